This design comes from an exercise in tuning for small area on the open sky130 flow, not from production work. Function was checked by simulation only, so behaviour that the tests miss may differ from the original. Runs are listed by start time; runs that overlapped did not see each other's results, and the first one shown may already differ from the original design. Not every run is shown, and edits may drop behaviour that the tests do not exercise. Power is estimated from default activity; no workload was simulated.

$ cat flow/config.mk
export PLATFORM = sky130hd
export DESIGN_NAME = FFT
export DESIGN_NICKNAME = FFT
export VERILOG_FILES = /design/flow/design.v
export SDC_FILE = /design/flow/constraint.sdc
export NUM_CORES = 4
export LEC_CHECK = 0
export CAP_MARGIN = 20
export CORE_MARGIN = 2
export CORE_UTILIZATION = 40
export SLEW_MARGIN = 20
$ cat flow/run.sh
#!/bin/bash
# synth_recipe.tcl (not shown) runs the flow's synth.tcl, then flattens the netlist and writes it again
# the make line also repeats each setting of config.mk as NAME=value (left out here)
make -C /OpenROAD-flow-scripts/flow DESIGN_CONFIG=/design/flow/config.mk WORK_HOME=/design/flow/orfs CLKGATE_MAP_FILE= SYNTH_SCRIPT=/design/flow/synth_recipe.tcl finish
$ cat flow/constraint.sdc
create_clock -name core_clock -period 10.0 [get_ports {clk}]
set_input_delay 2.0000 -clock core_clock [delete_from_list [all_inputs] [get_ports {clk}]]
set_output_delay 2.0000 -clock core_clock [all_outputs]
set_load 0.01 [all_outputs]
$ cat flow/design.v
module SR16(
    input                   clk,
    input                   rst_n,
    input [11:0]             in_r,  
    input [11:0]             in_i,  
    output [11:0]            out_r, 
    output [11:0]            out_i  
);
                    parameter LENGTH = 16;
    integer i;
    reg [11:0] r_bus [LENGTH-1:0];
    reg [11:0] i_bus [LENGTH-1:0];
    assign out_r = r_bus[0];
    assign out_i = i_bus[0];
    always@ (posedge clk or negedge rst_n) begin
        if(!rst_n) begin
            for(i = 0; i < LENGTH; i = i+1) begin
                r_bus[i] <= 0;
                i_bus[i] <= 0;
            end
        end
        else begin
            r_bus[LENGTH-1] <= in_r;
            i_bus[LENGTH-1] <= in_i;
            for(i = 0; i < (LENGTH-1); i = i+1) begin
                r_bus[i] <= r_bus[i+1];
                i_bus[i] <= i_bus[i+1];
            end
        end
    end
endmodule
module SR8(
    input                   clk,
    input                   rst_n,
    input [14:0]            in_r,
    input [14:0]            in_i,
    output [14:0]           out_r,
    output [14:0]           out_i
);
                    parameter LENGTH = 8;
    integer i;
    reg [14:0] r_bus [LENGTH-1:0];
    reg [14:0] i_bus [LENGTH-1:0];
    assign out_r = r_bus[0];
    assign out_i = i_bus[0];
    always@ (posedge clk or negedge rst_n) begin
        if(!rst_n) begin
            for(i = 0; i < LENGTH; i = i+1) begin
                r_bus[i] <= 0;
                i_bus[i] <= 0;
            end
        end
        else begin
            r_bus[LENGTH-1] <= in_r;
            i_bus[LENGTH-1] <= in_i;
            for(i = 0; i < (LENGTH-1); i = i+1) begin
                r_bus[i] <= r_bus[i+1];
                i_bus[i] <= i_bus[i+1];
            end
        end
    end
endmodule
module SR4(
    input                   clk,
    input                   rst_n,
    input [15:0]            in_r,
    input [15:0]            in_i,
    output [15:0]           out_r,
    output [15:0]           out_i
);
                    parameter LENGTH = 4;
    integer i;
    reg [15:0] r_bus [LENGTH-1:0];
    reg [15:0] i_bus [LENGTH-1:0];
    assign out_r = r_bus[0];
    assign out_i = i_bus[0];
    always@ (posedge clk or negedge rst_n) begin
        if(!rst_n) begin
            for(i = 0; i < LENGTH; i = i+1) begin
                r_bus[i] <= 0;
                i_bus[i] <= 0;
            end
        end
        else begin
            r_bus[LENGTH-1] <= in_r;
            i_bus[LENGTH-1] <= in_i;
            for(i = 0; i < (LENGTH-1); i = i+1) begin
                r_bus[i] <= r_bus[i+1];
                i_bus[i] <= i_bus[i+1];
            end
        end
    end
endmodule
module SR2(
    input                   clk,
    input                   rst_n,
    input [16:0]            in_r,
    input [16:0]            in_i,
    output [16:0]           out_r,
    output [16:0]           out_i
);
                    parameter LENGTH = 2;
    integer i;
    reg [16:0] r_bus [LENGTH-1:0];
    reg [16:0] i_bus [LENGTH-1:0];
    assign out_r = r_bus[0];
    assign out_i = i_bus[0];
    always@ (posedge clk or negedge rst_n) begin
        if(!rst_n) begin
            for(i = 0; i < LENGTH; i = i+1) begin
                r_bus[i] <= 0;
                i_bus[i] <= 0;
            end
        end
        else begin
            r_bus[LENGTH-1] <= in_r;
            i_bus[LENGTH-1] <= in_i;
            for(i = 0; i < (LENGTH-1); i = i+1) begin
                r_bus[i] <= r_bus[i+1];
                i_bus[i] <= i_bus[i+1];
            end
        end
    end
endmodule
module SR1(
    input                   clk,
    input                   rst_n,
    input [17:0]            in_r,
    input [17:0]            in_i,
    output [17:0]           out_r,
    output [17:0]           out_i
);
                    parameter LENGTH = 1;
    integer i;
    reg [17:0] r_bus [LENGTH-1:0];
    reg [17:0] i_bus [LENGTH-1:0];
    assign out_r = r_bus[0];
    assign out_i = i_bus[0];
    always@ (posedge clk or negedge rst_n) begin
        if(!rst_n) begin
            for(i = 0; i < LENGTH; i = i+1) begin
                r_bus[i] <= 0;
                i_bus[i] <= 0;
            end
        end
        else begin
            r_bus[LENGTH-1] <= in_r;
            i_bus[LENGTH-1] <= in_i;
            for(i = 0; i < (LENGTH-1); i = i+1) begin
                r_bus[i] <= r_bus[i+1];
                i_bus[i] <= i_bus[i+1];
            end
        end
    end
endmodule
module CTRL16(
    input                       clk,
    input                       rst_n,
    input                       valid_i,
    input signed [10:0]          data_in_r,  
    input signed [10:0]          data_in_i,  
    output reg                  valid_o,         
    output reg [1:0]            state,
    output reg signed [10:0]     data_out_r,  
    output reg signed [10:0]     data_out_i,  
    output reg signed [7:0]     WN_r,
    output reg signed [7:0]     WN_i
);
    parameter IDLE      = 2'b00;
    parameter FIRST     = 2'b01;
    parameter SECOND    = 2'b10;
    parameter WAITING   = 2'b11;
    reg [8:0] count, next_count;
    reg [1:0] next_state;
    reg next_valid_o;
    always@(*) begin
        next_count = count;
        next_state = state;
        next_valid_o = valid_o;
        case(state)
            IDLE: begin
                next_count = 0;
                if(valid_i) begin
                    next_state = WAITING;
                    next_count = 1;
                end
            end
            WAITING: begin
                next_count = count + 1;
                if(count == 16) begin
                    next_state = FIRST;
                    next_valid_o = 1;
                end
            end
            FIRST: begin
                next_count = count + 1;
                if(count == 32) begin
                    next_state = SECOND;
                end
            end
            SECOND: begin
                next_count = count + 1;
                if(count == 48) begin
                    if(valid_i) begin
                        next_state = FIRST;
                        next_count = 17;
                    end
                    else begin
                        next_state = IDLE;
                        next_count = 0;
                        next_valid_o = 0;
                    end
                end
            end
        endcase
    end
    always@(*) begin
        case(count)
            33: begin
                WN_r = 8'b01000000;
                WN_i = 8'b00000000;
            end
            34: begin
                WN_r = 8'b00111110;
                WN_i = 8'b11110011;
            end
            35: begin
                WN_r = 8'b00111011;
                WN_i = 8'b11100111;
            end
            36: begin
                WN_r = 8'b00110101;
                WN_i = 8'b11011100;
            end
            37: begin
                WN_r = 8'b00101101;
                WN_i = 8'b11010010;
            end
            38: begin
                WN_r = 8'b00100011;
                WN_i = 8'b11001010;
            end
            39: begin
                WN_r = 8'b00011000;
                WN_i = 8'b11000100;
            end
            40: begin
                WN_r = 8'b00001100;
                WN_i = 8'b11000001;
            end
            41: begin
                WN_r = 8'b00000000;
                WN_i = 8'b11000000;
            end
            42: begin
                WN_r = 8'b11110011;
                WN_i = 8'b11000001;
            end
            43: begin
                WN_r = 8'b11100111;
                WN_i = 8'b11000100;
            end
            44: begin
                WN_r = 8'b11011100;
                WN_i = 8'b11001010;
            end
            45: begin
                WN_r = 8'b11010010;
                WN_i = 8'b11010010;
            end
            46: begin
                WN_r = 8'b11001010;
                WN_i = 8'b11011100;
            end
            47: begin
                WN_r = 8'b11000100;
                WN_i = 8'b11100111;
            end
            48: begin
                WN_r = 8'b11000001;
                WN_i = 8'b11110011;
            end
            default: begin
                WN_r = 8'b00000000;
                WN_i = 8'b00000000;
            end
        endcase
    end
    always@(posedge clk or negedge rst_n) begin
        if(!rst_n) begin
            state <= IDLE;
            count <= 0;
            data_out_r <= 0;
            data_out_i <= 0;
            valid_o <= 0;
        end
        else begin
            state <= next_state;
            count <= next_count;
            data_out_r <= data_in_r;
            data_out_i <= data_in_i;
            valid_o <= next_valid_o;
        end
    end
endmodule
module CTRL8(
    input                       clk,
    input                       rst_n,
    input                       valid_i,
    input signed [13:0]         data_in_r,
    input signed [13:0]         data_in_i,
    output reg                  valid_o,         
    output reg [1:0]            state,
    output reg signed [13:0]    data_out_r,
    output reg signed [13:0]    data_out_i,
    output reg signed [7:0]     WN_r,
    output reg signed [7:0]     WN_i
);
    parameter IDLE      = 2'b00;
    parameter FIRST     = 2'b01;
    parameter SECOND    = 2'b10;
    parameter WAITING   = 2'b11;
    reg [8:0] count, next_count;
    reg [1:0] next_state;
    reg next_valid_o;
    always@(*) begin
        next_count = count;
        next_state = state;
        next_valid_o = valid_o;
        case(state)
            IDLE: begin
                next_count = 0;
                if(valid_i) begin
                    next_state = WAITING;
                    next_count = 1;
                end
            end
            WAITING: begin
                next_count = count + 1;
                if(count == 8) begin
                    next_state = FIRST;
                    next_valid_o = 1;
                end
            end
            FIRST: begin
                next_count = count + 1;
                if(count == 16) begin
                    next_state = SECOND;
                end
            end
            SECOND: begin
                next_count = count + 1;
                if(count == 24) begin
                    if(valid_i) begin
                        next_state = FIRST;
                        next_count = 9;
                    end
                    else begin
                        next_state = IDLE;
                        next_count = 0;
                        next_valid_o = 0;
                    end
                end
            end
        endcase
    end
    always@(*) begin
        case(count)
            17: begin
                WN_r = 8'b01000000;
                WN_i = 8'b00000000;
            end
            18: begin
                WN_r = 8'b00111011;
                WN_i = 8'b11100111;
            end
            19: begin
                WN_r = 8'b00101101;
                WN_i = 8'b11010010;
            end
            20: begin
                WN_r = 8'b00011000;
                WN_i = 8'b11000100;
            end
            21: begin
                WN_r = 8'b00000000;
                WN_i = 8'b11000000;
            end
            22: begin
                WN_r = 8'b11100111;
                WN_i = 8'b11000100;
            end
            23: begin
                WN_r = 8'b11010010;
                WN_i = 8'b11010010;
            end
            24: begin
                WN_r = 8'b11000100;
                WN_i = 8'b11100111;
            end
            default: begin
                WN_r = 8'b00000000;
                WN_i = 8'b00000000;
            end
        endcase
    end
    always@(posedge clk or negedge rst_n) begin
        if(!rst_n) begin
            state <= IDLE;
            count <= 0;
            data_out_r <= 0;
            data_out_i <= 0;
            valid_o <= 0;
        end
        else begin
            state <= next_state;
            count <= next_count;
            data_out_r <= data_in_r;
            data_out_i <= data_in_i;
            valid_o <= next_valid_o;
        end
    end
endmodule
module CTRL4(
    input                       clk,
    input                       rst_n,
    input                       valid_i,
    input signed [14:0]         data_in_r,
    input signed [14:0]         data_in_i,
    output reg                  valid_o,         
    output reg [1:0]            state,
    output reg signed [14:0]    data_out_r,
    output reg signed [14:0]    data_out_i,
    output reg [7:0]            WN_r,
    output reg [7:0]            WN_i
);
    parameter IDLE      = 2'b00;
    parameter FIRST     = 2'b01;
    parameter SECOND    = 2'b10;
    parameter WAITING   = 2'b11;
    parameter ZERO      = 2'b00;
    parameter ONE       = 2'b01;
    parameter TWO       = 2'b10;
    parameter THREE     = 2'b11;
    reg [8:0] count, next_count;
    reg [1:0] next_state;
    reg next_valid_o;
    always@(*) begin
        next_count = count;
        next_state = state;
        next_valid_o = valid_o;
        case(state)
            IDLE: begin
                next_count = 0;
                if(valid_i) begin
                    next_state = WAITING;
                    next_count = 1;
                end
            end
            WAITING: begin
                next_count = count + 1;
                if(count == 4) begin
                    next_state = FIRST;
                    next_valid_o = 1;
                end
            end
            FIRST: begin
                next_count = count + 1;
                if(count == 8) begin
                    next_state = SECOND;
                end
            end
            SECOND: begin
                next_count = count + 1;
                if(count == 12) begin
                    if(valid_i) begin
                        next_state = FIRST;
                        next_count = 5;
                    end
                    else begin
                        next_state = IDLE;
                        next_count = 0;
                        next_valid_o = 0;
                    end
                end
            end
        endcase
    end
    always@(*) begin
        case(count)
            9: begin
                WN_r = 8'b01000000;
                WN_i = 8'b00000000;
            end
            10: begin
                WN_r = 8'b00101101;
                WN_i = 8'b11010010;
            end
            11: begin
                WN_r = 8'b00000000;
                WN_i = 8'b11000000;
            end
            12: begin
                WN_r = 8'b11010010;
                WN_i = 8'b11010010;
            end
            default: begin
                WN_r = 8'b00000000;
                WN_i = 8'b00000000;
            end
        endcase
    end
    always@(posedge clk or negedge rst_n) begin
        if(!rst_n) begin
            state <= IDLE;
            count <= 0;
            data_out_r <= 0;
            data_out_i <= 0;
            valid_o <= 0;
        end
        else begin
            state <= next_state;
            count <= next_count;
            data_out_r <= data_in_r;
            data_out_i <= data_in_i;
            valid_o <= next_valid_o;
        end
    end
endmodule
module CTRL2(
    input                       clk,
    input                       rst_n,
    input                       valid_i,
    input signed [15:0]         data_in_r,
    input signed [15:0]         data_in_i,
    output reg                  valid_o,         
    output reg [1:0]            state,
    output reg signed [15:0]    data_out_r,
    output reg signed [15:0]    data_out_i,
    output reg [1:0]            WN
);
    parameter IDLE      = 2'b00;
    parameter FIRST     = 2'b01;
    parameter SECOND    = 2'b10;
    parameter WAITING   = 2'b11;
    parameter ZERO      = 2'b00;
    parameter ONE       = 2'b01;
    parameter TWO       = 2'b10;
    parameter THREE     = 2'b11;
    reg [8:0] count, next_count;
    reg [1:0] next_state;
    reg next_valid_o;
    always@(*) begin
        next_count = count;
        next_state = state;
        next_valid_o = valid_o;
        case(state)
            IDLE: begin
                next_count = 0;
                if(valid_i) begin
                    next_state = WAITING;
                    next_count = 1;
                end
            end
            WAITING: begin
                next_count = count + 1;
                if(count == 2) begin
                    next_state = FIRST;
                    next_valid_o = 1;
                end
            end
            FIRST: begin
                next_count = count + 1;
                if(count == 4) begin
                    next_state = SECOND;
                end
            end
            SECOND: begin
                next_count = count + 1;
                if(count == 6) begin
                    if(valid_i) begin
                        next_state = FIRST;
                        next_count = 3;
                    end
                    else begin
                        next_state = IDLE;
                        next_count = 0;
                        next_valid_o = 0;
                    end
                end
            end
        endcase
    end
    always@(*) begin
        case(count)
            5:      WN = ZERO;  
            6:      WN = ONE;   
            default: WN = ZERO;
        endcase
    end
    always@(posedge clk or negedge rst_n) begin
        if(!rst_n) begin
            state <= IDLE;
            count <= 0;
            data_out_r <= 0;
            data_out_i <= 0;
            valid_o <= 0;
        end
        else begin
            state <= next_state;
            count <= next_count;
            data_out_r <= data_in_r;
            data_out_i <= data_in_i;
            valid_o <= next_valid_o;
        end
    end
endmodule
module CTRL1(
    input                       clk,
    input                       rst_n,
    input                       valid_i,
    input signed [16:0]         data_in_r,
    input signed [16:0]         data_in_i,
    output reg                  valid_o,         
    output reg [1:0]            state,
    output reg signed [16:0]    data_out_r,
    output reg signed [16:0]    data_out_i
);
    parameter IDLE      = 2'b00;
    parameter FIRST     = 2'b01;
    parameter SECOND    = 2'b10;
    parameter WAITING   = 2'b11;
    reg [8:0] count, next_count;
    reg [1:0] next_state;
    reg next_valid_o;
    always@(*) begin
        next_count = count;
        next_state = state;
        next_valid_o = valid_o;
        case(state)
            IDLE: begin
                next_count = 0;
                if(valid_i) begin
                    next_state = WAITING;
                    next_count = 1;
                end
            end
            WAITING: begin
                next_count = count + 1;
                if(count == 1) begin
                    next_state = FIRST;
                    next_valid_o = 1;
                end
            end
            FIRST: begin
                next_count = count + 1;
                if(count == 2) begin
                    next_state = SECOND;
                end
            end
            SECOND: begin
                next_count = count + 1;
                if(count == 3) begin
                    if(valid_i) begin
                        next_state = FIRST;
                        next_count = 2;
                    end
                    else begin
                        next_state = IDLE;
                        next_count = 0;
                        next_valid_o = 0;
                    end
                end
            end
        endcase
    end
    always@(posedge clk or negedge rst_n) begin
        if(!rst_n) begin
            state <= IDLE;
            count <= 0;
            data_out_r <= 0;
            data_out_i <= 0;
            valid_o <= 0;
        end
        else begin
            state <= next_state;
            count <= next_count;
            data_out_r <= data_in_r;
            data_out_i <= data_in_i;
            valid_o <= next_valid_o;
        end
    end
endmodule
module BUTTERFLY_R2_1(
    input [1:0]                 state,
    input signed [10:0]          A_r,
    input signed [10:0]          A_i,
    input signed [11:0]          B_r,
    input signed [11:0]          B_i,
    input signed [7:0]          WN_r,
    input signed [7:0]          WN_i,
    output reg signed [13:0]    out_r,
    output reg signed [13:0]    out_i,
    output reg signed [11:0]     SR_r,
    output reg signed [11:0]     SR_i
);
    parameter IDLE      = 2'b00;
    parameter FIRST     = 2'b01;
    parameter SECOND    = 2'b10;
    parameter WAITING   = 2'b11;
    wire signed [19:0] mul13, mul24, mul14, mul23;
    wire signed [20:0] tempA, tempB;
    wire signed [11:0] A_ext_r, A_ext_i;
    wire signed [12:0] ApB_r, ApB_i;
    wire signed [12:0] AmB_r, AmB_i;
    assign A_ext_r = {A_r[10], A_r};
    assign A_ext_i = {A_i[10], A_i};
    assign ApB_r = A_ext_r + B_r;
    assign ApB_i = A_ext_i + B_i;
    assign AmB_r = B_r - A_ext_r;
    assign AmB_i = B_i - A_ext_i;
    assign mul13 = B_r * WN_r;
    assign mul24 = B_i * WN_i;
    assign mul14 = B_r * WN_i;
    assign mul23 = B_i * WN_r;
    assign tempA = mul13 - mul24;
    assign tempB = mul14 + mul23;
    always@(*) begin
        case(state)          
            IDLE: begin
                out_r = 0;
                out_i = 0;
                SR_r = 0;
                SR_i = 0;
            end
            WAITING: begin
                out_r = 0;
                out_i = 0;
                SR_r = A_ext_r;
                SR_i = A_ext_i;
            end
            FIRST: begin
                out_r = {ApB_r[12:0], 1'b0};
                out_i = {ApB_i[12:0], 1'b0};
                SR_r = AmB_r[11:0];  
                SR_i = AmB_i[11:0];
            end
            SECOND: begin
                out_r = {tempA[18:5]};
                out_i = {tempB[18:5]};
                SR_r = A_ext_r;
                SR_i = A_ext_i;
            end
            default: begin
                out_r = 0;
                out_i = 0;
                SR_r = 0;
                SR_i = 0;
            end
        endcase
    end
endmodule
module BUTTERFLY_R2_2(
    input [1:0]                 state,
    input signed [13:0]         A_r,
    input signed [13:0]         A_i,
    input signed [14:0]         B_r,
    input signed [14:0]         B_i,
    input signed [7:0]          WN_r,
    input signed [7:0]          WN_i,
    output reg signed [14:0]    out_r,
    output reg signed [14:0]    out_i,
    output reg signed [14:0]    SR_r,
    output reg signed [14:0]    SR_i
);
    parameter IDLE      = 2'b00;
    parameter FIRST     = 2'b01;
    parameter SECOND    = 2'b10;
    parameter WAITING   = 2'b11;
    wire signed [22:0] mul13, mul24, mul14, mul23;
    wire signed [23:0] tempA, tempB;
    assign mul13 = B_r * WN_r;
    assign mul24 = B_i * WN_i;
    assign mul14 = B_r * WN_i;
    assign mul23 = B_i * WN_r;
    assign tempA = mul13 - mul24;
    assign tempB = mul14 + mul23;
    always@(*) begin
        case(state)          
            IDLE: begin
                out_r = 0;
                out_i = 0;
                SR_r = 0;
                SR_i = 0;
            end
            WAITING: begin
                out_r = 0;
                out_i = 0;
                SR_r = {A_r[13], A_r};
                SR_i = {A_i[13], A_i};
            end
            FIRST: begin
                out_r = $signed({A_r[13], A_r}) + B_r;
                out_i = $signed({A_i[13], A_i}) + B_i;
                SR_r = B_r - $signed({A_r[13], A_r});  
                SR_i = B_i - $signed({A_i[13], A_i});
            end
            SECOND: begin
                out_r = tempA[20:6];
                out_i = tempB[20:6];
                SR_r = {A_r[13], A_r};
                SR_i = {A_i[13], A_i};
            end
            default: begin
                out_r = 0;
                out_i = 0;
                SR_r = 0;
                SR_i = 0;
            end
        endcase
    end
endmodule
module BUTTERFLY_R2_3(
    input [1:0]                 state,
    input signed [14:0]         A_r,
    input signed [14:0]         A_i,
    input signed [15:0]         B_r,
    input signed [15:0]         B_i,
    input signed [7:0]          WN_r,
    input signed [7:0]          WN_i,
    output reg signed [15:0]    out_r,
    output reg signed [15:0]    out_i,
    output reg signed [15:0]    SR_r,
    output reg signed [15:0]    SR_i
);
    parameter IDLE      = 2'b00;
    parameter FIRST     = 2'b01;
    parameter SECOND    = 2'b10;
    parameter WAITING   = 2'b11;
    parameter ZERO      = 2'b00;
    parameter ONE       = 2'b01;
    parameter TWO       = 2'b10;
    parameter THREE     = 2'b11;
    wire signed [23:0] mul13, mul24, mul14, mul23;
    wire signed [24:0] tempA, tempB;
    assign mul13 = B_r * WN_r;
    assign mul24 = B_i * WN_i;
    assign mul14 = B_r * WN_i;
    assign mul23 = B_i * WN_r;
    assign tempA = mul13 - mul24;
    assign tempB = mul14 + mul23;
    always@(*) begin
        case(state)          
            IDLE: begin
                out_r = 0;
                out_i = 0;
                SR_r = 0;
                SR_i = 0;
            end
            WAITING: begin
                out_r = 0;
                out_i = 0;
                SR_r = {A_r[14], A_r};
                SR_i = {A_i[14], A_i};
            end
            FIRST: begin
                out_r = $signed({A_r[14], A_r}) + B_r;
                out_i = $signed({A_i[14], A_i}) + B_i;
                SR_r = B_r - $signed({A_r[14], A_r});  
                SR_i = B_i - $signed({A_i[14], A_i});
            end
            SECOND: begin
                out_r = tempA[21:6];
                out_i = tempB[21:6];
                SR_r = {A_r[14], A_r};
                SR_i = {A_i[14], A_i};
            end
            default: begin
                out_r = 0;
                out_i = 0;
                SR_r = 0;
                SR_i = 0;
            end
        endcase
    end
endmodule
module BUTTERFLY_R2_4(
    input [1:0]                 state,
    input signed [15:0]         A_r,
    input signed [15:0]         A_i,
    input signed [16:0]         B_r,
    input signed [16:0]         B_i,
    input [1:0]                 WN,
    output reg signed [16:0]    out_r,
    output reg signed [16:0]    out_i,
    output reg signed [16:0]    SR_r,
    output reg signed [16:0]    SR_i
);
    parameter IDLE      = 2'b00;
    parameter FIRST     = 2'b01;
    parameter SECOND    = 2'b10;
    parameter WAITING   = 2'b11;
    parameter ZERO      = 2'b00;
    parameter ONE       = 2'b01;
    parameter TWO       = 2'b10;
    parameter THREE     = 2'b11;
    wire [16:0] B_r_neg;
    assign B_r_neg = ~B_r + 1;
    always@(*) begin
        case(state)          
            IDLE: begin
                out_r = 0;
                out_i = 0;
                SR_r = 0;
                SR_i = 0;
            end
            WAITING: begin
                out_r = 0;
                out_i = 0;
                SR_r = {A_r[15], A_r};
                SR_i = {A_i[15], A_i};
            end
            FIRST: begin
                out_r = $signed({A_r[15], A_r}) + B_r;
                out_i = $signed({A_i[15], A_i}) + B_i;
                SR_r = B_r - $signed({A_r[15], A_r});  
                SR_i = B_i - $signed({A_i[15], A_i});
            end
            SECOND: begin
                case(WN)
                    ZERO: begin
                        out_r = B_r;
                        out_i = B_i;
                    end
                    ONE: begin
                        out_r = B_i;
                        out_i = B_r_neg;
                    end
                    default: begin
                        out_r = B_r;
                        out_i = B_i;
                    end
                endcase
                SR_r = {A_r[15], A_r};
                SR_i = {A_i[15], A_i};
            end
            default: begin
                out_r = 0;
                out_i = 0;
                SR_r = 0;
                SR_i = 0;
            end
        endcase
    end
endmodule
module BUTTERFLY_R2_5(
    input [1:0]                 state,
    input signed [16:0]         A_r,
    input signed [16:0]         A_i,
    input signed [17:0]         B_r,
    input signed [17:0]         B_i,
    output reg signed [16:0]    out_r,
    output reg signed [16:0]    out_i,
    output reg signed [17:0]    SR_r,
    output reg signed [17:0]    SR_i
);
    parameter IDLE      = 2'b00;
    parameter FIRST     = 2'b01;
    parameter SECOND    = 2'b10;
    parameter WAITING   = 2'b11;
    always@(*) begin
        case(state)          
            IDLE: begin
                out_r = 0;
                out_i = 0;
                SR_r = 0;
                SR_i = 0;
            end
            WAITING: begin
                out_r = 0;
                out_i = 0;
                SR_r = {A_r[16], A_r};
                SR_i = {A_i[16], A_i};
            end
            FIRST: begin
                out_r = $signed({A_r[16], A_r}) + B_r[17:0];
                out_i = $signed({A_i[16], A_i}) + B_i[17:0];
                SR_r = B_r - $signed({A_r[16], A_r});  
                SR_i = B_i - $signed({A_i[16], A_i});
            end
            SECOND: begin
                out_r = B_r[16:0];
                out_i = B_i[16:0];
                SR_r = {A_r[16], A_r};
                SR_i = {A_i[16], A_i};
            end
            default: begin
                out_r = 0;
                out_i = 0;
                SR_r = 0;
                SR_i = 0;
            end
        endcase
    end
endmodule
module STAGE1(
    input                   clk,
    input                   rst_n,
    input                   valid_i,
    input signed [10:0]      data_in_r,
    input signed [10:0]      data_in_i,
    output                  valid_o,
    output signed [13:0]    data_out_r,
    output signed [13:0]    data_out_i
);
    reg  [10:0] data_in_r_r, data_in_i_r;
    reg  valid_i_r;
    wire [1:0] state_bus;
    wire [7:0] WN_r_bus, WN_i_bus;
    wire [11:0] SR_r_bus, SR_i_bus;
    wire [11:0] FB_r_bus, FB_i_bus;
    wire [10:0] data_r_bus, data_i_bus;
    CTRL16 Control_unit(
        .clk(clk),
        .rst_n(rst_n),
        .valid_i(valid_i_r),
        .data_in_r(data_in_r_r),
        .data_in_i(data_in_i_r),
        .valid_o(valid_o),
        .state(state_bus),
        .data_out_r(data_r_bus),
        .data_out_i(data_i_bus),
        .WN_r(WN_r_bus),
        .WN_i(WN_i_bus)
    );
    SR16 shiftregister(
        .clk(clk),
        .rst_n(rst_n),
        .in_r(SR_r_bus),
        .in_i(SR_i_bus),
        .out_r(FB_r_bus),
        .out_i(FB_i_bus)
    );
    BUTTERFLY_R2_1 butterfly(
        .state(state_bus),
        .A_r(data_r_bus),
        .A_i(data_i_bus),
        .B_r(FB_r_bus),
        .B_i(FB_i_bus),
        .WN_r(WN_r_bus),
        .WN_i(WN_i_bus),
        .out_r(data_out_r),
        .out_i(data_out_i),
        .SR_r(SR_r_bus),
        .SR_i(SR_i_bus)
    );
    always@(posedge clk or negedge rst_n) begin
        if(!rst_n) begin
            data_in_r_r <= 0;
            data_in_i_r <= 0;
            valid_i_r <= 0;
        end
        else begin
            data_in_r_r <= data_in_r;
            data_in_i_r <= data_in_i;
            valid_i_r <= valid_i;
        end
    end
endmodule
module STAGE2(
    input                   clk,
    input                   rst_n,
    input                   valid_i,
    input signed [13:0]     data_in_r,
    input signed [13:0]     data_in_i,
    output                  valid_o,
    output signed [14:0]    data_out_r,
    output signed [14:0]    data_out_i
);
    reg  [13:0] data_in_r_r, data_in_i_r;
    reg  valid_i_r;
    wire [1:0] state_bus;
    wire [7:0] WN_r_bus, WN_i_bus;
    wire [14:0] SR_r_bus, SR_i_bus;
    wire [14:0] FB_r_bus, FB_i_bus;
    wire [13:0] data_r_bus, data_i_bus;
    CTRL8 Control_unit(
        .clk(clk),
        .rst_n(rst_n),
        .valid_i(valid_i_r),
        .data_in_r(data_in_r_r),
        .data_in_i(data_in_i_r),
        .valid_o(valid_o),
        .state(state_bus),
        .data_out_r(data_r_bus),
        .data_out_i(data_i_bus),
        .WN_r(WN_r_bus),
        .WN_i(WN_i_bus)
    );
    SR8 shiftregister(
        .clk(clk),
        .rst_n(rst_n),
        .in_r(SR_r_bus),
        .in_i(SR_i_bus),
        .out_r(FB_r_bus),
        .out_i(FB_i_bus)
    );
    BUTTERFLY_R2_2 butterfly(
        .state(state_bus),
        .A_r(data_r_bus),
        .A_i(data_i_bus),
        .B_r(FB_r_bus),
        .B_i(FB_i_bus),
        .WN_r(WN_r_bus),
        .WN_i(WN_i_bus),
        .out_r(data_out_r),
        .out_i(data_out_i),
        .SR_r(SR_r_bus),
        .SR_i(SR_i_bus)
    );
    always@(posedge clk or negedge rst_n) begin
        if(!rst_n) begin
            data_in_r_r <= 0;
            data_in_i_r <= 0;
            valid_i_r <= 0;
        end
        else begin
            data_in_r_r <= data_in_r;
            data_in_i_r <= data_in_i;
            valid_i_r <= valid_i;
        end
    end
endmodule
module STAGE3(
    input                   clk,
    input                   rst_n,
    input                   valid_i,
    input signed [14:0]     data_in_r,
    input signed [14:0]     data_in_i,
    output                  valid_o,
    output signed [15:0]    data_out_r,
    output signed [15:0]    data_out_i
);
    reg  [14:0] data_in_r_r, data_in_i_r;
    reg  valid_i_r;
    wire [1:0] state_bus;
    wire [7:0] WN_r_bus, WN_i_bus;
    wire [15:0] SR_r_bus, SR_i_bus;
    wire [15:0] FB_r_bus, FB_i_bus;
    wire [14:0] data_r_bus, data_i_bus;
    CTRL4 Control_unit(
        .clk(clk),
        .rst_n(rst_n),
        .valid_i(valid_i_r),
        .data_in_r(data_in_r_r),
        .data_in_i(data_in_i_r),
        .valid_o(valid_o),
        .state(state_bus),
        .data_out_r(data_r_bus),
        .data_out_i(data_i_bus),
        .WN_r(WN_r_bus),
        .WN_i(WN_i_bus)
    );
    SR4 shiftregister(
        .clk(clk),
        .rst_n(rst_n),
        .in_r(SR_r_bus),
        .in_i(SR_i_bus),
        .out_r(FB_r_bus),
        .out_i(FB_i_bus)
    );
    BUTTERFLY_R2_3 butterfly(
        .state(state_bus),
        .A_r(data_r_bus),
        .A_i(data_i_bus),
        .B_r(FB_r_bus),
        .B_i(FB_i_bus),
        .WN_r(WN_r_bus),
        .WN_i(WN_i_bus),
        .out_r(data_out_r),
        .out_i(data_out_i),
        .SR_r(SR_r_bus),
        .SR_i(SR_i_bus)
    );
    always@(posedge clk or negedge rst_n) begin
        if(!rst_n) begin
            data_in_r_r <= 0;
            data_in_i_r <= 0;
            valid_i_r <= 0;
        end
        else begin
            data_in_r_r <= data_in_r;
            data_in_i_r <= data_in_i;
            valid_i_r <= valid_i;
        end
    end
endmodule
module STAGE4(
    input                   clk,
    input                   rst_n,
    input                   valid_i,
    input signed [15:0]     data_in_r,
    input signed [15:0]     data_in_i,
    output                  valid_o,
    output signed [16:0]    data_out_r,
    output signed [16:0]    data_out_i
);
    reg  [15:0] data_in_r_r, data_in_i_r;
    reg  valid_i_r;
    wire [1:0] state_bus;
    wire [1:0] WN;
    wire [16:0] SR_r_bus, SR_i_bus;
    wire [16:0] FB_r_bus, FB_i_bus;
    wire [15:0] data_r_bus, data_i_bus;
    CTRL2 Control_unit(
        .clk(clk),
        .rst_n(rst_n),
        .valid_i(valid_i_r),
        .data_in_r(data_in_r_r),
        .data_in_i(data_in_i_r),
        .valid_o(valid_o),
        .state(state_bus),
        .data_out_r(data_r_bus),
        .data_out_i(data_i_bus),
        .WN(WN)
    );
    SR2 shiftregister(
        .clk(clk),
        .rst_n(rst_n),
        .in_r(SR_r_bus),
        .in_i(SR_i_bus),
        .out_r(FB_r_bus),
        .out_i(FB_i_bus)
    );
    BUTTERFLY_R2_4 butterfly(
        .state(state_bus),
        .A_r(data_r_bus),
        .A_i(data_i_bus),
        .B_r(FB_r_bus),
        .B_i(FB_i_bus),
        .WN(WN),
        .out_r(data_out_r),
        .out_i(data_out_i),
        .SR_r(SR_r_bus),
        .SR_i(SR_i_bus)
    );
    always@(posedge clk or negedge rst_n) begin
        if(!rst_n) begin
            data_in_r_r <= 0;
            data_in_i_r <= 0;
            valid_i_r <= 0;
        end
        else begin
            data_in_r_r <= data_in_r;
            data_in_i_r <= data_in_i;
            valid_i_r <= valid_i;
        end
    end
endmodule
module STAGE5(
    input                   clk,
    input                   rst_n,
    input                   valid_i,
    input signed [16:0]     data_in_r,
    input signed [16:0]     data_in_i,
    output                  valid_o,
    output signed [16:0]    data_out_r,
    output signed [16:0]    data_out_i
);
    reg  [16:0] data_in_r_r, data_in_i_r;
    reg  valid_i_r;
    wire [1:0] state_bus;
    wire [17:0] SR_r_bus, SR_i_bus;
    wire [17:0] FB_r_bus, FB_i_bus;
    wire [16:0] data_r_bus, data_i_bus;
    CTRL1 Control_unit(
        .clk(clk),
        .rst_n(rst_n),
        .valid_i(valid_i_r),
        .data_in_r(data_in_r_r),
        .data_in_i(data_in_i_r),
        .valid_o(valid_o),
        .state(state_bus),
        .data_out_r(data_r_bus),
        .data_out_i(data_i_bus)
    );
    SR1 shiftregister(
        .clk(clk),
        .rst_n(rst_n),
        .in_r(SR_r_bus),
        .in_i(SR_i_bus),
        .out_r(FB_r_bus),
        .out_i(FB_i_bus)
    );
    BUTTERFLY_R2_5 butterfly(
        .state(state_bus),
        .A_r(data_r_bus),
        .A_i(data_i_bus),
        .B_r(FB_r_bus),
        .B_i(FB_i_bus),
        .out_r(data_out_r),
        .out_i(data_out_i),
        .SR_r(SR_r_bus),
        .SR_i(SR_i_bus)
    );
    always@(posedge clk or negedge rst_n) begin
        if(!rst_n) begin
            data_in_r_r <= 0;
            data_in_i_r <= 0;
            valid_i_r <= 0;
        end
        else begin
            data_in_r_r <= data_in_r;
            data_in_i_r <= data_in_i;
            valid_i_r <= valid_i;
        end
    end
endmodule
module SORTING(
    clk,
    rst_n,
    start_sorting,
    out_r,
    out_i,
    answer,
    seq
);
input                 clk, rst_n, start_sorting;
input  [16:0]         out_r;
input  [16:0]         out_i;
output [16:0]         answer;
output reg            seq;
integer i, j;
reg [8:0] count, next_count;
reg next_finish;
reg [16:0] answer_moved;
reg start, next_start;
reg [16:0] result[0:63];
reg [16:0] next_result_r[0:31];
reg [16:0] next_result_i[0:31];
assign answer = answer_moved;
always@(*) begin
    next_count = count;
    next_finish = seq;
    next_start = start;
    if(start_sorting || start) begin
        next_count = count + 1; 
        next_start = 1;
    end
    case(count)
        32: answer_moved = result[0];
        33: answer_moved = result[1];
        34: answer_moved = result[2];
        35: answer_moved = result[3];
        36: answer_moved = result[4];
        37: answer_moved = result[5];
        38: answer_moved = result[6];
        39: answer_moved = result[7];
        40: answer_moved = result[8];
        41: answer_moved = result[9];
        42: answer_moved = result[10];
        43: answer_moved = result[11];
        44: answer_moved = result[12];
        45: answer_moved = result[13];
        46: answer_moved = result[14];
        47: answer_moved = result[15];
        48: answer_moved = result[16];
        49: answer_moved = result[17];
        50: answer_moved = result[18];
        51: answer_moved = result[19];
        52: answer_moved = result[20];
        53: answer_moved = result[21];
        54: answer_moved = result[22];
        55: answer_moved = result[23];
        56: answer_moved = result[24];
        57: answer_moved = result[25];
        58: answer_moved = result[26];
        59: answer_moved = result[27];
        60: answer_moved = result[28];
        61: answer_moved = result[29];
        62: answer_moved = result[30];
        63: answer_moved = result[31];
        64: answer_moved = result[32];
        65: answer_moved = result[33];
        66: answer_moved = result[34];
        67: answer_moved = result[35];
        68: answer_moved = result[36];
        69: answer_moved = result[37];
        70: answer_moved = result[38];
        71: answer_moved = result[39];
        72: answer_moved = result[40];
        73: answer_moved = result[41];
        74: answer_moved = result[42];
        75: answer_moved = result[43];
        76: answer_moved = result[44];
        77: answer_moved = result[45];
        78: answer_moved = result[46];
        79: answer_moved = result[47];
        80: answer_moved = result[48];
        81: answer_moved = result[49];
        82: answer_moved = result[50];
        83: answer_moved = result[51];
        84: answer_moved = result[52];
        85: answer_moved = result[53];
        86: answer_moved = result[54];
        87: answer_moved = result[55];
        88: answer_moved = result[56];
        89: answer_moved = result[57];
        90: answer_moved = result[58];
        91: answer_moved = result[59];
        92: answer_moved = result[60];
        93: answer_moved = result[61];
        94: answer_moved = result[62];
        95: answer_moved = result[63];
        default: begin
            answer_moved = 0;
        end    
    endcase
    if(count == 31) next_finish = 1;
    if(count == 95) begin
        next_finish = 0;
        next_start = 0;
        next_count = 0;
    end
end
always@(*) begin
    for (i = 0; i < 32; i = i+1) begin
        next_result_r[i] = result[i];
        next_result_i[i] = result[i+32];
    end
    case(count)
        0 : begin
            if(start_sorting) begin
                next_result_r[0] = out_r;
                next_result_i[0] = out_i;
            end
        end
        1 : begin
            next_result_r[16] = out_r;
            next_result_i[16] = out_i;
        end
        2 : begin
            next_result_r[8] = out_r;
            next_result_i[8] = out_i;
        end
        3 : begin
            next_result_r[24] = out_r;
            next_result_i[24] = out_i;
        end
        4 : begin
            next_result_r[4] = out_r;
            next_result_i[4] = out_i;
        end
        5 : begin
            next_result_r[20] = out_r;
            next_result_i[20] = out_i;
        end
        6 : begin
            next_result_r[12] = out_r;
            next_result_i[12] = out_i;
        end
        7 : begin
            next_result_r[28] = out_r;
            next_result_i[28] = out_i;
        end
        8 : begin
            next_result_r[2] = out_r;
            next_result_i[2] = out_i;
        end
        9 : begin
            next_result_r[18] = out_r;
            next_result_i[18] = out_i;
        end
        10 : begin
            next_result_r[10] = out_r;
            next_result_i[10] = out_i;
        end
        11 : begin
            next_result_r[26] = out_r;
            next_result_i[26] = out_i;
        end
        12 : begin
            next_result_r[6] = out_r;
            next_result_i[6] = out_i;
        end
        13 : begin
            next_result_r[22] = out_r;
            next_result_i[22] = out_i;
        end
        14 : begin
            next_result_r[14] = out_r;
            next_result_i[14] = out_i;
        end
        15 : begin
            next_result_r[30] = out_r;
            next_result_i[30] = out_i;
        end
        16 : begin
            next_result_r[1] = out_r;
            next_result_i[1] = out_i;
        end
        17 : begin
            next_result_r[17] = out_r;
            next_result_i[17] = out_i;
        end
        18 : begin
            next_result_r[9] = out_r;
            next_result_i[9] = out_i;
        end
        19 : begin
            next_result_r[25] = out_r;
            next_result_i[25] = out_i;
        end
        20 : begin
            next_result_r[5] = out_r;
            next_result_i[5] = out_i;
        end
        21 : begin
            next_result_r[21] = out_r;
            next_result_i[21] = out_i;
        end
        22 : begin
            next_result_r[13] = out_r;
            next_result_i[13] = out_i;
        end
        23 : begin
            next_result_r[29] = out_r;
            next_result_i[29] = out_i;
        end
        24 : begin
            next_result_r[3] = out_r;
            next_result_i[3] = out_i;
        end
        25 : begin
            next_result_r[19] = out_r;
            next_result_i[19] = out_i;
        end
        26 : begin
            next_result_r[11] = out_r;
            next_result_i[11] = out_i;
        end
        27 : begin
            next_result_r[27] = out_r;
            next_result_i[27] = out_i;
        end
        28 : begin
            next_result_r[7] = out_r;
            next_result_i[7] = out_i;
        end
        29 : begin
            next_result_r[23] = out_r;
            next_result_i[23] = out_i;
        end
        30 : begin
            next_result_r[15] = out_r;
            next_result_i[15] = out_i;
        end
        31 : begin
            next_result_r[31] = out_r;
            next_result_i[31] = out_i;
        end
        default: begin
            for (i = 0; i < 32; i = i+1) begin
                next_result_r[i] = result[i];
                next_result_i[i] = result[i+32];
            end
        end
    endcase
end
always@(posedge clk or negedge rst_n) begin
    if(!rst_n)begin
        count <= 0;
        seq <= 0;
        start <= 0;
        for (i = 0; i < 32; i = i+1) begin
            result[i] <= 0;
            result[i+32] <= 0;
        end
    end
    else begin
        count <= next_count;
        seq <= next_finish;
        start <= next_start;
        for (i = 0; i < 32; i = i+1) begin
            result[i] <= next_result_r[i];
            result[i+32] <= next_result_i[i];
        end
    end
end
endmodule
module FFT(
    input                   clk,
    input                   rst_n,
    input                   valid_i,
    input signed [10:0]      x_r,
    output                  finish,
    output signed [16:0]    answer
);
    wire [0:3] valid_o_bus;
    wire [13:0] data_r_bus_1, data_i_bus_1;
    wire [14:0] data_r_bus_2, data_i_bus_2;
    wire [15:0] data_r_bus_3, data_i_bus_3;
    wire [16:0] data_r_bus_4, data_i_bus_4;
    wire [16:0] X_r, X_i;
    wire         done;
    STAGE1 stg1(
        .clk(clk),
        .rst_n(rst_n),
        .valid_i(valid_i),
        .data_in_r(x_r),
        .data_in_i(11'd0),
        .valid_o(valid_o_bus[0]),
        .data_out_r(data_r_bus_1),
        .data_out_i(data_i_bus_1)
    );
    STAGE2 stg2(
        .clk(clk),
        .rst_n(rst_n),
        .valid_i(valid_o_bus[0]),
        .data_in_r(data_r_bus_1),
        .data_in_i(data_i_bus_1),
        .valid_o(valid_o_bus[1]),
        .data_out_r(data_r_bus_2),
        .data_out_i(data_i_bus_2)
    );
    STAGE3 stg3(
        .clk(clk),
        .rst_n(rst_n),
        .valid_i(valid_o_bus[1]),
        .data_in_r(data_r_bus_2),
        .data_in_i(data_i_bus_2),
        .valid_o(valid_o_bus[2]),
        .data_out_r(data_r_bus_3),
        .data_out_i(data_i_bus_3)
    );
    STAGE4 stg4(
        .clk(clk),
        .rst_n(rst_n),
        .valid_i(valid_o_bus[2]),
        .data_in_r(data_r_bus_3),
        .data_in_i(data_i_bus_3),
        .valid_o(valid_o_bus[3]),
        .data_out_r(data_r_bus_4),
        .data_out_i(data_i_bus_4)
    );
    STAGE5 stg5(
        .clk(clk),
        .rst_n(rst_n),
        .valid_i(valid_o_bus[3]),
        .data_in_r(data_r_bus_4),
        .data_in_i(data_i_bus_4),
        .valid_o(done),
        .data_out_r(X_r),
        .data_out_i(X_i)
    );
    SORTING sort(
        .clk(clk),
        .rst_n(rst_n),
        .start_sorting(done),
        .out_r(X_r),
        .out_i(X_i),
        .answer(answer),
        .seq(finish)
);
endmodule
==> notes.md, run 1 <==
The flow ran to the end and the layout has no timing, DRC or antenna violations. Routability-driven placement finished with a final weighted congestion of 0.8773. The detail route stage leaves a number of antenna-violating nets equal to 0. After detailed routing, the number of remaining DRC violations is 0. The number of H-tree levels is 4. In this run the post-CTS setup repair buffer count came out at 0. The maximum clock skew at final layout is 0.1606 ns. The overall power after layout came out at 27.58 mW.

The number of max-capacitance violations reported is 0. The required time of the worst setup path came out at 10.78 ns. The number of nets produced by synthesis is 14980. The dominant register cell in the synthesized netlist is sky130_fd_sc_hd__dfrtp_1. The filler-free cell count of the finished design came out at 17500. The commonest non-fill, non-tap cell in the layout is sky130_fd_sc_hd__dfrtp_1. The count of buffering cells on the critical path with inverters included came out at 8.

In this run the clock root is driven by a sky130_fd_sc_hd__clkbuf_16. The final worst setup slack is 1.416 ns. The worst setup path startpoint is stg2.Control_unit.count[2].

The highest layer touched by signal routing is met5. The total wirelength of the detailed-routed design came out at 386.8 mm. The proportion of register bits with asynchronous set or reset after synthesis came out at 100.0%. Detailed routing placed a total of 174.2 mm of wire on met2.

After synthesis, flip-flops and latches occupy 42.73% of the total area. The count of unique library cells instantiated by Yosys is 105. The floorplan die area is 0.3397 mm2.

The largest incremental delay on the critical path came out at 0.76 ns. The area overhead of the layout relative to synthesis is 10.19%. Setup repair after global routing left no endpoint under its margin.

The tightest min-delay check is of the reg -> reg type. The cell with the biggest individual delay on the critical path is sky130_fd_sc_hd__o21ai_0. Leaving out fill and tap cells, the most frequent cells in the layout are sky130_fd_sc_hd__dfrtp_1, sky130_fd_sc_hd__nand2_1, sky130_fd_sc_hd__inv_1.

The cell that appears most often on the critical path is sky130_fd_sc_hd__fa_1. The first global-routing pass estimated 595.3 mm of wire. The kind of end point of the critical path is a register.

At the pin with the least slew margin, the transition time is 1.192 ns. The relative max-transition margin came out at 20.57%. The start point of the worst min-delay path is stg3.shiftregister.i_bus[1][11].

From bottom edge to top edge, the die measures 582.8 um. The share of cells above drive strength 1 came out at 6.234%. The largest net degree at the start of global routing came out at 168. Of the total synthesized cell area, the portion taken by full adders, half adders and majority gates is 22.86%. The setup-violating endpoint count in the final report came out at 0.

For this design, the sink count on the clock tree is 2288. The multiplexer share of the synthesized area came out at 0.2063%. The area taken by flip-flops and latches came out at 0.05725 mm2. The Yosys warning count came out at 34. The utilization of the core after routing came out at 44.29%. After routing, the total negative slack on setup checks comes to 0 ns. Averaged over all synthesized cells, the footprint is 10.18 um2. The simple logic cell fraction of the synthesized area came out at 12.04%. The CTS buffer count came out at 243. The clock-pin slew of the registers on the worst-case setup and hold paths is 0.06 ns. Once detailed placement completed, the half-perimeter wirelength came to 263.3 mm. The combinational family with the most area after synthesis is adder cells.

The overall die width is 582.8 um. The final routed wire length divided by cell count came out at 22.11 um. The classification of the worst setup path is reg -> reg.

The footprint of the multi-input gates came out at 0.06827 mm2. The source-to-sink clock delay at the later pin of the worst-skew pair is 0.98 ns. In this run the deepest clock path goes through 4 buffers.

The final number of max-transition violations came out at 0. The worst setup slack before clock tree synthesis came out at 1.511 ns. The via density per instance is 5.315. After the last flow step, the layout net total stands at 14730. The worst path uses 85.84% of the clock period. The post-synth design cell area came out at 0.1340 mm2.

The startpoint identified for the worst register-to-register timing path is stg2.Control_unit.count[2]. The met1 wire length is 172.4 mm. The total iterations of the first detailed-routing run came out at 6.

The minimum clock period came out at 8.584 ns. The power per cell area came out at 186.8 mW/mm2. The leakage dissipation came out at 70.41 nW.

Across all hold checks on the routed design, the worst slack comes to 0.2526 ns. The filler cell count in the final layout is 31600. The floorplan has 212 rows.

Summing all placed instances gives a cell area of 0.1392 mm2. The maximum vdd drop came out at 0.2864 mV. The total met3 wirelength after detailed routing is 27.75 mm. The area of all placed cells without fillers came out at 0.1477 mm2. The maximum achievable frequency is 0.1165 GHz. The cell family contributing the most delay on the critical path is adder cells. The count of boundary I/O pins is 32.

The initial core utilization is 40.19%. Global routing used 22.97% of the available tracks. The number of placed instances, taps included, is 17050.

The post-synthesis compound-gate area fraction is 12.36%. The number of buffer cells added on primary ports is 31. The arrival time of data at the critical path endpoint came out at 9.37 ns. TritonCTS built the clock tree.

In this run, synthesis inferred 0 flip-flops with an integrated enable. The via count of the first global-routing pass is 93850. The flip-flop and latch count after synthesis is 2288.

In this run, the number of DRC markers left after iteration 0 of detailed routing was 8231. The element type at the critical path start is a register. The share of the synthesized netlist area taken by xor and xnor gates is 3.111%.

The initial antenna violation count came out at 16. The vias after detailed routing is 93010. The hold-fix buffer count after cts is 0. The final-report hold violation count came out at 0. The total grt overflow came out at 0.

The number of gates given a new drive strength after cts is 0. The maximum fanout along the worst path came out at 29. The number of instances in the synthesized netlist is 13160. The core area is 0.3334 mm2.
layout make-up:
| cell class | count | area share (%) |
|---|---|---|
| clock buffer | 340 | 4.794 |
| inverter | 1644 | 4.179 |
| clock inverter | 102 | 0.8897 |
| sequential | 2288 | 38.77 |
| multi-input combinational | 8492 | 46.24 |
| tap | 4387 | 3.717 |
| antenna | 7 | 0.01186 |
| timing repair buffer | 239 | 1.397 |
path summary, 6_finish.rpt:
check	to	slack, ns	cells past startpoint
min in group asynchronous	stg5.data_in_i_r[0]	0.99	1
hold reg to reg	stg3.shiftregister.i_bus[0][11]	0.25	0
setup reg to reg	stg3.data_in_r_r[14]	1.42	29
setup / recovery	stg3.data_in_r_r[14]	1.42	29
hold / removal	stg3.shiftregister.i_bus[0][11]	0.25	0
max in group asynchronous	stg2.shiftregister.i_bus[7][6]	6.72	3
sequential cells by signal, indices dropped and copies added, names as in the netlist, 17 cells and up:
signal and count:
stg5.Control_unit.data_out_r 17, sort.result 1088, stg2.shiftregister.i_bus 120, stg1.shiftregister.r_bus 192
stg1.shiftregister.i_bus 192, stg5.Control_unit.data_out_i 17, stg4.shiftregister.i_bus 34, stg5.shiftregister.i_bus 17
stg5.data_in_i_r 17, stg5.data_in_r_r 17, stg3.shiftregister.r_bus 64, stg4.shiftregister.r_bus 34
stg2.shiftregister.r_bus 120, stg3.shiftregister.i_bus 64, stg5.shiftregister.r_bus 17
cells in the mapped netlist (20+ instances only):
| cell | number | share of area (%) |
|---|---|---|
| sky130_fd_sc_hd__a211oi_1 | 31 | 0.17 |
| sky130_fd_sc_hd__nor2b_1 | 146 | 0.68 |
| sky130_fd_sc_hd__or3_1 | 60 | 0.28 |
| sky130_fd_sc_hd__and3_1 | 50 | 0.23 |
| sky130_fd_sc_hd__ha_1 | 744 | 6.9 |
| sky130_fd_sc_hd__nand3_1 | 92 | 0.34 |
| sky130_fd_sc_hd__nand4_1 | 100 | 0.47 |
| sky130_fd_sc_hd__inv_1 | 1637 | 4.6 |
| sky130_fd_sc_hd__nor4_1 | 22 | 0.10 |
| sky130_fd_sc_hd__nand2b_1 | 90 | 0.42 |
| sky130_fd_sc_hd__a22o_1 | 142 | 0.93 |
| sky130_fd_sc_hd__a221oi_1 | 161 | 1.1 |
| sky130_fd_sc_hd__a21o_1 | 59 | 0.33 |
| sky130_fd_sc_hd__buf_1 | 20 | 0.056 |
| sky130_fd_sc_hd__o22ai_1 | 39 | 0.18 |
| sky130_fd_sc_hd__fa_1 | 1065 | 16 |
| sky130_fd_sc_hd__a21oi_1 | 278 | 1.0 |
| sky130_fd_sc_hd__clkbuf_1 | 696 | 1.9 |
| sky130_fd_sc_hd__xnor2_1 | 334 | 2.2 |
| sky130_fd_sc_hd__a31oi_1 | 23 | 0.11 |
| sky130_fd_sc_hd__o21a_1 | 32 | 0.18 |
| sky130_fd_sc_hd__a222oi_1 | 44 | 0.33 |
| sky130_fd_sc_hd__and2_1 | 413 | 1.9 |
| sky130_fd_sc_hd__nor3_1 | 92 | 0.34 |
| sky130_fd_sc_hd__o21bai_1 | 53 | 0.30 |
| sky130_fd_sc_hd__xor2_1 | 142 | 0.93 |
| sky130_fd_sc_hd__o21ai_0 | 1240 | 4.6 |
| sky130_fd_sc_hd__nand2_1 | 1825 | 5.1 |
| sky130_fd_sc_hd__a22oi_1 | 338 | 1.9 |
| sky130_fd_sc_hd__nor2_1 | 590 | 1.7 |
| sky130_fd_sc_hd__o31ai_1 | 20 | 0.11 |
| sky130_fd_sc_hd__dfrtp_1 | 2288 | 43 |
cell families (layout without fill, tap and decap cells):
logic type / count (synthesis) / count (layout)
other: 1 / 8
AO/OA/AOI/OAI: 2624 / 2624
buffers and inverters: 2381 / 2325
flip-flops: 2288 / 2288
XOR/XNOR: 476 / 476
multiplexers: 25 / 25
adder cells (fa/ha/maj): 1809 / 1809
AND/OR/NAND/NOR: 3557 / 3557
where the power goes:
part / switching (mW) / internal [mW] / leakage (nW)
Clock: 3.93 / 5.54 / 4.12
Sequential: 0.926 / 10.5 / 31.5
Combinational: 4.58 / 2.16 / 34.8
per-layer routing:
metal	track usage, %	vias to the layer above
li1	-	42240
met1	32.85	47250
met2	35.97	2855
met3	3.664	649
met4	6.793	14
met5	0	-
==> run 2: changes to the inputs <==
==> flow/design.v (replaced) <==
module FFT(
    input                   clk,
    input                   rst_n,
    input                   valid_i,
    input signed [10:0]     x_r,
    output                  finish,
    output signed [16:0]    answer
);
    function [15:0] w32;     
        input [3:0] i;
        case (i)
            4'd0:  w32 = {8'b01000000, 8'b00000000};
            4'd1:  w32 = {8'b00111110, 8'b11110011};
            4'd2:  w32 = {8'b00111011, 8'b11100111};
            4'd3:  w32 = {8'b00110101, 8'b11011100};
            4'd4:  w32 = {8'b00101101, 8'b11010010};
            4'd5:  w32 = {8'b00100011, 8'b11001010};
            4'd6:  w32 = {8'b00011000, 8'b11000100};
            4'd7:  w32 = {8'b00001100, 8'b11000001};
            4'd8:  w32 = {8'b00000000, 8'b11000000};
            4'd9:  w32 = {8'b11110011, 8'b11000001};
            4'd10: w32 = {8'b11100111, 8'b11000100};
            4'd11: w32 = {8'b11011100, 8'b11001010};
            4'd12: w32 = {8'b11010010, 8'b11010010};
            4'd13: w32 = {8'b11001010, 8'b11011100};
            4'd14: w32 = {8'b11000100, 8'b11100111};
            default: w32 = {8'b11000001, 8'b11110011};
        endcase
    endfunction
    function [15:0] w16;     
        input [2:0] i;
        case (i)
            3'd0: w16 = {8'b01000000, 8'b00000000};
            3'd1: w16 = {8'b00111011, 8'b11100111};
            3'd2: w16 = {8'b00101101, 8'b11010010};
            3'd3: w16 = {8'b00011000, 8'b11000100};
            3'd4: w16 = {8'b00000000, 8'b11000000};
            3'd5: w16 = {8'b11100111, 8'b11000100};
            3'd6: w16 = {8'b11010010, 8'b11010010};
            default: w16 = {8'b11000100, 8'b11100111};
        endcase
    endfunction
    function [15:0] w8;      
        input [1:0] i;
        case (i)
            2'd0: w8 = {8'b01000000, 8'b00000000};
            2'd1: w8 = {8'b00101101, 8'b11010010};
            2'd2: w8 = {8'b00000000, 8'b11000000};
            default: w8 = {8'b11010010, 8'b11010010};
        endcase
    endfunction
    reg [5:0] A;         
    reg [5:0] C1;        
    reg [6:0] C2;        
    always @(posedge clk or negedge rst_n) begin
        if (!rst_n) begin
            A <= 6'd63;
        end else if (A == 6'd63) begin
            if (valid_i) A <= 6'd0;
        end else begin
            A <= A + 6'd1;
        end
    end
    always @(posedge clk) begin
        if (A == 6'd33) C1 <= 6'd63;
        else            C1 <= C1 + 6'd1;
    end
    always @(posedge clk or negedge rst_n) begin
        if (!rst_n)              C2 <= 7'd127;
        else if (A == 6'd50)     C2 <= 7'd0;
        else if (C2 != 7'd127)   C2 <= C2 + 7'd1;
    end
    assign finish = (C2 >= 7'd21) && (C2 <= 7'd84);
    reg [351:0] ring;
    wire [10:0] ring_last = ring[351:341];
    always @(posedge clk) begin
        ring <= {ring[340:0], (valid_i ? x_r : ring_last)};
    end
    wire signed [10:0] Q0 = ring[18*11 +: 11];
    wire signed [10:0] Q1 = ring[2*11 +: 11];
    wire [5:0] C1n = C1 + 6'd1;
    wire g_next = ~C1n[4];
    wire signed [12:0] s1sum = {Q0[10], Q0[10], Q0} + {Q1[10], Q1[10], Q1};
    wire signed [12:0] s1dif = {Q0[10], Q0[10], Q0} - {Q1[10], Q1[10], Q1};
    reg  signed [12:0] dreg;
    always @(posedge clk) begin
        dreg <= g_next ? s1sum : s1dif;
    end
    wire [15:0] W1 = w32(C1[3:0]);
    wire signed [11:0] d1 = dreg[11:0];
    wire signed [19:0] m1r = d1 * $signed(W1[15:8]);
    wire signed [19:0] m1i = d1 * $signed(W1[7:0]);
    wire signed [13:0] s1_r = C1[4] ? m1r[18:5] : {dreg, 1'b0};
    wire signed [13:0] s1_i = C1[4] ? m1i[18:5] : 14'sd0;
    reg  [8*30-1:0] sr2;
    wire signed [14:0] b2r = sr2[8*30-1 -: 15];
    wire signed [14:0] b2i = sr2[8*30-16 -: 15];
    wire signed [14:0] a2r = {s1_r[13], s1_r};
    wire signed [14:0] a2i = {s1_i[13], s1_i};
    wire [15:0] W2 = w16(C1[2:0]);
    wire signed [22:0] m2a = b2r * $signed(W2[15:8]);
    wire signed [22:0] m2b = b2i * $signed(W2[7:0]);
    wire signed [22:0] m2c = b2r * $signed(W2[7:0]);
    wire signed [22:0] m2d = b2i * $signed(W2[15:8]);
    wire signed [23:0] t2r = m2a - m2b;
    wire signed [23:0] t2i = m2c + m2d;
    wire first2 = C1[3];
    wire signed [14:0] s2_r = first2 ? a2r + b2r : t2r[20:6];
    wire signed [14:0] s2_i = first2 ? a2i + b2i : t2i[20:6];
    wire [14:0] in2r = first2 ? b2r - a2r : a2r;
    wire [14:0] in2i = first2 ? b2i - a2i : a2i;
    always @(posedge clk) begin
        sr2 <= {sr2[7*30-1:0], in2r, in2i};
    end
    reg  [4*32-1:0] sr3;
    wire signed [15:0] b3r = sr3[4*32-1 -: 16];
    wire signed [15:0] b3i = sr3[4*32-17 -: 16];
    wire signed [15:0] a3r = {s2_r[14], s2_r};
    wire signed [15:0] a3i = {s2_i[14], s2_i};
    wire [15:0] W3 = w8(C1[1:0]);
    wire signed [23:0] m3a = b3r * $signed(W3[15:8]);
    wire signed [23:0] m3b = b3i * $signed(W3[7:0]);
    wire signed [23:0] m3c = b3r * $signed(W3[7:0]);
    wire signed [23:0] m3d = b3i * $signed(W3[15:8]);
    wire signed [24:0] t3r = m3a - m3b;
    wire signed [24:0] t3i = m3c + m3d;
    wire first3 = C1[2];
    wire signed [15:0] s3_r = first3 ? a3r + b3r : t3r[21:6];
    wire signed [15:0] s3_i = first3 ? a3i + b3i : t3i[21:6];
    wire [15:0] in3r = first3 ? b3r - a3r : a3r;
    wire [15:0] in3i = first3 ? b3i - a3i : a3i;
    always @(posedge clk) begin
        sr3 <= {sr3[3*32-1:0], in3r, in3i};
    end
    reg  [2*34-1:0] sr4;
    wire signed [16:0] b4r = sr4[2*34-1 -: 17];
    wire signed [16:0] b4i = sr4[2*34-18 -: 17];
    wire signed [16:0] a4r = {s3_r[15], s3_r};
    wire signed [16:0] a4i = {s3_i[15], s3_i};
    wire first4 = C1[1];
    wire [5:0] e4o = C1 - 6'd14;
    wire pass2 = e4o[5];
    wire [16:0] s4_r = first4 ? a4r + b4r : (C1[0] ? b4i : b4r);
    wire [16:0] s4_i = first4 ? a4i + b4i : (C1[0] ? -b4r : b4i);
    wire [16:0] y = pass2 ? s4_i : s4_r;
    wire [16:0] in4r = first4 ? b4r - a4r : a4r;
    wire [16:0] in4i = first4 ? b4i - a4i : a4i;
    always @(posedge clk) begin
        sr4 <= {sr4[34-1:0], in4r, in4i};
    end
    reg [16:0] sr5, zreg;
    wire first5 = C1[0];
    always @(posedge clk) begin
        sr5  <= first5 ? sr5 - y : y;
        zreg <= first5 ? sr5 + y : sr5;
    end
    wire [4:0] tp1 = C2[4:0];
    wire [4:0] tp2 = C2[4:0] + 5'd17;
    wire sel1 = tp1[4] & ~tp1[0];
    wire sel2 = tp2[3] & ~tp2[1];
    reg [15*17-1:0] bf1;
    reg [6*17-1:0]  bf2;
    wire [16:0] bf1_out = bf1[15*17-1 -: 17];
    wire [16:0] bf2_out = bf2[6*17-1 -: 17];
    wire [16:0] u2 = sel1 ? zreg : bf1_out;
    always @(posedge clk) begin
        bf1 <= {bf1[14*17-1:0], (sel1 ? bf1_out : zreg)};
        bf2 <= {bf2[5*17-1:0], (sel2 ? bf2_out : u2)};
    end
    assign answer = sel2 ? u2 : bf2_out;
endmodule
==> notes.md, run 2 <==
The run finished, with violations left. The layout checks failed on setup timing. The filler-free cell count of the finished design came out at 10740 (-39%). The worst setup path is captured at a register.

The required time of the worst setup path is 10.66 ns (-0.12 ns). After detailed routing, no signal wire sits above met4. The minimum clock period came out at 11.63 ns (+3.046 ns). The hold-fix buffer count after cts is 0 (unchanged). The initial core utilization was 40.13% (-0.060 points).

The CTS buffer count was 118 (-51%). The met1 wire length is 79.65 mm (-54%). The filler cell count in the final layout is 16540 (-48%). The area of all placed cells without fillers came out at 0.09008 mm2 (-39%). The proportion of register bits with asynchronous set or reset after synthesis is 1.061% (-99 points). The number of enable flip-flop cells after synthesis is 0 (unchanged).

The number of buffer cells added on primary ports came out at 31 (unchanged). The net total in the final layout is 9758 (-34%). The total routing usage reported by global routing is 19.92% (-3.1 points). The maximum achievable frequency came out at 0.08599 GHz (-26%). The final number of max-transition violations was 0 (unchanged). Among all flip-flop cells after synthesis, the most frequent one is sky130_fd_sc_hd__dfxtp_1. The DRC violation total after the first TritonRoute iteration came out at 2234 (-73%). The count of buffering cells on the critical path with inverters included came out at 10 (+2). The measured slew at the worst slew-check pin came out at 1.082 ns (-0.1094 ns).

From synthesis to final layout, the design area changed by 23.00%. The total DRC errors in the routed layout came out at 0 (unchanged). The instance count along the most critical hold path is 0 (unchanged). The height of the die is 431.9 um (-26%).

The via density per instance is 4.691 (-12%). The count of boundary I/O pins came out at 32 (unchanged). The floorplan row count is 157 (-26%). The total grt overflow was 0 (unchanged). The number of buffers between clock root and the deepest sink was 3 (-1). The total iterations of the first detailed-routing run came to 5 (-1). The floorplan die area is 0.1865 mm2 (-45%).

The number of instances in the synthesized netlist is 7224 (-45%). The largest net degree at the start of global routing is 69 (-59%). The total wirelength of the detailed-routed design is 181.6 mm (-53%).

The area after detailed placement is 0.08443 mm2 (-39%). The number of H-tree levels came out at 3 (-1). The source-to-sink clock delay at the later pin of the worst-skew pair came out at 0.77 ns (-0.21 ns).

The detailed-routed wire length on met2 came out at 89.55 mm (-49%). Counting instances in the post-synthesis netlist gives the leading cell types as sky130_fd_sc_hd__inv_1, sky130_fd_sc_hd__dfxtp_1, sky130_fd_sc_hd__fa_1. The number of nets produced by synthesis was 8726 (-42%). Sorting the synthesized cells by area gives the leading types as sky130_fd_sc_hd__dfxtp_1, sky130_fd_sc_hd__fa_1, sky130_fd_sc_hd__ha_1.

The endpoint identified for the worst register-to-register timing path is zreg[16]. TritonCTS built the clock tree. The cell total after placement came to 10480 (-39%).

The register area share after synthesis came out at 33.60% (-9.1 points). The biggest area contributor in the post-synthesis netlist is sky130_fd_sc_hd__dfxtp_1. The total met3 wirelength after detailed routing came to 6.372 mm (-77%). The overall die width is 431.9 um (-26%). The startpoint of the most critical register-to-register path is C1[0]. The relative max-transition margin is 27.63% (+7.1 points). The number of routed nets with antenna violations is 0 (unchanged). The clock-pin slew of the registers on the worst-case setup and hold paths was 0.06 ns (about the same). The utilization of the core after routing came out at 49.36% (+5.1 points).

The number of max-capacitance violations reported is 0 (unchanged). The maximum clock skew at final layout is 0.06368 ns (-0.09691 ns). The CTS sink count is 1225 (-46%). The classification of the worst setup path is reg -> reg. The setup-violating endpoint count in the final report came out at 26 (+26). In the final layout, the registers with the most flip-flops are ring: 352 flops, bf1: 255 flops, sr2: 240 flops. On the critical path, the stage with the largest delay is an instance of sky130_fd_sc_hd__fa_1. The worst hold path terminates at sr2[115]. The cell occurring most often along the worst timing path is sky130_fd_sc_hd__fa_1. The count of cells along the worst register-to-register path is 52 (+79%). The vias after detailed routing was 50390 (-46%). The final worst setup slack came out at -1.630 ns (-3.046 ns). The Yosys warning count is 1 (-97%). The flip-flop and latch count after synthesis is 1225 (-46%). The commonest non-fill, non-tap cell in the layout is sky130_fd_sc_hd__inv_1. The wire length of the first global-routing pass came out at 291.8 mm (-51%). The cell family contributing the most delay on the critical path is adder cells. The final routed wire length divided by cell count came out at 16.90 um (-24%). sky130_fd_sc_hd__inv_1 is the most common cell in the netlist. In the layout the commonest cells are sky130_fd_sc_hd__inv_1, sky130_fd_sc_hd__dfxtp_1, sky130_fd_sc_hd__buf_4.

The count of unique library cells instantiated by Yosys is 94 (-10%). The initial antenna violation count was 4 (-12). The worst reg-to-reg setup slack is -1.63 ns (-3.05 ns). The worst hold path begins at sr2[85]. The core area was 0.1825 mm2 (-45%). The average cell area after synthesis is 10.14 um2 (-0.43%).

The arrival time of data at the critical path endpoint came out at 12.29 ns (+2.92 ns). The final-report hold violation count came out at 0 (unchanged). Counting flops per register, the top entry is ring.

The share of cells above drive strength 1 was 19.98% (+14 points). The number of flip-flops in the largest register is 352 (-68%). The post-route fraction of the period consumed by the critical path is 116.3% (+30 points). The detailed placer's ending HPWL is 147.6 mm (-44%). The portion of synthesized cell area occupied by the leading cell type came to 33.13% (-9.6 points). The worst min-delay path class is reg -> reg. The tree is rooted in a sky130_fd_sc_hd__clkbuf_16. The element type at the critical path start is a register.

The largest incremental delay on the critical path is 0.52 ns (-0.24 ns). The routability-driven placement congestion ratio is 0.9141 (+4.2%). Setup repair after global routing could not meet its margin everywhere. The via count of the first global-routing pass is 53980 (-42%). The post-synth design cell area was 0.07324 mm2 (-45%). The maximum fanout along the worst path came to 4 (-86%).
## run 2: cell count changes in the layout (fill, tap and decap cells not counted), moves of 127 or more
cell                        previous run  this run
sky130_fd_sc_hd__nor2_1              528       329
sky130_fd_sc_hd__fa_1               1065       853
sky130_fd_sc_hd__inv_1              1637      1302
sky130_fd_sc_hd__ha_1                739       590
sky130_fd_sc_hd__o21ai_0            1240       157
sky130_fd_sc_hd__a22oi_1             331         0
sky130_fd_sc_hd__a221oi_1            160         3
sky130_fd_sc_hd__a22o_1              142         2
sky130_fd_sc_hd__nand2_1            1787       472
sky130_fd_sc_hd__dfxtp_1               0      1207
sky130_fd_sc_hd__dfrtp_1            2288         0
sky130_fd_sc_hd__buf_4               194      1077
sky130_fd_sc_hd__clkbuf_16           246       119
## run 2: timing repair
| action | in CTS | in global routing |
|---|---|---|
| setup endpoints to repair | 36 | 40 |
| cloned | 0 | 1 |
| gates resized for setup | 156 | 123 |
| setup buffers | 21 | 21 |
| pin swaps | 47 | 65 |
## run 2: metrics by stage
stage                     TNS [ns]  hold WS (ns)  setup slack, ns
after floorplan             -13.20        0.3096           -1.747
after global placement      -26.58        0.3095           -1.831
after detailed placement    -32.92        0.3121           -2.088
after CTS                   -17.69        0.2653           -1.522
after global routing        -31.56        0.2800           -2.038
final                       -17.60        0.2784           -1.630
## run 2: layer usage
layer	vias to the layer above	global-route usage (%)
met5	-	0
met4	0	6.460
met3	242	2.370
met2	825	35.04
met1	24790	25.34
li1	24530	-
## run 2: cells by family after synthesis
kind of cell	share of synthesized area [%]
adder cells (fa/ha/maj)	34.21
buffers and inverters	7.979
multiplexers	1.601
AND/OR/NAND/NOR	11.07
AO/OA/AOI/OAI	7.551
flip-flops	33.60
XOR/XNOR	3.998
## run 2: worst max path at each step
stage                     startpoint        to  cells after the start
after floorplan                C1[1]  zreg[16]                     56
after global placement         C1[0]  zreg[16]                     55
after detailed placement       C1[0]  zreg[16]                     54
after CTS                      C1[0]  zreg[16]                     52
after global routing           C1[0]  zreg[16]                     55
final                          C1[0]  zreg[16]                     52
## run 2: layout make-up
| type | instances | area [um2] | area share, % |
|---|---|---|---|
| Tap cell | 2385 | 2984 | 3.313 |
| Clock buffer | 160 | 3342 | 3.710 |
| Multi-Input combinational cell | 4446 | 44430 | 49.33 |
| Sequential cell | 1225 | 24620 | 27.33 |
| Inverter | 1325 | 4984 | 5.533 |
| Clock inverter | 59 | 783.3 | 0.8695 |
| Timing Repair Buffer | 1140 | 8925 | 9.908 |
| Antenna cell | 2 | 5.005 | 0.005556 |
Power of run 2 is not shown: default switching activity piles up to over one toggle a cycle in this logic, so the estimate is an artifact.
==> run 3: changes to the inputs <==
--- a/flow/design.v
+++ b/flow/design.v
@@ -49,9 +49,13 @@
             default: w8 = {8'b11010010, 8'b11010010};
         endcase
     endfunction
-    reg [5:0] A;         
-    reg [5:0] C1;        
-    reg [6:0] C2;        
+    reg [5:0] A;
+    reg [5:0] P;
+    reg [3:0] c2;
+    reg [2:0] c3;
+    reg [1:0] c4;
+    reg       pass2;
+    reg [6:0] C2;
     always @(posedge clk or negedge rst_n) begin
         if (!rst_n) begin
             A <= 6'd63;
@@ -62,8 +66,12 @@
         end
     end
     always @(posedge clk) begin
-        if (A == 6'd33) C1 <= 6'd63;
-        else            C1 <= C1 + 6'd1;
+        if (A == 6'd31) P <= 6'd0;
+        else            P <= P + 6'd1;
+        c2 <= P[3:0];
+        c3 <= c2[2:0];
+        c4 <= c3[1:0];
+        pass2 <= P[5] ^ ~P[4];
     end
     always @(posedge clk or negedge rst_n) begin
         if (!rst_n)              C2 <= 7'd127;
@@ -76,80 +84,89 @@
     always @(posedge clk) begin
         ring <= {ring[340:0], (valid_i ? x_r : ring_last)};
     end
-    wire signed [10:0] Q0 = ring[18*11 +: 11];
-    wire signed [10:0] Q1 = ring[2*11 +: 11];
-    wire [5:0] C1n = C1 + 6'd1;
-    wire g_next = ~C1n[4];
+    wire signed [10:0] Q0 = ring[16*11 +: 11];
+    wire signed [10:0] Q1 = ring[0 +: 11];
+    wire g1 = ~P[4];
     wire signed [12:0] s1sum = {Q0[10], Q0[10], Q0} + {Q1[10], Q1[10], Q1};
-    wire signed [12:0] s1dif = {Q0[10], Q0[10], Q0} - {Q1[10], Q1[10], Q1};
-    reg  signed [12:0] dreg;
-    always @(posedge clk) begin
-        dreg <= g_next ? s1sum : s1dif;
-    end
-    wire [15:0] W1 = w32(C1[3:0]);
-    wire signed [11:0] d1 = dreg[11:0];
+    wire signed [11:0] d1 = {Q0[10], Q0} - {Q1[10], Q1};
+    wire [15:0] W1 = w32(P[3:0]);
     wire signed [19:0] m1r = d1 * $signed(W1[15:8]);
     wire signed [19:0] m1i = d1 * $signed(W1[7:0]);
-    wire signed [13:0] s1_r = C1[4] ? m1r[18:5] : {dreg, 1'b0};
-    wire signed [13:0] s1_i = C1[4] ? m1i[18:5] : 14'sd0;
+    reg  signed [13:0] s1_r, s1_i;
+    always @(posedge clk) begin
+        s1_r <= g1 ? {s1sum, 1'b0} : m1r[18:5];
+        s1_i <= g1 ? 14'sd0 : m1i[18:5];
+    end
     reg  [8*30-1:0] sr2;
     wire signed [14:0] b2r = sr2[8*30-1 -: 15];
     wire signed [14:0] b2i = sr2[8*30-16 -: 15];
     wire signed [14:0] a2r = {s1_r[13], s1_r};
     wire signed [14:0] a2i = {s1_i[13], s1_i};
-    wire [15:0] W2 = w16(C1[2:0]);
+    wire [15:0] W2 = w16(c2[2:0]);
     wire signed [22:0] m2a = b2r * $signed(W2[15:8]);
     wire signed [22:0] m2b = b2i * $signed(W2[7:0]);
     wire signed [22:0] m2c = b2r * $signed(W2[7:0]);
     wire signed [22:0] m2d = b2i * $signed(W2[15:8]);
     wire signed [23:0] t2r = m2a - m2b;
     wire signed [23:0] t2i = m2c + m2d;
-    wire first2 = C1[3];
-    wire signed [14:0] s2_r = first2 ? a2r + b2r : t2r[20:6];
-    wire signed [14:0] s2_i = first2 ? a2i + b2i : t2i[20:6];
+    wire first2 = c2[3];
     wire [14:0] in2r = first2 ? b2r - a2r : a2r;
     wire [14:0] in2i = first2 ? b2i - a2i : a2i;
+    reg  signed [14:0] s2_r, s2_i;
     always @(posedge clk) begin
         sr2 <= {sr2[7*30-1:0], in2r, in2i};
+        s2_r <= first2 ? a2r + b2r : t2r[20:6];
+        s2_i <= first2 ? a2i + b2i : t2i[20:6];
     end
     reg  [4*32-1:0] sr3;
     wire signed [15:0] b3r = sr3[4*32-1 -: 16];
     wire signed [15:0] b3i = sr3[4*32-17 -: 16];
     wire signed [15:0] a3r = {s2_r[14], s2_r};
     wire signed [15:0] a3i = {s2_i[14], s2_i};
-    wire [15:0] W3 = w8(C1[1:0]);
-    wire signed [23:0] m3a = b3r * $signed(W3[15:8]);
-    wire signed [23:0] m3b = b3i * $signed(W3[7:0]);
-    wire signed [23:0] m3c = b3r * $signed(W3[7:0]);
-    wire signed [23:0] m3d = b3i * $signed(W3[15:8]);
-    wire signed [24:0] t3r = m3a - m3b;
-    wire signed [24:0] t3i = m3c + m3d;
-    wire first3 = C1[2];
-    wire signed [15:0] s3_r = first3 ? a3r + b3r : t3r[21:6];
-    wire signed [15:0] s3_i = first3 ? a3i + b3i : t3i[21:6];
+    wire q3odd = c3[0];
+    wire m3 = c3[1];
+    wire signed [16:0] S3 = b3r + b3i;
+    wire signed [16:0] D3 = b3i - b3r;
+    wire signed [16:0] N3 = -S3;
+    wire signed [16:0] k1in = m3 ? D3 : S3;
+    wire signed [16:0] k2in = m3 ? N3 : D3;
+    wire signed [19:0] k1x5 = {{3{k1in[16]}}, k1in} + {{1{k1in[16]}}, k1in, 2'b00};
+    wire signed [22:0] k1 = {{3{k1x5[19]}}, k1x5} + {k1x5, 3'b000};
+    wire signed [19:0] k2x5 = {{3{k2in[16]}}, k2in} + {{1{k2in[16]}}, k2in, 2'b00};
+    wire signed [22:0] k2 = {{3{k2x5[19]}}, k2x5} + {k2x5, 3'b000};
+    wire signed [16:0] o1 = m3 ? D3 : {b3i[15], b3i};
+    wire signed [16:0] o2 = m3 ? N3 : ~{b3r[15], b3r};
+    wire signed [22:0] p3r = k1 + {{6{o1[16]}}, o1};
+    wire signed [22:0] p3i = k2 + {{6{o2[16]}}, o2} + {22'd0, ~m3};
+    wire signed [15:0] nb3r = -b3r;
+    wire signed [15:0] t3r = q3odd ? p3r[21:6] : (m3 ? b3i : b3r);
+    wire signed [15:0] t3i = q3odd ? p3i[21:6] : (m3 ? nb3r : b3i);
+    wire first3 = c3[2];
     wire [15:0] in3r = first3 ? b3r - a3r : a3r;
     wire [15:0] in3i = first3 ? b3i - a3i : a3i;
+    reg  signed [15:0] s3_r, s3_i;
     always @(posedge clk) begin
         sr3 <= {sr3[3*32-1:0], in3r, in3i};
+        s3_r <= first3 ? a3r + b3r : t3r;
+        s3_i <= first3 ? a3i + b3i : t3i;
     end
     reg  [2*34-1:0] sr4;
     wire signed [16:0] b4r = sr4[2*34-1 -: 17];
     wire signed [16:0] b4i = sr4[2*34-18 -: 17];
     wire signed [16:0] a4r = {s3_r[15], s3_r};
     wire signed [16:0] a4i = {s3_i[15], s3_i};
-    wire first4 = C1[1];
-    wire [5:0] e4o = C1 - 6'd14;
-    wire pass2 = e4o[5];
-    wire [16:0] s4_r = first4 ? a4r + b4r : (C1[0] ? b4i : b4r);
-    wire [16:0] s4_i = first4 ? a4i + b4i : (C1[0] ? -b4r : b4i);
-    wire [16:0] y = pass2 ? s4_i : s4_r;
+    wire first4 = c4[1];
+    wire [16:0] y4a = pass2 ? a4i : a4r;
+    wire [16:0] y4b = pass2 ? b4i : b4r;
+    wire [16:0] y4s = pass2 ? (c4[0] ? -b4r : b4i) : (c4[0] ? b4i : b4r);
+    wire [16:0] y = first4 ? y4a + y4b : y4s;
     wire [16:0] in4r = first4 ? b4r - a4r : a4r;
     wire [16:0] in4i = first4 ? b4i - a4i : a4i;
     always @(posedge clk) begin
         sr4 <= {sr4[34-1:0], in4r, in4i};
     end
     reg [16:0] sr5, zreg;
-    wire first5 = C1[0];
+    wire first5 = c4[0];
     always @(posedge clk) begin
         sr5  <= first5 ? sr5 - y : y;
         zreg <= first5 ? sr5 + y : sr5;
==> notes.md, run 3 <==
The share of cells above drive strength 1 is 5.760% (-14 points). The number of buffers between clock root and the deepest sink is 3 (unchanged). The post-synth design cell area is 0.06961 mm2 (-5.0%). The arrival time of data at the critical path endpoint came out at 9.24 ns (-3.05 ns). The average cell area after synthesis is 9.988 um2 (-1.5%). The detailed placer's ending HPWL came out at 124.2 mm (-16%). The proportion of register bits with asynchronous set or reset after synthesis is 0.9901% (-0.071 points). The register area share after synthesis is 37.88% (+4.3 points). The number of routed nets with antenna violations is 0 (unchanged). The floorplan die area is 0.1774 mm2 (-4.9%).

The kind of end point of the critical path is a register. The clock-pin slew of the registers on the worst-case setup and hold paths is 0.08 ns (+0.02 ns). In this run the clock root is driven by a sky130_fd_sc_hd__clkbuf_16. The CTS sink count is 1313 (+7.2%). The setup path with the least slack is of type reg -> reg. The number of nets produced by synthesis was 8140 (-6.7%). The top cell types in the final layout, fill and taps aside, are sky130_fd_sc_hd__dfxtp_1, sky130_fd_sc_hd__inv_1, sky130_fd_sc_hd__fa_1. The net total in the final layout is 8102 (-17%). The count of unique library cells instantiated by Yosys came to 88 (-6.4%).

The maximum achievable frequency was 0.1163 GHz (+35%). The total DRC errors in the routed layout came out at 0 (unchanged). The commonest cells after synthesis are sky130_fd_sc_hd__dfxtp_1, sky130_fd_sc_hd__inv_1, sky130_fd_sc_hd__fa_1. The total grt overflow is 0 (unchanged). The post-route fraction of the period consumed by the critical path was 85.98% (-30 points).

The cell accounting for the most synthesized area is sky130_fd_sc_hd__dfxtp_1. The post-CTS setup buffer count came out at 0 (-100%). The total iterations of the first detailed-routing run is 7 (+2).

The filler cell count in the final layout is 16610 (+0.39%). Setup repair after global routing left no endpoint under its margin. The CTS buffer count came out at 119 (+0.85%).

The area taken by flip-flops and latches came out at 0.02638 mm2 (+7.2%). The setup-violating endpoint count in the final report came to 0 (-100%). The flip-flop and latch count after synthesis came out at 1313 (+7.2%). The via density per instance came out at 4.906 (+4.6%). The total routing usage reported by global routing came to 18.26% (-1.7 points).

The minimum clock period came out at 8.598 ns (-3.032 ns). sky130_fd_sc_hd__dfxtp_1 is the most common cell in the netlist. The initial core utilization came out at 40.13% (about the same). The number of gates given a new drive strength after cts is 0 (-100%). The via count of the first global-routing pass came to 46610 (-14%).

The overall die width came out at 421.2 um (-2.5%). The number of instances in the synthesized netlist came out at 6969 (-3.5%). The final number of max-transition violations came to 0 (unchanged).

The total met3 wirelength after detailed routing is 6.999 mm (+9.8%). The portion of synthesized cell area occupied by the leading cell type came to 37.39% (+4.3 points). The area overhead of the layout relative to synthesis is 9.893%. The routability-driven placement congestion ratio was 0.9065 (-0.83%). The number of buffer cells added on primary ports came to 31 (unchanged).

The number of flip-flops in the largest register is 352 (unchanged). The most flop-heavy register is ring. The final total negative setup slack is 0 ns (+17.60 ns).

The maximum fanout along the worst path is 24 (+20). The element type at the critical path start is a register. The footprint of the multi-input gates is 0.03874 mm2 (-13%). The DRC violation total after the first TritonRoute iteration is 2698 (+21%). The count of boundary I/O pins came out at 32 (unchanged). In the post-synthesis netlist, the biggest area contributors are sky130_fd_sc_hd__dfxtp_1, sky130_fd_sc_hd__fa_1, sky130_fd_sc_hd__ha_1. The vias after detailed routing is 45910 (-8.9%). The initial antenna violation count is 2 (-2). The wire length of the first global-routing pass is 258.3 mm (-11%). The run finished with no timing, DRC or antenna violations.

The number of max-capacitance violations reported is 0 (unchanged). The floorplan row count is 153 (-2.5%). The commonest non-fill, non-tap cell in the layout is sky130_fd_sc_hd__dfxtp_1. The number of enable flip-flop cells after synthesis came to 0 (unchanged).

The measured slew at the worst slew-check pin came out at 1.052 ns (-0.02980 ns). The highest metal layer with signal wires is met4. The path class of the tightest hold or removal check is reg -> reg. TritonCTS built the clock tree. The maximum clock skew at final layout was 0.04570 ns (-0.01798 ns). The final-report hold violation count came to 0 (unchanged). The relative max-transition margin came out at 29.85% (+2.2 points). The hold-fix buffer count after cts came to 0 (unchanged).

The final routed wire length divided by cell count is 17.29 um (+2.3%). The required time of the worst setup path is 10.64 ns (-0.02 ns). The source-to-sink clock delay at the later pin of the worst-skew pair came out at 0.75 ns (-0.02 ns). The largest net degree at the start of global routing is 88 (+28%).

The core area is 0.1734 mm2 (-5.0%). For this run, the leading register cell type out of synthesis is sky130_fd_sc_hd__dfxtp_1. The total wirelength of the detailed-routed design is 161.8 mm (-11%). The height of the die is 421.2 um (-2.5%).

The number of H-tree levels came to 3 (unchanged). The Yosys warning count is 1 (unchanged). The detailed-routed wire length on met2 came out at 71.80 mm (-20%). The largest registers in the layout are ring: 352 flops, bf1: 255 flops, sr2: 240 flops.

The met1 wire length came out at 78.01 mm (-2.1%).
run 3: cells by family after synthesis:
family / after synthesis / share of synthesized area, %
buf+inv: 1213 / 6.554
mux: 139 / 2.099
simple gates: 1710 / 11.94
compound gates: 1044 / 9.367
fa+ha+maj: 1157 / 27.16
xor+xnor: 393 / 5.006
flops: 1313 / 37.88
run 3: critical path, cell delays in order (launching register included):
cell and delay (ns):
sky130_fd_sc_hd__dfxtp_1 0.95, sky130_fd_sc_hd__clkinv_1 0.52, sky130_fd_sc_hd__nand2_1 0.36, sky130_fd_sc_hd__nor2_1 0.12, sky130_fd_sc_hd__a21o_1 0.59, sky130_fd_sc_hd__and2_1 0.38, sky130_fd_sc_hd__fa_1 0.43, sky130_fd_sc_hd__inv_1 0.08
sky130_fd_sc_hd__fa_1 0.43, sky130_fd_sc_hd__fa_1 0.47, sky130_fd_sc_hd__fa_1 0.52, sky130_fd_sc_hd__inv_1 0.05, sky130_fd_sc_hd__fa_1 0.48, sky130_fd_sc_hd__inv_1 0.05, sky130_fd_sc_hd__fa_1 0.48, sky130_fd_sc_hd__inv_1 0.04
sky130_fd_sc_hd__ha_1 0.32, sky130_fd_sc_hd__and3_1 0.18, sky130_fd_sc_hd__a211oi_1 0.54, sky130_fd_sc_hd__a31oi_1 0.33, sky130_fd_sc_hd__a211o_1 0.39, sky130_fd_sc_hd__a31o_2 0.28, sky130_fd_sc_hd__xor2_1 0.14, sky130_fd_sc_hd__a221o_1 0.34
run 3: area by class of cell:
cell class	instances	area share [%]
clock buffer	164	4.377
sequential	1313	34.49
clock inverter	57	1.008
tap	2325	3.803
timing repair buffer	82	0.9061
inverter	972	4.770
multi-input combinational	4443	50.64
antenna	2	0.006543
run 3: per-stage QoR:
stage	worst slack, ns	hold WS [ns]	std cells	cell area (um2)	util (%)
after global routing	0.9721	0.3129	9356	76490	44.10
after CTS	1.439	0.2983	9356	76480	44.10
final	1.402	0.2956	9358	76500	44.11
after floorplan	3.101	0.3096	6969	69610	-
after global placement	1.641	0.3096	9135	72360	41.72
after detailed placement	1.439	0.3121	9135	72360	41.72
run 3: path summary, 6_finish.rpt:
check                           end  slack (ns)    start  cells after the start
max reg2reg                s2_i[13]        1.40    c2[0]                     23
min in group asynchronous      A[4]        2.04    rst_n                      1
max in group asynchronous      A[0]        7.93    rst_n                      1
min                         sr3[80]        0.30  sr3[48]                      0
min reg2reg                 sr3[80]        0.30  sr3[48]                      0
max                        s2_i[13]        1.40    c2[0]                     23
run 3: routing by layer:
metal | vias to the layer above | track usage, %
met5 | - | 0
met2 | 979 | 28.73
met4 | 0 | 5.741
met3 | 262 | 2.478
met1 | 22320 | 25.96
li1 | 22350 | -
Power of run 3 is left out for the same reason.
==> run 4: changes to the inputs <==
--- a/flow/design.v
+++ b/flow/design.v
@@ -54,6 +54,7 @@
     reg [3:0] c2;
     reg [2:0] c3;
     reg [1:0] c4;
+    reg       c5;
     reg       pass2;
     reg [6:0] C2;
     always @(posedge clk or negedge rst_n) begin
@@ -66,11 +67,12 @@
         end
     end
     always @(posedge clk) begin
-        if (A == 6'd31) P <= 6'd0;
+        if (A == 6'd29) P <= 6'd63;
         else            P <= P + 6'd1;
         c2 <= P[3:0];
         c3 <= c2[2:0];
         c4 <= c3[1:0];
+        c5 <= c4[0];
         pass2 <= P[5] ^ ~P[4];
     end
     always @(posedge clk or negedge rst_n) begin
@@ -84,17 +86,24 @@
     always @(posedge clk) begin
         ring <= {ring[340:0], (valid_i ? x_r : ring_last)};
     end
-    wire signed [10:0] Q0 = ring[16*11 +: 11];
-    wire signed [10:0] Q1 = ring[0 +: 11];
+    wire signed [10:0] Q0 = ring[14*11 +: 11];
+    wire signed [10:0] Q1 = ring[30*11 +: 11];
+    wire [5:0] Pn = P + 6'd1;
+    wire gn = ~Pn[4];
+    wire [12:0] q0e = {Q0[10], Q0[10], Q0};
+    wire [12:0] q1e = {Q1[10], Q1[10], Q1} ^ {13{~gn}};
+    wire [12:0] dsum;
+    rca #(13) add_d (.a(q0e), .b(q1e), .ci(~gn), .s(dsum));
+    reg  [12:0] dreg;
+    always @(posedge clk) dreg <= dsum;
     wire g1 = ~P[4];
-    wire signed [12:0] s1sum = {Q0[10], Q0[10], Q0} + {Q1[10], Q1[10], Q1};
-    wire signed [11:0] d1 = {Q0[10], Q0} - {Q1[10], Q1};
+    wire signed [11:0] d1 = dreg[11:0];
     wire [15:0] W1 = w32(P[3:0]);
     wire signed [19:0] m1r = d1 * $signed(W1[15:8]);
     wire signed [19:0] m1i = d1 * $signed(W1[7:0]);
     reg  signed [13:0] s1_r, s1_i;
     always @(posedge clk) begin
-        s1_r <= g1 ? {s1sum, 1'b0} : m1r[18:5];
+        s1_r <= g1 ? {dreg, 1'b0} : m1r[18:5];
         s1_i <= g1 ? 14'sd0 : m1i[18:5];
     end
     reg  [8*30-1:0] sr2;
@@ -110,13 +119,18 @@
     wire signed [23:0] t2r = m2a - m2b;
     wire signed [23:0] t2i = m2c + m2d;
     wire first2 = c2[3];
-    wire [14:0] in2r = first2 ? b2r - a2r : a2r;
-    wire [14:0] in2i = first2 ? b2i - a2i : a2i;
+    wire [14:0] g2r, g2i, h2r, h2i;
+    rca #(15) ag2r (.a(a2r), .b(b2r), .ci(1'b0), .s(g2r));
+    rca #(15) ag2i (.a(a2i), .b(b2i), .ci(1'b0), .s(g2i));
+    rca #(15) ah2r (.a(b2r), .b(~a2r), .ci(1'b1), .s(h2r));
+    rca #(15) ah2i (.a(b2i), .b(~a2i), .ci(1'b1), .s(h2i));
+    wire [14:0] in2r = first2 ? h2r : a2r;
+    wire [14:0] in2i = first2 ? h2i : a2i;
     reg  signed [14:0] s2_r, s2_i;
     always @(posedge clk) begin
         sr2 <= {sr2[7*30-1:0], in2r, in2i};
-        s2_r <= first2 ? a2r + b2r : t2r[20:6];
-        s2_i <= first2 ? a2i + b2i : t2i[20:6];
+        s2_r <= first2 ? g2r : t2r[20:6];
+        s2_i <= first2 ? g2i : t2i[20:6];
     end
     reg  [4*32-1:0] sr3;
     wire signed [15:0] b3r = sr3[4*32-1 -: 16];
@@ -138,17 +152,21 @@
     wire signed [16:0] o2 = m3 ? N3 : ~{b3r[15], b3r};
     wire signed [22:0] p3r = k1 + {{6{o1[16]}}, o1};
     wire signed [22:0] p3i = k2 + {{6{o2[16]}}, o2} + {22'd0, ~m3};
-    wire signed [15:0] nb3r = -b3r;
-    wire signed [15:0] t3r = q3odd ? p3r[21:6] : (m3 ? b3i : b3r);
-    wire signed [15:0] t3i = q3odd ? p3i[21:6] : (m3 ? nb3r : b3i);
     wire first3 = c3[2];
-    wire [15:0] in3r = first3 ? b3r - a3r : a3r;
-    wire [15:0] in3i = first3 ? b3i - a3i : a3i;
+    wire [15:0] g3r, g3i, h3r, h3i;
+    rca #(16) ag3r (.a(a3r), .b(b3r), .ci(1'b0), .s(g3r));
+    rca #(16) ag3i (.a(a3i), .b(b3i), .ci(1'b0), .s(g3i));
+    rca #(16) ah3r (.a(first3 ? b3r : 16'd0), .b(first3 ? ~a3r : ~b3r), .ci(1'b1), .s(h3r));
+    rca #(16) ah3i (.a(b3i), .b(~a3i), .ci(1'b1), .s(h3i));
+    wire [15:0] t3r = q3odd ? p3r[21:6] : (m3 ? b3i : b3r);
+    wire [15:0] t3i = q3odd ? p3i[21:6] : (m3 ? h3r : b3i);
+    wire [15:0] in3r = first3 ? h3r : a3r;
+    wire [15:0] in3i = first3 ? h3i : a3i;
     reg  signed [15:0] s3_r, s3_i;
     always @(posedge clk) begin
         sr3 <= {sr3[3*32-1:0], in3r, in3i};
-        s3_r <= first3 ? a3r + b3r : t3r;
-        s3_i <= first3 ? a3i + b3i : t3i;
+        s3_r <= first3 ? g3r : t3r;
+        s3_i <= first3 ? g3i : t3i;
     end
     reg  [2*34-1:0] sr4;
     wire signed [16:0] b4r = sr4[2*34-1 -: 17];
@@ -156,20 +174,29 @@
     wire signed [16:0] a4r = {s3_r[15], s3_r};
     wire signed [16:0] a4i = {s3_i[15], s3_i};
     wire first4 = c4[1];
-    wire [16:0] y4a = pass2 ? a4i : a4r;
-    wire [16:0] y4b = pass2 ? b4i : b4r;
-    wire [16:0] y4s = pass2 ? (c4[0] ? -b4r : b4i) : (c4[0] ? b4i : b4r);
-    wire [16:0] y = first4 ? y4a + y4b : y4s;
-    wire [16:0] in4r = first4 ? b4r - a4r : a4r;
-    wire [16:0] in4i = first4 ? b4i - a4i : a4i;
+    wire neg4 = ~first4 & pass2 & c4[0];
+    wire [16:0] y4a = first4 ? (pass2 ? a4i : a4r) : 17'd0;
+    wire [16:0] y4b = first4 ? (pass2 ? b4i : b4r)
+                    : (pass2 ? (c4[0] ? ~b4r : b4i) : (c4[0] ? b4i : b4r));
+    wire [16:0] y4, h4r, h4i;
+    rca #(17) ay4  (.a(y4a), .b(y4b), .ci(neg4), .s(y4));
+    reg  [16:0] y;
+    always @(posedge clk) y <= y4;
+    rca #(17) ah4r (.a(b4r), .b(~a4r), .ci(1'b1), .s(h4r));
+    rca #(17) ah4i (.a(b4i), .b(~a4i), .ci(1'b1), .s(h4i));
+    wire [16:0] in4r = first4 ? h4r : a4r;
+    wire [16:0] in4i = first4 ? h4i : a4i;
     always @(posedge clk) begin
         sr4 <= {sr4[34-1:0], in4r, in4i};
     end
     reg [16:0] sr5, zreg;
-    wire first5 = c4[0];
-    always @(posedge clk) begin
-        sr5  <= first5 ? sr5 - y : y;
-        zreg <= first5 ? sr5 + y : sr5;
+    wire first5 = c5;
+    wire [16:0] g5, h5;
+    rca #(17) ag5 (.a(sr5), .b(y), .ci(1'b0), .s(g5));
+    rca #(17) ah5 (.a(sr5), .b(~y), .ci(1'b1), .s(h5));
+    always @(posedge clk) begin
+        sr5  <= first5 ? h5 : y;
+        zreg <= first5 ? g5 : sr5;
     end
     wire [4:0] tp1 = C2[4:0];
     wire [4:0] tp2 = C2[4:0] + 5'd17;
@@ -186,3 +213,19 @@
     end
     assign answer = sel2 ? u2 : bf2_out;
 endmodule
+module rca #(parameter W = 8) (
+    input  [W-1:0] a,
+    input  [W-1:0] b,
+    input          ci,
+    output [W-1:0] s
+);
+    wire [W:0] c;
+    assign c[0] = ci;
+    genvar k;
+    generate
+        for (k = 0; k < W; k = k + 1) begin : bit_
+            assign s[k]   = a[k] ^ b[k] ^ c[k];
+            assign c[k+1] = (a[k] & b[k]) | (a[k] & c[k]) | (b[k] & c[k]);
+        end
+    endgenerate
+endmodule
==> notes.md, run 4 <==
The routability-driven placement congestion ratio came to 0.9024 (-0.45%). The initial core utilization came out at 40.18% (+0.043 points). In this run the worst hold path is classified as reg -> reg. The met1 wire length is 65.00 mm (-17%). The proportion of register bits with asynchronous set or reset after synthesis came out at 0.9680% (-0.022 points). The highest metal layer with signal wires is met4. The count of unique library cells instantiated by Yosys is 89 (+1.1%). The number of routed nets with antenna violations is 0 (unchanged). The post-route fraction of the period consumed by the critical path came out at 90.38% (+4.4 points).

The number of max-capacitance violations reported came out at 0 (unchanged). The final routed wire length divided by cell count is 17.05 um (-1.4%). In the post-synthesis netlist, the biggest area contributors are sky130_fd_sc_hd__dfxtp_1, sky130_fd_sc_hd__fa_1, sky130_fd_sc_hd__ha_1.

The cell accounting for the most synthesized area is sky130_fd_sc_hd__dfxtp_1. The maximum clock skew at final layout is 0.05966 ns (+0.01396 ns). The post-synth design cell area came to 0.06429 mm2 (-7.6%). The number of gates given a new drive strength after cts came out at 0 (unchanged). The classification of the worst setup path is reg -> reg.

The area after detailed placement is 0.06677 mm2 (-7.7%). The multiplexer share of the synthesized area is 1.711% (-0.39 points). The wire length of the first global-routing pass came out at 221.6 mm (-14%). The largest incremental delay on the critical path came out at 0.47 ns (-0.48 ns). The share of the synthesized netlist area taken by xor and xnor gates came out at 3.332% (-1.7 points). The kind of end point of the critical path is a register.

The relative max-transition margin came out at 19.65% (-10 points). Among all flip-flop cells after synthesis, the most frequent one is sky130_fd_sc_hd__dfxtp_1. Setup repair after global routing left no endpoint under its margin.

In the layout the commonest cells are sky130_fd_sc_hd__dfxtp_1, sky130_fd_sc_hd__inv_1, sky130_fd_sc_hd__fa_1. The detailed-routed wire length on met2 is 60.66 mm (-16%). Sorting the synthesized cells by how often they occur yields sky130_fd_sc_hd__dfxtp_1, sky130_fd_sc_hd__inv_1, sky130_fd_sc_hd__fa_1.

The vias after detailed routing is 38570 (-16%). The number of buffer cells added on primary ports is 31 (unchanged). The required time of the worst setup path is 10.71 ns (+0.07 ns). The number of nets produced by synthesis came out at 7054 (-13%).

The CTS buffer count is 133 (+12%). The portion of synthesized cell area occupied by the leading cell type came out at 41.41% (+4.0 points). The area of all placed cells without fillers is 0.07145 mm2 (-6.6%). The number of H-tree levels is 4 (+1).

The post-synthesis compound-gate area fraction was 6.806% (-2.6 points). The Yosys warning count is 1 (unchanged). The average cell area after synthesis came out at 10.88 um2 (+8.9%).

The cell with the biggest individual delay on the critical path is sky130_fd_sc_hd__fa_1. The floorplan row count is 147 (-3.9%). The element type at the critical path start is a register. The most frequent cell after synthesis is sky130_fd_sc_hd__dfxtp_1. The total met3 wirelength after detailed routing came out at 8.354 mm (+19%).

The CTS sink count is 1343 (+2.3%). The floorplan die area came out at 0.1639 mm2 (-7.6%). The maximum fanout along the worst path is 16 (-33%). The largest net degree at the start of global routing is 91 (+3.4%). The run finished with no timing, DRC or antenna violations. The simple logic cell fraction of the synthesized area is 8.773% (-3.2 points). The root buffer cell chosen for the clock tree is sky130_fd_sc_hd__clkbuf_16.

The number of enable flip-flop cells after synthesis came out at 0 (unchanged). The number of buffers between clock root and the deepest sink was 3 (unchanged). Counting stages on the worst path, the most repeated cell is sky130_fd_sc_hd__fa_1. The source-to-sink clock delay at the later pin of the worst-skew pair came out at 0.79 ns (+0.04 ns). The core area came out at 0.1600 mm2 (-7.7%). The number of instances in the synthesized netlist came to 5910 (-15%).

The initial antenna violation count is 8 (+6). The share of cells above drive strength 1 came out at 6.432% (+0.67 points). The commonest non-fill, non-tap cell in the layout is sky130_fd_sc_hd__dfxtp_1. The measured slew at the worst slew-check pin came to 1.201 ns (+0.1486 ns). The clock-pin slew of the registers on the worst-case setup and hold paths came to 0.07 ns (about the same).

The register area share after synthesis came to 41.95% (+4.1 points). The number of flip-flops in the largest register came out at 352 (unchanged). The total DRC errors in the routed layout is 0 (unchanged). The setup-violating endpoint count in the final report is 0 (unchanged). The post-synthesis adder-cell area fraction is 31.01% (+3.8 points). The final-report hold violation count came out at 0 (unchanged). After synthesis, the largest family of logic cells by area is adder cells. The via count of the first global-routing pass is 39650 (-15%).

The final number of max-transition violations was 0 (unchanged). The arrival time of data at the critical path endpoint came out at 9.75 ns (+0.51 ns). The most flop-heavy register is ring. The hold-fix buffer count after cts came to 0 (unchanged). The final total negative setup slack came out at 0 ns (unchanged).

Traced cell by cell, the critical path runs through nor2b_1 -> or2_2 -> o21ai_0 -> a21oi_1 -> a21oi_1 -> fa_1 -> fa_1 -> fa_1 -> fa_1 -> fa_1 -> fa_1 -> fa_1 -> fa_1 -> fa_1 -> fa_1 -> fa_1 -> fa_1 -> fa_1 -> fa_1 -> fa_1 -> fa_1 -> xnor2_1 -> xnor2_1. The total routing usage reported by global routing came out at 17.49% (-0.77 points). The via density per instance is 4.758 (-3.0%). The area overhead of the layout relative to synthesis is 11.14%. The minimum clock period is 9.038 ns (+0.4406 ns). The total grt overflow came out at 0 (unchanged). The DRC violation total after the first TritonRoute iteration is 2612 (-3.2%). The total iterations of the first detailed-routing run is 5 (-2). TritonCTS built the clock tree. The height of the die is 404.9 um (-3.9%). The count of boundary I/O pins came to 32 (unchanged). The total wirelength of the detailed-routed design is 138.2 mm (-15%). The post-CTS setup buffer count is 0 (unchanged).

The net total in the final layout came out at 7056 (-13%). The largest registers in the layout are ring: 352 flops, bf1: 255 flops, sr2: 240 flops. The detailed placer's ending HPWL came out at 105.6 mm (-15%).

The flip-flop and latch count after synthesis came out at 1343 (+2.3%). The maximum achievable frequency is 0.1106 GHz (-4.9%). The overall die width is 404.9 um (-3.9%).
==> run 4: worst paths after layout <==
| path | start | to | slack [ns] | cells after the start |
|---|---|---|---|---|
| setup / recovery | c4[0] | y[16] | 0.96 | 23 |
| hold / removal | sr3[20] | sr3[52] | 0.28 | 0 |
| setup reg to reg | c4[0] | y[16] | 0.96 | 23 |
| hold reg to reg | sr3[20] | sr3[52] | 0.28 | 0 |
| max in group asynchronous | rst_n | A[2] | 8.01 | 1 |
| min in group asynchronous | rst_n | A[5] | 1.95 | 1 |
==> run 4: area by class of cell <==
class | instances | area (um2)
Tap cell | 2086 | 2610
Antenna cell | 3 | 7.507
Clock buffer | 172 | 3725
Clock inverter | 68 | 945.9
Timing Repair Buffer | 69 | 595.6
Sequential cell | 1343 | 26980
Inverter | 897 | 3367
Fill cell | 14930 | 88560
Multi-Input combinational cell | 3468 | 33220
==> run 4: cell families after synthesis <==
logic type	after synthesis
xor+xnor	243
mux	103
compound gates	724
flops	1343
buf+inv	1099
simple gates	1268
fa+ha+maj	1130
==> run 4: routing by layer <==
metal  GRT usage [%]  vias to the layer above
met2           26.68                      973
met4           5.590                        0
met3           3.411                      214
met1           24.94                    18960
met5               0                        -
li1                -                    18420
==> run 4: worst max-delay path: cells and delay by family, from the launching register on <==
family,cells,cell delay (ns)
XOR/XNOR,2,0.34
adder cells (fa/ha/maj),16,7.34
AO/OA/AOI/OAI,3,0.36
flip-flops,1,0.31
AND/OR/NAND/NOR,2,0.61
==> run 4: through the flow <==
| stage | instances | worst slack, ns | util, % | hold slack, ns |
|---|---|---|---|---|
| 2_1_floorplan | 5910 | 1.056 | - | 0.3096 |
| 3_3_place_gp | 7863 | 0.7907 | 41.73 | 0.3095 |
| 3_5_place_dp | 7863 | 0.8887 | 41.73 | 0.3121 |
| 4_1_cts | 8103 | 0.8643 | 44.65 | 0.2765 |
| 5_1_grt | 8103 | 0.5209 | 44.65 | 0.2845 |
| 6_report | 8106 | 0.9615 | 44.65 | 0.2760 |
Power of run 4 is left out for the same reason.
==> run 5: changes to the inputs <==
==> flow/design.v: back to that of run 3 <==
--- a/flow/config.mk
+++ b/flow/config.mk
@@ -7,5 +7,6 @@
 export LEC_CHECK = 0
 export CAP_MARGIN = 20
 export CORE_MARGIN = 2
-export CORE_UTILIZATION = 40
+export CORE_UTILIZATION = 60
+export CTS_BUF_LIST = sky130_fd_sc_hd__clkbuf_4 sky130_fd_sc_hd__clkbuf_8
 export SLEW_MARGIN = 20
==> notes.md, run 5 <==
The via count of the first global-routing pass came out at 47120 (+19%). The final routed wire length divided by cell count is 18.26 um (+7.1%). The post-synthesis adder-cell area fraction came out at 27.16% (-3.8 points).

In the layout the commonest cells are sky130_fd_sc_hd__dfxtp_1, sky130_fd_sc_hd__inv_1, sky130_fd_sc_hd__fa_1. Clock tree synthesis selected as its root buffer the cell sky130_fd_sc_hd__clkbuf_8. The CTS buffer count came out at 194 (+46%). The tightest min-delay check is of the reg -> reg type. The final total negative setup slack came out at 0 ns (unchanged). The source-to-sink clock delay at the later pin of the worst-skew pair was 0.92 ns (+0.13 ns). The maximum achievable frequency is 0.1156 GHz (+4.5%). The flow ran to the end and the layout has no timing, DRC or antenna violations. In the final layout, the registers with the most flip-flops are ring: 352 flops, bf1: 255 flops, sr2: 240 flops. The area growth from synthesis to layout is 8.716%.

The number of H-tree levels is 4 (unchanged). The total routing usage reported by global routing is 27.37% (+9.9 points). The met3 layer usage reported by global route came out at 6.371% (+3.0 points).

The number of buffers between clock root and the deepest sink came out at 3 (unchanged). The number of buffer cells added on primary ports came out at 31 (unchanged). The flip-flop and latch count after synthesis is 1313 (-2.2%). The wire length of the first global-routing pass is 252.6 mm (+14%). The post-CTS setup buffer count is 0 (unchanged). The number of routed nets with antenna violations came out at 0 (unchanged).

The utilization of the core after routing came out at 66.00% (+21 points). The detailed placer's ending HPWL came out at 121.2 mm (+15%). Setup repair after global routing left no endpoint under its margin.

The number of nets produced by synthesis came out at 8140 (+15%). The core area is 0.1147 mm2 (-28%). The arrival time of data at the critical path endpoint came out at 9.41 ns (-0.34 ns). Leaving out fill and tap cells, the most frequent cell in the layout is sky130_fd_sc_hd__dfxtp_1. The share of the synthesized netlist area taken by xor and xnor gates is 5.006% (+1.7 points).

The setup-violating endpoint count in the final report came out at 0 (unchanged). The clock-pin slew of the registers on the worst-case setup and hold paths is 0.06 ns (about the same). The count of unique library cells instantiated by Yosys was 88 (-1.1%). The multiplexer share of the synthesized area came out at 2.099% (+0.39 points).

The area taken by flip-flops and latches is 0.02638 mm2 (-2.2%). The final number of max-transition violations came out at 0 (unchanged). The DRC violation total after the first TritonRoute iteration came out at 2750 (+5.3%). The number of flip-flops in the largest register is 352 (unchanged). The count of boundary I/O pins is 32 (unchanged). The met2 usage in global routing is 42.70% (+16 points).

The vias after detailed routing is 46180 (+20%). Among all cell types in the netlist, the one instantiated most often is sky130_fd_sc_hd__dfxtp_1. The maximum clock skew at final layout is 0.05478 ns (-0.004878 ns). The number of instances in the synthesized netlist is 6969 (+18%). The portion of synthesized cell area occupied by the leading cell type came to 37.39% (-4.0 points). The footprint of the multi-input gates came out at 0.03875 mm2 (+17%). The post-synthesis compound-gate area fraction came out at 9.367% (+2.6 points).

The post-route fraction of the period consumed by the critical path is 86.48% (-3.9 points). STA classifies the critical path endpoint as a register. The total iterations of the first detailed-routing run is 5 (unchanged).

The overall die width came out at 344.6 um (-15%). The cell accounting for the most synthesized area is sky130_fd_sc_hd__dfxtp_1. The relative max-transition margin came out at 31.19% (+12 points). The maximum fanout along the worst path is 26 (+10). The routability-driven placement congestion ratio came to 0.9326 (+3.3%). The Yosys warning count is 1 (unchanged). After global routing, the most crowded layer is met2. The hold-fix buffer count after cts came out at 0 (unchanged). STA classifies the critical path startpoint as a register. The via density per instance came out at 5.334 (+12%). The initial core utilization was 60.71% (+21 points). The worst setup path is of the reg -> reg kind. The initial antenna violation count came out at 8 (unchanged). The CTS sink count came out at 1313 (-2.2%).

The area of all placed cells without fillers came out at 0.07568 mm2 (+5.9%). The total grt overflow is 0 (unchanged). The total DRC errors in the routed layout came out at 0 (unchanged). The number of max-capacitance violations reported was 0 (unchanged).

The total wirelength of the detailed-routed design came out at 158.1 mm (+14%). The height of the die was 344.6 um (-15%). The post-synth design cell area is 0.06961 mm2 (+8.3%). The average cell area after synthesis is 9.988 um2 (-8.2%). The floorplan die area came to 0.1188 mm2 (-28%). In the synthesized netlist, the cells that appear most often are sky130_fd_sc_hd__dfxtp_1, sky130_fd_sc_hd__inv_1, sky130_fd_sc_hd__fa_1.

The met1 usage was 37.25% (+12 points). ring holds more flip-flops than any other register. The area after detailed placement is 0.07132 mm2 (+6.8%). The share of cells above drive strength 1 was 7.603% (+1.2 points). The combinational family with the most area after synthesis is adder cells. The register area share after synthesis came out at 37.88% (-4.1 points).

The filler cell count in the final layout came to 9189 (-38%). The simple logic cell fraction of the synthesized area came out at 11.94% (+3.2 points). The floorplan row count is 124 (-16%). The dominant register cell in the synthesized netlist is sky130_fd_sc_hd__dfxtp_1. By area the synthesized netlist is led by sky130_fd_sc_hd__dfxtp_1, sky130_fd_sc_hd__fa_1, sky130_fd_sc_hd__ha_1. The minimum clock period came out at 8.648 ns (-0.3902 ns). The CTS tree is done.

The final-report hold violation count is 0 (unchanged). The measured slew at the worst slew-check pin is 1.006 ns (-0.1948 ns). The number of enable flip-flop cells after synthesis is 0 (unchanged). The net total in the final layout is 8171 (+16%). The proportion of register bits with asynchronous set or reset after synthesis is 0.9901% (+0.022 points).

The number of gates given a new drive strength after cts came to 0 (unchanged). The largest net degree at the start of global routing came out at 85 (-6.6%). The required time of the worst setup path is 10.76 ns (+0.05 ns).
run 5: per-stage QoR:
step	instances	setup WS [ns]	hold slack, ns
2_1_floorplan	6969	3.101	0.3096
3_3_place_gp	8316	1.548	0.3095
3_5_place_dp	8316	1.341	0.3121
4_1_cts	8654	1.319	0.2929
5_1_grt	8655	0.7653	0.2950
6_report	8657	1.352	0.2977
run 5: area by class of cell:
type	instances	share of cell area, %
Inverter	972	4.821
Clock buffer	280	4.671
Timing Repair Buffer	76	0.8564
Sequential cell	1313	34.86
Multi-Input combinational cell	4443	51.21
Antenna cell	3	0.009920
Clock inverter	58	1.073
Tap cell	1512	2.500
run 5: worst max-delay path: stages, from the launching register on:
cell	delay, ns
sky130_fd_sc_hd__dfxtp_1	0.49
sky130_fd_sc_hd__nor2_1	0.61
sky130_fd_sc_hd__nand2_1	0.65
sky130_fd_sc_hd__nand2_1	1.00
sky130_fd_sc_hd__nand2_1	0.19
sky130_fd_sc_hd__fa_1	0.57
sky130_fd_sc_hd__fa_1	0.43
sky130_fd_sc_hd__fa_1	0.47
sky130_fd_sc_hd__fa_1	0.49
sky130_fd_sc_hd__inv_1	0.05
sky130_fd_sc_hd__fa_1	0.47
sky130_fd_sc_hd__inv_1	0.05
sky130_fd_sc_hd__fa_1	0.47
sky130_fd_sc_hd__inv_1	0.04
sky130_fd_sc_hd__ha_1	0.32
sky130_fd_sc_hd__and3_1	0.18
sky130_fd_sc_hd__a211oi_1	0.54
sky130_fd_sc_hd__a31oi_1	0.30
sky130_fd_sc_hd__a211o_1	0.39
sky130_fd_sc_hd__a31o_2	0.29
sky130_fd_sc_hd__xor2_1	0.14
sky130_fd_sc_hd__a221o_1	0.35
run 5: path summary, 6_finish.rpt:
kind                        start  endpoint  slack (ns)  cells after the start
max                         c2[1]  s2_i[13]        1.35                     21
min                        sr4[7]   sr4[41]        0.30                      0
max reg2reg                 c2[1]  s2_i[13]        1.35                     21
min reg2reg                sr4[7]   sr4[41]        0.30                      0
max in group asynchronous   rst_n      A[2]        8.09                      1
min in group asynchronous   rst_n     C2[4]        1.86                      1
run 5: kinds of logic after synthesis:
group                      Yosys count
DFF                               1313
xor gates and xnor gates           393
and+or+nand+nor                   1710
adders and majority gates         1157
muxes                              139
AOI/OAI and AO/OA                 1044
buffers and inverters             1213
run 5: layer usage:
| layer | wire length, um | vias up | share of wire [%] |
|---|---|---|---|
| li1 | - | 22530 | - |
| met1 | 72040 | 22270 | 46 |
| met2 | 70170 | 1115 | 44 |
| met3 | 10330 | 264 | 6.5 |
| met4 | 5512 | 4 | 3.5 |
| met5 | 23 | - | 0.015 |
Power of run 5 is left out for the same reason.
==> run 6: changes to the inputs <==
--- a/flow/design.v
+++ b/flow/design.v
@@ -54,6 +54,7 @@
     reg [3:0] c2;
     reg [2:0] c3;
     reg [1:0] c4;
+    reg       c5;
     reg       pass2;
     reg [6:0] C2;
     always @(posedge clk or negedge rst_n) begin
@@ -66,11 +67,12 @@
         end
     end
     always @(posedge clk) begin
-        if (A == 6'd31) P <= 6'd0;
+        if (A == 6'd29) P <= 6'd63;
         else            P <= P + 6'd1;
         c2 <= P[3:0];
         c3 <= c2[2:0];
         c4 <= c3[1:0];
+        c5 <= c4[0];
         pass2 <= P[5] ^ ~P[4];
     end
     always @(posedge clk or negedge rst_n) begin
@@ -84,39 +86,58 @@
     always @(posedge clk) begin
         ring <= {ring[340:0], (valid_i ? x_r : ring_last)};
     end
-    wire signed [10:0] Q0 = ring[16*11 +: 11];
-    wire signed [10:0] Q1 = ring[0 +: 11];
+    wire signed [10:0] Q0 = ring[14*11 +: 11];
+    wire signed [10:0] Q1 = ring[30*11 +: 11];
+    wire [5:0] Pn = P + 6'd1;
+    wire gn = ~Pn[4];
+    wire [12:0] q0e = {Q0[10], Q0[10], Q0};
+    wire [12:0] q1e = {Q1[10], Q1[10], Q1} ^ {13{~gn}};
+    wire [12:0] dsum;
+    rca #(13) add_d (.a(q0e), .b(q1e), .ci(~gn), .s(dsum));
+    reg  [12:0] dreg;
+    always @(posedge clk) dreg <= dsum;
     wire g1 = ~P[4];
-    wire signed [12:0] s1sum = {Q0[10], Q0[10], Q0} + {Q1[10], Q1[10], Q1};
-    wire signed [11:0] d1 = {Q0[10], Q0} - {Q1[10], Q1};
+    wire signed [11:0] d1 = dreg[11:0];
     wire [15:0] W1 = w32(P[3:0]);
     wire signed [19:0] m1r = d1 * $signed(W1[15:8]);
     wire signed [19:0] m1i = d1 * $signed(W1[7:0]);
     reg  signed [13:0] s1_r, s1_i;
     always @(posedge clk) begin
-        s1_r <= g1 ? {s1sum, 1'b0} : m1r[18:5];
+        s1_r <= g1 ? {dreg, 1'b0} : m1r[18:5];
         s1_i <= g1 ? 14'sd0 : m1i[18:5];
     end
     reg  [8*30-1:0] sr2;
     wire signed [14:0] b2r = sr2[8*30-1 -: 15];
     wire signed [14:0] b2i = sr2[8*30-16 -: 15];
+    wire signed [14:0] f2r = sr2[29:15];
+    wire signed [14:0] f2i = sr2[14:0];
     wire signed [14:0] a2r = {s1_r[13], s1_r};
     wire signed [14:0] a2i = {s1_i[13], s1_i};
-    wire [15:0] W2 = w16(c2[2:0]);
-    wire signed [22:0] m2a = b2r * $signed(W2[15:8]);
-    wire signed [22:0] m2b = b2i * $signed(W2[7:0]);
-    wire signed [22:0] m2c = b2r * $signed(W2[7:0]);
-    wire signed [22:0] m2d = b2i * $signed(W2[15:8]);
-    wire signed [23:0] t2r = m2a - m2b;
-    wire signed [23:0] t2i = m2c + m2d;
     wire first2 = c2[3];
-    wire [14:0] in2r = first2 ? b2r - a2r : a2r;
-    wire [14:0] in2i = first2 ? b2i - a2i : a2i;
+    wire imode = ~c2[3] & (c2[2:0] != 3'd0);
+    wire [2:0] widx = imode ? c2[2:0] : c2[2:0] - 3'd1;
+    wire [15:0] W2 = w16(widx);
+    wire signed [7:0] cu = imode ? W2[7:0] : W2[15:8];       
+    wire signed [7:0] cv = imode ? W2[15:8] : -W2[7:0];      
+    wire signed [14:0] ur = imode ? b2r : f2r;
+    wire signed [14:0] ui = imode ? b2i : f2i;
+    wire signed [22:0] m2a = ur * cu;
+    wire signed [22:0] m2b = ui * cv;
+    wire signed [23:0] t2 = m2a + m2b;
+    reg  [7*15-1:0] prl;
+    wire [14:0] g2r, g2i, h2r, h2i;
+    rca #(15) ag2r (.a(a2r), .b(b2r), .ci(1'b0), .s(g2r));
+    rca #(15) ag2i (.a(a2i), .b(b2i), .ci(1'b0), .s(g2i));
+    rca #(15) ah2r (.a(b2r), .b(~a2r), .ci(1'b1), .s(h2r));
+    rca #(15) ah2i (.a(b2i), .b(~a2i), .ci(1'b1), .s(h2i));
+    wire [14:0] in2r = first2 ? h2r : a2r;
+    wire [14:0] in2i = first2 ? h2i : a2i;
     reg  signed [14:0] s2_r, s2_i;
     always @(posedge clk) begin
         sr2 <= {sr2[7*30-1:0], in2r, in2i};
-        s2_r <= first2 ? a2r + b2r : t2r[20:6];
-        s2_i <= first2 ? a2i + b2i : t2i[20:6];
+        prl <= {prl[6*15-1:0], t2[20:6]};
+        s2_r <= first2 ? g2r : prl[7*15-1 -: 15];
+        s2_i <= first2 ? g2i : (imode ? t2[20:6] : b2i);
     end
     reg  [4*32-1:0] sr3;
     wire signed [15:0] b3r = sr3[4*32-1 -: 16];
@@ -138,17 +159,21 @@
     wire signed [16:0] o2 = m3 ? N3 : ~{b3r[15], b3r};
     wire signed [22:0] p3r = k1 + {{6{o1[16]}}, o1};
     wire signed [22:0] p3i = k2 + {{6{o2[16]}}, o2} + {22'd0, ~m3};
-    wire signed [15:0] nb3r = -b3r;
-    wire signed [15:0] t3r = q3odd ? p3r[21:6] : (m3 ? b3i : b3r);
-    wire signed [15:0] t3i = q3odd ? p3i[21:6] : (m3 ? nb3r : b3i);
     wire first3 = c3[2];
-    wire [15:0] in3r = first3 ? b3r - a3r : a3r;
-    wire [15:0] in3i = first3 ? b3i - a3i : a3i;
+    wire [15:0] g3r, g3i, h3r, h3i;
+    rca #(16) ag3r (.a(a3r), .b(b3r), .ci(1'b0), .s(g3r));
+    rca #(16) ag3i (.a(a3i), .b(b3i), .ci(1'b0), .s(g3i));
+    rca #(16) ah3r (.a(first3 ? b3r : 16'd0), .b(first3 ? ~a3r : ~b3r), .ci(1'b1), .s(h3r));
+    rca #(16) ah3i (.a(b3i), .b(~a3i), .ci(1'b1), .s(h3i));
+    wire [15:0] t3r = q3odd ? p3r[21:6] : (m3 ? b3i : b3r);
+    wire [15:0] t3i = q3odd ? p3i[21:6] : (m3 ? h3r : b3i);
+    wire [15:0] in3r = first3 ? h3r : a3r;
+    wire [15:0] in3i = first3 ? h3i : a3i;
     reg  signed [15:0] s3_r, s3_i;
     always @(posedge clk) begin
         sr3 <= {sr3[3*32-1:0], in3r, in3i};
-        s3_r <= first3 ? a3r + b3r : t3r;
-        s3_i <= first3 ? a3i + b3i : t3i;
+        s3_r <= first3 ? g3r : t3r;
+        s3_i <= first3 ? g3i : t3i;
     end
     reg  [2*34-1:0] sr4;
     wire signed [16:0] b4r = sr4[2*34-1 -: 17];
@@ -156,20 +181,29 @@
     wire signed [16:0] a4r = {s3_r[15], s3_r};
     wire signed [16:0] a4i = {s3_i[15], s3_i};
     wire first4 = c4[1];
-    wire [16:0] y4a = pass2 ? a4i : a4r;
-    wire [16:0] y4b = pass2 ? b4i : b4r;
-    wire [16:0] y4s = pass2 ? (c4[0] ? -b4r : b4i) : (c4[0] ? b4i : b4r);
-    wire [16:0] y = first4 ? y4a + y4b : y4s;
-    wire [16:0] in4r = first4 ? b4r - a4r : a4r;
-    wire [16:0] in4i = first4 ? b4i - a4i : a4i;
+    wire neg4 = ~first4 & pass2 & c4[0];
+    wire [16:0] y4a = first4 ? (pass2 ? a4i : a4r) : 17'd0;
+    wire [16:0] y4b = first4 ? (pass2 ? b4i : b4r)
+                    : (pass2 ? (c4[0] ? ~b4r : b4i) : (c4[0] ? b4i : b4r));
+    wire [16:0] y4, h4r, h4i;
+    rca #(17) ay4  (.a(y4a), .b(y4b), .ci(neg4), .s(y4));
+    reg  [16:0] y;
+    always @(posedge clk) y <= y4;
+    rca #(17) ah4r (.a(b4r), .b(~a4r), .ci(1'b1), .s(h4r));
+    rca #(17) ah4i (.a(b4i), .b(~a4i), .ci(1'b1), .s(h4i));
+    wire [16:0] in4r = first4 ? h4r : a4r;
+    wire [16:0] in4i = first4 ? h4i : a4i;
     always @(posedge clk) begin
         sr4 <= {sr4[34-1:0], in4r, in4i};
     end
     reg [16:0] sr5, zreg;
-    wire first5 = c4[0];
-    always @(posedge clk) begin
-        sr5  <= first5 ? sr5 - y : y;
-        zreg <= first5 ? sr5 + y : sr5;
+    wire first5 = c5;
+    wire [16:0] g5, h5;
+    rca #(17) ag5 (.a(sr5), .b(y), .ci(1'b0), .s(g5));
+    rca #(17) ah5 (.a(sr5), .b(~y), .ci(1'b1), .s(h5));
+    always @(posedge clk) begin
+        sr5  <= first5 ? h5 : y;
+        zreg <= first5 ? g5 : sr5;
     end
     wire [4:0] tp1 = C2[4:0];
     wire [4:0] tp2 = C2[4:0] + 5'd17;
@@ -186,3 +220,19 @@
     end
     assign answer = sel2 ? u2 : bf2_out;
 endmodule
+module rca #(parameter W = 8) (
+    input  [W-1:0] a,
+    input  [W-1:0] b,
+    input          ci,
+    output [W-1:0] s
+);
+    wire [W:0] c;
+    assign c[0] = ci;
+    genvar k;
+    generate
+        for (k = 0; k < W; k = k + 1) begin : bit_
+            assign s[k]   = a[k] ^ b[k] ^ c[k];
+            assign c[k+1] = (a[k] & b[k]) | (a[k] & c[k]) | (b[k] & c[k]);
+        end
+    endgenerate
+endmodule
--- a/flow/config.mk
+++ b/flow/config.mk
@@ -7,6 +7,5 @@
 export LEC_CHECK = 0
 export CAP_MARGIN = 20
 export CORE_MARGIN = 2
-export CORE_UTILIZATION = 60
-export CTS_BUF_LIST = sky130_fd_sc_hd__clkbuf_4 sky130_fd_sc_hd__clkbuf_8
+export CORE_UTILIZATION = 40
 export SLEW_MARGIN = 20
==> notes.md, run 6 <==
The number of routed nets with antenna violations is 0 (unchanged). The number of max-capacitance violations reported is 0 (unchanged). The number of flip-flops in the largest register came out at 352 (unchanged). The measured slew at the worst slew-check pin came out at 1.028 ns (+0.02206 ns). The maximum achievable frequency came to 0.1178 GHz (+1.9%).

The cell occurring most often along the worst timing path is sky130_fd_sc_hd__fa_1. The CTS sink count came to 1448 (+10%). The register area share after synthesis came to 48.15% (+10 points). The hold-fix buffer count after cts is 0 (unchanged). The maximum fanout along the worst path came out at 31 (+19%). The maximum clock skew at final layout came out at 0.03348 ns (-0.02130 ns). The largest net degree at the start of global routing is 106 (+25%). The portion of synthesized cell area occupied by the leading cell type came to 47.59% (+10 points). The final total negative setup slack came out at 0 ns (unchanged).

The tightest min-delay check is of the reg -> reg type. The number of instances in the synthesized netlist came out at 5345 (-23%). The critical path in this run is classified as reg -> reg. The routability-driven placement congestion ratio is 0.8934 (-4.2%). Setup repair after global routing left no endpoint under its margin. The minimum clock period came to 8.488 ns (-0.1604 ns). The floorplan die area is 0.1540 mm2 (+30%).

The post-CTS setup buffer count is 0 (unchanged). In this run the clock root is driven by a sky130_fd_sc_hd__clkbuf_16. The height of the die is 392.5 um (+14%). The utilization of the core after routing came out at 45.15% (-21 points). The largest incremental delay on the critical path is 0.55 ns (-0.45 ns). The required time of the worst setup path came out at 10.64 ns (-0.12 ns). The setup-violating endpoint count in the final report is 0 (unchanged).

STA classifies the critical path endpoint as a register. The overall die width is 392.5 um (+14%). The proportion of register bits with asynchronous set or reset after synthesis came out at 0.8978% (-0.092 points). The area overhead of the layout relative to synthesis is 12.01%. The synthesized design spends more area on one cell type than any other, namely sky130_fd_sc_hd__dfxtp_1.

The number of buffer cells added on primary ports was 31 (unchanged). The number of H-tree levels is 4 (unchanged). The total wirelength of the detailed-routed design is 123.8 mm (-22%).

The via density per instance is 4.673 (-12%). STA classifies the critical path startpoint as a register. The total DRC errors in the routed layout is 0 (unchanged). By count the netlist is led by sky130_fd_sc_hd__dfxtp_1, sky130_fd_sc_hd__inv_1, sky130_fd_sc_hd__fa_1. The final routed wire length divided by cell count is 16.49 um (-9.7%).

The vias after detailed routing is 35070 (-24%). The core area is 0.1498 mm2 (+31%). The CTS buffer count is 139 (-28%). The initial core utilization came out at 40.31% (-20 points).

In the final layout, the registers with the most flip-flops are ring: 352 flops, bf1: 255 flops, sr2: 240 flops. TritonCTS built the clock tree. The average cell area after synthesis is 11.29 um2 (+13%).

The post-synth design cell area is 0.06037 mm2 (-13%). The total routing usage reported by global routing was 16.70% (-11 points). The filler-free cell count of the finished design came out at 7506 (-13%). The detailed placer's ending HPWL came out at 94.47 mm (-22%). The most frequent cell after synthesis is sky130_fd_sc_hd__dfxtp_1. The Yosys warning count was 1 (unchanged).

The area after detailed placement is 0.06281 mm2 (-12%). The final number of max-transition violations is 0 (unchanged). The floorplan row count is 142 (+15%). The clock-pin slew of the registers on the worst-case setup and hold paths is 0.07 ns (about the same). The share of cells above drive strength 1 is 7.380% (-0.22 points). For this run, the leading register cell type out of synthesis is sky130_fd_sc_hd__dfxtp_1. The area of all placed cells without fillers is 0.06762 mm2 (-11%). The final-report hold violation count is 0 (unchanged).

The via count of the first global-routing pass came out at 36290 (-23%). The total grt overflow is 0 (unchanged). The number of nets produced by synthesis was 6217 (-24%). The post-route fraction of the period consumed by the critical path came out at 84.88% (-1.6 points). The filler cell count in the final layout is 13830 (+51%).

The cell total after placement was 7252 (-13%). Leaving out fill and tap cells, the most frequent cell in the layout is sky130_fd_sc_hd__dfxtp_1. The arrival time of data at the critical path endpoint came out at 9.13 ns (-0.28 ns). The source-to-sink clock delay at the later pin of the worst-skew pair is 0.76 ns (-0.16 ns). The count of unique library cells instantiated by Yosys is 91 (+3.4%). The net total in the final layout came to 6249 (-24%). The wire length of the first global-routing pass was 199.9 mm (-21%).

The number of enable flip-flop cells after synthesis came out at 0 (unchanged). The count of buffering cells on the critical path with inverters included came out at 7 (+4). Among cell families on the critical path, the largest total delay comes from adder cells. The relative max-transition margin came to 29.68% (-1.5 points). The flip-flop and latch count after synthesis is 1448 (+10%). The initial antenna violation count came to 5 (-3). The slowest stage of the critical path is the sky130_fd_sc_hd__fa_1 cell.

The DRC violation total after the first TritonRoute iteration is 1943 (-29%). The number of buffers between clock root and the deepest sink came out at 3 (unchanged). The count of boundary I/O pins came out at 32 (unchanged).

The run finished with no timing, DRC or antenna violations. By area the synthesized netlist is led by sky130_fd_sc_hd__dfxtp_1, sky130_fd_sc_hd__fa_1, sky130_fd_sc_hd__ha_1. The total iterations of the first detailed-routing run is 6 (+1). The most flop-heavy register is ring. The number of gates given a new drive strength after cts came out at 0 (unchanged). In the layout the commonest cells are sky130_fd_sc_hd__dfxtp_1, sky130_fd_sc_hd__inv_1, sky130_fd_sc_hd__fa_1.
run 6: cell types whose count changed after synthesis, sizes merged, moves of 41 or more:
cell and change:
nor3 -55, nand3 -45, o21ai -107, inv -337
nand2 -145, a21oi -54, xnor2 -159, dfxtp +135
ha -304, and2 -76, clkbuf -80, mux2i -48
nor2b -74, and3 -41
run 6: cells by family after synthesis:
family | synth area share, %
flip-flops | 48.15
adder cells (fa/ha/maj) | 25.22
XOR/XNOR | 3.300
buffers and inverters | 5.090
AO/OA/AOI/OAI | 7.343
AND/OR/NAND/NOR | 8.956
multiplexers | 1.942
run 6: metrics by stage:
step / hold slack (ns) / worst slack, ns
floorplan: 0.3096 / 1.706
global placement: 0.3095 / 1.511
detailed placement: 0.3121 / 1.473
CTS: 0.2928 / 1.466
global route: 0.3016 / 1.043
finish: 0.2954 / 1.512
run 6: worst paths after layout:
kind / from / to / slack, ns / cells after the start
max in group asynchronous: rst_n / A[3] / 7.89 / 1
min in group asynchronous: rst_n / A[4] / 2.06 / 1
worst min register to register: sr3[20] / sr3[52] / 0.30 / 0
worst max-delay path: c2[0] / s2_i[14] / 1.51 / 29
worst min-delay path: sr3[20] / sr3[52] / 0.30 / 0
worst max register to register: c2[0] / s2_i[14] / 1.51 / 29
run 6: final cells by class:
type / instances / area (um2) / area share, %
Clock inverter: 60 / 888.4 / 1.314
Clock buffer: 192 / 3920 / 5.797
Timing Repair Buffer: 66 / 573.1 / 0.8475
Tap cell: 2016 / 2522 / 3.730
Antenna cell: 2 / 5.005 / 0.007401
Inverter: 635 / 2384 / 3.525
Sequential cell: 1448 / 29080 / 43.01
Multi-Input combinational cell: 3087 / 28240 / 41.77
run 6: routing by layer:
metal | up-vias | wire length (um) | track usage (%)
li1 | 17050 | - | -
met1 | 17180 | 58900 | 23.03
met2 | 609 | 54460 | 25.84
met3 | 236 | 5376 | 2.904
met4 | 6 | 5051 | 7.063
met5 | - | 26 | 0
Power of run 6 is left out for the same reason.
==> run 7: changes to the inputs <==
--- a/flow/config.mk
+++ b/flow/config.mk
@@ -8,4 +8,6 @@
 export CAP_MARGIN = 20
 export CORE_MARGIN = 2
 export CORE_UTILIZATION = 40
+export CTS_CLUSTER_DIAMETER = 100
+export CTS_CLUSTER_SIZE = 32
 export SLEW_MARGIN = 20
==> notes.md, run 7 <==
The flow ran to the end and the layout has no timing, DRC or antenna violations. The post-route fraction of the period consumed by the critical path came to 86.03% (+1.1 points). The floorplan row count came out at 142 (unchanged). The number of H-tree levels was 2 (-2). The flip-flop and latch count after synthesis came to 1448 (unchanged). The CTS buffer count is 54 (-61%). The largest incremental delay on the critical path was 0.55 ns (about the same). The via count of the first global-routing pass is 35130 (-3.2%). The tightest min-delay check is of the reg -> reg type. In the synthesized netlist the dominant register cell turns out to be sky130_fd_sc_hd__dfxtp_1. The height of the die came to 392.5 um (unchanged). The number of gates given a new drive strength after cts came out at 0 (unchanged). The number of buffer cells added on primary ports is 31 (unchanged). The count of unique library cells instantiated by Yosys came to 91 (unchanged). Sorting the synthesized cells by how often they occur yields sky130_fd_sc_hd__dfxtp_1, sky130_fd_sc_hd__inv_1, sky130_fd_sc_hd__fa_1. The final number of max-transition violations came out at 0 (unchanged). The hold-fix buffer count after cts came out at 0 (unchanged). The final-report hold violation count came out at 0 (unchanged). The root buffer cell chosen for the clock tree is sky130_fd_sc_hd__clkbuf_16. The portion of synthesized cell area occupied by the leading cell type came to 47.59% (unchanged). The clock-pin slew of the registers on the worst-case setup and hold paths is 0.12 ns (+0.05 ns). The met1 usage came to 23.21% (+0.18 points).

The met3 layer usage reported by global route came out at 1.686% (-1.2 points). The minimum clock period came out at 8.603 ns (+0.1147 ns). The initial antenna violation count came out at 1 (-4).

The DRC violation total after the first TritonRoute iteration came out at 2048 (+5.4%). Ranked by total cell area, the synthesized netlist is headed by sky130_fd_sc_hd__dfxtp_1, sky130_fd_sc_hd__fa_1, sky130_fd_sc_hd__ha_1. By instance count, the cell type seen most on the critical path is sky130_fd_sc_hd__fa_1.

The critical path is of the reg -> reg type. The maximum achievable frequency came out at 0.1162 GHz (-1.3%). The number of routed nets with antenna violations is 0 (unchanged).

The source-to-sink clock delay at the later pin of the worst-skew pair came out at 0.71 ns (-0.05 ns). The number of nets produced by synthesis came to 6217 (unchanged). The total wirelength of the detailed-routed design is 121.2 mm (-2.1%). The arrival time of data at the critical path endpoint came to 9.20 ns (+0.07 ns). The detailed placer's ending HPWL came out at 94.47 mm (unchanged).

In the final layout, the registers with the most flip-flops are ring: 352 flops, bf1: 255 flops, sr2: 240 flops. The via density per instance came out at 4.687 (+0.30%). The largest net degree at the start of global routing is 106 (unchanged).

The maximum clock skew at final layout is 0.04173 ns (+0.008247 ns). The number of enable flip-flop cells after synthesis is 0 (unchanged). The relative max-transition margin came to 31.08% (+1.4 points).

The number of instances in the synthesized netlist was 5345 (unchanged). The filler cell count in the final layout is 14120 (+2.0%). The vias after detailed routing came to 34350 (-2.1%). The overall die width was 392.5 um (unchanged).

The measured slew at the worst slew-check pin came out at 1.034 ns (+0.005636 ns). The average cell area after synthesis was 11.29 um2 (unchanged). The required time of the worst setup path is 10.60 ns (-0.04 ns). The setup-violating endpoint count in the final report came out at 0 (unchanged). The element type at the critical path start is a register. The number of max-capacitance violations reported is 0 (unchanged). The met2 usage in global routing came to 26.14% (+0.30 points). The post-synth design cell area is 0.06037 mm2 (unchanged). The proportion of register bits with asynchronous set or reset after synthesis came out at 0.8978% (unchanged). The count of buffering cells on the critical path with inverters included is 7 (unchanged). The total grt overflow is 0 (unchanged). The post-CTS setup buffer count is 0 (unchanged). The final total negative setup slack came out at 0 ns (unchanged). More flip-flops sit in one register than any other, and that register is ring. The maximum fanout along the worst path is 31 (unchanged). The total iterations of the first detailed-routing run is 5 (-1). Broken down by cell family, the worst path's largest delay share belongs to adder cells. The register area share after synthesis was 48.15% (unchanged). The number of buffers between clock root and the deepest sink came out at 3 (unchanged). Setup repair after global routing left no endpoint under its margin.

The routability-driven placement congestion ratio is 0.8934 (unchanged). STA classifies the critical path endpoint as a register. The count of boundary I/O pins is 32 (unchanged). The net total in the final layout is 6164 (-1.4%). The wire length of the first global-routing pass is 196.2 mm (-1.9%). The largest total area in the synthesized netlist belongs to sky130_fd_sc_hd__dfxtp_1. The most frequent cell after synthesis is sky130_fd_sc_hd__dfxtp_1. The initial core utilization came out at 40.31% (unchanged). The share of cells above drive strength 1 came out at 4.726% (-2.7 points). met2 is the most crowded layer. From synthesis to final layout, the design area changed by 6.711%.

The Yosys warning count is 1 (unchanged). The total routing usage reported by global routing is 16.20% (-0.49 points). For this design, the slowest cell found on the critical path is sky130_fd_sc_hd__fa_1. In the layout the commonest cells are sky130_fd_sc_hd__dfxtp_1, sky130_fd_sc_hd__inv_1, sky130_fd_sc_hd__fa_1. The total DRC errors in the routed layout is 0 (unchanged).

The final routed wire length divided by cell count came to 16.54 um (+0.27%). The core area is 0.1498 mm2 (unchanged). The floorplan die area was 0.1540 mm2 (unchanged). The CTS tree is done. The CTS sink count was 1448 (unchanged). The number of flip-flops in the largest register is 352 (unchanged).

The library cell used most frequently in the layout, excluding fill and tap cells, is sky130_fd_sc_hd__dfxtp_1.
## run 7: cell types whose count changed in the layout (fill, tap and decap cells not counted), moves of 4 or more
| cell | change |
|---|---|
| sky130_fd_sc_hd__clkbuf_16 | -87 |
| sky130_fd_sc_hd__clkbuf_1 | -23 |
| sky130_fd_sc_hd__clkbuf_8 | -20 |
| sky130_fd_sc_hd__clkinv_2 | -18 |
| sky130_fd_sc_hd__bufinv_16 | -11 |
| sky130_fd_sc_hd__clkinv_4 | -7 |
| sky130_fd_sc_hd__clkinv_8 | -4 |
## run 7: final timing paths
path,start,endpoint,slack (ns),cells past startpoint
worst max-delay path,c2[0],s2_i[14],1.40,29
worst min-delay path,prl[77],prl[92],0.30,0
worst max register to register,c2[0],s2_i[14],1.40,29
worst min register to register,prl[77],prl[92],0.30,0
max in group asynchronous,rst_n,C2[6],7.86,1
min in group asynchronous,rst_n,A[0],2.10,1
## run 7: area by class of cell
| type | count | area (um2) | share of cell area (%) |
|---|---|---|---|
| sequential | 1448 | 29080 | 45.15 |
| multi-input combinational | 3087 | 28240 | 43.84 |
| tap | 2016 | 2522 | 3.916 |
| inverter | 635 | 2384 | 3.700 |
| clock buffer | 62 | 1381 | 2.144 |
| timing repair buffer | 66 | 573.1 | 0.8896 |
| clock inverter | 13 | 224.0 | 0.3477 |
| antenna | 3 | 7.507 | 0.01165 |
## run 7: cells by family (layout without fill, tap and decap cells)
group	count (synthesis)	in the layout	share of synthesized area, %
DFF	1448	1448	48.15
and+or+nand+nor	1178	1178	8.956
adders and majority gates	860	860	25.22
buffers and inverters	810	776	5.090
AOI/OAI and AO/OA	722	722	7.343
xor gates and xnor gates	221	221	3.300
muxes	106	106	1.942
other	0	3	0
## run 7: through the flow
step	cells	hold slack, ns	worst slack, ns	instance area (um2)	util, %
after floorplan	5345	0.3096	1.706	60370	-
after global placement	7252	0.3095	1.511	62810	41.93
after detailed placement	7252	0.3121	1.473	62810	41.93
after CTS	7327	0.2969	1.419	64410	43.01
after global routing	7327	0.3038	0.9872	64410	43.01
final	7330	0.3029	1.397	64420	43.01
## run 7: routing by layer
metal / routed length (um) / vias up / part of all wire (%)
met1: 59180 / 16990 / 49
met2: 54740 / 482 / 45
met4: 3199 / 0 / 2.6
li1: - / 16770 / -
met5: 0 / - / 0
met3: 4116 / 111 / 3.4
## run 7: worst reg2reg max path: cells and delay by family, from the launching register on
kind / cells / cell delay [ns]
xor gates and xnor gates: 1 / 0.12
and+or+nand+nor: 3 / 0.52
adders and majority gates: 8 / 3.53
buffers and inverters: 7 / 1.41
DFF: 1 / 0.33
AOI/OAI and AO/OA: 10 / 2.64
Power of run 7 is left out for the same reason.
==> run 8: changes to the inputs <==
--- a/flow/config.mk
+++ b/flow/config.mk
@@ -9,5 +9,5 @@
 export CORE_MARGIN = 2
 export CORE_UTILIZATION = 40
 export CTS_CLUSTER_DIAMETER = 100
-export CTS_CLUSTER_SIZE = 32
+export CTS_CLUSTER_SIZE = 25
 export SLEW_MARGIN = 20
==> notes.md, run 8 <==
The total iterations of the first detailed-routing run is 5 (unchanged). The Yosys warning count is 1 (unchanged). The number of enable flip-flop cells after synthesis was 0 (unchanged).

Tracing the worst setup path back leads to its startpoint at c2[0]. The initial core utilization is 40.31% (unchanged). The hold-fix buffer count after cts is 0 (unchanged). The arrival time of data at the critical path endpoint is 9.08 ns (-0.12 ns). The relative max-transition margin is 29.29% (-1.8 points). The total wirelength of the detailed-routed design is 121.8 mm (+0.44%). The total routing usage reported by global routing is 16.38% (+0.18 points).

The worst setup path is launched from a register. The number of max-capacitance violations reported is 0 (unchanged). The final-report hold violation count is 0 (unchanged). The setup-violating endpoint count in the final report came out at 0 (unchanged). Setup repair after global routing left no endpoint under its margin.

The number of instances in the synthesized netlist is 5345 (unchanged). The largest individual stage delay along the critical path comes from the cell sky130_fd_sc_hd__fa_1. The average cell area after synthesis is 11.29 um2 (unchanged). The net total in the final layout came out at 6180 (+0.26%). The proportion of register bits with asynchronous set or reset after synthesis was 0.8978% (unchanged). The via density per instance came to 4.691 (about the same). In the layout the commonest cells are sky130_fd_sc_hd__dfxtp_1, sky130_fd_sc_hd__inv_1, sky130_fd_sc_hd__fa_1. The footprint of the multi-input gates came out at 0.02824 mm2 (unchanged). The post-CTS setup buffer count is 0 (unchanged). The floorplan row count is 142 (unchanged). The CTS sink count came out at 1448 (unchanged).

The detailed placer's ending HPWL came out at 94.47 mm (unchanged). The endpoint of the worst-slack reg-to-reg timing path is s2_i[14]. By count the netlist is led by sky130_fd_sc_hd__dfxtp_1, sky130_fd_sc_hd__inv_1, sky130_fd_sc_hd__fa_1.

By instance count, the leading cell after synthesis is sky130_fd_sc_hd__dfxtp_1. The required time of the worst setup path came to 10.58 ns (-0.02 ns). The dominant register cell in the synthesized netlist is sky130_fd_sc_hd__dfxtp_1. The post-synth design cell area is 0.06037 mm2 (unchanged). The total DRC errors in the routed layout came out at 0 (unchanged). The worst hold-check slack is 0.2948 ns (-0.008028 ns). The area overhead of the layout relative to synthesis came out at 7.352%. The share of cells above drive strength 1 came out at 5.030% (+0.30 points). The number of flip-flops in the largest register came to 352 (unchanged). TritonCTS built the clock tree. The routability-driven placement congestion ratio came out at 0.8934 (unchanged). The overall die width is 392.5 um (unchanged). The count of cells along the worst register-to-register path came to 29 (unchanged).

The initial antenna violation count came out at 2 (+1). The maximum fanout along the worst path came out at 31 (unchanged). In this run the clock root is driven by a sky130_fd_sc_hd__clkbuf_16. The number of buffer cells added on primary ports was 31 (unchanged). The number of routed nets with antenna violations is 0 (unchanged). The number of H-tree levels came out at 3 (+1). The final routed wire length divided by cell count came out at 16.57 um (+0.21%). The flip-flop and latch count after synthesis came out at 1448 (unchanged). The largest incremental delay on the critical path is 0.55 ns (about the same). The post-route fraction of the period consumed by the critical path is 84.96% (-1.1 points).

The number of gates given a new drive strength after cts came out at 0 (unchanged). The largest net degree at the start of global routing is 106 (unchanged). The measured slew at the worst slew-check pin came to 1.034 ns (+0.00004375 ns). The final number of max-transition violations came to 0 (unchanged).

The area taken by flip-flops and latches came out at 0.02908 mm2 (unchanged). The path class of the tightest hold or removal check is reg -> reg. The critical path is of the reg -> reg type.

The vias after detailed routing came out at 34460 (+0.32%). The largest registers in the layout are ring: 352 flops, bf1: 255 flops, sr2: 240 flops. The total grt overflow came out at 0 (unchanged).

The register area share after synthesis is 48.15% (unchanged). The via count of the first global-routing pass is 35420 (+0.84%). The number of nets produced by synthesis came out at 6217 (unchanged). The count of boundary I/O pins was 32 (unchanged). The portion of synthesized cell area occupied by the leading cell type is 47.59% (unchanged). The CTS buffer count was 70 (+30%). The core area came out at 0.1498 mm2 (unchanged). The source-to-sink clock delay at the later pin of the worst-skew pair came out at 0.70 ns (about the same). The worst register-to-register path begins at c2[0]. The number of buffers between clock root and the deepest sink is 3 (unchanged). By area the synthesized netlist is led by sky130_fd_sc_hd__dfxtp_1, sky130_fd_sc_hd__fa_1, sky130_fd_sc_hd__ha_1. The flow ran to the end and the layout has no timing, DRC or antenna violations. The filler cell count in the final layout is 14090 (-0.17%). The kind of end point of the critical path is a register. ring holds more flip-flops than any other register. The height of the die came out at 392.5 um (unchanged). The count of unique library cells instantiated by Yosys was 91 (unchanged). The worst reg-to-reg setup slack came out at 1.50 ns (+0.11 ns). The floorplan die area is 0.1540 mm2 (unchanged). The maximum clock skew at final layout is 0.04196 ns (+0.0002337 ns). The maximum achievable frequency came out at 0.1177 GHz (+1.3%).

The clock-pin slew of the registers on the worst-case setup and hold paths came out at 0.09 ns (-0.03 ns). The DRC violation total after the first TritonRoute iteration came out at 1853 (-9.5%). The final total negative setup slack was 0 ns (unchanged). The minimum clock period is 8.496 ns (-0.1062 ns). The wire length of the first global-routing pass came out at 197.2 mm (+0.51%). By instance count, the cell type seen most on the critical path is sky130_fd_sc_hd__fa_1. Summed over all instances, the cell type with the most area after synthesis is sky130_fd_sc_hd__dfxtp_1. Leaving out fill and tap cells, the most frequent cell in the layout is sky130_fd_sc_hd__dfxtp_1. Following the worst setup path forward leads to its endpoint at s2_i[14].
==> run 8: cells by family after synthesis <==
kind of cell,after synthesis,share of synthesized area (%)
flops,1448,48.15
xor+xnor,221,3.300
compound gates,722,7.343
fa+ha+maj,860,25.22
buf+inv,810,5.090
mux,106,1.942
simple gates,1178,8.956
==> run 8: per-stage QoR <==
stage	area, um2	worst slack [ns]	std cells	utilization (%)
2_1_floorplan	60370	1.706	5345	-
3_3_place_gp	62810	1.511	7252	41.93
3_5_place_dp	62810	1.473	7252	41.93
4_1_cts	64800	1.478	7344	43.26
5_1_grt	64800	1.061	7344	43.26
6_report	64810	1.504	7347	43.27
==> run 8: critical path: cells and delay by family (launching register included) <==
family	cells	cell delay, ns
AOI/OAI and AO/OA	10	2.57
xor gates and xnor gates	1	0.12
adders and majority gates	8	3.51
buffers and inverters	7	1.35
DFF	1	0.32
and+or+nand+nor	3	0.51
==> run 8: per-layer routing <==
layer	part of all wire, %	vias up	track usage, %
li1	-	16810	-
met1	49	17060	23.27
met2	45	464	26.12
met3	3.3	129	2.103
met4	2.8	2	4.734
met5	0.011	-	0
==> run 8: area by class of cell <==
type | count | share of cell area [%]
clock buffers | 78 | 2.749
multi-input cells | 3087 | 43.58
diodes | 3 | 0.01158
repair buffers | 66 | 0.8843
flip-flops and latches | 1448 | 44.88
well taps | 2016 | 3.892
clock inverters | 14 | 0.3244
inverters | 635 | 3.678
==> run 8: worst min-delay path by stage <==
stage / slack (ns) / endpoint / cells after the start / from
3_5_place_dp: 0.31 / bf2[97] / 0 / bf2[80]
6_report: 0.29 / sr3[59] / 0 / sr3[27]
4_1_cts: 0.29 / sr3[59] / 0 / sr3[27]
3_3_place_gp: 0.31 / ring[219] / 0 / ring[208]
2_1_floorplan: 0.31 / bf1[100] / 0 / bf1[83]
5_1_grt: 0.30 / sr3[58] / 0 / sr3[26]
Power of run 8 is left out for the same reason.
==> run 9: too many edits to list; what changed since run 8 <==
flow/design.v: 238 -> 905 lines; modules unchanged: 1
  FFT: edited, 222 -> 215 lines
  s1mul: new, 275 lines, not shown
  s2mul: new, 399 lines, shown in part
==> module FFT, changes in run 9 <==
@@ -6,47 +6,38 @@
     output                  finish,
     output signed [16:0]    answer
 );
-    function [15:0] w32;     
+    function [15:0] w32m;    
         input [3:0] i;
         case (i)
-            4'd0:  w32 = {8'b01000000, 8'b00000000};
-            4'd1:  w32 = {8'b00111110, 8'b11110011};
-            4'd2:  w32 = {8'b00111011, 8'b11100111};
-            4'd3:  w32 = {8'b00110101, 8'b11011100};
-            4'd4:  w32 = {8'b00101101, 8'b11010010};
-            4'd5:  w32 = {8'b00100011, 8'b11001010};
-            4'd6:  w32 = {8'b00011000, 8'b11000100};
-            4'd7:  w32 = {8'b00001100, 8'b11000001};
-            4'd8:  w32 = {8'b00000000, 8'b11000000};
-            4'd9:  w32 = {8'b11110011, 8'b11000001};
-            4'd10: w32 = {8'b11100111, 8'b11000100};
-            4'd11: w32 = {8'b11011100, 8'b11001010};
-            4'd12: w32 = {8'b11010010, 8'b11010010};
-            4'd13: w32 = {8'b11001010, 8'b11011100};
-            4'd14: w32 = {8'b11000100, 8'b11100111};
-            default: w32 = {8'b11000001, 8'b11110011};
+            4'd0:  w32m = {1'b0, 7'd64, 1'b0, 7'd0};
+            4'd1:  w32m = {1'b0, 7'd62, 1'b1, 7'd13};
+            4'd2:  w32m = {1'b0, 7'd59, 1'b1, 7'd25};
+            4'd3:  w32m = {1'b0, 7'd53, 1'b1, 7'd36};
+            4'd4:  w32m = {1'b0, 7'd45, 1'b1, 7'd46};
+            4'd5:  w32m = {1'b0, 7'd35, 1'b1, 7'd54};
+            4'd6:  w32m = {1'b0, 7'd24, 1'b1, 7'd60};
+            4'd7:  w32m = {1'b0, 7'd12, 1'b1, 7'd63};
+            4'd8:  w32m = {1'b0, 7'd0,  1'b1, 7'd64};
+            4'd9:  w32m = {1'b1, 7'd13, 1'b1, 7'd63};
+            4'd10: w32m = {1'b1, 7'd25, 1'b1, 7'd60};
+            4'd11: w32m = {1'b1, 7'd36, 1'b1, 7'd54};
+            4'd12: w32m = {1'b1, 7'd46, 1'b1, 7'd46};
+            4'd13: w32m = {1'b1, 7'd54, 1'b1, 7'd36};
+            4'd14: w32m = {1'b1, 7'd60, 1'b1, 7'd25};
+            default: w32m = {1'b1, 7'd63, 1'b1, 7'd13};
         endcase
     endfunction
-    function [15:0] w16;     
+    function [15:0] w16m;    
         input [2:0] i;
         case (i)
-            3'd0: w16 = {8'b01000000, 8'b00000000};
-            3'd1: w16 = {8'b00111011, 8'b11100111};
-            3'd2: w16 = {8'b00101101, 8'b11010010};
-            3'd3: w16 = {8'b00011000, 8'b11000100};
-            3'd4: w16 = {8'b00000000, 8'b11000000};
-            3'd5: w16 = {8'b11100111, 8'b11000100};
-            3'd6: w16 = {8'b11010010, 8'b11010010};
-            default: w16 = {8'b11000100, 8'b11100111};
-        endcase
-    endfunction
-    function [15:0] w8;      
-        input [1:0] i;
-        case (i)
-            2'd0: w8 = {8'b01000000, 8'b00000000};
-            2'd1: w8 = {8'b00101101, 8'b11010010};
-            2'd2: w8 = {8'b00000000, 8'b11000000};
-            default: w8 = {8'b11010010, 8'b11010010};
+            3'd0: w16m = {1'b0, 7'd64, 1'b0, 7'd0};
+            3'd1: w16m = {1'b0, 7'd59, 1'b1, 7'd25};
+            3'd2: w16m = {1'b0, 7'd45, 1'b1, 7'd46};
+            3'd3: w16m = {1'b0, 7'd24, 1'b1, 7'd60};
+            3'd4: w16m = {1'b0, 7'd0,  1'b1, 7'd64};
+            3'd5: w16m = {1'b1, 7'd25, 1'b1, 7'd60};
+            3'd6: w16m = {1'b1, 7'd46, 1'b1, 7'd46};
+            default: w16m = {1'b1, 7'd60, 1'b1, 7'd25};
         endcase
     endfunction
     reg [5:0] A;
@@ -98,13 +89,14 @@
     always @(posedge clk) dreg <= dsum;
     wire g1 = ~P[4];
     wire signed [11:0] d1 = dreg[11:0];
-    wire [15:0] W1 = w32(P[3:0]);
-    wire signed [19:0] m1r = d1 * $signed(W1[15:8]);
-    wire signed [19:0] m1i = d1 * $signed(W1[7:0]);
+    wire [15:0] W1 = w32m(P[3:0]);
+    wire [13:0] m1r, m1i;
+    s1mul mul1 (.d(d1), .sr(W1[15]), .mr(W1[14:8]), .si(W1[7]), .mi(W1[6:0]),
+                .pr(m1r), .pi(m1i));
     reg  signed [13:0] s1_r, s1_i;
     always @(posedge clk) begin
-        s1_r <= g1 ? {dreg, 1'b0} : m1r[18:5];
-        s1_i <= g1 ? 14'sd0 : m1i[18:5];
+        s1_r <= g1 ? {dreg, 1'b0} : m1r;
+        s1_i <= g1 ? 14'sd0 : m1i;
     end
     reg  [8*30-1:0] sr2;
     wire signed [14:0] b2r = sr2[8*30-1 -: 15];
@@ -116,14 +108,15 @@
     wire first2 = c2[3];
     wire imode = ~c2[3] & (c2[2:0] != 3'd0);
     wire [2:0] widx = imode ? c2[2:0] : c2[2:0] - 3'd1;
-    wire [15:0] W2 = w16(widx);
-    wire signed [7:0] cu = imode ? W2[7:0] : W2[15:8];       
-    wire signed [7:0] cv = imode ? W2[15:8] : -W2[7:0];      
+    wire [15:0] W2 = w16m(widx);
+    wire       su = imode ? W2[7] : W2[15];
+    wire [6:0] mu = imode ? W2[6:0] : W2[14:8];
+    wire       sv = imode ? W2[15] : ~W2[7];
+    wire [6:0] mv = imode ? W2[14:8] : W2[6:0];
     wire signed [14:0] ur = imode ? b2r : f2r;
     wire signed [14:0] ui = imode ? b2i : f2i;
-    wire signed [22:0] m2a = ur * cu;
-    wire signed [22:0] m2b = ui * cv;
-    wire signed [23:0] t2 = m2a + m2b;
+    wire [14:0] t2;
+    s2mul mul2 (.u(ur), .su(su), .mu(mu), .v(ui), .sv(sv), .mv(mv), .p(t2));
     reg  [7*15-1:0] prl;
     wire [14:0] g2r, g2i, h2r, h2i;
     rca #(15) ag2r (.a(a2r), .b(b2r), .ci(1'b0), .s(g2r));
@@ -135,9 +128,9 @@
     reg  signed [14:0] s2_r, s2_i;
     always @(posedge clk) begin
         sr2 <= {sr2[7*30-1:0], in2r, in2i};
-        prl <= {prl[6*15-1:0], t2[20:6]};
+        prl <= {prl[6*15-1:0], t2};
         s2_r <= first2 ? g2r : prl[7*15-1 -: 15];
-        s2_i <= first2 ? g2i : (imode ? t2[20:6] : b2i);
+        s2_i <= first2 ? g2i : (imode ? t2 : b2i);
     end
     reg  [4*32-1:0] sr3;
     wire signed [15:0] b3r = sr3[4*32-1 -: 16];
==> module s2mul as of run 9, first 17 of 399 lines <==
module s2mul (input [14:0] u, input su, input [6:0] mu, input [14:0] v, input sv, input [6:0] mv,
              output [14:0] p);
    wire s2a_w0 = (mu[0] & (u[5] ^ su)) ^ (mu[1] & (u[4] ^ su));
    wire s2a_w1 = (mu[0] & (u[5] ^ su)) & (mu[1] & (u[4] ^ su));
    wire s2a_w2 = (mu[0] & (u[6] ^ su)) ^ (mu[1] & (u[5] ^ su)) ^ (mu[2] & (u[4] ^ su));
    wire s2a_w3 = ((mu[0] & (u[6] ^ su)) & (mu[1] & (u[5] ^ su))) | ((mu[0] & (u[6] ^ su)) & (mu[2] & (u[4] ^ su))) | ((mu[1] & (u[5] ^ su)) & (mu[2] & (u[4] ^ su)));
    wire s2a_w4 = (mu[3] & (u[3] ^ su)) ^ (mu[4] & (u[2] ^ su)) ^ (mu[5] & (u[1] ^ su));
    wire s2a_w5 = ((mu[3] & (u[3] ^ su)) & (mu[4] & (u[2] ^ su))) | ((mu[3] & (u[3] ^ su)) & (mu[5] & (u[1] ^ su))) | ((mu[4] & (u[2] ^ su)) & (mu[5] & (u[1] ^ su)));
    wire s2a_w6 = (mu[0] & (u[7] ^ su)) ^ (mu[1] & (u[6] ^ su)) ^ (mu[2] & (u[5] ^ su));
    wire s2a_w7 = ((mu[0] & (u[7] ^ su)) & (mu[1] & (u[6] ^ su))) | ((mu[0] & (u[7] ^ su)) & (mu[2] & (u[5] ^ su))) | ((mu[1] & (u[6] ^ su)) & (mu[2] & (u[5] ^ su)));
    wire s2a_w8 = (mu[3] & (u[4] ^ su)) ^ (mu[4] & (u[3] ^ su));
    wire s2a_w9 = (mu[3] & (u[4] ^ su)) & (mu[4] & (u[3] ^ su));
    wire s2a_w10 = (mu[0] & (u[8] ^ su)) ^ (mu[1] & (u[7] ^ su)) ^ (mu[2] & (u[6] ^ su));
    wire s2a_w11 = ((mu[0] & (u[8] ^ su)) & (mu[1] & (u[7] ^ su))) | ((mu[0] & (u[8] ^ su)) & (mu[2] & (u[6] ^ su))) | ((mu[1] & (u[7] ^ su)) & (mu[2] & (u[6] ^ su)));
    wire s2a_w12 = (mu[3] & (u[5] ^ su)) ^ (mu[4] & (u[4] ^ su));
    wire s2a_w13 = (mu[3] & (u[5] ^ su)) & (mu[4] & (u[4] ^ su));
    wire s2a_w14 = (mu[0] & (u[9] ^ su)) ^ (mu[1] & (u[8] ^ su)) ^ (mu[2] & (u[7] ^ su));
==> notes.md, run 9 <==
The portion of synthesized cell area occupied by the leading cell type was 49.74% (+2.2 points). The initial core utilization is 40.25% (-0.053 points). In the post-synthesis netlist, the cell with the most instances is sky130_fd_sc_hd__dfxtp_1. The largest net degree at the start of global routing is 81 (-24%). The number of instances in the synthesized netlist came out at 5059 (-5.4%).

The CTS tree is done. Setup repair after global routing left no endpoint under its margin. The proportion of register bits with asynchronous set or reset after synthesis is 0.8978% (unchanged). The vias after detailed routing is 32540 (-5.6%). The arrival time of data at the critical path endpoint is 9.43 ns (+0.35 ns). The total DRC errors in the routed layout is 0 (unchanged).

The via count of the first global-routing pass is 32950 (-7.0%). The number of nets produced by synthesis came out at 5823 (-6.3%). The area after detailed placement is 0.06012 mm2 (-4.3%).

The number of routed nets with antenna violations came out at 0 (unchanged). The area taken by flip-flops and latches came out at 0.02908 mm2 (unchanged). The number of max-capacitance violations reported is 0 (unchanged). The detailed placer's ending HPWL came out at 88.38 mm (-6.4%).

The flip-flop and latch count after synthesis came out at 1448 (unchanged). The floorplan row count came out at 139 (-2.1%). The largest registers in the layout are ring: 352 flops, bf1: 255 flops, sr2: 240 flops. The filler cell count in the final layout is 13360 (-5.2%).

The worst hold path belongs to the class reg -> reg. The maximum achievable frequency came out at 0.1131 GHz (-3.9%). The net total in the final layout was 5805 (-6.1%). The maximum fanout along the worst path is 16 (-48%). The tree is rooted in a sky130_fd_sc_hd__clkbuf_16. The initial antenna violation count was 1 (-1).

The run finished with no timing, DRC or antenna violations. The total wirelength of the detailed-routed design came out at 114.2 mm (-6.2%). The measured slew at the worst slew-check pin came out at 1.047 ns (+0.01300 ns). Sorting the synthesized cells by area gives the leading types as sky130_fd_sc_hd__dfxtp_1, sky130_fd_sc_hd__fa_1, sky130_fd_sc_hd__ha_1.

The post-synth design cell area came out at 0.05775 mm2 (-4.3%). The total routing usage reported by global routing is 15.86% (-0.52 points). The height of the die came to 384.0 um (-2.2%). The required time of the worst setup path came out at 10.58 ns (about the same).

The number of buffer cells added on primary ports is 31 (unchanged). The via density per instance came out at 4.673 (-0.38%). STA classifies the critical path endpoint as a register.

The area overhead of the layout relative to synthesis came out at 7.862%. The largest incremental delay on the critical path came out at 0.55 ns (about the same). The core area came out at 0.1435 mm2 (-4.2%). The routability-driven placement congestion ratio came to 0.8874 (-0.67%). The CTS buffer count came out at 71 (+1.4%). The register area share after synthesis came out at 50.33% (+2.2 points).

The hold-fix buffer count after cts was 0 (unchanged). The slowest stage of the critical path belongs to the cell sky130_fd_sc_hd__fa_1. The wire length of the first global-routing pass was 183.6 mm (-6.9%). The DRC violation total after the first TritonRoute iteration was 1903 (+2.7%).

The area of all placed cells without fillers came out at 0.06229 mm2 (-3.9%). The floorplan die area came out at 0.1474 mm2 (-4.3%). The share of cells above drive strength 1 is 4.803% (-0.23 points). The number of H-tree levels came to 3 (unchanged). The Yosys warning count is 1 (unchanged). The biggest area contributor in the post-synthesis netlist is sky130_fd_sc_hd__dfxtp_1. The post-route fraction of the period consumed by the critical path came to 88.45% (+3.5 points).

The maximum clock skew at final layout came out at 0.04631 ns (+0.004349 ns). The most flop-heavy register is ring. The CTS sink count is 1448 (unchanged). The relative max-transition margin is 29.95% (+0.66 points). The worst setup path is of the reg -> reg kind. The final routed wire length divided by cell count came out at 16.40 um (-1.0%). In the layout the commonest cells are sky130_fd_sc_hd__dfxtp_1, sky130_fd_sc_hd__fa_1, sky130_fd_sc_hd__inv_1.

The worst setup path is launched from a register. In the synthesized netlist, the cells that appear most often are sky130_fd_sc_hd__dfxtp_1, sky130_fd_sc_hd__fa_1, sky130_fd_sc_hd__inv_1. The total grt overflow is 0 (unchanged). The total iterations of the first detailed-routing run came out at 5 (unchanged).

The final-report hold violation count is 0 (unchanged). The count of boundary I/O pins is 32 (unchanged). The count of unique library cells instantiated by Yosys is 81 (-11%). The number of buffers between clock root and the deepest sink is 3 (unchanged). The number of flip-flops in the largest register is 352 (unchanged).

The minimum clock period was 8.845 ns (+0.3482 ns). The final total negative setup slack is 0 ns (unchanged). Among the stages of the critical path, the cell type that occurs most often is sky130_fd_sc_hd__fa_1. The setup-violating endpoint count in the final report is 0 (unchanged). The source-to-sink clock delay at the later pin of the worst-skew pair was 0.70 ns (about the same).

The number of gates given a new drive strength after cts is 0 (unchanged). The post-CTS setup buffer count was 0 (unchanged). The library cell used most frequently in the layout, excluding fill and tap cells, is sky130_fd_sc_hd__dfxtp_1. The number of enable flip-flop cells after synthesis is 0 (unchanged).

The final number of max-transition violations is 0 (unchanged). The most used flip-flop cell after synthesis is sky130_fd_sc_hd__dfxtp_1. The overall die width came out at 384.0 um (-2.2%). The footprint of the multi-input gates is 0.02612 mm2 (-7.5%). The average cell area after synthesis is 11.42 um2 (+1.1%). The clock-pin slew of the registers on the worst-case setup and hold paths is 0.10 ns (about the same).
## run 9: per-layer routing
metal	part of all wire (%)	wire length (um)	vias to the layer above	global-route usage, %
met5	0	0	-	0
met4	2.4	2710	0	4.372
met3	3.3	3773	135	1.918
met2	46	52410	486	25.70
met1	48	55340	15960	22.34
li1	-	-	15960	-
## run 9: kinds of logic after synthesis
family	after synthesis	synth area share, %
mux	133	2.463
compound gates	671	6.861
flops	1448	50.33
buf+inv	682	4.478
simple gates	1112	8.774
fa+ha+maj	751	23.07
xor+xnor	261	4.019
other cells	1	0.006493
## run 9: layout make-up
class | instances | area share, %
inverter | 524 | 3.157
tap | 1903 | 3.822
clock buffer | 77 | 2.888
clock inverter | 14 | 0.5041
timing repair buffer | 67 | 0.9962
antenna | 2 | 0.008034
sequential | 1448 | 46.69
multi-input combinational | 2929 | 41.94
## run 9: per-stage QoR
| stage | hold slack, ns | util (%) | setup WS [ns] | cells |
|---|---|---|---|---|
| CTS | 0.3065 | 43.37 | 1.133 | 6960 |
| global route | 0.3179 | 43.41 | 0.5588 | 6962 |
| floorplan | 0.3096 | - | 1.835 | 5059 |
| finish | 0.3132 | 43.42 | 1.155 | 6964 |
| detailed placement | 0.3121 | 41.90 | 1.159 | 6869 |
| global placement | 0.3096 | 41.90 | 1.267 | 6869 |
## run 9: final timing paths
path                          from  endpoint  slack, ns  cells past startpoint
setup / recovery             c2[0]  s2_i[14]       1.16                     30
hold / removal             sr3[65]   sr3[97]       0.31                      0
setup reg to reg             c2[0]  s2_i[14]       1.16                     30
hold reg to reg            sr3[65]   sr3[97]       0.31                      0
max in group asynchronous    rst_n      A[4]       7.95                      1
min in group asynchronous    rst_n     C2[6]       2.02                      1
## run 9: worst max-delay path, delay by kind of cell (launching register included)
kind,cells,cell delay (ns)
and+or+nand+nor,5,0.90
xor gates and xnor gates,1,0.09
DFF,1,0.34
adders and majority gates,8,3.48
AOI/OAI and AO/OA,11,2.98
buffers and inverters,5,0.93
Power of run 9 is left out for the same reason.
==> run 10: changes to the inputs <==
==> flow/design.v (replaced) <==
module FFT(
    input                   clk,
    input                   rst_n,
    input                   valid_i,
    input signed [10:0]     x_r,
    output                  finish,
    output signed [16:0]    answer
);
    reg [5:0] A;
    reg [5:0] P;
    reg [3:0] c2;
    reg [2:0] c3;
    reg [1:0] c4;
    reg       c5;
    reg       pass2;
    reg [6:0] C2;
    always @(posedge clk or negedge rst_n) begin
        if (!rst_n) begin
            A <= 6'd63;
        end else if (A == 6'd63) begin
            if (valid_i) A <= 6'd0;
        end else begin
            A <= A + 6'd1;
        end
    end
    always @(posedge clk) begin
        if (A == 6'd29) P <= 6'd63;
        else            P <= P + 6'd1;
        c2 <= P[3:0];
        c3 <= c2[2:0];
        c4 <= c3[1:0];
        c5 <= c4[0];
        pass2 <= P[5] ^ ~P[4];
    end
    always @(posedge clk or negedge rst_n) begin
        if (!rst_n)              C2 <= 7'd127;
        else if (A == 6'd50)     C2 <= 7'd0;
        else if (C2 != 7'd127)   C2 <= C2 + 7'd1;
    end
    assign finish = (C2 >= 7'd21) && (C2 <= 7'd84);
    reg [351:0] ring;
    wire [10:0] ring_last = ring[351:341];
    always @(posedge clk) begin
        ring <= {ring[340:0], (valid_i ? x_r : ring_last)};
    end
    wire signed [10:0] Q0 = ring[14*11 +: 11];
    wire signed [10:0] Q1 = ring[30*11 +: 11];
    wire [5:0] Pn = P + 6'd1;
    wire gn = ~Pn[4];
    wire [12:0] q0e = {Q0[10], Q0[10], Q0};
    wire [12:0] q1e = {Q1[10], Q1[10], Q1} ^ {13{~gn}};
    wire [12:0] dsum;
    rca #(13) add_d (.a(q0e), .b(q1e), .ci(~gn), .s(dsum));
    reg  [12:0] dreg;
    always @(posedge clk) dreg <= dsum;
    wire g1 = ~P[4];
    wire signed [11:0] d1 = dreg[11:0];
    wire [13:0] m1r, m1i;
    s1mulb mul1 (.d(d1), .idx(P[3:0]), .pr(m1r), .pi(m1i));
    reg  signed [13:0] s1_r, s1_i;
    always @(posedge clk) begin
        s1_r <= g1 ? {dreg, 1'b0} : m1r;
        s1_i <= g1 ? 14'sd0 : m1i;
    end
    reg  [8*30-1:0] sr2;
    wire signed [14:0] b2r = sr2[8*30-1 -: 15];
    wire signed [14:0] b2i = sr2[8*30-16 -: 15];
    wire signed [14:0] f2r = sr2[29:15];
    wire signed [14:0] f2i = sr2[14:0];
    wire signed [14:0] a2r = {s1_r[13], s1_r};
    wire signed [14:0] a2i = {s1_i[13], s1_i};
    wire first2 = c2[3];
    wire imode = ~c2[3] & (c2[2:0] != 3'd0);
    wire [2:0] widx = imode ? c2[2:0] : c2[2:0] - 3'd1;
    wire signed [14:0] ur = imode ? b2r : f2r;
    wire signed [14:0] ui = imode ? b2i : f2i;
    wire [14:0] t2;
    s2mulb mul2 (.u(ur), .v(ui), .imode(imode), .widx(widx), .p(t2));
    reg  [7*15-1:0] prl;
    wire [14:0] g2r, g2i, h2r, h2i;
    rca #(15) ag2r (.a(a2r), .b(b2r), .ci(1'b0), .s(g2r));
    rca #(15) ag2i (.a(a2i), .b(b2i), .ci(1'b0), .s(g2i));
    rca #(15) ah2r (.a(b2r), .b(~a2r), .ci(1'b1), .s(h2r));
    rca #(15) ah2i (.a(b2i), .b(~a2i), .ci(1'b1), .s(h2i));
    wire [14:0] in2r = first2 ? h2r : a2r;
    wire [14:0] in2i = first2 ? h2i : a2i;
    reg  signed [14:0] s2_r, s2_i;
    always @(posedge clk) begin
        sr2 <= {sr2[7*30-1:0], in2r, in2i};
        prl <= {prl[6*15-1:0], t2};
        s2_r <= first2 ? g2r : prl[7*15-1 -: 15];
        s2_i <= first2 ? g2i : (imode ? t2 : b2i);
    end
    reg  [4*32-1:0] sr3;
    wire signed [15:0] b3r = sr3[4*32-1 -: 16];
    wire signed [15:0] b3i = sr3[4*32-17 -: 16];
    wire signed [15:0] a3r = {s2_r[14], s2_r};
    wire signed [15:0] a3i = {s2_i[14], s2_i};
    wire q3odd = c3[0];
    wire m3 = c3[1];
    wire signed [16:0] S3 = b3r + b3i;
    wire signed [16:0] D3 = b3i - b3r;
    wire signed [16:0] N3 = -S3;
    wire signed [16:0] k1in = m3 ? D3 : S3;
    wire signed [16:0] k2in = m3 ? N3 : D3;
    wire signed [19:0] k1x5 = {{3{k1in[16]}}, k1in} + {{1{k1in[16]}}, k1in, 2'b00};
    wire signed [22:0] k1 = {{3{k1x5[19]}}, k1x5} + {k1x5, 3'b000};
    wire signed [19:0] k2x5 = {{3{k2in[16]}}, k2in} + {{1{k2in[16]}}, k2in, 2'b00};
    wire signed [22:0] k2 = {{3{k2x5[19]}}, k2x5} + {k2x5, 3'b000};
    wire signed [16:0] o1 = m3 ? D3 : {b3i[15], b3i};
    wire signed [16:0] o2 = m3 ? N3 : ~{b3r[15], b3r};
    wire signed [22:0] p3r = k1 + {{6{o1[16]}}, o1};
    wire signed [22:0] p3i = k2 + {{6{o2[16]}}, o2} + {22'd0, ~m3};
    wire first3 = c3[2];
    wire [15:0] g3r, g3i, h3r, h3i;
    rca #(16) ag3r (.a(a3r), .b(b3r), .ci(1'b0), .s(g3r));
    rca #(16) ag3i (.a(a3i), .b(b3i), .ci(1'b0), .s(g3i));
    rca #(16) ah3r (.a(first3 ? b3r : 16'd0), .b(first3 ? ~a3r : ~b3r), .ci(1'b1), .s(h3r));
    rca #(16) ah3i (.a(b3i), .b(~a3i), .ci(1'b1), .s(h3i));
    wire [15:0] t3r = q3odd ? p3r[21:6] : (m3 ? b3i : b3r);
    wire [15:0] t3i = q3odd ? p3i[21:6] : (m3 ? h3r : b3i);
    wire [15:0] in3r = first3 ? h3r : a3r;
    wire [15:0] in3i = first3 ? h3i : a3i;
    reg  signed [15:0] s3_r, s3_i;
    always @(posedge clk) begin
        sr3 <= {sr3[3*32-1:0], in3r, in3i};
        s3_r <= first3 ? g3r : t3r;
        s3_i <= first3 ? g3i : t3i;
    end
    reg  [2*34-1:0] sr4;
    wire signed [16:0] b4r = sr4[2*34-1 -: 17];
    wire signed [16:0] b4i = sr4[2*34-18 -: 17];
    wire signed [16:0] a4r = {s3_r[15], s3_r};
    wire signed [16:0] a4i = {s3_i[15], s3_i};
    wire first4 = c4[1];
    wire neg4 = ~first4 & pass2 & c4[0];
    wire [16:0] y4a = first4 ? (pass2 ? a4i : a4r) : 17'd0;
    wire [16:0] y4b = first4 ? (pass2 ? b4i : b4r)
                    : (pass2 ? (c4[0] ? ~b4r : b4i) : (c4[0] ? b4i : b4r));
    wire [16:0] y4, h4r, h4i;
    rca #(17) ay4  (.a(y4a), .b(y4b), .ci(neg4), .s(y4));
    reg  [16:0] y;
    always @(posedge clk) y <= y4;
    rca #(17) ah4r (.a(b4r), .b(~a4r), .ci(1'b1), .s(h4r));
    rca #(17) ah4i (.a(b4i), .b(~a4i), .ci(1'b1), .s(h4i));
    wire [16:0] in4r = first4 ? h4r : a4r;
    wire [16:0] in4i = first4 ? h4i : a4i;
    always @(posedge clk) begin
        sr4 <= {sr4[34-1:0], in4r, in4i};
    end
    reg [16:0] sr5, zreg;
    wire first5 = c5;
    wire [16:0] g5, h5;
    rca #(17) ag5 (.a(sr5), .b(y), .ci(1'b0), .s(g5));
    rca #(17) ah5 (.a(sr5), .b(~y), .ci(1'b1), .s(h5));
    always @(posedge clk) begin
        sr5  <= first5 ? h5 : y;
        zreg <= first5 ? g5 : sr5;
    end
    wire [4:0] tp1 = C2[4:0];
    wire [4:0] tp2 = C2[4:0] + 5'd17;
    wire sel1 = tp1[4] & ~tp1[0];
    wire sel2 = tp2[3] & ~tp2[1];
    reg [15*17-1:0] bf1;
    reg [6*17-1:0]  bf2;
    wire [16:0] bf1_out = bf1[15*17-1 -: 17];
    wire [16:0] bf2_out = bf2[6*17-1 -: 17];
    wire [16:0] u2 = sel1 ? zreg : bf1_out;
    always @(posedge clk) begin
        bf1 <= {bf1[14*17-1:0], (sel1 ? bf1_out : zreg)};
        bf2 <= {bf2[5*17-1:0], (sel2 ? bf2_out : u2)};
    end
    assign answer = sel2 ? u2 : bf2_out;
endmodule
module rca #(parameter W = 8) (
    input  [W-1:0] a,
    input  [W-1:0] b,
    input          ci,
    output [W-1:0] s
);
    wire [W:0] c;
    assign c[0] = ci;
    genvar k;
    generate
        for (k = 0; k < W; k = k + 1) begin : bit_
            assign s[k]   = a[k] ^ b[k] ^ c[k];
            assign c[k+1] = (a[k] & b[k]) | (a[k] & c[k]) | (b[k] & c[k]);
        end
    endgenerate
endmodule
module s1mulb (input [11:0] d, input [3:0] idx, output [13:0] pr, output [13:0] pi);
    function [11:0] bc1r;
        input [3:0] i;
        case (i)
            4'd0: bc1r = 12'h200;
            4'd1: bc1r = 12'h206;
            4'd2: bc1r = 12'h22d;
            4'd3: bc1r = 12'h349;
            4'd4: bc1r = 12'h369;
            4'd5: bc1r = 12'h38d;
            4'd6: bc1r = 12'h0b0;
            4'd7: bc1r = 12'h068;
            4'd8: bc1r = 12'h000;
            4'd9: bc1r = 12'h14d;
            4'd10: bc1r = 12'h195;
            4'd11: bc1r = 12'haa8;
            4'd12: bc1r = 12'ha4e;
            4'd13: bc1r = 12'ha6e;
            4'd14: bc1r = 12'ha08;
            4'd15: bc1r = 12'ha01;
            default: bc1r = 12'h000;
        endcase
    endfunction
    function [11:0] bc1i;
        input [3:0] i;
        case (i)
            4'd0: bc1i = 12'h000;
            4'd1: bc1i = 12'h14d;
            4'd2: bc1i = 12'h195;
            4'd3: bc1i = 12'haa8;
            4'd4: bc1i = 12'ha4e;
            4'd5: bc1i = 12'ha6e;
            4'd6: bc1i = 12'ha08;
            4'd7: bc1i = 12'ha01;
            4'd8: bc1i = 12'ha00;
            4'd9: bc1i = 12'ha01;
            4'd10: bc1i = 12'ha08;
            4'd11: bc1i = 12'ha6e;
            4'd12: bc1i = 12'ha4e;
            4'd13: bc1i = 12'haa8;
            4'd14: bc1i = 12'h195;
            4'd15: bc1i = 12'h14d;
            default: bc1i = 12'h000;
        endcase
    endfunction
    wire [11:0] cr = bc1r(idx);
    wire [11:0] ci = bc1i(idx);
    wire s1a_w0 = (((cr[0] & d[6]) | (cr[1] & d[5])) ^ cr[2]) ^ (((cr[3] & d[4]) | (cr[4] & d[3])) ^ cr[5]);
    wire s1a_w1 = (((cr[0] & d[6]) | (cr[1] & d[5])) ^ cr[2]) & (((cr[3] & d[4]) | (cr[4] & d[3])) ^ cr[5]);
    wire s1a_w2 = (((cr[0] & d[7]) | (cr[1] & d[6])) ^ cr[2]) ^ (((cr[3] & d[5]) | (cr[4] & d[4])) ^ cr[5]);
    wire s1a_w3 = (((cr[0] & d[7]) | (cr[1] & d[6])) ^ cr[2]) & (((cr[3] & d[5]) | (cr[4] & d[4])) ^ cr[5]);
    wire s1a_w4 = (((cr[0] & d[8]) | (cr[1] & d[7])) ^ cr[2]) ^ (((cr[3] & d[6]) | (cr[4] & d[5])) ^ cr[5]);
    wire s1a_w5 = (((cr[0] & d[8]) | (cr[1] & d[7])) ^ cr[2]) & (((cr[3] & d[6]) | (cr[4] & d[5])) ^ cr[5]);
    wire s1a_w6 = (((cr[0] & d[9]) | (cr[1] & d[8])) ^ cr[2]) ^ (((cr[3] & d[7]) | (cr[4] & d[6])) ^ cr[5]);
    wire s1a_w7 = (((cr[0] & d[9]) | (cr[1] & d[8])) ^ cr[2]) & (((cr[3] & d[7]) | (cr[4] & d[6])) ^ cr[5]);
    wire s1a_w8 = (((cr[0] & d[10]) | (cr[1] & d[9])) ^ cr[2]) ^ (((cr[3] & d[8]) | (cr[4] & d[7])) ^ cr[5]);
    wire s1a_w9 = (((cr[0] & d[10]) | (cr[1] & d[9])) ^ cr[2]) & (((cr[3] & d[8]) | (cr[4] & d[7])) ^ cr[5]);
    wire s1a_w10 = (((cr[0] & d[11]) | (cr[1] & d[10])) ^ cr[2]) ^ (((cr[3] & d[9]) | (cr[4] & d[8])) ^ cr[5]);
    wire s1a_w11 = (((cr[0] & d[11]) | (cr[1] & d[10])) ^ cr[2]) & (((cr[3] & d[9]) | (cr[4] & d[8])) ^ cr[5]);
    wire s1a_w12 = ~((((cr[0] & d[11]) | (cr[1] & d[11])) ^ cr[2])) ^ (((cr[3] & d[10]) | (cr[4] & d[9])) ^ cr[5]) ^ (((cr[6] & d[8]) | (cr[7] & d[7])) ^ cr[8]);
    wire s1a_w13 = (~((((cr[0] & d[11]) | (cr[1] & d[11])) ^ cr[2])) & (((cr[3] & d[10]) | (cr[4] & d[9])) ^ cr[5])) | (~((((cr[0] & d[11]) | (cr[1] & d[11])) ^ cr[2])) & (((cr[6] & d[8]) | (cr[7] & d[7])) ^ cr[8])) | ((((cr[3] & d[10]) | (cr[4] & d[9])) ^ cr[5]) & (((cr[6] & d[8]) | (cr[7] & d[7])) ^ cr[8]));
    wire s1a_w14 = (((cr[3] & d[11]) | (cr[4] & d[10])) ^ cr[5]) ^ (((cr[6] & d[9]) | (cr[7] & d[8])) ^ cr[8]);
    wire s1a_w15 = (((cr[3] & d[11]) | (cr[4] & d[10])) ^ cr[5]) & (((cr[6] & d[9]) | (cr[7] & d[8])) ^ cr[8]);
    wire s1a_w16 = (((cr[0] & d[4]) | (cr[1] & d[3])) ^ cr[2]) ^ (((cr[3] & d[2]) | (cr[4] & d[1])) ^ cr[5]);
    wire s1a_w17 = (((cr[0] & d[4]) | (cr[1] & d[3])) ^ cr[2]) & (((cr[3] & d[2]) | (cr[4] & d[1])) ^ cr[5]);
    wire s1a_w18 = (((cr[0] & d[5]) | (cr[1] & d[4])) ^ cr[2]) ^ (((cr[3] & d[3]) | (cr[4] & d[2])) ^ cr[5]);
    wire s1a_w19 = (((cr[0] & d[5]) | (cr[1] & d[4])) ^ cr[2]) & (((cr[3] & d[3]) | (cr[4] & d[2])) ^ cr[5]);
    wire s1a_w20 = s1a_w0 ^ (((cr[6] & d[2]) | (cr[7] & d[1])) ^ cr[8]) ^ (((cr[9] & d[0]) | (cr[10] & 1'b0)) ^ cr[11]);
    wire s1a_w21 = (s1a_w0 & (((cr[6] & d[2]) | (cr[7] & d[1])) ^ cr[8])) | (s1a_w0 & (((cr[9] & d[0]) | (cr[10] & 1'b0)) ^ cr[11])) | ((((cr[6] & d[2]) | (cr[7] & d[1])) ^ cr[8]) & (((cr[9] & d[0]) | (cr[10] & 1'b0)) ^ cr[11]));
    wire s1a_w22 = s1a_w1 ^ s1a_w2 ^ (((cr[6] & d[3]) | (cr[7] & d[2])) ^ cr[8]);
    wire s1a_w23 = (s1a_w1 & s1a_w2) | (s1a_w1 & (((cr[6] & d[3]) | (cr[7] & d[2])) ^ cr[8])) | (s1a_w2 & (((cr[6] & d[3]) | (cr[7] & d[2])) ^ cr[8]));
    wire s1a_w24 = s1a_w3 ^ s1a_w4 ^ (((cr[6] & d[4]) | (cr[7] & d[3])) ^ cr[8]);
    wire s1a_w25 = (s1a_w3 & s1a_w4) | (s1a_w3 & (((cr[6] & d[4]) | (cr[7] & d[3])) ^ cr[8])) | (s1a_w4 & (((cr[6] & d[4]) | (cr[7] & d[3])) ^ cr[8]));
    wire s1a_w26 = s1a_w5 ^ s1a_w6 ^ (((cr[6] & d[5]) | (cr[7] & d[4])) ^ cr[8]);
    wire s1a_w27 = (s1a_w5 & s1a_w6) | (s1a_w5 & (((cr[6] & d[5]) | (cr[7] & d[4])) ^ cr[8])) | (s1a_w6 & (((cr[6] & d[5]) | (cr[7] & d[4])) ^ cr[8]));
    wire s1a_w28 = s1a_w7 ^ s1a_w8 ^ (((cr[6] & d[6]) | (cr[7] & d[5])) ^ cr[8]);
    wire s1a_w29 = (s1a_w7 & s1a_w8) | (s1a_w7 & (((cr[6] & d[6]) | (cr[7] & d[5])) ^ cr[8])) | (s1a_w8 & (((cr[6] & d[6]) | (cr[7] & d[5])) ^ cr[8]));
    wire s1a_w30 = s1a_w9 ^ s1a_w10 ^ (((cr[6] & d[7]) | (cr[7] & d[6])) ^ cr[8]);
    wire s1a_w31 = (s1a_w9 & s1a_w10) | (s1a_w9 & (((cr[6] & d[7]) | (cr[7] & d[6])) ^ cr[8])) | (s1a_w10 & (((cr[6] & d[7]) | (cr[7] & d[6])) ^ cr[8]));
    wire s1a_w32 = s1a_w11 ^ s1a_w12 ^ (((cr[9] & d[6]) | (cr[10] & d[5])) ^ cr[11]);
    wire s1a_w33 = (s1a_w11 & s1a_w12) | (s1a_w11 & (((cr[9] & d[6]) | (cr[10] & d[5])) ^ cr[11])) | (s1a_w12 & (((cr[9] & d[6]) | (cr[10] & d[5])) ^ cr[11]));
    wire s1a_w34 = s1a_w13 ^ s1a_w14 ^ (((cr[9] & d[7]) | (cr[10] & d[6])) ^ cr[11]);
    wire s1a_w35 = (s1a_w13 & s1a_w14) | (s1a_w13 & (((cr[9] & d[7]) | (cr[10] & d[6])) ^ cr[11])) | (s1a_w14 & (((cr[9] & d[7]) | (cr[10] & d[6])) ^ cr[11]));
    wire s1a_w36 = s1a_w15 ^ ~((((cr[3] & d[11]) | (cr[4] & d[11])) ^ cr[5])) ^ (((cr[6] & d[10]) | (cr[7] & d[9])) ^ cr[8]);
    wire s1a_w37 = (s1a_w15 & ~((((cr[3] & d[11]) | (cr[4] & d[11])) ^ cr[5]))) | (s1a_w15 & (((cr[6] & d[10]) | (cr[7] & d[9])) ^ cr[8])) | (~((((cr[3] & d[11]) | (cr[4] & d[11])) ^ cr[5])) & (((cr[6] & d[10]) | (cr[7] & d[9])) ^ cr[8]));
    wire s1a_w38 = (((cr[6] & d[11]) | (cr[7] & d[10])) ^ cr[8]) ^ (((cr[9] & d[9]) | (cr[10] & d[8])) ^ cr[11]);
    wire s1a_w39 = (((cr[6] & d[11]) | (cr[7] & d[10])) ^ cr[8]) & (((cr[9] & d[9]) | (cr[10] & d[8])) ^ cr[11]);
    wire s1a_w40 = (((cr[0] & d[2]) | (cr[1] & d[1])) ^ cr[2]) ^ (((cr[3] & d[0]) | (cr[4] & 1'b0)) ^ cr[5]);
    wire s1a_w41 = (((cr[0] & d[2]) | (cr[1] & d[1])) ^ cr[2]) & (((cr[3] & d[0]) | (cr[4] & 1'b0)) ^ cr[5]);
    wire s1a_w42 = (((cr[0] & d[3]) | (cr[1] & d[2])) ^ cr[2]) ^ (((cr[3] & d[1]) | (cr[4] & d[0])) ^ cr[5]);
    wire s1a_w43 = (((cr[0] & d[3]) | (cr[1] & d[2])) ^ cr[2]) & (((cr[3] & d[1]) | (cr[4] & d[0])) ^ cr[5]);
    wire s1a_w44 = s1a_w16 ^ (((cr[6] & d[0]) | (cr[7] & 1'b0)) ^ cr[8]) ^ cr[8];
    wire s1a_w45 = (s1a_w16 & (((cr[6] & d[0]) | (cr[7] & 1'b0)) ^ cr[8])) | (s1a_w16 & cr[8]) | ((((cr[6] & d[0]) | (cr[7] & 1'b0)) ^ cr[8]) & cr[8]);
    wire s1a_w46 = s1a_w17 ^ s1a_w18 ^ (((cr[6] & d[1]) | (cr[7] & d[0])) ^ cr[8]);
    wire s1a_w47 = (s1a_w17 & s1a_w18) | (s1a_w17 & (((cr[6] & d[1]) | (cr[7] & d[0])) ^ cr[8])) | (s1a_w18 & (((cr[6] & d[1]) | (cr[7] & d[0])) ^ cr[8]));
    wire s1a_w48 = s1a_w19 ^ s1a_w20 ^ cr[11];
    wire s1a_w49 = (s1a_w19 & s1a_w20) | (s1a_w19 & cr[11]) | (s1a_w20 & cr[11]);
    wire s1a_w50 = s1a_w21 ^ s1a_w22 ^ (((cr[9] & d[1]) | (cr[10] & d[0])) ^ cr[11]);
    wire s1a_w51 = (s1a_w21 & s1a_w22) | (s1a_w21 & (((cr[9] & d[1]) | (cr[10] & d[0])) ^ cr[11])) | (s1a_w22 & (((cr[9] & d[1]) | (cr[10] & d[0])) ^ cr[11]));
    wire s1a_w52 = s1a_w23 ^ s1a_w24 ^ (((cr[9] & d[2]) | (cr[10] & d[1])) ^ cr[11]);
    wire s1a_w53 = (s1a_w23 & s1a_w24) | (s1a_w23 & (((cr[9] & d[2]) | (cr[10] & d[1])) ^ cr[11])) | (s1a_w24 & (((cr[9] & d[2]) | (cr[10] & d[1])) ^ cr[11]));
    wire s1a_w54 = s1a_w25 ^ s1a_w26 ^ (((cr[9] & d[3]) | (cr[10] & d[2])) ^ cr[11]);
    wire s1a_w55 = (s1a_w25 & s1a_w26) | (s1a_w25 & (((cr[9] & d[3]) | (cr[10] & d[2])) ^ cr[11])) | (s1a_w26 & (((cr[9] & d[3]) | (cr[10] & d[2])) ^ cr[11]));
    wire s1a_w56 = s1a_w27 ^ s1a_w28 ^ (((cr[9] & d[4]) | (cr[10] & d[3])) ^ cr[11]);
    wire s1a_w57 = (s1a_w27 & s1a_w28) | (s1a_w27 & (((cr[9] & d[4]) | (cr[10] & d[3])) ^ cr[11])) | (s1a_w28 & (((cr[9] & d[4]) | (cr[10] & d[3])) ^ cr[11]));
    wire s1a_w58 = s1a_w29 ^ s1a_w30 ^ (((cr[9] & d[5]) | (cr[10] & d[4])) ^ cr[11]);
    wire s1a_w59 = (s1a_w29 & s1a_w30) | (s1a_w29 & (((cr[9] & d[5]) | (cr[10] & d[4])) ^ cr[11])) | (s1a_w30 & (((cr[9] & d[5]) | (cr[10] & d[4])) ^ cr[11]));
    wire s1a_w60 = s1a_w31 ^ s1a_w32 ^ 1'b1;
    wire s1a_w61 = (s1a_w31 & s1a_w32) | (s1a_w31 & 1'b1) | (s1a_w32 & 1'b1);
    wire s1a_w62 = s1a_w33 ^ s1a_w34 ^ 1'b1;
    wire s1a_w63 = (s1a_w33 & s1a_w34) | (s1a_w33 & 1'b1) | (s1a_w34 & 1'b1);
    wire s1a_w64 = s1a_w35 ^ s1a_w36 ^ (((cr[9] & d[8]) | (cr[10] & d[7])) ^ cr[11]);
    wire s1a_w65 = (s1a_w35 & s1a_w36) | (s1a_w35 & (((cr[9] & d[8]) | (cr[10] & d[7])) ^ cr[11])) | (s1a_w36 & (((cr[9] & d[8]) | (cr[10] & d[7])) ^ cr[11]));
    wire s1a_w66 = s1a_w37 ^ s1a_w38 ^ 1'b1;
    wire s1a_w67 = (s1a_w37 & s1a_w38) | (s1a_w37 & 1'b1) | (s1a_w38 & 1'b1);
    wire s1a_w68 = s1a_w39 ^ ~((((cr[6] & d[11]) | (cr[7] & d[11])) ^ cr[8])) ^ (((cr[9] & d[10]) | (cr[10] & d[9])) ^ cr[11]);
    wire s1a_w69 = (s1a_w39 & ~((((cr[6] & d[11]) | (cr[7] & d[11])) ^ cr[8]))) | (s1a_w39 & (((cr[9] & d[10]) | (cr[10] & d[9])) ^ cr[11])) | (~((((cr[6] & d[11]) | (cr[7] & d[11])) ^ cr[8])) & (((cr[9] & d[10]) | (cr[10] & d[9])) ^ cr[11]));
    wire s1a_w70 = (((cr[9] & d[11]) | (cr[10] & d[10])) ^ cr[11]) ^ 1'b1;
    wire s1a_w71 = (((cr[9] & d[11]) | (cr[10] & d[10])) ^ cr[11]) & 1'b1;
    wire [18:0] s1a_a = {s1a_w71, s1a_w69, s1a_w67, s1a_w65, s1a_w63, s1a_w61, s1a_w59, s1a_w57, s1a_w55, s1a_w53, s1a_w51, s1a_w49, s1a_w47, s1a_w45, s1a_w43, s1a_w41, s1a_w40, (((cr[0] & d[1]) | (cr[1] & d[0])) ^ cr[2]), (((cr[0] & d[0]) | (cr[1] & 1'b0)) ^ cr[2])};
    wire [18:0] s1a_b = {~((((cr[9] & d[11]) | (cr[10] & d[11])) ^ cr[11])), s1a_w70, s1a_w68, s1a_w66, s1a_w64, s1a_w62, s1a_w60, s1a_w58, s1a_w56, s1a_w54, s1a_w52, s1a_w50, s1a_w48, s1a_w46, s1a_w44, s1a_w42, cr[5], 1'b0, cr[2]};
    wire [18:0] s1a;
    rca #(19) s1a_add (.a(s1a_a), .b(s1a_b), .ci(1'b0), .s(s1a));
    assign pr = s1a[18:5];
    wire s1b_w0 = (((ci[0] & d[6]) | (ci[1] & d[5])) ^ ci[2]) ^ (((ci[3] & d[4]) | (ci[4] & d[3])) ^ ci[5]);
    wire s1b_w1 = (((ci[0] & d[6]) | (ci[1] & d[5])) ^ ci[2]) & (((ci[3] & d[4]) | (ci[4] & d[3])) ^ ci[5]);
    wire s1b_w2 = (((ci[0] & d[7]) | (ci[1] & d[6])) ^ ci[2]) ^ (((ci[3] & d[5]) | (ci[4] & d[4])) ^ ci[5]);
    wire s1b_w3 = (((ci[0] & d[7]) | (ci[1] & d[6])) ^ ci[2]) & (((ci[3] & d[5]) | (ci[4] & d[4])) ^ ci[5]);
    wire s1b_w4 = (((ci[0] & d[8]) | (ci[1] & d[7])) ^ ci[2]) ^ (((ci[3] & d[6]) | (ci[4] & d[5])) ^ ci[5]);
    wire s1b_w5 = (((ci[0] & d[8]) | (ci[1] & d[7])) ^ ci[2]) & (((ci[3] & d[6]) | (ci[4] & d[5])) ^ ci[5]);
    wire s1b_w6 = (((ci[0] & d[9]) | (ci[1] & d[8])) ^ ci[2]) ^ (((ci[3] & d[7]) | (ci[4] & d[6])) ^ ci[5]);
    wire s1b_w7 = (((ci[0] & d[9]) | (ci[1] & d[8])) ^ ci[2]) & (((ci[3] & d[7]) | (ci[4] & d[6])) ^ ci[5]);
    wire s1b_w8 = (((ci[0] & d[10]) | (ci[1] & d[9])) ^ ci[2]) ^ (((ci[3] & d[8]) | (ci[4] & d[7])) ^ ci[5]);
    wire s1b_w9 = (((ci[0] & d[10]) | (ci[1] & d[9])) ^ ci[2]) & (((ci[3] & d[8]) | (ci[4] & d[7])) ^ ci[5]);
    wire s1b_w10 = (((ci[0] & d[11]) | (ci[1] & d[10])) ^ ci[2]) ^ (((ci[3] & d[9]) | (ci[4] & d[8])) ^ ci[5]);
    wire s1b_w11 = (((ci[0] & d[11]) | (ci[1] & d[10])) ^ ci[2]) & (((ci[3] & d[9]) | (ci[4] & d[8])) ^ ci[5]);
    wire s1b_w12 = ~((((ci[0] & d[11]) | (ci[1] & d[11])) ^ ci[2])) ^ (((ci[3] & d[10]) | (ci[4] & d[9])) ^ ci[5]) ^ (((ci[6] & d[8]) | (ci[7] & d[7])) ^ ci[8]);
    wire s1b_w13 = (~((((ci[0] & d[11]) | (ci[1] & d[11])) ^ ci[2])) & (((ci[3] & d[10]) | (ci[4] & d[9])) ^ ci[5])) | (~((((ci[0] & d[11]) | (ci[1] & d[11])) ^ ci[2])) & (((ci[6] & d[8]) | (ci[7] & d[7])) ^ ci[8])) | ((((ci[3] & d[10]) | (ci[4] & d[9])) ^ ci[5]) & (((ci[6] & d[8]) | (ci[7] & d[7])) ^ ci[8]));
    wire s1b_w14 = (((ci[3] & d[11]) | (ci[4] & d[10])) ^ ci[5]) ^ (((ci[6] & d[9]) | (ci[7] & d[8])) ^ ci[8]);
    wire s1b_w15 = (((ci[3] & d[11]) | (ci[4] & d[10])) ^ ci[5]) & (((ci[6] & d[9]) | (ci[7] & d[8])) ^ ci[8]);
    wire s1b_w16 = (((ci[0] & d[4]) | (ci[1] & d[3])) ^ ci[2]) ^ (((ci[3] & d[2]) | (ci[4] & d[1])) ^ ci[5]);
    wire s1b_w17 = (((ci[0] & d[4]) | (ci[1] & d[3])) ^ ci[2]) & (((ci[3] & d[2]) | (ci[4] & d[1])) ^ ci[5]);
    wire s1b_w18 = (((ci[0] & d[5]) | (ci[1] & d[4])) ^ ci[2]) ^ (((ci[3] & d[3]) | (ci[4] & d[2])) ^ ci[5]);
    wire s1b_w19 = (((ci[0] & d[5]) | (ci[1] & d[4])) ^ ci[2]) & (((ci[3] & d[3]) | (ci[4] & d[2])) ^ ci[5]);
    wire s1b_w20 = s1b_w0 ^ (((ci[6] & d[2]) | (ci[7] & d[1])) ^ ci[8]) ^ (((ci[9] & d[0]) | (ci[10] & 1'b0)) ^ ci[11]);
    wire s1b_w21 = (s1b_w0 & (((ci[6] & d[2]) | (ci[7] & d[1])) ^ ci[8])) | (s1b_w0 & (((ci[9] & d[0]) | (ci[10] & 1'b0)) ^ ci[11])) | ((((ci[6] & d[2]) | (ci[7] & d[1])) ^ ci[8]) & (((ci[9] & d[0]) | (ci[10] & 1'b0)) ^ ci[11]));
    wire s1b_w22 = s1b_w1 ^ s1b_w2 ^ (((ci[6] & d[3]) | (ci[7] & d[2])) ^ ci[8]);
    wire s1b_w23 = (s1b_w1 & s1b_w2) | (s1b_w1 & (((ci[6] & d[3]) | (ci[7] & d[2])) ^ ci[8])) | (s1b_w2 & (((ci[6] & d[3]) | (ci[7] & d[2])) ^ ci[8]));
    wire s1b_w24 = s1b_w3 ^ s1b_w4 ^ (((ci[6] & d[4]) | (ci[7] & d[3])) ^ ci[8]);
    wire s1b_w25 = (s1b_w3 & s1b_w4) | (s1b_w3 & (((ci[6] & d[4]) | (ci[7] & d[3])) ^ ci[8])) | (s1b_w4 & (((ci[6] & d[4]) | (ci[7] & d[3])) ^ ci[8]));
    wire s1b_w26 = s1b_w5 ^ s1b_w6 ^ (((ci[6] & d[5]) | (ci[7] & d[4])) ^ ci[8]);
    wire s1b_w27 = (s1b_w5 & s1b_w6) | (s1b_w5 & (((ci[6] & d[5]) | (ci[7] & d[4])) ^ ci[8])) | (s1b_w6 & (((ci[6] & d[5]) | (ci[7] & d[4])) ^ ci[8]));
    wire s1b_w28 = s1b_w7 ^ s1b_w8 ^ (((ci[6] & d[6]) | (ci[7] & d[5])) ^ ci[8]);
    wire s1b_w29 = (s1b_w7 & s1b_w8) | (s1b_w7 & (((ci[6] & d[6]) | (ci[7] & d[5])) ^ ci[8])) | (s1b_w8 & (((ci[6] & d[6]) | (ci[7] & d[5])) ^ ci[8]));
    wire s1b_w30 = s1b_w9 ^ s1b_w10 ^ (((ci[6] & d[7]) | (ci[7] & d[6])) ^ ci[8]);
    wire s1b_w31 = (s1b_w9 & s1b_w10) | (s1b_w9 & (((ci[6] & d[7]) | (ci[7] & d[6])) ^ ci[8])) | (s1b_w10 & (((ci[6] & d[7]) | (ci[7] & d[6])) ^ ci[8]));
    wire s1b_w32 = s1b_w11 ^ s1b_w12 ^ (((ci[9] & d[6]) | (ci[10] & d[5])) ^ ci[11]);
    wire s1b_w33 = (s1b_w11 & s1b_w12) | (s1b_w11 & (((ci[9] & d[6]) | (ci[10] & d[5])) ^ ci[11])) | (s1b_w12 & (((ci[9] & d[6]) | (ci[10] & d[5])) ^ ci[11]));
    wire s1b_w34 = s1b_w13 ^ s1b_w14 ^ (((ci[9] & d[7]) | (ci[10] & d[6])) ^ ci[11]);
    wire s1b_w35 = (s1b_w13 & s1b_w14) | (s1b_w13 & (((ci[9] & d[7]) | (ci[10] & d[6])) ^ ci[11])) | (s1b_w14 & (((ci[9] & d[7]) | (ci[10] & d[6])) ^ ci[11]));
    wire s1b_w36 = s1b_w15 ^ ~((((ci[3] & d[11]) | (ci[4] & d[11])) ^ ci[5])) ^ (((ci[6] & d[10]) | (ci[7] & d[9])) ^ ci[8]);
    wire s1b_w37 = (s1b_w15 & ~((((ci[3] & d[11]) | (ci[4] & d[11])) ^ ci[5]))) | (s1b_w15 & (((ci[6] & d[10]) | (ci[7] & d[9])) ^ ci[8])) | (~((((ci[3] & d[11]) | (ci[4] & d[11])) ^ ci[5])) & (((ci[6] & d[10]) | (ci[7] & d[9])) ^ ci[8]));
    wire s1b_w38 = (((ci[6] & d[11]) | (ci[7] & d[10])) ^ ci[8]) ^ (((ci[9] & d[9]) | (ci[10] & d[8])) ^ ci[11]);
    wire s1b_w39 = (((ci[6] & d[11]) | (ci[7] & d[10])) ^ ci[8]) & (((ci[9] & d[9]) | (ci[10] & d[8])) ^ ci[11]);
    wire s1b_w40 = (((ci[0] & d[2]) | (ci[1] & d[1])) ^ ci[2]) ^ (((ci[3] & d[0]) | (ci[4] & 1'b0)) ^ ci[5]);
    wire s1b_w41 = (((ci[0] & d[2]) | (ci[1] & d[1])) ^ ci[2]) & (((ci[3] & d[0]) | (ci[4] & 1'b0)) ^ ci[5]);
    wire s1b_w42 = (((ci[0] & d[3]) | (ci[1] & d[2])) ^ ci[2]) ^ (((ci[3] & d[1]) | (ci[4] & d[0])) ^ ci[5]);
    wire s1b_w43 = (((ci[0] & d[3]) | (ci[1] & d[2])) ^ ci[2]) & (((ci[3] & d[1]) | (ci[4] & d[0])) ^ ci[5]);
    wire s1b_w44 = s1b_w16 ^ (((ci[6] & d[0]) | (ci[7] & 1'b0)) ^ ci[8]) ^ ci[8];
    wire s1b_w45 = (s1b_w16 & (((ci[6] & d[0]) | (ci[7] & 1'b0)) ^ ci[8])) | (s1b_w16 & ci[8]) | ((((ci[6] & d[0]) | (ci[7] & 1'b0)) ^ ci[8]) & ci[8]);
    wire s1b_w46 = s1b_w17 ^ s1b_w18 ^ (((ci[6] & d[1]) | (ci[7] & d[0])) ^ ci[8]);
    wire s1b_w47 = (s1b_w17 & s1b_w18) | (s1b_w17 & (((ci[6] & d[1]) | (ci[7] & d[0])) ^ ci[8])) | (s1b_w18 & (((ci[6] & d[1]) | (ci[7] & d[0])) ^ ci[8]));
    wire s1b_w48 = s1b_w19 ^ s1b_w20 ^ ci[11];
    wire s1b_w49 = (s1b_w19 & s1b_w20) | (s1b_w19 & ci[11]) | (s1b_w20 & ci[11]);
    wire s1b_w50 = s1b_w21 ^ s1b_w22 ^ (((ci[9] & d[1]) | (ci[10] & d[0])) ^ ci[11]);
    wire s1b_w51 = (s1b_w21 & s1b_w22) | (s1b_w21 & (((ci[9] & d[1]) | (ci[10] & d[0])) ^ ci[11])) | (s1b_w22 & (((ci[9] & d[1]) | (ci[10] & d[0])) ^ ci[11]));
    wire s1b_w52 = s1b_w23 ^ s1b_w24 ^ (((ci[9] & d[2]) | (ci[10] & d[1])) ^ ci[11]);
    wire s1b_w53 = (s1b_w23 & s1b_w24) | (s1b_w23 & (((ci[9] & d[2]) | (ci[10] & d[1])) ^ ci[11])) | (s1b_w24 & (((ci[9] & d[2]) | (ci[10] & d[1])) ^ ci[11]));
    wire s1b_w54 = s1b_w25 ^ s1b_w26 ^ (((ci[9] & d[3]) | (ci[10] & d[2])) ^ ci[11]);
    wire s1b_w55 = (s1b_w25 & s1b_w26) | (s1b_w25 & (((ci[9] & d[3]) | (ci[10] & d[2])) ^ ci[11])) | (s1b_w26 & (((ci[9] & d[3]) | (ci[10] & d[2])) ^ ci[11]));
    wire s1b_w56 = s1b_w27 ^ s1b_w28 ^ (((ci[9] & d[4]) | (ci[10] & d[3])) ^ ci[11]);
    wire s1b_w57 = (s1b_w27 & s1b_w28) | (s1b_w27 & (((ci[9] & d[4]) | (ci[10] & d[3])) ^ ci[11])) | (s1b_w28 & (((ci[9] & d[4]) | (ci[10] & d[3])) ^ ci[11]));
    wire s1b_w58 = s1b_w29 ^ s1b_w30 ^ (((ci[9] & d[5]) | (ci[10] & d[4])) ^ ci[11]);
    wire s1b_w59 = (s1b_w29 & s1b_w30) | (s1b_w29 & (((ci[9] & d[5]) | (ci[10] & d[4])) ^ ci[11])) | (s1b_w30 & (((ci[9] & d[5]) | (ci[10] & d[4])) ^ ci[11]));
    wire s1b_w60 = s1b_w31 ^ s1b_w32 ^ 1'b1;
    wire s1b_w61 = (s1b_w31 & s1b_w32) | (s1b_w31 & 1'b1) | (s1b_w32 & 1'b1);
    wire s1b_w62 = s1b_w33 ^ s1b_w34 ^ 1'b1;
    wire s1b_w63 = (s1b_w33 & s1b_w34) | (s1b_w33 & 1'b1) | (s1b_w34 & 1'b1);
    wire s1b_w64 = s1b_w35 ^ s1b_w36 ^ (((ci[9] & d[8]) | (ci[10] & d[7])) ^ ci[11]);
    wire s1b_w65 = (s1b_w35 & s1b_w36) | (s1b_w35 & (((ci[9] & d[8]) | (ci[10] & d[7])) ^ ci[11])) | (s1b_w36 & (((ci[9] & d[8]) | (ci[10] & d[7])) ^ ci[11]));
    wire s1b_w66 = s1b_w37 ^ s1b_w38 ^ 1'b1;
    wire s1b_w67 = (s1b_w37 & s1b_w38) | (s1b_w37 & 1'b1) | (s1b_w38 & 1'b1);
    wire s1b_w68 = s1b_w39 ^ ~((((ci[6] & d[11]) | (ci[7] & d[11])) ^ ci[8])) ^ (((ci[9] & d[10]) | (ci[10] & d[9])) ^ ci[11]);
    wire s1b_w69 = (s1b_w39 & ~((((ci[6] & d[11]) | (ci[7] & d[11])) ^ ci[8]))) | (s1b_w39 & (((ci[9] & d[10]) | (ci[10] & d[9])) ^ ci[11])) | (~((((ci[6] & d[11]) | (ci[7] & d[11])) ^ ci[8])) & (((ci[9] & d[10]) | (ci[10] & d[9])) ^ ci[11]));
    wire s1b_w70 = (((ci[9] & d[11]) | (ci[10] & d[10])) ^ ci[11]) ^ 1'b1;
    wire s1b_w71 = (((ci[9] & d[11]) | (ci[10] & d[10])) ^ ci[11]) & 1'b1;
    wire [18:0] s1b_a = {s1b_w71, s1b_w69, s1b_w67, s1b_w65, s1b_w63, s1b_w61, s1b_w59, s1b_w57, s1b_w55, s1b_w53, s1b_w51, s1b_w49, s1b_w47, s1b_w45, s1b_w43, s1b_w41, s1b_w40, (((ci[0] & d[1]) | (ci[1] & d[0])) ^ ci[2]), (((ci[0] & d[0]) | (ci[1] & 1'b0)) ^ ci[2])};
    wire [18:0] s1b_b = {~((((ci[9] & d[11]) | (ci[10] & d[11])) ^ ci[11])), s1b_w70, s1b_w68, s1b_w66, s1b_w64, s1b_w62, s1b_w60, s1b_w58, s1b_w56, s1b_w54, s1b_w52, s1b_w50, s1b_w48, s1b_w46, s1b_w44, s1b_w42, ci[5], 1'b0, ci[2]};
    wire [18:0] s1b;
    rca #(19) s1b_add (.a(s1b_a), .b(s1b_b), .ci(1'b0), .s(s1b));
    assign pi = s1b[18:5];
endmodule
module s2mulb (input [14:0] u, input [14:0] v, input imode, input [2:0] widx, output [14:0] p);
    function [11:0] bc2u;
        input [3:0] i;
        case (i)
            4'd0: bc2u = 12'h200;
            4'd1: bc2u = 12'h22d;
            4'd2: bc2u = 12'h369;
            4'd3: bc2u = 12'h0b0;
            4'd4: bc2u = 12'h000;
            4'd5: bc2u = 12'h195;
            4'd6: bc2u = 12'ha4e;
            4'd7: bc2u = 12'ha08;
            4'd8: bc2u = 12'h000;
            4'd9: bc2u = 12'h195;
            4'd10: bc2u = 12'ha4e;
            4'd11: bc2u = 12'ha08;
            4'd12: bc2u = 12'ha00;
            4'd13: bc2u = 12'ha08;
            4'd14: bc2u = 12'ha4e;
            4'd15: bc2u = 12'h195;
            default: bc2u = 12'h000;
        endcase
    endfunction
    function [11:0] bc2v;
        input [3:0] i;
        case (i)
            4'd0: bc2v = 12'h000;
            4'd1: bc2v = 12'h0b1;
            4'd2: bc2v = 12'h346;
            4'd3: bc2v = 12'h228;
            4'd4: bc2v = 12'h200;
            4'd5: bc2v = 12'h228;
            4'd6: bc2v = 12'h346;
            4'd7: bc2v = 12'h0b1;
            4'd8: bc2v = 12'h200;
            4'd9: bc2v = 12'h22d;
            4'd10: bc2v = 12'h369;
            4'd11: bc2v = 12'h0b0;
            4'd12: bc2v = 12'h000;
            4'd13: bc2v = 12'h195;
            4'd14: bc2v = 12'ha4e;
            4'd15: bc2v = 12'ha08;
            default: bc2v = 12'h000;
        endcase
    endfunction
    wire [11:0] cu = bc2u({imode, widx});
    wire [11:0] cv = bc2v({imode, widx});
    wire s2a_w0 = (((cu[0] & u[6]) | (cu[1] & u[5])) ^ cu[2]) ^ (((cu[3] & u[4]) | (cu[4] & u[3])) ^ cu[5]);
    wire s2a_w1 = (((cu[0] & u[6]) | (cu[1] & u[5])) ^ cu[2]) & (((cu[3] & u[4]) | (cu[4] & u[3])) ^ cu[5]);
    wire s2a_w2 = (((cu[0] & u[4]) | (cu[1] & u[3])) ^ cu[2]) ^ (((cu[3] & u[2]) | (cu[4] & u[1])) ^ cu[5]) ^ (((cu[6] & u[0]) | (cu[7] & 1'b0)) ^ cu[8]);
    wire s2a_w3 = ((((cu[0] & u[4]) | (cu[1] & u[3])) ^ cu[2]) & (((cu[3] & u[2]) | (cu[4] & u[1])) ^ cu[5])) | ((((cu[0] & u[4]) | (cu[1] & u[3])) ^ cu[2]) & (((cu[6] & u[0]) | (cu[7] & 1'b0)) ^ cu[8])) | ((((cu[3] & u[2]) | (cu[4] & u[1])) ^ cu[5]) & (((cu[6] & u[0]) | (cu[7] & 1'b0)) ^ cu[8]));
    wire s2a_w4 = (((cu[0] & u[5]) | (cu[1] & u[4])) ^ cu[2]) ^ (((cu[3] & u[3]) | (cu[4] & u[2])) ^ cu[5]);
    wire s2a_w5 = (((cu[0] & u[5]) | (cu[1] & u[4])) ^ cu[2]) & (((cu[3] & u[3]) | (cu[4] & u[2])) ^ cu[5]);
    wire s2a_w6 = s2a_w0 ^ (((cu[6] & u[2]) | (cu[7] & u[1])) ^ cu[8]) ^ (((cu[9] & u[0]) | (cu[10] & 1'b0)) ^ cu[11]);
    wire s2a_w7 = (s2a_w0 & (((cu[6] & u[2]) | (cu[7] & u[1])) ^ cu[8])) | (s2a_w0 & (((cu[9] & u[0]) | (cu[10] & 1'b0)) ^ cu[11])) | ((((cu[6] & u[2]) | (cu[7] & u[1])) ^ cu[8]) & (((cu[9] & u[0]) | (cu[10] & 1'b0)) ^ cu[11]));
    wire s2a_w8 = cu[11] ^ (((cv[0] & v[6]) | (cv[1] & v[5])) ^ cv[2]) ^ (((cv[3] & v[4]) | (cv[4] & v[3])) ^ cv[5]);
    wire s2a_w9 = (cu[11] & (((cv[0] & v[6]) | (cv[1] & v[5])) ^ cv[2])) | (cu[11] & (((cv[3] & v[4]) | (cv[4] & v[3])) ^ cv[5])) | ((((cv[0] & v[6]) | (cv[1] & v[5])) ^ cv[2]) & (((cv[3] & v[4]) | (cv[4] & v[3])) ^ cv[5]));
    wire s2a_w10 = s2a_w1 ^ (((cu[0] & u[7]) | (cu[1] & u[6])) ^ cu[2]) ^ (((cu[3] & u[5]) | (cu[4] & u[4])) ^ cu[5]);
    wire s2a_w11 = (s2a_w1 & (((cu[0] & u[7]) | (cu[1] & u[6])) ^ cu[2])) | (s2a_w1 & (((cu[3] & u[5]) | (cu[4] & u[4])) ^ cu[5])) | ((((cu[0] & u[7]) | (cu[1] & u[6])) ^ cu[2]) & (((cu[3] & u[5]) | (cu[4] & u[4])) ^ cu[5]));
    wire s2a_w12 = (((cu[6] & u[3]) | (cu[7] & u[2])) ^ cu[8]) ^ (((cu[9] & u[1]) | (cu[10] & u[0])) ^ cu[11]) ^ (((cv[0] & v[7]) | (cv[1] & v[6])) ^ cv[2]);
    wire s2a_w13 = ((((cu[6] & u[3]) | (cu[7] & u[2])) ^ cu[8]) & (((cu[9] & u[1]) | (cu[10] & u[0])) ^ cu[11])) | ((((cu[6] & u[3]) | (cu[7] & u[2])) ^ cu[8]) & (((cv[0] & v[7]) | (cv[1] & v[6])) ^ cv[2])) | ((((cu[9] & u[1]) | (cu[10] & u[0])) ^ cu[11]) & (((cv[0] & v[7]) | (cv[1] & v[6])) ^ cv[2]));
    wire s2a_w14 = (((cv[3] & v[5]) | (cv[4] & v[4])) ^ cv[5]) ^ (((cv[6] & v[3]) | (cv[7] & v[2])) ^ cv[8]);
    wire s2a_w15 = (((cv[3] & v[5]) | (cv[4] & v[4])) ^ cv[5]) & (((cv[6] & v[3]) | (cv[7] & v[2])) ^ cv[8]);
    wire s2a_w16 = (((cu[0] & u[8]) | (cu[1] & u[7])) ^ cu[2]) ^ (((cu[3] & u[6]) | (cu[4] & u[5])) ^ cu[5]) ^ (((cu[6] & u[4]) | (cu[7] & u[3])) ^ cu[8]);
    wire s2a_w17 = ((((cu[0] & u[8]) | (cu[1] & u[7])) ^ cu[2]) & (((cu[3] & u[6]) | (cu[4] & u[5])) ^ cu[5])) | ((((cu[0] & u[8]) | (cu[1] & u[7])) ^ cu[2]) & (((cu[6] & u[4]) | (cu[7] & u[3])) ^ cu[8])) | ((((cu[3] & u[6]) | (cu[4] & u[5])) ^ cu[5]) & (((cu[6] & u[4]) | (cu[7] & u[3])) ^ cu[8]));
    wire s2a_w18 = (((cu[9] & u[2]) | (cu[10] & u[1])) ^ cu[11]) ^ (((cv[0] & v[8]) | (cv[1] & v[7])) ^ cv[2]) ^ (((cv[3] & v[6]) | (cv[4] & v[5])) ^ cv[5]);
    wire s2a_w19 = ((((cu[9] & u[2]) | (cu[10] & u[1])) ^ cu[11]) & (((cv[0] & v[8]) | (cv[1] & v[7])) ^ cv[2])) | ((((cu[9] & u[2]) | (cu[10] & u[1])) ^ cu[11]) & (((cv[3] & v[6]) | (cv[4] & v[5])) ^ cv[5])) | ((((cv[0] & v[8]) | (cv[1] & v[7])) ^ cv[2]) & (((cv[3] & v[6]) | (cv[4] & v[5])) ^ cv[5]));
    wire s2a_w20 = (((cv[6] & v[4]) | (cv[7] & v[3])) ^ cv[8]) ^ (((cv[9] & v[2]) | (cv[10] & v[1])) ^ cv[11]);
    wire s2a_w21 = (((cv[6] & v[4]) | (cv[7] & v[3])) ^ cv[8]) & (((cv[9] & v[2]) | (cv[10] & v[1])) ^ cv[11]);
    wire s2a_w22 = (((cu[0] & u[9]) | (cu[1] & u[8])) ^ cu[2]) ^ (((cu[3] & u[7]) | (cu[4] & u[6])) ^ cu[5]) ^ (((cu[6] & u[5]) | (cu[7] & u[4])) ^ cu[8]);
    wire s2a_w23 = ((((cu[0] & u[9]) | (cu[1] & u[8])) ^ cu[2]) & (((cu[3] & u[7]) | (cu[4] & u[6])) ^ cu[5])) | ((((cu[0] & u[9]) | (cu[1] & u[8])) ^ cu[2]) & (((cu[6] & u[5]) | (cu[7] & u[4])) ^ cu[8])) | ((((cu[3] & u[7]) | (cu[4] & u[6])) ^ cu[5]) & (((cu[6] & u[5]) | (cu[7] & u[4])) ^ cu[8]));
    wire s2a_w24 = (((cu[9] & u[3]) | (cu[10] & u[2])) ^ cu[11]) ^ (((cv[0] & v[9]) | (cv[1] & v[8])) ^ cv[2]) ^ (((cv[3] & v[7]) | (cv[4] & v[6])) ^ cv[5]);
    wire s2a_w25 = ((((cu[9] & u[3]) | (cu[10] & u[2])) ^ cu[11]) & (((cv[0] & v[9]) | (cv[1] & v[8])) ^ cv[2])) | ((((cu[9] & u[3]) | (cu[10] & u[2])) ^ cu[11]) & (((cv[3] & v[7]) | (cv[4] & v[6])) ^ cv[5])) | ((((cv[0] & v[9]) | (cv[1] & v[8])) ^ cv[2]) & (((cv[3] & v[7]) | (cv[4] & v[6])) ^ cv[5]));
    wire s2a_w26 = (((cv[6] & v[5]) | (cv[7] & v[4])) ^ cv[8]) ^ (((cv[9] & v[3]) | (cv[10] & v[2])) ^ cv[11]);
    wire s2a_w27 = (((cv[6] & v[5]) | (cv[7] & v[4])) ^ cv[8]) & (((cv[9] & v[3]) | (cv[10] & v[2])) ^ cv[11]);
    wire s2a_w28 = (((cu[0] & u[10]) | (cu[1] & u[9])) ^ cu[2]) ^ (((cu[3] & u[8]) | (cu[4] & u[7])) ^ cu[5]) ^ (((cu[6] & u[6]) | (cu[7] & u[5])) ^ cu[8]);
    wire s2a_w29 = ((((cu[0] & u[10]) | (cu[1] & u[9])) ^ cu[2]) & (((cu[3] & u[8]) | (cu[4] & u[7])) ^ cu[5])) | ((((cu[0] & u[10]) | (cu[1] & u[9])) ^ cu[2]) & (((cu[6] & u[6]) | (cu[7] & u[5])) ^ cu[8])) | ((((cu[3] & u[8]) | (cu[4] & u[7])) ^ cu[5]) & (((cu[6] & u[6]) | (cu[7] & u[5])) ^ cu[8]));
    wire s2a_w30 = (((cu[9] & u[4]) | (cu[10] & u[3])) ^ cu[11]) ^ (((cv[0] & v[10]) | (cv[1] & v[9])) ^ cv[2]) ^ (((cv[3] & v[8]) | (cv[4] & v[7])) ^ cv[5]);
    wire s2a_w31 = ((((cu[9] & u[4]) | (cu[10] & u[3])) ^ cu[11]) & (((cv[0] & v[10]) | (cv[1] & v[9])) ^ cv[2])) | ((((cu[9] & u[4]) | (cu[10] & u[3])) ^ cu[11]) & (((cv[3] & v[8]) | (cv[4] & v[7])) ^ cv[5])) | ((((cv[0] & v[10]) | (cv[1] & v[9])) ^ cv[2]) & (((cv[3] & v[8]) | (cv[4] & v[7])) ^ cv[5]));
    wire s2a_w32 = (((cv[6] & v[6]) | (cv[7] & v[5])) ^ cv[8]) ^ (((cv[9] & v[4]) | (cv[10] & v[3])) ^ cv[11]);
    wire s2a_w33 = (((cv[6] & v[6]) | (cv[7] & v[5])) ^ cv[8]) & (((cv[9] & v[4]) | (cv[10] & v[3])) ^ cv[11]);
    wire s2a_w34 = (((cu[0] & u[11]) | (cu[1] & u[10])) ^ cu[2]) ^ (((cu[3] & u[9]) | (cu[4] & u[8])) ^ cu[5]) ^ (((cu[6] & u[7]) | (cu[7] & u[6])) ^ cu[8]);
    wire s2a_w35 = ((((cu[0] & u[11]) | (cu[1] & u[10])) ^ cu[2]) & (((cu[3] & u[9]) | (cu[4] & u[8])) ^ cu[5])) | ((((cu[0] & u[11]) | (cu[1] & u[10])) ^ cu[2]) & (((cu[6] & u[7]) | (cu[7] & u[6])) ^ cu[8])) | ((((cu[3] & u[9]) | (cu[4] & u[8])) ^ cu[5]) & (((cu[6] & u[7]) | (cu[7] & u[6])) ^ cu[8]));
    wire s2a_w36 = (((cu[9] & u[5]) | (cu[10] & u[4])) ^ cu[11]) ^ (((cv[0] & v[11]) | (cv[1] & v[10])) ^ cv[2]) ^ (((cv[3] & v[9]) | (cv[4] & v[8])) ^ cv[5]);
    wire s2a_w37 = ((((cu[9] & u[5]) | (cu[10] & u[4])) ^ cu[11]) & (((cv[0] & v[11]) | (cv[1] & v[10])) ^ cv[2])) | ((((cu[9] & u[5]) | (cu[10] & u[4])) ^ cu[11]) & (((cv[3] & v[9]) | (cv[4] & v[8])) ^ cv[5])) | ((((cv[0] & v[11]) | (cv[1] & v[10])) ^ cv[2]) & (((cv[3] & v[9]) | (cv[4] & v[8])) ^ cv[5]));
    wire s2a_w38 = (((cv[6] & v[7]) | (cv[7] & v[6])) ^ cv[8]) ^ (((cv[9] & v[5]) | (cv[10] & v[4])) ^ cv[11]);
    wire s2a_w39 = (((cv[6] & v[7]) | (cv[7] & v[6])) ^ cv[8]) & (((cv[9] & v[5]) | (cv[10] & v[4])) ^ cv[11]);
    wire s2a_w40 = (((cu[0] & u[12]) | (cu[1] & u[11])) ^ cu[2]) ^ (((cu[3] & u[10]) | (cu[4] & u[9])) ^ cu[5]) ^ (((cu[6] & u[8]) | (cu[7] & u[7])) ^ cu[8]);
    wire s2a_w41 = ((((cu[0] & u[12]) | (cu[1] & u[11])) ^ cu[2]) & (((cu[3] & u[10]) | (cu[4] & u[9])) ^ cu[5])) | ((((cu[0] & u[12]) | (cu[1] & u[11])) ^ cu[2]) & (((cu[6] & u[8]) | (cu[7] & u[7])) ^ cu[8])) | ((((cu[3] & u[10]) | (cu[4] & u[9])) ^ cu[5]) & (((cu[6] & u[8]) | (cu[7] & u[7])) ^ cu[8]));
    wire s2a_w42 = (((cu[9] & u[6]) | (cu[10] & u[5])) ^ cu[11]) ^ (((cv[0] & v[12]) | (cv[1] & v[11])) ^ cv[2]) ^ (((cv[3] & v[10]) | (cv[4] & v[9])) ^ cv[5]);
    wire s2a_w43 = ((((cu[9] & u[6]) | (cu[10] & u[5])) ^ cu[11]) & (((cv[0] & v[12]) | (cv[1] & v[11])) ^ cv[2])) | ((((cu[9] & u[6]) | (cu[10] & u[5])) ^ cu[11]) & (((cv[3] & v[10]) | (cv[4] & v[9])) ^ cv[5])) | ((((cv[0] & v[12]) | (cv[1] & v[11])) ^ cv[2]) & (((cv[3] & v[10]) | (cv[4] & v[9])) ^ cv[5]));
    wire s2a_w44 = (((cv[6] & v[8]) | (cv[7] & v[7])) ^ cv[8]) ^ (((cv[9] & v[6]) | (cv[10] & v[5])) ^ cv[11]);
    wire s2a_w45 = (((cv[6] & v[8]) | (cv[7] & v[7])) ^ cv[8]) & (((cv[9] & v[6]) | (cv[10] & v[5])) ^ cv[11]);
    wire s2a_w46 = (((cu[0] & u[13]) | (cu[1] & u[12])) ^ cu[2]) ^ (((cu[3] & u[11]) | (cu[4] & u[10])) ^ cu[5]) ^ (((cu[6] & u[9]) | (cu[7] & u[8])) ^ cu[8]);
    wire s2a_w47 = ((((cu[0] & u[13]) | (cu[1] & u[12])) ^ cu[2]) & (((cu[3] & u[11]) | (cu[4] & u[10])) ^ cu[5])) | ((((cu[0] & u[13]) | (cu[1] & u[12])) ^ cu[2]) & (((cu[6] & u[9]) | (cu[7] & u[8])) ^ cu[8])) | ((((cu[3] & u[11]) | (cu[4] & u[10])) ^ cu[5]) & (((cu[6] & u[9]) | (cu[7] & u[8])) ^ cu[8]));
    wire s2a_w48 = (((cu[9] & u[7]) | (cu[10] & u[6])) ^ cu[11]) ^ (((cv[0] & v[13]) | (cv[1] & v[12])) ^ cv[2]) ^ (((cv[3] & v[11]) | (cv[4] & v[10])) ^ cv[5]);
    wire s2a_w49 = ((((cu[9] & u[7]) | (cu[10] & u[6])) ^ cu[11]) & (((cv[0] & v[13]) | (cv[1] & v[12])) ^ cv[2])) | ((((cu[9] & u[7]) | (cu[10] & u[6])) ^ cu[11]) & (((cv[3] & v[11]) | (cv[4] & v[10])) ^ cv[5])) | ((((cv[0] & v[13]) | (cv[1] & v[12])) ^ cv[2]) & (((cv[3] & v[11]) | (cv[4] & v[10])) ^ cv[5]));
    wire s2a_w50 = (((cv[6] & v[9]) | (cv[7] & v[8])) ^ cv[8]) ^ (((cv[9] & v[7]) | (cv[10] & v[6])) ^ cv[11]);
    wire s2a_w51 = (((cv[6] & v[9]) | (cv[7] & v[8])) ^ cv[8]) & (((cv[9] & v[7]) | (cv[10] & v[6])) ^ cv[11]);
    wire s2a_w52 = (((cu[0] & u[14]) | (cu[1] & u[13])) ^ cu[2]) ^ (((cu[3] & u[12]) | (cu[4] & u[11])) ^ cu[5]) ^ (((cu[6] & u[10]) | (cu[7] & u[9])) ^ cu[8]);
    wire s2a_w53 = ((((cu[0] & u[14]) | (cu[1] & u[13])) ^ cu[2]) & (((cu[3] & u[12]) | (cu[4] & u[11])) ^ cu[5])) | ((((cu[0] & u[14]) | (cu[1] & u[13])) ^ cu[2]) & (((cu[6] & u[10]) | (cu[7] & u[9])) ^ cu[8])) | ((((cu[3] & u[12]) | (cu[4] & u[11])) ^ cu[5]) & (((cu[6] & u[10]) | (cu[7] & u[9])) ^ cu[8]));
    wire s2a_w54 = (((cu[9] & u[8]) | (cu[10] & u[7])) ^ cu[11]) ^ (((cv[0] & v[14]) | (cv[1] & v[13])) ^ cv[2]) ^ (((cv[3] & v[12]) | (cv[4] & v[11])) ^ cv[5]);
    wire s2a_w55 = ((((cu[9] & u[8]) | (cu[10] & u[7])) ^ cu[11]) & (((cv[0] & v[14]) | (cv[1] & v[13])) ^ cv[2])) | ((((cu[9] & u[8]) | (cu[10] & u[7])) ^ cu[11]) & (((cv[3] & v[12]) | (cv[4] & v[11])) ^ cv[5])) | ((((cv[0] & v[14]) | (cv[1] & v[13])) ^ cv[2]) & (((cv[3] & v[12]) | (cv[4] & v[11])) ^ cv[5]));
    wire s2a_w56 = (((cv[6] & v[10]) | (cv[7] & v[9])) ^ cv[8]) ^ (((cv[9] & v[8]) | (cv[10] & v[7])) ^ cv[11]);
    wire s2a_w57 = (((cv[6] & v[10]) | (cv[7] & v[9])) ^ cv[8]) & (((cv[9] & v[8]) | (cv[10] & v[7])) ^ cv[11]);
    wire s2a_w58 = ~((((cu[0] & u[14]) | (cu[1] & u[14])) ^ cu[2])) ^ (((cu[3] & u[13]) | (cu[4] & u[12])) ^ cu[5]) ^ (((cu[6] & u[11]) | (cu[7] & u[10])) ^ cu[8]);
    wire s2a_w59 = (~((((cu[0] & u[14]) | (cu[1] & u[14])) ^ cu[2])) & (((cu[3] & u[13]) | (cu[4] & u[12])) ^ cu[5])) | (~((((cu[0] & u[14]) | (cu[1] & u[14])) ^ cu[2])) & (((cu[6] & u[11]) | (cu[7] & u[10])) ^ cu[8])) | ((((cu[3] & u[13]) | (cu[4] & u[12])) ^ cu[5]) & (((cu[6] & u[11]) | (cu[7] & u[10])) ^ cu[8]));
    wire s2a_w60 = (((cu[9] & u[9]) | (cu[10] & u[8])) ^ cu[11]) ^ ~((((cv[0] & v[14]) | (cv[1] & v[14])) ^ cv[2])) ^ (((cv[3] & v[13]) | (cv[4] & v[12])) ^ cv[5]);
    wire s2a_w61 = ((((cu[9] & u[9]) | (cu[10] & u[8])) ^ cu[11]) & ~((((cv[0] & v[14]) | (cv[1] & v[14])) ^ cv[2]))) | ((((cu[9] & u[9]) | (cu[10] & u[8])) ^ cu[11]) & (((cv[3] & v[13]) | (cv[4] & v[12])) ^ cv[5])) | (~((((cv[0] & v[14]) | (cv[1] & v[14])) ^ cv[2])) & (((cv[3] & v[13]) | (cv[4] & v[12])) ^ cv[5]));
    wire s2a_w62 = (((cv[6] & v[11]) | (cv[7] & v[10])) ^ cv[8]) ^ (((cv[9] & v[9]) | (cv[10] & v[8])) ^ cv[11]);
    wire s2a_w63 = (((cv[6] & v[11]) | (cv[7] & v[10])) ^ cv[8]) & (((cv[9] & v[9]) | (cv[10] & v[8])) ^ cv[11]);
    wire s2a_w64 = (((cu[3] & u[14]) | (cu[4] & u[13])) ^ cu[5]) ^ (((cu[6] & u[12]) | (cu[7] & u[11])) ^ cu[8]) ^ (((cu[9] & u[10]) | (cu[10] & u[9])) ^ cu[11]);
    wire s2a_w65 = ((((cu[3] & u[14]) | (cu[4] & u[13])) ^ cu[5]) & (((cu[6] & u[12]) | (cu[7] & u[11])) ^ cu[8])) | ((((cu[3] & u[14]) | (cu[4] & u[13])) ^ cu[5]) & (((cu[9] & u[10]) | (cu[10] & u[9])) ^ cu[11])) | ((((cu[6] & u[12]) | (cu[7] & u[11])) ^ cu[8]) & (((cu[9] & u[10]) | (cu[10] & u[9])) ^ cu[11]));
    wire s2a_w66 = (((cv[3] & v[14]) | (cv[4] & v[13])) ^ cv[5]) ^ (((cv[6] & v[12]) | (cv[7] & v[11])) ^ cv[8]) ^ (((cv[9] & v[10]) | (cv[10] & v[9])) ^ cv[11]);
    wire s2a_w67 = ((((cv[3] & v[14]) | (cv[4] & v[13])) ^ cv[5]) & (((cv[6] & v[12]) | (cv[7] & v[11])) ^ cv[8])) | ((((cv[3] & v[14]) | (cv[4] & v[13])) ^ cv[5]) & (((cv[9] & v[10]) | (cv[10] & v[9])) ^ cv[11])) | ((((cv[6] & v[12]) | (cv[7] & v[11])) ^ cv[8]) & (((cv[9] & v[10]) | (cv[10] & v[9])) ^ cv[11]));
    wire s2a_w68 = ~((((cu[3] & u[14]) | (cu[4] & u[14])) ^ cu[5])) ^ (((cu[6] & u[13]) | (cu[7] & u[12])) ^ cu[8]) ^ (((cu[9] & u[11]) | (cu[10] & u[10])) ^ cu[11]);
    wire s2a_w69 = (~((((cu[3] & u[14]) | (cu[4] & u[14])) ^ cu[5])) & (((cu[6] & u[13]) | (cu[7] & u[12])) ^ cu[8])) | (~((((cu[3] & u[14]) | (cu[4] & u[14])) ^ cu[5])) & (((cu[9] & u[11]) | (cu[10] & u[10])) ^ cu[11])) | ((((cu[6] & u[13]) | (cu[7] & u[12])) ^ cu[8]) & (((cu[9] & u[11]) | (cu[10] & u[10])) ^ cu[11]));
    wire s2a_w70 = ~((((cv[3] & v[14]) | (cv[4] & v[14])) ^ cv[5])) ^ (((cv[6] & v[13]) | (cv[7] & v[12])) ^ cv[8]);
    wire s2a_w71 = ~((((cv[3] & v[14]) | (cv[4] & v[14])) ^ cv[5])) & (((cv[6] & v[13]) | (cv[7] & v[12])) ^ cv[8]);
    wire s2a_w72 = (((cu[0] & u[2]) | (cu[1] & u[1])) ^ cu[2]) ^ (((cu[3] & u[0]) | (cu[4] & 1'b0)) ^ cu[5]) ^ cu[5];
    wire s2a_w73 = ((((cu[0] & u[2]) | (cu[1] & u[1])) ^ cu[2]) & (((cu[3] & u[0]) | (cu[4] & 1'b0)) ^ cu[5])) | ((((cu[0] & u[2]) | (cu[1] & u[1])) ^ cu[2]) & cu[5]) | ((((cu[3] & u[0]) | (cu[4] & 1'b0)) ^ cu[5]) & cu[5]);
    wire s2a_w74 = (((cu[0] & u[3]) | (cu[1] & u[2])) ^ cu[2]) ^ (((cu[3] & u[1]) | (cu[4] & u[0])) ^ cu[5]);
    wire s2a_w75 = (((cu[0] & u[3]) | (cu[1] & u[2])) ^ cu[2]) & (((cu[3] & u[1]) | (cu[4] & u[0])) ^ cu[5]);
    wire s2a_w76 = s2a_w2 ^ cu[8] ^ (((cv[0] & v[4]) | (cv[1] & v[3])) ^ cv[2]);
    wire s2a_w77 = (s2a_w2 & cu[8]) | (s2a_w2 & (((cv[0] & v[4]) | (cv[1] & v[3])) ^ cv[2])) | (cu[8] & (((cv[0] & v[4]) | (cv[1] & v[3])) ^ cv[2]));
    wire s2a_w78 = (((cv[3] & v[2]) | (cv[4] & v[1])) ^ cv[5]) ^ (((cv[6] & v[0]) | (cv[7] & 1'b0)) ^ cv[8]);
    wire s2a_w79 = (((cv[3] & v[2]) | (cv[4] & v[1])) ^ cv[5]) & (((cv[6] & v[0]) | (cv[7] & 1'b0)) ^ cv[8]);
    wire s2a_w80 = s2a_w3 ^ s2a_w4 ^ (((cu[6] & u[1]) | (cu[7] & u[0])) ^ cu[8]);
    wire s2a_w81 = (s2a_w3 & s2a_w4) | (s2a_w3 & (((cu[6] & u[1]) | (cu[7] & u[0])) ^ cu[8])) | (s2a_w4 & (((cu[6] & u[1]) | (cu[7] & u[0])) ^ cu[8]));
    wire s2a_w82 = (((cv[0] & v[5]) | (cv[1] & v[4])) ^ cv[2]) ^ (((cv[3] & v[3]) | (cv[4] & v[2])) ^ cv[5]) ^ (((cv[6] & v[1]) | (cv[7] & v[0])) ^ cv[8]);
    wire s2a_w83 = ((((cv[0] & v[5]) | (cv[1] & v[4])) ^ cv[2]) & (((cv[3] & v[3]) | (cv[4] & v[2])) ^ cv[5])) | ((((cv[0] & v[5]) | (cv[1] & v[4])) ^ cv[2]) & (((cv[6] & v[1]) | (cv[7] & v[0])) ^ cv[8])) | ((((cv[3] & v[3]) | (cv[4] & v[2])) ^ cv[5]) & (((cv[6] & v[1]) | (cv[7] & v[0])) ^ cv[8]));
    wire s2a_w84 = s2a_w5 ^ s2a_w6 ^ s2a_w8;
    wire s2a_w85 = (s2a_w5 & s2a_w6) | (s2a_w5 & s2a_w8) | (s2a_w6 & s2a_w8);
    wire s2a_w86 = (((cv[6] & v[2]) | (cv[7] & v[1])) ^ cv[8]) ^ (((cv[9] & v[0]) | (cv[10] & 1'b0)) ^ cv[11]) ^ cv[11];
    wire s2a_w87 = ((((cv[6] & v[2]) | (cv[7] & v[1])) ^ cv[8]) & (((cv[9] & v[0]) | (cv[10] & 1'b0)) ^ cv[11])) | ((((cv[6] & v[2]) | (cv[7] & v[1])) ^ cv[8]) & cv[11]) | ((((cv[9] & v[0]) | (cv[10] & 1'b0)) ^ cv[11]) & cv[11]);
    wire s2a_w88 = s2a_w7 ^ s2a_w9 ^ s2a_w10;
    wire s2a_w89 = (s2a_w7 & s2a_w9) | (s2a_w7 & s2a_w10) | (s2a_w9 & s2a_w10);
    wire s2a_w90 = s2a_w12 ^ s2a_w14 ^ (((cv[9] & v[1]) | (cv[10] & v[0])) ^ cv[11]);
    wire s2a_w91 = (s2a_w12 & s2a_w14) | (s2a_w12 & (((cv[9] & v[1]) | (cv[10] & v[0])) ^ cv[11])) | (s2a_w14 & (((cv[9] & v[1]) | (cv[10] & v[0])) ^ cv[11]));
    wire s2a_w92 = s2a_w11 ^ s2a_w13 ^ s2a_w15;
    wire s2a_w93 = (s2a_w11 & s2a_w13) | (s2a_w11 & s2a_w15) | (s2a_w13 & s2a_w15);
    wire s2a_w94 = s2a_w16 ^ s2a_w18 ^ s2a_w20;
    wire s2a_w95 = (s2a_w16 & s2a_w18) | (s2a_w16 & s2a_w20) | (s2a_w18 & s2a_w20);
    wire s2a_w96 = s2a_w17 ^ s2a_w19 ^ s2a_w21;
    wire s2a_w97 = (s2a_w17 & s2a_w19) | (s2a_w17 & s2a_w21) | (s2a_w19 & s2a_w21);
    wire s2a_w98 = s2a_w22 ^ s2a_w24 ^ s2a_w26;
    wire s2a_w99 = (s2a_w22 & s2a_w24) | (s2a_w22 & s2a_w26) | (s2a_w24 & s2a_w26);
    wire s2a_w100 = s2a_w23 ^ s2a_w25 ^ s2a_w27;
    wire s2a_w101 = (s2a_w23 & s2a_w25) | (s2a_w23 & s2a_w27) | (s2a_w25 & s2a_w27);
    wire s2a_w102 = s2a_w28 ^ s2a_w30 ^ s2a_w32;
    wire s2a_w103 = (s2a_w28 & s2a_w30) | (s2a_w28 & s2a_w32) | (s2a_w30 & s2a_w32);
    wire s2a_w104 = s2a_w29 ^ s2a_w31 ^ s2a_w33;
    wire s2a_w105 = (s2a_w29 & s2a_w31) | (s2a_w29 & s2a_w33) | (s2a_w31 & s2a_w33);
    wire s2a_w106 = s2a_w34 ^ s2a_w36 ^ s2a_w38;
    wire s2a_w107 = (s2a_w34 & s2a_w36) | (s2a_w34 & s2a_w38) | (s2a_w36 & s2a_w38);
    wire s2a_w108 = s2a_w35 ^ s2a_w37 ^ s2a_w39;
    wire s2a_w109 = (s2a_w35 & s2a_w37) | (s2a_w35 & s2a_w39) | (s2a_w37 & s2a_w39);
    wire s2a_w110 = s2a_w40 ^ s2a_w42 ^ s2a_w44;
    wire s2a_w111 = (s2a_w40 & s2a_w42) | (s2a_w40 & s2a_w44) | (s2a_w42 & s2a_w44);
    wire s2a_w112 = s2a_w41 ^ s2a_w43 ^ s2a_w45;
    wire s2a_w113 = (s2a_w41 & s2a_w43) | (s2a_w41 & s2a_w45) | (s2a_w43 & s2a_w45);
    wire s2a_w114 = s2a_w46 ^ s2a_w48 ^ s2a_w50;
    wire s2a_w115 = (s2a_w46 & s2a_w48) | (s2a_w46 & s2a_w50) | (s2a_w48 & s2a_w50);
    wire s2a_w116 = s2a_w47 ^ s2a_w49 ^ s2a_w51;
    wire s2a_w117 = (s2a_w47 & s2a_w49) | (s2a_w47 & s2a_w51) | (s2a_w49 & s2a_w51);
    wire s2a_w118 = s2a_w52 ^ s2a_w54 ^ s2a_w56;
    wire s2a_w119 = (s2a_w52 & s2a_w54) | (s2a_w52 & s2a_w56) | (s2a_w54 & s2a_w56);
    wire s2a_w120 = s2a_w53 ^ s2a_w55 ^ s2a_w57;
    wire s2a_w121 = (s2a_w53 & s2a_w55) | (s2a_w53 & s2a_w57) | (s2a_w55 & s2a_w57);
    wire s2a_w122 = s2a_w58 ^ s2a_w60 ^ s2a_w62;
    wire s2a_w123 = (s2a_w58 & s2a_w60) | (s2a_w58 & s2a_w62) | (s2a_w60 & s2a_w62);
    wire s2a_w124 = s2a_w59 ^ s2a_w61 ^ s2a_w63;
    wire s2a_w125 = (s2a_w59 & s2a_w61) | (s2a_w59 & s2a_w63) | (s2a_w61 & s2a_w63);
    wire s2a_w126 = s2a_w64 ^ s2a_w66 ^ 1'b1;
    wire s2a_w127 = (s2a_w64 & s2a_w66) | (s2a_w64 & 1'b1) | (s2a_w66 & 1'b1);
    wire s2a_w128 = s2a_w65 ^ s2a_w67 ^ s2a_w68;
    wire s2a_w129 = (s2a_w65 & s2a_w67) | (s2a_w65 & s2a_w68) | (s2a_w67 & s2a_w68);
    wire s2a_w130 = s2a_w70 ^ (((cv[9] & v[11]) | (cv[10] & v[10])) ^ cv[11]) ^ 1'b1;
    wire s2a_w131 = (s2a_w70 & (((cv[9] & v[11]) | (cv[10] & v[10])) ^ cv[11])) | (s2a_w70 & 1'b1) | ((((cv[9] & v[11]) | (cv[10] & v[10])) ^ cv[11]) & 1'b1);
    wire s2a_w132 = s2a_w69 ^ s2a_w71 ^ (((cu[6] & u[14]) | (cu[7] & u[13])) ^ cu[8]);
    wire s2a_w133 = (s2a_w69 & s2a_w71) | (s2a_w69 & (((cu[6] & u[14]) | (cu[7] & u[13])) ^ cu[8])) | (s2a_w71 & (((cu[6] & u[14]) | (cu[7] & u[13])) ^ cu[8]));
    wire s2a_w134 = (((cu[9] & u[12]) | (cu[10] & u[11])) ^ cu[11]) ^ (((cv[6] & v[14]) | (cv[7] & v[13])) ^ cv[8]) ^ (((cv[9] & v[12]) | (cv[10] & v[11])) ^ cv[11]);
    wire s2a_w135 = ((((cu[9] & u[12]) | (cu[10] & u[11])) ^ cu[11]) & (((cv[6] & v[14]) | (cv[7] & v[13])) ^ cv[8])) | ((((cu[9] & u[12]) | (cu[10] & u[11])) ^ cu[11]) & (((cv[9] & v[12]) | (cv[10] & v[11])) ^ cv[11])) | ((((cv[6] & v[14]) | (cv[7] & v[13])) ^ cv[8]) & (((cv[9] & v[12]) | (cv[10] & v[11])) ^ cv[11]));
    wire s2a_w136 = ~((((cu[6] & u[14]) | (cu[7] & u[14])) ^ cu[8])) ^ (((cu[9] & u[13]) | (cu[10] & u[12])) ^ cu[11]) ^ ~((((cv[6] & v[14]) | (cv[7] & v[14])) ^ cv[8]));
    wire s2a_w137 = (~((((cu[6] & u[14]) | (cu[7] & u[14])) ^ cu[8])) & (((cu[9] & u[13]) | (cu[10] & u[12])) ^ cu[11])) | (~((((cu[6] & u[14]) | (cu[7] & u[14])) ^ cu[8])) & ~((((cv[6] & v[14]) | (cv[7] & v[14])) ^ cv[8]))) | ((((cu[9] & u[13]) | (cu[10] & u[12])) ^ cu[11]) & ~((((cv[6] & v[14]) | (cv[7] & v[14])) ^ cv[8])));
    wire s2a_w138 = (((cv[9] & v[13]) | (cv[10] & v[12])) ^ cv[11]) ^ 1'b1;
    wire s2a_w139 = (((cv[9] & v[13]) | (cv[10] & v[12])) ^ cv[11]) & 1'b1;
    wire s2a_w140 = (((cu[0] & u[0]) | (cu[1] & 1'b0)) ^ cu[2]) ^ cu[2];
    wire s2a_w141 = (((cu[0] & u[0]) | (cu[1] & 1'b0)) ^ cu[2]) & cu[2];
    wire s2a_w142 = s2a_w72 ^ (((cv[0] & v[2]) | (cv[1] & v[1])) ^ cv[2]);
    wire s2a_w143 = s2a_w72 & (((cv[0] & v[2]) | (cv[1] & v[1])) ^ cv[2]);
    wire s2a_w144 = s2a_w73 ^ s2a_w74 ^ (((cv[0] & v[3]) | (cv[1] & v[2])) ^ cv[2]);
    wire s2a_w145 = (s2a_w73 & s2a_w74) | (s2a_w73 & (((cv[0] & v[3]) | (cv[1] & v[2])) ^ cv[2])) | (s2a_w74 & (((cv[0] & v[3]) | (cv[1] & v[2])) ^ cv[2]));
    wire s2a_w146 = s2a_w75 ^ s2a_w76 ^ s2a_w78;
    wire s2a_w147 = (s2a_w75 & s2a_w76) | (s2a_w75 & s2a_w78) | (s2a_w76 & s2a_w78);
    wire s2a_w148 = s2a_w77 ^ s2a_w79 ^ s2a_w80;
    wire s2a_w149 = (s2a_w77 & s2a_w79) | (s2a_w77 & s2a_w80) | (s2a_w79 & s2a_w80);
    wire s2a_w150 = s2a_w81 ^ s2a_w83 ^ s2a_w84;
    wire s2a_w151 = (s2a_w81 & s2a_w83) | (s2a_w81 & s2a_w84) | (s2a_w83 & s2a_w84);
    wire s2a_w152 = s2a_w85 ^ s2a_w87 ^ s2a_w88;
    wire s2a_w153 = (s2a_w85 & s2a_w87) | (s2a_w85 & s2a_w88) | (s2a_w87 & s2a_w88);
    wire s2a_w154 = s2a_w89 ^ s2a_w91 ^ s2a_w92;
    wire s2a_w155 = (s2a_w89 & s2a_w91) | (s2a_w89 & s2a_w92) | (s2a_w91 & s2a_w92);
    wire s2a_w156 = s2a_w93 ^ s2a_w95 ^ s2a_w96;
    wire s2a_w157 = (s2a_w93 & s2a_w95) | (s2a_w93 & s2a_w96) | (s2a_w95 & s2a_w96);
    wire s2a_w158 = s2a_w97 ^ s2a_w99 ^ s2a_w100;
    wire s2a_w159 = (s2a_w97 & s2a_w99) | (s2a_w97 & s2a_w100) | (s2a_w99 & s2a_w100);
    wire s2a_w160 = s2a_w101 ^ s2a_w103 ^ s2a_w104;
    wire s2a_w161 = (s2a_w101 & s2a_w103) | (s2a_w101 & s2a_w104) | (s2a_w103 & s2a_w104);
    wire s2a_w162 = s2a_w105 ^ s2a_w107 ^ s2a_w108;
    wire s2a_w163 = (s2a_w105 & s2a_w107) | (s2a_w105 & s2a_w108) | (s2a_w107 & s2a_w108);
    wire s2a_w164 = s2a_w109 ^ s2a_w111 ^ s2a_w112;
    wire s2a_w165 = (s2a_w109 & s2a_w111) | (s2a_w109 & s2a_w112) | (s2a_w111 & s2a_w112);
    wire s2a_w166 = s2a_w113 ^ s2a_w115 ^ s2a_w116;
    wire s2a_w167 = (s2a_w113 & s2a_w115) | (s2a_w113 & s2a_w116) | (s2a_w115 & s2a_w116);
    wire s2a_w168 = s2a_w117 ^ s2a_w119 ^ s2a_w120;
    wire s2a_w169 = (s2a_w117 & s2a_w119) | (s2a_w117 & s2a_w120) | (s2a_w119 & s2a_w120);
    wire s2a_w170 = s2a_w121 ^ s2a_w123 ^ s2a_w124;
    wire s2a_w171 = (s2a_w121 & s2a_w123) | (s2a_w121 & s2a_w124) | (s2a_w123 & s2a_w124);
    wire s2a_w172 = s2a_w125 ^ s2a_w127 ^ s2a_w128;
    wire s2a_w173 = (s2a_w125 & s2a_w127) | (s2a_w125 & s2a_w128) | (s2a_w127 & s2a_w128);
    wire s2a_w174 = s2a_w129 ^ s2a_w131 ^ s2a_w132;
    wire s2a_w175 = (s2a_w129 & s2a_w131) | (s2a_w129 & s2a_w132) | (s2a_w131 & s2a_w132);
    wire s2a_w176 = s2a_w133 ^ s2a_w135 ^ s2a_w136;
    wire s2a_w177 = (s2a_w133 & s2a_w135) | (s2a_w133 & s2a_w136) | (s2a_w135 & s2a_w136);
    wire s2a_w178 = s2a_w137 ^ s2a_w139 ^ (((cu[9] & u[14]) | (cu[10] & u[13])) ^ cu[11]);
    wire s2a_w179 = (s2a_w137 & s2a_w139) | (s2a_w137 & (((cu[9] & u[14]) | (cu[10] & u[13])) ^ cu[11])) | (s2a_w139 & (((cu[9] & u[14]) | (cu[10] & u[13])) ^ cu[11]));
    wire s2a_w180 = s2a_w140 ^ (((cv[0] & v[0]) | (cv[1] & 1'b0)) ^ cv[2]);
    wire s2a_w181 = s2a_w140 & (((cv[0] & v[0]) | (cv[1] & 1'b0)) ^ cv[2]);
    wire s2a_w182 = s2a_w141 ^ (((cu[0] & u[1]) | (cu[1] & u[0])) ^ cu[2]) ^ (((cv[0] & v[1]) | (cv[1] & v[0])) ^ cv[2]);
    wire s2a_w183 = (s2a_w141 & (((cu[0] & u[1]) | (cu[1] & u[0])) ^ cu[2])) | (s2a_w141 & (((cv[0] & v[1]) | (cv[1] & v[0])) ^ cv[2])) | ((((cu[0] & u[1]) | (cu[1] & u[0])) ^ cu[2]) & (((cv[0] & v[1]) | (cv[1] & v[0])) ^ cv[2]));
    wire s2a_w184 = s2a_w142 ^ (((cv[3] & v[0]) | (cv[4] & 1'b0)) ^ cv[5]) ^ cv[5];
    wire s2a_w185 = (s2a_w142 & (((cv[3] & v[0]) | (cv[4] & 1'b0)) ^ cv[5])) | (s2a_w142 & cv[5]) | ((((cv[3] & v[0]) | (cv[4] & 1'b0)) ^ cv[5]) & cv[5]);
    wire s2a_w186 = s2a_w143 ^ s2a_w144 ^ (((cv[3] & v[1]) | (cv[4] & v[0])) ^ cv[5]);
    wire s2a_w187 = (s2a_w143 & s2a_w144) | (s2a_w143 & (((cv[3] & v[1]) | (cv[4] & v[0])) ^ cv[5])) | (s2a_w144 & (((cv[3] & v[1]) | (cv[4] & v[0])) ^ cv[5]));
    wire s2a_w188 = s2a_w145 ^ s2a_w146 ^ cv[8];
    wire s2a_w189 = (s2a_w145 & s2a_w146) | (s2a_w145 & cv[8]) | (s2a_w146 & cv[8]);
    wire s2a_w190 = s2a_w147 ^ s2a_w148 ^ s2a_w82;
    wire s2a_w191 = (s2a_w147 & s2a_w148) | (s2a_w147 & s2a_w82) | (s2a_w148 & s2a_w82);
    wire s2a_w192 = s2a_w149 ^ s2a_w150 ^ s2a_w86;
    wire s2a_w193 = (s2a_w149 & s2a_w150) | (s2a_w149 & s2a_w86) | (s2a_w150 & s2a_w86);
    wire s2a_w194 = s2a_w151 ^ s2a_w152 ^ s2a_w90;
    wire s2a_w195 = (s2a_w151 & s2a_w152) | (s2a_w151 & s2a_w90) | (s2a_w152 & s2a_w90);
    wire s2a_w196 = s2a_w153 ^ s2a_w154 ^ s2a_w94;
    wire s2a_w197 = (s2a_w153 & s2a_w154) | (s2a_w153 & s2a_w94) | (s2a_w154 & s2a_w94);
    wire s2a_w198 = s2a_w155 ^ s2a_w156 ^ s2a_w98;
    wire s2a_w199 = (s2a_w155 & s2a_w156) | (s2a_w155 & s2a_w98) | (s2a_w156 & s2a_w98);
    wire s2a_w200 = s2a_w157 ^ s2a_w158 ^ s2a_w102;
    wire s2a_w201 = (s2a_w157 & s2a_w158) | (s2a_w157 & s2a_w102) | (s2a_w158 & s2a_w102);
    wire s2a_w202 = s2a_w159 ^ s2a_w160 ^ s2a_w106;
    wire s2a_w203 = (s2a_w159 & s2a_w160) | (s2a_w159 & s2a_w106) | (s2a_w160 & s2a_w106);
    wire s2a_w204 = s2a_w161 ^ s2a_w162 ^ s2a_w110;
    wire s2a_w205 = (s2a_w161 & s2a_w162) | (s2a_w161 & s2a_w110) | (s2a_w162 & s2a_w110);
    wire s2a_w206 = s2a_w163 ^ s2a_w164 ^ s2a_w114;
    wire s2a_w207 = (s2a_w163 & s2a_w164) | (s2a_w163 & s2a_w114) | (s2a_w164 & s2a_w114);
    wire s2a_w208 = s2a_w165 ^ s2a_w166 ^ s2a_w118;
    wire s2a_w209 = (s2a_w165 & s2a_w166) | (s2a_w165 & s2a_w118) | (s2a_w166 & s2a_w118);
    wire s2a_w210 = s2a_w167 ^ s2a_w168 ^ s2a_w122;
    wire s2a_w211 = (s2a_w167 & s2a_w168) | (s2a_w167 & s2a_w122) | (s2a_w168 & s2a_w122);
    wire s2a_w212 = s2a_w169 ^ s2a_w170 ^ s2a_w126;
    wire s2a_w213 = (s2a_w169 & s2a_w170) | (s2a_w169 & s2a_w126) | (s2a_w170 & s2a_w126);
    wire s2a_w214 = s2a_w171 ^ s2a_w172 ^ s2a_w130;
    wire s2a_w215 = (s2a_w171 & s2a_w172) | (s2a_w171 & s2a_w130) | (s2a_w172 & s2a_w130);
    wire s2a_w216 = s2a_w173 ^ s2a_w174 ^ s2a_w134;
    wire s2a_w217 = (s2a_w173 & s2a_w174) | (s2a_w173 & s2a_w134) | (s2a_w174 & s2a_w134);
    wire s2a_w218 = s2a_w175 ^ s2a_w176 ^ s2a_w138;
    wire s2a_w219 = (s2a_w175 & s2a_w176) | (s2a_w175 & s2a_w138) | (s2a_w176 & s2a_w138);
    wire s2a_w220 = s2a_w177 ^ s2a_w178 ^ (((cv[9] & v[14]) | (cv[10] & v[13])) ^ cv[11]);
    wire s2a_w221 = (s2a_w177 & s2a_w178) | (s2a_w177 & (((cv[9] & v[14]) | (cv[10] & v[13])) ^ cv[11])) | (s2a_w178 & (((cv[9] & v[14]) | (cv[10] & v[13])) ^ cv[11]));
    wire [20:0] s2a_a = {s2a_w219, s2a_w217, s2a_w215, s2a_w213, s2a_w211, s2a_w209, s2a_w207, s2a_w205, s2a_w203, s2a_w201, s2a_w199, s2a_w197, s2a_w195, s2a_w193, s2a_w191, s2a_w189, s2a_w187, s2a_w185, s2a_w183, s2a_w181, s2a_w180};
    wire [20:0] s2a_b = {s2a_w220, s2a_w218, s2a_w216, s2a_w214, s2a_w212, s2a_w210, s2a_w208, s2a_w206, s2a_w204, s2a_w202, s2a_w200, s2a_w198, s2a_w196, s2a_w194, s2a_w192, s2a_w190, s2a_w188, s2a_w186, s2a_w184, s2a_w182, cv[2]};
    wire [20:0] s2a = s2a_a + s2a_b;
    assign p = s2a[20:6];
endmodule
--- a/flow/config.mk
+++ b/flow/config.mk
@@ -9,5 +9,5 @@
 export CORE_MARGIN = 2
 export CORE_UTILIZATION = 40
 export CTS_CLUSTER_DIAMETER = 100
-export CTS_CLUSTER_SIZE = 25
+export CTS_CLUSTER_SIZE = 28
 export SLEW_MARGIN = 20
==> notes.md, run 10 <==
The number of enable flip-flop cells after synthesis came out at 0 (unchanged). The overall die width is 375.0 um (-2.3%). The total iterations of the first detailed-routing run is 5 (unchanged). The number of buffer cells added on primary ports is 31 (unchanged).

The worst hold path belongs to the class reg -> reg. The largest net degree at the start of global routing is 84 (+3.7%). The relative max-transition margin came out at 28.95% (-1.0 points). The post-route fraction of the period consumed by the critical path is 84.82% (-3.6 points). TritonCTS built the clock tree. The clock-pin slew of the registers on the worst-case setup and hold paths is 0.10 ns (about the same). The average cell area after synthesis is 11.59 um2 (+1.5%). The maximum clock skew at final layout is 0.02867 ns (-0.01764 ns). Clock tree synthesis selected as its root buffer the cell sky130_fd_sc_hd__clkbuf_16. The final-report hold violation count came out at 0 (unchanged). The minimum clock period is 8.482 ns (-0.3624 ns). The cell accounting for the most synthesized area is sky130_fd_sc_hd__dfxtp_1. The setup-violating endpoint count in the final report is 0 (unchanged). Leaving out fill and tap cells, the most frequent cell in the layout is sky130_fd_sc_hd__dfxtp_1. The vias after detailed routing came to 31030 (-4.6%). The antenna diode instance count came to 0 (-2). The via count of the first global-routing pass is 30920 (-6.2%). The core area came out at 0.1370 mm2 (-4.5%). The count of unique library cells instantiated by Yosys came to 96 (+19%). The flip-flop and latch count after synthesis is 1454 (+0.41%). The flow ran to the end and the layout has no timing, DRC or antenna violations. The worst setup path is of the reg -> reg kind. The DRC violation total after the first TritonRoute iteration came to 1831 (-3.8%).

The worst setup path is captured at a register. The number of routed nets with antenna violations came out at 0 (unchanged). The maximum fanout along the worst path came to 25 (+9). The proportion of register bits with asynchronous set or reset after synthesis is 0.8941% (-0.0037 points). The total DRC errors in the routed layout came out at 0 (unchanged). The floorplan die area is 0.1407 mm2 (-4.6%). The total grt overflow is 0 (unchanged). The number of instances in the synthesized netlist came out at 4753 (-6.0%). Sorting the synthesized cells by area gives the leading types as sky130_fd_sc_hd__dfxtp_1, sky130_fd_sc_hd__fa_1, sky130_fd_sc_hd__ha_1. The CTS sink count was 1454 (+0.41%). The post-CTS setup buffer count was 0 (unchanged). The number of max-capacitance violations reported is 0 (unchanged). The required time of the worst setup path came out at 10.62 ns (+0.04 ns). The initial core utilization was 40.20% (-0.051 points). The source-to-sink clock delay at the later pin of the worst-skew pair is 0.69 ns (about the same). The net total in the final layout came out at 5298 (-8.7%). The post-synth design cell area came out at 0.05507 mm2 (-4.7%). The wire length of the first global-routing pass is 171.8 mm (-6.5%).

The final total negative setup slack came to 0 ns (unchanged). The register with the most flip-flops in the final layout is ring. The arrival time of data at the critical path endpoint came out at 9.10 ns (-0.33 ns). The final routed wire length divided by cell count came to 16.44 um (+0.23%). The hold-fix buffer count after cts came to 0 (unchanged). The CTS buffer count is 59 (-17%). The area overhead of the layout relative to synthesis is 6.778%. The detailed placer's ending HPWL is 80.51 mm (-8.9%). The number of gates given a new drive strength after cts came out at 0 (unchanged). The register area share after synthesis is 53.01% (+2.7 points). The worst reg-to-reg setup slack was 1.52 ns (+0.36 ns).

Leaving out fill and tap cells, the most frequent cells in the layout are sky130_fd_sc_hd__dfxtp_1, sky130_fd_sc_hd__inv_1, sky130_fd_sc_hd__fa_1. The via density per instance is 4.780 (+2.3%). The number of nets produced by synthesis is 5365 (-7.9%). The share of cells above drive strength 1 is 5.469% (+0.67 points). The measured slew at the worst slew-check pin came out at 1.066 ns (+0.01892 ns).

The total wirelength of the detailed-routed design is 106.8 mm (-6.5%). The routability-driven placement congestion ratio came out at 0.8904 (+0.34%). The number of flip-flops in the largest register is 352 (unchanged). In the post-synthesis netlist, the cell with the most instances is sky130_fd_sc_hd__dfxtp_1. The height of the die was 375.0 um (-2.3%). The final number of max-transition violations is 0 (unchanged).

Setup repair after global routing left no endpoint under its margin. The portion of synthesized cell area occupied by the leading cell type came out at 52.39% (+2.6 points). The count of boundary I/O pins is 32 (unchanged). The Yosys warning count came to 3 (+2). Among all flip-flop cells after synthesis, the most frequent one is sky130_fd_sc_hd__dfxtp_1. The floorplan row count is 136 (-2.2%). The total routing usage reported by global routing is 15.29% (-0.57 points). The maximum achievable frequency came out at 0.1179 GHz (+4.3%). The number of buffers between clock root and the deepest sink is 3 (unchanged). The worst setup path is launched from a register. Counting instances in the post-synthesis netlist gives the leading cell types as sky130_fd_sc_hd__dfxtp_1, sky130_fd_sc_hd__inv_1, sky130_fd_sc_hd__fa_1. The largest registers in the layout are ring: 352 flops, bf1: 255 flops, sr2: 240 flops. The number of H-tree levels came out at 2 (-1). The initial antenna violation count came out at 3 (+2).
run 10: cell types whose count changed after synthesis, moves of 23 or more:
cell / change
sky130_fd_sc_hd__a21oi_1: +23
sky130_fd_sc_hd__xnor2_1: +80
sky130_fd_sc_hd__o22ai_1: +85
sky130_fd_sc_hd__nand2_1: -108
sky130_fd_sc_hd__fa_1: -138
sky130_fd_sc_hd__inv_1: -133
sky130_fd_sc_hd__and2_1: -143
sky130_fd_sc_hd__a22oi_1: +67
sky130_fd_sc_hd__nor2_1: -83
run 10: path summary, 6_finish.rpt:
kind,start,endpoint,cells past startpoint
setup / recovery,c4[0],y[16],23
hold / removal,prl[64],prl[79],0
setup reg to reg,c4[0],y[16],23
hold reg to reg,prl[64],prl[79],0
max in group asynchronous,rst_n,A[5],1
min in group asynchronous,rst_n,C2[2],1
run 10: through the flow:
stage	instances	hold slack [ns]	setup WS [ns]	cell area, um2	util, %
floorplan	4753	0.3096	2.231	55070	-
global placement	6419	0.3096	1.625	57170	41.73
detailed placement	6419	0.3121	1.521	57170	41.73
CTS	6493	0.2999	1.500	58800	42.93
global route	6493	0.3226	0.8563	58800	42.93
finish	6493	0.3180	1.518	58800	42.93
run 10: area by class of cell:
class,count,area [um2]
fill,12790,78180
inverter,394,1479
timing repair buffer,68,588.1
clock buffer,65,1509
sequential,1454,29200
clock inverter,9,123.9
multi-input combinational,2709,23650
tap,1794,2245
run 10: cells by family after synthesis:
| logic type | Yosys count | share of synthesized area [%] |
|---|---|---|
| compound gates | 875 | 9.759 |
| xor+xnor | 343 | 5.560 |
| fa+ha+maj | 604 | 18.94 |
| buf+inv | 590 | 4.103 |
| flops | 1454 | 53.01 |
| mux | 136 | 2.645 |
| simple gates | 751 | 5.982 |
run 10: routing by layer:
metal | vias to the layer above | global-route usage (%) | wire length (um)
met3 | 106 | 1.720 | 3652
met1 | 15100 | 22.20 | 53060
li1 | 15370 | - | -
met5 | - | 0 | 13
met4 | 2 | 3.500 | 1992
met2 | 457 | 24.42 | 48040
run 10: worst max-delay path: stages (launching register included):
cell and delay (ns):
sky130_fd_sc_hd__dfxtp_1 0.36, sky130_fd_sc_hd__nor2b_1 0.13, sky130_fd_sc_hd__buf_4 0.25, sky130_fd_sc_hd__nand2_1 0.48, sky130_fd_sc_hd__a211oi_1 0.38, sky130_fd_sc_hd__a31oi_1 0.09, sky130_fd_sc_hd__fa_1 0.45, sky130_fd_sc_hd__fa_1 0.39
sky130_fd_sc_hd__fa_1 0.39, sky130_fd_sc_hd__fa_1 0.39, sky130_fd_sc_hd__fa_1 0.39, sky130_fd_sc_hd__fa_1 0.41, sky130_fd_sc_hd__fa_1 0.40, sky130_fd_sc_hd__fa_1 0.39, sky130_fd_sc_hd__fa_1 0.40, sky130_fd_sc_hd__fa_1 0.40
sky130_fd_sc_hd__fa_1 0.42, sky130_fd_sc_hd__fa_1 0.40, sky130_fd_sc_hd__fa_1 0.40, sky130_fd_sc_hd__fa_1 0.39, sky130_fd_sc_hd__fa_1 0.38, sky130_fd_sc_hd__fa_1 0.38, sky130_fd_sc_hd__xnor2_1 0.21, sky130_fd_sc_hd__xnor2_1 0.13
Power of run 10 is left out for the same reason.
==> run 11: changes to the inputs <==
--- a/flow/config.mk
+++ b/flow/config.mk
@@ -8,6 +8,6 @@
 export CAP_MARGIN = 20
 export CORE_MARGIN = 2
 export CORE_UTILIZATION = 40
-export CTS_CLUSTER_DIAMETER = 100
-export CTS_CLUSTER_SIZE = 28
+export CTS_CLUSTER_DIAMETER = 80
+export CTS_CLUSTER_SIZE = 32
 export SLEW_MARGIN = 20
==> notes.md, run 11 <==
The flow ran to the end and the layout has no timing, DRC or antenna violations. The arrival time of data at the critical path endpoint is 9.10 ns (about the same). The initial antenna violation count is 3 (unchanged). The CTS buffer count is 57 (-3.4%).

The number of flip-flops in the largest register is 352 (unchanged). The worst setup slack before clock tree synthesis is 1.521 ns (unchanged). The total routing usage reported by global routing is 15.27% (about the same). The post-CTS setup buffer count came out at 0 (unchanged). The average cell area after synthesis came out at 11.59 um2 (unchanged).

In the layout the commonest cells are sky130_fd_sc_hd__dfxtp_1, sky130_fd_sc_hd__inv_1, sky130_fd_sc_hd__fa_1. The share of cells above drive strength 1 came to 5.692% (+0.22 points). The Yosys warning count came out at 3 (unchanged). The count of buffering cells on the critical path with inverters included came out at 1 (unchanged). The cell accounting for the most synthesized area is sky130_fd_sc_hd__dfxtp_1. The met2 usage in global routing is 24.46% (+0.045 points).

The number of enable flip-flop cells after synthesis came out at 0 (unchanged). The met1 usage is 22.09% (-0.11 points). The filler cell count in the final layout is 12760 (-0.24%). The largest individual stage delay along the critical path comes from the cell sky130_fd_sc_hd__nand2_1. The multiplexer share of the synthesized area came to 2.645% (unchanged).

The number of instances in the synthesized netlist came out at 4753 (unchanged). The total DRC errors in the routed layout was 0 (unchanged). The floorplan row count is 136 (unchanged). The count of boundary I/O pins came out at 32 (unchanged). The post-synthesis adder-cell area fraction is 18.94% (unchanged). Yosys attributes the largest share of cell area to sky130_fd_sc_hd__dfxtp_1, sky130_fd_sc_hd__fa_1, sky130_fd_sc_hd__ha_1. The largest incremental delay on the critical path is 0.48 ns (about the same). The final worst setup slack came to 1.509 ns (-0.008790 ns). The number of buffer cells added on primary ports came out at 31 (unchanged). The height of the die is 375.0 um (unchanged). The overall die width is 375.0 um (unchanged). The setup-violating endpoint count in the final report was 0 (unchanged). The most flop-heavy register is ring. The via count of the first global-routing pass is 30980 (+0.18%). The largest net degree at the start of global routing came out at 84 (unchanged). The maximum clock skew at final layout was 0.04487 ns (+0.01620 ns). The total wirelength of the detailed-routed design came to 106.7 mm (about the same). The layer flagged by global routing as most heavily used is met2.

The hold-fix buffer count after cts is 0 (unchanged). The path class of the tightest hold or removal check is reg -> reg. The CTS sink count came out at 1454 (unchanged).

The core area came out at 0.1370 mm2 (unchanged). The footprint of the multi-input gates came to 0.02365 mm2 (unchanged). The detailed placer's ending HPWL is 80.51 mm (unchanged).

In the final layout, the registers with the most flip-flops are ring: 352 flops, bf1: 255 flops, sr2: 240 flops. The area after detailed placement came out at 0.05717 mm2 (unchanged). The measured slew at the worst slew-check pin was 1.026 ns (-0.03942 ns).

The initial core utilization is 40.20% (unchanged). The via density per instance came out at 4.765 (-0.31%). The number of max-capacitance violations reported is 0 (unchanged). The relative max-transition margin came to 31.58% (+2.6 points). For this run, the leading register cell type out of synthesis is sky130_fd_sc_hd__dfxtp_1. The final-report hold violation count is 0 (unchanged). The worst setup path is launched from a register.

Setup repair after global routing left no endpoint under its margin. TritonCTS built the clock tree. In the synthesized netlist, the cells that appear most often are sky130_fd_sc_hd__dfxtp_1, sky130_fd_sc_hd__inv_1, sky130_fd_sc_hd__fa_1. The post-synthesis compound-gate area fraction is 9.759% (unchanged). The final routed wire length divided by cell count is 16.40 um (-0.24%). The final total negative setup slack came out at 0 ns (unchanged). The source-to-sink clock delay at the later pin of the worst-skew pair was 0.70 ns (about the same). The vias after detailed routing is 30990 (-0.16%). The maximum fanout along the worst path was 25 (unchanged).

The required time of the worst setup path is 10.61 ns (about the same). The area overhead of the layout relative to synthesis is 7.184%. The DRC violation total after the first TritonRoute iteration came out at 1866 (+1.9%). The number of buffers between clock root and the deepest sink is 3 (unchanged).

The met3 layer usage reported by global route came out at 1.596% (-0.12 points). The simple logic cell fraction of the synthesized area came to 5.982% (unchanged). The tree is rooted in a sky130_fd_sc_hd__clkbuf_16. The routability-driven placement congestion ratio came to 0.8904 (unchanged).

The net total in the final layout is 5296 (-0.038%). The kind of end point of the critical path is a register. The final number of max-transition violations came out at 0 (unchanged).

The worst hold-check slack came out at 0.3112 ns (-0.006784 ns). The wire length of the first global-routing pass is 171.6 mm (-0.11%). The number of nets produced by synthesis came to 5365 (unchanged). Among cell families on the critical path, the largest total delay comes from adder cells.

The area of all placed cells without fillers was 0.05902 mm2 (+0.38%). The share of the synthesized netlist area taken by xor and xnor gates was 5.560% (unchanged). The flip-flop and latch count after synthesis came out at 1454 (unchanged).

The number of H-tree levels was 2 (unchanged). The total grt overflow came to 0 (unchanged). The floorplan die area is 0.1407 mm2 (unchanged).

The portion of synthesized cell area occupied by the leading cell type is 52.39% (unchanged). The minimum clock period is 8.491 ns (+0.008790 ns). The post-synth design cell area is 0.05507 mm2 (unchanged). The count of unique library cells instantiated by Yosys is 96 (unchanged). The area taken by flip-flops and latches came to 0.02920 mm2 (unchanged). The signal on the critical path passes through nor2b_1 -> buf_4 -> nand2_1 -> a211oi_1 -> a31oi_1 -> fa_1 -> fa_1 -> fa_1 -> fa_1 -> fa_1 -> fa_1 -> fa_1 -> fa_1 -> fa_1 -> fa_1 -> fa_1 -> fa_1 -> fa_1 -> fa_1 -> fa_1 -> fa_1 -> xnor2_1 -> xnor2_1. The number of routed nets with antenna violations was 0 (unchanged). The critical path is of the reg -> reg type. The total iterations of the first detailed-routing run is 5 (unchanged). The proportion of register bits with asynchronous set or reset after synthesis is 0.8941% (unchanged). The combinational family with the most area after synthesis is adder cells. The register area share after synthesis is 53.01% (unchanged). The most numerous cell type found on the critical path is sky130_fd_sc_hd__fa_1.

The number of gates given a new drive strength after cts came to 0 (unchanged). The post-route fraction of the period consumed by the critical path is 84.91% (+0.088 points). The commonest non-fill, non-tap cell in the layout is sky130_fd_sc_hd__dfxtp_1. The clock-pin slew of the registers on the worst-case setup and hold paths came out at 0.11 ns (about the same).

The maximum achievable frequency came out at 0.1178 GHz (-0.10%). The most frequent cell after synthesis is sky130_fd_sc_hd__dfxtp_1.
run 11: cell count changes in the layout (fill, tap and decap cells not counted):
cell                        previous run  this run
sky130_fd_sc_hd__clkinv_4              0         1
sky130_fd_sc_hd__inv_6                 1         5
sky130_fd_sc_hd__bufinv_16             0         3
sky130_fd_sc_hd__clkinv_8              4         5
sky130_fd_sc_hd__diode_2               0         1
sky130_fd_sc_hd__inv_16                1         2
sky130_fd_sc_hd__inv_8                 2         1
sky130_fd_sc_hd__clkinv_16             0         4
sky130_fd_sc_hd__clkbuf_16            59        57
sky130_fd_sc_hd__clkbuf_1              5         3
run 11: through the flow:
stage	util [%]	cells
5_1_grt	43.09	6502
2_1_floorplan	-	4753
3_3_place_gp	41.73	6419
6_report	43.09	6503
3_5_place_dp	41.73	6419
4_1_cts	43.09	6502
run 11: logic make-up (layout without fill, tap and decap cells):
| family | Yosys count | count (layout) |
|---|---|---|
| and+or+nand+nor | 751 | 751 |
| xor gates and xnor gates | 343 | 343 |
| other | 0 | 1 |
| DFF | 1454 | 1454 |
| muxes | 136 | 136 |
| buffers and inverters | 590 | 545 |
| AOI/OAI and AO/OA | 875 | 875 |
| adders and majority gates | 604 | 604 |
run 11: layout make-up:
cell class | instances | area share, %
flip-flops and latches | 1454 | 49.48
multi-input cells | 2709 | 40.07
well taps | 1794 | 3.803
inverters | 394 | 2.506
clock buffers | 61 | 2.459
repair buffers | 68 | 0.9963
clock inverters | 22 | 0.6826
diodes | 1 | 0.004240
run 11: path summary, 6_finish.rpt:
kind | startpoint | slack, ns | to | cells after the start
hold / removal | sr2[111] | 0.31 | sr2[141] | 0
setup reg to reg | c4[0] | 1.51 | y[16] | 23
max in group asynchronous | rst_n | 7.94 | C2[4] | 1
hold reg to reg | sr2[111] | 0.31 | sr2[141] | 0
setup / recovery | c4[0] | 1.51 | y[16] | 23
min in group asynchronous | rst_n | 2.03 | C2[2] | 1
run 11: layer usage:
layer | wire [um] | vias up
met3 | 3309 | 122
met1 | 53180 | 15020
met5 | 13 | -
li1 | - | 15370
met2 | 47910 | 478
met4 | 2252 | 2
run 11: worst reg2reg max path: cells and delay by family, from the launching register on:
family / cells / cell delay (ns)
buf+inv: 1 / 0.26
simple gates: 2 / 0.61
compound gates: 2 / 0.47
fa+ha+maj: 16 / 6.38
xor+xnor: 2 / 0.34
flops: 1 / 0.36
Power of run 11 is left out for the same reason.
==> run 12: changes to the inputs <==
--- a/flow/config.mk
+++ b/flow/config.mk
@@ -7,7 +7,8 @@
 export LEC_CHECK = 0
 export CAP_MARGIN = 20
 export CORE_MARGIN = 2
-export CORE_UTILIZATION = 40
-export CTS_CLUSTER_DIAMETER = 80
-export CTS_CLUSTER_SIZE = 32
+export CORE_UTILIZATION = 55
+export CTS_CLUSTER_DIAMETER = 100
+export CTS_CLUSTER_SIZE = 28
+export PLACE_DENSITY = 0.75
 export SLEW_MARGIN = 20
==> notes.md, run 12 <==
The area growth from synthesis to layout is 5.789%. The antenna diode instance count is 0 (-1). The post-synthesis compound-gate area fraction came to 9.759% (unchanged). Among all cell types in the netlist, the one instantiated most often is sky130_fd_sc_hd__dfxtp_1.

The largest incremental delay on the critical path is 0.45 ns (-0.03 ns). The wire length of the first global-routing pass is 167.4 mm (-2.4%). Traced cell by cell, the critical path runs through nor2b_1 -> buf_4 -> nand2_1 -> a211oi_1 -> a31oi_1 -> fa_1 -> fa_1 -> fa_1 -> fa_1 -> fa_1 -> fa_1 -> fa_1 -> fa_1 -> fa_1 -> fa_1 -> fa_1 -> fa_1 -> fa_1 -> fa_1 -> fa_1 -> fa_1 -> xnor2_1 -> xnor2_1. The initial core utilization came out at 55.23% (+15 points).

The total grt overflow is 0 (unchanged). The number of buffers between clock root and the deepest sink is 3 (unchanged). In the layout the commonest cells are sky130_fd_sc_hd__dfxtp_1, sky130_fd_sc_hd__inv_1, sky130_fd_sc_hd__fa_1. The worst reg-to-reg setup slack was 1.53 ns (+0.02 ns).

The CTS buffer count is 61 (+7.0%). The DRC violation total after the first TritonRoute iteration came out at 1833 (-1.8%). The number of buffer cells added on primary ports is 31 (unchanged). The setup-violating endpoint count in the final report came out at 0 (unchanged). The maximum fanout along the worst path came out at 25 (unchanged). The minimum clock period came out at 8.471 ns (-0.02007 ns).

The share of the synthesized netlist area taken by xor and xnor gates is 5.560% (unchanged). The total iterations of the first detailed-routing run is 5 (unchanged). The via count of the first global-routing pass came out at 31800 (+2.6%). The number of max-capacitance violations reported was 0 (unchanged). The combinational family with the most area after synthesis is adder cells. The clock-pin slew of the registers on the worst-case setup and hold paths is 0.10 ns (about the same). The largest net degree at the start of global routing came to 90 (+7.1%). The core area is 0.09971 mm2 (-27%). The classification of the worst setup path is reg -> reg. The number of flip-flops in the largest register was 352 (unchanged). The portion of synthesized cell area occupied by the leading cell type came out at 52.39% (unchanged). The met2 usage in global routing came out at 33.73% (+9.3 points). The slowest stage of the critical path belongs to the cell sky130_fd_sc_hd__nand2_1. The maximum achievable frequency is 0.1181 GHz (+0.24%). The total DRC errors in the routed layout came out at 0 (unchanged). The count of boundary I/O pins was 32 (unchanged). In this run the most used layer during global routing was met2.

The tightest min-delay check is of the reg -> reg type. The number of routed nets with antenna violations came out at 0 (unchanged). The simple logic cell fraction of the synthesized area came out at 5.982% (unchanged). The vias after detailed routing came out at 31450 (+1.5%). The flip-flop and latch count after synthesis is 1454 (unchanged). The cell family contributing the most delay on the critical path is adder cells. Ranked by total cell area, the synthesized netlist is headed by sky130_fd_sc_hd__dfxtp_1, sky130_fd_sc_hd__fa_1, sky130_fd_sc_hd__ha_1. Setup repair after global routing left no endpoint under its margin.

The final routed wire length divided by cell count came to 17.18 um (+4.8%). The proportion of register bits with asynchronous set or reset after synthesis came out at 0.8941% (unchanged). The total routing usage reported by global routing came out at 20.41% (+5.1 points). The met3 layer usage reported by global route is 2.387% (+0.79 points). The number of gates given a new drive strength after cts came out at 0 (unchanged). The number of instances in the synthesized netlist came out at 4753 (unchanged). The post-synth design cell area is 0.05507 mm2 (unchanged). The initial antenna violation count was 3 (unchanged). The average cell area after synthesis came out at 11.59 um2 (unchanged). The Yosys warning count came to 3 (unchanged).

The met1 usage is 28.07% (+6.0 points). The most critical setup path has its startpoint at c4[0]. Among all flip-flop cells after synthesis, the most frequent one is sky130_fd_sc_hd__dfxtp_1.

The final-report hold violation count was 0 (unchanged). The largest registers in the layout are ring: 352 flops, bf1: 255 flops, sr2: 240 flops. The final number of max-transition violations came to 0 (unchanged). Following the worst setup path forward leads to its endpoint at y[16]. The count of cells along the worst register-to-register path is 23 (unchanged). The number of enable flip-flop cells after synthesis was 0 (unchanged). The required time of the worst setup path came out at 10.59 ns (-0.02 ns). The register area share after synthesis is 53.01% (unchanged). The flow ran to the end and the layout has no timing, DRC or antenna violations. The endpoint identified for the worst register-to-register timing path is y[16]. The filler cell count in the final layout came out at 8074 (-37%).

The overall die width is 320.4 um (-15%). The share of cells above drive strength 1 is 5.345% (-0.35 points). TritonCTS built the clock tree. The routability-driven placement congestion ratio came to 0.9124 (+2.5%).

The most flop-heavy register is ring. The startpoint identified for the worst register-to-register timing path is c4[0]. The worst setup path is captured at a register.

The number of H-tree levels came out at 2 (unchanged). The relative max-transition margin is 32.37% (+0.79 points). The cell accounting for the most synthesized area is sky130_fd_sc_hd__dfxtp_1.

The net total in the final layout is 5296 (unchanged). The commonest non-fill, non-tap cell in the layout is sky130_fd_sc_hd__dfxtp_1. The hold-fix buffer count after cts is 0 (unchanged).

The post-CTS setup buffer count came out at 0 (unchanged). The worst setup path is launched from a register. The number of nets produced by synthesis is 5365 (unchanged). The maximum clock skew at final layout came out at 0.04468 ns (-0.0001872 ns). The via density per instance came out at 5.247 (+10%). The count of unique library cells instantiated by Yosys came out at 96 (unchanged). The arrival time of data at the critical path endpoint came out at 9.06 ns (-0.04 ns). The number of cells on the critical path came to 23 (unchanged). The clock tree root buffer cell is sky130_fd_sc_hd__clkbuf_16. The total wirelength of the detailed-routed design came out at 103.0 mm (-3.4%).

By instance count, the cell type seen most on the critical path is sky130_fd_sc_hd__fa_1. The floorplan row count is 116 (-15%). The measured slew at the worst slew-check pin came out at 1.012 ns (-0.01468 ns). The detailed placer's ending HPWL is 76.93 mm (-4.4%). The post-synthesis adder-cell area fraction came to 18.94% (unchanged). The height of the die came out at 320.4 um (-15%). Sorting the synthesized cells by how often they occur yields sky130_fd_sc_hd__dfxtp_1, sky130_fd_sc_hd__inv_1, sky130_fd_sc_hd__fa_1.

The post-route fraction of the period consumed by the critical path was 84.71% (-0.20 points). The floorplan die area came to 0.1027 mm2 (-27%). The count of buffering cells on the critical path with inverters included is 1 (unchanged). The CTS sink count is 1454 (unchanged). The final total negative setup slack is 0 ns (unchanged). The multiplexer share of the synthesized area came out at 2.645% (unchanged). The source-to-sink clock delay at the later pin of the worst-skew pair came out at 0.67 ns (-0.03 ns).
## run 12: cell counts after synthesis
Identical to the previous run, type by type.
## run 12: per-layer routing
metal	share of wire, %	vias up
li1	-	15360
met1	46	15220
met2	46	707
met3	4.2	167
met4	3.3	0
met5	0	-
## run 12: per-stage QoR
stage | util, % | std cells | worst slack (ns) | hold slack [ns] | area (um2)
2_1_floorplan | - | 4753 | 2.231 | 0.3096 | 55070
3_3_place_gp | 56.66 | 5918 | 1.700 | 0.3095 | 56500
3_5_place_dp | 56.66 | 5918 | 1.566 | 0.3121 | 56500
4_1_cts | 58.40 | 5993 | 1.556 | 0.2999 | 58230
5_1_grt | 58.42 | 5994 | 1.145 | 0.2940 | 58260
6_report | 58.42 | 5994 | 1.529 | 0.2971 | 58260
## run 12: layout make-up
type / instances / area [um2] / area share [%]
flip-flops and latches: 1454 / 29200 / 50.13
multi-input cells: 2709 / 23640 / 40.58
repair buffers: 64 / 578.1 / 0.9923
well taps: 1298 / 1624 / 2.788
clock inverters: 7 / 158.9 / 0.2728
inverters: 394 / 1479 / 2.539
clock buffers: 68 / 1574 / 2.702
## run 12: how the worst min path moves through the flow
stage / start / endpoint / slack, ns / cells after the start
2_1_floorplan: bf1[83] / bf1[100] / 0.31 / 0
3_3_place_gp: ring[199] / ring[210] / 0.31 / 0
3_5_place_dp: bf1[122] / bf1[139] / 0.31 / 0
4_1_cts: bf1[83] / bf1[100] / 0.30 / 0
5_1_grt: bf1[83] / bf1[100] / 0.29 / 0
6_report: bf1[83] / bf1[100] / 0.30 / 0
## run 12: kinds of logic (layout without fill, tap and decap cells)
| logic type | count (synthesis) | after routing |
|---|---|---|
| buffers and inverters | 590 | 533 |
| multiplexers | 136 | 136 |
| XOR/XNOR | 343 | 343 |
| adder cells (fa/ha/maj) | 604 | 604 |
| flip-flops | 1454 | 1454 |
| AND/OR/NAND/NOR | 751 | 751 |
| AO/OA/AOI/OAI | 875 | 875 |
Power of run 12 is left out for the same reason.
==> run 13: changes to the inputs <==
--- a/flow/design.v
+++ b/flow/design.v
@@ -23,9 +23,12 @@
             A <= A + 6'd1;
         end
     end
+    always @(posedge clk or negedge rst_n) begin
+        if (!rst_n)          P <= 6'd0;
+        else if (A == 6'd29) P <= 6'd63;
+        else                 P <= P + 6'd1;
+    end
     always @(posedge clk) begin
-        if (A == 6'd29) P <= 6'd63;
-        else            P <= P + 6'd1;
         c2 <= P[3:0];
         c3 <= c2[2:0];
         c4 <= c3[1:0];
--- a/flow/config.mk
+++ b/flow/config.mk
@@ -7,8 +7,7 @@
 export LEC_CHECK = 0
 export CAP_MARGIN = 20
 export CORE_MARGIN = 2
-export CORE_UTILIZATION = 55
+export CORE_UTILIZATION = 40
 export CTS_CLUSTER_DIAMETER = 100
 export CTS_CLUSTER_SIZE = 28
-export PLACE_DENSITY = 0.75
 export SLEW_MARGIN = 20
==> notes.md, run 13 <==
The total iterations of the first detailed-routing run is 5 (unchanged). By instance count, the leading cell after synthesis is sky130_fd_sc_hd__dfxtp_1. The register with the most flip-flops in the final layout is ring.

Sorting the synthesized cells by area gives the leading types as sky130_fd_sc_hd__dfxtp_1, sky130_fd_sc_hd__fa_1, sky130_fd_sc_hd__ha_1. The footprint of the multi-input gates is 0.02337 mm2 (-1.1%). The number of buffers between clock root and the deepest sink came out at 3 (unchanged). The worst register-to-register path ends at s1_i[12].

The number of buffer cells added on primary ports came to 31 (unchanged). The number of routed nets with antenna violations is 0 (unchanged). STA classifies the critical path endpoint as a register.

The final-report hold violation count is 0 (unchanged). The area overhead of the layout relative to synthesis came out at 6.924%. The measured slew at the worst slew-check pin is 1.003 ns (-0.008796 ns).

The hold-fix buffer count after cts is 0 (unchanged). The final total negative setup slack is 0 ns (unchanged). The floorplan die area is 0.1389 mm2 (+35%).

The floorplan row count is 135 (+16%). In this run the worst setup path begins at P[1]. The filler cell count in the final layout came to 12780 (+58%). The number of gates given a new drive strength after cts was 0 (unchanged). Counting stages on the worst path, the most repeated cell is sky130_fd_sc_hd__fa_1. The critical path is of the reg -> reg type. The CTS sink count is 1433 (-1.4%). The worst hold path belongs to the class reg -> reg.

The total wirelength of the detailed-routed design came out at 105.1 mm (+2.1%). The run finished with no timing, DRC or antenna violations. The Yosys warning count is 3 (unchanged).

The count of unique library cells instantiated by Yosys is 86 (-10%). The total routing usage reported by global routing came to 15.20% (-5.2 points). Leaving out fill and tap cells, the most frequent cell in the layout is sky130_fd_sc_hd__dfxtp_1. The maximum fanout along the worst path is 13 (-48%). The post-route fraction of the period consumed by the critical path was 84.93% (+0.22 points).

Setup repair after global routing left no endpoint under its margin. The maximum clock skew at final layout came out at 0.03953 ns (-0.005152 ns). The overall die width is 372.7 um (+16%). The core area came to 0.1351 mm2 (+36%). By count the netlist is led by sky130_fd_sc_hd__dfxtp_1, sky130_fd_sc_hd__inv_1, sky130_fd_sc_hd__fa_1. The register area share after synthesis is 52.96% (about the same).

In this run the worst setup path terminates at s1_i[12]. The number of instances in the synthesized netlist was 4724 (-0.61%). The detailed placer's ending HPWL is 79.17 mm (+2.9%).

The wire length of the first global-routing pass was 170.0 mm (+1.5%). The utilization of the core after routing came out at 43.02% (-15 points). The largest net degree at the start of global routing is 86 (-4.4%). Leaving out fill and tap cells, the most frequent cells in the layout are sky130_fd_sc_hd__dfxtp_1, sky130_fd_sc_hd__inv_1, sky130_fd_sc_hd__fa_1. The portion of synthesized cell area occupied by the leading cell type came to 52.06% (-0.33 points). On the critical path, the stage with the largest delay is an instance of sky130_fd_sc_hd__a21oi_1. Summed over all instances, the cell type with the most area after synthesis is sky130_fd_sc_hd__dfxtp_1.

The setup-violating endpoint count in the final report came out at 0 (unchanged). The initial core utilization was 40.24% (-15 points). The dominant register cell in the synthesized netlist is sky130_fd_sc_hd__dfxtp_1. The vias after detailed routing is 30560 (-2.8%).

In the final layout, the registers with the most flip-flops are ring: 352 flops, bf1: 255 flops, sr2: 240 flops. The total grt overflow is 0 (unchanged). The area after detailed placement came out at 0.05654 mm2 (about the same). In this run the clock root is driven by a sky130_fd_sc_hd__clkbuf_16.

The number of max-capacitance violations reported is 0 (unchanged). The CTS buffer count is 58 (-4.9%). The area taken by flip-flops and latches is 0.02882 mm2 (-1.3%). The arrival time of data at the critical path endpoint came out at 9.11 ns (+0.05 ns). The worst reg-to-reg setup slack is 1.51 ns (-0.02 ns).

The final routed wire length divided by cell count came out at 16.27 um (-5.3%). The clock-pin slew of the registers on the worst-case setup and hold paths is 0.10 ns (about the same). The worst setup slack before clock tree synthesis is 1.524 ns (-0.04215 ns). The proportion of register bits with asynchronous set or reset after synthesis came out at 1.326% (+0.43 points). The post-CTS setup buffer count is 0 (unchanged). The flip-flop and latch count after synthesis is 1433 (-1.4%).

The count of boundary I/O pins came out at 32 (unchanged). The number of nets produced by synthesis was 5335 (-0.56%). The count of cells along the worst register-to-register path was 30 (+30%). The startpoint of the most critical register-to-register path is P[1]. The height of the die came out at 372.7 um (+16%). The maximum achievable frequency is 0.1178 GHz (-0.26%). The area of all placed cells without fillers came out at 0.05814 mm2 (-0.20%). The number of H-tree levels is 2 (unchanged).

The average cell area after synthesis came out at 11.51 um2 (-0.65%). The final number of max-transition violations was 0 (unchanged). The final worst setup slack is 1.507 ns (-0.02174 ns).

The largest incremental delay on the critical path is 0.68 ns (+0.23 ns). The net total in the final layout came to 5276 (-0.38%). The routability-driven placement congestion ratio is 0.9189 (+0.71%).

The number of enable flip-flop cells after synthesis was 0 (unchanged). The post-synth design cell area came out at 0.05437 mm2 (-1.3%). The initial antenna violation count came out at 2 (-1).

The DRC violation total after the first TritonRoute iteration came out at 1684 (-8.1%). The total DRC errors in the routed layout is 0 (unchanged). The via density per instance is 4.730 (-9.8%). TritonCTS built the clock tree. The minimum clock period came out at 8.493 ns (+0.02174 ns).

The source-to-sink clock delay at the later pin of the worst-skew pair was 0.70 ns (+0.03 ns). The share of cells above drive strength 1 came out at 5.022% (-0.32 points). The relative max-transition margin came to 33.14% (+0.78 points). The element type at the critical path start is a register. The number of flip-flops in the largest register came to 352 (unchanged). The via count of the first global-routing pass is 31010 (-2.5%). The required time of the worst setup path came out at 10.62 ns (+0.03 ns).
[run 13: cell count changes in the layout (fill, tap and decap cells not counted), moves of 13 or more]
cell                      delta
sky130_fd_sc_hd__nor2_1     +42
sky130_fd_sc_hd__dfxtp_1    -28
sky130_fd_sc_hd__nor2b_1    +22
sky130_fd_sc_hd__xor2_1     +21
sky130_fd_sc_hd__buf_4      +17
sky130_fd_sc_hd__o21ai_0    -13
sky130_fd_sc_hd__xnor2_1    -13
[run 13: through the flow]
stage | instances | hold slack (ns)
floorplan | 4724 | 0.3096
global placement | 6385 | 0.3096
detailed placement | 6385 | 0.3121
CTS | 6459 | 0.3170
global route | 6460 | 0.3262
finish | 6461 | 0.3077
[run 13: cell type report]
class	instances	share of cell area (%)
diodes	1	0.004304
clock buffers	67	2.572
clock inverters	7	0.1636
inverters	388	2.505
multi-input cells	2704	40.20
flip-flops and latches	1433	49.56
well taps	1781	3.833
repair buffers	80	1.158
[run 13: critical path: cells and delay by family, from the launching register on]
family	cells	cell delay (ns)
AND/OR/NAND/NOR	2	0.24
adder cells (fa/ha/maj)	18	6.02
XOR/XNOR	1	0.20
buffers and inverters	6	0.45
flip-flops	1	0.61
AO/OA/AOI/OAI	3	0.92
[run 13: logic make-up (layout without fill, tap and decap cells)]
group / count (synthesis) / count (layout) / share of synthesized area, %
AO/OA/AOI/OAI: 833 / 833 / 9.308
XOR/XNOR: 348 / 348 / 5.645
adder cells (fa/ha/maj): 603 / 603 / 19.16
buffers and inverters: 587 / 542 / 4.112
flip-flops: 1433 / 1433 / 52.96
multiplexers: 127 / 127 / 2.501
other: 0 / 1 / 0
AND/OR/NAND/NOR: 793 / 793 / 6.305
[run 13: worst min path at each step]
stage / start / cells past startpoint / to
final: bf1[21] / 0 / bf1[38]
after detailed placement: ring[208] / 0 / ring[219]
after global placement: sr2[85] / 0 / sr2[115]
after floorplan: bf1[83] / 0 / bf1[100]
after global routing: sr2[196] / 0 / sr2[226]
after CTS: sr2[183] / 0 / sr2[213]
[run 13: per-layer routing]
layer / wire (um) / global-route usage (%)
met1: 50860 / 21.31
met2: 47600 / 24.79
met3: 3794 / 1.677
met4: 2856 / 4.403
met5: 0 / 0
Power of run 13 is left out for the same reason.

separate check: timing with driven ports:
How much do the figures lean on ideal ports? The routed layouts below were timed once more, with nothing changed but the port constraints.
Step 1, drivers: a clkbuf_16 drives clk and a buf_2 each remaining input, both assumed.
Step 2 times the ports against the registers' clock, not the clock port: input delays grow and output delays shrink by t, the midpoint of the rising clock arrivals with the driver on.
a / b / c = ideal ports / drivers / drivers and shift; a / b = the first two.
| run | shift t [ns] | slack for setup (ns) | hold WS [ns] | worst setup path at the end | slew at the worst register clock pin (ns) |
|---|---|---|---|---|---|
| run 1 | 1.001 | 1.416 / 1.416 / 1.416 | 0.253 / 0.253 / 0.253 | register to register | 0.07 / 0.07 |
| run 2 | 0.822 | -1.630 / -1.630 / -1.630 | 0.278 / 0.278 / 0.278 | register to register | 0.07 / 0.07 |
| run 3 | 0.808 | 1.402 / 1.402 / 1.402 | 0.296 / 0.296 / 0.296 | register to register | 0.08 / 0.08 |
| run 4 | 0.838 | 0.962 / 0.962 / 0.962 | 0.276 / 0.276 / 0.276 | register to register | 0.07 / 0.07 |
| run 5 | 0.958 | 1.352 / 1.352 / 1.352 | 0.298 / 0.298 / 0.298 | register to register | 0.07 / 0.07 |
| run 6 | 0.817 | 1.512 / 1.512 / 1.512 | 0.295 / 0.295 / 0.295 | register to register | 0.07 / 0.07 |
| run 7 | 0.770 | 1.397 / 1.397 / 1.397 | 0.303 / 0.303 / 0.303 | register to register | 0.12 / 0.12 |
| run 8 | 0.753 | 1.504 / 1.504 / 1.504 | 0.295 / 0.295 / 0.295 | register to register | 0.10 / 0.10 |
| run 9 | 0.750 | 1.155 / 1.155 / 1.155 | 0.313 / 0.313 / 0.313 | register to register | 0.10 / 0.10 |
| run 10 | 0.752 | 1.518 / 1.518 / 1.518 | 0.318 / 0.318 / 0.318 | register to register | 0.11 / 0.11 |
| run 11 | 0.754 | 1.509 / 1.509 / 1.509 | 0.311 / 0.311 / 0.311 | register to register | 0.12 / 0.12 |
| run 12 | 0.720 | 1.529 / 1.529 / 1.529 | 0.297 / 0.297 / 0.297 | register to register | 0.10 / 0.10 |
| run 13 | 0.754 | 1.507 / 1.507 / 1.507 | 0.308 / 0.308 / 0.308 | register to register | 0.11 / 0.11 |
